Background: an optimization exercise with open tools, aiming at small area and a short achievable clock period. Do not read the settings as production practice.
At most, simulation tests tie the RTL to the original design; equivalence was not proved.
Order is by start time. A run may have started before the one above it ended, and the first run may already hold edits.
Not every run is shown, and edits may drop behaviour that the tests do not exercise.
The RTL of runs 4 to 8, 10, 11, 13 to 17, 21, 22, 34 and 41 to 46 was laid out without a check of its function.
The clock cells of runs 8 to 11 and 13 to 50 come from the design's own scripts or RTL, not from TritonCTS.
No driver is modelled on the clock port, so clock power and skew are understated where the tree is cut down; a real chip needs a root buffer or a tree.
Power figures rest on the tool's default switching activity, not on a simulated workload.

<file path="design/flow/run.sh">
#!/bin/bash
# synth_recipe.tcl (not shown) runs the flow's synth.tcl, then flattens the netlist and writes it again
# the make line also repeats each setting of config.mk as NAME=value (left out here)
make -C /OpenROAD-flow-scripts/flow DESIGN_CONFIG=/design/flow/config.mk WORK_HOME=/design/flow/orfs CLKGATE_MAP_FILE= SYNTH_SCRIPT=/design/flow/synth_recipe.tcl finish
</file>
<file path="design/flow/config.mk">
export PLATFORM = sky130hd
export DESIGN_NAME = Router_Top_Level_1x3
export DESIGN_NICKNAME = Router_Top_Level_1x3
export VERILOG_FILES = /design/flow/design.v
export SDC_FILE = /design/flow/constraint.sdc
export NUM_CORES = 4
export LEC_CHECK = 0
export CAP_MARGIN = 20
export CORE_MARGIN = 2
export CORE_UTILIZATION = 40
export SLEW_MARGIN = 20
</file>
<file path="design/flow/design.v">
`timescale 1ns / 1ps
module FIFO_Project(clk,resetnfi,soft_reset,read_enb,write_enb,data_infi,lfd_statefi,data_out,empty,full);
input clk,resetnfi,soft_reset,read_enb,write_enb,lfd_statefi;
input [7:0] data_infi;
output reg [7:0]data_out;
output empty, full;
integer i;
reg [4:0]write_ptr; 
reg [4:0]read_ptr; 
reg [5:0] counter;
reg [8:0] fifo [15:0];
always@(posedge clk)
begin
    if (!resetnfi)
    begin
       write_ptr <= 0;
       for(i=0;i<16;i=i+1) 
       begin 
           fifo[i] <= 9'd0;
       end
    end
    else if (soft_reset)
    begin
        write_ptr <= 0;
        for(i=0;i<16;i=i+1) 
        begin 
           fifo[i] <= 9'd0;
       end   
    end
    else if (write_enb == 1'b1 && full == 1'b0)
    begin
        fifo[write_ptr[3:0]] <= {lfd_statefi,data_infi};
        write_ptr <= write_ptr + 1;
    end   
end
always@(posedge clk)
begin
    if (!resetnfi)
    begin
       data_out <= 0;
       read_ptr <= 0;
    end
    else if (soft_reset)
    begin
        data_out <= 0;
        read_ptr <= 0;
    end
    else if(read_enb == 1'b1 && empty == 0)
    begin
        data_out <= fifo[read_ptr[3:0]];
        read_ptr <= read_ptr + 1;
    end
end
always@(posedge clk)
begin
    if (!resetnfi)
    begin
       counter <= 0;
    end
    else if (soft_reset)
    begin
        counter <= 0;
    end
    else if (read_enb && !empty)
    begin
        if (fifo[read_ptr[3:0]][8] == 1'b1)
        begin
            counter <= fifo[read_ptr[3:0]][7:2] + 1'b1;
        end
        else if (counter != 0)
        begin
            counter <= counter -1;
        end
    end
end
assign full = (write_ptr == {~read_ptr[4],read_ptr[3:0]}) ? 1'b1 : 1'b0;
assign empty = (write_ptr == read_ptr ) ? 1'b1 : 1'b0;
endmodule
`timescale 1ns / 1ps
module Synchronizer_Project(detect_adds,data_ins,write_enb_reg,clocks,resetns,valid_out_0s,valid_out_1s,valid_out_2s,read_enb_0s,read_enb_1s,read_enb_2s,write_enb,fifo_full,empty_0,empty_1,empty_2,soft_reset_0,soft_reset_1,soft_reset_2,full_0,full_1,full_2);
input detect_adds,write_enb_reg,clocks,resetns;
input read_enb_0s,read_enb_1s,read_enb_2s;
input [1:0] data_ins;
input empty_0,empty_1,empty_2,full_0,full_1,full_2;
output valid_out_0s,valid_out_1s,valid_out_2s;
output reg soft_reset_0,soft_reset_1,soft_reset_2 , fifo_full;
output reg [2:0] write_enb;
reg [1:0]din;
reg [4:0] cnt0, cnt1,cnt2;
assign valid_out_0s = !empty_0;
assign valid_out_1s = !empty_1;
assign valid_out_2s = !empty_2;
always@(posedge clocks)
begin
    if (~resetns)
        din <= 2'b0;
    else if (detect_adds)
        din <= data_ins;
end
always@(*)
begin
    case(din)
    2'b00: begin
           fifo_full <= full_0;
           if (write_enb_reg)
               write_enb <=3'b001;
           else
               write_enb <= 0;
           end
    2'b01: begin
           fifo_full<=full_1;
           if(write_enb_reg)
               write_enb<=3'b010;
           else
               write_enb<=0;
           end
    2'b10: begin
           fifo_full<=full_2;
           if(write_enb_reg)
               write_enb<=3'b100;
           else
               write_enb<=0;
           end
    default: begin
            fifo_full<=0;
            write_enb<=0;
            end
    endcase 
end
always@(posedge clocks)
begin
	if(~resetns)
	begin
		cnt0<=0;
		soft_reset_0<=0;
	end
	else if(~valid_out_0s || read_enb_0s)
	begin
		cnt0<=0;
		soft_reset_0<=1'b0;
	end
	else
	begin
		if(1'b1)
		begin
			if(cnt0==29)
			begin
				soft_reset_0<=1'b1;
				cnt0<=0;
			end
			else
			begin
				soft_reset_0<=1'b0;
				cnt0<=cnt0+1'b1;
			end
		end
		else
			cnt0<=0;
	end
end
always@(posedge clocks)
begin
	if(~resetns)
	begin
		cnt1<=0;
		soft_reset_1<=0;
	end
	else if(~valid_out_1s || read_enb_1s)
	begin
		cnt1<=0;
		soft_reset_1<=1'b0;
	end
	else
	begin
		if(1'b1)
		begin
			if(cnt1==29)
			begin
				soft_reset_1<=1'b1;
				cnt1<=0;
			end
			else
			begin
				soft_reset_1<=1'b0;
				cnt1<=cnt1+1'b1;
			end
		end
		else
			cnt1<=0;
	end
end
always@(posedge clocks)
begin
	if(~resetns)
	begin
		cnt2<=0;
		soft_reset_2<=0;
	end
	else if(~valid_out_2s || read_enb_2s)
	begin
		cnt2<=0;
		soft_reset_2<=1'b0;
	end
	else
	begin
		if(1'b1)
		begin
			if(cnt2==29)
			begin
				soft_reset_2<=1'b1;
				cnt2<=0;
			end
			else
			begin
				soft_reset_2<=1'b0;
				cnt2<=cnt2+1'b1;
			end
		end
		else
			cnt2<=0;
	end
end
endmodule
`timescale 1ns / 1ps
module FSM_Project(clockf,resetnf,pkt_validf,busyf,parity_done,data_inf,soft_reset_0,soft_reset_1,soft_reset_2,fifo_fullf,low_pkt_valid,fifo_empty_0,fifo_empty_1,fifo_empty_2,detect_add,ld_state,laf_state,full_state,write_enb_regf,rst_int_reg,lfd_state);
input clockf,resetnf,pkt_validf,soft_reset_0,soft_reset_1,soft_reset_2,fifo_fullf,parity_done;
input [1:0] data_inf;
input low_pkt_valid,fifo_empty_0,fifo_empty_1,fifo_empty_2;
output busyf,detect_add,ld_state,laf_state,full_state,write_enb_regf,rst_int_reg,lfd_state;
parameter decode_address = 3'b000,
          load_first_data = 3'b001,
          load_data = 3'b010,
          load_parity = 3'b011,
          check_parity_error = 3'b100,
          fifo_full_state = 3'b101,
          load_after_full = 3'b110,
          wait_till_empty = 3'b111;
reg [2:0] present_state,next_state;
reg [1:0] addr;
always@(posedge clockf)
begin
    if(!resetnf || soft_reset_0 || soft_reset_1 || soft_reset_2)
        present_state <= decode_address;
    else
        present_state <= next_state;
    if (present_state == decode_address)
        addr <= data_inf;
end
always@(*)
begin
    next_state = decode_address;
    case(present_state)
    decode_address : begin
                     if ((pkt_validf & (data_inf[1:0] == 0) & fifo_empty_0) | 
                         (pkt_validf & (data_inf[1:0] == 1) & fifo_empty_1) | 
                         (pkt_validf & (data_inf[1:0] == 2) & fifo_empty_2))
                        next_state = load_first_data;
                     else if ((pkt_validf & (data_inf[1:0] == 0) & !fifo_empty_0) | 
                              (pkt_validf & (data_inf[1:0] == 1) & !fifo_empty_1) | 
                              (pkt_validf & (data_inf[1:0] == 2) & !fifo_empty_2))
                        next_state = wait_till_empty;
                     else 
                        next_state = decode_address;
                     end
    load_first_data : begin next_state = load_data; end
    load_data       : begin
                      if (!fifo_fullf && !pkt_validf)
                          next_state = load_parity;
                      else if (fifo_fullf)
                          next_state = fifo_full_state;
                      else
                          next_state = load_data;
                      end
    load_parity     : begin next_state = check_parity_error; end
    fifo_full_state : begin
                      if (!fifo_fullf)
                          next_state = load_after_full;
                      else
                          next_state = fifo_full_state;
                      end
    check_parity_error : begin
                         if (!fifo_fullf)
                            next_state = decode_address;
                         else next_state = fifo_full_state; end
    load_after_full : begin 
                      if (parity_done)
                          next_state = decode_address;
                      else if (!parity_done && low_pkt_valid)
                          next_state = load_parity;
                      else if (!parity_done && !low_pkt_valid)
                          next_state = load_data;
                      else
                          next_state = load_after_full;
                      end
    wait_till_empty : begin 
                      if ((fifo_empty_0 && (addr == 0)) ||
                          (fifo_empty_1 && (addr == 1)) ||
                          (fifo_empty_2 && (addr == 2)))
                         next_state = load_first_data; 
                      else next_state = wait_till_empty;
                      end
    default: next_state = decode_address;
    endcase
end
assign detect_add = (present_state == decode_address);
assign ld_state = (present_state == load_data);
assign laf_state = (present_state == load_after_full);
assign full_state = (present_state ==  fifo_full_state);
assign write_enb_regf = ((present_state == load_data) || (present_state == load_parity) || (present_state == load_after_full));
assign rst_int_reg = (present_state == check_parity_error);
assign lfd_state = (present_state == load_first_data);
assign busyf = !((present_state == decode_address) || (present_state == load_data));
endmodule
`timescale 1ns / 1ps
module Register_Project(input clockr,resetnr,pkt_validr,
input [7:0] data_inr,
input fifo_fullr,detect_addr,ld_stater,laf_stater,full_stater,lfd_state,rst_int_regr,
output reg err,parity_doner,low_pkt_validr,
output reg [7:0] data_out);
reg [7:0] hold_header_byte,fifo_full_state_byte,internal_parity,packet_parity_byte;
always@(posedge clockr)
begin
	if(!resetnr)
	begin
		parity_doner<=1'b0;
	end
	else
	begin
		if(ld_stater && !fifo_fullr && !pkt_validr)
			parity_doner<=1'b1;
		else if(laf_stater && low_pkt_validr && !parity_doner)
			parity_doner<=1'b1;
		else
		begin
			if(detect_addr)
				parity_doner<=1'b0;
		end
	end
end
always@(posedge clockr)
begin
	if(!resetnr)
		low_pkt_validr<=1'b0;
	else
	begin
		if(rst_int_regr)
			low_pkt_validr<=1'b0;
		if(ld_stater==1'b1 && pkt_validr==1'b0)
			low_pkt_validr<=1'b1;
	end
end
always@(posedge clockr)
begin
	if(!resetnr)
		data_out<=8'b0;
	else
	begin
		if(detect_addr && pkt_validr)
			hold_header_byte<=data_inr;
		else if(lfd_state)
			data_out<=hold_header_byte;
		else if(ld_stater && !fifo_fullr)
			data_out<=data_inr;
		else if(ld_stater && fifo_fullr)
			fifo_full_state_byte<=data_inr;
		else
		begin
		if(laf_stater)
			data_out<=fifo_full_state_byte;
		end
	end
end
always@(posedge clockr)
	begin
		if(!resetnr)
			internal_parity<=8'b0;
		else if(lfd_state)
			internal_parity<=internal_parity ^ hold_header_byte;
		else if(ld_stater && pkt_validr && !full_stater)
			internal_parity<=internal_parity ^ data_inr;
		else
		begin
			if (detect_addr)
				internal_parity<=8'b0;
		end
end
always@(posedge clockr)
begin
	if(!resetnr)
		packet_parity_byte<=8'b0;
	else
	begin
		if(!pkt_validr && ld_stater)
			packet_parity_byte<=data_inr;
	end
end
always@(posedge clockr)
begin
	if(!resetnr)
		err<=1'b0;
	else
	begin
		if(parity_doner)
		begin
			if(internal_parity!=packet_parity_byte)
				err<=1'b1;
			else
				err<=1'b0;
		end
	end
end
endmodule
`timescale 1ns / 1ps
module Router_Top_Level_1x3(clock,resetn,read_enb_0,read_enb_1,read_enb_2,data_in,pkt_valid,data_out_0,data_out_1,data_out_2,valid_out_0,valid_out_1,valid_out_2,error,busy);
input clock,resetn,read_enb_0,read_enb_1,read_enb_2,pkt_valid;
input [7:0] data_in;
output valid_out_0,valid_out_1,valid_out_2,error,busy;
output [7:0] data_out_0,data_out_1,data_out_2;
wire [2:0] soft_reset,write_enable,empty,full_f,valid_out;
wire [7:0] reg_out;
assign valid_out_0 = valid_out[0];
assign valid_out_1 = valid_out[1];
assign valid_out_2 = valid_out[2];
FIFO_Project fifo_0
            (.clk(clock)
            ,.resetnfi(resetn)
            ,.soft_reset(soft_reset[0])
            ,.read_enb(read_enb_0)
            ,.write_enb(write_enable[0])
            ,.data_infi(reg_out)
            ,.lfd_statefi(lfdstate)
            ,.data_out(data_out_0),
            .empty(empty[0])
            ,.full(full_f[0]));
FIFO_Project fifo_1
            (.clk(clock)
            ,.resetnfi(resetn)
            ,.soft_reset(soft_reset[1])
            ,.read_enb(read_enb_1)
            ,.write_enb(write_enable[1])
            ,.data_infi(reg_out)
            ,.lfd_statefi(lfdstate)
            ,.data_out(data_out_1),
            .empty(empty[1])
            ,.full(full_f[1]));
FIFO_Project fifo_2
            (.clk(clock)
            ,.resetnfi(resetn)
            ,.soft_reset(soft_reset[2])
            ,.read_enb(read_enb_2)
            ,.write_enb(write_enable[2])
            ,.data_infi(reg_out)
            ,.lfd_statefi(lfdstate)
            ,.data_out(data_out_2),
            .empty(empty[2])
            ,.full(full_f[2]));
Synchronizer_Project sync(.detect_adds(detect_address)
                    ,.data_ins(data_in[1:0])
                    ,.write_enb_reg(write_en_reg)
                    ,.clocks(clock)
                    ,.resetns(resetn)
                    ,.valid_out_0s(valid_out[0])
                    ,.valid_out_1s(valid_out[1])
                    ,.valid_out_2s(valid_out[2])
                    ,.read_enb_0s(read_enb_0)
                    ,.read_enb_1s(read_enb_1)
                    ,.read_enb_2s(read_enb_2)
                    ,.write_enb(write_enable)
                    ,.fifo_full(fifofull)
                    ,.empty_0(empty[0])
                    ,.empty_1(empty[1])
                    ,.empty_2(empty[2])
                    ,.soft_reset_0(soft_reset[0])
                    ,.soft_reset_1(soft_reset[1])
                    ,.soft_reset_2(soft_reset[2])
                    ,.full_0(full_f[0])
                    ,.full_1(full_f[1])
                    ,.full_2(full_f[2]));
FSM_Project fsm0(.clockf(clock)
                ,.resetnf(resetn)
                ,.pkt_validf(pkt_valid)
                ,.busyf(busy)
                ,.parity_done(paritydone)
                ,.data_inf(data_in[1:0])
                ,.soft_reset_0(soft_reset[0])
                ,.soft_reset_1(soft_reset[1])
                ,.soft_reset_2(soft_reset[2])
                ,.fifo_fullf(fifofull)
                ,.low_pkt_valid(lowpktvalid)
                ,.fifo_empty_0(empty[0])
                ,.fifo_empty_1(empty[1])
                ,.fifo_empty_2(empty[2])
                ,.detect_add(detect_address)
                ,.ld_state(ldstate)
                ,.laf_state(lafstate)
                ,.full_state(fullstate)
                ,.write_enb_regf(write_en_reg)
                ,.rst_int_reg(rstintreg)
                ,.lfd_state(lfdstate));
Register_Project register(.clockr(clock)
                   ,.resetnr(resetn)
                   ,.pkt_validr(pkt_valid)
                   ,.data_inr(data_in)
                   ,.fifo_fullr(fifofull)
                   ,.rst_int_regr(rstintreg)
                   ,.detect_addr(detect_address)
                   ,.ld_stater(ldstate)
                   ,.laf_stater(lafstate)
                   ,.full_stater(fullstate)
                   ,.lfd_state(lfdstate)
                   ,.parity_doner(paritydone)
                   ,.low_pkt_validr(lowpktvalid)
                   ,.err(error)
                   ,.data_out(reg_out));
endmodule
</file>
<file path="design/flow/constraint.sdc">
create_clock -name core_clock -period 5.0 [get_ports {clock}]
set_input_delay 1.0000 -clock core_clock [delete_from_list [all_inputs] [get_ports {clock}]]
set_output_delay 1.0000 -clock core_clock [all_outputs]
set_load 0.01 [all_outputs]
</file>
==> out/results.tsv, run 1 <==
metric	value	unit
Fin. Hold Viols	0	
CP delay by family, top	flip-flops	
# rows	88	
reg2reg setup slack	2.00	ns
synth warn	14	
Die ar.	60300	sq um
cts hold-fix bufs	0	
Commonest cells post-synth	edfxtp_1, and2_1, dfxtp_1	
RD Place Congestion	0.794	
M1 GR Usage	26.3	%
EDFF count, synth	402	
cell taking the most area after synthesis	edfxtp_1	
post-cts resize count	0	
top post-synthesis cells by area	edfxtp_1, and2_1, mux4_2, dfxtp_1, nor2_1	
Worst Path Max Fanout	17	
#FFs+latches synth	506	
simple-gate portion of the synthesized area	17.3	%
CTS max path bufs	3	
GR Util All Layers	18.7	%
Rel. slew slack	37.0	%
global-route wire length before repair	85200	um
Leakage Power	0.00921	uW
slowest CP cell	dfxtp_1	
FMAX	269	MHz
r2r startpoint	fifo_0.write_ptr[2]	
Clock Skew	0.0201	ns
fill count	5139	
Residual DRC	0	
Synth Instances	1747	
Port Buffers	42	
synthesized area per cell	13.4	sq um
Skew-Pair Late Insertion Delay	0.61	ns
min cycle time layout	3.71	ns
Worst R2R Path Depth	6	
post-synthesis mux area share	9.51	%
layout cell share with drive strength beyond 1	17.2	%
Worst Hold Class	reg2reg	
global-route met3 utilization	2.95	%
total grt overflow	0	
Mapped Area	23400	sq um
Multi-input gate area	8680	sq um
Setup CP Type	reg2out	
max-slew violations	0	
number of buffers created by CTS	54	
Post-Route WL	55300	um
Post-synth ARST share	0	%
Tcrit/Tclk final	74.2	%
worst slack, placed	1.15	ns
Worst Max-Slew Pin Slew	0.944	ns
maxcap violations	0	
Layout area overhead	13.2	%
Worst EP required	4.00	ns
via count of the first global-routing pass	14000	
CTS root buf	clkbuf_16	
RR Endpoint	fifo_0.fifo[5][5]	
Ports	43	
busiest layer in global routing	met2	
Post-CTS Setup Bufs	0	
Setup crit end kind	primary output	
via count	13600	
Vias/cell	5.32	
CTS Sinks	506	
total power	11200	uW
Syn Nets	1782	
complex-gate fraction of the synthesized area	6.75	%
Nets	1788	
sequential fraction of the synthesis area	60.6	%
Final setup viols	0	
ANT nets after route	0	
status	no timing/DRC/antenna violations	
fin area	26400	sq um
Seq. cell area	14200	sq um
XOR/XNOR share of the synthesized area	2.35	%
1st-iter DRT viols	1106	
largest net degree at the start of global routing	50	
largest family of logic cells by synthesized area	simple AND/OR/NAND/NOR gates	
VDD IR-drop max	313	uV
initial antenna violation count	0	
Post-DP Area	24500	sq um
hold path start	fifo_1.data_out[4]	
dpl hpwl	36100	um
Worst EP arrival	2.71	ns
width of the die	246	um
Die Y	246	um
setup TNS	0	ns
Initial Util	40.5	%
grt met2 use	30.4	%
Most used DFF post-synth	edfxtp_1	
drt first pass iters	5	
post-synthesis adder-cell area fraction	1.12	%
CP Launch Type	register	
count leader, synth	edfxtp_1	
Slowest Stage Delay on Critical Path	0.72	ns
post-DR wirelength/cell	21.6	um
Synth top area share	51.7	%
CTS tree	built	
Worst-path clk slew	0.06	ns
Pwr Density	424	nW/um^2
RSZ-0062 raised after global routing	no	
Worst Hold Depth	2	
hold worst-path end	fifo_1.data_out[4]	
CORE AREA	57700	sq um
# H-tree levels	2	
crit path cell chain	xnor2_1, nand4_2, buf_4, or2_2, clkdlybuf4s50_1	
min setup slack post-route	1.29	ns
Cell variety after synth	61	
buffers plus inverters on the worst setup path	2	
[cells in the final DEF (no fill, tap or decap), types with 16 or more instances in the layout]
cell type / netlist / final
a21o_1: 33 / 33
a21oi_1: 50 / 50
a22oi_1: 48 / 48
and2_1: 387 / 387
buf_4: 1 / 24
clkbuf_16: 0 / 55
clkdlybuf4s50_1: 0 / 42
dfxtp_1: 104 / 93
edfxtp_1: 402 / 402
ha_1: 21 / 21
inv_1: 17 / 17
mux4_2: 96 / 96
nand2_1: 74 / 74
nor2_1: 98 / 98
o211ai_1: 16 / 16
o21ai_0: 17 / 17
or2_2: 48 / 48
xnor2_1: 29 / 29
xor2_1: 30 / 30
[report_power, final]
part           total, uW  switching, uW  internal, uW
sequential          5080            310          4770
clock               4380           1700          2670
combinational       1740           1090           654
[per-layer routing]
layer	part of all wire (%)	vias up	wire length [um]
met1	45	6795	24800
met2	48	415	26300
met5	0	-	0
met3	5.7	78	3160
met4	1.8	0	1020
li1	-	6361	-
[area by class of cell]
type | instances | share of cell area (%)
sequential | 506 | 53.6
multi-input combinational | 1107 | 32.8
clock buffer | 62 | 5.38
tap | 765 | 3.62
timing repair buffer | 66 | 2.27
clock inverter | 40 | 2.04
inverter | 18 | 0.256
antenna | 1 | 0.00947
[worst max path at each step]
stage,start,to,slack [ns],cells past startpoint
2_1_floorplan,resetn,register.hold_header_byte[0],2.17,4
4_1_cts,fifo_0.write_ptr[2],valid_out_0,1.26,5
6_report,fifo_0.write_ptr[2],valid_out_0,1.29,5
3_3_place_gp,resetn,fifo_2.fifo[7][1],1.25,6
3_5_place_dp,resetn,fifo_2.fifo[7][0],1.15,6
5_1_grt,fifo_0.write_ptr[2],valid_out_0,1.17,5
[per-stage QoR]
stage / std cells / utilization [%] / hold WS (ns)
after floorplan: 1747 / - / 0.433
after global placement: 2462 / 42.4 / 0.446
after detailed placement: 2462 / 42.4 / 0.450
after CTS: 2564 / 45.8 / 0.459
final: 2565 / 45.8 / 0.456
after global routing: 2564 / 45.8 / 0.481
[flip-flops by register name, summed over array words and instances, names as in the netlist, 2 cells and up]
register	count
register.hold_header_byte	8
fifo_2.data_out	8
sync.cnt2	5
register.fifo_full_state_byte	8
fifo_2.read_ptr	5
fifo_0.write_ptr	5
fifo_1.data_out	8
register.internal_parity	8
sync.din	2
fifo_0.read_ptr	5
register.packet_parity_byte	8
fifo_1.fifo	128
sync.cnt1	5
fsm0.present_state	3
fifo_2.write_ptr	5
fifo_1.write_ptr	5
fsm0.addr	2
sync.cnt0	5
fifo_0.fifo	128
fifo_1.read_ptr	5
fifo_2.fifo	128
fifo_0.data_out	8
register.data_out	8
[worst reg2reg max path: stages (launching register included)]
cell	delay (ns)
dfxtp_1	0.72
xnor2_1	0.21
nand4_2	0.11
buf_4	0.21
o211ai_1	0.73
nor2_1	0.30
or2_2	0.45
[cells by family after synthesis]
kind of cell | after synthesis
adders and majority gates | 21
muxes | 102
DFF | 506
xor gates and xnor gates | 61
AOI/OAI and AO/OA | 221
and+or+nand+nor | 702
buffers and inverters | 134
==> run 2, diff against run 1 <==
==> design/flow/design.v (replaced) <==
`timescale 1ns / 1ps
module FIFO_Project(clk, resetn, soft_reset, read_enb, write_enb, data_in,
                    data_out, valid, full);
input clk, resetn, soft_reset, read_enb, write_enb;
input [7:0] data_in;
output reg [7:0] data_out;
output reg valid;    
output reg full;
reg [3:0] write_ptr;
reg [3:0] read_ptr;
reg [7:0] fifo [0:15];
wire clr = !resetn || soft_reset;
wire wr  = write_enb && !full;
wire rd  = read_enb && valid;
always @(posedge clk)
    if (wr)
        fifo[write_ptr] <= data_in;
always @(posedge clk)
    if (clr)
        write_ptr <= 4'd0;
    else if (wr)
        write_ptr <= write_ptr + 4'd1;
always @(posedge clk)
    if (clr) begin
        data_out <= 8'd0;
        read_ptr <= 4'd0;
    end else if (rd) begin
        data_out <= fifo[read_ptr];
        read_ptr <= read_ptr + 4'd1;
    end
always @(posedge clk)
    if (clr) begin
        valid <= 1'b0;
        full  <= 1'b0;
    end else if (wr && !rd) begin
        valid <= 1'b1;
        full  <= (write_ptr + 4'd1) == read_ptr;
    end else if (rd && !wr) begin
        valid <= (read_ptr + 4'd1) != write_ptr;
        full  <= 1'b0;
    end
endmodule
`timescale 1ns / 1ps
module Synchronizer_Project(clk, resetn, valid, read_enb, soft_reset);
input clk, resetn, valid, read_enb;
output reg soft_reset;
reg [4:0] cnt;
always @(posedge clk)
    if (!resetn || !valid || read_enb) begin
        cnt <= 5'd0;
        soft_reset <= 1'b0;
    end else if (cnt == 5'd29) begin
        cnt <= 5'd0;
        soft_reset <= 1'b1;
    end else begin
        cnt <= cnt + 5'd1;
        soft_reset <= 1'b0;
    end
endmodule
`timescale 1ns / 1ps
module FSM_Project(clk, resetn, soft_reset, pkt_valid, addr_in, empty_in,
                   fifo_full, parity_done, low_pkt_valid, addr,
                   detect_add, lfd_state, ld_state, lp_state, cpe_state,
                   full_state, laf_state, busy);
input clk, resetn, soft_reset, pkt_valid;
input [1:0] addr_in;
input [2:0] empty_in;
input fifo_full, parity_done, low_pkt_valid;
output reg [1:0] addr;
output detect_add, lfd_state, ld_state, lp_state, cpe_state, full_state, laf_state;
output reg busy;
localparam decode_address     = 3'b000,
           load_first_data    = 3'b001,
           load_data          = 3'b010,
           load_parity        = 3'b011,
           check_parity_error = 3'b100,
           fifo_full_state    = 3'b101,
           load_after_full    = 3'b110,
           wait_till_empty    = 3'b111;
reg [2:0] state, next_state;
wire [3:0] empty4 = {1'b0, empty_in};
wire hdr_ok     = pkt_valid && (addr_in != 2'd3);
wire hdr_empty  = empty4[addr_in];
wire addr_empty = empty4[addr];
always @(*) begin
    case (state)
    decode_address:     next_state = !hdr_ok ? decode_address :
                                     hdr_empty ? load_first_data : wait_till_empty;
    load_first_data:    next_state = load_data;
    load_data:          next_state = fifo_full ? fifo_full_state :
                                     !pkt_valid ? load_parity : load_data;
    load_parity:        next_state = check_parity_error;
    check_parity_error: next_state = fifo_full ? fifo_full_state : decode_address;
    fifo_full_state:    next_state = fifo_full ? fifo_full_state : load_after_full;
    load_after_full:    next_state = parity_done ? decode_address :
                                     low_pkt_valid ? load_parity : load_data;
    default:            next_state = addr_empty ? load_first_data : wait_till_empty;
    endcase
end
always @(posedge clk)
    if (!resetn || soft_reset) begin
        state <= decode_address;
        busy  <= 1'b0;
    end else begin
        state <= next_state;
        busy  <= !(next_state == decode_address || next_state == load_data);
    end
always @(posedge clk)
    if (state == decode_address)
        addr <= addr_in;
assign detect_add = state == decode_address;
assign lfd_state  = state == load_first_data;
assign ld_state   = state == load_data;
assign lp_state   = state == load_parity;
assign cpe_state  = state == check_parity_error;
assign full_state = state == fifo_full_state;
assign laf_state  = state == load_after_full;
endmodule
`timescale 1ns / 1ps
module Register_Project(input clk, resetn, pkt_valid,
                        input [7:0] data_in,
                        input fifo_full, detect_add, ld_state, laf_state, lfd_state, cpe_state,
                        output reg err, parity_done, low_pkt_valid,
                        output reg [7:0] data_out);
reg [7:0] hold_header_byte, fifo_full_state_byte, internal_parity, packet_parity_byte;
always @(posedge clk)
    if (!resetn)
        parity_done <= 1'b0;
    else if (ld_state && !fifo_full && !pkt_valid)
        parity_done <= 1'b1;
    else if (laf_state && low_pkt_valid && !parity_done)
        parity_done <= 1'b1;
    else if (detect_add)
        parity_done <= 1'b0;
always @(posedge clk)
    if (!resetn)
        low_pkt_valid <= 1'b0;
    else if (ld_state && !pkt_valid)
        low_pkt_valid <= 1'b1;
    else if (cpe_state)
        low_pkt_valid <= 1'b0;
always @(posedge clk)
    if (resetn && detect_add && pkt_valid)
        hold_header_byte <= data_in;
always @(posedge clk)
    if (resetn && ld_state && fifo_full)
        fifo_full_state_byte <= data_in;
always @(posedge clk)
    if (!resetn)
        data_out <= 8'd0;
    else if (lfd_state)
        data_out <= hold_header_byte;
    else if (ld_state && !fifo_full)
        data_out <= data_in;
    else if (laf_state)
        data_out <= fifo_full_state_byte;
always @(posedge clk)
    if (!resetn)
        internal_parity <= 8'd0;
    else if (lfd_state)
        internal_parity <= internal_parity ^ hold_header_byte;
    else if (ld_state && pkt_valid)
        internal_parity <= internal_parity ^ data_in;
    else if (detect_add)
        internal_parity <= 8'd0;
always @(posedge clk)
    if (!resetn)
        packet_parity_byte <= 8'd0;
    else if (ld_state && !pkt_valid)
        packet_parity_byte <= data_in;
always @(posedge clk)
    if (!resetn)
        err <= 1'b0;
    else if (parity_done)
        err <= internal_parity != packet_parity_byte;
endmodule
`timescale 1ns / 1ps
module Router_Top_Level_1x3(clock,resetn,read_enb_0,read_enb_1,read_enb_2,data_in,pkt_valid,data_out_0,data_out_1,data_out_2,valid_out_0,valid_out_1,valid_out_2,error,busy);
input clock,resetn,read_enb_0,read_enb_1,read_enb_2,pkt_valid;
input [7:0] data_in;
output valid_out_0,valid_out_1,valid_out_2,error,busy;
output [7:0] data_out_0,data_out_1,data_out_2;
wire [2:0] soft_reset, valid, full, read_enb;
wire [7:0] reg_out;
wire [1:0] addr;
wire detect_add, lfd_state, ld_state, lp_state, cpe_state, full_state, laf_state;
wire parity_done, low_pkt_valid;
assign read_enb = {read_enb_2, read_enb_1, read_enb_0};
assign valid_out_0 = valid[0];
assign valid_out_1 = valid[1];
assign valid_out_2 = valid[2];
wire [3:0] full4 = {1'b0, full};
wire fifo_full = full4[addr];
wire write_enb_reg = ld_state || lp_state || laf_state;
wire [2:0] write_enb = {3{write_enb_reg}} & {addr == 2'd2, addr == 2'd1, addr == 2'd0};
FIFO_Project fifo_0(.clk(clock), .resetn(resetn), .soft_reset(soft_reset[0]),
                    .read_enb(read_enb_0), .write_enb(write_enb[0]), .data_in(reg_out),
                    .data_out(data_out_0), .valid(valid[0]), .full(full[0]));
FIFO_Project fifo_1(.clk(clock), .resetn(resetn), .soft_reset(soft_reset[1]),
                    .read_enb(read_enb_1), .write_enb(write_enb[1]), .data_in(reg_out),
                    .data_out(data_out_1), .valid(valid[1]), .full(full[1]));
FIFO_Project fifo_2(.clk(clock), .resetn(resetn), .soft_reset(soft_reset[2]),
                    .read_enb(read_enb_2), .write_enb(write_enb[2]), .data_in(reg_out),
                    .data_out(data_out_2), .valid(valid[2]), .full(full[2]));
Synchronizer_Project sync_0(.clk(clock), .resetn(resetn), .valid(valid[0]),
                            .read_enb(read_enb_0), .soft_reset(soft_reset[0]));
Synchronizer_Project sync_1(.clk(clock), .resetn(resetn), .valid(valid[1]),
                            .read_enb(read_enb_1), .soft_reset(soft_reset[1]));
Synchronizer_Project sync_2(.clk(clock), .resetn(resetn), .valid(valid[2]),
                            .read_enb(read_enb_2), .soft_reset(soft_reset[2]));
FSM_Project fsm0(.clk(clock), .resetn(resetn), .soft_reset(|soft_reset),
                 .pkt_valid(pkt_valid), .addr_in(data_in[1:0]), .empty_in(~valid),
                 .fifo_full(fifo_full), .parity_done(parity_done), .low_pkt_valid(low_pkt_valid),
                 .addr(addr), .detect_add(detect_add), .lfd_state(lfd_state), .ld_state(ld_state),
                 .lp_state(lp_state), .cpe_state(cpe_state), .full_state(full_state),
                 .laf_state(laf_state), .busy(busy));
Register_Project register(.clk(clock), .resetn(resetn), .pkt_valid(pkt_valid), .data_in(data_in),
                          .fifo_full(fifo_full), .detect_add(detect_add), .ld_state(ld_state),
                          .laf_state(laf_state), .lfd_state(lfd_state), .cpe_state(cpe_state),
                          .err(error), .parity_done(parity_done), .low_pkt_valid(low_pkt_valid),
                          .data_out(reg_out));
endmodule
==> run 2 against run 1 <==
  * Power is 12% lower
  * Clock skew grew 0.0045 ns
  * Clock-buffer cell count grew 10
  * Largest cell class unchanged
  * Largest power group unchanged
==> out/results.tsv, run 2 <==
metric	value	unit
status	no timing/DRC/antenna violations	
combinational fraction of design power	5.8	%
hold worst-path end	sync_0.cnt[0]	
CTS Sinks	505	
layout cell share with drive strength beyond 1	18.5	%
CTS max path bufs	3	
hold path start	sync_0.cnt[0]	
most common cell after layout, fill and taps aside	edfxtp_1	
Synth Instances	1224	
via count	10600	
Syn Nets	1262	
Worst Hold Class	reg2reg	
post-cts resize count	0	
maxcap violations	0	
count leader, synth	edfxtp_1	
Skew-Pair Late Insertion Delay	0.60	ns
Mapped Area	20300	sq um
VDD IR-drop max	257	uV
Worst EP arrival	3.36	ns
Seq pwr share	54.2	%
Post-DP Area	21500	sq um
CORE AREA	50200	sq um
clock group share of total power	40.0	%
post-DR wirelength/cell	21.1	um
Final setup viols	0	
non-filler instance count after layout	1994	
RR Endpoint	fifo_1.fifo[10][5]	
CTS tree	built	
Setup CP Type	reg2reg	
synth warn	4	
sequential fraction of the synthesis area	69.5	%
Clock Skew	0.0246	ns
fill count	4283	
Largest regs	fifo_0.fifo x128, fifo_1.fifo x128, fifo_2.fifo x128	
1st-iter DRT viols	730	
min cycle time layout	3.15	ns
number of buffers created by CTS	52	
width of the die	230	um
EDFF count, synth	402	
FMAX	317	MHz
Synth top area share	59.3	%
cts hold-fix bufs	0	
cell taking the most area after synthesis	edfxtp_1	
Port Buffers	42	
Sw Share	23.2	%
placed cells	1897	
r2r startpoint	fsm0.state[1]	
CP Launch Type	register	
GR Util All Layers	16.1	%
Tcrit/Tclk final	63.0	%
Die ar.	52700	sq um
Post-synth ARST share	0	%
Nets	1318	
drt first pass iters	5	
largest net degree at the start of global routing	50	
Setup crit end kind	register	
Worst Hold Depth	1	
# H-tree levels	2	
ANT nets after route	0	
Worst-path clk slew	0.06	ns
Int Pwr	7530	uW
top post-synthesis cells by area	edfxtp_1, dfxtp_1, mux4_2, nor2_1, xor2_1	
Most used DFF post-synth	edfxtp_1	
Worst Max-Slew Pin Slew	1.09	ns
Cell variety after synth	61	
# rows	82	
Worst EP required	5.21	ns
Commonest cells post-synth	edfxtp_1, dfxtp_1, nor2_1	
RSZ-0062 raised after global routing	no	
Worst R2R Path Depth	5	
Vias/cell	5.31	
P_sw	2280	uW
Post-Route WL	42000	um
RD Place Congestion	0.791	
fin area	23300	sq um
Initial Util	40.5	%
CTS root buf	clkbuf_16	
Multi-input gate area	5840	sq um
max-slew violations	0	
crit path from	fsm0.state[1]	
Fin. Hold Viols	0	
#FFs+latches synth	505	
Residual DRC	0	
Pwr Density	422	nW/um^2
Seq. cell area	14200	sq um
Leakage Power	0.00751	uW
Rel. slew slack	27.2	%
initial antenna violation count	0	
commonest cells after routing, fill and taps aside	edfxtp_1, nor2_1, dfxtp_1	
Worst Path Max Fanout	18	
Die Y	230	um
synthesized area per cell	16.6	sq um
reg2reg setup slack	1.85	ns
global-route wire length before repair	65100	um
via count of the first global-routing pass	10900	
Post-CTS Setup Bufs	0	
dpl hpwl	26200	um
Ports	43	
Antenna Cells	0	
setup TNS	0	ns
Layout area overhead	14.3	%
total grt overflow	0	
[run 2: layout make-up]
| type | instances | share of cell area [%] |
|---|---|---|
| inverters | 17 | 0.274 |
| clock inverters | 24 | 0.979 |
| flip-flops and latches | 505 | 60.8 |
| clock buffers | 72 | 6.62 |
| repair buffers | 63 | 2.57 |
| well taps | 672 | 3.62 |
| multi-input cells | 641 | 25.1 |
[run 2: worst max-delay path, cell delays in order, from the launching register on]
cell	delay, ns
dfxtp_1	0.67
a21boi_0	0.68
buf_4	0.28
and2_1	0.29
nand2_1	0.20
nor2_1	0.66
[run 2: logic make-up (layout without fill, tap and decap cells)]
logic type	count (synthesis)	count (layout)	synth area share, %
xor gates and xnor gates	60	60	2.58
DFF	505	505	69.5
buffers and inverters	78	176	1.83
AOI/OAI and AO/OA	146	146	5.60
adders and majority gates	24	24	1.48
muxes	139	139	12.4
and+or+nand+nor	272	272	6.67
[run 2: stage by stage]
step | utilization, % | hold WS [ns] | power, uW | worst slack [ns]
2_1_floorplan | - | 0.433 | 5600 | 2.59
5_1_grt | 46.4 | 0.491 | 10200 | 1.57
4_1_cts | 46.3 | 0.475 | 9900 | 1.79
6_report | 46.4 | 0.472 | 9800 | 1.85
3_5_place_dp | 42.8 | 0.457 | 5980 | 1.48
3_3_place_gp | 42.8 | 0.446 | 5950 | 1.60
[run 2: routing by layer]
layer | vias to the layer above | wire length (um) | track usage, % | share of wire (%)
met3 | 69 | 1480 | 2.39 | 3.5
met4 | 0 | 1040 | 5.58 | 2.5
met1 | 5385 | 18800 | 21.7 | 45
li1 | 4924 | - | - | -
met2 | 215 | 20700 | 26.8 | 49
met5 | - | 0 | 0 | 0
[run 2: worst max-delay path by stage]
stage | depth (start not counted) | endpoint
floorplan | 7 | fifo_0.full
global placement | 5 | fifo_2.data_out[0]
detailed placement | 5 | fifo_2.data_out[2]
CTS | 5 | fifo_0.fifo[8][4]
global route | 5 | fifo_0.fifo[8][4]
finish | 5 | fifo_1.fifo[10][5]
[run 2: power by group through the flow]
stage | registers, uW | clock network (uW) | logic, uW
3_3_place_gp | 5420 | 0 | 531
4_1_cts | 5350 | 4010 | 538
3_5_place_dp | 5440 | 0 | 535
5_1_grt | 5360 | 4170 | 627
2_1_floorplan | 5180 | 0 | 419
6_report | 5310 | 3920 | 570
==> run 3, diff against run 2 <==
--- a/design/flow/config.mk
+++ b/design/flow/config.mk
@@ -7,5 +7,7 @@
 export LEC_CHECK = 0
 export CAP_MARGIN = 20
 export CORE_MARGIN = 2
-export CORE_UTILIZATION = 40
+export CORE_UTILIZATION = 55
+export PLACE_DENSITY = 0.65
+export SETUP_SLACK_MARGIN = 3.0
 export SLEW_MARGIN = 20
==> run 3 against run 2 <==
  * Via count rose by 2.0%
  * Register-to-register slack improved by 1.1 ns
  * Worst hold slack got worse by 0.0065 ns
  * Power fell by 0.56%
  * Maximum frequency rose by 53%
  * Critical path depth fell by 4
  * Combinational power rose by 25%
  * Design area rose by 4.4%
  * Utilization rose by 20 points
  * Clock power fell by 5%
  * Non-clock buffer count rose by 44
  * Critical path type is now reg2out
  * Largest cell class unchanged
==> out/results.tsv, run 3 <==
metric	value	unit
status	no timing/DRC/antenna violations	
hold worst-path end	sync_2.cnt[0]	
Synth Instances	1224	
number of buffers created by CTS	50	
sequential fraction of the synthesis area	69.5	%
cts hold-fix bufs	0	
most common cell after layout, fill and taps aside	edfxtp_1	
Worst Hold Depth	1	
RD Place Congestion	0.791	
Final setup viols	0	
Largest regs	fifo_0.fifo x128, fifo_1.fifo x128, fifo_2.fifo x128	
maxcap violations	0	
count leader, synth	edfxtp_1	
RSZ-0062 raised after global routing	yes	
Port Buffers	42	
layout cell share with drive strength beyond 1	32.4	%
M1 GR Usage	32.0	%
CORE AREA	36500	sq um
Worst Path Max Fanout	2	
cell taking the most area after synthesis	edfxtp_1	
slowest CP cell	dfxtp_4	
dpl hpwl	25500	um
setup TNS	0	ns
global-route met3 utilization	3.21	%
CP Launch Type	register	
Vias/cell	5.90	
Cell variety after synth	61	
Worst EP arrival	1.06	ns
clock group share of total power	38.1	%
Clock Skew	0.0144	ns
fill count	2470	
Setup crit end kind	primary output	
#FFs+latches synth	505	
P_sw	2310	uW
Post-Route WL	42500	um
Slowest Stage Delay on Critical Path	0.39	ns
grt met2 use	36.7	%
Seq pwr share	54.6	%
# H-tree levels	2	
Rel. slew slack	26.4	%
total grt overflow	0	
Worst R2R Path Depth	7	
CTS Sinks	505	
Worst Max-Slew Pin Slew	1.10	ns
Mapped Area	20300	sq um
Antenna Cells	0	
Worst Hold Class	reg2reg	
ANT nets after route	0	
Synth top area share	59.3	%
# rows	70	
Tcrit/Tclk final	41.2	%
drt first pass iters	4	
top post-synthesis cells by area	edfxtp_1, dfxtp_1, mux4_2, nor2_1, xor2_1	
Ports	43	
Hold Slack	0.466	ns
r2r startpoint	fsm0.addr[0]	
CTS tree	built	
Residual DRC	0	
Pwr Density	402	nW/um^2
commonest cells after routing, fill and taps aside	edfxtp_1, mux4_2, dfxtp_1	
Post-synth ARST share	0	%
CTS max path bufs	3	
Commonest cells post-synth	edfxtp_1, dfxtp_1, nor2_1	
Multi-input gate area	6550	sq um
crit path cell chain	buf_6	
1st-iter DRT viols	589	
synthesized area per cell	16.6	sq um
width of the die	196	um
Sw Share	23.7	%
Die Y	196	um
global-route wire length before repair	65200	um
Syn Nets	1262	
Leakage Power	0.00794	uW
largest net degree at the start of global routing	50	
via count of the first global-routing pass	10900	
via count	10800	
synth warn	4	
Skew-Pair Late Insertion Delay	0.57	ns
Setup CP Type	reg2out	
min cycle time layout	2.06	ns
hold path start	sync_2.cnt[0]	
FMAX	486	MHz
Layout area overhead	19.4	%
Worst-path clk slew	0.06	ns
Fin. Hold Viols	0	
max-slew violations	0	
VDD IR-drop max	272	uV
EDFF count, synth	402	
reg2reg setup slack	2.94	ns
combinational fraction of design power	7.3	%
Seq. cell area	14200	sq um
CP delay by family, top	flip-flops	
busiest layer in global routing	met2	
initial antenna violation count	0	
Initial Util	55.7	%
crit path from	fifo_0.valid	
post-DR wirelength/cell	23.2	um
Int Pwr	7440	uW
buffers plus inverters on the worst setup path	1	
Most used DFF post-synth	edfxtp_1	
CTS root buf	clkbuf_16	
Die ar.	38500	sq um
Worst EP required	4.00	ns
Nets	1360	
RR Endpoint	fifo_0.full	
GR Util All Layers	22.5	%
run 3: final cells by class:
cell class	instances	share of cell area [%]
Sequential cell	505	58.6
Clock buffer	74	6.03
Timing Repair Buffer	107	4.93
Inverter	17	0.314
Multi-Input combinational cell	641	27.0
Tap cell	468	2.41
Clock inverter	19	0.727
run 3: logic make-up (layout without fill, tap and decap cells):
logic type | count (synthesis) | after routing | synth area share, %
AO/OA/AOI/OAI | 146 | 146 | 5.60
XOR/XNOR | 60 | 60 | 2.58
adder cells (fa/ha/maj) | 24 | 24 | 1.48
buffers and inverters | 78 | 217 | 1.83
flip-flops | 505 | 505 | 69.5
multiplexers | 139 | 139 | 12.4
AND/OR/NAND/NOR | 272 | 272 | 6.67
run 3: metal layers:
| metal | part of all wire (%) | up-vias | wire length [um] |
|---|---|---|---|
| li1 | - | 5018 | - |
| met3 | 4.4 | 70 | 1890 |
| met2 | 49 | 243 | 20700 |
| met5 | 0 | - | 0 |
| met1 | 44 | 5475 | 18900 |
| met4 | 2.4 | 0 | 1010 |
run 3: how the worst max path moves through the flow:
| stage | slack [ns] | cells after the start | endpoint |
|---|---|---|---|
| floorplan | 2.77 | 7 | fifo_0.full |
| global placement | 1.78 | 5 | fifo_0.data_out[3] |
| detailed placement | 1.72 | 5 | fifo_0.data_out[3] |
| CTS | 2.92 | 1 | valid_out_0 |
| global route | 2.88 | 7 | fifo_0.full |
| finish | 2.94 | 1 | valid_out_0 |
run 3: stage by stage:
| stage | instance area (sq um) | worst slack (ns) | cells | util [%] | power, uW |
|---|---|---|---|---|---|
| after floorplan | 20700 | 2.77 | 1224 | - | 5620 |
| after global placement | 21500 | 1.78 | 1679 | 58.8 | 5960 |
| after detailed placement | 21500 | 1.72 | 1679 | 58.8 | 5980 |
| after CTS | 24100 | 2.92 | 1821 | 65.9 | 9790 |
| after global routing | 24300 | 2.88 | 1831 | 66.5 | 10100 |
| final | 24300 | 2.94 | 1831 | 66.5 | 9750 |
run 3: power by group through the flow:
stage               combinational (uW)  clock [uW]  sequential, uW
floorplan                          444           0            5180
global placement                   540           0            5420
detailed placement                 546           0            5430
CTS                                684        3780            5320
global route                       770        3950            5370
finish                             711        3720            5320
run 3: timing repair:
item / CTS / global route
setup buffers: 49 / 10
endpoints found under the setup margin: 505 / 319
cloned: 0 / 0
pin swaps: 20 / 12
gates resized for setup: 270 / 27
==> run 4, diff against run 3 <==
--- a/design/flow/design.v
+++ b/design/flow/design.v
@@ -20,12 +20,20 @@
         write_ptr <= 4'd0;
     else if (wr)
         write_ptr <= write_ptr + 4'd1;
+wire [15:0] rsel = 16'd1 << read_ptr;
+reg [7:0] rdata;
+integer k;
+always @(*) begin
+    rdata = 8'd0;
+    for (k = 0; k < 16; k = k + 1)
+        rdata = rdata | (fifo[k] & {8{rsel[k]}});
+end
 always @(posedge clk)
     if (clr) begin
         data_out <= 8'd0;
         read_ptr <= 4'd0;
     end else if (rd) begin
-        data_out <= fifo[read_ptr];
+        data_out <= rdata;
         read_ptr <= read_ptr + 4'd1;
     end
 always @(posedge clk)
@@ -49,11 +57,11 @@
     if (!resetn || !valid || read_enb) begin
         cnt <= 5'd0;
         soft_reset <= 1'b0;
-    end else if (cnt == 5'd29) begin
+    end else if (cnt == 5'b11000) begin
         cnt <= 5'd0;
         soft_reset <= 1'b1;
     end else begin
-        cnt <= cnt + 5'd1;
+        cnt <= {cnt[3:0], ~(cnt[4] ^ cnt[2])};
         soft_reset <= 1'b0;
     end
 endmodule
@@ -122,7 +130,7 @@
                         input fifo_full, detect_add, ld_state, laf_state, lfd_state, cpe_state,
                         output reg err, parity_done, low_pkt_valid,
                         output reg [7:0] data_out);
-reg [7:0] hold_header_byte, fifo_full_state_byte, internal_parity, packet_parity_byte;
+reg [7:0] fifo_full_state_byte, internal_parity, packet_parity_byte;
 always @(posedge clk)
     if (!resetn)
         parity_done <= 1'b0;
@@ -140,33 +148,22 @@
     else if (cpe_state)
         low_pkt_valid <= 1'b0;
 always @(posedge clk)
-    if (resetn && detect_add && pkt_valid)
-        hold_header_byte <= data_in;
-always @(posedge clk)
     if (resetn && ld_state && fifo_full)
         fifo_full_state_byte <= data_in;
 always @(posedge clk)
-    if (!resetn)
-        data_out <= 8'd0;
-    else if (lfd_state)
-        data_out <= hold_header_byte;
-    else if (ld_state && !fifo_full)
+    if ((detect_add && pkt_valid) || (ld_state && !fifo_full))
         data_out <= data_in;
     else if (laf_state)
         data_out <= fifo_full_state_byte;
 always @(posedge clk)
-    if (!resetn)
-        internal_parity <= 8'd0;
-    else if (lfd_state)
-        internal_parity <= internal_parity ^ hold_header_byte;
+    if (lfd_state)
+        internal_parity <= data_out;
     else if (ld_state && pkt_valid)
         internal_parity <= internal_parity ^ data_in;
     else if (detect_add)
         internal_parity <= 8'd0;
 always @(posedge clk)
-    if (!resetn)
-        packet_parity_byte <= 8'd0;
-    else if (ld_state && !pkt_valid)
+    if (ld_state && !pkt_valid)
         packet_parity_byte <= data_in;
 always @(posedge clk)
     if (!resetn)
--- a/design/flow/config.mk
+++ b/design/flow/config.mk
@@ -8,6 +8,8 @@
 export CAP_MARGIN = 20
 export CORE_MARGIN = 2
 export CORE_UTILIZATION = 55
+export CTS_CLUSTER_DIAMETER = 100
+export CTS_CLUSTER_SIZE = 30
 export PLACE_DENSITY = 0.65
 export SETUP_SLACK_MARGIN = 3.0
 export SLEW_MARGIN = 20
==> run 4 against run 3 <==
  * Critical path depth unchanged
  * Clock power down 46%
  * Die area down 2.1%
  * Power down 23%
  * Cell count up 7.9%
  * Routed wire length up 19%
  * Utilization down 0.065 points
  * Worst setup slack worse by 0.0023 ns
  * Clock skew up 0.0051 ns
  * Critical path type unchanged
  * Sequential share of layout area up 1.7 points
  * Worst hold slack worse by 0.033 ns
==> out/results.tsv, run 4 <==
metric	value	unit
status	no timing/DRC/antenna violations	
most common cell after layout, fill and taps aside	edfxtp_1	
Setup CP Type	reg2out	
GR Util All Layers	26.3	%
Post-DP Area	20900	sq um
Worst EP arrival	1.06	ns
Commonest cells post-synth	edfxtp_1, nand2_1, nor2_1	
max-slew violations	0	
Worst EP required	4.00	ns
Ports	43	
Pwr Density	320	nW/um^2
via count	12500	
Worst Path Max Fanout	2	
number of buffers created by CTS	20	
top post-synthesis cells by area	edfxtp_1, dfxtp_1, ha_1, nand2_1, a22oi_1	
initial antenna violation count	0	
Residual DRC	0	
via count of the first global-routing pass	12000	
Mapped Area	19900	sq um
Most used DFF post-synth	edfxtp_1	
drt first pass iters	5	
Hold Slack	0.433	ns
Vias/cell	6.33	
RD Place Congestion	0.857	
r2r startpoint	fifo_0.read_ptr[0]	
Post-Route WL	50500	um
Critical Path Stages	1	
Setup crit end kind	primary output	
synth warn	4	
Slowest Stage Delay on Critical Path	0.40	ns
RSZ-0062 raised after global routing	yes	
crit path cell chain	buf_6	
largest net degree at the start of global routing	50	
count leader, synth	edfxtp_1	
Leakage Power	0.00769	uW
maxcap violations	0	
non-filler instance count after layout	1976	
Worst Hold Class	reg2reg	
total power	7550	uW
# rows	69	
fin area	23600	sq um
CTS max path bufs	3	
reg2reg setup slack	3.01	ns
CP delay by family, top	flip-flops	
cts hold-fix bufs	0	
EDFF count, synth	418	
Cell variety after synth	66	
FMAX	485	MHz
Die ar.	37700	sq um
VDD IR-drop max	269	uV
crit path from	fifo_1.valid	
setup TNS	0	ns
post-DR wirelength/cell	25.6	um
layout cell share with drive strength beyond 1	24.6	%
Largest regs	fifo_0.fifo x128, fifo_1.fifo x128, fifo_2.fifo x128	
CTS root buf	clkbuf_16	
Synth top area share	63.0	%
Port Buffers	42	
sequential fraction of the synthesis area	71.0	%
ANT nets after route	0	
CP Launch Type	register	
dpl hpwl	29200	um
CTS Sinks	497	
# H-tree levels	1	
Worst Hold Depth	2	
Worst R2R Path Depth	8	
Syn Nets	1453	
1st-iter DRT viols	1243	
CORE AREA	35600	sq um
synthesized area per cell	14.2	sq um
width of the die	194	um
Final setup viols	0	
slowest CP cell	dfxtp_4	
RR Endpoint	fifo_0.data_out[6]	
Die Y	194	um
Worst Max-Slew Pin Slew	1.09	ns
Rel. slew slack	26.4	%
Layout area overhead	18.6	%
Multi-input gate area	6290	sq um
Synth Instances	1406	
min cycle time layout	2.06	ns
Tcrit/Tclk final	41.2	%
Skew-Pair Late Insertion Delay	0.55	ns
CTS tree	built	
#FFs+latches synth	497	
crit path capture	valid_out_1	
Initial Util	56.0	%
Nets	1548	
Worst-path clk slew	0.12	ns
cell taking the most area after synthesis	edfxtp_1	
commonest cells after routing, fill and taps aside	edfxtp_1, nand2_1, buf_4	
global-route wire length before repair	75500	um
buffers plus inverters on the worst setup path	1	
total grt overflow	0	
Seq. cell area	14200	sq um
Antenna Cells	0	
placed cells	1846	
Fin. Hold Viols	0	
fill count	2518	
Clock Skew	0.0195	ns
Post-synth ARST share	0	%
## run 4: cell types whose count changed in the layout (fill, tap and decap cells not counted), moves of 15 or more
cell       delta
mux4_2       -86
a21oi_1      +32
nand2_1      +57
edfxtp_1     +16
buf_4        +25
dfxtp_1      -21
o21ai_0      +46
a221oi_1     +28
a21boi_0     -15
a31oi_1      +23
mux2i_1      -16
a22oi_1      +38
clkbuf_16    -32
## run 4: cell families after synthesis
group,after synthesis,share of synthesized area [%]
DFF,497,71.0
AOI/OAI and AO/OA,343,12.2
and+or+nand+nor,330,8.11
buffers and inverters,111,2.16
xor gates and xnor gates,59,2.60
muxes,33,1.85
adders and majority gates,33,2.07
## run 4: cell type report
| type | count | share of cell area [%] |
|---|---|---|
| multi-input combinational | 798 | 26.6 |
| sequential | 497 | 60.3 |
| clock buffer | 34 | 2.43 |
| tap | 461 | 2.44 |
| inverter | 26 | 0.514 |
| clock inverter | 2 | 0.0741 |
| timing repair buffer | 158 | 7.64 |
## run 4: what timing repair did
action                                  in CTS  in global routing
pin swaps                                   34                 28
cloned                                       2                  0
endpoints found under the setup margin     509                354
setup buffers                               55                 37
resized for setup                          351                 70
## run 4: where the power goes
group | internal (uW) | switching [uW]
Clock | 806 | 1200
Sequential | 4690 | 70.5
Combinational | 277 | 504
Total | 5780 | 1770
## run 4: through the flow
stage	worst slack [ns]	utilization (%)
after floorplan	2.84	-
after global placement	1.86	58.9
after detailed placement	1.76	58.9
after CTS	2.79	64.5
after global routing	2.91	66.4
final	2.94	66.4
## run 4: worst min path at each step
stage / startpoint / slack (ns) / end
2_1_floorplan: sync_0.cnt[3] / 0.41 / sync_0.cnt[4]
3_3_place_gp: sync_2.cnt[3] / 0.41 / sync_2.cnt[4]
3_5_place_dp: sync_2.cnt[3] / 0.42 / sync_2.cnt[4]
4_1_cts: sync_1.cnt[3] / 0.44 / sync_1.cnt[4]
5_1_grt: sync_2.cnt[3] / 0.48 / sync_2.cnt[4]
6_report: sync_1.cnt[3] / 0.43 / sync_1.cnt[4]
## run 4: metal layers
layer  vias up  wire, um  track usage, %
met5         -         0               0
met4         0      1540            7.46
met3        84      3640            2.80
met2       532     24200            42.8
met1      6275     21100            37.9
li1       5619         -               -
==> run 5, diff against run 4 <==
--- a/design/flow/config.mk
+++ b/design/flow/config.mk
@@ -7,9 +7,7 @@
 export LEC_CHECK = 0
 export CAP_MARGIN = 20
 export CORE_MARGIN = 2
-export CORE_UTILIZATION = 55
-export CTS_CLUSTER_DIAMETER = 100
-export CTS_CLUSTER_SIZE = 30
-export PLACE_DENSITY = 0.65
+export CORE_UTILIZATION = 70
+export PLACE_DENSITY = 0.78
 export SETUP_SLACK_MARGIN = 3.0
 export SLEW_MARGIN = 20
==> run 5 against run 4 <==
  * Synthesized cell count unchanged
  * Worst hold slack got worse by 0.0031 ns
  * Sequential power increased by 0.8%
  * Largest power group unchanged
==> out/results.tsv, run 5 <==
metric	value	unit
largest net degree at the start of global routing	50	
Final Core Density	87.6	%
Leakage Power	0.00812	uW
Sw Share	23.6	%
Syn Nets	1453	
top post-synthesis cells by area	edfxtp_1, dfxtp_1, ha_1, nand2_1, a22oi_1	
# H-tree levels	2	
Residual DRC	0	
synthesized area per cell	14.2	sq um
Setup crit end kind	primary output	
#FFs+latches synth	497	
# rows	61	
Synth top area share	63.0	%
Fin. Hold Viols	0	
dpl hpwl	28300	um
CTS tree	built	
sequential fraction of the synthesis area	71.0	%
Die ar.	29800	sq um
CP delay by family, top	flip-flops	
crit path cell chain	buf_6	
Mapped Area	19900	sq um
Clock Skew	0.0178	ns
status	no timing/DRC/antenna violations	
Tcrit/Tclk final	41.9	%
Post-synth ARST share	0	%
post-DR wirelength/cell	29.6	um
setup TNS	0	ns
Layout area overhead	22.6	%
RSZ-0062 raised after global routing	yes	
via count	14100	
RR Endpoint	fifo_0.full	
reg2reg setup slack	2.91	ns
hold worst-path end	sync_2.cnt[4]	
Synth Instances	1406	
FMAX	477	MHz
RD Place Congestion	0.887	
most common cell after layout, fill and taps aside	edfxtp_1	
global-route wire length before repair	80600	um
Pwr Density	367	nW/um^2
top routing layer in use	met4	
Ports	43	
1st-iter DRT viols	2573	
Vias/cell	7.21	
Setup CP Type	reg2out	
Int Pwr	6850	uW
EDFF count, synth	418	
commonest cells after routing, fill and taps aside	edfxtp_1, nand2_1, buf_4	
clock group share of total power	37.3	%
ANT nets after route	0	
Worst EP required	4.00	ns
hold path start	sync_2.cnt[3]	
Seq pwr share	53.6	%
Port Buffers	42	
Worst Max-Slew Pin Slew	1.13	ns
Worst Path Max Fanout	6	
CTS Sinks	497	
Hold Slack	0.430	ns
Rel. slew slack	24.9	%
CORE AREA	27900	sq um
CP Launch Type	register	
Worst Hold Class	reg2reg	
Nets	1584	
Worst-path clk slew	0.06	ns
count leader, synth	edfxtp_1	
GR Util All Layers	35.6	%
WL met3	6970	um
Worst R2R Path Depth	7	
Slowest Stage Delay on Critical Path	0.42	ns
r2r startpoint	fsm0.addr[0]	
Commonest cells post-synth	edfxtp_1, nand2_1, nor2_1	
VDD IR-drop max	450	uV
Antenna Cells	0	
via count of the first global-routing pass	13500	
total grt overflow	0	
min cycle time layout	2.10	ns
cts hold-fix bufs	0	
initial antenna violation count	1	
routed length on met2	27500	um
Skew-Pair Late Insertion Delay	0.55	ns
CTS root buf	clkbuf_16	
Post-Route WL	57700	um
cell taking the most area after synthesis	edfxtp_1	
drt first pass iters	8	
combinational fraction of design power	9.1	%
number of buffers created by CTS	47	
Worst EP arrival	1.10	ns
Worst Hold Depth	2	
synth warn	4	
maxcap violations	0	
Die Y	173	um
max-slew violations	0	
P_sw	2120	uW
M1 WL	19700	um
Cell variety after synth	66	
Largest regs	fifo_0.fifo x128, fifo_1.fifo x128, fifo_2.fifo x128	
layout cell share with drive strength beyond 1	27.1	%
CTS max path bufs	3	
Most used DFF post-synth	edfxtp_1	
buffers plus inverters on the worst setup path	1	
Final setup viols	0	
Initial Util	71.5	%
slowest CP cell	dfxtp_4	
width of the die	173	um
## run 5: worst max-delay path by stage
stage / from / depth (start not counted) / slack, ns / endpoint
detailed placement: resetn / 6 / 1.66 / fifo_2.data_out[4]
CTS: fifo_1.valid / 1 / 2.91 / valid_out_1
global route: fsm0.addr[0] / 7 / 2.84 / fifo_0.full
floorplan: fsm0.state[0] / 5 / 2.84 / fifo_2.fifo[15][0]
finish: fifo_1.valid / 1 / 2.90 / valid_out_1
global placement: read_enb_2 / 7 / 1.85 / fifo_2.full
## run 5: per-layer routing
layer | track usage [%] | vias to the layer above
met5 | 0 | -
li1 | - | 5712
met2 | 57.8 | 1202
met1 | 48.0 | 6837
met4 | 14.6 | 0
met3 | 6.99 | 305
## run 5: power by group through the flow
stage / sequential, uW / combinational [uW] / clock [uW]
3_3_place_gp: 4880 / 586 / 0
6_report: 4800 / 812 / 3350
5_1_grt: 4810 / 845 / 3470
3_5_place_dp: 4890 / 602 / 0
4_1_cts: 4800 / 692 / 3300
2_1_floorplan: 4910 / 301 / 0
## run 5: layout make-up
| class | count | area (sq um) |
|---|---|---|
| clock buffer | 62 | 1270 |
| clock inverter | 22 | 133 |
| fill | 1132 | 3450 |
| inverter | 26 | 136 |
| multi-input combinational | 798 | 6300 |
| sequential | 497 | 14200 |
| tap | 378 | 473 |
| timing repair buffer | 167 | 1860 |
## run 5: kinds of logic (layout without fill, tap and decap cells)
family / count (synthesis) / after routing / synth area share (%)
muxes: 33 / 33 / 1.85
and+or+nand+nor: 330 / 330 / 8.11
AOI/OAI and AO/OA: 343 / 343 / 12.2
buffers and inverters: 111 / 277 / 2.16
adders and majority gates: 33 / 33 / 2.07
DFF: 497 / 497 / 71.0
xor gates and xnor gates: 59 / 59 / 2.60
## run 5: timing repair
action | CTS | global route
pin swaps | 39 | 37
endpoints found under the setup margin | 509 | 389
buffers inserted | 59 | 40
cloned | 3 | 3
resized for setup | 342 | 88
## run 5: per-stage QoR
| step | total power [uW] | cells | setup slack, ns | instance area, sq um |
|---|---|---|---|---|
| 2_1_floorplan | 5210 | 1406 | 2.84 | 20100 |
| 3_5_place_dp | 5490 | 1761 | 1.66 | 20800 |
| 6_report | 8960 | 1950 | 2.90 | 24400 |
| 3_3_place_gp | 5470 | 1761 | 1.85 | 20800 |
| 4_1_cts | 8790 | 1907 | 2.91 | 23600 |
| 5_1_grt | 9130 | 1950 | 2.84 | 24400 |
==> run 6, diff against run 5 <==
--- a/design/flow/design.v
+++ b/design/flow/design.v
@@ -36,17 +36,12 @@
         data_out <= rdata;
         read_ptr <= read_ptr + 4'd1;
     end
-always @(posedge clk)
-    if (clr) begin
-        valid <= 1'b0;
-        full  <= 1'b0;
-    end else if (wr && !rd) begin
-        valid <= 1'b1;
-        full  <= (write_ptr + 4'd1) == read_ptr;
-    end else if (rd && !wr) begin
-        valid <= (read_ptr + 4'd1) != write_ptr;
-        full  <= 1'b0;
-    end
+wire last_one = (read_ptr + 4'd1) == write_ptr;
+wire last_gap = (write_ptr + 4'd1) == read_ptr;
+always @(posedge clk) begin
+    valid <= !clr && (wr || (valid && !(read_enb && last_one)));
+    full  <= !clr && !(read_enb && valid) && (wr ? last_gap : full);
+end
 endmodule
 `timescale 1ns / 1ps
 module Synchronizer_Project(clk, resetn, valid, read_enb, soft_reset);
--- a/design/flow/config.mk
+++ b/design/flow/config.mk
@@ -7,7 +7,9 @@
 export LEC_CHECK = 0
 export CAP_MARGIN = 20
 export CORE_MARGIN = 2
-export CORE_UTILIZATION = 70
-export PLACE_DENSITY = 0.78
-export SETUP_SLACK_MARGIN = 3.0
+export CORE_UTILIZATION = 55
+export CTS_CLUSTER_DIAMETER = 100
+export CTS_CLUSTER_SIZE = 30
+export PLACE_DENSITY = 0.65
+export SETUP_SLACK_MARGIN = 2.9
 export SLEW_MARGIN = 20
==> run 6 against run 5 <==
  * Via count shrank 13%
  * Worst hold slack gained 0.0027 ns
  * Combinational power grew 3.7%
  * Sequential power grew 3%
  * Clock-buffer cell count shrank 27
  * Worst setup slack gained 0.035 ns
  * Global-route usage shrank 10 points
  * Power shrank 13%
==> out/results.tsv, run 6 <==
metric	value	unit
status	no timing/DRC/antenna violations	
post-DR wirelength/cell	25.3	um
Synth Instances	1385	
cts hold-fix bufs	0	
Die ar.	37600	sq um
Largest regs	fifo_0.fifo x128, fifo_1.fifo x128, fifo_2.fifo x128	
min cycle time layout	2.06	ns
Worst Hold Depth	2	
fin area	22500	sq um
Tcrit/Tclk final	41.2	%
#FFs+latches synth	497	
via count of the first global-routing pass	11700	
Vias/cell	6.37	
Post-DP Area	20700	sq um
buffers plus inverters on the worst setup path	1	
Die Y	194	um
crit path cell chain	buf_6	
width of the die	194	um
Most used DFF post-synth	edfxtp_1	
GR Util All Layers	25.4	%
sequential fraction of the synthesis area	71.3	%
CORE AREA	35600	sq um
non-filler instance count after layout	1916	
cell taking the most area after synthesis	edfxtp_1	
CP Launch Type	register	
synth warn	4	
Clock Skew	0.0219	ns
Worst Path Max Fanout	2	
combinational fraction of design power	10.8	%
Final setup viols	0	
Initial Util	55.7	%
VDD IR-drop max	302	uV
P_sw	1920	uW
maxcap violations	0	
number of buffers created by CTS	20	
Critical Path Stages	1	
max-slew violations	0	
EDFF count, synth	418	
synthesized area per cell	14.3	sq um
Nets	1485	
CTS Sinks	497	
Post-synth ARST share	0	%
dpl hpwl	28700	um
CP delay by family, top	flip-flops	
layout cell share with drive strength beyond 1	20.3	%
Leakage Power	0.00724	uW
Mapped Area	19800	sq um
Worst EP arrival	1.06	ns
Ports	43	
clock group share of total power	25.9	%
Worst Hold Class	reg2reg	
CTS tree	built	
Worst R2R Path Depth	7	
RD Place Congestion	0.819	
Layout area overhead	13.4	%
Worst Max-Slew Pin Slew	1.13	ns
global-route wire length before repair	73000	um
Pwr Density	347	nW/um^2
Port Buffers	42	
Slowest Stage Delay on Critical Path	0.39	ns
initial antenna violation count	0	
Antenna Cells	0	
Cell variety after synth	62	
placed cells	1824	
largest net degree at the start of global routing	50	
most common cell after layout, fill and taps aside	edfxtp_1	
Final Core Density	63.2	%
drt first pass iters	5	
top post-synthesis cells by area	edfxtp_1, dfxtp_1, ha_1, xor2_1, nand2_1	
Post-Route WL	48600	um
1st-iter DRT viols	1248	
Synth top area share	63.3	%
CTS root buf	clkbuf_16	
slowest CP cell	dfxtp_4	
Residual DRC	0	
Commonest cells post-synth	edfxtp_1, nand2_1, nor2_1	
via count	12200	
CTS max path bufs	3	
FMAX	485	MHz
Sw Share	24.6	%
Int Pwr	5880	uW
ANT nets after route	0	
count leader, synth	edfxtp_1	
# H-tree levels	1	
setup TNS	0	ns
Skew-Pair Late Insertion Delay	0.55	ns
# rows	69	
Seq pwr share	63.3	%
Worst EP required	4.00	ns
RSZ-0062 raised after global routing	yes	
Worst-path clk slew	0.11	ns
Setup crit end kind	primary output	
Fin. Hold Viols	0	
commonest cells after routing, fill and taps aside	edfxtp_1, nand2_1, a21oi_1	
Syn Nets	1429	
Rel. slew slack	24.8	%
total grt overflow	0	
Setup CP Type	reg2out	
[run 6: stage by stage]
step	setup slack, ns	total power [uW]	hold WS (ns)
CTS	2.79	7780	0.433
global placement	1.85	5790	0.407
finish	2.94	7790	0.433
detailed placement	1.77	5800	0.419
global route	2.84	8030	0.446
floorplan	2.91	5430	0.405
[run 6: what timing repair did]
| item | 4_1_cts | 5_1_grt |
|---|---|---|
| pin swaps | 28 | 13 |
| setup endpoints to repair | 466 | 318 |
| cloned | 0 | 1 |
| gates resized for setup | 290 | 48 |
| setup buffers | 42 | 13 |
[run 6: path summary, 6_finish.rpt]
path | start | endpoint | slack [ns]
worst max-delay path | fifo_1.valid | valid_out_1 | 2.94
worst min-delay path | sync_0.cnt[3] | sync_0.cnt[4] | 0.43
worst max register to register | fifo_2.read_ptr[0] | fifo_2.data_out[1] | 2.94
worst min register to register | sync_0.cnt[3] | sync_0.cnt[4] | 0.43
[run 6: area by class of cell]
class / instances / area, sq um
fillers: 2629 / 13100
flip-flops and latches: 497 / 14200
clock inverters: 1 / 16.3
clock buffers: 35 / 578
repair buffers: 121 / 1150
multi-input cells: 779 / 5860
inverters: 22 / 87.6
well taps: 461 / 577
[run 6: metal layers]
| metal | GRT usage, % | up-vias | part of all wire, % |
|---|---|---|---|
| met4 | 6.99 | 0 | 2.8 |
| met2 | 41.8 | 573 | 48 |
| met5 | 0 | - | 0 |
| met1 | 36.1 | 6087 | 42 |
| met3 | 2.99 | 79 | 7.2 |
| li1 | - | 5474 | - |
[run 6: kinds of logic after synthesis]
group                      count (synthesis)  synth area share (%)
DFF                                      497                  71.3
muxes                                     32                  1.73
and+or+nand+nor                          318                  7.66
adders and majority gates                 30                  1.89
xor gates and xnor gates                  58                  2.56
AOI/OAI and AO/OA                        341                  12.5
buffers and inverters                    109                  2.35
[run 6: power groups by stage]
stage / Clock [uW] / Combinational, uW / Sequential (uW)
2_1_floorplan: 0 / 351 / 5080
5_1_grt: 2170 / 908 / 4950
4_1_cts: 2040 / 810 / 4940
3_3_place_gp: 0 / 756 / 5030
3_5_place_dp: 0 / 768 / 5030
6_report: 2020 / 842 / 4930
==> run 7, diff against run 6 <==
--- a/design/flow/config.mk
+++ b/design/flow/config.mk
@@ -11,5 +11,5 @@
 export CTS_CLUSTER_DIAMETER = 100
 export CTS_CLUSTER_SIZE = 30
 export PLACE_DENSITY = 0.65
-export SETUP_SLACK_MARGIN = 2.9
+export SETUP_SLACK_MARGIN = 2.7
 export SLEW_MARGIN = 20
==> run 7 against run 6 <==
  * Still clean
  * Highest routed layer is now met5
  * Die area stayed put
  * Synthesized area stayed put
  * Worst hold slack better by 0.0063 ns
  * Maximum frequency is 11% lower
  * Sequential share of layout area is 2.2 points higher
  * Largest cell class unchanged
  * Via count is 1.4% lower
  * Flip-flop and latch count stayed put
  * Design area is 3.7% lower
  * Utilization is 2.3 points lower
  * First-iteration DRC count is 9.8% higher
==> out/results.tsv, run 7 <==
metric	value	unit
cell taking the most area after synthesis	edfxtp_1	
commonest cells after routing, fill and taps aside	edfxtp_1, nand2_1, dfxtp_1	
layout cell share with drive strength beyond 1	12.0	%
Port Buffers	42	
Die Y	194	um
Final setup viols	0	
Initial Util	55.7	%
synth warn	4	
Setup CP Type	reg2reg	
Die ar.	37600	sq um
most common cell after layout, fill and taps aside	edfxtp_1	
CTS root buf	clkbuf_16	
status	no timing/DRC/antenna violations	
Worst Path Max Fanout	8	
largest net degree at the start of global routing	50	
setup TNS	0	ns
Clock Skew	0.0181	ns
Antenna Cells	0	
Worst Hold Class	reg2reg	
Mapped Area	19800	sq um
Largest regs	fifo_0.fifo x128, fifo_1.fifo x128, fifo_2.fifo x128	
worst slack, placed	2.10	ns
CTS tree	built	
Post-DP Area	20700	sq um
fin area	21700	sq um
RR Endpoint	fifo_1.fifo[7][0]	
#FFs+latches synth	497	
# H-tree levels	1	
Worst R2R Path Depth	5	
CTS max path bufs	3	
Worst EP required	5.20	ns
Rel. slew slack	44.7	%
CTS Sinks	497	
via count of the first global-routing pass	11800	
max-slew violations	0	
total power	7750	uW
Syn Nets	1429	
Commonest cells post-synth	edfxtp_1, nand2_1, nor2_1	
min cycle time layout	2.31	ns
Synth Instances	1385	
width of the die	194	um
ANT nets after route	0	
total grt overflow	0	
Pwr Density	358	nW/um^2
count leader, synth	edfxtp_1	
Fin. Hold Viols	0	
via count	12000	
initial antenna violation count	2	
Vias/cell	6.41	
Layout area overhead	9.23	%
Synth top area share	63.3	%
post-DR wirelength/cell	25.4	um
Tcrit/Tclk final	46.2	%
VDD IR-drop max	280	uV
Cell variety after synth	62	
Residual DRC	0	
CP Launch Type	register	
Ports	43	
Worst Max-Slew Pin Slew	0.829	ns
Setup crit end kind	register	
CORE AREA	35600	sq um
Nets	1448	
drt first pass iters	5	
top post-synthesis cells by area	edfxtp_1, dfxtp_1, ha_1, xor2_1, nand2_1	
Post-Route WL	47700	um
synthesized area per cell	14.3	sq um
RSZ-0062 raised after global routing	yes	
reg2reg setup slack	2.69	ns
min setup slack post-route	2.69	ns
FMAX	432	MHz
Worst Hold Depth	2	
1st-iter DRT viols	1370	
Post-synth ARST share	0	%
Leakage Power	0.00695	uW
hold worst-path end	sync_0.cnt[4]	
# rows	69	
RD Place Congestion	0.841	
GR Util All Layers	25.2	%
r2r startpoint	fsm0.addr[1]	
Worst EP arrival	2.51	ns
global-route wire length before repair	73000	um
EDFF count, synth	418	
number of buffers created by CTS	20	
maxcap violations	0	
Final Core Density	60.9	%
Worst-path clk slew	0.11	ns
dpl hpwl	29300	um
hold path start	sync_0.cnt[3]	
sequential fraction of the synthesis area	71.3	%
Most used DFF post-synth	edfxtp_1	
Skew-Pair Late Insertion Delay	0.55	ns
## run 7: cell counts after synthesis
Identical to the previous run, type by type.
## run 7: cell type report
class	count	area, sq um
flip-flops and latches	497	14200
fillers	2783	13900
multi-input cells	779	5530
repair buffers	84	707
well taps	461	577
clock buffers	34	574
inverters	22	90.1
clock inverters	1	16.3
## run 7: routing by layer
| layer | global-route usage, % | routed length (um) |
|---|---|---|
| met5 | 0 | 13 |
| met1 | 36.7 | 20400 |
| met4 | 5.84 | 966 |
| met2 | 41.3 | 23100 |
| met3 | 2.84 | 3260 |
## run 7: cells by family (layout without fill, tap and decap cells)
family	count (synthesis)	count (layout)	share of synthesized area, %
mux	32	32	1.73
flops	497	497	71.3
simple gates	318	318	7.66
xor+xnor	58	58	2.56
compound gates	341	341	12.5
buf+inv	109	141	2.35
fa+ha+maj	30	30	1.89
## run 7: critical path, cell delays in order (launching register included)
cell and delay [ns]:
edfxtp_1 0.53, a21o_1 0.26, nor4_4 0.27, buf_4 0.18, nand2_1 0.19, nor2_2 0.52
## run 7: how the worst max path moves through the flow
stage / startpoint / end
CTS: fsm0.addr[1] / fifo_1.fifo[2][4]
global placement: resetn / fsm0.busy
finish: fsm0.addr[1] / fifo_1.fifo[7][0]
global route: fsm0.addr[1] / fifo_1.fifo[7][0]
floorplan: fsm0.addr[1] / fifo_0.fifo[0][0]
detailed placement: read_enb_1 / fifo_1.data_out[7]
## run 7: repair_timing
item	in CTS	in global routing
resized for setup	111	30
hold buffers	0	0
endpoints found under the setup margin	374	229
buffers inserted	5	1
pin swaps	4	2
## run 7: where the power goes
part           internal [uW]  switching, uW
combinational            229            573
clock                    808           1220
sequential              4810            109
## run 7: stage by stage
step	cells	hold WS [ns]
after global placement	1836	0.411
after floorplan	1385	0.405
after detailed placement	1836	0.425
after CTS	1876	0.440
after global routing	1878	0.455
final	1878	0.439
==> run 8, diff against run 7 <==
==> design/flow/flow/run.sh (new file) <==
#!/bin/bash
# Standard ORFS layout, except that the clock tree is a hand-built two-level
# inverter tree (flow/cts_hook.tcl) instead of TritonCTS's buffer H-tree.
set -euo pipefail
work=$(pwd)
bash standard.sh PRE_CTS_TCL="$work/flow/cts_hook.tcl" finish > "$work/standard.log" 2>&1
==> design/flow/flow/cts_hook.tcl (new file) <==
proc cell_out { master } {
  foreach mt [$master getMTerms] {
    if {[$mt getIoType] eq "OUTPUT"} { return [$mt getName] }
  }
}
proc build_clock_tree { rows cols leaf_master root_master } {
  set db [ord::get_db]
  set block [ord::get_db_block]
  set clk [$block findNet clock]
  set sinks {}
  foreach it [$clk getITerms] {
    set bb [[$it getInst] getBBox]
    lappend sinks [list $it [expr {([$bb xMin] + [$bb xMax]) / 2}] [expr {([$bb yMin] + [$bb yMax]) / 2}]]
  }
  set n [llength $sinks]
  set lm [$db findMaster $leaf_master]
  set rm [$db findMaster $root_master]
  set lo [cell_out $lm]
  set ro [cell_out $rm]
  set nroot [expr {($rows > 1 ? 2 : 1) * ($cols > 1 ? 2 : 1)}]
  for {set q 0} {$q < $nroot} {incr q} {
    set rootnet($q) [odb::dbNet_create $block clknet_root_$q]
    $rootnet($q) setSigType CLOCK
    set qx($q) 0; set qy($q) 0; set qn($q) 0
  }
  set sinks [lsort -integer -index 2 $sinks]
  set i 0
  for {set r 0} {$r < $rows} {incr r} {
    set row [lsort -integer -index 1 [lrange $sinks [expr {$r * $n / $rows}] [expr {($r + 1) * $n / $rows - 1}]]]
    set m [llength $row]
    for {set c 0} {$c < $cols} {incr c} {
      set g [lrange $row [expr {$c * $m / $cols}] [expr {($c + 1) * $m / $cols - 1}]]
      set gx 0; set gy 0
      foreach s $g { incr gx [lindex $s 1]; incr gy [lindex $s 2] }
      set gx [expr {$gx / [llength $g]}]
      set gy [expr {$gy / [llength $g]}]
      set q [expr {($rows > 1 && $r >= $rows / 2 ? 2 : 0) + ($cols > 1 && $c >= $cols / 2 ? 1 : 0)}]
      if {$nroot == 2 && $rows == 1} { set q [expr {$c >= $cols / 2}] }
      incr qx($q) $gx; incr qy($q) $gy; incr qn($q)
      set buf [odb::dbInst_create $block $lm clkbuf_leaf_$i]
      set net [odb::dbNet_create $block clknet_leaf_$i]
      $net setSigType CLOCK
      $buf setLocation [expr {$gx - [$lm getWidth] / 2}] [expr {$gy - [$lm getHeight] / 2}]
      $buf setPlacementStatus PLACED
      [$buf findITerm A] connect $rootnet($q)
      [$buf findITerm $lo] connect $net
      foreach s $g {
        set it [lindex $s 0]
        $it disconnect
        $it connect $net
      }
      incr i
    }
  }
  for {set q 0} {$q < $nroot} {incr q} {
    set root [odb::dbInst_create $block $rm clkbuf_root_$q]
    set cx [expr {$qx($q) / $qn($q)}]; set cy [expr {$qy($q) / $qn($q)}]
    $root setLocation [expr {$cx - [$rm getWidth] / 2}] [expr {$cy - [$rm getHeight] / 2}]
    $root setPlacementStatus PLACED
    [$root findITerm A] connect $clk
    [$root findITerm $ro] connect $rootnet($q)
  }
  puts "clock tree: $n sinks, $i leaves, $nroot roots"
}

# Sourced by ORFS cts.tcl as PRE_CTS_TCL: the clock tree is built by
# build_clock_tree above in place of TritonCTS; the rest of cts.tcl (legalizing,
# timing repair) runs unchanged. The tree has no inverter that
# repair_clock_inverters should clone, so that step is skipped.
rename repair_clock_inverters orfs_repair_clock_inverters
proc repair_clock_inverters { args } {}
rename clock_tree_synthesis orfs_clock_tree_synthesis
proc clock_tree_synthesis { args } {
  build_clock_tree 4 6 sky130_fd_sc_hd__clkinv_8 sky130_fd_sc_hd__clkinv_16
  set_propagated_clock [all_clocks]
}
==> design/flow/standard.sh (new file) <==
#!/bin/bash
# synth_recipe.tcl (not shown) runs the flow's synth.tcl, then flattens the netlist and writes it again
# the make line also repeats each setting of config.mk as NAME=value (left out here)
make -C /OpenROAD-flow-scripts/flow DESIGN_CONFIG=/design/flow/config.mk WORK_HOME=/design/flow/orfs CLKGATE_MAP_FILE= SYNTH_SCRIPT=/design/flow/synth_recipe.tcl "${@:-finish}"
--- a/design/flow/config.mk
+++ b/design/flow/config.mk
@@ -8,8 +8,6 @@
 export CAP_MARGIN = 20
 export CORE_MARGIN = 2
 export CORE_UTILIZATION = 55
-export CTS_CLUSTER_DIAMETER = 100
-export CTS_CLUSTER_SIZE = 30
 export PLACE_DENSITY = 0.65
-export SETUP_SLACK_MARGIN = 2.7
+export SETUP_SLACK_MARGIN = 3.2
 export SLEW_MARGIN = 20
removed: design/flow/run.sh
==> run 8 against run 7 <==
  * Still clean
  * Clock skew rose by 0.0014 ns
  * Global-route usage is 2.0 points higher
  * Clock power shrank 18%
  * Utilization grew 8.9 points
  * Register-to-register slack improved by 0.36 ns
  * Combinational power up 36%
  * Cell count grew 7.4%
  * Critical path depth increased by 1
  * Largest power group unchanged
  * Highest routed layer is now met4
==> out/results.tsv, run 8 <==
metric	value	unit
1st-iter DRT viols	1375	
Layout area overhead	25.2	%
EDFF count, synth	418	
Skew-Pair Late Insertion Delay	0.21	ns
Mapped Area	19800	sq um
Clock Skew	0.0195	ns
Initial Util	55.7	%
Pwr Density	308	nW/um^2
RD Place Congestion	0.806	
Residual DRC	0	
Worst-path clk slew	0.09	ns
top post-synthesis cells by area	edfxtp_1, dfxtp_1, ha_1, xor2_1, nand2_1	
post-DR wirelength/cell	26.5	um
VDD IR-drop max	298	uV
busiest layer in global routing	met2	
Tcrit/Tclk final	39.0	%
Commonest cells post-synth	edfxtp_1, nand2_1, nor2_1	
Worst Hold Class	reg2reg	
total power	7650	uW
setup TNS	0	ns
sequential fraction of the synthesis area	71.3	%
GR Util All Layers	27.2	%
Post-Route WL	53400	um
total grt overflow	0	
Slowest Stage Delay on Critical Path	0.47	ns
global-route met3 utilization	3.74	%
layout cell share with drive strength beyond 1	31.4	%
crit path cell chain	buf_6, nor4_4, buf_6, nand2_8, nor3_4, buf_12	
Worst Max-Slew Pin Slew	0.731	ns
simple-gate portion of the synthesized area	7.66	%
# rows	69	
Fin. Hold Viols	0	
width of the die	194	um
Most used DFF post-synth	edfxtp_1	
FMAX	513	MHz
largest family of logic cells by synthesized area	compound AO/OA/AOI/OAI gates	
grt met2 use	44.1	%
Ports	43	
Nets	1602	
Worst Hold Depth	2	
synth warn	4	
maxcap violations	0	
Rel. slew slack	51.1	%
complex-gate fraction of the synthesized area	12.5	%
CORE AREA	35600	sq um
RR Endpoint	fifo_0.fifo[0][3]	
CP Launch Type	register	
global-route wire length before repair	78200	um
via count of the first global-routing pass	12600	
post-synthesis mux area share	1.73	%
cell taking the most area after synthesis	edfxtp_1	
r2r startpoint	fsm0.addr[0]	
Largest regs	fifo_0.fifo x128, fifo_1.fifo x128, fifo_2.fifo x128	
hold worst-path end	sync_0.cnt[4]	
ANT nets after route	0	
fill count	2322	
XOR/XNOR share of the synthesized area	2.56	%
Die ar.	37600	sq um
Worst EP required	4.93	ns
hold path start	sync_0.cnt[3]	
Synth top area share	63.3	%
Die Y	194	um
Synth Instances	1385	
most common cell after layout, fill and taps aside	edfxtp_1	
reg2reg setup slack	3.05	ns
initial antenna violation count	0	
Worst Path Max Fanout	8	
#FFs+latches synth	497	
Worst EP arrival	1.88	ns
slowest CP cell	edfxtp_1	
Syn Nets	1429	
Leakage Power	0.00814	uW
Vias/cell	6.44	
Antenna Cells	0	
via count	13000	
largest net degree at the start of global routing	51	
most frequent CP cell	buf_6	
Worst R2R Path Depth	6	
Seq. cell area	14200	sq um
M1 GR Usage	39.1	%
synthesized area per cell	14.3	sq um
Cell variety after synth	62	
Setup crit end kind	register	
Port Buffers	42	
dpl hpwl	28100	um
post-synthesis adder-cell area fraction	1.89	%
drt first pass iters	5	
Final setup viols	0	
Post-synth ARST share	0	%
count leader, synth	edfxtp_1	
Multi-input gate area	6580	sq um
commonest cells after routing, fill and taps aside	edfxtp_1, buf_4, nand2_1	
min cycle time layout	1.95	ns
status	no timing/DRC/antenna violations	
RSZ-0062 raised after global routing	yes	
max-slew violations	0	
Setup CP Type	reg2reg	
[run 8: cell counts after synthesis]
No cell type changed its count.
[run 8: per-layer routing]
metal	wire [um]	vias to the layer above
met5	0	-
met4	1430	0
met3	4370	88
met2	25700	623
met1	21900	6552
li1	-	5723
[run 8: final cells by class]
class | instances | share of cell area [%]
sequential | 497 | 57.3
multi-input combinational | 781 | 26.5
timing repair buffer | 228 | 11.4
inverter | 50 | 2.49
tap | 461 | 2.32
[run 8: report_power, final]
part	switching [uW]	total, uW	internal (uW)
clock	1400	1670	267
combinational	701	1090	390
sequential	78.2	4890	4810
total	2180	7650	5470
[run 8: kinds of logic (layout without fill, tap and decap cells)]
| group | count (synthesis) | after routing |
|---|---|---|
| DFF | 497 | 497 |
| AOI/OAI and AO/OA | 341 | 342 |
| and+or+nand+nor | 318 | 319 |
| buffers and inverters | 109 | 278 |
| xor gates and xnor gates | 58 | 58 |
| muxes | 32 | 32 |
| adders and majority gates | 30 | 30 |
[run 8: through the flow]
stage	cell area, sq um	hold slack (ns)	cells	utilization (%)	setup slack, ns
floorplan	20200	0.405	1385	-	2.97
global placement	20900	0.410	1822	58.8	1.91
detailed placement	20900	0.416	1822	58.8	1.91
CTS	24000	0.428	1974	67.5	3.02
global route	24800	0.466	2017	69.8	3.00
finish	24800	0.427	2017	69.8	3.05
[run 8: worst max-delay path, delay by kind of cell, from the launching register on]
kind,cells,cell delay (ns)
AND/OR/NAND/NOR,3,0.60
flip-flops,1,0.47
buffers and inverters,3,0.58
[run 8: worst max path at each step]
stage	to	start	cells past startpoint
CTS	fifo_1.fifo[0][1]	fsm0.addr[1]	6
finish	fifo_0.fifo[0][3]	fsm0.addr[0]	6
global placement	fsm0.busy	resetn	6
floorplan	fsm0.busy	pkt_valid	6
detailed placement	fsm0.busy	resetn	6
global route	fifo_0.fifo[2][6]	fsm0.addr[0]	6
[run 8: timing repair]
action | CTS | global route
pin swaps | 108 | 76
setup endpoints to repair | 540 | 429
gates resized for setup | 371 | 117
cloned | 12 | 0
hold buffers | 0 | 0
buffers inserted | 112 | 43
==> run 9, diff against run 8 <==
--- a/design/flow/design.v
+++ b/design/flow/design.v
@@ -6,41 +6,33 @@
 output reg [7:0] data_out;
 output reg valid;    
 output reg full;
-reg [3:0] write_ptr;
-reg [3:0] read_ptr;
 reg [7:0] fifo [0:15];
+reg [3:0] last;      
 wire clr = !resetn || soft_reset;
 wire wr  = write_enb && !full;
 wire rd  = read_enb && valid;
+integer k;
 always @(posedge clk)
-    if (wr)
-        fifo[write_ptr] <= data_in;
+    if (wr) begin
+        fifo[0] <= data_in;
+        for (k = 1; k < 16; k = k + 1)
+            fifo[k] <= fifo[k - 1];
+    end
 always @(posedge clk)
     if (clr)
-        write_ptr <= 4'd0;
-    else if (wr)
-        write_ptr <= write_ptr + 4'd1;
-wire [15:0] rsel = 16'd1 << read_ptr;
-reg [7:0] rdata;
-integer k;
-always @(*) begin
-    rdata = 8'd0;
-    for (k = 0; k < 16; k = k + 1)
-        rdata = rdata | (fifo[k] & {8{rsel[k]}});
-end
+        data_out <= 8'd0;
+    else if (rd)
+        data_out <= fifo[last];
 always @(posedge clk)
-    if (clr) begin
-        data_out <= 8'd0;
-        read_ptr <= 4'd0;
-    end else if (rd) begin
-        data_out <= rdata;
-        read_ptr <= read_ptr + 4'd1;
-    end
-wire last_one = (read_ptr + 4'd1) == write_ptr;
-wire last_gap = (write_ptr + 4'd1) == read_ptr;
+    if (clr)
+        last <= 4'd0;
+    else if (wr && !rd && valid)
+        last <= last + 4'd1;
+    else if (rd && !wr && last != 4'd0)
+        last <= last - 4'd1;
 always @(posedge clk) begin
-    valid <= !clr && (wr || (valid && !(read_enb && last_one)));
-    full  <= !clr && !(read_enb && valid) && (wr ? last_gap : full);
+    valid <= !clr && (wr || (valid && !(read_enb && last == 4'd0)));
+    full  <= !clr && !(read_enb && valid) && (wr ? (valid && last == 4'd14) : full);
 end
 endmodule
 `timescale 1ns / 1ps
@@ -72,52 +64,37 @@
 output reg [1:0] addr;
 output detect_add, lfd_state, ld_state, lp_state, cpe_state, full_state, laf_state;
 output reg busy;
-localparam decode_address     = 3'b000,
-           load_first_data    = 3'b001,
-           load_data          = 3'b010,
-           load_parity        = 3'b011,
-           check_parity_error = 3'b100,
-           fifo_full_state    = 3'b101,
-           load_after_full    = 3'b110,
-           wait_till_empty    = 3'b111;
-reg [2:0] state, next_state;
+reg s_da, s_lfd, s_ld, s_lp, s_cpe, s_ffs, s_laf, s_wte;
 wire [3:0] empty4 = {1'b0, empty_in};
 wire hdr_ok     = pkt_valid && (addr_in != 2'd3);
 wire hdr_empty  = empty4[addr_in];
 wire addr_empty = empty4[addr];
-always @(*) begin
-    case (state)
-    decode_address:     next_state = !hdr_ok ? decode_address :
-                                     hdr_empty ? load_first_data : wait_till_empty;
-    load_first_data:    next_state = load_data;
-    load_data:          next_state = fifo_full ? fifo_full_state :
-                                     !pkt_valid ? load_parity : load_data;
-    load_parity:        next_state = check_parity_error;
-    check_parity_error: next_state = fifo_full ? fifo_full_state : decode_address;
-    fifo_full_state:    next_state = fifo_full ? fifo_full_state : load_after_full;
-    load_after_full:    next_state = parity_done ? decode_address :
-                                     low_pkt_valid ? load_parity : load_data;
-    default:            next_state = addr_empty ? load_first_data : wait_till_empty;
-    endcase
+wire clr = !resetn || soft_reset;
+always @(posedge clk) begin
+    s_da  <= clr || (s_da && !hdr_ok) || (s_cpe && !fifo_full) || (s_laf && parity_done);
+    s_lfd <= !clr && ((s_da && hdr_ok && hdr_empty) || (s_wte && addr_empty));
+    s_wte <= !clr && ((s_da && hdr_ok && !hdr_empty) || (s_wte && !addr_empty));
+    s_ld  <= !clr && (s_lfd || (s_ld && !fifo_full && pkt_valid) ||
+                      (s_laf && !parity_done && !low_pkt_valid));
+    s_lp  <= !clr && ((s_ld && !fifo_full && !pkt_valid) ||
+                      (s_laf && !parity_done && low_pkt_valid));
+    s_cpe <= !clr && s_lp;
+    s_ffs <= !clr && ((s_ld || s_cpe || s_ffs) && fifo_full);
+    s_laf <= !clr && s_ffs && !fifo_full;
+    busy  <= !clr && ((s_da && hdr_ok) || (s_ld && (fifo_full || !pkt_valid)) ||
+                      s_lp || s_ffs || s_wte || (s_cpe && fifo_full) ||
+                      (s_laf && !parity_done && low_pkt_valid));
 end
 always @(posedge clk)
-    if (!resetn || soft_reset) begin
-        state <= decode_address;
-        busy  <= 1'b0;
-    end else begin
-        state <= next_state;
-        busy  <= !(next_state == decode_address || next_state == load_data);
-    end
-always @(posedge clk)
-    if (state == decode_address)
+    if (s_da)
         addr <= addr_in;
-assign detect_add = state == decode_address;
-assign lfd_state  = state == load_first_data;
-assign ld_state   = state == load_data;
-assign lp_state   = state == load_parity;
-assign cpe_state  = state == check_parity_error;
-assign full_state = state == fifo_full_state;
-assign laf_state  = state == load_after_full;
+assign detect_add = s_da;
+assign lfd_state  = s_lfd;
+assign ld_state   = s_ld;
+assign lp_state   = s_lp;
+assign cpe_state  = s_cpe;
+assign full_state = s_ffs;
+assign laf_state  = s_laf;
 endmodule
 `timescale 1ns / 1ps
 module Register_Project(input clk, resetn, pkt_valid,
@@ -143,10 +120,10 @@
     else if (cpe_state)
         low_pkt_valid <= 1'b0;
 always @(posedge clk)
-    if (resetn && ld_state && fifo_full)
+    if (ld_state && fifo_full)
         fifo_full_state_byte <= data_in;
 always @(posedge clk)
-    if ((detect_add && pkt_valid) || (ld_state && !fifo_full))
+    if (detect_add || (ld_state && !fifo_full))
         data_out <= data_in;
     else if (laf_state)
         data_out <= fifo_full_state_byte;
--- a/design/flow/config.mk
+++ b/design/flow/config.mk
@@ -9,5 +9,5 @@
 export CORE_MARGIN = 2
 export CORE_UTILIZATION = 55
 export PLACE_DENSITY = 0.65
-export SETUP_SLACK_MARGIN = 3.2
+export SETUP_SLACK_MARGIN = 3.25
 export SLEW_MARGIN = 20
==> run 9 against run 8 <==
  * Still clean
  * Flip-flop and latch count shrank 7
  * Synthesized area shrank 4.1%
  * Die area shrank 4.0%
  * Global-route usage shrank 2.3 points
  * Design area shrank 3.1%
  * Sequential share of layout area grew 1.3 points
  * Critical path depth is the same
  * Utilization grew 0.36 points
  * Clock skew shrank 0.0019 ns
  * Sequential power shrank 7.4%
  * Clock power shrank 2%
  * Worst setup slack lost 0.015 ns
  * Largest cell class unchanged
  * Largest power group unchanged
  * Highest routed layer unchanged
==> out/results.tsv, run 9 <==
metric	value	unit
CORE AREA	34300	sq um
Post-DP Area	20000	sq um
Layout area overhead	26.6	%
Skew-Pair Late Insertion Delay	0.21	ns
status	no timing/DRC/antenna violations	
Pwr Density	275	nW/um^2
Syn Nets	1291	
CP delay by family, top	simple AND/OR/NAND/NOR gates	
combinational fraction of design power	6.8	%
Worst Hold Class	reg2reg	
Worst Path Max Fanout	8	
global-route wire length before repair	69600	um
most frequent CP cell	buf_12	
VDD IR-drop max	233	uV
Int Pwr	4970	uW
cell taking the most area after synthesis	edfxtp_1	
Post-Route WL	47100	um
Multi-input gate area	5540	sq um
Setup crit end kind	register	
Seq pwr share	68.5	%
total grt overflow	0	
Port Buffers	42	
initial antenna violation count	1	
Residual DRC	0	
FMAX	509	MHz
post-DR wirelength/cell	24.4	um
setup TNS	0	ns
Die ar.	36100	sq um
#FFs+latches synth	490	
GR Util All Layers	24.9	%
total power	6610	uW
Nets	1503	
fill count	2192	
Slowest Stage Delay on Critical Path	0.44	ns
buffers plus inverters on the worst setup path	4	
WL met3	3660	um
clock group share of total power	24.7	%
Tcrit/Tclk final	39.3	%
most common cell after layout, fill and taps aside	edfxtp_1	
CP Launch Type	register	
Initial Util	55.4	%
maxcap violations	0	
sequential fraction of the synthesis area	73.6	%
Worst Max-Slew Pin Slew	0.572	ns
Synth top area share	66.0	%
fin area	24100	sq um
Most used DFF post-synth	edfxtp_1	
Cell variety after synth	70	
RD Place Congestion	0.801	
drt first pass iters	8	
Sw Share	24.9	%
Hold Slack	0.429	ns
Worst EP required	4.92	ns
Clock Skew	0.0177	ns
Antenna Cells	0	
count leader, synth	edfxtp_1	
layout cell share with drive strength beyond 1	33.6	%
top post-synthesis cells by area	edfxtp_1, dfxtp_1, a22oi_1, nand2_1, o21ai_0	
Final setup viols	0	
Post-synth ARST share	0	%
Final Core Density	70.2	%
min cycle time layout	1.96	ns
RSZ-0062 raised after global routing	yes	
Worst-path clk slew	0.09	ns
Rel. slew slack	61.8	%
routed length on met2	22600	um
max-slew violations	0	
Vias/cell	6.32	
Commonest cells post-synth	edfxtp_1, nand2_1, dfxtp_1	
# rows	68	
Mapped Area	19000	sq um
dpl hpwl	23700	um
Ports	43	
via count	12200	
Worst EP arrival	1.88	ns
crit path cell chain	or3b_4, or2b_4, clkinvlp_4, buf_12, buf_12, buf_16	
Leakage Power	0.00805	uW
commonest cells after routing, fill and taps aside	edfxtp_1, buf_4, nand2_1	
Fin. Hold Viols	0	
Setup CP Type	reg2reg	
Synth Instances	1262	
P_sw	1650	uW
EDFF count, synth	418	
M1 WL	19900	um
1st-iter DRT viols	1243	
synthesized area per cell	15.1	sq um
slowest CP cell	edfxtp_1	
ANT nets after route	0	
width of the die	190	um
via count of the first global-routing pass	11800	
Die Y	190	um
top routing layer in use	met4	
synth warn	5	
largest net degree at the start of global routing	61	
Largest regs	fifo_0.fifo x128, fifo_1.fifo x128, fifo_2.fifo x128	
Seq. cell area	14100	sq um
==> run 9: cell count changes after synthesis, moves of 15 or more <==
| cell | before | now |
|---|---|---|
| nor2_1 | 85 | 26 |
| xor2_1 | 39 | 13 |
| a22oi_1 | 38 | 59 |
| o22ai_1 | 1 | 21 |
| buf_2 | 33 | 15 |
| a31oi_1 | 22 | 6 |
| ha_1 | 30 | 15 |
| nand3_1 | 41 | 26 |
==> run 9: routing by layer <==
layer,vias up,track usage [%]
met5,-,0
met4,0,4.89
met3,60,3.63
met2,534,39.2
met1,6161,37.5
li1,5425,-
==> run 9: stage by stage <==
stage	setup slack, ns	instances
floorplan	1.59	1262
global placement	2.07	1706
detailed placement	2.03	1706
CTS	3.08	1875
global route	2.97	1927
finish	3.04	1927
==> run 9: cell type report <==
cell class / instances / area share (%)
repair buffers: 249 / 13.2
repair inverters: 7 / 0.218
inverters: 48 / 2.61
multi-input cells: 678 / 23.0
well taps: 455 / 2.37
flip-flops and latches: 490 / 58.6
==> run 9: power by group through the flow <==
stage          logic [uW]  registers (uW)  clock network (uW)
3_5_place_dp          235            4630                   0
3_3_place_gp          232            4630                   0
6_report              451            4530                1630
5_1_grt               479            4540                1810
2_1_floorplan         171            4600                   0
4_1_cts               389            4530                1680
==> run 9: repair_timing <==
item                                    4_1_cts  5_1_grt
pin swaps                                    92       49
hold endpoints to repair                      0        0
endpoints found under the setup margin      536      410
gates cloned                                 29       18
gates resized for setup                     442       78
hold buffers                                  0        0
setup buffers                               112       34
==> run 9: path summary, 6_finish.rpt <==
path	startpoint	to	slack (ns)	cells after the start
worst max-delay path	fsm0.addr[0]	fifo_2.fifo[13][1]	3.04	6
worst min-delay path	sync_1.cnt[3]	sync_1.cnt[4]	0.43	2
worst max register to register	fsm0.addr[0]	fifo_2.fifo[13][1]	3.04	6
worst min register to register	sync_1.cnt[3]	sync_1.cnt[4]	0.43	2
==> run 9: worst reg2reg max path: stages (launching register included) <==
cell and delay, ns:
edfxtp_1 0.44, or3b_4 0.40, or2b_4 0.28, clkinvlp_4 0.15, buf_12 0.15, buf_12 0.10, buf_16 0.13
==> run 9: kinds of logic (layout without fill, tap and decap cells) <==
logic type / count (synthesis) / in the layout / share of synthesized area [%]
flops: 490 / 490 / 73.6
mux: 46 / 46 / 2.60
buf+inv: 95 / 304 / 2.06
xor+xnor: 25 / 25 / 1.15
fa+ha+maj: 15 / 15 / 0.987
simple gates: 257 / 257 / 6.92
compound gates: 334 / 335 / 12.7
==> run 10, diff against run 9 <==
--- a/design/flow/design.v
+++ b/design/flow/design.v
@@ -23,13 +23,10 @@
         data_out <= 8'd0;
     else if (rd)
         data_out <= fifo[last];
+wire [3:0] last_rd   = wr ? last : (last == 4'd0 ? 4'd0 : last - 4'd1);
+wire [3:0] last_nord = (wr && valid) ? last + 4'd1 : last;
 always @(posedge clk)
-    if (clr)
-        last <= 4'd0;
-    else if (wr && !rd && valid)
-        last <= last + 4'd1;
-    else if (rd && !wr && last != 4'd0)
-        last <= last - 4'd1;
+    last <= clr ? 4'd0 : (read_enb && valid) ? last_rd : last_nord;
 always @(posedge clk) begin
     valid <= !clr && (wr || (valid && !(read_enb && last == 4'd0)));
     full  <= !clr && !(read_enb && valid) && (wr ? (valid && last == 4'd14) : full);
@@ -56,7 +53,7 @@
 module FSM_Project(clk, resetn, soft_reset, pkt_valid, addr_in, empty_in,
                    fifo_full, parity_done, low_pkt_valid, addr,
                    detect_add, lfd_state, ld_state, lp_state, cpe_state,
-                   full_state, laf_state, busy);
+                   full_state, laf_state, busy, write_enb);
 input clk, resetn, soft_reset, pkt_valid;
 input [1:0] addr_in;
 input [2:0] empty_in;
@@ -64,30 +61,42 @@
 output reg [1:0] addr;
 output detect_add, lfd_state, ld_state, lp_state, cpe_state, full_state, laf_state;
 output reg busy;
+output reg [2:0] write_enb;    
 reg s_da, s_lfd, s_ld, s_lp, s_cpe, s_ffs, s_laf, s_wte;
 wire [3:0] empty4 = {1'b0, empty_in};
 wire hdr_ok     = pkt_valid && (addr_in != 2'd3);
 wire hdr_empty  = empty4[addr_in];
 wire addr_empty = empty4[addr];
 wire clr = !resetn || soft_reset;
+wire n_da  = clr || (s_da && !hdr_ok) || (s_cpe && !fifo_full) || (s_laf && parity_done);
+wire n_lfd = !clr && ((s_da && hdr_ok && hdr_empty) || (s_wte && addr_empty));
+wire n_wte = !clr && ((s_da && hdr_ok && !hdr_empty) || (s_wte && !addr_empty));
+wire n_ld  = !clr && (s_lfd || (s_ld && !fifo_full && pkt_valid) ||
+                      (s_laf && !parity_done && !low_pkt_valid));
+wire n_lp  = !clr && ((s_ld && !fifo_full && !pkt_valid) ||
+                      (s_laf && !parity_done && low_pkt_valid));
+wire n_cpe = !clr && s_lp;
+wire n_ffs = !clr && ((s_ld || s_cpe || s_ffs) && fifo_full);
+wire n_laf = !clr && s_ffs && !fifo_full;
+wire n_busy = !clr && ((s_da && hdr_ok) || (s_ld && (fifo_full || !pkt_valid)) ||
+                       s_lp || s_ffs || s_wte || (s_cpe && fifo_full) ||
+                       (s_laf && !parity_done && low_pkt_valid));
+wire [1:0] n_addr = s_da ? addr_in : addr;
+wire n_we = n_ld || n_lp || n_laf;
 always @(posedge clk) begin
-    s_da  <= clr || (s_da && !hdr_ok) || (s_cpe && !fifo_full) || (s_laf && parity_done);
-    s_lfd <= !clr && ((s_da && hdr_ok && hdr_empty) || (s_wte && addr_empty));
-    s_wte <= !clr && ((s_da && hdr_ok && !hdr_empty) || (s_wte && !addr_empty));
-    s_ld  <= !clr && (s_lfd || (s_ld && !fifo_full && pkt_valid) ||
-                      (s_laf && !parity_done && !low_pkt_valid));
-    s_lp  <= !clr && ((s_ld && !fifo_full && !pkt_valid) ||
-                      (s_laf && !parity_done && low_pkt_valid));
-    s_cpe <= !clr && s_lp;
-    s_ffs <= !clr && ((s_ld || s_cpe || s_ffs) && fifo_full);
-    s_laf <= !clr && s_ffs && !fifo_full;
-    busy  <= !clr && ((s_da && hdr_ok) || (s_ld && (fifo_full || !pkt_valid)) ||
-                      s_lp || s_ffs || s_wte || (s_cpe && fifo_full) ||
-                      (s_laf && !parity_done && low_pkt_valid));
+    s_da  <= n_da;
+    s_lfd <= n_lfd;
+    s_wte <= n_wte;
+    s_ld  <= n_ld;
+    s_lp  <= n_lp;
+    s_cpe <= n_cpe;
+    s_ffs <= n_ffs;
+    s_laf <= n_laf;
+    busy  <= n_busy;
+    write_enb <= {3{n_we}} & {n_addr == 2'd2, n_addr == 2'd1, n_addr == 2'd0};
 end
 always @(posedge clk)
-    if (s_da)
-        addr <= addr_in;
+    addr <= n_addr;
 assign detect_add = s_da;
 assign lfd_state  = s_lfd;
 assign ld_state   = s_ld;
@@ -160,8 +169,7 @@
 assign valid_out_2 = valid[2];
 wire [3:0] full4 = {1'b0, full};
 wire fifo_full = full4[addr];
-wire write_enb_reg = ld_state || lp_state || laf_state;
-wire [2:0] write_enb = {3{write_enb_reg}} & {addr == 2'd2, addr == 2'd1, addr == 2'd0};
+wire [2:0] write_enb;
 FIFO_Project fifo_0(.clk(clock), .resetn(resetn), .soft_reset(soft_reset[0]),
                     .read_enb(read_enb_0), .write_enb(write_enb[0]), .data_in(reg_out),
                     .data_out(data_out_0), .valid(valid[0]), .full(full[0]));
@@ -182,7 +190,7 @@
                  .fifo_full(fifo_full), .parity_done(parity_done), .low_pkt_valid(low_pkt_valid),
                  .addr(addr), .detect_add(detect_add), .lfd_state(lfd_state), .ld_state(ld_state),
                  .lp_state(lp_state), .cpe_state(cpe_state), .full_state(full_state),
-                 .laf_state(laf_state), .busy(busy));
+                 .laf_state(laf_state), .busy(busy), .write_enb(write_enb));
 Register_Project register(.clk(clock), .resetn(resetn), .pkt_valid(pkt_valid), .data_in(data_in),
                           .fifo_full(fifo_full), .detect_add(detect_add), .ld_state(ld_state),
                           .laf_state(laf_state), .lfd_state(lfd_state), .cpe_state(cpe_state),
--- a/design/flow/config.mk
+++ b/design/flow/config.mk
@@ -9,5 +9,5 @@
 export CORE_MARGIN = 2
 export CORE_UTILIZATION = 55
 export PLACE_DENSITY = 0.65
-export SETUP_SLACK_MARGIN = 3.25
+export SETUP_SLACK_MARGIN = 3.15
 export SLEW_MARGIN = 20
==> run 10 against run 9 <==
  * Worst hold slack lost 0.0012 ns
  * Synthesized area grew 1.6%
  * Maximum frequency shrank 2.2%
  * Clock skew is essentially flat
  * Sequential power grew 0.9%
  * Design area shrank 5.0%
  * Flip-flop and latch count grew 3
  * Global-route usage shrank 0.98 points
  * Cell count shrank 2.0%
  * Routed wire length shrank 4.1%
  * Critical endpoint is now fifo_1.data_out[1]
  * Largest cell class unchanged
==> out/results.tsv, run 10 <==
metric	value	unit
largest net degree at the start of global routing	131	
width of the die	191	um
Synth top area share	64.7	%
RR Endpoint	fifo_1.data_out[1]	
crit path from	fifo_1.last[0]	
Die Y	191	um
Post-synth ARST share	0	%
Die ar.	36600	sq um
Initial Util	55.9	%
global-route wire length before repair	67600	um
Leakage Power	0.00738	uW
worst slack, placed	1.88	ns
Pwr Density	281	nW/um^2
Vias/cell	6.39	
CP Launch Type	register	
EDFF count, synth	416	
post-DR wirelength/cell	23.9	um
Seq. cell area	14100	sq um
Worst Hold Class	reg2reg	
Antenna Cells	0	
Synth Instances	1309	
most common cell after layout, fill and taps aside	edfxtp_1	
Fin. Hold Viols	0	
cell taking the most area after synthesis	edfxtp_1	
fill count	2438	
sequential fraction of the synthesis area	72.6	%
Rel. slew slack	26.0	%
reg2reg setup slack	2.99	ns
Cell variety after synth	75	
Worst EP arrival	2.09	ns
Slowest Stage Delay on Critical Path	0.38	ns
slowest CP cell	dfxtp_4	
total grt overflow	0	
count leader, synth	edfxtp_1	
min cycle time layout	2.01	ns
cts hold-fix bufs	0	
top post-synthesis cells by area	edfxtp_1, dfxtp_1, a22oi_1, nand2_1, mux2i_1	
r2r startpoint	fifo_1.last[0]	
Syn Nets	1338	
Worst Path Max Fanout	6	
Layout area overhead	18.4	%
# rows	68	
setup TNS	0	ns
top routing layer in use	met4	
via count	12100	
via count of the first global-routing pass	11400	
Worst EP required	5.08	ns
Tcrit/Tclk final	40.2	%
Multi-input gate area	5760	sq um
GR Util All Layers	23.9	%
crit path cell chain	buf_6, ha_4, buf_12, buf_8, nor3_4, nand2_2, buf_6, o21ai_0, o21ai_1	
min setup slack post-route	2.99	ns
crit path capture	fifo_1.data_out[1]	
VDD IR-drop max	203	uV
drt first pass iters	7	
most frequent CP cell	buf_6	
Commonest cells post-synth	edfxtp_1, dfxtp_1, nand2_1	
Skew-Pair Late Insertion Delay	0.21	ns
Worst R2R Path Depth	9	
initial antenna violation count	1	
Residual DRC	0	
Most used DFF post-synth	edfxtp_1	
dpl hpwl	25000	um
WL met3	3680	um
Post-Route WL	45200	um
Clock Skew	0.0179	ns
Mapped Area	19300	sq um
Largest regs	fifo_0.fifo x128, fifo_1.fifo x128, fifo_2.fifo x128	
Worst-path clk slew	0.08	ns
RD Place Congestion	0.800	
Port Buffers	42	
M1 WL	19700	um
synth warn	5	
Final setup viols	0	
CORE AREA	34500	sq um
Setup CP Type	reg2reg	
commonest cells after routing, fill and taps aside	edfxtp_1, buf_4, nand2_1	
Setup crit end kind	register	
layout cell share with drive strength beyond 1	26.3	%
routed length on met2	20600	um
FMAX	498	MHz
Nets	1465	
Ports	43	
max-slew violations	0	
maxcap violations	0	
ANT nets after route	0	
Worst Max-Slew Pin Slew	1.10	ns
status	no timing/DRC/antenna violations	
1st-iter DRT viols	1325	
RSZ-0062 raised after global routing	yes	
synthesized area per cell	14.8	sq um
#FFs+latches synth	493	
-- run 10: where the power goes --
part / internal (uW) / total (uW) / switching, uW
registers: 4490 / 4570 / 71.1
logic: 103 / 238 / 135
clock network: 267 / 1630 / 1360
-- run 10: through the flow --
stage	power, uW	hold slack (ns)	utilization, %	cell area [sq um]	cells
4_1_cts	6450	0.429	64.3	22200	1860
3_3_place_gp	4840	0.409	58.7	20300	1750
2_1_floorplan	4760	0.405	-	19500	1309
3_5_place_dp	4850	0.418	58.7	20300	1750
6_report	6430	0.428	66.2	22900	1889
5_1_grt	6660	0.453	66.2	22900	1889
-- run 10: cell families (layout without fill, tap and decap cells) --
logic type,count (synthesis),count (layout),share of synthesized area [%]
xor gates and xnor gates,26,26,1.18
DFF,493,493,72.6
adders and majority gates,15,15,0.972
buffers and inverters,99,220,2.22
muxes,44,44,2.56
and+or+nand+nor,274,278,7.03
AOI/OAI and AO/OA,358,358,13.4
-- run 10: worst max-delay path: cells and delay by family (launching register included) --
kind | cells | cell delay, ns
simple gates | 2 | 0.45
fa+ha+maj | 1 | 0.18
compound gates | 2 | 0.30
flops | 1 | 0.38
buf+inv | 4 | 0.57
-- run 10: timing repair --
action	4_1_cts	5_1_grt
pin swaps	49	49
hold endpoints to repair	0	0
gates resized for setup	270	135
gates cloned	12	3
buffers inserted	70	26
endpoints found under the setup margin	332	85
-- run 10: area by class of cell --
type	instances	area share (%)
sequential	493	61.7
tap	455	2.49
multi-input combinational	721	25.2
timing repair inverter	1	0.0219
timing repair buffer	173	7.99
inverter	46	2.63
-- run 10: how the worst min path moves through the flow --
stage	from	end	slack (ns)	depth (start not counted)
after detailed placement	sync_0.cnt[3]	sync_0.cnt[4]	0.42	2
after global routing	fifo_0.fifo[1][7]	fifo_0.fifo[2][7]	0.45	0
after global placement	sync_0.cnt[3]	sync_0.cnt[4]	0.41	2
after CTS	sync_0.cnt[3]	sync_0.cnt[4]	0.43	2
after floorplan	sync_0.cnt[3]	sync_0.cnt[4]	0.41	2
final	sync_0.cnt[3]	sync_0.cnt[4]	0.43	2
-- run 10: routing by layer --
| layer | up-vias | global-route usage, % |
|---|---|---|
| li1 | 5402 | - |
| met4 | 0 | 4.97 |
| met2 | 539 | 36.6 |
| met3 | 70 | 2.53 |
| met1 | 6067 | 37.4 |
| met5 | - | 0 |
==> run 11, diff against run 10 <==
--- a/design/flow/config.mk
+++ b/design/flow/config.mk
@@ -9,5 +9,5 @@
 export CORE_MARGIN = 2
 export CORE_UTILIZATION = 55
 export PLACE_DENSITY = 0.65
-export SETUP_SLACK_MARGIN = 3.15
+export SETUP_SLACK_MARGIN = 3.25
 export SLEW_MARGIN = 20
==> run 11 against run 10 <==
  * Still clean on timing, DRC and antenna
  * Flip-flop and latch count did not move
  * First-iteration DRC count grew 8.3%
  * Power grew 0.41%
  * Design area rose by 0.61%
  * Synthesized cell count did not move
  * Critical path depth decreased by 1
  * Via count up 0.44%
  * Sequential share of layout area fell by 0.25 points
  * Clock skew is 0.0024 ns lower
  * Worst setup slack better by 0.054 ns
  * Combinational power rose by 5%
  * Clock power hardly changed
  * Critical path type unchanged
  * Critical endpoint unchanged
==> out/results.tsv, run 11 <==
metric	value	unit
Mapped Area	19300	sq um
Post-synth ARST share	0	%
1st-iter DRT viols	1435	
Final setup viols	0	
Largest regs	fifo_0.fifo x128, fifo_1.fifo x128, fifo_2.fifo x128	
Initial Util	55.9	%
Worst Path Max Fanout	11	
Commonest cells post-synth	edfxtp_1, dfxtp_1, nand2_1	
Setup crit end kind	register	
GR Util All Layers	24.3	%
Syn Nets	1338	
maxcap violations	0	
#FFs+latches synth	493	
via count	12100	
EDFF count, synth	416	
min setup slack post-route	3.05	ns
most common cell after layout, fill and taps aside	edfxtp_1	
Worst EP arrival	2.05	ns
Pwr Density	281	nW/um^2
Worst-path clk slew	0.08	ns
Leakage Power	0.00747	uW
Tcrit/Tclk final	39.1	%
total grt overflow	0	
count leader, synth	edfxtp_1	
Skew-Pair Late Insertion Delay	0.21	ns
RD Place Congestion	0.838	
CP Launch Type	register	
Synth top area share	64.7	%
FMAX	512	MHz
synth warn	5	
initial antenna violation count	0	
RSZ-0062 raised after global routing	yes	
Hold Slack	0.424	ns
Worst Max-Slew Pin Slew	0.781	ns
Vias/cell	6.39	
cts hold-fix bufs	0	
status	no timing/DRC/antenna violations	
Worst EP required	5.10	ns
largest net degree at the start of global routing	112	
Residual DRC	0	
slowest CP cell	dfxtp_4	
cell taking the most area after synthesis	edfxtp_1	
Worst Hold Class	reg2reg	
Final Core Density	66.6	%
dpl hpwl	24800	um
crit path cell chain	buf_4, ha_4, buf_12, nor2b_4, a221oi_2, a21oi_2, a2111oi_4, o21ai_1	
via count of the first global-routing pass	11800	
Nets	1471	
buffers plus inverters on the worst setup path	2	
ANT nets after route	0	
Layout area overhead	19.1	%
synthesized area per cell	14.8	sq um
# rows	68	
global-route wire length before repair	69300	um
post-DR wirelength/cell	24.1	um
Port Buffers	42	
Die ar.	36600	sq um
Ports	43	
Rel. slew slack	47.9	%
width of the die	191	um
CORE AREA	34500	sq um
max-slew violations	0	
Fin. Hold Viols	0	
drt first pass iters	7	
Cell variety after synth	75	
Post-Route WL	45800	um
Synth Instances	1309	
min cycle time layout	1.95	ns
commonest cells after routing, fill and taps aside	edfxtp_1, buf_4, nand2_1	
Most used DFF post-synth	edfxtp_1	
setup TNS	0	ns
Slowest Stage Delay on Critical Path	0.38	ns
Clock Skew	0.0155	ns
worst slack, placed	1.79	ns
Die Y	191	um
top post-synthesis cells by area	edfxtp_1, dfxtp_1, a22oi_1, nand2_1, mux2i_1	
Setup CP Type	reg2reg	
layout cell share with drive strength beyond 1	28.3	%
sequential fraction of the synthesis area	72.6	%
VDD IR-drop max	218	uV
CP delay by family, top	compound AO/OA/AOI/OAI gates	
## run 11: cell types whose count changed in the layout (fill, tap and decap cells not counted), moves of 5 or more
| cell | before | now |
|---|---|---|
| clkbuf_2 | 16 | 0 |
| o21ai_0 | 37 | 43 |
| a22oi_1 | 52 | 57 |
| dfxtp_1 | 41 | 32 |
| clkdlybuf4s15_1 | 12 | 0 |
| o21ai_1 | 15 | 9 |
| dfxtp_4 | 11 | 18 |
| a22oi_2 | 15 | 10 |
| buf_12 | 16 | 25 |
| buf_2 | 1 | 31 |
## run 11: worst paths after layout
check                       end           start  slack (ns)  cells past startpoint
max          fifo_1.data_out[1]  fifo_1.last[0]        3.05                      8
min               sync_0.cnt[4]   sync_0.cnt[3]        0.42                      2
max reg2reg  fifo_1.data_out[1]  fifo_1.last[0]        3.05                      8
min reg2reg       sync_0.cnt[4]   sync_0.cnt[3]        0.42                      2
## run 11: cell type report
cell class                      instances  area [sq um]
Multi-Input combinational cell        721          5750
Antenna cell                            2          5.00
Fill cell                            2456         11500
Timing Repair inverter                  1          5.00
Tap cell                              455           569
Timing Repair Buffer                  179          1940
Inverter                               46           604
Sequential cell                       493         14100
## run 11: report_power, final
part,leakage (uW),internal [uW],switching (uW)
Combinational,0.00283,110,139
Clock,0.000211,266,1380
Sequential,0.00443,4490,71.4
Total,0.00747,4870,1590
## run 11: worst reg2reg max path, cell delays in order, from the launching register on
cell	delay, ns
dfxtp_4	0.38
buf_4	0.15
ha_4	0.17
buf_12	0.15
nor2b_4	0.17
a221oi_2	0.31
a21oi_2	0.09
a2111oi_4	0.35
o21ai_1	0.09
## run 11: through the flow
step                power, uW  instance area [sq um]  instances
floorplan                4760                  19700       1309
global placement         4840                  20300       1747
detailed placement       4850                  20300       1747
CTS                      6470                  22400       1864
global route             6670                  23000       1895
finish                   6460                  23000       1897
## run 11: per-layer routing
metal  routed length [um]  vias up  global-route usage (%)
li1                     -     5433                       -
met1                20400     6170                    36.8
met2                21500      472                    38.7
met3                 2920       56                    2.40
met4                  895        0                    5.03
met5                    0        -                       0
## run 11: timing repair
action,CTS,global route
resized for setup,375,82
setup buffers,79,24
pin swaps,57,61
endpoints found under the setup margin,336,354
gates cloned,10,7
## run 11: cell families after synthesis
kind of cell / after synthesis / synth area share, %
AOI/OAI and AO/OA: 358 / 13.4
xor gates and xnor gates: 26 / 1.18
adders and majority gates: 15 / 0.972
buffers and inverters: 99 / 2.22
DFF: 493 / 72.6
muxes: 44 / 2.56
and+or+nand+nor: 274 / 7.03
==> run 12, diff against run 11 <==
==> design/flow/design.v: back to that of run 9 <==
==> design/flow/run.sh (new file) <==
#!/bin/bash
# synth_recipe.tcl (not shown) runs the flow's synth.tcl, then flattens the netlist and writes it again
# the make line also repeats each setting of config.mk as NAME=value (left out here)
make -C /OpenROAD-flow-scripts/flow DESIGN_CONFIG=/design/flow/config.mk WORK_HOME=/design/flow/orfs CLKGATE_MAP_FILE= SYNTH_SCRIPT=/design/flow/synth_recipe.tcl finish
--- a/design/flow/config.mk
+++ b/design/flow/config.mk
@@ -8,6 +8,8 @@
 export CAP_MARGIN = 20
 export CORE_MARGIN = 2
 export CORE_UTILIZATION = 55
+export CTS_CLUSTER_DIAMETER = 100
+export CTS_CLUSTER_SIZE = 30
 export PLACE_DENSITY = 0.65
-export SETUP_SLACK_MARGIN = 3.25
+export SETUP_SLACK_MARGIN = 2.9
 export SLEW_MARGIN = 20
removed: design/flow/flow/run.sh
removed: design/flow/flow/cts_hook.tcl
removed: design/flow/standard.sh
==> run 12 against run 11 <==
  * Still clean
  * Sequential power is essentially flat
  * Sequential share of layout area up 4.4 points
  * Critical path depth fell by 7
  * Utilization down 4.3 points
  * Clock skew increased by 0.0040 ns
  * Routed wire length shrank 11%
  * Synthesized cell count is 3.6% lower
  * Power rose by 5.6%
  * Maximum frequency down 5.6%
  * Cell count down 5.9%
  * First-iteration DRC count is 26% lower
  * Worst hold slack improved by 0.013 ns
  * Critical endpoint is now data_out_2[1]
  * Largest cell class unchanged
==> out/results.tsv, run 12 <==
metric	value	unit
fill count	2525	
Tcrit/Tclk final	41.4	%
drt first pass iters	5	
CTS root buf	clkbuf_16	
Clock Skew	0.0195	ns
reg2reg setup slack	2.93	ns
Worst Max-Slew Pin Slew	0.675	ns
total power	6820	uW
max-slew violations	0	
Post-DP Area	19900	sq um
Layout area overhead	12.4	%
via count	11200	
EDFF count, synth	418	
simple-gate portion of the synthesized area	6.92	%
placed cells	1709	
hold worst-path end	sync_0.cnt[4]	
Synth top area share	66.0	%
Slowest Stage Delay on Critical Path	0.38	ns
ANT nets after route	0	
Post-Route WL	40600	um
Die Y	190	um
VDD IR-drop max	260	uV
Fin. Hold Viols	0	
Worst EP required	4.00	ns
CORE AREA	34300	sq um
Post-synth ARST share	0	%
width of the die	190	um
RD Place Congestion	0.806	
CP delay by family, top	flip-flops	
layout cell share with drive strength beyond 1	18.1	%
non-filler instance count after layout	1785	
commonest cells after routing, fill and taps aside	edfxtp_1, nand2_1, a22oi_1	
post-DR wirelength/cell	22.7	um
synth warn	5	
Setup crit end kind	primary output	
Most used DFF post-synth	edfxtp_1	
via count of the first global-routing pass	10700	
XOR/XNOR share of the synthesized area	1.15	%
count leader, synth	edfxtp_1	
Synth Instances	1262	
Residual DRC	0	
Skew-Pair Late Insertion Delay	0.56	ns
dpl hpwl	23800	um
Final Core Density	62.3	%
post-synthesis mux area share	2.60	%
total grt overflow	0	
Seq. cell area	14100	sq um
maxcap violations	0	
complex-gate fraction of the synthesized area	12.7	%
Vias/cell	6.26	
GR Util All Layers	22.3	%
largest net degree at the start of global routing	56	
Syn Nets	1291	
Final setup viols	0	
Initial Util	55.4	%
Worst R2R Path Depth	6	
sequential fraction of the synthesis area	73.6	%
cts hold-fix bufs	0	
RR Endpoint	fifo_2.fifo[15][4]	
FMAX	483	MHz
Leakage Power	0.00688	uW
Worst Hold Depth	2	
r2r startpoint	fsm0.addr[1]	
#FFs+latches synth	490	
status	no timing/DRC/antenna violations	
buffers plus inverters on the worst setup path	1	
fin area	21400	sq um
min cycle time layout	2.07	ns
Commonest cells post-synth	edfxtp_1, nand2_1, dfxtp_1	
synthesized area per cell	15.1	sq um
cell taking the most area after synthesis	edfxtp_1	
Setup CP Type	reg2out	
number of buffers created by CTS	20	
top post-synthesis cells by area	edfxtp_1, dfxtp_1, a22oi_1, nand2_1, o21ai_0	
Mapped Area	19000	sq um
Multi-input gate area	4910	sq um
most common cell after layout, fill and taps aside	edfxtp_1	
CTS max path bufs	3	
Worst-path clk slew	0.11	ns
Worst Path Max Fanout	2	
largest family of logic cells by synthesized area	compound AO/OA/AOI/OAI gates	
Cell variety after synth	70	
global-route wire length before repair	62600	um
CP Launch Type	register	
RSZ-0062 raised after global routing	yes	
# H-tree levels	1	
Nets	1346	
Pwr Density	319	nW/um^2
crit path cell chain	buf_2	
CTS Sinks	490	
hold path start	sync_0.cnt[3]	
Ports	43	
Die ar.	36100	sq um
Largest regs	fifo_0.fifo x128, fifo_1.fifo x128, fifo_2.fifo x128	
initial antenna violation count	1	
post-synthesis adder-cell area fraction	0.987	%
Antenna Cells	0	
CTS tree	built	
Worst Hold Class	reg2reg	
slowest CP cell	dfxtp_4	
Port Buffers	42	
Worst EP arrival	1.07	ns
setup TNS	0	ns
Rel. slew slack	54.8	%
1st-iter DRT viols	1056	
# rows	68	
==> run 12: worst reg2reg max path, cell delays in order (launching register included) <==
cell        delay, ns
edfxtp_1         0.52
or3b_4           0.43
or2b_4           0.29
clkinvlp_4       0.12
buf_12           0.15
buf_12           0.12
buf_16           0.15
==> run 12: per-layer routing <==
metal	vias to the layer above	GRT usage [%]	wire length [um]
met1	5672	36.2	19100
met3	53	2.64	2520
met2	363	32.4	18100
li1	5093	-	-
met5	-	0	10
met4	2	4.59	774
==> run 12: worst max-delay path by stage <==
stage | start | endpoint | slack, ns | depth (start not counted)
after detailed placement | resetn | fifo_1.data_out[6] | 1.68 | 6
after floorplan | fsm0.s_ld | fifo_2.fifo[0][0] | 1.59 | 5
after global placement | resetn | fifo_1.data_out[6] | 1.73 | 6
final | fifo_2.data_out[1] | data_out_2[1] | 2.93 | 1
after CTS | fsm0.addr[1] | fifo_0.fifo[7][0] | 2.89 | 4
after global routing | fifo_1.last[0] | fifo_1.data_out[6] | 2.86 | 7
==> run 12: cell type report <==
cell class / instances / area share (%)
clock buffer: 33 / 2.67
clock inverter: 2 / 0.117
inverter: 20 / 0.422
multi-input combinational: 677 / 23.0
sequential: 490 / 65.8
tap: 455 / 2.66
timing repair buffer: 106 / 5.24
timing repair inverter: 2 / 0.0703
==> run 12: stage by stage <==
| step | hold slack, ns | setup slack, ns |
|---|---|---|
| after global placement | 0.407 | 1.73 |
| after CTS | 0.436 | 2.89 |
| after detailed placement | 0.419 | 1.68 |
| after global routing | 0.451 | 2.86 |
| final | 0.437 | 2.93 |
| after floorplan | 0.405 | 1.59 |
==> run 12: kinds of logic (layout without fill, tap and decap cells) <==
group | count (synthesis) | count (layout)
flip-flops | 490 | 490
buffers and inverters | 95 | 163
multiplexers | 46 | 46
adder cells (fa/ha/maj) | 15 | 15
AND/OR/NAND/NOR | 257 | 257
XOR/XNOR | 25 | 25
AO/OA/AOI/OAI | 334 | 334
==> run 12: report_power, final <==
group | switching (uW) | internal [uW] | total (uW)
Clock | 1210 | 808 | 2010
Sequential | 62.8 | 4470 | 4530
Combinational | 161 | 118 | 279
==> run 12: what timing repair did <==
item | CTS | global route
setup buffers | 25 | 8
endpoints found under the hold margin | 0 | 0
setup endpoints to repair | 464 | 301
cloned | 7 | 1
pin swaps | 5 | 9
gates resized for setup | 236 | 42
==> run 13, diff against run 12 <==
--- a/design/flow/design.v
+++ b/design/flow/design.v
@@ -18,22 +18,26 @@
         for (k = 1; k < 16; k = k + 1)
             fifo[k] <= fifo[k - 1];
     end
+wire [7:0] rdata;
+FIFO_Read_Mux read_mux(.d({fifo[15], fifo[14], fifo[13], fifo[12], fifo[11], fifo[10], fifo[9], fifo[8],
+                          fifo[7], fifo[6], fifo[5], fifo[4], fifo[3], fifo[2], fifo[1], fifo[0]}),
+                       .sel(last), .q(rdata));
 always @(posedge clk)
     if (clr)
         data_out <= 8'd0;
     else if (rd)
-        data_out <= fifo[last];
-always @(posedge clk)
-    if (clr)
-        last <= 4'd0;
-    else if (wr && !rd && valid)
-        last <= last + 4'd1;
-    else if (rd && !wr && last != 4'd0)
-        last <= last - 4'd1;
+        data_out <= rdata;
+wire [3:0] last_rd   = wr ? last : (last == 4'd0 ? 4'd0 : last - 4'd1);
+wire [3:0] last_nord = (wr && valid) ? last + 4'd1 : last;
+always @(posedge clk)
+    last <= clr ? 4'd0 : (read_enb && valid) ? last_rd : last_nord;
 always @(posedge clk) begin
     valid <= !clr && (wr || (valid && !(read_enb && last == 4'd0)));
     full  <= !clr && !(read_enb && valid) && (wr ? (valid && last == 4'd14) : full);
 end
+endmodule
+module FIFO_Read_Mux(input [127:0] d, input [3:0] sel, output [7:0] q);
+assign q = d[8*sel +: 8];
 endmodule
 `timescale 1ns / 1ps
 module Synchronizer_Project(clk, resetn, valid, read_enb, soft_reset);
@@ -56,7 +60,7 @@
 module FSM_Project(clk, resetn, soft_reset, pkt_valid, addr_in, empty_in,
                    fifo_full, parity_done, low_pkt_valid, addr,
                    detect_add, lfd_state, ld_state, lp_state, cpe_state,
-                   full_state, laf_state, busy);
+                   full_state, laf_state, busy, write_enb);
 input clk, resetn, soft_reset, pkt_valid;
 input [1:0] addr_in;
 input [2:0] empty_in;
@@ -64,30 +68,42 @@
 output reg [1:0] addr;
 output detect_add, lfd_state, ld_state, lp_state, cpe_state, full_state, laf_state;
 output reg busy;
+output reg [2:0] write_enb;    
 reg s_da, s_lfd, s_ld, s_lp, s_cpe, s_ffs, s_laf, s_wte;
 wire [3:0] empty4 = {1'b0, empty_in};
 wire hdr_ok     = pkt_valid && (addr_in != 2'd3);
 wire hdr_empty  = empty4[addr_in];
 wire addr_empty = empty4[addr];
 wire clr = !resetn || soft_reset;
+wire n_da  = clr || (s_da && !hdr_ok) || (s_cpe && !fifo_full) || (s_laf && parity_done);
+wire n_lfd = !clr && ((s_da && hdr_ok && hdr_empty) || (s_wte && addr_empty));
+wire n_wte = !clr && ((s_da && hdr_ok && !hdr_empty) || (s_wte && !addr_empty));
+wire n_ld  = !clr && (s_lfd || (s_ld && !fifo_full && pkt_valid) ||
+                      (s_laf && !parity_done && !low_pkt_valid));
+wire n_lp  = !clr && ((s_ld && !fifo_full && !pkt_valid) ||
+                      (s_laf && !parity_done && low_pkt_valid));
+wire n_cpe = !clr && s_lp;
+wire n_ffs = !clr && ((s_ld || s_cpe || s_ffs) && fifo_full);
+wire n_laf = !clr && s_ffs && !fifo_full;
+wire n_busy = !clr && ((s_da && hdr_ok) || (s_ld && (fifo_full || !pkt_valid)) ||
+                       s_lp || s_ffs || s_wte || (s_cpe && fifo_full) ||
+                       (s_laf && !parity_done && low_pkt_valid));
+wire [1:0] n_addr = s_da ? addr_in : addr;
+wire n_we = n_ld || n_lp || n_laf;
 always @(posedge clk) begin
-    s_da  <= clr || (s_da && !hdr_ok) || (s_cpe && !fifo_full) || (s_laf && parity_done);
-    s_lfd <= !clr && ((s_da && hdr_ok && hdr_empty) || (s_wte && addr_empty));
-    s_wte <= !clr && ((s_da && hdr_ok && !hdr_empty) || (s_wte && !addr_empty));
-    s_ld  <= !clr && (s_lfd || (s_ld && !fifo_full && pkt_valid) ||
-                      (s_laf && !parity_done && !low_pkt_valid));
-    s_lp  <= !clr && ((s_ld && !fifo_full && !pkt_valid) ||
-                      (s_laf && !parity_done && low_pkt_valid));
-    s_cpe <= !clr && s_lp;
-    s_ffs <= !clr && ((s_ld || s_cpe || s_ffs) && fifo_full);
-    s_laf <= !clr && s_ffs && !fifo_full;
-    busy  <= !clr && ((s_da && hdr_ok) || (s_ld && (fifo_full || !pkt_valid)) ||
-                      s_lp || s_ffs || s_wte || (s_cpe && fifo_full) ||
-                      (s_laf && !parity_done && low_pkt_valid));
+    s_da  <= n_da;
+    s_lfd <= n_lfd;
+    s_wte <= n_wte;
+    s_ld  <= n_ld;
+    s_lp  <= n_lp;
+    s_cpe <= n_cpe;
+    s_ffs <= n_ffs;
+    s_laf <= n_laf;
+    busy  <= n_busy;
+    write_enb <= {3{n_we}} & {n_addr == 2'd2, n_addr == 2'd1, n_addr == 2'd0};
 end
 always @(posedge clk)
-    if (s_da)
-        addr <= addr_in;
+    addr <= n_addr;
 assign detect_add = s_da;
 assign lfd_state  = s_lfd;
 assign ld_state   = s_ld;
@@ -160,8 +176,7 @@
 assign valid_out_2 = valid[2];
 wire [3:0] full4 = {1'b0, full};
 wire fifo_full = full4[addr];
-wire write_enb_reg = ld_state || lp_state || laf_state;
-wire [2:0] write_enb = {3{write_enb_reg}} & {addr == 2'd2, addr == 2'd1, addr == 2'd0};
+wire [2:0] write_enb;
 FIFO_Project fifo_0(.clk(clock), .resetn(resetn), .soft_reset(soft_reset[0]),
                     .read_enb(read_enb_0), .write_enb(write_enb[0]), .data_in(reg_out),
                     .data_out(data_out_0), .valid(valid[0]), .full(full[0]));
@@ -182,7 +197,7 @@
                  .fifo_full(fifo_full), .parity_done(parity_done), .low_pkt_valid(low_pkt_valid),
                  .addr(addr), .detect_add(detect_add), .lfd_state(lfd_state), .ld_state(ld_state),
                  .lp_state(lp_state), .cpe_state(cpe_state), .full_state(full_state),
-                 .laf_state(laf_state), .busy(busy));
+                 .laf_state(laf_state), .busy(busy), .write_enb(write_enb));
 Register_Project register(.clk(clock), .resetn(resetn), .pkt_valid(pkt_valid), .data_in(data_in),
                           .fifo_full(fifo_full), .detect_add(detect_add), .ld_state(ld_state),
                           .laf_state(laf_state), .lfd_state(lfd_state), .cpe_state(cpe_state),
==> design/flow/flow/run.sh (new file) <==
#!/bin/bash
# Standard ORFS layout, except that the clock tree is a hand-built two-level
# inverter tree (flow/cts_hook.tcl) instead of TritonCTS's buffer H-tree.
set -euo pipefail
work=$(pwd)
bash standard.sh PRE_CTS_TCL="$work/flow/cts_hook.tcl" finish > "$work/standard.log" 2>&1
==> design/flow/flow/cts_hook.tcl: back to that of run 8 <==
==> design/flow/standard.sh (new file) <==
#!/bin/bash
# synth_recipe.tcl (not shown) runs the flow's synth.tcl, then flattens the netlist and writes it again
# the make line also repeats each setting of config.mk as NAME=value (left out here)
make -C /OpenROAD-flow-scripts/flow DESIGN_CONFIG=/design/flow/config.mk WORK_HOME=/design/flow/orfs CLKGATE_MAP_FILE= SYNTH_SCRIPT=/design/flow/synth_recipe.tcl "${@:-finish}"
--- a/design/flow/config.mk
+++ b/design/flow/config.mk
@@ -8,8 +8,8 @@
 export CAP_MARGIN = 20
 export CORE_MARGIN = 2
 export CORE_UTILIZATION = 55
-export CTS_CLUSTER_DIAMETER = 100
-export CTS_CLUSTER_SIZE = 30
 export PLACE_DENSITY = 0.65
-export SETUP_SLACK_MARGIN = 2.9
+export SETUP_SLACK_MARGIN = 3.2
 export SLEW_MARGIN = 20
+export SYNTH_HIERARCHICAL = 1
+export SYNTH_MINIMUM_KEEP_SIZE = 0
removed: design/flow/run.sh
==> run 13 against run 12 <==
  * Still clean on timing, DRC and antenna
  * Maximum frequency increased by 14%
  * Power decreased by 6.7%
  * Utilization decreased by 1.3 points
  * Critical path depth increased by 4
  * Worst setup slack improved by 0.25 ns
  * Critical endpoint is now fifo_0.last[3]
  * Largest cell class unchanged
  * Largest power group unchanged
==> out/results.tsv, run 13 <==
metric	value	unit
synthesized area per cell	18.2	sq um
Cell variety after synth	58	
Skew-Pair Late Insertion Delay	0.21	ns
Worst Path Max Fanout	13	
Residual DRC	0	
cts hold-fix bufs	0	
dpl hpwl	20600	um
CP delay by family, top	simple AND/OR/NAND/NOR gates	
Die ar.	37100	sq um
Commonest cells post-synth	edfxtp_1, nand2_1, dfxtp_1	
Worst EP required	5.10	ns
Pwr Density	295	nW/um^2
drt first pass iters	5	
Post-Route WL	35500	um
1st-iter DRT viols	726	
total power	6370	uW
Worst-path clk slew	0.08	ns
Initial Util	55.3	%
fill count	2534	
status	no timing/DRC/antenna violations	
Port Buffers	42	
Fin. Hold Viols	0	
slowest CP cell	or4_4	
Syn Nets	1102	
Final Core Density	61.0	%
Final setup viols	0	
Most used DFF post-synth	edfxtp_1	
VDD IR-drop max	212	uV
buffers plus inverters on the worst setup path	1	
Mapped Area	19500	sq um
Ports	43	
Post-synth ARST share	0	%
most common cell after layout, fill and taps aside	edfxtp_1	
layout cell share with drive strength beyond 1	25.3	%
Largest regs	fifo_0.fifo x128, fifo_1.fifo x128, fifo_2.fifo x128	
Post-DP Area	20300	sq um
# rows	69	
Rel. slew slack	55.8	%
Tcrit/Tclk final	36.3	%
width of the die	192	um
total grt overflow	0	
Leakage Power	0.00682	uW
Worst Hold Class	reg2reg	
Seq. cell area	14100	sq um
Die Y	192	um
max-slew violations	0	
Nets	1177	
fin area	21600	sq um
Vias/cell	5.99	
Setup crit end kind	register	
Setup CP Type	in2reg	
global-route wire length before repair	54600	um
Worst Max-Slew Pin Slew	0.661	ns
CP Launch Type	input port	
CORE AREA	35300	sq um
initial antenna violation count	1	
via count	9647	
Layout area overhead	10.3	%
setup TNS	0	ns
largest net degree at the start of global routing	96	
FMAX	551	MHz
RSZ-0062 raised after global routing	yes	
via count of the first global-routing pass	9438	
Clock Skew	0.0128	ns
EDFF count, synth	416	
Slowest Stage Delay on Critical Path	0.44	ns
min cycle time layout	1.82	ns
RD Place Congestion	0.768	
cell taking the most area after synthesis	edfxtp_1	
commonest cells after routing, fill and taps aside	edfxtp_1, nand2_1, mux4_2	
sequential fraction of the synthesis area	71.8	%
maxcap violations	0	
Synth Instances	1076	
top post-synthesis cells by area	edfxtp_1, dfxtp_1, mux4_2, mux4_1, a22oi_1	
Worst EP arrival	1.91	ns
count leader, synth	edfxtp_1	
ANT nets after route	0	
#FFs+latches synth	493	
post-DR wirelength/cell	22.0	um
crit path cell chain	buf_8, nand2_8, or4_4, a211oi_2, o2bb2ai_1	
synth warn	11	
Synth top area share	63.9	%
Multi-input gate area	5260	sq um
GR Util All Layers	18.8	%
run 13: cell families after synthesis:
logic type	synth area share (%)
AO/OA/AOI/OAI	5.09
adder cells (fa/ha/maj)	0.768
AND/OR/NAND/NOR	5.99
XOR/XNOR	1.12
flip-flops	71.8
multiplexers	12.8
buffers and inverters	2.43
run 13: final cells by class:
cell class                 instances  share of cell area, %
antenna                            1                 0.0116
inverter                          50                   2.75
multi-input combinational        512                   24.4
sequential                       493                   65.4
tap                              461                   2.68
timing repair buffer              94                   4.75
run 13: per-module statistics from Yosys (local to each module, per instance):
module / flip-flops and latches / cells inside / cell area (sq um)
Router_Top_Level_1x3: 0 / 7 / 37.5
FSM_Project: 14 / 59 / 579
Synchronizer_Project: 6 / 15 / 195
FIFO_Read_Mux: 0 / 70 / 1030
Register_Project: 35 / 95 / 1450
FIFO_Project: 142 / 220 / 4600
run 13: repair_timing:
action,4_1_cts,5_1_grt
pin swaps,3,6
setup buffers,21,11
gates cloned,2,7
resized for setup,200,79
setup endpoints to repair,240,70
run 13: path summary, 6_finish.rpt:
kind | endpoint | cells past startpoint | slack [ns] | start
worst max-delay path | fifo_0.last[3] | 5 | 3.18 | read_enb_0
worst min-delay path | fifo_1.fifo[10][4] | 0 | 0.44 | fifo_1.fifo[9][4]
worst max register to register | fifo_1.data_out[4] | 6 | 3.21 | fifo_1.last[0]
worst min register to register | fifo_1.fifo[10][4] | 0 | 0.44 | fifo_1.fifo[9][4]
run 13: metrics by stage:
step | hold WS (ns) | cells | setup slack [ns]
global route | 0.449 | 1610 | 3.14
floorplan | 0.417 | 1076 | 3.08
detailed placement | 0.426 | 1541 | 2.05
CTS | 0.446 | 1592 | 3.12
finish | 0.440 | 1611 | 3.18
global placement | 0.421 | 1541 | 2.04
run 13: worst reg2reg max path, cell delays in order (launching register included):
cell       delay [ns]
dfxtp_4          0.47
clkbuf_16        0.20
mux4_1           0.54
a22oi_1          0.25
nand2_1          0.09
nand2_1          0.07
a21oi_1          0.06
run 13: power by group:
| part | switching (uW) | internal, uW | leakage [uW] |
|---|---|---|---|
| Sequential | 63.4 | 4490 | 0.00442 |
| Combinational | 111 | 92.6 | 0.00219 |
| Clock | 1340 | 266 | 0.000211 |
run 13: layer usage:
metal | GRT usage (%) | up-vias | routed length (um)
li1 | - | 4418 | -
met1 | 29.7 | 4957 | 16500
met2 | 28.5 | 223 | 16400
met3 | 2.42 | 49 | 1810
met4 | 3.76 | 0 | 756
met5 | 0 | - | 0
==> run 14, diff against run 13 <==
--- a/design/flow/config.mk
+++ b/design/flow/config.mk
@@ -11,5 +11,3 @@
 export PLACE_DENSITY = 0.65
 export SETUP_SLACK_MARGIN = 3.2
 export SLEW_MARGIN = 20
-export SYNTH_HIERARCHICAL = 1
-export SYNTH_MINIMUM_KEEP_SIZE = 0
==> run 14 against run 13 <==
  * Die area fell by 1.3%
  * Clock skew down 0.0013 ns
  * Global-route usage rose by 2.1 points
  * Synthesized area is 1.3% lower
  * Sequential share of layout area down 1.0 points
  * Highest routed layer unchanged
  * Largest cell class unchanged
  * Maximum frequency fell by 5.2%
  * Combinational power up 14%
  * Critical endpoint is now fifo_0.data_out[5]
==> out/results.tsv, run 14 <==
metric	value	unit
status	no timing/DRC/antenna violations	
RSZ-0062 raised after global routing	yes	
Final Core Density	63.4	%
Post-synth ARST share	0	%
Final setup viols	0	
Pwr Density	292	nW/um^2
max-slew violations	0	
Setup CP Type	in2reg	
Syn Nets	1199	
Leakage Power	0.00702	uW
global-route met3 utilization	2.40	%
CORE AREA	34500	sq um
Most used DFF post-synth	edfxtp_1	
maxcap violations	0	
most common cell after layout, fill and taps aside	edfxtp_1	
Die ar.	36600	sq um
most frequent CP cell	buf_12	
Setup crit end kind	register	
drt first pass iters	5	
Port Buffers	42	
slowest CP cell	a221oi_2	
#FFs+latches synth	493	
Antenna Cells	0	
total grt overflow	0	
grt met2 use	31.8	%
Worst-path clk slew	0.08	ns
M1 GR Usage	33.1	%
ANT nets after route	0	
top post-synthesis cells by area	edfxtp_1, dfxtp_1, mux2i_1, mux4_2, o21ai_0	
Worst Hold Depth	2	
count leader, synth	edfxtp_1	
min cycle time layout	1.92	ns
Rel. slew slack	61.2	%
global-route wire length before repair	59700	um
FMAX	522	MHz
post-DR wirelength/cell	22.2	um
post-synthesis mux area share	11.2	%
RD Place Congestion	0.773	
dpl hpwl	22300	um
VDD IR-drop max	277	uV
Vias/cell	5.99	
Layout area overhead	13.6	%
Nets	1299	
via count	10300	
min setup slack post-route	3.08	ns
Worst Hold Class	reg2reg	
worst slack, placed	1.67	ns
Ports	43	
Hold Slack	0.419	ns
reg2reg setup slack	3.18	ns
width of the die	191	um
Skew-Pair Late Insertion Delay	0.20	ns
EDFF count, synth	416	
largest family of logic cells by synthesized area	multiplexers	
Largest regs	fifo_0.fifo x128, fifo_1.fifo x128, fifo_2.fifo x128	
Slowest Stage Delay on Critical Path	0.22	ns
Worst R2R Path Depth	8	
largest net degree at the start of global routing	75	
synthesized area per cell	16.4	sq um
via count of the first global-routing pass	10200	
Worst Max-Slew Pin Slew	0.581	ns
Synth Instances	1173	
commonest cells after routing, fill and taps aside	edfxtp_1, mux2i_1, o21ai_0	
Initial Util	55.8	%
crit path cell chain	buf_12, nor2b_4, buf_12, a31oi_1, o21ai_1, a221oi_2, nor3_1	
post-synthesis adder-cell area fraction	0.779	%
Die Y	191	um
Worst EP required	5.09	ns
Fin. Hold Viols	0	
Commonest cells post-synth	edfxtp_1, mux2i_1, dfxtp_1	
busiest layer in global routing	met1	
fill count	2548	
Residual DRC	0	
Synth top area share	64.8	%
synth warn	5	
1st-iter DRT viols	1108	
complex-gate fraction of the synthesized area	6.83	%
setup TNS	0	ns
Post-Route WL	38400	um
Mapped Area	19300	sq um
sequential fraction of the synthesis area	72.8	%
total power	6400	uW
GR Util All Layers	20.9	%
CP Launch Type	input port	
layout cell share with drive strength beyond 1	26.0	%
simple-gate portion of the synthesized area	5.62	%
XOR/XNOR share of the synthesized area	0.999	%
initial antenna violation count	0	
Tcrit/Tclk final	38.3	%
Clock Skew	0.0115	ns
Worst EP arrival	2.00	ns
Cell variety after synth	58	
# rows	68	
Worst Path Max Fanout	6	
cell taking the most area after synthesis	edfxtp_1	
==> run 14: changes by cell type after synthesis, moves of 13 or more <==
cell	previous run	this run
o21ai_0	19	76
a221oi_1	1	15
mux4_1	42	0
mux2i_1	6	104
o211ai_1	0	18
a22oi_1	48	17
clkbuf_1	6	28
nor2_1	14	27
buf_6	15	1
nand2_1	96	60
nand3_1	3	24
a21oi_1	41	17
==> run 14: path summary, 6_finish.rpt <==
| kind | start | end |
|---|---|---|
| worst max register to register | fifo_0.last[1] | fifo_0.data_out[3] |
| worst min register to register | sync_1.cnt[3] | sync_1.cnt[4] |
| worst max-delay path | resetn | fifo_0.data_out[5] |
| worst min-delay path | sync_1.cnt[3] | sync_1.cnt[4] |
==> run 14: cells by family after synthesis <==
family                     after synthesis
AOI/OAI and AO/OA                      201
buffers and inverters                   75
adders and majority gates               12
DFF                                    493
muxes                                  157
and+or+nand+nor                        213
xor gates and xnor gates                22
==> run 14: layout make-up <==
type | instances | area, sq um | area share [%]
Inverter | 43 | 587 | 2.68
Multi-Input combinational cell | 605 | 5350 | 24.4
Sequential cell | 493 | 14100 | 64.4
Tap cell | 455 | 569 | 2.60
Timing Repair Buffer | 127 | 1280 | 5.83
Timing Repair inverter | 3 | 17.5 | 0.0799
==> run 14: worst max-delay path: cells and delay by family <==
| family | cells | cell delay, ns |
|---|---|---|
| AOI/OAI and AO/OA | 3 | 0.52 |
| buffers and inverters | 2 | 0.26 |
| and+or+nand+nor | 2 | 0.22 |
==> run 14: metal layers <==
layer	vias up	routed length (um)
li1	4797	-
met1	5215	18100
met2	284	17500
met3	48	2080
met4	0	713
met5	-	0
==> run 14: power breakdown <==
part	internal, uW	switching, uW
sequential	4490	65.6
combinational	104	128
clock	267	1350
total	4860	1540
==> run 14: timing repair <==
| item | in CTS | in global routing |
|---|---|---|
| hold buffers | 0 | 0 |
| resized for setup | 242 | 77 |
| buffers inserted | 34 | 34 |
| setup endpoints to repair | 240 | 276 |
| cloned | 6 | 2 |
| endpoints found under the hold margin | 0 | 0 |
| pin swaps | 14 | 21 |
==> run 14: through the flow <==
step	cell area, sq um	instances
finish	21900	1726
global route	21900	1726
CTS	21500	1690
detailed placement	20300	1622
global placement	20200	1621
floorplan	19500	1173
==> run 15, diff against run 14 <==
--- a/design/flow/config.mk
+++ b/design/flow/config.mk
@@ -9,5 +9,7 @@
 export CORE_MARGIN = 2
 export CORE_UTILIZATION = 55
 export PLACE_DENSITY = 0.65
-export SETUP_SLACK_MARGIN = 3.2
+export SETUP_SLACK_MARGIN = 3.3
 export SLEW_MARGIN = 20
+export SYNTH_HIERARCHICAL = 1
+export SYNTH_MINIMUM_KEEP_SIZE = 0
==> run 15 against run 14 <==
  * Critical path depth down 2
  * Design area up 2.7%
  * Utilization up 0.27 points
  * Cell count down 4.4%
  * Global-route usage down 1.3 points
  * Worst setup slack better by 0.12 ns
  * Still clean on timing, DRC and antenna
  * Die area up 1.3%
==> out/results.tsv, run 15 <==
metric	value	unit
status	no timing/DRC/antenna violations	
Rel. slew slack	39.4	%
sequential fraction of the synthesis area	71.8	%
Commonest cells post-synth	edfxtp_1, nand2_1, dfxtp_1	
crit path cell chain	buf_12, nand2_8, or4_4, a211oi_2, o2bb2ai_1	
max-slew violations	0	
Worst EP required	5.09	ns
buffers plus inverters on the worst setup path	1	
#FFs+latches synth	493	
total grt overflow	0	
Post-Route WL	37200	um
Antenna Cells	0	
Residual DRC	0	
Die ar.	37100	sq um
cts hold-fix bufs	0	
top post-synthesis cells by area	edfxtp_1, dfxtp_1, mux4_2, mux4_1, a22oi_1	
CP Launch Type	input port	
via count of the first global-routing pass	9605	
most common cell after layout, fill and taps aside	edfxtp_1	
Layout area overhead	15.1	%
Nets	1217	
Fin. Hold Viols	0	
Port Buffers	42	
Skew-Pair Late Insertion Delay	0.21	ns
FMAX	557	MHz
ANT nets after route	0	
Most used DFF post-synth	edfxtp_1	
Cell variety after synth	58	
Ports	43	
1st-iter DRT viols	826	
synthesized area per cell	18.2	sq um
Clock Skew	0.0134	ns
via count	9938	
Leakage Power	0.00712	uW
Worst Max-Slew Pin Slew	0.905	ns
Largest regs	fifo_0.fifo x128, fifo_1.fifo x128, fifo_2.fifo x128	
Worst Hold Class	reg2reg	
Synth Instances	1076	
dpl hpwl	20800	um
slowest CP cell	or4_4	
fill count	2442	
initial antenna violation count	1	
CP delay by family, top	simple AND/OR/NAND/NOR gates	
Setup CP Type	in2reg	
count leader, synth	edfxtp_1	
Worst-path clk slew	0.08	ns
total power	6400	uW
GR Util All Layers	19.6	%
RD Place Congestion	0.840	
Final setup viols	0	
min cycle time layout	1.80	ns
width of the die	192	um
Worst Path Max Fanout	7	
commonest cells after routing, fill and taps aside	edfxtp_1, nand2_1, mux4_2	
VDD IR-drop max	221	uV
Mapped Area	19500	sq um
# rows	69	
cell taking the most area after synthesis	edfxtp_1	
synth warn	11	
Initial Util	55.3	%
Tcrit/Tclk final	35.9	%
Worst EP arrival	1.89	ns
layout cell share with drive strength beyond 1	34.7	%
maxcap violations	0	
setup TNS	0	ns
global-route wire length before repair	56200	um
Setup crit end kind	register	
RSZ-0062 raised after global routing	yes	
EDFF count, synth	416	
Syn Nets	1102	
Synth top area share	63.9	%
Pwr Density	285	nW/um^2
Vias/cell	6.02	
post-DR wirelength/cell	22.6	um
drt first pass iters	5	
Die Y	192	um
Post-synth ARST share	0	%
Slowest Stage Delay on Critical Path	0.42	ns
CORE AREA	35300	sq um
largest net degree at the start of global routing	79	
-- run 15: final cells by class --
type	instances	area [sq um]	area share, %
tap	461	577	2.56
inverter	50	596	2.65
timing repair buffer	132	1610	7.15
multi-input combinational	514	5580	24.8
sequential	493	14100	62.8
-- run 15: cell families after synthesis --
group,after synthesis,share of synthesized area [%]
AO/OA/AOI/OAI,145,5.09
XOR/XNOR,25,1.12
adder cells (fa/ha/maj),12,0.768
buffers and inverters,71,2.43
flip-flops,493,71.8
multiplexers,112,12.8
AND/OR/NAND/NOR,218,5.99
-- run 15: path summary, 6_finish.rpt --
check	to	startpoint	cells after the start	slack, ns
max	fifo_1.last[3]	read_enb_1	5	3.20
min	fifo_1.fifo[15][5]	fifo_1.fifo[14][5]	0	0.44
max reg2reg	fifo_2.last[1]	fifo_2.last[0]	8	3.24
min reg2reg	fifo_1.fifo[15][5]	fifo_1.fifo[14][5]	0	0.44
-- run 15: timing repair --
item | 4_1_cts | 5_1_grt
cloned | 8 | 3
endpoints found under the hold margin | 0 | 0
setup buffers | 49 | 20
pin swaps | 21 | 50
setup endpoints to repair | 354 | 90
gates resized for setup | 327 | 127
-- run 15: modules after synthesis (local to each module, per instance) --
module                times used  flip-flops and latches
FIFO_Project                   3                     142
FIFO_Read_Mux                  3                       0
FSM_Project                    1                      14
Synchronizer_Project           3                       6
Register_Project               1                      35
Router_Top_Level_1x3           1                       0
-- run 15: where the power goes --
part | internal [uW] | switching, uW
sequential | 4490 | 62.5
clock | 267 | 1350
combinational | 112 | 124
-- run 15: per-stage QoR --
stage | area (sq um) | utilization [%] | setup slack (ns) | cells | hold slack (ns)
finish | 22500 | 63.7 | 3.20 | 1650 | 0.439
global route | 22500 | 63.7 | 3.16 | 1650 | 0.450
CTS | 21800 | 61.8 | 3.17 | 1627 | 0.444
detailed placement | 20300 | 57.5 | 2.12 | 1542 | 0.424
global placement | 20300 | 57.5 | 2.15 | 1542 | 0.420
floorplan | 19600 | - | 3.08 | 1076 | 0.417
-- run 15: layer usage --
layer	vias up	GRT usage, %	routed length [um]
li1	4486	-	-
met1	5173	31.3	17400
met5	-	0	11
met3	26	2.67	2040
met2	251	30.0	17400
met4	2	1.97	373
==> run 16, diff against run 15 <==
--- a/design/flow/design.v
+++ b/design/flow/design.v
@@ -29,8 +29,10 @@
         data_out <= rdata;
 wire [3:0] last_rd   = wr ? last : (last == 4'd0 ? 4'd0 : last - 4'd1);
 wire [3:0] last_nord = (wr && valid) ? last + 4'd1 : last;
-always @(posedge clk)
-    last <= clr ? 4'd0 : (read_enb && valid) ? last_rd : last_nord;
+wire [3:0] last_next;
+FIFO_Pick4 pick_last(.clr(clr), .sel(read_enb && valid), .a(last_rd), .b(last_nord), .q(last_next));
+always @(posedge clk)
+    last <= last_next;
 always @(posedge clk) begin
     valid <= !clr && (wr || (valid && !(read_enb && last == 4'd0)));
     full  <= !clr && !(read_enb && valid) && (wr ? (valid && last == 4'd14) : full);
@@ -38,6 +40,9 @@
 endmodule
 module FIFO_Read_Mux(input [127:0] d, input [3:0] sel, output [7:0] q);
 assign q = d[8*sel +: 8];
+endmodule
+module FIFO_Pick4(input clr, input sel, input [3:0] a, input [3:0] b, output [3:0] q);
+assign q = clr ? 4'd0 : sel ? a : b;
 endmodule
 `timescale 1ns / 1ps
 module Synchronizer_Project(clk, resetn, valid, read_enb, soft_reset);
@@ -100,7 +105,7 @@
     s_ffs <= n_ffs;
     s_laf <= n_laf;
     busy  <= n_busy;
-    write_enb <= {3{n_we}} & {n_addr == 2'd2, n_addr == 2'd1, n_addr == 2'd0};
+    write_enb <= {3{n_we}} & {addr == 2'd2, addr == 2'd1, addr == 2'd0};
 end
 always @(posedge clk)
     addr <= n_addr;
--- a/design/flow/config.mk
+++ b/design/flow/config.mk
@@ -9,7 +9,7 @@
 export CORE_MARGIN = 2
 export CORE_UTILIZATION = 55
 export PLACE_DENSITY = 0.65
-export SETUP_SLACK_MARGIN = 3.3
+export SETUP_SLACK_MARGIN = 3.2
 export SLEW_MARGIN = 20
 export SYNTH_HIERARCHICAL = 1
 export SYNTH_MINIMUM_KEEP_SIZE = 0
==> run 16 against run 15 <==
  * Flip-flop and latch count unchanged
  * Sequential share of layout area up 2.9 points
  * Worst hold slack worse by 0.00051 ns
  * Via count is 4.9% lower
  * Clock skew hardly changed
  * Sequential power about the same
  * First-iteration DRC count decreased by 13%
  * Synthesized area decreased by 0.49%
  * Maximum frequency is 0.54% lower
  * Design area fell by 4.5%
  * Highest routed layer is now met4
==> out/results.tsv, run 16 <==
metric	value	unit
Int Pwr	4810	uW
status	no timing/DRC/antenna violations	
GR Util All Layers	18.6	%
Syn Nets	1074	
count leader, synth	edfxtp_1	
via count	9448	
Die Y	192	um
global-route wire length before repair	53700	um
Seq pwr share	72.1	%
max-slew violations	0	
drt first pass iters	5	
layout cell share with drive strength beyond 1	26.0	%
RSZ-0062 raised after global routing	yes	
Fin. Hold Viols	0	
Post-synth ARST share	0	%
maxcap violations	0	
via count of the first global-routing pass	9273	
slowest CP cell	edfxtp_1	
Skew-Pair Late Insertion Delay	0.21	ns
Antenna Cells	0	
crit path cell chain	mux2i_1, o22ai_2, inv_2, a21oi_4, buf_12, mux2_4	
Synth top area share	64.6	%
Layout area overhead	10.5	%
Post-Route WL	34700	um
CP delay by family, top	multiplexers	
Setup crit end kind	register	
Clock Skew	0.0129	ns
synth warn	11	
Final Core Density	61.9	%
sequential fraction of the synthesis area	72.3	%
Vias/cell	5.93	
1st-iter DRT viols	717	
# rows	68	
Leakage Power	0.00693	uW
cts hold-fix bufs	0	
Pwr Density	293	nW/um^2
Worst Path Max Fanout	7	
min cycle time layout	1.81	ns
ANT nets after route	0	
RD Place Congestion	0.764	
Port Buffers	42	
Worst EP required	4.95	ns
Worst Hold Class	reg2reg	
non-filler instance count after layout	1594	
Worst-path clk slew	0.08	ns
top post-synthesis cells by area	edfxtp_1, dfxtp_1, mux4_2, mux4_1, a22oi_1	
Hold Slack	0.438	ns
clock group share of total power	25.6	%
Synth Instances	1048	
setup TNS	0	ns
Commonest cells post-synth	edfxtp_1, nand2_1, dfxtp_1	
Tcrit/Tclk final	36.1	%
CP Launch Type	register	
cell taking the most area after synthesis	edfxtp_1	
#FFs+latches synth	493	
combinational fraction of design power	2.3	%
dpl hpwl	20000	um
Cell variety after synth	59	
Rel. slew slack	57.3	%
VDD IR-drop max	189	uV
Ports	43	
Nets	1167	
Final setup viols	0	
placed cells	1514	
CORE AREA	34700	sq um
buffers plus inverters on the worst setup path	2	
Initial Util	56.0	%
reg2reg setup slack	3.19	ns
total grt overflow	0	
fill count	2513	
EDFF count, synth	418	
Mapped Area	19400	sq um
synthesized area per cell	18.6	sq um
FMAX	554	MHz
Residual DRC	0	
P_sw	1490	uW
post-DR wirelength/cell	21.8	um
commonest cells after routing, fill and taps aside	edfxtp_1, nand2_1, mux4_2	
Worst Max-Slew Pin Slew	0.639	ns
Largest regs	fifo_0.fifo x128, fifo_1.fifo x128, fifo_2.fifo x128	
most common cell after layout, fill and taps aside	edfxtp_1	
Sw Share	23.6	%
Slowest Stage Delay on Critical Path	0.43	ns
Most used DFF post-synth	edfxtp_1	
width of the die	192	um
largest net degree at the start of global routing	137	
Worst EP arrival	1.76	ns
Die ar.	36900	sq um
initial antenna violation count	0	
Setup CP Type	reg2reg	
[run 16: metal layers]
| metal | up-vias | share of wire [%] | track usage, % |
|---|---|---|---|
| met1 | 4900 | 48 | 29.3 |
| met5 | - | 0 | 0 |
| met3 | 35 | 3.2 | 1.53 |
| met2 | 167 | 47 | 29.5 |
| li1 | 4346 | - | - |
| met4 | 0 | 1.7 | 2.67 |
[run 16: logic make-up after synthesis]
| kind of cell | Yosys count | synth area share, % |
|---|---|---|
| adder cells (fa/ha/maj) | 12 | 0.772 |
| multiplexers | 125 | 13.5 |
| AO/OA/AOI/OAI | 121 | 4.27 |
| AND/OR/NAND/NOR | 211 | 5.97 |
| buffers and inverters | 58 | 1.94 |
| flip-flops | 493 | 72.3 |
| XOR/XNOR | 28 | 1.26 |
[run 16: power groups by stage]
stage / Combinational [uW] / Clock, uW / Sequential, uW
5_1_grt: 160 / 1810 / 4550
3_5_place_dp: 131 / 0 / 4640
2_1_floorplan: 88.2 / 0 / 4610
3_3_place_gp: 129 / 0 / 4640
6_report: 147 / 1610 / 4540
4_1_cts: 144 / 1680 / 4540
[run 16: cell type report]
type	count	area (sq um)	area share, %
sequential	493	14100	65.7
multi-input combinational	497	5180	24.1
timing repair buffer	97	918	4.27
inverter	49	679	3.16
tap	455	569	2.65
timing repair inverter	3	31.3	0.146
[run 16: timing repair]
action | in CTS | in global routing
setup buffers | 18 | 28
endpoints found under the setup margin | 144 | 71
cloned | 3 | 3
pin swaps | 2 | 3
resized for setup | 190 | 70
[run 16: final timing paths]
check / startpoint / to / cells past startpoint
setup / recovery: fsm0.addr[1] / register.data_out[5] / 6
hold / removal: fifo_1.fifo[9][2] / fifo_1.fifo[10][2] / 0
setup reg to reg: fsm0.addr[1] / register.data_out[5] / 6
hold reg to reg: fifo_1.fifo[9][2] / fifo_1.fifo[10][2] / 0
[run 16: modules after synthesis (local to each module, per instance)]
module                cells  times used
Register_Project         95           1
FIFO_Project            203           3
Router_Top_Level_1x3      7           1
Synchronizer_Project     15           3
FIFO_Pick4                9           3
FIFO_Read_Mux            70           3
FSM_Project              55           1
[run 16: metrics by stage]
step	cell area [sq um]	setup slack, ns	total power (uW)
global placement	20200	2.27	4770
detailed placement	20200	2.22	4770
CTS	21200	3.18	6370
finish	21500	3.19	6300
floorplan	19500	3.21	4700
global route	21500	3.15	6520
==> run 17, diff against run 16 <==
--- a/design/flow/config.mk
+++ b/design/flow/config.mk
@@ -9,7 +9,7 @@
 export CORE_MARGIN = 2
 export CORE_UTILIZATION = 55
 export PLACE_DENSITY = 0.65
-export SETUP_SLACK_MARGIN = 3.2
+export SETUP_SLACK_MARGIN = 3.1
 export SLEW_MARGIN = 20
 export SYNTH_HIERARCHICAL = 1
 export SYNTH_MINIMUM_KEEP_SIZE = 0
==> run 17 against run 16 <==
  * Largest power group unchanged
  * Clock skew is 0.00089 ns lower
  * Global-route usage is 0.72 points lower
  * Cell count is 2.0% lower
==> out/results.tsv, run 17 <==
metric	value	unit
1st-iter DRT viols	767	
drt first pass iters	5	
Worst EP required	4.00	ns
crit path cell chain	dlygate4sd2_1	
FMAX	534	MHz
sequential fraction of the synthesis area	72.3	%
Skew-Pair Late Insertion Delay	0.20	ns
reg2reg setup slack	3.14	ns
Rel. slew slack	51.5	%
ANT nets after route	0	
r2r startpoint	fsm0.addr[1]	
Syn Nets	1074	
Tcrit/Tclk final	37.4	%
Commonest cells post-synth	edfxtp_1, nand2_1, dfxtp_1	
slowest CP cell	dfxtp_1	
Cell variety after synth	59	
Setup crit end kind	primary output	
global-route wire length before repair	52100	um
total power	6280	uW
most common cell after layout, fill and taps aside	edfxtp_1	
Layout area overhead	8.16	%
total grt overflow	0	
RD Place Congestion	0.748	
commonest cells after routing, fill and taps aside	edfxtp_1, nand2_1, dfxtp_1	
# rows	68	
Pwr Density	299	nW/um^2
Worst Max-Slew Pin Slew	0.725	ns
Worst EP arrival	0.87	ns
Vias/cell	5.97	
top post-synthesis cells by area	edfxtp_1, dfxtp_1, mux4_2, mux4_1, a22oi_1	
crit path from	fifo_1.data_out[7]	
Leakage Power	0.00674	uW
Initial Util	56.0	%
status	no timing/DRC/antenna violations	
Fin. Hold Viols	0	
RSZ-0062 raised after global routing	yes	
Worst Hold Class	reg2reg	
Most used DFF post-synth	edfxtp_1	
buffers plus inverters on the worst setup path	1	
Mapped Area	19400	sq um
layout cell share with drive strength beyond 1	17.5	%
Hold Slack	0.439	ns
Worst-path clk slew	0.08	ns
Nets	1134	
min cycle time layout	1.87	ns
max-slew violations	0	
Die ar.	36900	sq um
width of the die	192	um
Final setup viols	0	
setup TNS	0	ns
via count of the first global-routing pass	9156	
CP Launch Type	register	
Port Buffers	42	
CORE AREA	34700	sq um
dpl hpwl	20000	um
Worst Path Max Fanout	2	
Largest regs	fifo_0.fifo x128, fifo_1.fifo x128, fifo_2.fifo x128	
Synth Instances	1048	
GR Util All Layers	17.9	%
#FFs+latches synth	493	
cell taking the most area after synthesis	edfxtp_1	
cts hold-fix bufs	0	
initial antenna violation count	2	
Die Y	192	um
Critical Path Stages	1	
Worst R2R Path Depth	6	
VDD IR-drop max	229	uV
synthesized area per cell	18.6	sq um
CP delay by family, top	flip-flops	
hold path start	fifo_1.fifo[14][3]	
count leader, synth	edfxtp_1	
crit path capture	data_out_1[7]	
post-DR wirelength/cell	21.1	um
largest net degree at the start of global routing	137	
Residual DRC	0	
Clock Skew	0.0120	ns
Synth top area share	64.6	%
Ports	43	
via count	9322	
Setup CP Type	reg2out	
Slowest Stage Delay on Critical Path	0.39	ns
synth warn	11	
Post-Route WL	33000	um
RR Endpoint	register.data_out[2]	
Post-synth ARST share	0	%
EDFF count, synth	418	
maxcap violations	0	
==> run 17: kinds of logic (layout without fill, tap and decap cells) <==
logic type | after synthesis | after routing | share of synthesized area [%]
AOI/OAI and AO/OA | 121 | 121 | 4.27
and+or+nand+nor | 211 | 211 | 5.97
buffers and inverters | 58 | 116 | 1.94
muxes | 125 | 125 | 13.5
DFF | 493 | 493 | 72.3
other | 0 | 1 | 0
adders and majority gates | 12 | 12 | 0.772
xor gates and xnor gates | 28 | 28 | 1.26
==> run 17: timing repair <==
action                                  in CTS  in global routing
resized for setup                           97                 27
buffers inserted                            13                  4
endpoints found under the setup margin     211                130
cloned                                       0                  1
pin swaps                                    2                  1
==> run 17: modules after synthesis (local to each module, per instance) <==
module	times used	flops+latches	cell area, sq um	cells inside
Synchronizer_Project	3	6	195	15
FIFO_Pick4	3	0	60.1	9
FIFO_Project	3	142	4500	203
Register_Project	1	35	1450	95
Router_Top_Level_1x3	1	0	37.5	7
FSM_Project	1	14	584	55
FIFO_Read_Mux	3	0	1030	70
==> run 17: worst min-delay path by stage <==
stage | cells after the start | to
global placement | 0 | fifo_0.fifo[3][7]
CTS | 0 | fifo_0.fifo[2][2]
global route | 0 | fifo_0.fifo[6][0]
detailed placement | 0 | fifo_2.fifo[2][2]
floorplan | 0 | fifo_0.fifo[10][2]
finish | 0 | fifo_1.fifo[15][3]
==> run 17: metrics by stage <==
stage | worst slack [ns] | std cells | area [sq um] | utilization, %
floorplan | 3.12 | 1048 | 19500 | -
global placement | 2.27 | 1515 | 20200 | 58.2
detailed placement | 2.22 | 1515 | 20200 | 58.2
CTS | 3.00 | 1556 | 21000 | 60.4
global route | 3.08 | 1562 | 21000 | 60.6
finish | 3.13 | 1562 | 21000 | 60.6
==> run 17: area by class of cell <==
type / instances / area [sq um]
antenna: 1 / 2.50
fill: 2534 / 13700
inverter: 49 / 637
multi-input combinational: 497 / 5060
sequential: 493 / 14100
tap: 455 / 569
timing repair buffer: 67 / 668
==> run 17: where the power goes <==
| part | internal (uW) | switching, uW |
|---|---|---|
| logic | 57.2 | 78.3 |
| registers | 4480 | 55.6 |
| clock network | 267 | 1340 |
==> run 17: routing by layer <==
metal  vias to the layer above  global-route usage, %  wire length [um]
met5                         -                      0                 0
met4                         0                   2.79               512
met3                        26                   2.05              1360
met2                       174                   27.5             15400
met1                      4832                   28.5             15800
li1                       4290                      -                 -
==> run 18, diff against run 17 <==
--- a/design/flow/design.v
+++ b/design/flow/design.v
@@ -1,11 +1,12 @@
 `timescale 1ns / 1ps
 module FIFO_Project(clk, resetn, soft_reset, read_enb, write_enb, data_in,
-                    data_out, valid, full);
+                    data_out, valid, full, full_next);
 input clk, resetn, soft_reset, read_enb, write_enb;
 input [7:0] data_in;
 output reg [7:0] data_out;
 output reg valid;    
 output reg full;
+output full_next;
 reg [7:0] fifo [0:15];
 reg [3:0] last;      
 wire clr = !resetn || soft_reset;
@@ -33,9 +34,10 @@
 FIFO_Pick4 pick_last(.clr(clr), .sel(read_enb && valid), .a(last_rd), .b(last_nord), .q(last_next));
 always @(posedge clk)
     last <= last_next;
+assign full_next = !clr && !(read_enb && valid) && (wr ? (valid && last == 4'd14) : full);
 always @(posedge clk) begin
     valid <= !clr && (wr || (valid && !(read_enb && last == 4'd0)));
-    full  <= !clr && !(read_enb && valid) && (wr ? (valid && last == 4'd14) : full);
+    full  <= full_next;
 end
 endmodule
 module FIFO_Read_Mux(input [127:0] d, input [3:0] sel, output [7:0] q);
@@ -179,18 +181,24 @@
 assign valid_out_0 = valid[0];
 assign valid_out_1 = valid[1];
 assign valid_out_2 = valid[2];
-wire [3:0] full4 = {1'b0, full};
-wire fifo_full = full4[addr];
+wire [2:0] full_next;
+wire [3:0] full_next4 = {1'b0, full_next};
+reg fifo_full;
+always @(posedge clock)
+    fifo_full <= full_next4[addr];
 wire [2:0] write_enb;
 FIFO_Project fifo_0(.clk(clock), .resetn(resetn), .soft_reset(soft_reset[0]),
                     .read_enb(read_enb_0), .write_enb(write_enb[0]), .data_in(reg_out),
-                    .data_out(data_out_0), .valid(valid[0]), .full(full[0]));
+                    .data_out(data_out_0), .valid(valid[0]), .full(full[0]),
+                    .full_next(full_next[0]));
 FIFO_Project fifo_1(.clk(clock), .resetn(resetn), .soft_reset(soft_reset[1]),
                     .read_enb(read_enb_1), .write_enb(write_enb[1]), .data_in(reg_out),
-                    .data_out(data_out_1), .valid(valid[1]), .full(full[1]));
+                    .data_out(data_out_1), .valid(valid[1]), .full(full[1]),
+                    .full_next(full_next[1]));
 FIFO_Project fifo_2(.clk(clock), .resetn(resetn), .soft_reset(soft_reset[2]),
                     .read_enb(read_enb_2), .write_enb(write_enb[2]), .data_in(reg_out),
-                    .data_out(data_out_2), .valid(valid[2]), .full(full[2]));
+                    .data_out(data_out_2), .valid(valid[2]), .full(full[2]),
+                    .full_next(full_next[2]));
 Synchronizer_Project sync_0(.clk(clock), .resetn(resetn), .valid(valid[0]),
                             .read_enb(read_enb_0), .soft_reset(soft_reset[0]));
 Synchronizer_Project sync_1(.clk(clock), .resetn(resetn), .valid(valid[1]),
==> design/flow/flow/run.sh (replaced) <==
#!/bin/bash
# Standard ORFS layout, except that the clock tree is a hand-built two-level
# inverter tree (flow/cts_hook.tcl) instead of TritonCTS's buffer H-tree, and
# the port buffers start as buf_4 instead of the smallest buffer.
set -euo pipefail
work=$(pwd)
bash standard.sh PRE_CTS_TCL="$work/flow/cts_hook.tcl" \
  BUFFER_PORTS_ARGS="-buffer_cell sky130_fd_sc_hd__buf_4" finish > "$work/standard.log" 2>&1
--- a/design/flow/config.mk
+++ b/design/flow/config.mk
@@ -9,7 +9,7 @@
 export CORE_MARGIN = 2
 export CORE_UTILIZATION = 55
 export PLACE_DENSITY = 0.65
-export SETUP_SLACK_MARGIN = 3.1
+export SETUP_SLACK_MARGIN = 3.2
 export SLEW_MARGIN = 20
 export SYNTH_HIERARCHICAL = 1
 export SYNTH_MINIMUM_KEEP_SIZE = 0
==> run 18 against run 17 <==
  * Cell count up 1.6%
  * First-iteration DRC count grew 8.7%
  * Clock power about the same
  * Worst setup slack better by 0.094 ns
  * Global-route usage rose by 0.72 points
  * Die area rose by 0.11%
  * Sequential share of layout area is 1.4 points lower
  * Power increased by 0.24%
  * Worst hold slack improved by 0.0017 ns
  * Largest cell class unchanged
==> out/results.tsv, run 18 <==
metric	value	unit
status	no timing/DRC/antenna violations	
#FFs+latches synth	494	
max-slew violations	0	
Worst-path clk slew	0.08	ns
Antenna Cells	0	
Nets	1160	
Hold Slack	0.441	ns
via count of the first global-routing pass	9291	
Clock Skew	0.0188	ns
Pwr Density	293	nW/um^2
slowest CP cell	inv_4	
Most used DFF post-synth	edfxtp_1	
drt first pass iters	5	
cell taking the most area after synthesis	edfxtp_1	
Cell variety after synth	59	
initial antenna violation count	3	
CP delay by family, top	buffers and inverters	
dpl hpwl	20100	um
largest net degree at the start of global routing	137	
CORE AREA	34700	sq um
complex-gate fraction of the synthesized area	4.26	%
Fin. Hold Viols	0	
width of the die	192	um
Ports	43	
Setup CP Type	in2reg	
VDD IR-drop max	208	uV
RD Place Congestion	0.745	
XOR/XNOR share of the synthesized area	1.26	%
1st-iter DRT viols	834	
global-route wire length before repair	53800	um
buffers plus inverters on the worst setup path	2	
Initial Util	56.1	%
sequential fraction of the synthesis area	72.3	%
Worst EP arrival	1.86	ns
Largest regs	fifo_0.fifo x128, fifo_1.fifo x128, fifo_2.fifo x128	
simple-gate portion of the synthesized area	5.98	%
Port Buffers	42	
Worst Path Max Fanout	13	
top post-synthesis cells by area	edfxtp_1, dfxtp_1, mux4_2, mux4_1, a22oi_1	
Synth Instances	1049	
maxcap violations	0	
Slowest Stage Delay on Critical Path	0.22	ns
CP Launch Type	input port	
post-synthesis mux area share	13.5	%
Worst EP required	5.08	ns
Layout area overhead	10.5	%
Die Y	192	um
synth warn	12	
Syn Nets	1075	
min cycle time layout	1.78	ns
count leader, synth	edfxtp_1	
FMAX	562	MHz
Residual DRC	0	
setup TNS	0	ns
Final setup viols	0	
commonest cells after routing, fill and taps aside	edfxtp_1, nand2_1, dfxtp_1	
Post-Route WL	35400	um
Die ar.	36900	sq um
total grt overflow	0	
most common cell after layout, fill and taps aside	edfxtp_1	
Synth top area share	64.5	%
RSZ-0062 raised after global routing	yes	
synthesized area per cell	18.6	sq um
largest family of logic cells by synthesized area	multiplexers	
Rel. slew slack	59.5	%
# rows	68	
Commonest cells post-synth	edfxtp_1, nand2_1, dfxtp_1	
Post-synth ARST share	0	%
Mapped Area	19500	sq um
ANT nets after route	0	
layout cell share with drive strength beyond 1	23.0	%
Vias/cell	6.00	
Worst Max-Slew Pin Slew	0.607	ns
post-synthesis adder-cell area fraction	0.771	%
Setup crit end kind	register	
via count	9529	
worst slack, placed	2.43	ns
reg2reg setup slack	3.26	ns
crit path cell chain	buf_4, nand2_8, inv_4, nor3_4, mux2i_1, o21ai_0	
EDFF count, synth	418	
min setup slack post-route	3.22	ns
non-filler instance count after layout	1587	
cts hold-fix bufs	0	
post-DR wirelength/cell	22.3	um
Worst Hold Class	reg2reg	
Tcrit/Tclk final	35.6	%
placed cells	1516	
Leakage Power	0.00690	uW
Skew-Pair Late Insertion Delay	0.21	ns
GR Util All Layers	18.6	%
==> run 18: cell types whose count changed in the layout (fill, tap and decap cells not counted), moves of 6 or more <==
cell | previous run | this run
dlygate4sd2_1 | 25 | 0
dfxtp_2 | 8 | 1
a22oi_2 | 0 | 9
a22oi_1 | 48 | 39
dfxtp_1 | 59 | 67
buf_4 | 13 | 66
clkdlybuf4s50_1 | 6 | 0
==> run 18: cell families (layout without fill, tap and decap cells) <==
logic type	after synthesis	after routing
adders and majority gates	12	12
buffers and inverters	58	141
AOI/OAI and AO/OA	121	121
xor gates and xnor gates	28	28
DFF	494	494
and+or+nand+nor	211	211
muxes	125	125
==> run 18: path summary, 6_finish.rpt <==
kind	start	end	depth (start not counted)
worst max-delay path	read_enb_0	fifo_full	6
worst min-delay path	fifo_2.fifo[7][2]	fifo_2.fifo[8][2]	0
worst max register to register	fifo_2.last[0]	fifo_2.data_out[5]	8
worst min register to register	fifo_2.fifo[7][2]	fifo_2.fifo[8][2]	0
==> run 18: per-layer routing <==
layer  GRT usage (%)  up-vias  routed length [um]
met3            2.06       34                1780
met1            29.5     4907               16500
met2            28.5      249               16500
met4            3.41        2                 674
li1                -     4337                   -
met5               0        -                  14
==> run 18: timing repair <==
action,in CTS,in global routing
resized for setup,45,40
endpoints found under the setup margin,46,33
buffers inserted,15,17
endpoints found under the hold margin,0,0
gates cloned,3,8
pin swaps,0,3
==> run 18: per-stage QoR <==
| stage | total power, uW | util [%] | instance area [sq um] |
|---|---|---|---|
| floorplan | 4700 | - | 19500 |
| global placement | 4780 | 58.0 | 20100 |
| detailed placement | 4780 | 58.0 | 20100 |
| CTS | 6370 | 60.6 | 21000 |
| global route | 6550 | 62.0 | 21500 |
| finish | 6300 | 62.0 | 21500 |
==> run 18: Yosys stat by module, one instance, submodules excluded <==
module | copies in the design | cell area, sq um
FIFO_Pick4 | 3 | 60.1
FIFO_Project | 3 | 4500
FIFO_Read_Mux | 3 | 1030
FSM_Project | 1 | 584
Register_Project | 1 | 1450
Router_Top_Level_1x3 | 1 | 60.1
Synchronizer_Project | 3 | 195
==> run 18: layout make-up <==
cell class	instances	area, sq um
flip-flops and latches	494	14100
fillers	2476	13200
multi-input cells	497	5140
repair buffers	89	993
inverters	49	666
well taps	455	569
repair inverters	3	33.8
==> run 18: power breakdown <==
group          total (uW)  switching [uW]  internal, uW  leakage [uW]
combinational         135            80.3          54.8       0.00227
sequential           4550            59.3          4490       0.00442
clock                1610            1340           266      0.000211
==> run 19, diff against run 18 <==
--- a/design/flow/flow/cts_hook.tcl
+++ b/design/flow/flow/cts_hook.tcl
@@ -71,6 +71,6 @@
 proc repair_clock_inverters { args } {}
 rename clock_tree_synthesis orfs_clock_tree_synthesis
 proc clock_tree_synthesis { args } {
-  build_clock_tree 4 6 sky130_fd_sc_hd__clkinv_8 sky130_fd_sc_hd__clkinv_16
+  build_clock_tree 4 4 sky130_fd_sc_hd__clkinv_8 sky130_fd_sc_hd__clkinv_16
   set_propagated_clock [all_clocks]
 }
--- a/design/flow/config.mk
+++ b/design/flow/config.mk
@@ -9,7 +9,7 @@
 export CORE_MARGIN = 2
 export CORE_UTILIZATION = 55
 export PLACE_DENSITY = 0.65
-export SETUP_SLACK_MARGIN = 3.2
+export SETUP_SLACK_MARGIN = 3.25
 export SLEW_MARGIN = 20
 export SYNTH_HIERARCHICAL = 1
 export SYNTH_MINIMUM_KEEP_SIZE = 0
==> run 19 against run 18 <==
  * Synthesized cell count did not move
  * Flip-flop and latch count did not move
  * Critical path depth fell by 5
  * Largest power group unchanged
  * Highest routed layer is now met4
  * Critical path type is now reg2out
  * Die area did not move
  * Worst hold slack improved by 0.0042 ns
  * Clock power fell by 12%
  * Maximum frequency rose by 3.1%
  * Cell count fell by 0.50%
  * Sequential share of layout area rose by 0.28 points
==> out/results.tsv, run 19 <==
metric	value	unit
status	no timing/DRC/antenna violations	
Worst Max-Slew Pin Slew	0.593	ns
Initial Util	56.1	%
Nets	1152	
# rows	68	
crit path cell chain	buf_4	
most common cell after layout, fill and taps aside	edfxtp_1	
Syn Nets	1075	
layout cell share with drive strength beyond 1	25.3	%
CP Launch Type	register	
CORE AREA	34700	sq um
1st-iter DRT viols	789	
RD Place Congestion	0.738	
setup TNS	0	ns
Slowest Stage Delay on Critical Path	0.38	ns
Setup crit end kind	primary output	
Multi-input gate area	5270	sq um
Worst EP required	4.00	ns
Ports	43	
via count of the first global-routing pass	9146	
Die ar.	36900	sq um
cts hold-fix bufs	0	
Post-Route WL	34600	um
Worst-path clk slew	0.11	ns
maxcap violations	0	
count leader, synth	edfxtp_1	
Seq. cell area	14100	sq um
Layout area overhead	10.1	%
Post-synth ARST share	0	%
dpl hpwl	20100	um
buffers plus inverters on the worst setup path	1	
Mapped Area	19500	sq um
Pwr Density	285	nW/um^2
total grt overflow	0	
Tcrit/Tclk final	34.5	%
Synth top area share	64.5	%
Worst EP arrival	0.72	ns
FMAX	580	MHz
largest net degree at the start of global routing	137	
EDFF count, synth	418	
Vias/cell	6.02	
post-DR wirelength/cell	21.9	um
Most used DFF post-synth	edfxtp_1	
ANT nets after route	0	
cell taking the most area after synthesis	edfxtp_1	
Worst Path Max Fanout	2	
Commonest cells post-synth	edfxtp_1, nand2_1, dfxtp_1	
CP delay by family, top	flip-flops	
RSZ-0062 raised after global routing	yes	
#FFs+latches synth	494	
drt first pass iters	7	
Clock Skew	0.0176	ns
Die Y	192	um
Skew-Pair Late Insertion Delay	0.20	ns
Hold Slack	0.445	ns
top post-synthesis cells by area	edfxtp_1, dfxtp_1, mux4_2, mux4_1, a22oi_1	
Port Buffers	42	
fill count	2470	
Final setup viols	0	
global-route wire length before repair	52500	um
Residual DRC	0	
commonest cells after routing, fill and taps aside	edfxtp_1, nand2_1, buf_4	
Antenna Cells	0	
VDD IR-drop max	222	uV
Synth Instances	1049	
GR Util All Layers	18.0	%
Setup CP Type	reg2out	
max-slew violations	0	
Worst Hold Class	reg2reg	
Leakage Power	0.00680	uW
Fin. Hold Viols	0	
Largest regs	fifo_0.fifo x128, fifo_1.fifo x128, fifo_2.fifo x128	
synthesized area per cell	18.6	sq um
slowest CP cell	dfxtp_4	
initial antenna violation count	0	
Rel. slew slack	60.4	%
via count	9509	
Cell variety after synth	59	
synth warn	12	
sequential fraction of the synthesis area	72.3	%
min cycle time layout	1.72	ns
width of the die	192	um
run 19: cell count changes in the layout (fill, tap and decap cells not counted), moves of 3 or more:
cell	previous run	this run
dfxtp_1	67	63
a22oi_1	39	26
nor3b_2	5	2
nor3b_4	0	3
mux4_2	58	66
mux4_1	38	30
clkinv_8	24	16
dfxtp_2	1	5
a22oi_2	9	22
run 19: worst paths after layout:
path | end | slack, ns | startpoint | cells past startpoint
min | fifo_0.fifo[13][3] | 0.44 | fifo_0.fifo[12][3] | 0
max reg2reg | fifo_1.data_out[3] | 3.29 | fifo_1.last[0] | 6
max | valid_out_2 | 3.28 | fifo_2.valid | 1
min reg2reg | fifo_0.fifo[13][3] | 0.44 | fifo_0.fifo[12][3] | 0
run 19: power breakdown:
part / switching, uW / internal [uW]
registers: 55.5 / 4490
clock network: 1210 / 215
logic: 85.5 / 60.5
total: 1350 / 4770
run 19: repair_timing:
action                     in CTS  in global routing
resized for setup              54                 76
pin swaps                       1                 10
setup buffers                  15                 21
setup endpoints to repair      56                 49
gates cloned                    0                  8
run 19: cell families after synthesis:
kind of cell	share of synthesized area, %
AO/OA/AOI/OAI	4.26
XOR/XNOR	1.26
adder cells (fa/ha/maj)	0.771
buffers and inverters	1.93
flip-flops	72.3
multiplexers	13.5
AND/OR/NAND/NOR	5.98
run 19: per-layer routing:
metal / global-route usage (%) / vias up / routed length (um)
met5: 0 / - / 0
met4: 2.44 / 0 / 524
met3: 1.39 / 28 / 1310
met2: 27.8 / 178 / 16100
met1: 29.2 / 5000 / 16700
li1: - / 4303 / -
run 19: modules after synthesis (local to each module, per instance):
| module | flops+latches | copies in the design |
|---|---|---|
| FIFO_Project | 142 | 3 |
| Synchronizer_Project | 6 | 3 |
| FIFO_Read_Mux | 0 | 3 |
| FIFO_Pick4 | 0 | 3 |
| Router_Top_Level_1x3 | 1 | 1 |
| Register_Project | 35 | 1 |
| FSM_Project | 14 | 1 |
run 19: metrics by stage:
step / setup WS (ns) / cells / util, % / instance area (sq um) / power (uW)
global route: 3.17 / 1579 / 61.7 / 21400 / 6330
floorplan: 3.25 / 1049 / - / 19500 / 4700
global placement: 2.52 / 1515 / 58.0 / 20100 / 4770
CTS: 3.19 / 1550 / 60.1 / 20800 / 6180
detailed placement: 2.48 / 1515 / 58.0 / 20100 / 4780
finish: 3.28 / 1579 / 61.7 / 21400 / 6120
run 19: cell type report:
type | instances | share of cell area, %
sequential | 494 | 65.9
timing repair inverter | 4 | 0.210
multi-input combinational | 497 | 24.6
timing repair buffer | 88 | 4.20
tap | 455 | 2.66
inverter | 41 | 2.50
==> run 20, diff against run 19 <==
--- a/design/flow/config.mk
+++ b/design/flow/config.mk
@@ -7,8 +7,8 @@
 export LEC_CHECK = 0
 export CAP_MARGIN = 20
 export CORE_MARGIN = 2
-export CORE_UTILIZATION = 55
-export PLACE_DENSITY = 0.65
+export CORE_UTILIZATION = 65
+export PLACE_DENSITY = 0.75
 export SETUP_SLACK_MARGIN = 3.25
 export SLEW_MARGIN = 20
 export SYNTH_HIERARCHICAL = 1
==> run 20 against run 19 <==
  * Sequential share of layout area fell by 0.058 points
  * Sequential power barely moved
  * Combinational power barely moved
  * Worst setup slack improved by 0.00076 ns
  * Critical path type unchanged
  * Clock skew fell by 0.0050 ns
  * Die area fell by 15%
  * Utilization rose by 11 points
  * Critical path depth did not move
==> out/results.tsv, run 20 <==
metric	value	unit
Largest regs	fifo_0.fifo x128, fifo_1.fifo x128, fifo_2.fifo x128	
CP delay by family, top	flip-flops	
Die Y	177	um
count leader, synth	edfxtp_1	
Most used DFF post-synth	edfxtp_1	
Mapped Area	19500	sq um
drt first pass iters	5	
ANT nets after route	0	
Ports	43	
Skew-Pair Late Insertion Delay	0.19	ns
Setup CP Type	reg2out	
Slowest Stage Delay on Critical Path	0.39	ns
Worst-path clk slew	0.11	ns
min cycle time layout	1.72	ns
reg2reg setup slack	3.29	ns
WL met3	1920	um
Synth Instances	1049	
most common cell after layout, fill and taps aside	edfxtp_1	
initial antenna violation count	0	
1st-iter DRT viols	964	
Pwr Density	285	nW/um^2
Antenna Cells	0	
cell taking the most area after synthesis	edfxtp_1	
Port Buffers	42	
Nets	1160	
Die ar.	31300	sq um
sequential fraction of the synthesis area	72.3	%
Initial Util	65.9	%
fill count	1776	
VDD IR-drop max	249	uV
Worst Path Max Fanout	2	
synth warn	12	
top post-synthesis cells by area	edfxtp_1, dfxtp_1, mux4_2, mux4_1, a22oi_1	
worst slack, placed	2.52	ns
buffers plus inverters on the worst setup path	1	
slowest CP cell	dfxtp_1	
Post-Route WL	35200	um
via count of the first global-routing pass	9027	
total grt overflow	0	
Post-synth ARST share	0	%
dpl hpwl	20000	um
RSZ-0062 raised after global routing	yes	
synthesized area per cell	18.6	sq um
Worst Hold Class	reg2reg	
Rel. slew slack	58.1	%
#FFs+latches synth	494	
Hold Slack	0.446	ns
commonest cells after routing, fill and taps aside	edfxtp_1, nand2_1, buf_4	
post-DR wirelength/cell	23.1	um
FMAX	580	MHz
Tcrit/Tclk final	34.5	%
CP Launch Type	register	
EDFF count, synth	418	
Clock Skew	0.0126	ns
maxcap violations	0	
Worst EP required	4.00	ns
setup TNS	0	ns
Cell variety after synth	59	
M1 WL	16100	um
RD Place Congestion	0.799	
Vias/cell	6.38	
max-slew violations	0	
Fin. Hold Viols	0	
CORE AREA	29600	sq um
layout cell share with drive strength beyond 1	25.3	%
routed length on met2	16800	um
Commonest cells post-synth	edfxtp_1, nand2_1, dfxtp_1	
global-route wire length before repair	52000	um
Residual DRC	0	
top routing layer in use	met4	
Syn Nets	1075	
Final setup viols	0	
Worst Max-Slew Pin Slew	0.628	ns
total power	6120	uW
Worst EP arrival	0.72	ns
# rows	63	
largest net degree at the start of global routing	137	
Layout area overhead	10.2	%
Leakage Power	0.00685	uW
Synth top area share	64.5	%
Post-DP Area	20000	sq um
via count	9712	
status	no timing/DRC/antenna violations	
crit path cell chain	buf_4	
min setup slack post-route	3.28	ns
width of the die	177	um
Setup crit end kind	primary output	
fin area	21400	sq um
GR Util All Layers	21.1	%
## run 20: what timing repair did
action | CTS | global route
cloned | 1 | 13
resized for setup | 56 | 68
pin swaps | 0 | 7
buffers inserted | 15 | 23
hold buffers | 0 | 0
endpoints found under the setup margin | 47 | 48
## run 20: routing by layer
layer	up-vias	GRT usage (%)
met1	5040	34.3
met2	314	32.4
met3	33	2.30
met5	-	0
met4	0	2.89
li1	4325	-
## run 20: area by class of cell
type / count / area, sq um / area share (%)
sequential: 494 / 14100 / 65.8
multi-input combinational: 497 / 5230 / 24.4
timing repair buffer: 94 / 993 / 4.63
inverter: 41 / 552 / 2.57
tap: 390 / 488 / 2.28
timing repair inverter: 6 / 67.6 / 0.315
## run 20: worst reg2reg max path, cell delays in order, from the launching register on
cell     delay [ns]
dfxtp_4        0.44
buf_6          0.16
mux4_1         0.60
a22oi_2        0.22
nand2_1        0.08
nand2_1        0.06
a21oi_1        0.06
## run 20: cell families after synthesis
family | synth area share (%)
AOI/OAI and AO/OA | 4.26
and+or+nand+nor | 5.98
buffers and inverters | 1.93
xor gates and xnor gates | 1.26
adders and majority gates | 0.771
DFF | 72.3
muxes | 13.5
## run 20: worst paths after layout
kind / startpoint / to / depth (start not counted)
worst max-delay path: fifo_1.data_out[0] / data_out_1[0] / 1
worst min-delay path: fifo_0.fifo[3][5] / fifo_0.fifo[4][5] / 0
worst max register to register: fifo_1.last[0] / fifo_1.data_out[1] / 6
worst min register to register: fifo_0.fifo[3][5] / fifo_0.fifo[4][5] / 0
## run 20: power by group
group          internal (uW)  switching [uW]  leakage, uW
logic                   63.4            86.0      0.00228
registers               4490            59.5      0.00442
clock network            216            1200     0.000156
## run 20: metrics by stage
step | instances | util, %
5_1_grt | 1522 | 72.5
2_1_floorplan | 1049 | -
3_3_place_gp | 1450 | 67.8
6_report | 1522 | 72.5
3_5_place_dp | 1450 | 67.8
4_1_cts | 1486 | 70.3
## run 20: modules after synthesis (local to each module, per instance)
module | flops+latches | area (sq um)
Router_Top_Level_1x3 | 1 | 60.1
FIFO_Read_Mux | 0 | 1030
FIFO_Pick4 | 0 | 60.1
Synchronizer_Project | 6 | 195
FSM_Project | 14 | 584
FIFO_Project | 142 | 4500
Register_Project | 35 | 1450
==> run 21, diff against run 20 <==
--- a/design/flow/design.v
+++ b/design/flow/design.v
@@ -41,7 +41,38 @@
 end
 endmodule
 module FIFO_Read_Mux(input [127:0] d, input [3:0] sel, output [7:0] q);
-assign q = d[8*sel +: 8];
+wire [15:0] s;
+FIFO_Dec16 dec(.a(sel), .y(s));
+genvar b;
+generate
+    for (b = 0; b < 8; b = b + 1) begin : bit_
+        wire [5:0] n;
+        FIFO_AOI222 g0(.a1(s[0]),  .a2(d[8*0+b]),  .b1(s[1]),  .b2(d[8*1+b]),  .c1(s[2]),  .c2(d[8*2+b]),  .y(n[0]));
+        FIFO_AOI222 g1(.a1(s[3]),  .a2(d[8*3+b]),  .b1(s[4]),  .b2(d[8*4+b]),  .c1(s[5]),  .c2(d[8*5+b]),  .y(n[1]));
+        FIFO_AOI222 g2(.a1(s[6]),  .a2(d[8*6+b]),  .b1(s[7]),  .b2(d[8*7+b]),  .c1(s[8]),  .c2(d[8*8+b]),  .y(n[2]));
+        FIFO_AOI222 g3(.a1(s[9]),  .a2(d[8*9+b]),  .b1(s[10]), .b2(d[8*10+b]), .c1(s[11]), .c2(d[8*11+b]), .y(n[3]));
+        FIFO_AOI222 g4(.a1(s[12]), .a2(d[8*12+b]), .b1(s[13]), .b2(d[8*13+b]), .c1(s[14]), .c2(d[8*14+b]), .y(n[4]));
+        assign n[5] = !(s[15] && d[8*15+b]);
+        assign q[b] = !(&n);
+    end
+endgenerate
+endmodule
+module FIFO_Dec16(input [3:0] a, output [15:0] y);
+wire [3:0] lo_n, hi_n;
+FIFO_Dec4n dec_lo(.a(a[1:0]), .y_n(lo_n));
+FIFO_Dec4n dec_hi(.a(a[3:2]), .y_n(hi_n));
+genvar k;
+generate
+    for (k = 0; k < 16; k = k + 1) begin : out_
+        assign y[k] = !(lo_n[k % 4] || hi_n[k / 4]);
+    end
+endgenerate
+endmodule
+module FIFO_Dec4n(input [1:0] a, output [3:0] y_n);
+assign y_n = ~(4'd1 << a);
+endmodule
+module FIFO_AOI222(input a1, a2, b1, b2, c1, c2, output y);
+assign y = !((a1 && a2) || (b1 && b2) || (c1 && c2));
 endmodule
 module FIFO_Pick4(input clr, input sel, input [3:0] a, input [3:0] b, output [3:0] q);
 assign q = clr ? 4'd0 : sel ? a : b;
--- a/design/flow/config.mk
+++ b/design/flow/config.mk
@@ -7,8 +7,8 @@
 export LEC_CHECK = 0
 export CAP_MARGIN = 20
 export CORE_MARGIN = 2
-export CORE_UTILIZATION = 65
-export PLACE_DENSITY = 0.75
+export CORE_UTILIZATION = 55
+export PLACE_DENSITY = 0.65
 export SETUP_SLACK_MARGIN = 3.25
 export SLEW_MARGIN = 20
 export SYNTH_HIERARCHICAL = 1
==> run 21 against run 20 <==
  * Register-to-register slack worse by 0.18 ns
  * Power about the same
  * Clock power is essentially flat
  * Sequential share of layout area increased by 2.8 points
  * Maximum frequency down 8.8%
  * Critical path type is now reg2reg
  * Highest routed layer unchanged
==> out/results.tsv, run 21 <==
metric	value	unit
status	no timing/DRC/antenna violations	
Worst Max-Slew Pin Slew	0.691	ns
min cycle time layout	1.89	ns
max-slew violations	0	
Post-synth ARST share	0	%
Die ar.	34700	sq um
commonest cells after routing, fill and taps aside	edfxtp_1, a222oi_1, nand2_1	
Most used DFF post-synth	edfxtp_1	
Post-CTS Setup Bufs	24	
sequential fraction of the synthesis area	77.0	%
Mapped Area	18300	sq um
worst slack, placed	2.58	ns
initial antenna violation count	0	
buffers plus inverters on the worst setup path	0	
VDD IR-drop max	208	uV
crit path cell chain	or2_4, nor2_4, a222oi_1, and3_1, nand4_1, nand2_1, a21oi_1	
Pwr Density	297	nW/um^2
Final setup viols	0	
Synth Instances	1106	
global-route wire length before repair	58300	um
via count of the first global-routing pass	9899	
Commonest cells post-synth	edfxtp_1, a222oi_1, nand2_1	
Nets	1240	
Skew-Pair Late Insertion Delay	0.20	ns
Die Y	186	um
layout cell share with drive strength beyond 1	22.4	%
Cell variety after synth	55	
Worst EP arrival	1.98	ns
Synth top area share	68.6	%
Worst-path clk slew	0.11	ns
post-DR wirelength/cell	23.3	um
min setup slack post-route	3.11	ns
FMAX	529	MHz
RSZ-0062 raised after global routing	yes	
Setup CP Type	reg2reg	
Ports	43	
CP delay by family, top	compound AO/OA/AOI/OAI gates	
setup TNS	0	ns
Final Core Density	63.2	%
#FFs+latches synth	494	
largest net degree at the start of global routing	137	
EDFF count, synth	418	
Slowest Stage Delay on Critical Path	0.64	ns
Rel. slew slack	54.0	%
total grt overflow	0	
RD Place Congestion	0.828	
synth warn	12	
post-cts resize count	136	
Setup crit end kind	register	
Worst EP required	5.09	ns
Vias/cell	6.27	
Fin. Hold Viols	0	
dpl hpwl	23400	um
Syn Nets	1132	
1st-iter DRT viols	1592	
Initial Util	56.1	%
synthesized area per cell	16.5	sq um
Post-Route WL	38500	um
GR Util All Layers	21.0	%
CORE AREA	32600	sq um
Residual DRC	0	
total power	6120	uW
Largest regs	fifo_0.fifo x128, fifo_1.fifo x128, fifo_2.fifo x128	
top post-synthesis cells by area	edfxtp_1, dfxtp_1, a222oi_1, nand2_1, nor2_1	
# rows	66	
cell taking the most area after synthesis	edfxtp_1	
Antenna Cells	0	
maxcap violations	0	
Tcrit/Tclk final	37.8	%
count leader, synth	edfxtp_1	
most common cell after layout, fill and taps aside	edfxtp_1	
CP Launch Type	register	
Clock Skew	0.0228	ns
width of the die	186	um
slowest CP cell	a222oi_1	
Port Buffers	42	
Leakage Power	0.00647	uW
Worst Hold Class	reg2reg	
cts hold-fix bufs	0	
Layout area overhead	12.7	%
drt first pass iters	7	
via count	10400	
Worst Path Max Fanout	8	
ANT nets after route	0	
-- run 21: changes by cell type after synthesis, sizes merged, moves of 24 or more --
cell / before / now
and3: 10 / 34
mux4: 96 / 0
nand4: 0 / 24
a222oi: 0 / 120
nor2: 25 / 70
a22oi: 48 / 0
-- run 21: stage by stage --
stage                     cells  hold slack (ns)  instance area, sq um
after global placement     1580            0.428                 19100
final                      1654            0.445                 20600
after global routing       1654            0.459                 20600
after CTS                  1625            0.450                 20100
after detailed placement   1580            0.432                 19100
after floorplan            1106            0.425                 18300
-- run 21: where the power goes --
part	total [uW]	internal, uW	switching (uW)	leakage (uW)
Sequential	4550	4490	56.1	0.00443
Combinational	128	48.6	79.9	0.00189
Clock	1450	215	1230	0.000156
-- run 21: per-module statistics from Yosys, one instance, submodules excluded, excerpt --
module | copies in the design | flops+latches
FIFO_Read_Mux | 3 | 0
FSM_Project | 1 | 14
FIFO_Pick4 | 3 | 0
FIFO_AOI222 | 120 | 0
Synchronizer_Project | 3 | 6
FIFO_Dec16 | 3 | 0
FIFO_Project | 3 | 142
Register_Project | 1 | 35
-- run 21: cell type report --
cell class	count	area, sq um
Sequential cell	494	14100
Fill cell	2354	12000
Multi-Input combinational cell	581	4580
Timing Repair Buffer	91	754
Tap cell	442	553
Inverter	41	536
Timing Repair inverter	5	53.8
-- run 21: worst paths after layout --
| path | start | to | slack, ns | cells past startpoint |
|---|---|---|---|---|
| worst min-delay path | fifo_0.fifo[4][2] | fifo_0.fifo[5][2] | 0.45 | 0 |
| worst min register to register | fifo_0.fifo[4][2] | fifo_0.fifo[5][2] | 0.45 | 0 |
| worst max-delay path | fifo_1.last[3] | fifo_1.data_out[6] | 3.11 | 7 |
| worst max register to register | fifo_1.last[3] | fifo_1.data_out[6] | 3.11 | 7 |
-- run 21: metal layers --
layer  part of all wire, %  global-route usage (%)  routed length, um
met5                     0                       0                  0
met4                   2.4                    4.00                930
met3                   6.9                    2.88               2670
met2                    47                    34.0              18200
met1                    43                    31.0              16700
-- run 21: cells by family after synthesis --
| family | count (synthesis) | synth area share (%) |
|---|---|---|
| AND/OR/NAND/NOR | 319 | 9.34 |
| AO/OA/AOI/OAI | 193 | 9.13 |
| XOR/XNOR | 28 | 1.34 |
| flip-flops | 494 | 77.0 |
| adder cells (fa/ha/maj) | 12 | 0.821 |
| multiplexers | 29 | 1.68 |
| buffers and inverters | 31 | 0.725 |
==> run 22, diff against run 21 <==
--- a/design/flow/config.mk
+++ b/design/flow/config.mk
@@ -9,7 +9,7 @@
 export CORE_MARGIN = 2
 export CORE_UTILIZATION = 55
 export PLACE_DENSITY = 0.65
-export SETUP_SLACK_MARGIN = 3.25
+export SETUP_SLACK_MARGIN = 3.2
 export SLEW_MARGIN = 20
 export SYNTH_HIERARCHICAL = 1
 export SYNTH_MINIMUM_KEEP_SIZE = 0
==> run 22 against run 21 <==
  * Flip-flop and latch count unchanged
  * Design area down 1.6%
  * Via count down 1.9%
  * Clock skew down 0.0053 ns
  * Combinational power about the same
  * Synthesized area unchanged
  * Routed wire length down 5.2%
  * Sequential share of layout area up 1.1 points
  * Clock power about the same
  * Sequential power about the same
  * Global-route usage down 1.1 points
==> out/results.tsv, run 22 <==
metric	value	unit
P_sw	1360	uW
sequential fraction of the synthesis area	77.0	%
Setup CP Type	reg2reg	
Skew-Pair Late Insertion Delay	0.20	ns
combinational fraction of design power	2.1	%
Clock Skew	0.0175	ns
setup TNS	0	ns
VDD IR-drop max	202	uV
Worst-path clk slew	0.11	ns
RD Place Congestion	0.797	
Seq pwr share	74.4	%
# rows	66	
Worst Hold Class	reg2reg	
cell taking the most area after synthesis	edfxtp_1	
max-slew violations	0	
Most used DFF post-synth	edfxtp_1	
cts hold-fix bufs	0	
Antenna Cells	0	
Layout area overhead	11.0	%
commonest cells after routing, fill and taps aside	edfxtp_1, a222oi_1, nand2_1	
count leader, synth	edfxtp_1	
r2r startpoint	fifo_2.last[2]	
via count	10200	
Synth top area share	68.6	%
Final setup viols	0	
Worst EP required	5.09	ns
drt first pass iters	8	
Worst Max-Slew Pin Slew	0.683	ns
hold path start	fifo_1.fifo[9][1]	
initial antenna violation count	1	
post-DR wirelength/cell	22.3	um
global-route met3 utilization	1.75	%
Die ar.	34700	sq um
total power	6110	uW
fill count	2395	
Tcrit/Tclk final	36.8	%
Ports	43	
Initial Util	56.1	%
dpl hpwl	23000	um
slowest CP cell	a222oi_1	
Post-Route WL	36400	um
Setup crit end kind	register	
Worst EP arrival	1.93	ns
Syn Nets	1132	
RSZ-0062 raised after global routing	yes	
Synth Instances	1106	
Rel. slew slack	54.3	%
Die Y	186	um
global-route wire length before repair	55600	um
width of the die	186	um
reg2reg setup slack	3.16	ns
ANT nets after route	0	
Residual DRC	0	
CORE AREA	32600	sq um
Post-synth ARST share	0	%
GR Util All Layers	19.9	%
via count of the first global-routing pass	9721	
RR Endpoint	fifo_2.data_out[0]	
most common cell after layout, fill and taps aside	edfxtp_1	
synth warn	12	
Slowest Stage Delay on Critical Path	0.52	ns
Worst Path Max Fanout	8	
Int Pwr	4750	uW
Fin. Hold Viols	0	
clock group share of total power	23.5	%
busiest layer in global routing	met2	
Sw Share	22.2	%
1st-iter DRT viols	1374	
grt met2 use	32.1	%
Cell variety after synth	55	
Pwr Density	301	nW/um^2
top post-synthesis cells by area	edfxtp_1, dfxtp_1, a222oi_1, nand2_1, nor2_1	
buffers plus inverters on the worst setup path	0	
Worst Hold Depth	0	
Nets	1220	
CP Launch Type	register	
Commonest cells post-synth	edfxtp_1, a222oi_1, nand2_1	
crit path cell chain	or2_4, nor2_4, a222oi_1, and3_1, nand4_1, nand2_1, a21oi_1	
FMAX	544	MHz
Mapped Area	18300	sq um
total grt overflow	0	
Leakage Power	0.00637	uW
Vias/cell	6.22	
#FFs+latches synth	494	
largest net degree at the start of global routing	137	
M1 GR Usage	30.0	%
Port Buffers	42	
hold worst-path end	fifo_1.fifo[10][1]	
status	no timing/DRC/antenna violations	
EDFF count, synth	418	
min cycle time layout	1.84	ns
synthesized area per cell	16.5	sq um
maxcap violations	0	
Largest regs	fifo_0.fifo x128, fifo_1.fifo x128, fifo_2.fifo x128	
CP delay by family, top	simple AND/OR/NAND/NOR gates	
Worst R2R Path Depth	7	
layout cell share with drive strength beyond 1	19.5	%
-- run 22: routing by layer --
| metal | wire length, um | vias up |
|---|---|---|
| li1 | - | 4657 |
| met1 | 16300 | 5150 |
| met2 | 17400 | 310 |
| met3 | 1970 | 51 |
| met4 | 734 | 2 |
| met5 | 16 | - |
-- run 22: cell type report --
class                      instances  area (sq um)  area share (%)
timing repair buffer              71           541            2.66
timing repair inverter             5          56.3           0.277
inverter                          41           546            2.69
multi-input combinational        581          4470            22.0
tap                              442           553            2.73
sequential                       494         14100            69.6
-- run 22: cells by family after synthesis --
| kind of cell | count (synthesis) | share of synthesized area [%] |
|---|---|---|
| muxes | 29 | 1.68 |
| AOI/OAI and AO/OA | 193 | 9.13 |
| and+or+nand+nor | 319 | 9.34 |
| xor gates and xnor gates | 28 | 1.34 |
| DFF | 494 | 77.0 |
| buffers and inverters | 31 | 0.725 |
| adders and majority gates | 12 | 0.821 |
-- run 22: power groups by stage --
stage | sequential (uW) | clock, uW | combinational [uW]
global placement | 4650 | 0 | 116
global route | 4550 | 1630 | 137
finish | 4550 | 1430 | 126
CTS | 4550 | 1490 | 120
floorplan | 4620 | 0 | 78.0
detailed placement | 4650 | 0 | 117
-- run 22: through the flow --
stage          util, %  cells  hold slack (ns)  worst slack, ns  cell area [sq um]
2_1_floorplan        -   1106            0.425             3.21              18300
3_3_place_gp      58.6   1580            0.427             2.75              19100
3_5_place_dp      58.6   1580            0.432             2.69              19100
4_1_cts           60.9   1610            0.458             3.18              19900
5_1_grt           62.2   1634            0.467             3.11              20300
6_report          62.2   1634            0.457             3.16              20300
-- run 22: how the worst max path moves through the flow --
stage / startpoint / to / cells past startpoint
final: fifo_2.last[2] / fifo_2.data_out[0] / 7
after global routing: fifo_1.last[0] / fifo_1.data_out[3] / 7
after global placement: resetn / fifo_full / 5
after CTS: read_enb_1 / fifo_full / 6
after detailed placement: resetn / fifo_full / 5
after floorplan: resetn / fifo_full / 5
-- run 22: Yosys stat by module (local to each module, per instance) --
module	copies in the design	cells	flip-flops and latches
FIFO_AOI222	120	1	0
FIFO_Read_Mux	3	25	0
FIFO_Pick4	3	9	0
FIFO_Dec16	3	16	0
FIFO_Dec4n	6	4	0
Synchronizer_Project	3	15	6
FSM_Project	1	55	14
Router_Top_Level_1x3	1	8	1
FIFO_Project	3	203	142
Register_Project	1	95	35
-- run 22: repair_timing --
action | in CTS | in global routing
setup endpoints to repair | 44 | 43
gates resized for setup | 102 | 53
pin swaps | 14 | 51
gates cloned | 0 | 5
buffers inserted | 10 | 19
==> run 23, diff against run 22 <==
--- a/design/flow/design.v
+++ b/design/flow/design.v
@@ -46,16 +46,19 @@
 genvar b;
 generate
     for (b = 0; b < 8; b = b + 1) begin : bit_
-        wire [5:0] n;
-        FIFO_AOI222 g0(.a1(s[0]),  .a2(d[8*0+b]),  .b1(s[1]),  .b2(d[8*1+b]),  .c1(s[2]),  .c2(d[8*2+b]),  .y(n[0]));
-        FIFO_AOI222 g1(.a1(s[3]),  .a2(d[8*3+b]),  .b1(s[4]),  .b2(d[8*4+b]),  .c1(s[5]),  .c2(d[8*5+b]),  .y(n[1]));
-        FIFO_AOI222 g2(.a1(s[6]),  .a2(d[8*6+b]),  .b1(s[7]),  .b2(d[8*7+b]),  .c1(s[8]),  .c2(d[8*8+b]),  .y(n[2]));
-        FIFO_AOI222 g3(.a1(s[9]),  .a2(d[8*9+b]),  .b1(s[10]), .b2(d[8*10+b]), .c1(s[11]), .c2(d[8*11+b]), .y(n[3]));
-        FIFO_AOI222 g4(.a1(s[12]), .a2(d[8*12+b]), .b1(s[13]), .b2(d[8*13+b]), .c1(s[14]), .c2(d[8*14+b]), .y(n[4]));
-        assign n[5] = !(s[15] && d[8*15+b]);
-        assign q[b] = !(&n);
+        wire lo, hi;
+        FIFO_AO8 g_lo(.s(s[7:0]),
+                      .d({d[8*7+b], d[8*6+b], d[8*5+b], d[8*4+b], d[8*3+b], d[8*2+b], d[8*1+b], d[8*0+b]}),
+                      .y(lo));
+        FIFO_AO8 g_hi(.s(s[15:8]),
+                      .d({d[8*15+b], d[8*14+b], d[8*13+b], d[8*12+b], d[8*11+b], d[8*10+b], d[8*9+b], d[8*8+b]}),
+                      .y(hi));
+        assign q[b] = lo || hi;
     end
 endgenerate
+endmodule
+module FIFO_AO8(input [7:0] s, input [7:0] d, output y);
+assign y = |(s & d);
 endmodule
 module FIFO_Dec16(input [3:0] a, output [15:0] y);
 wire [3:0] lo_n, hi_n;
@@ -70,9 +73,6 @@
 endmodule
 module FIFO_Dec4n(input [1:0] a, output [3:0] y_n);
 assign y_n = ~(4'd1 << a);
-endmodule
-module FIFO_AOI222(input a1, a2, b1, b2, c1, c2, output y);
-assign y = !((a1 && a2) || (b1 && b2) || (c1 && c2));
 endmodule
 module FIFO_Pick4(input clr, input sel, input [3:0] a, input [3:0] b, output [3:0] q);
 assign q = clr ? 4'd0 : sel ? a : b;
--- a/design/flow/config.mk
+++ b/design/flow/config.mk
@@ -9,7 +9,7 @@
 export CORE_MARGIN = 2
 export CORE_UTILIZATION = 55
 export PLACE_DENSITY = 0.65
-export SETUP_SLACK_MARGIN = 3.2
+export SETUP_SLACK_MARGIN = 3.25
 export SLEW_MARGIN = 20
 export SYNTH_HIERARCHICAL = 1
 export SYNTH_MINIMUM_KEEP_SIZE = 0
==> run 23 against run 22 <==
  * Critical path depth is 6 lower
  * Cell count is 5.3% higher
  * Clock skew is 0.0020 ns lower
  * Sequential power hardly changed
  * First-iteration DRC count is 38% lower
  * Worst hold slack worse by 0.0050 ns
  * Routed wire length is 4.5% higher
  * Synthesized cell count is 6.2% higher
  * Critical endpoint is now valid_out_1
==> out/results.tsv, run 23 <==
metric	value	unit
top post-synthesis cells by area	edfxtp_1, dfxtp_1, a22oi_1, nand4_1, nor2_1	
Fin. Hold Viols	0	
Mapped Area	18600	sq um
drt first pass iters	5	
min cycle time layout	1.73	ns
Initial Util	55.7	%
Leakage Power	0.00651	uW
max-slew violations	0	
routed length on met2	18000	um
non-filler instance count after layout	1720	
buffers plus inverters on the worst setup path	1	
cts hold-fix bufs	0	
Vias/cell	6.05	
WL met3	2200	um
Post-synth ARST share	0	%
CP Launch Type	register	
synth warn	12	
Worst EP arrival	0.73	ns
initial antenna violation count	1	
Commonest cells post-synth	edfxtp_1, a22oi_1, dfxtp_1	
Syn Nets	1201	
CORE AREA	33400	sq um
Final setup viols	0	
Slowest Stage Delay on Critical Path	0.41	ns
EDFF count, synth	418	
simple-gate portion of the synthesized area	9.52	%
Port Buffers	42	
Setup crit end kind	primary output	
width of the die	188	um
FMAX	579	MHz
ANT nets after route	0	
Residual DRC	0	
total power	6130	uW
via count of the first global-routing pass	9908	
Worst Path Max Fanout	6	
placed cells	1658	
Worst Hold Class	reg2reg	
Pwr Density	293	nW/um^2
post-synthesis mux area share	1.66	%
Tcrit/Tclk final	34.6	%
Ports	43	
Most used DFF post-synth	edfxtp_1	
crit path cell chain	buf_6	
status	no timing/DRC/antenna violations	
XOR/XNOR share of the synthesized area	1.32	%
setup TNS	0	ns
total grt overflow	0	
commonest cells after routing, fill and taps aside	edfxtp_1, a22oi_1, buf_4	
Worst Max-Slew Pin Slew	0.595	ns
dpl hpwl	23500	um
Largest regs	fifo_0.fifo x128, fifo_1.fifo x128, fifo_2.fifo x128	
Antenna Cells	0	
Nets	1300	
sequential fraction of the synthesis area	75.8	%
GR Util All Layers	20.7	%
most common cell after layout, fill and taps aside	edfxtp_1	
Synth Instances	1175	
Synth top area share	67.6	%
top routing layer in use	met5	
post-synthesis adder-cell area fraction	0.808	%
largest net degree at the start of global routing	137	
count leader, synth	edfxtp_1	
Setup CP Type	reg2out	
Rel. slew slack	60.3	%
Skew-Pair Late Insertion Delay	0.20	ns
Layout area overhead	12.4	%
RD Place Congestion	0.775	
global-route wire length before repair	57400	um
cell taking the most area after synthesis	edfxtp_1	
Worst-path clk slew	0.12	ns
Die Y	188	um
VDD IR-drop max	190	uV
maxcap violations	0	
#FFs+latches synth	494	
slowest CP cell	dfxtp_4	
complex-gate fraction of the synthesized area	10.3	%
synthesized area per cell	15.8	sq um
RSZ-0062 raised after global routing	yes	
Die ar.	35300	sq um
Cell variety after synth	55	
largest family of logic cells by synthesized area	compound AO/OA/AOI/OAI gates	
layout cell share with drive strength beyond 1	21.1	%
# rows	67	
CP delay by family, top	flip-flops	
M1 WL	17000	um
Post-Route WL	38100	um
via count	10400	
Worst EP required	4.00	ns
Clock Skew	0.0155	ns
1st-iter DRT viols	851	
post-DR wirelength/cell	22.1	um
==> run 23: cell count changes after synthesis <==
| cell | before | now |
|---|---|---|
| a22oi_1 | 0 | 192 |
| or2_1 | 6 | 30 |
| and3_1 | 31 | 7 |
| nand2_1 | 92 | 68 |
| nand4_1 | 24 | 48 |
| a222oi_1 | 120 | 0 |
| buf_2 | 4 | 1 |
==> run 23: repair_timing <==
action,in CTS,in global routing
setup endpoints to repair,58,56
pin swaps,6,14
resized for setup,176,37
cloned,1,2
buffers inserted,5,34
==> run 23: logic make-up (layout without fill, tap and decap cells) <==
family,Yosys count,after routing
AOI/OAI and AO/OA,265,265
xor gates and xnor gates,28,28
adders and majority gates,12,12
buffers and inverters,28,125
DFF,494,494
muxes,29,29
and+or+nand+nor,319,319
==> run 23: metal layers <==
layer	global-route usage, %	vias to the layer above
li1	-	4830
met1	31.9	5220
met2	32.6	299
met3	1.93	47
met4	4.15	2
met5	0	-
==> run 23: Yosys stat by module (local to each module, per instance) <==
module	cell area [sq um]	cells inside	copies in the design
FIFO_Project	4500	203	3
Register_Project	1450	95	1
FSM_Project	584	55	1
Synchronizer_Project	195	15	3
FIFO_Dec16	60.1	16	3
FIFO_Pick4	60.1	9	3
Router_Top_Level_1x3	60.1	8	1
FIFO_Read_Mux	50.0	8	3
FIFO_AO8	36.3	5	48
FIFO_Dec4n	22.5	4	6
==> run 23: cell type report <==
cell class	instances	area (sq um)
fillers	2494	12500
inverters	41	536
multi-input cells	653	4960
flip-flops and latches	494	14100
well taps	448	561
repair buffers	81	639
repair inverters	3	31.3
==> run 23: stage by stage <==
stage | hold slack (ns) | utilization (%) | setup slack [ns] | area, sq um
3_5_place_dp | 0.433 | 58.3 | 2.57 | 19400
5_1_grt | 0.466 | 62.6 | 3.20 | 20900
6_report | 0.452 | 62.6 | 3.27 | 20900
4_1_cts | 0.459 | 61.3 | 3.18 | 20400
2_1_floorplan | 0.427 | - | 3.25 | 18600
3_3_place_gp | 0.428 | 58.3 | 2.66 | 19400
==> run 23: path summary, 6_finish.rpt <==
kind,start,endpoint,slack [ns],cells past startpoint
setup / recovery,fifo_1.valid,valid_out_1,3.27,1
hold / removal,fifo_2.fifo[1][2],fifo_2.fifo[2][2],0.45,0
setup reg to reg,fifo_0.last[3],fifo_0.data_out[4],3.31,8
hold reg to reg,fifo_2.fifo[1][2],fifo_2.fifo[2][2],0.45,0
==> run 23: power breakdown <==
group	internal, uW	switching [uW]
Clock	216	1240
Combinational	46.9	76.4
Sequential	4490	58.5
==> run 24, diff against run 23 <==
--- a/design/flow/config.mk
+++ b/design/flow/config.mk
@@ -9,7 +9,7 @@
 export CORE_MARGIN = 2
 export CORE_UTILIZATION = 55
 export PLACE_DENSITY = 0.65
-export SETUP_SLACK_MARGIN = 3.25
+export SETUP_SLACK_MARGIN = 3.35
 export SLEW_MARGIN = 20
 export SYNTH_HIERARCHICAL = 1
 export SYNTH_MINIMUM_KEEP_SIZE = 0
==> run 24 against run 23 <==
  * Maximum frequency is 2.1% higher
  * Sequential share of layout area down 2.8 points
  * Critical endpoint is now data_out_2[2]
  * Power barely moved
  * Routed wire length up 4.2%
  * Global-route usage increased by 0.79 points
  * Critical path type unchanged
  * Flip-flop and latch count unchanged
  * Clock power is essentially flat
  * Largest cell class unchanged
==> out/results.tsv, run 24 <==
metric	value	unit
M1 GR Usage	32.4	%
RSZ-0062 raised after global routing	yes	
1st-iter DRT viols	963	
EDFF count, synth	418	
hold path start	fifo_0.fifo[2][1]	
top post-synthesis cells by area	edfxtp_1, dfxtp_1, a22oi_1, nand4_1, nor2_1	
VDD IR-drop max	203	uV
Syn Nets	1201	
min cycle time layout	1.69	ns
drt first pass iters	5	
r2r startpoint	fifo_0.last[2]	
Die ar.	35300	sq um
setup TNS	0	ns
Antenna Cells	0	
Post-synth ARST share	0	%
global-route met3 utilization	2.26	%
Tcrit/Tclk final	33.9	%
status	no timing/DRC/antenna violations	
Ports	43	
CORE AREA	33400	sq um
crit path cell chain	buf_6	
Pwr Density	281	nW/um^2
fin area	21800	sq um
largest net degree at the start of global routing	69	
count leader, synth	edfxtp_1	
Worst-path clk slew	0.12	ns
cts hold-fix bufs	0	
grt met2 use	34.4	%
Post-Route WL	39700	um
reg2reg setup slack	3.33	ns
dpl hpwl	23700	um
Slowest Stage Delay on Critical Path	0.38	ns
hold worst-path end	fifo_0.fifo[3][1]	
Cell variety after synth	55	
sequential fraction of the synthesis area	75.8	%
commonest cells after routing, fill and taps aside	edfxtp_1, a22oi_1, a22oi_2	
CP delay by family, top	flip-flops	
fill count	2398	
Most used DFF post-synth	edfxtp_1	
ANT nets after route	0	
post-DR wirelength/cell	22.7	um
max-slew violations	0	
# rows	67	
CP Launch Type	register	
#FFs+latches synth	494	
total power	6130	uW
Rel. slew slack	59.5	%
maxcap violations	0	
busiest layer in global routing	met2	
most common cell after layout, fill and taps aside	edfxtp_1	
GR Util All Layers	21.5	%
Clock Skew	0.0184	ns
RR Endpoint	fifo_0.data_out[2]	
Largest regs	fifo_0.fifo x128, fifo_1.fifo x128, fifo_2.fifo x128	
Commonest cells post-synth	edfxtp_1, a22oi_1, dfxtp_1	
Final setup viols	0	
Worst Hold Depth	0	
Residual DRC	0	
slowest CP cell	dfxtp_4	
FMAX	591	MHz
synthesized area per cell	15.8	sq um
width of the die	188	um
Worst Hold Class	reg2reg	
Post-DP Area	19500	sq um
layout cell share with drive strength beyond 1	29.5	%
cell taking the most area after synthesis	edfxtp_1	
synth warn	12	
Worst EP required	4.00	ns
via count of the first global-routing pass	10200	
global-route wire length before repair	59300	um
Mapped Area	18600	sq um
Layout area overhead	17.6	%
initial antenna violation count	1	
Synth Instances	1175	
buffers plus inverters on the worst setup path	1	
Worst EP arrival	0.69	ns
total grt overflow	0	
Setup CP Type	reg2out	
Initial Util	55.7	%
Worst Path Max Fanout	2	
Synth top area share	67.6	%
Critical Path Stages	1	
Multi-input gate area	5380	sq um
Worst R2R Path Depth	8	
Vias/cell	6.03	
via count	10600	
Port Buffers	42	
Worst Max-Slew Pin Slew	0.608	ns
Seq. cell area	14200	sq um
Setup crit end kind	primary output	
Die Y	188	um
Leakage Power	0.00682	uW
Nets	1331	
RD Place Congestion	0.786	
Skew-Pair Late Insertion Delay	0.20	ns
Fin. Hold Viols	0	
## run 24: cell types whose count changed in the layout (fill, tap and decap cells not counted), moves of 11 or more
cell     delta
buf_6      +34
a22oi_1    -60
buf_4      -16
buf_12     +12
dfxtp_1    -11
a22oi_2    +60
## run 24: kinds of logic (layout without fill, tap and decap cells)
logic type,Yosys count,after routing,share of synthesized area (%)
DFF,494,494,75.8
buffers and inverters,28,156,0.633
AOI/OAI and AO/OA,265,265,10.3
adders and majority gates,12,12,0.808
and+or+nand+nor,319,319,9.52
muxes,29,29,1.66
xor gates and xnor gates,28,28,1.32
## run 24: modules after synthesis, one instance, submodules excluded, a selection
module            copies in the design  cell area (sq um)
FSM_Project                          1                584
FIFO_AO8                            48               36.3
FIFO_Read_Mux                        3               50.0
Register_Project                     1               1450
FIFO_Dec4n                           6               22.5
FIFO_Pick4                           3               60.1
## run 24: repair_timing
action / 4_1_cts / 5_1_grt
setup endpoints to repair: 81 / 102
endpoints found under the hold margin: 0 / 0
cloned: 3 / 2
buffers inserted: 22 / 46
resized for setup: 242 / 98
pin swaps: 19 / 80
## run 24: power by group
part / switching [uW] / internal (uW)
logic: 81.8 / 56.4
registers: 62.1 / 4480
clock network: 1230 / 215
total: 1370 / 4760
## run 24: worst max-delay path by stage
stage | start | end | slack [ns]
global route | fifo_1.last[0] | fifo_1.data_out[1] | 3.25
floorplan | read_enb_0 | fifo_0.last[0] | 3.35
CTS | read_enb_1 | fifo_full | 3.27
finish | fifo_2.data_out[2] | data_out_2[2] | 3.31
global placement | resetn | fifo_full | 2.71
detailed placement | resetn | fifo_full | 2.69
## run 24: layout make-up
type,instances,share of cell area [%]
Sequential cell,494,65.0
Multi-Input combinational cell,653,24.6
Timing Repair Buffer,110,5.21
Tap cell,448,2.57
Timing Repair inverter,5,0.223
Inverter,41,2.43
## run 24: metal layers
layer  up-vias  wire [um]
li1       4877          -
met1      5332      17900
met2       287      18700
met3        56       2150
met4         2        929
met5         -         13
## run 24: stage by stage
stage,utilization [%],worst slack (ns),hold WS (ns),std cells
floorplan,-,3.35,0.427,1175
global placement,58.4,2.71,0.428,1658
detailed placement,58.4,2.69,0.433,1658
CTS,62.6,3.27,0.448,1703
global route,65.5,3.25,0.468,1751
finish,65.5,3.31,0.456,1751
==> run 25, diff against run 24 <==
--- a/design/flow/config.mk
+++ b/design/flow/config.mk
@@ -9,7 +9,7 @@
 export CORE_MARGIN = 2
 export CORE_UTILIZATION = 55
 export PLACE_DENSITY = 0.65
-export SETUP_SLACK_MARGIN = 3.35
+export SETUP_SLACK_MARGIN = 3.4
 export SLEW_MARGIN = 20
 export SYNTH_HIERARCHICAL = 1
 export SYNTH_MINIMUM_KEEP_SIZE = 0
==> run 25 against run 24 <==
  * Still clean
  * Via count increased by 2.3%
  * First-iteration DRC count decreased by 2.4%
  * Critical path depth increased by 8
  * Critical path type is now reg2reg
==> out/results.tsv, run 25 <==
metric	value	unit
Post-synth ARST share	0	%
GR Util All Layers	22.2	%
Worst Max-Slew Pin Slew	0.620	ns
layout cell share with drive strength beyond 1	33.5	%
Slowest Stage Delay on Critical Path	0.40	ns
max-slew violations	0	
1st-iter DRT viols	940	
Ports	43	
Largest regs	fifo_0.fifo x128, fifo_1.fifo x128, fifo_2.fifo x128	
Mapped Area	18600	sq um
comb_multi_in	653	
Synth Instances	1175	
Port Buffers	42	
Setup CP Type	reg2reg	
EDFF count, synth	418	
dpl hpwl	23800	um
slowest CP cell	dfxtp_4	
synthesized area per cell	15.8	sq um
Commonest cells post-synth	edfxtp_1, a22oi_1, dfxtp_1	
status	no timing/DRC/antenna violations	
Tap Cells	448	
P_sw	1390	uW
drt first pass iters	5	
# rows	67	
cts hold-fix bufs	0	
RSZ-0062 raised after global routing	yes	
Cell variety after synth	55	
Multi-input gate area	5570	sq um
post-DR wirelength/cell	22.9	um
Worst Hold Class	reg2reg	
Leading cell kind	sequential cells	
#FFs+latches synth	494	
clock group share of total power	23.7	%
width of the die	188	um
total power	6150	uW
RD Place Congestion	0.781	
Clock Skew	0.0117	ns
commonest cells after routing, fill and taps aside	edfxtp_1, a22oi_1, a22oi_2	
Worst EP arrival	1.79	ns
Worst Path Max Fanout	8	
CP delay by family, top	simple AND/OR/NAND/NOR gates	
combinational fraction of design power	2.3	%
Final setup viols	0	
Worst EP required	5.09	ns
Fin. Hold Viols	0	
Initial Util	55.7	%
synth warn	12	
initial antenna violation count	0	
fill count	2325	
maxcap violations	0	
via count	10800	
Worst-path clk slew	0.11	ns
Synth top area share	67.6	%
sequential fraction of the synthesis area	75.8	%
Leakage Power	0.00696	uW
Seq/total area	63.7	%
Layout area overhead	19.8	%
Rel. slew slack	58.6	%
Die ar.	35300	sq um
Antenna Cells	0	
global-route wire length before repair	62000	um
Nets	1354	
cell taking the most area after synthesis	edfxtp_1	
setup TNS	0	ns
Vias/cell	6.09	
CORE AREA	33400	sq um
Setup crit end kind	register	
Skew-Pair Late Insertion Delay	0.20	ns
Syn Nets	1201	
Post-Route WL	40700	um
Residual DRC	0	
via count of the first global-routing pass	10700	
Pwr Density	277	nW/um^2
Inverters excl. clock	47	
Most used DFF post-synth	edfxtp_1	
FMAX	589	MHz
ANT nets after route	0	
VDD IR-drop max	220	uV
Int Pwr	4760	uW
most common cell after layout, fill and taps aside	edfxtp_1	
CP Launch Type	register	
min cycle time layout	1.70	ns
Seq. cell area	14200	sq um
Sw Share	22.6	%
count leader, synth	edfxtp_1	
Seq cells	494	
Seq pwr share	74.0	%
crit path cell chain	buf_6, nand2b_4, nor2_4, buf_12, a22oi_2, nand4_1, or2_1, nand2_1, a21oi_1	
Tcrit/Tclk final	34.0	%
Die Y	188	um
buffers plus inverters on the worst setup path	2	
top post-synthesis cells by area	edfxtp_1, dfxtp_1, a22oi_1, nand4_1, nor2_1	
multi-input combinational area share	25.0	%
largest net degree at the start of global routing	69	
total grt overflow	0	
[run 25: cell count changes in the layout (fill, tap and decap cells not counted), sizes merged]
cell    change
buf        +25
clkbuf      -3
inv         +1
[run 25: repair_timing]
item,CTS,global route
endpoints found under the setup margin,90,86
buffers inserted,55,35
pin swaps,57,94
gates resized for setup,278,103
cloned,4,2
hold endpoints to repair,0,0
[run 25: metal layers]
layer / part of all wire, % / global-route usage, % / up-vias
li1: - / - / 4944
met1: 45 / 33.1 / 5504
met2: 48 / 36.2 / 297
met3: 4.5 / 2.13 / 52
met4: 2.5 / 4.88 / 0
met5: 0 / 0 / -
[run 25: modules after synthesis, one instance, submodules excluded, excerpt]
module                copies in the design  flip-flops and latches  area (sq um)
Register_Project                         1                      35          1450
FSM_Project                              1                      14           584
Synchronizer_Project                     3                       6           195
FIFO_Dec16                               3                       0          60.1
FIFO_Read_Mux                            3                       0          50.0
FIFO_AO8                                48                       0          36.3
FIFO_Dec4n                               6                       0          22.5
[run 25: power by group through the flow]
| stage | Combinational (uW) | Sequential, uW | Clock (uW) |
|---|---|---|---|
| 2_1_floorplan | 81.6 | 4620 | 0 |
| 3_3_place_gp | 119 | 4650 | 0 |
| 3_5_place_dp | 121 | 4650 | 0 |
| 4_1_cts | 133 | 4550 | 1490 |
| 5_1_grt | 156 | 4560 | 1640 |
| 6_report | 143 | 4550 | 1460 |
[run 25: stage by stage]
stage / util, % / area [sq um] / worst slack [ns] / hold WS, ns / instances
after CTS: 64.1 / 21400 / 3.30 / 0.457 / 1737
after global routing: 66.7 / 22200 / 3.25 / 0.461 / 1774
after detailed placement: 58.6 / 19500 / 2.70 / 0.434 / 1658
final: 66.7 / 22200 / 3.30 / 0.455 / 1774
after global placement: 58.6 / 19500 / 2.81 / 0.429 / 1658
after floorplan: - / 18700 / 3.39 / 0.427 / 1175
[run 25: cells by family after synthesis]
logic type	after synthesis	synth area share [%]
XOR/XNOR	28	1.32
multiplexers	29	1.66
buffers and inverters	28	0.633
AO/OA/AOI/OAI	265	10.3
adder cells (fa/ha/maj)	12	0.808
flip-flops	494	75.8
AND/OR/NAND/NOR	319	9.52
[run 25: worst paths after layout]
check | depth (start not counted) | slack, ns | end | start
hold reg to reg | 0 | 0.45 | fifo_2.fifo[2][1] | fifo_2.fifo[1][1]
setup / recovery | 9 | 3.30 | fifo_2.data_out[5] | fifo_2.last[1]
setup reg to reg | 9 | 3.30 | fifo_2.data_out[5] | fifo_2.last[1]
hold / removal | 0 | 0.45 | fifo_2.fifo[2][1] | fifo_2.fifo[1][1]
==> run 26, diff against run 25 <==
--- a/design/flow/config.mk
+++ b/design/flow/config.mk
@@ -9,7 +9,7 @@
 export CORE_MARGIN = 2
 export CORE_UTILIZATION = 55
 export PLACE_DENSITY = 0.65
-export SETUP_SLACK_MARGIN = 3.4
+export SETUP_SLACK_MARGIN = 3.3
 export SLEW_MARGIN = 20
 export SYNTH_HIERARCHICAL = 1
 export SYNTH_MINIMUM_KEEP_SIZE = 0
==> run 26 against run 25 <==
  * Routed wire length fell by 5.7%
  * Die area did not move
  * Synthesized area did not move
  * Critical path type is now reg2out
  * Sequential share of layout area rose by 3.7 points
  * Clock power barely moved
  * Combinational power fell by 11%
  * Still clean
  * Global-route usage fell by 1.1 points
  * Maximum frequency rose by 0.73%
  * Register-to-register slack improved by 0.05 ns
  * Sequential power barely moved
  * Design area fell by 5.6%
==> out/results.tsv, run 26 <==
metric	value	unit
status	no timing/DRC/antenna violations	
Post-synth ARST share	0	%
Slowest Stage Delay on Critical Path	0.38	ns
Worst Hold Class	reg2reg	
via count	10300	
post-synthesis mux area share	1.66	%
Die ar.	35300	sq um
RD Place Congestion	0.785	
Worst EP arrival	0.69	ns
Setup CP Type	reg2out	
drt first pass iters	5	
Synth top area share	67.6	%
total grt overflow	0	
RSZ-0062 raised after global routing	yes	
setup TNS	0	ns
Post-DP Area	19400	sq um
cell taking the most area after synthesis	edfxtp_1	
fill count	2508	
VDD IR-drop max	223	uV
Worst-path clk slew	0.11	ns
Initial Util	55.7	%
total power	6130	uW
ANT nets after route	0	
non-filler instance count after layout	1717	
width of the die	188	um
complex-gate fraction of the synthesized area	10.3	%
Critical Path Stages	1	
# rows	67	
Syn Nets	1201	
Worst EP required	4.00	ns
Seq. cell area	14200	sq um
Pwr Density	292	nW/um^2
Cell variety after synth	55	
crit path cell chain	buf_6	
Die Y	188	um
Fin. Hold Viols	0	
commonest cells after routing, fill and taps aside	edfxtp_1, a22oi_1, nand2_1	
XOR/XNOR share of the synthesized area	1.32	%
top post-synthesis cells by area	edfxtp_1, dfxtp_1, a22oi_1, nand4_1, nor2_1	
crit path capture	data_out_1[5]	
Ports	43	
Rel. slew slack	57.0	%
Mapped Area	18600	sq um
placed cells	1658	
grt met2 use	34.0	%
Worst R2R Path Depth	8	
GR Util All Layers	21.1	%
largest net degree at the start of global routing	69	
CP delay by family, top	flip-flops	
Most used DFF post-synth	edfxtp_1	
Worst Max-Slew Pin Slew	0.645	ns
Vias/cell	6.00	
initial antenna violation count	1	
RR Endpoint	fifo_1.data_out[1]	
layout cell share with drive strength beyond 1	22.6	%
post-synthesis adder-cell area fraction	0.808	%
Layout area overhead	13.1	%
slowest CP cell	dfxtp_2	
min setup slack post-route	3.31	ns
Final Core Density	62.9	%
Hold Slack	0.457	ns
cts hold-fix bufs	0	
fin area	21000	sq um
worst slack, placed	2.59	ns
max-slew violations	0	
Nets	1296	
Leakage Power	0.00652	uW
Largest regs	fifo_0.fifo x128, fifo_1.fifo x128, fifo_2.fifo x128	
1st-iter DRT viols	1073	
via count of the first global-routing pass	10000	
Tcrit/Tclk final	33.7	%
Residual DRC	0	
global-route met3 utilization	2.30	%
Multi-input gate area	5060	sq um
sequential fraction of the synthesis area	75.8	%
post-DR wirelength/cell	22.3	um
min cycle time layout	1.69	ns
EDFF count, synth	418	
Skew-Pair Late Insertion Delay	0.19	ns
dpl hpwl	23800	um
#FFs+latches synth	494	
Port Buffers	42	
Setup crit end kind	primary output	
Post-Route WL	38400	um
maxcap violations	0	
Commonest cells post-synth	edfxtp_1, a22oi_1, dfxtp_1	
r2r startpoint	fifo_1.last[1]	
Clock Skew	0.0145	ns
CP Launch Type	register	
M1 GR Usage	32.0	%
buffers plus inverters on the worst setup path	1	
synth warn	12	
simple-gate portion of the synthesized area	9.52	%
Synth Instances	1175	
global-route wire length before repair	58800	um
largest family of logic cells by synthesized area	compound AO/OA/AOI/OAI gates	
reg2reg setup slack	3.35	ns
Worst Path Max Fanout	2	
count leader, synth	edfxtp_1	
CORE AREA	33400	sq um
busiest layer in global routing	met2	
synthesized area per cell	15.8	sq um
crit path from	fifo_1.data_out[5]	
most common cell after layout, fill and taps aside	edfxtp_1	
Final setup viols	0	
FMAX	593	MHz
run 26: changes by cell type in the layout (fill, tap and decap cells not counted), moves of 4 or more:
cell,change
a21oi_1,+7
a21oi_2,-7
a22oi_1,+70
a22oi_2,-70
buf_12,-11
buf_4,-21
buf_6,-26
dfxtp_1,+4
inv_1,+6
inv_2,-5
inv_8,-5
run 26: cells by family (layout without fill, tap and decap cells):
family / Yosys count / count (layout)
flip-flops: 494 / 494
AND/OR/NAND/NOR: 319 / 319
adder cells (fa/ha/maj): 12 / 12
multiplexers: 29 / 29
buffers and inverters: 28 / 121
other: 0 / 1
XOR/XNOR: 28 / 28
AO/OA/AOI/OAI: 265 / 265
run 26: layout make-up:
| class | count | share of cell area, % |
|---|---|---|
| flip-flops and latches | 494 | 67.4 |
| repair inverters | 3 | 0.125 |
| multi-input cells | 653 | 24.1 |
| repair buffers | 77 | 3.20 |
| well taps | 448 | 2.67 |
| diodes | 1 | 0.0119 |
| inverters | 41 | 2.48 |
run 26: worst reg2reg max path: cells and delay by family (launching register included):
kind	cells	cell delay [ns]
AOI/OAI and AO/OA	2	0.25
buffers and inverters	1	0.14
DFF	1	0.41
and+or+nand+nor	5	0.74
run 26: Yosys stat by module (local to each module, per instance), a selection:
module / times used / cell area (sq um)
FIFO_Dec16: 3 / 60.1
FSM_Project: 1 / 584
Register_Project: 1 / 1450
FIFO_Dec4n: 6 / 22.5
Synchronizer_Project: 3 / 195
FIFO_AO8: 48 / 36.3
FIFO_Pick4: 3 / 60.1
FIFO_Read_Mux: 3 / 50.0
Router_Top_Level_1x3: 1 / 60.1
run 26: how the worst min path moves through the flow:
stage / cells after the start / endpoint / from
after global placement: 0 / fifo_0.fifo[11][4] / fifo_0.fifo[10][4]
after detailed placement: 0 / fifo_0.fifo[11][0] / fifo_0.fifo[10][0]
after global routing: 0 / fifo_1.fifo[8][5] / fifo_1.fifo[7][5]
after CTS: 0 / fifo_1.fifo[7][2] / fifo_1.fifo[6][2]
final: 0 / fifo_0.fifo[11][0] / fifo_0.fifo[10][0]
after floorplan: 0 / fifo_0.fifo[11][0] / fifo_0.fifo[10][0]
run 26: layer usage:
layer	vias to the layer above	share of wire, %
li1	4834	-
met1	5126	46
met2	302	47
met3	40	5.4
met4	0	1.8
met5	-	0
run 26: timing repair:
item	4_1_cts	5_1_grt
setup endpoints to repair	81	63
gates resized for setup	194	63
gates cloned	3	0
setup buffers	4	31
pin swaps	1	25
run 26: power by group:
part	leakage [uW]	internal (uW)	switching, uW
clock network	0.000156	217	1230
registers	0.00444	4490	60.9
logic	0.00193	48.8	78.2
==> run 27, diff against run 26 <==
--- a/design/flow/flow/cts_hook.tcl
+++ b/design/flow/flow/cts_hook.tcl
@@ -71,6 +71,6 @@
 proc repair_clock_inverters { args } {}
 rename clock_tree_synthesis orfs_clock_tree_synthesis
 proc clock_tree_synthesis { args } {
-  build_clock_tree 4 4 sky130_fd_sc_hd__clkinv_8 sky130_fd_sc_hd__clkinv_16
+  build_clock_tree 4 4 sky130_fd_sc_hd__inv_12 sky130_fd_sc_hd__inv_16
   set_propagated_clock [all_clocks]
 }
--- a/design/flow/config.mk
+++ b/design/flow/config.mk
@@ -5,11 +5,11 @@
 export SDC_FILE = /design/flow/constraint.sdc
 export NUM_CORES = 4
 export LEC_CHECK = 0
-export CAP_MARGIN = 20
+export CAP_MARGIN = 0
 export CORE_MARGIN = 2
 export CORE_UTILIZATION = 55
 export PLACE_DENSITY = 0.65
 export SETUP_SLACK_MARGIN = 3.3
-export SLEW_MARGIN = 20
+export SLEW_MARGIN = 0
 export SYNTH_HIERARCHICAL = 1
 export SYNTH_MINIMUM_KEEP_SIZE = 0
==> run 27 against run 26 <==
  * Power increased by 1.3%
  * Register-to-register slack got worse by 0.02 ns
  * Flip-flop and latch count unchanged
  * Global-route usage about the same
  * Routed wire length increased by 0.24%
  * Combinational power about the same
  * Synthesized area unchanged
  * Design area decreased by 0.41%
  * Maximum frequency increased by 0.28%
  * Sequential power about the same
  * Die area unchanged
  * Cell count decreased by 0.12%
==> out/results.tsv, run 27 <==
metric	value	unit
combinational fraction of design power	2.1	%
cell taking the most area after synthesis	edfxtp_1	
crit path capture	data_out_2[7]	
CP Launch Type	register	
RD Place Congestion	0.785	
Syn Nets	1201	
Final Core Density	62.7	%
synthesized area per cell	15.8	sq um
Worst-path clk slew	0.11	ns
count leader, synth	edfxtp_1	
initial antenna violation count	1	
width of the die	188	um
Skew-Pair Late Insertion Delay	0.17	ns
Initial Util	55.7	%
Commonest cells post-synth	edfxtp_1, a22oi_1, dfxtp_1	
status	no timing/DRC/antenna violations	
Worst R2R Path Depth	8	
total grt overflow	0	
Critical Path Stages	1	
Clock Skew	0.0130	ns
cts hold-fix bufs	0	
via count of the first global-routing pass	10000	
largest net degree at the start of global routing	69	
EDFF count, synth	418	
Leakage Power	0.00649	uW
Setup CP Type	reg2out	
Setup crit end kind	primary output	
slowest CP cell	dfxtp_2	
Worst EP arrival	0.68	ns
Hold Slack	0.455	ns
top post-synthesis cells by area	edfxtp_1, dfxtp_1, a22oi_1, nand4_1, nor2_1	
CORE AREA	33400	sq um
P_sw	1430	uW
maxcap violations	0	
fill count	2502	
VDD IR-drop max	228	uV
synth warn	12	
Ports	43	
Largest regs	fifo_0.fifo x128, fifo_1.fifo x128, fifo_2.fifo x128	
Seq pwr share	73.3	%
Most used DFF post-synth	edfxtp_1	
min cycle time layout	1.68	ns
1st-iter DRT viols	997	
Residual DRC	0	
Vias/cell	6.03	
drt first pass iters	5	
setup TNS	0	ns
most common cell after layout, fill and taps aside	edfxtp_1	
Rel. slew slack	56.9	%
max-slew violations	0	
global-route wire length before repair	58900	um
Pwr Density	297	nW/um^2
Port Buffers	42	
reg2reg setup slack	3.33	ns
layout cell share with drive strength beyond 1	22.0	%
crit path from	fifo_2.data_out[7]	
Layout area overhead	12.6	%
Nets	1294	
clock group share of total power	24.6	%
RSZ-0062 raised after global routing	yes	
sequential fraction of the synthesis area	75.8	%
Seq. cell area	14200	sq um
via count	10300	
Synth top area share	67.6	%
commonest cells after routing, fill and taps aside	edfxtp_1, a22oi_1, nand2_1	
post-DR wirelength/cell	22.4	um
Int Pwr	4780	uW
# rows	67	
Fin. Hold Viols	0	
Post-synth ARST share	0	%
Cell variety after synth	55	
Sw Share	23.0	%
Final setup viols	0	
Post-Route WL	38500	um
Die Y	188	um
total power	6200	uW
dpl hpwl	23800	um
Worst Path Max Fanout	2	
GR Util All Layers	21.2	%
crit path cell chain	buf_4	
RR Endpoint	fifo_1.data_out[1]	
ANT nets after route	0	
FMAX	595	MHz
Multi-input gate area	5070	sq um
Synth Instances	1175	
r2r startpoint	fifo_1.last[1]	
Tcrit/Tclk final	33.6	%
CP delay by family, top	flip-flops	
Mapped Area	18600	sq um
Slowest Stage Delay on Critical Path	0.39	ns
Worst EP required	4.00	ns
Die ar.	35300	sq um
buffers plus inverters on the worst setup path	1	
Worst Max-Slew Pin Slew	0.646	ns
#FFs+latches synth	494	
Worst Hold Class	reg2reg	
==> run 27: area by class of cell <==
class	instances	area share (%)
sequential	494	67.7
multi-input combinational	653	24.3
timing repair buffer	75	2.95
tap	448	2.68
inverter	41	2.31
timing repair inverter	3	0.126
antenna	1	0.0120
==> run 27: cells by family (layout without fill, tap and decap cells) <==
group	count (synthesis)	in the layout	share of synthesized area [%]
fa+ha+maj	12	12	0.808
xor+xnor	28	28	1.32
flops	494	494	75.8
simple gates	319	319	9.52
other cells	0	1	0
mux	29	29	1.66
compound gates	265	265	10.3
buf+inv	28	119	0.633
==> run 27: Yosys stat by module, one instance, submodules excluded <==
module	cells inside	area, sq um
Synchronizer_Project	15	195
FIFO_Project	203	4500
Router_Top_Level_1x3	8	60.1
FIFO_Dec4n	4	22.5
Register_Project	95	1450
FSM_Project	55	584
FIFO_Dec16	16	60.1
FIFO_Read_Mux	8	50.0
FIFO_Pick4	9	60.1
FIFO_AO8	5	36.3
==> run 27: per-layer routing <==
layer | global-route usage, % | vias to the layer above | routed length (um)
li1 | - | 4836 | -
met1 | 31.8 | 5158 | 17600
met2 | 34.0 | 299 | 18000
met3 | 2.66 | 41 | 2190
met4 | 3.63 | 0 | 718
met5 | 0 | - | 0
==> run 27: through the flow <==
stage               instances  cell area, sq um  setup WS (ns)
finish                   1715             20900           3.32
global route             1714             20900           3.26
CTS                      1686             20500           3.24
detailed placement       1658             19400           2.59
global placement         1658             19400           2.66
floorplan                1175             18600           3.31
==> run 27: worst min-delay path by stage <==
stage / cells after the start / slack (ns) / endpoint / startpoint
2_1_floorplan: 0 / 0.43 / fifo_0.fifo[11][0] / fifo_0.fifo[10][0]
3_3_place_gp: 0 / 0.43 / fifo_0.fifo[11][4] / fifo_0.fifo[10][4]
3_5_place_dp: 0 / 0.43 / fifo_0.fifo[11][0] / fifo_0.fifo[10][0]
4_1_cts: 0 / 0.46 / fifo_1.fifo[7][2] / fifo_1.fifo[6][2]
5_1_grt: 0 / 0.46 / fifo_1.fifo[8][5] / fifo_1.fifo[7][5]
6_report: 0 / 0.45 / fifo_1.fifo[7][2] / fifo_1.fifo[6][2]
==> run 27: power groups by stage <==
stage | logic (uW) | clock network [uW] | registers, uW
global route | 140 | 1700 | 4560
CTS | 125 | 1580 | 4550
floorplan | 77.7 | 0 | 4620
detailed placement | 117 | 0 | 4650
finish | 128 | 1530 | 4550
global placement | 115 | 0 | 4650
==> run 27: what timing repair did <==
action	in CTS	in global routing
cloned	3	0
endpoints found under the setup margin	75	44
pin swaps	2	24
hold endpoints to repair	0	0
setup buffers	5	28
gates resized for setup	187	52
==> run 28, diff against run 27 <==
==> design/flow/config.mk (replaced) <==
export PLATFORM = sky130hd
export DESIGN_NAME = Router_Top_Level_1x3
export DESIGN_NICKNAME = Router_Top_Level_1x3
export VERILOG_FILES = /design/flow/design.v
export SDC_FILE = /design/flow/constraint.sdc
export NUM_CORES = 4
export LEC_CHECK = 0
export CAP_MARGIN = 20
export CORE_MARGIN = 2
export CORE_UTILIZATION = 55
export PLACE_DENSITY = 0.65
export SETUP_SLACK_MARGIN = 3.35
export SLEW_MARGIN = 20
export SYNTH_HIERARCHICAL = 1
export SYNTH_MINIMUM_KEEP_SIZE = 0
==> run 28 against run 27 <==
  * Still clean on timing, DRC and antenna
  * Critical path depth grew 7
  * Clock skew is 0.013 ns higher
  * Worst setup slack worse by 0.012 ns
  * Largest cell class unchanged
  * Largest power group unchanged
==> out/results.tsv, run 28 <==
metric	value	unit
global-route wire length before repair	59100	um
Clock Skew	0.0257	ns
most common cell after layout, fill and taps aside	edfxtp_1	
initial antenna violation count	2	
commonest cells after routing, fill and taps aside	edfxtp_1, a22oi_1, buf_4	
Slowest Stage Delay on Critical Path	0.43	ns
Rel. slew slack	58.1	%
Largest regs	fifo_0.fifo x128, fifo_1.fifo x128, fifo_2.fifo x128	
Nets	1329	
layout cell share with drive strength beyond 1	29.0	%
Pwr Density	286	nW/um^2
ANT nets after route	0	
Skew-Pair Late Insertion Delay	0.18	ns
Fin. Hold Viols	0	
Worst EP required	5.07	ns
min cycle time layout	1.69	ns
Cell variety after synth	55	
sequential fraction of the synthesis area	75.8	%
cell taking the most area after synthesis	edfxtp_1	
combinational fraction of design power	2.3	%
Seq pwr share	73.2	%
Initial Util	55.7	%
synthesized area per cell	15.8	sq um
top post-synthesis cells by area	edfxtp_1, dfxtp_1, a22oi_1, nand4_1, nor2_1	
Most used DFF post-synth	edfxtp_1	
Residual DRC	0	
1st-iter DRT viols	911	
Synth Instances	1175	
via count	10500	
Synth top area share	67.6	%
dpl hpwl	23700	um
Commonest cells post-synth	edfxtp_1, a22oi_1, dfxtp_1	
crit path cell chain	or2_4, nor2_4, buf_12, a22oi_1, nand4_1, or2_1, nand2_1, a21oi_1	
drt first pass iters	5	
VDD IR-drop max	204	uV
Final setup viols	0	
RD Place Congestion	0.786	
Setup CP Type	reg2reg	
# rows	67	
total grt overflow	0	
Worst-path clk slew	0.12	ns
FMAX	591	MHz
status	no timing/DRC/antenna violations	
Die Y	188	um
setup TNS	0	ns
width of the die	188	um
Syn Nets	1201	
Vias/cell	6.01	
count leader, synth	edfxtp_1	
maxcap violations	0	
Worst Path Max Fanout	8	
P_sw	1430	uW
Post-Route WL	39500	um
Port Buffers	42	
CORE AREA	33400	sq um
CP Launch Type	register	
clock group share of total power	24.5	%
CP delay by family, top	simple AND/OR/NAND/NOR gates	
EDFF count, synth	418	
#FFs+latches synth	494	
Post-synth ARST share	0	%
max-slew violations	0	
total power	6210	uW
Worst EP arrival	1.77	ns
via count of the first global-routing pass	10200	
Int Pwr	4780	uW
Mapped Area	18600	sq um
post-DR wirelength/cell	22.6	um
Ports	43	
cts hold-fix bufs	0	
Setup crit end kind	register	
GR Util All Layers	21.4	%
Die ar.	35300	sq um
Tcrit/Tclk final	33.9	%
Worst Hold Class	reg2reg	
Leakage Power	0.00675	uW
largest net degree at the start of global routing	69	
Sw Share	23.0	%
Worst Max-Slew Pin Slew	0.628	ns
Layout area overhead	17.1	%
buffers plus inverters on the worst setup path	1	
RSZ-0062 raised after global routing	yes	
synth warn	12	
slowest CP cell	dfxtp_4	
[run 28: worst paths after layout]
check / start / endpoint / slack, ns / cells after the start
setup / recovery: fifo_2.last[0] / fifo_2.data_out[7] / 3.31 / 8
setup reg to reg: fifo_2.last[0] / fifo_2.data_out[7] / 3.31 / 8
hold / removal: fifo_0.fifo[2][1] / fifo_0.fifo[3][1] / 0.44 / 0
hold reg to reg: fifo_0.fifo[2][1] / fifo_0.fifo[3][1] / 0.44 / 0
[run 28: Yosys stat by module (local to each module, per instance)]
module	cells	copies in the design
FIFO_AO8	5	48
FIFO_Dec16	16	3
FIFO_Dec4n	4	6
FIFO_Pick4	9	3
FIFO_Project	203	3
FIFO_Read_Mux	8	3
FSM_Project	55	1
Register_Project	95	1
Router_Top_Level_1x3	8	1
Synchronizer_Project	15	3
[run 28: logic make-up (layout without fill, tap and decap cells)]
group	Yosys count	after routing	synth area share, %
fa+ha+maj	12	12	0.808
buf+inv	28	154	0.633
compound gates	265	265	10.3
mux	29	29	1.66
simple gates	319	319	9.52
flops	494	494	75.8
xor+xnor	28	28	1.32
other cells	0	2	0
[run 28: cell type report]
class                   instances  area (sq um)
multi-input cells             653          5360
well taps                     448           561
fillers                      2405         11600
inverters                      41           500
diodes                          2          5.00
repair buffers                108          1080
repair inverters                5          48.8
flip-flops and latches        494         14200
[run 28: what timing repair did]
action,CTS,global route
gates cloned,3,2
endpoints found under the setup margin,101,86
resized for setup,234,105
pin swaps,5,78
buffers inserted,12,54
[run 28: power groups by stage]
| stage | Sequential [uW] | Combinational [uW] | Clock [uW] |
|---|---|---|---|
| global route | 4550 | 156 | 1720 |
| CTS | 4550 | 127 | 1580 |
| finish | 4540 | 142 | 1520 |
| floorplan | 4620 | 78.6 | 0 |
| global placement | 4650 | 116 | 0 |
| detailed placement | 4650 | 117 | 0 |
[run 28: metrics by stage]
step	instances	hold WS (ns)	setup WS (ns)	utilization (%)	area, sq um
after detailed placement	1658	0.433	2.69	58.4	19500
after global placement	1658	0.428	2.71	58.4	19500
after floorplan	1175	0.427	3.35	-	18700
after global routing	1749	0.468	3.22	65.2	21700
final	1751	0.444	3.31	65.2	21700
after CTS	1693	0.448	3.27	62.0	20700
[run 28: layer usage]
metal | vias to the layer above | wire (um) | GRT usage (%)
met1 | 5271 | 17900 | 32.2
met5 | - | 16 | 0
met2 | 281 | 18600 | 33.5
met3 | 57 | 1970 | 2.25
met4 | 2 | 1040 | 5.94
li1 | 4906 | - | -
==> run 29, diff against run 28 <==
--- a/design/flow/config.mk
+++ b/design/flow/config.mk
@@ -9,7 +9,7 @@
 export CORE_MARGIN = 2
 export CORE_UTILIZATION = 55
 export PLACE_DENSITY = 0.65
-export SETUP_SLACK_MARGIN = 3.35
+export SETUP_SLACK_MARGIN = 3.4
 export SLEW_MARGIN = 20
 export SYNTH_HIERARCHICAL = 1
 export SYNTH_MINIMUM_KEEP_SIZE = 0
==> run 29 against run 28 <==
  * Worst setup slack improved by 0.016 ns
  * Clock skew fell by 0.014 ns
  * Via count rose by 3.3%
  * Routed wire length rose by 2.0%
  * First-iteration DRC count rose by 4.8%
  * Power rose by 0.29%
  * Clock power barely moved
  * Register-to-register slack improved by 0.02 ns
  * Worst hold slack improved by 0.0075 ns
  * Cell count rose by 1.3%
  * Critical path type unchanged
  * Critical endpoint is now fifo_1.data_out[3]
==> out/results.tsv, run 29 <==
metric	value	unit
Worst R2R Path Depth	9	
top post-synthesis cells by area	edfxtp_1, dfxtp_1, a22oi_1, nand4_1, nor2_1	
ANT nets after route	0	
CP Launch Type	register	
fill count	2353	
worst slack, placed	2.70	ns
Initial Util	55.7	%
r2r startpoint	fifo_1.last[2]	
maxcap violations	0	
Die ar.	35300	sq um
layout cell share with drive strength beyond 1	31.9	%
RR Endpoint	fifo_1.data_out[3]	
Fin. Hold Viols	0	
min setup slack post-route	3.32	ns
Worst EP required	5.06	ns
Post-Route WL	40300	um
Mapped Area	18600	sq um
Final Core Density	66.3	%
Final setup viols	0	
Nets	1354	
Antenna Cells	0	
Cell variety after synth	55	
RSZ-0062 raised after global routing	yes	
hold path start	fifo_2.fifo[1][1]	
Hold Slack	0.451	ns
largest net degree at the start of global routing	69	
Vias/cell	6.12	
Synth top area share	67.6	%
Seq. cell area	14200	sq um
Slowest Stage Delay on Critical Path	0.38	ns
crit path cell chain	buf_8, nand2b_4, nor2_4, buf_12, a22oi_2, nand4_1, or2_1, nand2_1, a21oi_1	
Rel. slew slack	58.4	%
CORE AREA	33400	sq um
Clock Skew	0.0117	ns
FMAX	596	MHz
GR Util All Layers	22.0	%
Tcrit/Tclk final	33.6	%
setup TNS	0	ns
dpl hpwl	23800	um
Skew-Pair Late Insertion Delay	0.17	ns
synthesized area per cell	15.8	sq um
Worst Path Max Fanout	8	
Most used DFF post-synth	edfxtp_1	
Ports	43	
Synth Instances	1175	
Worst Max-Slew Pin Slew	0.624	ns
min cycle time layout	1.68	ns
non-filler instance count after layout	1774	
max-slew violations	0	
cell taking the most area after synthesis	edfxtp_1	
initial antenna violation count	0	
slowest CP cell	dfxtp_4	
Layout area overhead	19.2	%
Worst Hold Class	reg2reg	
1st-iter DRT viols	955	
Syn Nets	1201	
buffers plus inverters on the worst setup path	2	
post-DR wirelength/cell	22.7	um
hold worst-path end	fifo_2.fifo[2][1]	
Residual DRC	0	
via count	10900	
Worst EP arrival	1.74	ns
width of the die	188	um
Worst-path clk slew	0.11	ns
Leakage Power	0.00695	uW
# rows	67	
most common cell after layout, fill and taps aside	edfxtp_1	
EDFF count, synth	418	
VDD IR-drop max	225	uV
Port Buffers	42	
#FFs+latches synth	494	
count leader, synth	edfxtp_1	
cts hold-fix bufs	0	
sequential fraction of the synthesis area	75.8	%
Worst Hold Depth	0	
Setup CP Type	reg2reg	
reg2reg setup slack	3.32	ns
commonest cells after routing, fill and taps aside	edfxtp_1, a22oi_1, a22oi_2, buf_4, nand2_1	
synth warn	12	
RD Place Congestion	0.781	
Setup crit end kind	register	
via count of the first global-routing pass	10600	
status	no timing/DRC/antenna violations	
Pwr Density	281	nW/um^2
total grt overflow	0	
Largest regs	fifo_0.fifo x128, fifo_1.fifo x128, fifo_2.fifo x128	
placed cells	1658	
Die Y	188	um
Multi-input gate area	5490	sq um
CP delay by family, top	simple AND/OR/NAND/NOR gates	
global-route wire length before repair	61600	um
Commonest cells post-synth	edfxtp_1, a22oi_1, dfxtp_1	
drt first pass iters	5	
Post-synth ARST share	0	%
-- run 29: worst max-delay path by stage --
stage,from,to,slack (ns),cells after the start
after floorplan,read_enb_2,fifo_2.last[0],3.39,5
after global placement,resetn,fifo_full,2.81,5
after detailed placement,resetn,fifo_full,2.70,5
after CTS,fifo_2.last[1],fifo_2.data_out[3],3.29,8
after global routing,fifo_2.last[2],fifo_2.data_out[5],3.24,8
final,fifo_1.last[2],fifo_1.data_out[3],3.32,9
-- run 29: layer usage --
| layer | track usage (%) | routed length [um] |
|---|---|---|
| met5 | 0 | 0 |
| met4 | 4.85 | 946 |
| met3 | 2.04 | 1940 |
| met2 | 35.6 | 19500 |
| met1 | 33.1 | 17900 |
-- run 29: stage by stage --
step | cell area (sq um) | total power, uW
CTS | 21300 | 6260
detailed placement | 19500 | 4770
floorplan | 18700 | 4700
global placement | 19500 | 4770
finish | 22100 | 6230
global route | 22100 | 6440
-- run 29: area by class of cell --
cell class / instances / share of cell area, %
timing repair inverter: 6 / 0.260
sequential: 494 / 64.0
inverter: 41 / 2.28
timing repair buffer: 132 / 6.11
multi-input combinational: 653 / 24.8
tap: 448 / 2.53
-- run 29: power breakdown --
| group | switching [uW] | total (uW) | internal [uW] |
|---|---|---|---|
| Sequential | 62.9 | 4550 | 4490 |
| Clock | 1290 | 1540 | 242 |
| Combinational | 83.7 | 143 | 59.7 |
-- run 29: kinds of logic after synthesis --
group / Yosys count / synth area share, %
muxes: 29 / 1.66
DFF: 494 / 75.8
buffers and inverters: 28 / 0.633
adders and majority gates: 12 / 0.808
xor gates and xnor gates: 28 / 1.32
AOI/OAI and AO/OA: 265 / 10.3
and+or+nand+nor: 319 / 9.52
-- run 29: modules after synthesis (local to each module, per instance) --
module                area (sq um)  copies in the design  cells inside  flip-flops and latches
FIFO_Project                  4500                     3           203                     142
Register_Project              1450                     1            95                      35
FSM_Project                    584                     1            55                      14
Synchronizer_Project           195                     3            15                       6
FIFO_Dec16                    60.1                     3            16                       0
FIFO_Pick4                    60.1                     3             9                       0
Router_Top_Level_1x3          60.1                     1             8                       1
FIFO_Read_Mux                 50.0                     3             8                       0
FIFO_AO8                      36.3                    48             5                       0
FIFO_Dec4n                    22.5                     6             4                       0
-- run 29: timing repair --
item                                    4_1_cts  5_1_grt
buffers inserted                             52       38
pin swaps                                    50      101
endpoints found under the setup margin      109       88
gates resized for setup                     271       92
cloned                                        4        2
==> run 30, diff against run 29 <==
--- a/design/flow/config.mk
+++ b/design/flow/config.mk
@@ -8,8 +8,8 @@
 export CAP_MARGIN = 20
 export CORE_MARGIN = 2
 export CORE_UTILIZATION = 55
-export PLACE_DENSITY = 0.65
-export SETUP_SLACK_MARGIN = 3.4
+export PLACE_DENSITY = 0.5
+export SETUP_SLACK_MARGIN = 3.3
 export SLEW_MARGIN = 20
 export SYNTH_HIERARCHICAL = 1
 export SYNTH_MINIMUM_KEEP_SIZE = 0
==> run 30 against run 29 <==
  * Still clean on timing, DRC and antenna
  * Maximum frequency shrank 0.12%
  * Via count decreased by 4.8%
  * Design area fell by 4.9%
==> out/results.tsv, run 30 <==
metric	value	unit
Worst Max-Slew Pin Slew	0.625	ns
P_sw	1430	uW
cts hold-fix bufs	0	
most common cell after layout, fill and taps aside	edfxtp_1	
Worst-path clk slew	0.11	ns
Rel. slew slack	58.3	%
Leakage Power	0.00656	uW
Residual DRC	0	
Tcrit/Tclk final	33.6	%
#FFs+latches synth	494	
Synth top area share	67.6	%
Nets	1311	
fill count	2577	
FMAX	595	MHz
total grt overflow	0	
Commonest cells post-synth	edfxtp_1, a22oi_1, dfxtp_1	
initial antenna violation count	1	
commonest cells after routing, fill and taps aside	edfxtp_1, a22oi_1, buf_4	
Die Y	188	um
Worst Hold Class	reg2reg	
CORE AREA	33400	sq um
Post-Route WL	38800	um
global-route wire length before repair	59700	um
largest net degree at the start of global routing	69	
CP Launch Type	input port	
Sw Share	23.1	%
clock group share of total power	24.7	%
Post-synth ARST share	0	%
Skew-Pair Late Insertion Delay	0.17	ns
Worst EP arrival	1.79	ns
Clock Skew	0.0105	ns
count leader, synth	edfxtp_1	
total power	6210	uW
Vias/cell	5.97	
layout cell share with drive strength beyond 1	23.2	%
via count of the first global-routing pass	10100	
Die ar.	35300	sq um
VDD IR-drop max	210	uV
setup TNS	0	ns
Synth Instances	1175	
Layout area overhead	13.3	%
ANT nets after route	0	
reg2reg setup slack	3.33	ns
Inverters excl. clock	44	
top post-synthesis cells by area	edfxtp_1, dfxtp_1, a22oi_1, nand4_1, nor2_1	
Final setup viols	0	
multi-input combinational area share	24.1	%
min cycle time layout	1.68	ns
Ports	43	
Multi-input gate area	5080	sq um
Cell variety after synth	55	
Worst Path Max Fanout	13	
comb_multi_in	653	
Pwr Density	295	nW/um^2
Seq cells	494	
Leading cell kind	sequential cells	
Fin. Hold Viols	0	
Largest regs	fifo_0.fifo x128, fifo_1.fifo x128, fifo_2.fifo x128	
RSZ-0062 raised after global routing	yes	
max-slew violations	0	
cell taking the most area after synthesis	edfxtp_1	
Port Buffers	42	
Seq. cell area	14200	sq um
sequential fraction of the synthesis area	75.8	%
Antenna Cells	0	
status	no timing/DRC/antenna violations	
Most used DFF post-synth	edfxtp_1	
Setup crit end kind	register	
Syn Nets	1201	
via count	10300	
drt first pass iters	5	
Setup CP Type	in2reg	
synthesized area per cell	15.8	sq um
Mapped Area	18600	sq um
Initial Util	55.7	%
Tap Cells	448	
Seq pwr share	73.2	%
Seq/total area	67.2	%
dpl hpwl	23800	um
width of the die	188	um
Int Pwr	4780	uW
maxcap violations	0	
GR Util All Layers	21.5	%
combinational fraction of design power	2.1	%
synth warn	12	
Worst EP required	5.11	ns
# rows	67	
EDFF count, synth	418	
post-DR wirelength/cell	22.4	um
1st-iter DRT viols	911	
RD Place Congestion	0.777	
-- run 30: cell counts after synthesis --
Identical to the previous run, type by type.
-- run 30: what timing repair did --
action	CTS	global route
pin swaps	3	49
endpoints found under the setup margin	75	57
gates cloned	3	0
resized for setup	193	47
buffers inserted	5	45
-- run 30: through the flow --
stage | instance area (sq um) | utilization, % | hold WS, ns | worst slack (ns) | std cells
6_report | 21000 | 63.1 | 0.448 | 3.32 | 1731
5_1_grt | 21000 | 63.1 | 0.467 | 3.25 | 1731
4_1_cts | 20500 | 61.4 | 0.449 | 3.26 | 1686
3_5_place_dp | 19400 | 58.3 | 0.433 | 2.66 | 1658
3_3_place_gp | 19400 | 58.3 | 0.429 | 2.64 | 1658
2_1_floorplan | 18600 | - | 0.427 | 3.31 | 1175
-- run 30: worst max-delay path, cell delays in order --
cell and delay, ns:
buf_4 0.13, nand2_4 0.12, inv_4 0.10, nor3_2 0.21, mux2i_1 0.11, o21ai_1 0.12
-- run 30: metal layers --
layer,routed length [um],track usage [%],part of all wire [%],vias to the layer above
li1,-,-,-,4853
met5,13,0,0.034,-
met3,1630,1.89,4.2,46
met1,18100,33.6,47,5211
met2,18300,33.8,47,227
met4,749,3.48,1.9,2
-- run 30: power groups by stage --
| stage | logic [uW] | registers, uW | clock network (uW) |
|---|---|---|---|
| floorplan | 77.7 | 4620 | 0 |
| global placement | 116 | 4650 | 0 |
| detailed placement | 117 | 4650 | 0 |
| CTS | 124 | 4550 | 1600 |
| global route | 143 | 4560 | 1740 |
| finish | 130 | 4550 | 1530 |
-- run 30: final timing paths --
check,start,to,cells after the start
worst max-delay path,read_enb_0,fifo_full,6
worst min-delay path,fifo_0.fifo[5][1],fifo_0.fifo[6][1],0
worst max register to register,fifo_1.last[2],fifo_1.data_out[5],9
worst min register to register,fifo_0.fifo[5][1],fifo_0.fifo[6][1],0
-- run 30: cells by family after synthesis --
group           synth area share (%)
flops                           75.8
buf+inv                        0.633
simple gates                    9.52
xor+xnor                        1.32
mux                             1.66
compound gates                  10.3
fa+ha+maj                      0.808
-- run 30: per-module statistics from Yosys (local to each module, per instance) --
module                flip-flops and latches  copies in the design  area (sq um)  cells
FIFO_AO8                                   0                    48          36.3      5
FIFO_Read_Mux                              0                     3          50.0      8
Router_Top_Level_1x3                       1                     1          60.1      8
FIFO_Dec4n                                 0                     6          22.5      4
FIFO_Pick4                                 0                     3          60.1      9
Register_Project                          35                     1          1450     95
Synchronizer_Project                       6                     3           195     15
FIFO_Project                             142                     3          4500    203
FIFO_Dec16                                 0                     3          60.1     16
FSM_Project                               14                     1           584     55
==> run 31, diff against run 30 <==
--- a/design/flow/config.mk
+++ b/design/flow/config.mk
@@ -8,7 +8,7 @@
 export CAP_MARGIN = 20
 export CORE_MARGIN = 2
 export CORE_UTILIZATION = 55
-export PLACE_DENSITY = 0.5
+export PLACE_DENSITY = 0.8
 export SETUP_SLACK_MARGIN = 3.3
 export SLEW_MARGIN = 20
 export SYNTH_HIERARCHICAL = 1
==> run 31 against run 30 <==
  * Still clean on timing, DRC and antenna
  * Clock power barely moved
  * Register-to-register slack got worse by 0.03 ns
  * Cell count barely moved
  * Global-route usage fell by 0.78 points
  * Power fell by 0.38%
  * Via count rose by 4.3%
  * Flip-flop and latch count did not move
  * Combinational power barely moved
  * Worst hold slack improved by 0.0097 ns
  * Critical endpoint is now fifo_0.data_out[2]
==> out/results.tsv, run 31 <==
metric	value	unit
status	no timing/DRC/antenna violations	
CORE AREA	33400	sq um
initial antenna violation count	0	
most common cell after layout, fill and taps aside	edfxtp_1	
top post-synthesis cells by area	edfxtp_1, dfxtp_1, a22oi_1, nand4_1, nor2_1	
Port Buffers	42	
Setup CP Type	reg2reg	
Nets	1312	
crit path cell chain	or2_4, nor2_4, buf_12, a22oi_1, nand4_1, or2_1, nand2_1, a21oi_1	
hold worst-path end	fifo_2.fifo[4][2]	
RSZ-0062 raised after global routing	yes	
Final setup viols	0	
via count	10800	
Tcrit/Tclk final	34.0	%
total grt overflow	0	
Skew-Pair Late Insertion Delay	0.18	ns
synth warn	12	
EDFF count, synth	418	
Synth top area share	67.6	%
Rel. slew slack	58.5	%
Clock Skew	0.0169	ns
Synth Instances	1175	
GR Util All Layers	20.7	%
min cycle time layout	1.70	ns
dpl hpwl	23700	um
Worst-path clk slew	0.11	ns
Worst R2R Path Depth	8	
RR Endpoint	fifo_0.data_out[2]	
Leakage Power	0.00658	uW
Worst Path Max Fanout	8	
Worst EP arrival	1.78	ns
global-route wire length before repair	58100	um
Cell variety after synth	55	
setup TNS	0	ns
Die ar.	35300	sq um
slowest CP cell	dfxtp_4	
#FFs+latches synth	494	
Worst Max-Slew Pin Slew	0.622	ns
1st-iter DRT viols	1162	
commonest cells after routing, fill and taps aside	edfxtp_1, a22oi_1, buf_4	
ANT nets after route	0	
Vias/cell	6.23	
Post-synth ARST share	0	%
Post-Route WL	38800	um
synthesized area per cell	15.8	sq um
Die Y	188	um
Worst Hold Depth	0	
count leader, synth	edfxtp_1	
Syn Nets	1201	
FMAX	588	MHz
via count of the first global-routing pass	10300	
Fin. Hold Viols	0	
max-slew violations	0	
Worst EP required	5.08	ns
Ports	43	
post-DR wirelength/cell	22.4	um
largest net degree at the start of global routing	69	
width of the die	188	um
Mapped Area	18600	sq um
Largest regs	fifo_0.fifo x128, fifo_1.fifo x128, fifo_2.fifo x128	
Commonest cells post-synth	edfxtp_1, a22oi_1, dfxtp_1	
maxcap violations	0	
cell taking the most area after synthesis	edfxtp_1	
Seq. cell area	14100	sq um
placed cells	1658	
# rows	67	
fill count	2319	
hold path start	fifo_2.fifo[3][2]	
Multi-input gate area	5060	sq um
reg2reg setup slack	3.30	ns
sequential fraction of the synthesis area	75.8	%
Most used DFF post-synth	edfxtp_1	
Pwr Density	294	nW/um^2
layout cell share with drive strength beyond 1	22.3	%
Initial Util	55.7	%
RD Place Congestion	0.784	
Setup crit end kind	register	
Layout area overhead	13.3	%
Residual DRC	0	
r2r startpoint	fifo_0.last[1]	
Worst Hold Class	reg2reg	
Antenna Cells	0	
VDD IR-drop max	196	uV
Slowest Stage Delay on Critical Path	0.42	ns
cts hold-fix bufs	0	
drt first pass iters	5	
non-filler instance count after layout	1732	
CP Launch Type	register	
## run 31: cell counts after synthesis
No cell type changed its count.
## run 31: how the worst max path moves through the flow
stage,startpoint,cells after the start,end
after floorplan,fifo_0.full,6,fifo_0.last[1]
after global placement,resetn,5,fifo_full
after detailed placement,resetn,5,fifo_full
after CTS,read_enb_2,6,fifo_full
after global routing,read_enb_0,6,fifo_full
final,fifo_0.last[1],8,fifo_0.data_out[2]
## run 31: report_power, final
part	switching, uW	internal [uW]
combinational	80.7	51.9
sequential	57.9	4490
clock	1270	239
total	1410	4780
## run 31: worst max-delay path: cells and delay by family, from the launching register on
kind,cells,cell delay [ns]
simple gates,5,0.75
buf+inv,1,0.14
flops,1,0.42
compound gates,2,0.29
## run 31: per-module statistics from Yosys (local to each module, per instance), excerpt
module / cells / cell area (sq um) / flip-flops and latches
Synchronizer_Project: 15 / 195 / 6
FIFO_Read_Mux: 8 / 50.0 / 0
FIFO_Dec4n: 4 / 22.5 / 0
Register_Project: 95 / 1450 / 35
Router_Top_Level_1x3: 8 / 60.1 / 1
FIFO_Project: 203 / 4500 / 142
## run 31: area by class of cell
type,instances,area share (%)
Inverter,41,2.32
Multi-Input combinational cell,653,24.1
Sequential cell,494,67.2
Tap cell,448,2.66
Timing Repair Buffer,93,3.60
Timing Repair inverter,3,0.125
## run 31: kinds of logic (layout without fill, tap and decap cells)
| logic type | Yosys count | after routing | share of synthesized area [%] |
|---|---|---|---|
| compound gates | 265 | 265 | 10.3 |
| xor+xnor | 28 | 28 | 1.32 |
| simple gates | 319 | 319 | 9.52 |
| flops | 494 | 494 | 75.8 |
| buf+inv | 28 | 137 | 0.633 |
| mux | 29 | 29 | 1.66 |
| fa+ha+maj | 12 | 12 | 0.808 |
## run 31: layer usage
layer / vias to the layer above / global-route usage (%) / wire, um
met5: - / 0 / 0
met4: 0 / 2.97 / 556
met3: 40 / 2.00 / 2660
met2: 432 / 34.6 / 19400
met1: 5446 / 30.5 / 16100
li1: 4868 / - / -
## run 31: timing repair
action	4_1_cts	5_1_grt
setup endpoints to repair	62	47
gates resized for setup	172	55
buffers inserted	10	41
pin swaps	4	35
gates cloned	3	0
## run 31: metrics by stage
step                power, uW  setup WS [ns]  util (%)  area (sq um)  hold WS (ns)
floorplan                4700           3.31         -         18600         0.427
global placement         4760           2.63      58.3         19400         0.428
detailed placement       4760           2.58      58.3         19400         0.434
CTS                      6230           3.23      61.3         20500         0.454
global route             6370           3.24      63.0         21000         0.467
finish                   6190           3.30      63.0         21000         0.458
==> run 32, diff against run 31 <==
--- a/design/flow/config.mk
+++ b/design/flow/config.mk
@@ -8,7 +8,8 @@
 export CAP_MARGIN = 20
 export CORE_MARGIN = 2
 export CORE_UTILIZATION = 55
-export PLACE_DENSITY = 0.8
+export GPL_ROUTABILITY_DRIVEN = 0
+export PLACE_DENSITY = 0.65
 export SETUP_SLACK_MARGIN = 3.3
 export SLEW_MARGIN = 20
 export SYNTH_HIERARCHICAL = 1
==> run 32 against run 31 <==
  * Combinational power about the same
  * Routed wire length fell by 0.87%
  * Clock skew shrank 0.0045 ns
  * Worst hold slack worse by 0.0013 ns
  * Critical path depth fell by 7
  * Via count decreased by 3.6%
  * Global-route usage up 0.51 points
  * Worst setup slack improved by 0.031 ns
  * Still clean
  * Die area stayed put
  * Maximum frequency increased by 1.9%
  * Design area fell by 0.48%
==> out/results.tsv, run 32 <==
metric	value	unit
Worst Path Max Fanout	2	
slowest CP cell	dfxtp_1	
Nets	1296	
Commonest cells post-synth	edfxtp_1, a22oi_1, dfxtp_1	
setup TNS	0	ns
placed cells	1658	
top routing layer in use	met4	
Sw Share	23.0	%
Fin. Hold Viols	0	
via count	10400	
Post-DP Area	19400	sq um
via count of the first global-routing pass	10000	
combinational fraction of design power	2.1	%
Worst Hold Class	reg2reg	
buffers plus inverters on the worst setup path	1	
routed length on met2	17900	um
Seq pwr share	73.3	%
1st-iter DRT viols	992	
crit path cell chain	buf_4	
Residual DRC	0	
clock group share of total power	24.6	%
Most used DFF post-synth	edfxtp_1	
sequential fraction of the synthesis area	75.8	%
Post-synth ARST share	0	%
Cell variety after synth	55	
Final Core Density	62.7	%
FMAX	599	MHz
M1 WL	17600	um
Syn Nets	1201	
Post-Route WL	38400	um
fin area	20900	sq um
status	no timing/DRC/antenna violations	
Int Pwr	4780	uW
max-slew violations	0	
Tcrit/Tclk final	33.4	%
global-route wire length before repair	59000	um
width of the die	188	um
Vias/cell	6.05	
Hold Slack	0.456	ns
Setup crit end kind	primary output	
dpl hpwl	23800	um
ANT nets after route	0	
synth warn	12	
CORE AREA	33400	sq um
total grt overflow	0	
Clock Skew	0.0124	ns
RSZ-0062 raised after global routing	yes	
Skew-Pair Late Insertion Delay	0.17	ns
layout cell share with drive strength beyond 1	22.3	%
Initial Util	55.7	%
Pwr Density	297	nW/um^2
Slowest Stage Delay on Critical Path	0.38	ns
min cycle time layout	1.67	ns
Mapped Area	18600	sq um
fill count	2507	
GR Util All Layers	21.2	%
top post-synthesis cells by area	edfxtp_1, dfxtp_1, a22oi_1, nand4_1, nor2_1	
most common cell after layout, fill and taps aside	edfxtp_1	
Port Buffers	42	
Ports	43	
Worst Max-Slew Pin Slew	0.642	ns
count leader, synth	edfxtp_1	
Synth top area share	67.6	%
cell taking the most area after synthesis	edfxtp_1	
CP delay by family, top	flip-flops	
Worst-path clk slew	0.11	ns
Largest regs	fifo_0.fifo x128, fifo_1.fifo x128, fifo_2.fifo x128	
P_sw	1430	uW
Worst EP arrival	0.67	ns
cts hold-fix bufs	0	
CP Launch Type	register	
Final setup viols	0	
drt first pass iters	5	
largest net degree at the start of global routing	69	
WL met3	2140	um
EDFF count, synth	418	
# rows	67	
Setup CP Type	reg2out	
total power	6210	uW
Die ar.	35300	sq um
Layout area overhead	12.7	%
VDD IR-drop max	228	uV
worst slack, placed	2.59	ns
Worst EP required	4.00	ns
synthesized area per cell	15.8	sq um
min setup slack post-route	3.33	ns
maxcap violations	0	
post-DR wirelength/cell	22.4	um
Synth Instances	1175	
initial antenna violation count	1	
non-filler instance count after layout	1717	
Leakage Power	0.00650	uW
#FFs+latches synth	494	
commonest cells after routing, fill and taps aside	edfxtp_1, a22oi_1, buf_4	
Rel. slew slack	57.2	%
Die Y	188	um
run 32: changes by cell type in the layout (fill, tap and decap cells not counted), moves of 4 or more:
cell,previous run,this run
dfxtp_1,55,41
buf_4,82,63
buf_6,2,6
dfxtp_2,6,19
run 32: layout make-up:
type	count	area [sq um]	share of cell area (%)
antenna	1	2.50	0.0120
multi-input combinational	653	5080	24.3
tap	448	561	2.68
inverter	41	483	2.31
sequential	494	14200	67.6
timing repair buffer	77	626	2.99
timing repair inverter	3	26.3	0.126
run 32: layer usage:
metal / up-vias / track usage, %
met4: 0 / 3.73
met1: 5217 / 32.1
met2: 284 / 33.8
li1: 4850 / -
met5: - / 0
met3: 44 / 2.62
run 32: cells by family (layout without fill, tap and decap cells):
family | count (synthesis) | after routing | synth area share (%)
AOI/OAI and AO/OA | 265 | 265 | 10.3
other | 0 | 1 | 0
DFF | 494 | 494 | 75.8
muxes | 29 | 29 | 1.66
and+or+nand+nor | 319 | 319 | 9.52
buffers and inverters | 28 | 121 | 0.633
adders and majority gates | 12 | 12 | 0.808
xor gates and xnor gates | 28 | 28 | 1.32
run 32: power by group through the flow:
stage	Clock (uW)	Sequential, uW	Combinational [uW]
detailed placement	0	4650	117
finish	1530	4550	131
floorplan	0	4620	77.7
CTS	1570	4550	124
global route	1700	4560	144
global placement	0	4650	115
run 32: repair_timing:
action / CTS / global route
endpoints found under the hold margin: 0 / 0
pin swaps: 1 / 31
gates cloned: 3 / 0
gates resized for setup: 192 / 51
setup endpoints to repair: 81 / 41
setup buffers: 4 / 31
run 32: worst paths after layout:
check                      from                 end  slack (ns)  cells after the start
max          fifo_2.data_out[1]       data_out_2[1]        3.33                      1
max reg2reg      fifo_1.last[1]  fifo_1.data_out[1]        3.35                      8
min          fifo_1.fifo[13][5]  fifo_1.fifo[14][5]        0.46                      0
min reg2reg  fifo_1.fifo[13][5]  fifo_1.fifo[14][5]        0.46                      0
run 32: per-module statistics from Yosys, one instance, submodules excluded:
module	cell area, sq um	cells	flip-flops and latches
FIFO_Project	4500	203	142
Register_Project	1450	95	35
FSM_Project	584	55	14
Synchronizer_Project	195	15	6
FIFO_Dec16	60.1	16	0
FIFO_Pick4	60.1	9	0
Router_Top_Level_1x3	60.1	8	1
FIFO_Read_Mux	50.0	8	0
FIFO_AO8	36.3	5	0
FIFO_Dec4n	22.5	4	0
==> run 33, diff against run 32 <==
--- a/design/flow/config.mk
+++ b/design/flow/config.mk
@@ -8,7 +8,6 @@
 export CAP_MARGIN = 20
 export CORE_MARGIN = 2
 export CORE_UTILIZATION = 55
-export GPL_ROUTABILITY_DRIVEN = 0
 export PLACE_DENSITY = 0.65
 export SETUP_SLACK_MARGIN = 3.3
 export SLEW_MARGIN = 20
==> run 33 against run 32 <==
  * Critical path depth is the same
  * Clock skew up 0.00058 ns
  * Register-to-register slack worse by 0.02 ns
  * Critical endpoint is now data_out_2[7]
  * Maximum frequency decreased by 0.67%
==> out/results.tsv, run 33 <==
metric	value	unit
via count of the first global-routing pass	10000	
Most used DFF post-synth	edfxtp_1	
RD Place Congestion	0.785	
fin area	20900	sq um
total power	6200	uW
non-filler instance count after layout	1715	
Mapped Area	18600	sq um
Worst Path Max Fanout	2	
GR Util All Layers	21.2	%
Post-DP Area	19400	sq um
P_sw	1430	uW
buffers plus inverters on the worst setup path	1	
Post-synth ARST share	0	%
Residual DRC	0	
status	no timing/DRC/antenna violations	
width of the die	188	um
placed cells	1658	
Setup CP Type	reg2out	
Slowest Stage Delay on Critical Path	0.39	ns
Worst-path clk slew	0.11	ns
slowest CP cell	dfxtp_2	
layout cell share with drive strength beyond 1	22.0	%
total grt overflow	0	
Synth top area share	67.6	%
Final Core Density	62.7	%
Worst R2R Path Depth	8	
post-DR wirelength/cell	22.4	um
Leakage Power	0.00649	uW
Pwr Density	297	nW/um^2
dpl hpwl	23800	um
maxcap violations	0	
commonest cells after routing, fill and taps aside	edfxtp_1, a22oi_1, nand2_1	
crit path capture	data_out_2[7]	
Nets	1294	
Worst Hold Class	reg2reg	
r2r startpoint	fifo_1.last[1]	
Worst Max-Slew Pin Slew	0.646	ns
min setup slack post-route	3.32	ns
Synth Instances	1175	
Largest regs	fifo_0.fifo x128, fifo_1.fifo x128, fifo_2.fifo x128	
CP Launch Type	register	
Initial Util	55.7	%
worst slack, placed	2.59	ns
Vias/cell	6.03	
drt first pass iters	5	
initial antenna violation count	1	
Die Y	188	um
RR Endpoint	fifo_1.data_out[1]	
Cell variety after synth	55	
Commonest cells post-synth	edfxtp_1, a22oi_1, dfxtp_1	
Final setup viols	0	
global-route wire length before repair	58900	um
Fin. Hold Viols	0	
Worst EP arrival	0.68	ns
most common cell after layout, fill and taps aside	edfxtp_1	
Hold Slack	0.455	ns
top post-synthesis cells by area	edfxtp_1, dfxtp_1, a22oi_1, nand4_1, nor2_1	
FMAX	595	MHz
Rel. slew slack	56.9	%
sequential fraction of the synthesis area	75.8	%
Tcrit/Tclk final	33.6	%
count leader, synth	edfxtp_1	
Sw Share	23.0	%
combinational fraction of design power	2.1	%
via count	10300	
1st-iter DRT viols	997	
Ports	43	
Int Pwr	4780	uW
Skew-Pair Late Insertion Delay	0.17	ns
CORE AREA	33400	sq um
# rows	67	
min cycle time layout	1.68	ns
synth warn	12	
Clock Skew	0.0130	ns
crit path from	fifo_2.data_out[7]	
RSZ-0062 raised after global routing	yes	
Port Buffers	42	
Worst EP required	4.00	ns
clock group share of total power	24.6	%
Setup crit end kind	primary output	
setup TNS	0	ns
max-slew violations	0	
synthesized area per cell	15.8	sq um
cell taking the most area after synthesis	edfxtp_1	
reg2reg setup slack	3.33	ns
Die ar.	35300	sq um
Syn Nets	1201	
Layout area overhead	12.6	%
Seq pwr share	73.3	%
crit path cell chain	buf_4	
Post-Route WL	38500	um
largest net degree at the start of global routing	69	
Critical Path Stages	1	
CP delay by family, top	flip-flops	
ANT nets after route	0	
EDFF count, synth	418	
VDD IR-drop max	228	uV
#FFs+latches synth	494	
==> run 33: cell families after synthesis <==
kind of cell	after synthesis	share of synthesized area, %
XOR/XNOR	28	1.32
multiplexers	29	1.66
buffers and inverters	28	0.633
adder cells (fa/ha/maj)	12	0.808
flip-flops	494	75.8
AO/OA/AOI/OAI	265	10.3
AND/OR/NAND/NOR	319	9.52
==> run 33: area by class of cell <==
class / count / area (sq um)
Fill cell: 2502 / 12400
Sequential cell: 494 / 14200
Timing Repair Buffer: 75 / 617
Antenna cell: 1 / 2.50
Tap cell: 448 / 561
Inverter: 41 / 483
Multi-Input combinational cell: 653 / 5070
Timing Repair inverter: 3 / 26.3
==> run 33: routing by layer <==
metal	GRT usage (%)	wire, um
met3	2.66	2190
met1	31.8	17600
met4	3.63	718
met2	34.0	18000
met5	0	0
==> run 33: per-module statistics from Yosys (local to each module, per instance), excerpt <==
| module | times used | flip-flops and latches | cells inside |
|---|---|---|---|
| Register_Project | 1 | 35 | 95 |
| FIFO_Dec16 | 3 | 0 | 16 |
| FIFO_Read_Mux | 3 | 0 | 8 |
| Synchronizer_Project | 3 | 6 | 15 |
| FIFO_Project | 3 | 142 | 203 |
| FIFO_Pick4 | 3 | 0 | 9 |
==> run 33: how the worst min path moves through the flow <==
stage                             from                  to  slack [ns]  cells after the start
finish               fifo_1.fifo[6][2]   fifo_1.fifo[7][2]        0.45                      0
global placement    fifo_0.fifo[10][4]  fifo_0.fifo[11][4]        0.43                      0
global route         fifo_1.fifo[7][5]   fifo_1.fifo[8][5]        0.46                      0
detailed placement  fifo_0.fifo[10][0]  fifo_0.fifo[11][0]        0.43                      0
floorplan           fifo_0.fifo[10][0]  fifo_0.fifo[11][0]        0.43                      0
CTS                  fifo_1.fifo[6][2]   fifo_1.fifo[7][2]        0.46                      0
==> run 33: repair_timing <==
item	CTS	global route
resized for setup	187	52
setup buffers	5	28
hold endpoints to repair	0	0
setup endpoints to repair	75	44
gates cloned	3	0
pin swaps	2	24
hold buffers	0	0
==> run 33: power groups by stage <==
stage	sequential (uW)	combinational [uW]	clock [uW]
finish	4550	128	1530
global route	4560	140	1700
CTS	4550	125	1580
detailed placement	4650	117	0
global placement	4650	115	0
floorplan	4620	77.7	0
==> run 34, diff against run 33 <==
--- a/design/flow/design.v
+++ b/design/flow/design.v
@@ -1,12 +1,11 @@
 `timescale 1ns / 1ps
 module FIFO_Project(clk, resetn, soft_reset, read_enb, write_enb, data_in,
-                    data_out, valid, full, full_next);
+                    data_out, valid, full);
 input clk, resetn, soft_reset, read_enb, write_enb;
 input [7:0] data_in;
 output reg [7:0] data_out;
 output reg valid;    
 output reg full;
-output full_next;
 reg [7:0] fifo [0:15];
 reg [3:0] last;      
 wire clr = !resetn || soft_reset;
@@ -34,7 +33,7 @@
 FIFO_Pick4 pick_last(.clr(clr), .sel(read_enb && valid), .a(last_rd), .b(last_nord), .q(last_next));
 always @(posedge clk)
     last <= last_next;
-assign full_next = !clr && !(read_enb && valid) && (wr ? (valid && last == 4'd14) : full);
+wire full_next = !clr && !(read_enb && valid) && (wr ? (valid && last == 4'd14) : full);
 always @(posedge clk) begin
     valid <= !clr && (wr || (valid && !(read_enb && last == 4'd0)));
     full  <= full_next;
@@ -103,7 +102,7 @@
 input [1:0] addr_in;
 input [2:0] empty_in;
 input fifo_full, parity_done, low_pkt_valid;
-output reg [1:0] addr;
+output reg [2:0] addr;        
 output detect_add, lfd_state, ld_state, lp_state, cpe_state, full_state, laf_state;
 output reg busy;
 output reg [2:0] write_enb;    
@@ -111,7 +110,7 @@
 wire [3:0] empty4 = {1'b0, empty_in};
 wire hdr_ok     = pkt_valid && (addr_in != 2'd3);
 wire hdr_empty  = empty4[addr_in];
-wire addr_empty = empty4[addr];
+wire addr_empty = |(addr & empty_in);
 wire clr = !resetn || soft_reset;
 wire n_da  = clr || (s_da && !hdr_ok) || (s_cpe && !fifo_full) || (s_laf && parity_done);
 wire n_lfd = !clr && ((s_da && hdr_ok && hdr_empty) || (s_wte && addr_empty));
@@ -126,7 +125,7 @@
 wire n_busy = !clr && ((s_da && hdr_ok) || (s_ld && (fifo_full || !pkt_valid)) ||
                        s_lp || s_ffs || s_wte || (s_cpe && fifo_full) ||
                        (s_laf && !parity_done && low_pkt_valid));
-wire [1:0] n_addr = s_da ? addr_in : addr;
+wire [2:0] n_addr = s_da ? {addr_in == 2'd2, addr_in == 2'd1, addr_in == 2'd0} : addr;
 wire n_we = n_ld || n_lp || n_laf;
 always @(posedge clk) begin
     s_da  <= n_da;
@@ -138,7 +137,7 @@
     s_ffs <= n_ffs;
     s_laf <= n_laf;
     busy  <= n_busy;
-    write_enb <= {3{n_we}} & {addr == 2'd2, addr == 2'd1, addr == 2'd0};
+    write_enb <= {3{n_we}} & addr;
 end
 always @(posedge clk)
     addr <= n_addr;
@@ -205,31 +204,24 @@
 output [7:0] data_out_0,data_out_1,data_out_2;
 wire [2:0] soft_reset, valid, full, read_enb;
 wire [7:0] reg_out;
-wire [1:0] addr;
+wire [2:0] addr;
 wire detect_add, lfd_state, ld_state, lp_state, cpe_state, full_state, laf_state;
 wire parity_done, low_pkt_valid;
 assign read_enb = {read_enb_2, read_enb_1, read_enb_0};
 assign valid_out_0 = valid[0];
 assign valid_out_1 = valid[1];
 assign valid_out_2 = valid[2];
-wire [2:0] full_next;
-wire [3:0] full_next4 = {1'b0, full_next};
-reg fifo_full;
-always @(posedge clock)
-    fifo_full <= full_next4[addr];
+wire fifo_full = |(addr & full);
 wire [2:0] write_enb;
 FIFO_Project fifo_0(.clk(clock), .resetn(resetn), .soft_reset(soft_reset[0]),
                     .read_enb(read_enb_0), .write_enb(write_enb[0]), .data_in(reg_out),
-                    .data_out(data_out_0), .valid(valid[0]), .full(full[0]),
-                    .full_next(full_next[0]));
+                    .data_out(data_out_0), .valid(valid[0]), .full(full[0]));
 FIFO_Project fifo_1(.clk(clock), .resetn(resetn), .soft_reset(soft_reset[1]),
                     .read_enb(read_enb_1), .write_enb(write_enb[1]), .data_in(reg_out),
-                    .data_out(data_out_1), .valid(valid[1]), .full(full[1]),
-                    .full_next(full_next[1]));
+                    .data_out(data_out_1), .valid(valid[1]), .full(full[1]));
 FIFO_Project fifo_2(.clk(clock), .resetn(resetn), .soft_reset(soft_reset[2]),
                     .read_enb(read_enb_2), .write_enb(write_enb[2]), .data_in(reg_out),
-                    .data_out(data_out_2), .valid(valid[2]), .full(full[2]),
-                    .full_next(full_next[2]));
+                    .data_out(data_out_2), .valid(valid[2]), .full(full[2]));
 Synchronizer_Project sync_0(.clk(clock), .resetn(resetn), .valid(valid[0]),
                             .read_enb(read_enb_0), .soft_reset(soft_reset[0]));
 Synchronizer_Project sync_1(.clk(clock), .resetn(resetn), .valid(valid[1]),
==> run 34 against run 33 <==
  * Worst hold slack got worse by 0.0043 ns
  * Sequential power about the same
  * Clock skew decreased by 0.00087 ns
  * Combinational power increased by 16%
  * Utilization increased by 0.24 points
  * Critical path type is now in2reg
  * Highest routed layer unchanged
==> out/results.tsv, run 34 <==
metric	value	unit
Worst Hold Depth	0	
Worst Hold Class	reg2reg	
Worst Path Max Fanout	7	
top routing layer in use	met4	
top post-synthesis cells by area	edfxtp_1, dfxtp_1, a22oi_1, nand4_1, nor2_1	
Clock Skew	0.0121	ns
cell taking the most area after synthesis	edfxtp_1	
1st-iter DRT viols	1059	
GR Util All Layers	21.0	%
largest net degree at the start of global routing	69	
Residual DRC	0	
hold path start	fifo_2.fifo[13][1]	
drt first pass iters	7	
Commonest cells post-synth	edfxtp_1, a22oi_1, dfxtp_1	
sequential fraction of the synthesis area	75.8	%
RSZ-0062 raised after global routing	yes	
Worst-path clk slew	0.11	ns
post-DR wirelength/cell	22.0	um
Layout area overhead	13.1	%
status	no timing/DRC/antenna violations	
synth warn	11	
Syn Nets	1198	
VDD IR-drop max	189	uV
Die Y	188	um
Largest regs	fifo_0.fifo x128, fifo_1.fifo x128, fifo_2.fifo x128	
Vias/cell	6.01	
Final Core Density	62.9	%
Leakage Power	0.00659	uW
ANT nets after route	0	
commonest cells after routing, fill and taps aside	edfxtp_1, a22oi_1, buf_4	
FMAX	591	MHz
RD Place Congestion	0.812	
EDFF count, synth	419	
maxcap violations	0	
Mapped Area	18600	sq um
Die ar.	35200	sq um
most common cell after layout, fill and taps aside	edfxtp_1	
reg2reg setup slack	3.36	ns
Rel. slew slack	57.2	%
global-route wire length before repair	58800	um
Setup crit end kind	register	
buffers plus inverters on the worst setup path	2	
Final setup viols	0	
via count	10300	
M1 WL	17600	um
Pwr Density	298	nW/um^2
busiest layer in global routing	met1	
dpl hpwl	23400	um
worst slack, placed	2.82	ns
Ports	43	
CP Launch Type	input port	
Most used DFF post-synth	edfxtp_1	
CORE AREA	33400	sq um
M1 GR Usage	33.2	%
#FFs+latches synth	494	
grt met2 use	32.5	%
Post-DP Area	19500	sq um
Initial Util	55.7	%
Multi-input gate area	5090	sq um
slowest CP cell	a2111oi_4	
Worst EP required	5.03	ns
layout cell share with drive strength beyond 1	22.9	%
Synth Instances	1172	
Setup CP Type	in2reg	
via count of the first global-routing pass	10100	
Cell variety after synth	60	
count leader, synth	edfxtp_1	
Post-synth ARST share	0	%
fin area	21000	sq um
width of the die	188	um
fill count	2501	
Port Buffers	42	
global-route met3 utilization	1.93	%
min setup slack post-route	3.31	ns
Nets	1300	
hold worst-path end	fifo_2.fifo[14][1]	
Synth top area share	67.8	%
# rows	67	
initial antenna violation count	1	
total grt overflow	0	
Skew-Pair Late Insertion Delay	0.17	ns
crit path cell chain	buf_4, inv_1, a2111oi_4, a41oi_2	
synthesized area per cell	15.8	sq um
r2r startpoint	fifo_0.last[0]	
Fin. Hold Viols	0	
RR Endpoint	fifo_0.data_out[6]	
Post-Route WL	37900	um
min cycle time layout	1.69	ns
Slowest Stage Delay on Critical Path	0.35	ns
Worst R2R Path Depth	8	
Worst Max-Slew Pin Slew	0.641	ns
setup TNS	0	ns
max-slew violations	0	
CP delay by family, top	compound AO/OA/AOI/OAI gates	
routed length on met2	17700	um
Seq. cell area	14200	sq um
WL met3	1850	um
Worst EP arrival	1.73	ns
Tcrit/Tclk final	33.9	%
run 34: cell types whose count changed in the layout (fill, tap and decap cells not counted), sizes merged, moves of 2 or more:
cell	delta
a222oi	+2
buf	+6
o21ai	-2
nor3	-3
mux2i	-2
o22ai	-2
and2	+3
run 34: final cells by class:
cell class,instances,share of cell area [%]
timing repair buffer,83,3.16
timing repair inverter,3,0.125
antenna,1,0.0119
inverter,41,2.31
tap,448,2.67
multi-input combinational,651,24.2
sequential,494,67.5
run 34: how the worst max path moves through the flow:
stage / end / from / slack (ns) / cells after the start
2_1_floorplan: register.packet_parity_byte[0] / pkt_valid / 3.33 / 2
3_3_place_gp: fifo_0.valid / resetn / 2.81 / 3
3_5_place_dp: fifo_0.valid / resetn / 2.82 / 3
4_1_cts: fifo_1.data_out[7] / fifo_1.last[2] / 3.22 / 7
5_1_grt: register.data_out[1] / fsm0.addr[1] / 3.24 / 5
6_report: fsm0.busy / pkt_valid / 3.31 / 4
run 34: power by group:
group / switching (uW) / leakage (uW) / internal, uW
registers: 64.3 / 0.00444 / 4510
clock network: 1290 / 0.000156 / 242
logic: 93.2 / 0.00199 / 54.7
total: 1450 / 0.00659 / 4800
run 34: repair_timing:
item,in CTS,in global routing
hold buffers,0,0
resized for setup,159,85
gates cloned,4,0
pin swaps,3,26
buffers inserted,11,30
endpoints found under the setup margin,84,75
run 34: worst register-to-register path: cells and delay by family (launching register included):
kind	cells	cell delay [ns]
AOI/OAI and AO/OA	2	0.21
and+or+nand+nor	5	0.81
buffers and inverters	1	0.12
DFF	1	0.39
run 34: logic make-up after synthesis:
family | count (synthesis) | share of synthesized area [%]
AND/OR/NAND/NOR | 319 | 9.49
AO/OA/AOI/OAI | 264 | 10.4
multiplexers | 27 | 1.55
buffers and inverters | 28 | 0.633
XOR/XNOR | 28 | 1.32
flip-flops | 494 | 75.8
adder cells (fa/ha/maj) | 12 | 0.809
run 34: metrics by stage:
| stage | total power (uW) | hold slack (ns) | instances |
|---|---|---|---|
| 6_report | 6250 | 0.450 | 1721 |
| 5_1_grt | 6450 | 0.466 | 1720 |
| 4_1_cts | 6300 | 0.457 | 1690 |
| 3_5_place_dp | 4810 | 0.433 | 1655 |
| 3_3_place_gp | 4800 | 0.427 | 1655 |
| 2_1_floorplan | 4730 | 0.427 | 1172 |
==> run 35, diff against run 34 <==
==> design/flow/design.v: back to that of run 23 <==
--- a/design/flow/flow/cts_hook.tcl
+++ b/design/flow/flow/cts_hook.tcl
@@ -71,6 +71,6 @@
 proc repair_clock_inverters { args } {}
 rename clock_tree_synthesis orfs_clock_tree_synthesis
 proc clock_tree_synthesis { args } {
-  build_clock_tree 4 4 sky130_fd_sc_hd__inv_12 sky130_fd_sc_hd__inv_16
+  build_clock_tree 4 6 sky130_fd_sc_hd__inv_12 sky130_fd_sc_hd__inv_16
   set_propagated_clock [all_clocks]
 }
==> run 35 against run 34 <==
  * Still clean
  * Routed wire length rose by 1.4%
  * Maximum frequency rose by 1.1%
  * Synthesized area barely moved
  * First-iteration DRC count fell by 4.9%
  * Largest power group unchanged
  * Sequential power barely moved
  * Synthesized cell count rose by 0.26%
  * Combinational power fell by 14%
  * Die area barely moved
  * Sequential share of layout area barely moved
  * Highest routed layer unchanged
==> out/results.tsv, run 35 <==
metric	value	unit
Initial Util	55.7	%
reg2reg setup slack	3.33	ns
Sw Share	24.5	%
Worst Hold Class	reg2reg	
post-DR wirelength/cell	22.3	um
Tcrit/Tclk final	33.5	%
1st-iter DRT viols	1007	
min cycle time layout	1.67	ns
largest net degree at the start of global routing	69	
Worst Path Max Fanout	13	
Clock Skew	0.0122	ns
synth warn	12	
Post-DP Area	19400	sq um
Worst-path clk slew	0.08	ns
# rows	67	
total grt overflow	0	
top post-synthesis cells by area	edfxtp_1, dfxtp_1, a22oi_1, nand4_1, nor2_1	
fin area	21000	sq um
Layout area overhead	13.0	%
largest family of logic cells by synthesized area	compound AO/OA/AOI/OAI gates	
Leakage Power	0.00653	uW
XOR/XNOR share of the synthesized area	1.32	%
crit path capture	fifo_full	
min setup slack post-route	3.33	ns
cell taking the most area after synthesis	edfxtp_1	
Commonest cells post-synth	edfxtp_1, a22oi_1, dfxtp_1	
Die Y	188	um
RSZ-0062 raised after global routing	yes	
max-slew violations	0	
dpl hpwl	23800	um
Vias/cell	6.03	
RD Place Congestion	0.785	
layout cell share with drive strength beyond 1	22.1	%
Residual DRC	0	
Setup CP Type	in2reg	
Worst EP arrival	1.77	ns
Top Consumer	sequential cells	
width of the die	188	um
Cell variety after synth	55	
RR Endpoint	fifo_0.data_out[5]	
Post-Route WL	38400	um
synthesized area per cell	15.8	sq um
Largest regs	fifo_0.fifo x128, fifo_1.fifo x128, fifo_2.fifo x128	
status	no timing/DRC/antenna violations	
#FFs+latches synth	494	
cts hold-fix bufs	0	
Final Core Density	62.9	%
maxcap violations	0	
Post-synth ARST share	0	%
Port Buffers	42	
worst slack, placed	2.59	ns
Hold Slack	0.442	ns
drt first pass iters	5	
P_clk	1740	uW
Nets	1303	
total power	6420	uW
non-filler instance count after layout	1724	
Int Pwr	4850	uW
GR Util All Layers	21.3	%
post-synthesis mux area share	1.66	%
via count	10400	
sequential fraction of the synthesis area	75.8	%
commonest cells after routing, fill and taps aside	edfxtp_1, a22oi_1, buf_4	
initial antenna violation count	2	
via count of the first global-routing pass	10100	
CORE AREA	33400	sq um
Most used DFF post-synth	edfxtp_1	
clock group share of total power	27.1	%
Worst Max-Slew Pin Slew	0.614	ns
placed cells	1658	
count leader, synth	edfxtp_1	
simple-gate portion of the synthesized area	9.52	%
combinational gate power	128	uW
Final setup viols	0	
Mapped Area	18600	sq um
Fin. Hold Viols	0	
P_sw	1570	uW
Worst Hold Depth	0	
FMAX	597	MHz
setup TNS	0	ns
VDD IR-drop max	241	uV
crit path from	read_enb_1	
P_seq	4550	uW
Die ar.	35300	sq um
post-synthesis adder-cell area fraction	0.808	%
Skew-Pair Late Insertion Delay	0.17	ns
Rel. slew slack	59.1	%
most common cell after layout, fill and taps aside	edfxtp_1	
Syn Nets	1201	
CP Launch Type	input port	
Worst R2R Path Depth	8	
Worst EP required	5.09	ns
complex-gate fraction of the synthesized area	10.3	%
global-route wire length before repair	59200	um
EDFF count, synth	418	
r2r startpoint	fifo_0.last[0]	
Seq pwr share	70.9	%
Setup crit end kind	register	
Synth Instances	1175	
Synth top area share	67.6	%
ANT nets after route	0	
Ports	43	
combinational fraction of design power	2.0	%
Pwr Density	306	nW/um^2
==> run 35: cell count changes in the layout (fill, tap and decap cells not counted), moves of 3 or more <==
| cell | before | now |
|---|---|---|
| a22oi_1 | 170 | 181 |
| a22oi_2 | 22 | 11 |
| and2_1 | 14 | 11 |
| buf_6 | 6 | 3 |
| dfxtp_2 | 11 | 18 |
| dfxtp_4 | 19 | 15 |
| inv_12 | 16 | 24 |
| mux2i_1 | 12 | 15 |
| nand2_4 | 6 | 2 |
| nand2_8 | 0 | 3 |
| nor3_4 | 0 | 3 |
==> run 35: modules after synthesis (local to each module, per instance), excerpt <==
module	times used	area, sq um
FIFO_Pick4	3	60.1
FSM_Project	1	584
FIFO_Read_Mux	3	50.0
FIFO_AO8	48	36.3
Register_Project	1	1450
Router_Top_Level_1x3	1	60.1
FIFO_Project	3	4500
Synchronizer_Project	3	195
FIFO_Dec16	3	60.1
==> run 35: worst max-delay path, cell delays in order <==
cell,delay [ns]
buf_6,0.12
nand2_8,0.09
inv_8,0.06
nor3_4,0.23
mux2i_1,0.11
o21ai_1,0.14
==> run 35: area by class of cell <==
type / count / area (sq um)
Timing Repair inverter: 3 / 26.3
Sequential cell: 494 / 14200
Multi-Input combinational cell: 653 / 5040
Tap cell: 448 / 561
Antenna cell: 1 / 2.50
Inverter: 49 / 613
Timing Repair Buffer: 76 / 582
Fill cell: 2506 / 12400
==> run 35: layer usage <==
metal,GRT usage (%),wire length [um]
met5,0,0
met4,4.42,846
met3,2.75,2340
met2,33.9,18100
met1,32.0,17200
==> run 35: worst min-delay path by stage <==
stage | end | from
2_1_floorplan | fifo_0.fifo[11][0] | fifo_0.fifo[10][0]
3_3_place_gp | fifo_0.fifo[11][4] | fifo_0.fifo[10][4]
6_report | fifo_2.fifo[15][1] | fifo_2.fifo[14][1]
5_1_grt | fifo_2.fifo[6][4] | fifo_2.fifo[5][4]
4_1_cts | fifo_2.fifo[15][1] | fifo_2.fifo[14][1]
3_5_place_dp | fifo_0.fifo[11][0] | fifo_0.fifo[10][0]
==> run 35: kinds of logic after synthesis <==
| kind of cell | Yosys count |
|---|---|
| AND/OR/NAND/NOR | 319 |
| flip-flops | 494 |
| XOR/XNOR | 28 |
| AO/OA/AOI/OAI | 265 |
| buffers and inverters | 28 |
| multiplexers | 29 |
| adder cells (fa/ha/maj) | 12 |
==> run 35: timing repair <==
item	4_1_cts	5_1_grt
pin swaps	1	28
endpoints found under the hold margin	0	0
cloned	3	0
setup endpoints to repair	72	47
setup buffers	4	30
gates resized for setup	177	54
==> run 36, diff against run 35 <==
--- a/design/flow/flow/cts_hook.tcl
+++ b/design/flow/flow/cts_hook.tcl
@@ -71,6 +71,6 @@
 proc repair_clock_inverters { args } {}
 rename clock_tree_synthesis orfs_clock_tree_synthesis
 proc clock_tree_synthesis { args } {
-  build_clock_tree 4 6 sky130_fd_sc_hd__inv_12 sky130_fd_sc_hd__inv_16
+  build_clock_tree 4 4 sky130_fd_sc_hd__inv_12 sky130_fd_sc_hd__inv_16
   set_propagated_clock [all_clocks]
 }
--- a/design/flow/config.mk
+++ b/design/flow/config.mk
@@ -9,7 +9,7 @@
 export CORE_MARGIN = 2
 export CORE_UTILIZATION = 55
 export PLACE_DENSITY = 0.65
-export SETUP_SLACK_MARGIN = 3.3
+export SETUP_SLACK_MARGIN = 3.32
 export SLEW_MARGIN = 20
 export SYNTH_HIERARCHICAL = 1
 export SYNTH_MINIMUM_KEEP_SIZE = 0
==> run 36 against run 35 <==
  * Still clean on timing, DRC and antenna
  * Clock skew increased by 0.0015 ns
  * Worst hold slack gained 0.016 ns
  * Via count up 1.2%
  * Maximum frequency decreased by 1.2%
  * Critical path depth is the same
  * Clock power fell by 11%
  * Largest cell class unchanged
==> out/results.tsv, run 36 <==
metric	value	unit
count leader, synth	edfxtp_1	
most common cell after layout, fill and taps aside	edfxtp_1	
Final setup viols	0	
status	no timing/DRC/antenna violations	
Layout area overhead	15.7	%
Initial Util	55.7	%
Hold Slack	0.458	ns
Vias/cell	6.04	
largest net degree at the start of global routing	69	
Worst R2R Path Depth	9	
via count	10500	
Clock Skew	0.0136	ns
CORE AREA	33400	sq um
#FFs+latches synth	494	
Mapped Area	18600	sq um
top post-synthesis cells by area	edfxtp_1, dfxtp_1, a22oi_1, nand4_1, nor2_1	
RSZ-0062 raised after global routing	yes	
GR Util All Layers	21.2	%
synthesized area per cell	15.8	sq um
initial antenna violation count	0	
maxcap violations	0	
setup TNS	0	ns
hold worst-path end	fifo_2.fifo[3][4]	
Synth Instances	1175	
sequential fraction of the synthesis area	75.8	%
r2r startpoint	fifo_0.last[0]	
min cycle time layout	1.69	ns
Post-synth ARST share	0	%
Nets	1323	
Skew-Pair Late Insertion Delay	0.17	ns
Worst Hold Depth	0	
Residual DRC	0	
Fin. Hold Viols	0	
RD Place Congestion	0.768	
cts hold-fix bufs	0	
Syn Nets	1201	
commonest cells after routing, fill and taps aside	edfxtp_1, a22oi_1, buf_4	
Worst EP required	5.11	ns
width of the die	188	um
reg2reg setup slack	3.31	ns
# rows	67	
Die Y	188	um
Pwr Density	289	nW/um^2
Rel. slew slack	59.8	%
Leakage Power	0.00676	uW
via count of the first global-routing pass	10200	
non-filler instance count after layout	1743	
Worst Max-Slew Pin Slew	0.602	ns
ANT nets after route	0	
placed cells	1658	
hold path start	fifo_2.fifo[2][4]	
RR Endpoint	fifo_0.data_out[1]	
FMAX	590	MHz
Cell variety after synth	55	
Worst-path clk slew	0.11	ns
1st-iter DRT viols	1035	
Port Buffers	42	
Worst Hold Class	reg2reg	
EDFF count, synth	418	
Post-Route WL	39000	um
Synth top area share	67.6	%
drt first pass iters	5	
Most used DFF post-synth	edfxtp_1	
Largest regs	fifo_0.fifo x128, fifo_1.fifo x128, fifo_2.fifo x128	
dpl hpwl	23400	um
total power	6220	uW
Setup crit end kind	register	
Ports	43	
CP Launch Type	input port	
cell taking the most area after synthesis	edfxtp_1	
total grt overflow	0	
Setup CP Type	in2reg	
global-route wire length before repair	59000	um
max-slew violations	0	
layout cell share with drive strength beyond 1	26.4	%
post-DR wirelength/cell	22.4	um
Commonest cells post-synth	edfxtp_1, a22oi_1, dfxtp_1	
Tcrit/Tclk final	33.9	%
Worst EP arrival	1.80	ns
Worst Path Max Fanout	13	
Antenna Cells	0	
synth warn	12	
VDD IR-drop max	204	uV
Die ar.	35300	sq um
[run 36: cell counts after synthesis]
No cell type changed its count.
[run 36: routing by layer]
metal  track usage, %  part of all wire [%]  wire (um)  up-vias
li1                 -                     -          -     4891
met1             32.7                    46      18000     5319
met2             33.6                    47      18300      272
met3             2.36                   4.9       1920       44
met4             3.45                   2.0        775        0
met5                0                     0          0        -
[run 36: how the worst max path moves through the flow]
| stage | slack, ns | to | start |
|---|---|---|---|
| global placement | 2.57 | fifo_full | resetn |
| CTS | 3.23 | fifo_full | read_enb_0 |
| global route | 3.24 | fifo_full | read_enb_1 |
| floorplan | 3.32 | fifo_full | resetn |
| finish | 3.31 | fifo_full | read_enb_1 |
| detailed placement | 2.51 | fifo_full | resetn |
[run 36: logic make-up after synthesis]
family / share of synthesized area, %
flip-flops: 75.8
adder cells (fa/ha/maj): 0.808
multiplexers: 1.66
AO/OA/AOI/OAI: 10.3
XOR/XNOR: 1.32
AND/OR/NAND/NOR: 9.52
buffers and inverters: 0.633
[run 36: cell type report]
class / instances / area [sq um]
Sequential cell: 494 / 14200
Fill cell: 2454 / 11900
Multi-Input combinational cell: 653 / 5250
Timing Repair Buffer: 103 / 987
Tap cell: 448 / 561
Inverter: 41 / 490
Timing Repair inverter: 4 / 37.5
[run 36: repair_timing]
action                     CTS  global route
pin swaps                    7            52
resized for setup          193            88
setup endpoints to repair   70            74
setup buffers               14            47
gates cloned                 3             1
[run 36: Yosys stat by module (local to each module, per instance)]
module / times used / area (sq um) / cells
FIFO_Read_Mux: 3 / 50.0 / 8
FIFO_AO8: 48 / 36.3 / 5
FIFO_Dec16: 3 / 60.1 / 16
FIFO_Project: 3 / 4500 / 203
Router_Top_Level_1x3: 1 / 60.1 / 8
Register_Project: 1 / 1450 / 95
FSM_Project: 1 / 584 / 55
FIFO_Pick4: 3 / 60.1 / 9
FIFO_Dec4n: 6 / 22.5 / 4
Synchronizer_Project: 3 / 195 / 15
[run 36: metrics by stage]
stage / cell area [sq um] / setup slack, ns / utilization (%)
after floorplan: 18700 / 3.32 / -
after global placement: 19500 / 2.57 / 58.4
after detailed placement: 19500 / 2.51 / 58.4
after CTS: 20600 / 3.23 / 61.8
after global routing: 21500 / 3.24 / 64.4
final: 21500 / 3.31 / 64.4
[run 36: power by group]
part           switching (uW)  total [uW]  internal [uW]
clock                    1300        1540            241
sequential               60.5        4550           4490
combinational            80.3         133           52.9
[run 36: worst max-delay path, stage by stage]
cell and delay, ns:
buf_4 0.16, nand2_8 0.10, inv_6 0.08, nor3_4 0.24
mux2i_1 0.10, o21ai_1 0.12
==> run 37, diff against run 36 <==
--- a/design/flow/config.mk
+++ b/design/flow/config.mk
@@ -9,7 +9,8 @@
 export CORE_MARGIN = 2
 export CORE_UTILIZATION = 55
 export PLACE_DENSITY = 0.65
-export SETUP_SLACK_MARGIN = 3.32
+export SETUP_SLACK_MARGIN = 3.3
 export SLEW_MARGIN = 20
 export SYNTH_HIERARCHICAL = 1
 export SYNTH_MINIMUM_KEEP_SIZE = 0
+export TNS_END_PERCENT = 0
==> run 37 against run 36 <==
  * Design area decreased by 3.9%
  * Synthesized area did not move
  * First-iteration DRC count decreased by 14%
  * Routed wire length is 3.7% lower
  * Clock power barely moved
  * Global-route usage shrank 0.68 points
  * Utilization is 2.5 points lower
  * Worst hold slack got worse by 0.0060 ns
  * Die area is the same
  * Cell count shrank 2.5%
  * Critical path depth is the same
  * Flip-flop and latch count unchanged
  * Critical path type is now reg2reg
  * Critical endpoint is now fifo_1.last[3]
  * Largest cell class unchanged
  * Largest power group unchanged
==> out/results.tsv, run 37 <==
metric	value	unit
top post-synthesis cells by area	edfxtp_1, dfxtp_1, a22oi_1, nand4_1, nor2_1	
drt first pass iters	7	
Layout area overhead	11.2	%
most common cell after layout, fill and taps aside	edfxtp_1	
Post-Route WL	37500	um
# rows	67	
RSZ-0062 raised after global routing	yes	
GR Util All Layers	20.5	%
cell taking the most area after synthesis	edfxtp_1	
Worst Hold Class	reg2reg	
global-route wire length before repair	57100	um
sequential fraction of the synthesis area	75.8	%
EDFF count, synth	418	
setup TNS	0	ns
Die Y	188	um
Fin. Hold Viols	0	
Clock Skew	0.0107	ns
initial antenna violation count	0	
Antenna Cells	0	
via count	10300	
reg2reg setup slack	3.22	ns
layout cell share with drive strength beyond 1	18.2	%
status	no timing/DRC/antenna violations	
count leader, synth	edfxtp_1	
Worst EP required	5.06	ns
Skew-Pair Late Insertion Delay	0.17	ns
Hold Slack	0.452	ns
Vias/cell	6.05	
Setup crit end kind	register	
Nets	1280	
Die ar.	35300	sq um
Ports	43	
Synth Instances	1175	
min cycle time layout	1.78	ns
CORE AREA	33400	sq um
placed cells	1658	
Worst EP arrival	1.84	ns
CP Launch Type	register	
Commonest cells post-synth	edfxtp_1, a22oi_1, dfxtp_1	
Mapped Area	18600	sq um
1st-iter DRT viols	889	
cts hold-fix bufs	0	
largest net degree at the start of global routing	137	
commonest cells after routing, fill and taps aside	edfxtp_1, a22oi_1, nand2_1	
Most used DFF post-synth	edfxtp_1	
Leakage Power	0.00639	uW
max-slew violations	0	
post-DR wirelength/cell	22.1	um
Setup CP Type	reg2reg	
Residual DRC	0	
Cell variety after synth	55	
Rel. slew slack	63.6	%
Worst Max-Slew Pin Slew	0.545	ns
total grt overflow	0	
#FFs+latches synth	494	
via count of the first global-routing pass	9839	
FMAX	562	MHz
dpl hpwl	23500	um
Initial Util	55.7	%
Tcrit/Tclk final	35.6	%
Synth top area share	67.6	%
ANT nets after route	0	
fill count	2517	
non-filler instance count after layout	1700	
Pwr Density	300	nW/um^2
Final setup viols	0	
Port Buffers	42	
synth warn	12	
Largest regs	fifo_0.fifo x128, fifo_1.fifo x128, fifo_2.fifo x128	
maxcap violations	0	
Worst-path clk slew	0.11	ns
Syn Nets	1201	
synthesized area per cell	15.8	sq um
RD Place Congestion	0.775	
Worst Path Max Fanout	68	
Post-synth ARST share	0	%
VDD IR-drop max	189	uV
width of the die	188	um
## run 37: layout make-up
cell class	count	area (sq um)	area share, %
multi-input combinational	653	4940	23.9
timing repair inverter	3	33.8	0.164
sequential	494	14100	68.4
tap	448	561	2.71
timing repair buffer	61	487	2.36
inverter	41	505	2.45
## run 37: final timing paths
check,start,to,cells after the start
min reg2reg,fifo_2.fifo[1][2],fifo_2.fifo[2][2],0
max reg2reg,fifo_1.full,fifo_1.last[3],6
min,fifo_2.fifo[1][2],fifo_2.fifo[2][2],0
max,fifo_1.full,fifo_1.last[3],6
## run 37: kinds of logic (layout without fill, tap and decap cells)
kind of cell | count (synthesis) | after routing | synth area share [%]
flops | 494 | 494 | 75.8
simple gates | 319 | 319 | 9.52
compound gates | 265 | 265 | 10.3
mux | 29 | 29 | 1.66
xor+xnor | 28 | 28 | 1.32
buf+inv | 28 | 105 | 0.633
fa+ha+maj | 12 | 12 | 0.808
## run 37: timing repair
item,4_1_cts,5_1_grt
pin swaps,3,7
gates resized for setup,155,36
setup endpoints to repair,75,79
buffers inserted,2,17
cloned,0,3
## run 37: report_power, final
part	leakage [uW]	internal (uW)	switching, uW
clock	0.000156	241	1290
sequential	0.00442	4490	58.7
combinational	0.00181	46.3	75.9
## run 37: per-module statistics from Yosys (local to each module, per instance)
module,cell area (sq um),flops+latches,cells,copies in the design
Router_Top_Level_1x3,60.1,1,8,1
Register_Project,1450,35,95,1
FIFO_Dec4n,22.5,0,4,6
FIFO_Project,4500,142,203,3
FSM_Project,584,14,55,1
Synchronizer_Project,195,6,15,3
FIFO_Read_Mux,50.0,0,8,3
FIFO_Dec16,60.1,0,16,3
FIFO_AO8,36.3,0,5,48
FIFO_Pick4,60.1,0,9,3
## run 37: per-stage QoR
step | cell area [sq um] | worst slack, ns | total power (uW) | util, %
after floorplan | 18600 | 3.25 | 4700 | -
after global placement | 19400 | 2.66 | 4760 | 58.3
after detailed placement | 19400 | 2.57 | 4770 | 58.3
after CTS | 20300 | 3.22 | 6260 | 60.9
after global routing | 20700 | 3.08 | 6390 | 61.9
final | 20700 | 3.22 | 6200 | 61.9
## run 37: worst max-delay path, cell delays in order (launching register included)
cell	delay [ns]
dfxtp_1	0.34
nand2b_4	0.27
clkinv_16	0.20
nor4_2	0.24
mux2_1	0.37
mux2i_1	0.17
nor2_1	0.06
## run 37: metal layers
metal	vias up	global-route usage, %	routed length, um
met5	-	0	0
met4	0	3.79	818
met3	47	2.13	2100
met2	290	32.3	17600
met1	5159	31.8	17000
li1	4795	-	-
==> run 38, diff against run 37 <==
--- a/design/flow/config.mk
+++ b/design/flow/config.mk
@@ -13,4 +13,4 @@
 export SLEW_MARGIN = 20
 export SYNTH_HIERARCHICAL = 1
 export SYNTH_MINIMUM_KEEP_SIZE = 0
-export TNS_END_PERCENT = 0
+export TNS_END_PERCENT = 30
==> run 38 against run 37 <==
  * Still clean
  * Critical path depth decreased by 5
  * Synthesized area unchanged
  * Maximum frequency increased by 0.52%
  * First-iteration DRC count increased by 9.8%
  * Largest cell class unchanged
==> out/results.tsv, run 38 <==
metric	value	unit
status	no timing/DRC/antenna violations	
sequential fraction of the synthesis area	75.8	%
Residual DRC	0	
GR Util All Layers	20.9	%
Worst EP arrival	0.77	ns
Tcrit/Tclk final	35.4	%
largest family of logic cells by synthesized area	compound AO/OA/AOI/OAI gates	
max-slew violations	0	
Fin. Hold Viols	0	
setup TNS	0	ns
XOR/XNOR share of the synthesized area	1.32	%
simple-gate portion of the synthesized area	9.52	%
Final Core Density	62.0	%
Largest regs	fifo_0.fifo x128, fifo_1.fifo x128, fifo_2.fifo x128	
Ports	43	
min cycle time layout	1.77	ns
Cell variety after synth	55	
via count of the first global-routing pass	9981	
synthesized area per cell	15.8	sq um
1st-iter DRT viols	976	
slowest CP cell	dfxtp_4	
top routing layer in use	met4	
CORE AREA	33400	sq um
layout cell share with drive strength beyond 1	19.0	%
synth warn	12	
total grt overflow	0	
width of the die	188	um
most common cell after layout, fill and taps aside	edfxtp_1	
worst slack, placed	2.59	ns
CP delay by family, top	flip-flops	
Commonest cells post-synth	edfxtp_1, a22oi_1, dfxtp_1	
Worst Hold Class	reg2reg	
Post-synth ARST share	0	%
# rows	67	
ANT nets after route	0	
count leader, synth	edfxtp_1	
Rel. slew slack	64.4	%
Slowest Stage Delay on Critical Path	0.45	ns
placed cells	1658	
RSZ-0062 raised after global routing	yes	
Synth Instances	1175	
Skew-Pair Late Insertion Delay	0.17	ns
Initial Util	55.7	%
post-synthesis adder-cell area fraction	0.808	%
Die ar.	35300	sq um
reg2reg setup slack	3.31	ns
Most used DFF post-synth	edfxtp_1	
hold path start	fifo_0.fifo[6][6]	
Port Buffers	42	
crit path cell chain	buf_4	
post-DR wirelength/cell	22.6	um
via count	10300	
maxcap violations	0	
non-filler instance count after layout	1704	
Worst Path Max Fanout	9	
Final setup viols	0	
Setup crit end kind	primary output	
Worst EP required	4.00	ns
buffers plus inverters on the worst setup path	1	
VDD IR-drop max	228	uV
Post-Route WL	38500	um
global-route wire length before repair	58300	um
complex-gate fraction of the synthesized area	10.3	%
Die Y	188	um
routed length on met2	17900	um
Vias/cell	6.03	
Clock Skew	0.0110	ns
CP Launch Type	register	
min setup slack post-route	3.23	ns
Mapped Area	18600	sq um
initial antenna violation count	1	
FMAX	565	MHz
Layout area overhead	11.4	%
M1 WL	17600	um
post-synthesis mux area share	1.66	%
top post-synthesis cells by area	edfxtp_1, dfxtp_1, a22oi_1, nand4_1, nor2_1	
Hold Slack	0.455	ns
#FFs+latches synth	494	
Worst-path clk slew	0.11	ns
cts hold-fix bufs	0	
largest net degree at the start of global routing	137	
WL met3	2190	um
Synth top area share	67.6	%
Setup CP Type	reg2out	
dpl hpwl	23800	um
Leakage Power	0.00641	uW
crit path from	fifo_1.valid	
RD Place Congestion	0.785	
Nets	1283	
drt first pass iters	5	
commonest cells after routing, fill and taps aside	edfxtp_1, a22oi_1, nand2_1	
Syn Nets	1201	
cell taking the most area after synthesis	edfxtp_1	
Worst Max-Slew Pin Slew	0.533	ns
Pwr Density	300	nW/um^2
r2r startpoint	fifo_2.last[2]	
EDFF count, synth	418	
[run 38: cell types whose count changed in the layout (fill, tap and decap cells not counted), moves of 2 or more]
cell,delta
nor3_2,+2
nor2_2,+3
nor2_4,-3
buf_4,-2
buf_2,+2
a22oi_1,-4
a22oi_2,+4
inv_8,+2
[run 38: kinds of logic (layout without fill, tap and decap cells)]
| kind of cell | after synthesis | after routing |
|---|---|---|
| DFF | 494 | 494 |
| and+or+nand+nor | 319 | 319 |
| AOI/OAI and AO/OA | 265 | 265 |
| muxes | 29 | 29 |
| xor gates and xnor gates | 28 | 28 |
| buffers and inverters | 28 | 108 |
| adders and majority gates | 12 | 12 |
| other | 0 | 1 |
[run 38: power breakdown]
group	internal [uW]	switching, uW	total [uW]	leakage [uW]
registers	4490	60.7	4550	0.00442
clock network	242	1290	1530	0.000156
logic	47.1	77.9	125	0.00183
total	4780	1430	6210	0.00641
[run 38: worst paths after layout]
path | to | cells after the start
min | fifo_0.fifo[7][6] | 0
min reg2reg | fifo_0.fifo[7][6] | 0
max | valid_out_1 | 1
max reg2reg | fifo_2.data_out[1] | 7
[run 38: per-module statistics from Yosys, one instance, submodules excluded, a selection]
module / cell area (sq um) / cells
FIFO_Dec16: 60.1 / 16
FSM_Project: 584 / 55
Register_Project: 1450 / 95
Synchronizer_Project: 195 / 15
FIFO_Dec4n: 22.5 / 4
FIFO_Read_Mux: 50.0 / 8
FIFO_AO8: 36.3 / 5
Router_Top_Level_1x3: 60.1 / 8
[run 38: final cells by class]
class	instances	area (sq um)
multi-input cells	653	4940
diodes	1	2.50
repair buffers	62	495
inverters	41	508
flip-flops and latches	494	14100
well taps	448	561
fillers	2536	12700
repair inverters	5	56.3
[run 38: per-layer routing]
layer	global-route usage (%)	up-vias
li1	-	4810
met4	4.09	0
met1	31.6	5138
met5	0	-
met3	2.68	43
met2	33.1	282
[run 38: through the flow]
step / power (uW) / cell area, sq um
4_1_cts: 6250 / 20400
6_report: 6210 / 20700
3_3_place_gp: 4760 / 19400
3_5_place_dp: 4770 / 19400
2_1_floorplan: 4700 / 18600
5_1_grt: 6400 / 20700
[run 38: timing repair]
action,4_1_cts,5_1_grt
pin swaps,2,7
hold endpoints to repair,0,0
resized for setup,170,20
gates cloned,0,5
setup endpoints to repair,75,76
buffers inserted,2,18
==> run 39, diff against run 38 <==
--- a/design/flow/config.mk
+++ b/design/flow/config.mk
@@ -7,10 +7,9 @@
 export LEC_CHECK = 0
 export CAP_MARGIN = 20
 export CORE_MARGIN = 2
-export CORE_UTILIZATION = 55
+export CORE_UTILIZATION = 50
 export PLACE_DENSITY = 0.65
 export SETUP_SLACK_MARGIN = 3.3
 export SLEW_MARGIN = 20
 export SYNTH_HIERARCHICAL = 1
 export SYNTH_MINIMUM_KEEP_SIZE = 0
-export TNS_END_PERCENT = 30
==> run 39 against run 38 <==
  * Still clean
  * Global-route usage decreased by 2.0 points
  * First-iteration DRC count decreased by 11%
  * Synthesized area unchanged
  * Flip-flop and latch count unchanged
  * Cell count increased by 2.7%
  * Die area increased by 9.8%
==> out/results.tsv, run 39 <==
metric	value	unit
Worst Hold Class	reg2reg	
Setup CP Type	reg2reg	
sequential fraction of the synthesis area	75.8	%
CP Launch Type	register	
Syn Nets	1201	
min cycle time layout	1.71	ns
CORE AREA	36600	sq um
synth warn	12	
post-DR wirelength/cell	21.5	um
Leakage Power	0.00656	uW
FMAX	585	MHz
drt first pass iters	5	
cell taking the most area after synthesis	edfxtp_1	
# rows	70	
status	no timing/DRC/antenna violations	
Worst R2R Path Depth	8	
Synth Instances	1175	
Worst Hold Depth	0	
synthesized area per cell	15.8	sq um
Multi-input gate area	5070	sq um
Rel. slew slack	59.3	%
Tcrit/Tclk final	34.2	%
reg2reg setup slack	3.29	ns
Largest regs	fifo_0.fifo x128, fifo_1.fifo x128, fifo_2.fifo x128	
Worst EP required	5.07	ns
Hold Slack	0.455	ns
Post-Route WL	37700	um
count leader, synth	edfxtp_1	
Vias/cell	5.93	
worst slack, placed	2.52	ns
Worst Path Max Fanout	8	
top post-synthesis cells by area	edfxtp_1, dfxtp_1, a22oi_1, nand4_1, nor2_1	
Port Buffers	42	
Mapped Area	18600	sq um
largest net degree at the start of global routing	69	
Most used DFF post-synth	edfxtp_1	
Die ar.	38700	sq um
Nets	1310	
Ports	43	
setup TNS	0	ns
VDD IR-drop max	162	uV
initial antenna violation count	1	
total grt overflow	0	
Post-DP Area	19500	sq um
RD Place Congestion	0.781	
layout cell share with drive strength beyond 1	22.1	%
Die Y	197	um
Pwr Density	295	nW/um^2
Commonest cells post-synth	edfxtp_1, a22oi_1, dfxtp_1	
1st-iter DRT viols	867	
most common cell after layout, fill and taps aside	edfxtp_1	
Synth top area share	67.6	%
max-slew violations	0	
fill count	2818	
Post-synth ARST share	0	%
Residual DRC	0	
Worst-path clk slew	0.11	ns
via count of the first global-routing pass	9944	
Fin. Hold Viols	0	
EDFF count, synth	418	
#FFs+latches synth	494	
Setup crit end kind	register	
Cell variety after synth	55	
dpl hpwl	23400	um
Antenna Cells	0	
global-route wire length before repair	57300	um
ANT nets after route	0	
commonest cells after routing, fill and taps aside	edfxtp_1, a22oi_1, buf_4	
Clock Skew	0.0126	ns
maxcap violations	0	
width of the die	197	um
Layout area overhead	13.3	%
fin area	21000	sq um
Worst Max-Slew Pin Slew	0.609	ns
GR Util All Layers	18.9	%
Seq. cell area	14100	sq um
via count	10400	
Final setup viols	0	
RSZ-0062 raised after global routing	yes	
Worst EP arrival	1.78	ns
Skew-Pair Late Insertion Delay	0.17	ns
Initial Util	50.7	%
min setup slack post-route	3.29	ns
-- run 39: cell counts after synthesis --
Identical to the previous run, type by type.
-- run 39: repair_timing --
action                     in CTS  in global routing
cloned                          3                  0
pin swaps                       6                 42
setup endpoints to repair      56                 42
buffers inserted               11                 38
gates resized for setup       180                 45
hold buffers                    0                  0
-- run 39: cell type report --
cell class                 count  area share, %
sequential                   494           67.2
multi-input combinational    653           24.1
timing repair buffer          91           3.49
inverter                      41           2.31
timing repair inverter         3          0.125
tap                          468           2.78
-- run 39: worst max-delay path, stage by stage (launching register included) --
cell	delay [ns]
dfxtp_4	0.40
or2_4	0.20
nor2_4	0.06
buf_12	0.14
a22oi_1	0.20
nand4_1	0.20
or2_1	0.27
nand2_1	0.06
a21oi_1	0.06
-- run 39: power breakdown --
part	leakage, uW	switching (uW)	internal (uW)
combinational	0.00197	78.6	50.0
sequential	0.00443	57.5	4490
clock	0.000156	1290	242
total	0.00656	1430	4780
-- run 39: metrics by stage --
| step | cells | utilization [%] | power [uW] |
|---|---|---|---|
| floorplan | 1175 | - | 4700 |
| global placement | 1678 | 53.2 | 4760 |
| detailed placement | 1678 | 53.2 | 4770 |
| CTS | 1712 | 56.1 | 6260 |
| global route | 1750 | 57.5 | 6400 |
| finish | 1750 | 57.5 | 6210 |
-- run 39: modules after synthesis, one instance, submodules excluded, a selection --
module                cell area [sq um]  flip-flops and latches  copies in the design  cells inside
FIFO_AO8                           36.3                       0                    48             5
FIFO_Dec4n                         22.5                       0                     6             4
FIFO_Pick4                         60.1                       0                     3             9
FIFO_Project                       4500                     142                     3           203
FIFO_Read_Mux                      50.0                       0                     3             8
Register_Project                   1450                      35                     1            95
Router_Top_Level_1x3               60.1                       1                     1             8
Synchronizer_Project                195                       6                     3            15
-- run 39: logic make-up (layout without fill, tap and decap cells) --
kind of cell               after synthesis  in the layout  synth area share (%)
buffers and inverters                   28            135                 0.633
muxes                                   29             29                  1.66
xor gates and xnor gates                28             28                  1.32
DFF                                    494            494                  75.8
and+or+nand+nor                        319            319                  9.52
AOI/OAI and AO/OA                      265            265                  10.3
adders and majority gates               12             12                 0.808
-- run 39: worst paths after layout --
kind	startpoint	endpoint
hold reg to reg	fifo_2.fifo[13][7]	fifo_2.fifo[14][7]
setup / recovery	fifo_1.last[1]	fifo_1.data_out[7]
hold / removal	fifo_2.fifo[13][7]	fifo_2.fifo[14][7]
setup reg to reg	fifo_1.last[1]	fifo_1.data_out[7]
-- run 39: routing by layer --
metal	share of wire, %	track usage [%]
met5	0.021	0
met4	0.99	1.75
met3	4.8	1.66
met2	49	31.2
met1	45	28.7
==> run 40, diff against run 39 <==
--- a/design/flow/config.mk
+++ b/design/flow/config.mk
@@ -7,7 +7,7 @@
 export LEC_CHECK = 0
 export CAP_MARGIN = 20
 export CORE_MARGIN = 2
-export CORE_UTILIZATION = 50
+export CORE_UTILIZATION = 60
 export PLACE_DENSITY = 0.65
 export SETUP_SLACK_MARGIN = 3.3
 export SLEW_MARGIN = 20
==> run 40 against run 39 <==
  * Largest cell class unchanged
  * Worst hold slack worse by 0.0040 ns
  * Synthesized area unchanged
  * Clock skew grew 0.00065 ns
  * Still clean on timing, DRC and antenna
==> out/results.tsv, run 40 <==
metric	value	unit
status	no timing/DRC/antenna violations	
Leakage Power	0.00662	uW
Commonest cells post-synth	edfxtp_1, a22oi_1, dfxtp_1	
fill count	2105	
Skew-Pair Late Insertion Delay	0.17	ns
complex-gate fraction of the synthesized area	10.3	%
cts hold-fix bufs	0	
1st-iter DRT viols	1078	
Post-DP Area	19400	sq um
total power	6190	uW
Tcrit/Tclk final	34.0	%
Synth top area share	67.6	%
GR Util All Layers	22.3	%
Post-Route WL	37700	um
Worst-path clk slew	0.11	ns
ANT nets after route	0	
FMAX	588	MHz
Worst Max-Slew Pin Slew	0.617	ns
commonest cells after routing, fill and taps aside	edfxtp_1, a22oi_1, buf_4	
count leader, synth	edfxtp_1	
Nets	1310	
Residual DRC	0	
layout cell share with drive strength beyond 1	22.9	%
RD Place Congestion	0.756	
Mapped Area	18600	sq um
Die ar.	32400	sq um
synth warn	12	
setup TNS	0	ns
# rows	64	
max-slew violations	0	
Worst Path Max Fanout	8	
dpl hpwl	23100	um
Clock Skew	0.0133	ns
Synth Instances	1175	
initial antenna violation count	2	
most common cell after layout, fill and taps aside	edfxtp_1	
min cycle time layout	1.70	ns
Initial Util	60.9	%
Die Y	180	um
Syn Nets	1201	
Post-synth ARST share	0	%
via count	10400	
Port Buffers	42	
post-synthesis mux area share	1.66	%
Pwr Density	295	nW/um^2
Hold Slack	0.451	ns
non-filler instance count after layout	1679	
post-synthesis adder-cell area fraction	0.808	%
reg2reg setup slack	3.30	ns
cell taking the most area after synthesis	edfxtp_1	
largest net degree at the start of global routing	69	
synthesized area per cell	15.8	sq um
r2r startpoint	fifo_0.last[1]	
Slowest Stage Delay on Critical Path	0.40	ns
Largest regs	fifo_0.fifo x128, fifo_1.fifo x128, fifo_2.fifo x128	
total grt overflow	0	
crit path capture	fifo_0.data_out[4]	
RSZ-0062 raised after global routing	yes	
drt first pass iters	7	
Final setup viols	0	
Setup crit end kind	register	
Fin. Hold Viols	0	
placed cells	1606	
simple-gate portion of the synthesized area	9.52	%
crit path cell chain	or2_4, nor2_4, a22oi_1, nand4_1, or2_1, nand2_1, a21oi_2	
Most used DFF post-synth	edfxtp_1	
fin area	21000	sq um
RR Endpoint	fifo_0.data_out[4]	
Worst EP arrival	1.81	ns
Rel. slew slack	58.9	%
XOR/XNOR share of the synthesized area	1.32	%
EDFF count, synth	418	
Cell variety after synth	55	
crit path from	fifo_0.last[1]	
maxcap violations	0	
Ports	43	
Worst R2R Path Depth	7	
Vias/cell	6.17	
global-route wire length before repair	57400	um
CP Launch Type	register	
slowest CP cell	dfxtp_4	
Worst Hold Class	reg2reg	
VDD IR-drop max	251	uV
#FFs+latches synth	494	
post-DR wirelength/cell	22.4	um
largest family of logic cells by synthesized area	compound AO/OA/AOI/OAI gates	
top post-synthesis cells by area	edfxtp_1, dfxtp_1, a22oi_1, nand4_1, nor2_1	
Setup CP Type	reg2reg	
CORE AREA	30500	sq um
sequential fraction of the synthesis area	75.8	%
Layout area overhead	13.0	%
Worst EP required	5.10	ns
via count of the first global-routing pass	9852	
width of the die	180	um
[run 40: cell counts after synthesis]
Identical to the previous run, type by type.
[run 40: final cells by class]
| type | count | area, sq um | area share (%) |
|---|---|---|---|
| inverters | 41 | 475 | 2.27 |
| repair inverters | 3 | 26.3 | 0.125 |
| flip-flops and latches | 494 | 14200 | 67.5 |
| diodes | 1 | 2.50 | 0.0119 |
| multi-input cells | 653 | 5100 | 24.3 |
| repair buffers | 91 | 729 | 3.48 |
| well taps | 396 | 495 | 2.36 |
[run 40: repair_timing]
item                                    4_1_cts  5_1_grt
endpoints found under the setup margin       64       53
cloned                                        3        0
gates resized for setup                     186       51
pin swaps                                     3       51
hold endpoints to repair                      0        0
setup buffers                                 8       41
[run 40: modules after synthesis (local to each module, per instance)]
module                cell area (sq um)  cells inside
Router_Top_Level_1x3               60.1             8
FIFO_Dec16                         60.1            16
FIFO_Dec4n                         22.5             4
FIFO_Pick4                         60.1             9
FIFO_Read_Mux                      50.0             8
FIFO_AO8                           36.3             5
Synchronizer_Project                195            15
FIFO_Project                       4500           203
Register_Project                   1450            95
FSM_Project                         584            55
[run 40: worst max-delay path, delay by kind of cell, from the launching register on]
kind	cells	cell delay, ns
and+or+nand+nor	5	0.96
DFF	1	0.40
AOI/OAI and AO/OA	2	0.27
[run 40: worst min path at each step]
stage	end	cells after the start	slack (ns)	start
floorplan	fifo_0.fifo[11][0]	0	0.43	fifo_0.fifo[10][0]
global placement	fifo_2.fifo[14][1]	0	0.43	fifo_2.fifo[13][1]
finish	fifo_2.fifo[14][2]	0	0.45	fifo_2.fifo[13][2]
CTS	fifo_2.fifo[14][1]	0	0.45	fifo_2.fifo[13][1]
detailed placement	fifo_0.fifo[2][7]	0	0.43	fifo_0.fifo[1][7]
global route	fifo_2.fifo[14][2]	0	0.46	fifo_2.fifo[13][2]
[run 40: per-layer routing]
metal / vias to the layer above / part of all wire [%] / GRT usage [%]
li1: 4862 / - / -
met3: 50 / 4.9 / 1.74
met1: 5155 / 47 / 35.1
met5: - / 0.035 / 0
met4: 2 / 2.1 / 4.20
met2: 293 / 46 / 35.1
[run 40: through the flow]
stage | worst slack (ns) | util (%)
finish | 3.30 | 68.8
global route | 3.23 | 68.8
CTS | 3.22 | 66.9
detailed placement | 2.63 | 63.5
global placement | 2.70 | 63.5
floorplan | 3.31 | -
[run 40: where the power goes]
group          leakage, uW  switching (uW)  internal [uW]  total [uW]
Sequential         0.00443            59.3           4490        4550
Clock             0.000156            1280            242        1520
Combinational      0.00203            76.6           47.1         124
Total              0.00662            1410           4780        6190
==> run 41, diff against run 40 <==
--- a/design/flow/design.v
+++ b/design/flow/design.v
@@ -1,14 +1,15 @@
 `timescale 1ns / 1ps
 module FIFO_Project(clk, resetn, soft_reset, read_enb, write_enb, data_in,
-                    data_out, valid, full, full_next);
+                    data_out, valid, full);
 input clk, resetn, soft_reset, read_enb, write_enb;
 input [7:0] data_in;
 output reg [7:0] data_out;
 output reg valid;    
 output reg full;
-output full_next;
 reg [7:0] fifo [0:15];
-reg [3:0] last;      
+reg [3:0] lo_n, hi_n;    
+wire last_is_0  = !lo_n[0] && !hi_n[0];
+wire last_is_14 = !lo_n[2] && !hi_n[3];
 wire clr = !resetn || soft_reset;
 wire wr  = write_enb && !full;
 wire rd  = read_enb && valid;
@@ -22,27 +23,30 @@
 wire [7:0] rdata;
 FIFO_Read_Mux read_mux(.d({fifo[15], fifo[14], fifo[13], fifo[12], fifo[11], fifo[10], fifo[9], fifo[8],
                           fifo[7], fifo[6], fifo[5], fifo[4], fifo[3], fifo[2], fifo[1], fifo[0]}),
-                       .sel(last), .q(rdata));
+                       .lo_n(lo_n), .hi_n(hi_n), .q(rdata));
 always @(posedge clk)
     if (clr)
         data_out <= 8'd0;
     else if (rd)
         data_out <= rdata;
-wire [3:0] last_rd   = wr ? last : (last == 4'd0 ? 4'd0 : last - 4'd1);
-wire [3:0] last_nord = (wr && valid) ? last + 4'd1 : last;
-wire [3:0] last_next;
-FIFO_Pick4 pick_last(.clr(clr), .sel(read_enb && valid), .a(last_rd), .b(last_nord), .q(last_next));
-always @(posedge clk)
-    last <= last_next;
-assign full_next = !clr && !(read_enb && valid) && (wr ? (valid && last == 4'd14) : full);
+wire [7:0] pos     = {hi_n, lo_n};
+wire [7:0] pos_up  = {lo_n[3] ? hi_n : {hi_n[2:0], hi_n[3]}, lo_n[2:0], lo_n[3]};
+wire [7:0] pos_dn  = {lo_n[0] ? hi_n : {hi_n[0], hi_n[3:1]}, lo_n[0], lo_n[3:1]};
+wire [7:0] pos_rd   = (wr || last_is_0) ? pos : pos_dn;
+wire [7:0] pos_nord = (wr && valid) ? pos_up : pos;
+wire [7:0] pos_next;
+FIFO_Pick8 pick_pos(.clr(clr), .sel(read_enb && valid), .a(pos_rd), .b(pos_nord), .q(pos_next));
+always @(posedge clk)
+    {hi_n, lo_n} <= pos_next;
+wire full_next = !clr && !(read_enb && valid) && (wr ? (valid && last_is_14) : full);
 always @(posedge clk) begin
-    valid <= !clr && (wr || (valid && !(read_enb && last == 4'd0)));
+    valid <= !clr && (wr || (valid && !(read_enb && last_is_0)));
     full  <= full_next;
 end
 endmodule
-module FIFO_Read_Mux(input [127:0] d, input [3:0] sel, output [7:0] q);
+module FIFO_Read_Mux(input [127:0] d, input [3:0] lo_n, input [3:0] hi_n, output [7:0] q);
 wire [15:0] s;
-FIFO_Dec16 dec(.a(sel), .y(s));
+FIFO_Sel16 dec(.lo_n(lo_n), .hi_n(hi_n), .y(s));
 genvar b;
 generate
     for (b = 0; b < 8; b = b + 1) begin : bit_
@@ -60,10 +64,7 @@
 module FIFO_AO8(input [7:0] s, input [7:0] d, output y);
 assign y = |(s & d);
 endmodule
-module FIFO_Dec16(input [3:0] a, output [15:0] y);
-wire [3:0] lo_n, hi_n;
-FIFO_Dec4n dec_lo(.a(a[1:0]), .y_n(lo_n));
-FIFO_Dec4n dec_hi(.a(a[3:2]), .y_n(hi_n));
+module FIFO_Sel16(input [3:0] lo_n, input [3:0] hi_n, output [15:0] y);
 genvar k;
 generate
     for (k = 0; k < 16; k = k + 1) begin : out_
@@ -71,11 +72,8 @@
     end
 endgenerate
 endmodule
-module FIFO_Dec4n(input [1:0] a, output [3:0] y_n);
-assign y_n = ~(4'd1 << a);
-endmodule
-module FIFO_Pick4(input clr, input sel, input [3:0] a, input [3:0] b, output [3:0] q);
-assign q = clr ? 4'd0 : sel ? a : b;
+module FIFO_Pick8(input clr, input sel, input [7:0] a, input [7:0] b, output [7:0] q);
+assign q = clr ? 8'b1110_1110 : sel ? a : b;
 endmodule
 `timescale 1ns / 1ps
 module Synchronizer_Project(clk, resetn, valid, read_enb, soft_reset);
@@ -103,7 +101,7 @@
 input [1:0] addr_in;
 input [2:0] empty_in;
 input fifo_full, parity_done, low_pkt_valid;
-output reg [1:0] addr;
+output reg [2:0] addr;        
 output detect_add, lfd_state, ld_state, lp_state, cpe_state, full_state, laf_state;
 output reg busy;
 output reg [2:0] write_enb;    
@@ -111,7 +109,7 @@
 wire [3:0] empty4 = {1'b0, empty_in};
 wire hdr_ok     = pkt_valid && (addr_in != 2'd3);
 wire hdr_empty  = empty4[addr_in];
-wire addr_empty = empty4[addr];
+wire addr_empty = |(addr & empty_in);
 wire clr = !resetn || soft_reset;
 wire n_da  = clr || (s_da && !hdr_ok) || (s_cpe && !fifo_full) || (s_laf && parity_done);
 wire n_lfd = !clr && ((s_da && hdr_ok && hdr_empty) || (s_wte && addr_empty));
@@ -126,7 +124,7 @@
 wire n_busy = !clr && ((s_da && hdr_ok) || (s_ld && (fifo_full || !pkt_valid)) ||
                        s_lp || s_ffs || s_wte || (s_cpe && fifo_full) ||
                        (s_laf && !parity_done && low_pkt_valid));
-wire [1:0] n_addr = s_da ? addr_in : addr;
+wire [2:0] n_addr = s_da ? {addr_in == 2'd2, addr_in == 2'd1, addr_in == 2'd0} : addr;
 wire n_we = n_ld || n_lp || n_laf;
 always @(posedge clk) begin
     s_da  <= n_da;
@@ -138,7 +136,7 @@
     s_ffs <= n_ffs;
     s_laf <= n_laf;
     busy  <= n_busy;
-    write_enb <= {3{n_we}} & {addr == 2'd2, addr == 2'd1, addr == 2'd0};
+    write_enb <= {3{n_we}} & addr;
 end
 always @(posedge clk)
     addr <= n_addr;
@@ -205,31 +203,24 @@
 output [7:0] data_out_0,data_out_1,data_out_2;
 wire [2:0] soft_reset, valid, full, read_enb;
 wire [7:0] reg_out;
-wire [1:0] addr;
+wire [2:0] addr;
 wire detect_add, lfd_state, ld_state, lp_state, cpe_state, full_state, laf_state;
 wire parity_done, low_pkt_valid;
 assign read_enb = {read_enb_2, read_enb_1, read_enb_0};
 assign valid_out_0 = valid[0];
 assign valid_out_1 = valid[1];
 assign valid_out_2 = valid[2];
-wire [2:0] full_next;
-wire [3:0] full_next4 = {1'b0, full_next};
-reg fifo_full;
-always @(posedge clock)
-    fifo_full <= full_next4[addr];
+wire fifo_full = |(addr & full);
 wire [2:0] write_enb;
 FIFO_Project fifo_0(.clk(clock), .resetn(resetn), .soft_reset(soft_reset[0]),
                     .read_enb(read_enb_0), .write_enb(write_enb[0]), .data_in(reg_out),
-                    .data_out(data_out_0), .valid(valid[0]), .full(full[0]),
-                    .full_next(full_next[0]));
+                    .data_out(data_out_0), .valid(valid[0]), .full(full[0]));
 FIFO_Project fifo_1(.clk(clock), .resetn(resetn), .soft_reset(soft_reset[1]),
                     .read_enb(read_enb_1), .write_enb(write_enb[1]), .data_in(reg_out),
-                    .data_out(data_out_1), .valid(valid[1]), .full(full[1]),
-                    .full_next(full_next[1]));
+                    .data_out(data_out_1), .valid(valid[1]), .full(full[1]));
 FIFO_Project fifo_2(.clk(clock), .resetn(resetn), .soft_reset(soft_reset[2]),
                     .read_enb(read_enb_2), .write_enb(write_enb[2]), .data_in(reg_out),
-                    .data_out(data_out_2), .valid(valid[2]), .full(full[2]),
-                    .full_next(full_next[2]));
+                    .data_out(data_out_2), .valid(valid[2]), .full(full[2]));
 Synchronizer_Project sync_0(.clk(clock), .resetn(resetn), .valid(valid[0]),
                             .read_enb(read_enb_0), .soft_reset(soft_reset[0]));
 Synchronizer_Project sync_1(.clk(clock), .resetn(resetn), .valid(valid[1]),
--- a/design/flow/config.mk
+++ b/design/flow/config.mk
@@ -7,7 +7,7 @@
 export LEC_CHECK = 0
 export CAP_MARGIN = 20
 export CORE_MARGIN = 2
-export CORE_UTILIZATION = 60
+export CORE_UTILIZATION = 55
 export PLACE_DENSITY = 0.65
 export SETUP_SLACK_MARGIN = 3.3
 export SLEW_MARGIN = 20
==> run 41 against run 40 <==
  * Highest routed layer is now met4
  * Largest power group unchanged
  * Cell count is 2.8% higher
  * Global-route usage fell by 1.3 points
  * Critical path depth down 6
  * Still clean on timing, DRC and antenna
  * Die area rose by 12%
  * Critical endpoint is now valid_out_1
==> out/results.tsv, run 41 <==
metric	value	unit
Final setup viols	0	
sequential fraction of the synthesis area	75.2	%
width of the die	190	um
Worst EP required	4.00	ns
synthesized area per cell	16.1	sq um
EDFF count, synth	419	
routed length on met2	18500	um
#FFs+latches synth	506	
Die Y	190	um
top post-synthesis cells by area	edfxtp_1, dfxtp_1, a22oi_1, nand4_1, nor2_1	
Nets	1287	
Worst EP arrival	0.70	ns
synth warn	11	
M1 GR Usage	32.2	%
M1 WL	17900	um
Worst R2R Path Depth	5	
Fin. Hold Viols	0	
dpl hpwl	24000	um
total power	6410	uW
via count of the first global-routing pass	10400	
WL met3	1950	um
fill count	2590	
max-slew violations	0	
Die ar.	36100	sq um
busiest layer in global routing	met2	
buffers plus inverters on the worst setup path	1	
Most used DFF post-synth	edfxtp_1	
CP Launch Type	register	
min setup slack post-route	3.30	ns
r2r startpoint	fsm0.addr[0]	
maxcap violations	0	
Synth top area share	66.1	%
Seq. cell area	14400	sq um
Layout area overhead	9.94	%
CORE AREA	34300	sq um
CP delay by family, top	flip-flops	
ANT nets after route	0	
crit path from	fifo_1.valid	
Post-Route WL	38900	um
via count	10500	
Synth Instances	1184	
top routing layer in use	met4	
setup TNS	0	ns
GR Util All Layers	21.1	%
RD Place Congestion	0.820	
cell taking the most area after synthesis	edfxtp_1	
Cell variety after synth	63	
Tcrit/Tclk final	34.0	%
RR Endpoint	register.data_out[0]	
largest net degree at the start of global routing	68	
global-route wire length before repair	59500	um
drt first pass iters	6	
status	no timing/DRC/antenna violations	
Mapped Area	19000	sq um
min cycle time layout	1.70	ns
Worst Max-Slew Pin Slew	0.507	ns
post-DR wirelength/cell	22.6	um
Syn Nets	1198	
most common cell after layout, fill and taps aside	edfxtp_1	
Commonest cells post-synth	edfxtp_1, a22oi_1, dfxtp_1	
Largest regs	fifo_0.fifo x128, fifo_1.fifo x128, fifo_2.fifo x128	
crit path capture	valid_out_1	
FMAX	588	MHz
worst slack, placed	3.01	ns
Skew-Pair Late Insertion Delay	0.17	ns
layout cell share with drive strength beyond 1	22.7	%
Slowest Stage Delay on Critical Path	0.42	ns
Post-synth ARST share	0	%
Final Core Density	61.0	%
Residual DRC	0	
grt met2 use	34.2	%
Worst Path Max Fanout	4	
Setup CP Type	reg2out	
Port Buffers	42	
Leakage Power	0.00662	uW
# rows	68	
VDD IR-drop max	234	uV
global-route met3 utilization	1.86	%
total grt overflow	0	
initial antenna violation count	0	
Vias/cell	6.06	
Pwr Density	306	nW/um^2
count leader, synth	edfxtp_1	
slowest CP cell	dfxtp_4	
Worst-path clk slew	0.12	ns
1st-iter DRT viols	863	
Rel. slew slack	66.2	%
Initial Util	55.5	%
crit path cell chain	buf_6	
Worst Hold Class	reg2reg	
Setup crit end kind	primary output	
Clock Skew	0.0129	ns
Hold Slack	0.450	ns
RSZ-0062 raised after global routing	yes	
Multi-input gate area	4810	sq um
commonest cells after routing, fill and taps aside	edfxtp_1, a22oi_1, buf_4	
reg2reg setup slack	3.34	ns
Ports	43	
Antenna Cells	0	
Critical Path Stages	1	
run 41: changes by cell type in the layout (fill, tap and decap cells not counted), moves of 10 or more:
cell	before	now
nor2_2	0	46
nor2_4	48	5
dfxtp_2	14	38
a22oi_1	175	192
a22oi_2	17	0
mux2_2	8	23
a211o_2	0	12
ha_1	12	0
nor2b_1	0	12
nand2b_4	18	7
buf_4	76	66
run 41: power by group:
group	internal (uW)	switching, uW
clock network	243	1320
registers	4610	69.1
logic	62.5	105
run 41: what timing repair did:
item | CTS | global route
hold buffers | 0 | 0
gates resized for setup | 77 | 47
setup endpoints to repair | 78 | 73
setup buffers | 16 | 14
pin swaps | 3 | 8
gates cloned | 3 | 2
run 41: worst register-to-register path: stages (launching register included):
cell,delay [ns]
edfxtp_1,0.41
a222oi_1,0.40
inv_2,0.08
inv_1,0.10
a21oi_4,0.12
mux2_2,0.32
run 41: how the worst min path moves through the flow:
stage / from / to / slack (ns) / cells after the start
3_5_place_dp: fifo_2.fifo[0][2] / fifo_2.fifo[1][2] / 0.43 / 0
6_report: fifo_0.fifo[13][2] / fifo_0.fifo[14][2] / 0.45 / 0
5_1_grt: fifo_0.fifo[14][5] / fifo_0.fifo[15][5] / 0.47 / 0
3_3_place_gp: fifo_2.fifo[10][6] / fifo_2.fifo[11][6] / 0.43 / 0
4_1_cts: fifo_2.fifo[1][4] / fifo_2.fifo[2][4] / 0.45 / 0
2_1_floorplan: fifo_0.fifo[10][0] / fifo_0.fifo[11][0] / 0.43 / 0
run 41: modules after synthesis, one instance, submodules excluded:
module	cells	copies in the design	area, sq um	flops+latches
FIFO_Sel16	16	3	60.1	0
FIFO_Project	206	3	4620	146
Router_Top_Level_1x3	6	1	31.3	0
FIFO_Pick8	18	3	143	0
FSM_Project	54	1	609	15
Synchronizer_Project	15	3	195	6
FIFO_Read_Mux	8	3	50.0	0
FIFO_AO8	5	48	36.3	0
Register_Project	95	1	1450	35
run 41: cell type report:
type,count,share of cell area (%)
sequential,506,68.8
multi-input combinational,653,23.0
tap,455,2.72
timing repair buffer,72,2.71
inverter,35,2.45
timing repair inverter,5,0.341
run 41: logic make-up (layout without fill, tap and decap cells):
group	count (synthesis)	count (layout)	synth area share, %
simple gates	301	301	9.17
mux	48	48	2.91
flops	506	506	75.2
compound gates	285	285	11.1
buf+inv	25	112	0.697
xor+xnor	19	19	0.874
run 41: through the flow:
step                instance area (sq um)  cells
global route                        20900   1726
detailed placement                  20000   1671
global placement                    20000   1671
finish                              20900   1726
CTS                                 20700   1710
floorplan                           19200   1184
==> run 42, diff against run 41 <==
--- a/design/flow/config.mk
+++ b/design/flow/config.mk
@@ -9,7 +9,7 @@
 export CORE_MARGIN = 2
 export CORE_UTILIZATION = 55
 export PLACE_DENSITY = 0.65
-export SETUP_SLACK_MARGIN = 3.3
+export SETUP_SLACK_MARGIN = 3.36
 export SLEW_MARGIN = 20
 export SYNTH_HIERARCHICAL = 1
 export SYNTH_MINIMUM_KEEP_SIZE = 0
==> run 42 against run 41 <==
  * Worst setup slack worse by 0.0055 ns
  * Synthesized area stayed put
  * Clock skew is 0.0020 ns lower
  * Still clean
  * Largest power group unchanged
==> out/results.tsv, run 42 <==
metric	value	unit
VDD IR-drop max	200	uV
Hold Slack	0.458	ns
top post-synthesis cells by area	edfxtp_1, dfxtp_1, a22oi_1, nand4_1, nor2_1	
Die ar.	36100	sq um
Most used DFF post-synth	edfxtp_1	
Initial Util	55.5	%
ANT nets after route	0	
post-DR wirelength/cell	22.3	um
Synth Instances	1184	
Final setup viols	0	
Worst Max-Slew Pin Slew	0.572	ns
Critical Path Stages	1	
FMAX	586	MHz
Worst EP arrival	0.71	ns
Die Y	190	um
GR Util All Layers	21.3	%
Syn Nets	1198	
Setup crit end kind	primary output	
Commonest cells post-synth	edfxtp_1, a22oi_1, dfxtp_1	
Fin. Hold Viols	0	
cts hold-fix bufs	0	
Worst Hold Class	reg2reg	
Rel. slew slack	61.8	%
Worst-path clk slew	0.11	ns
fin area	21300	sq um
M1 GR Usage	32.3	%
grt met2 use	34.1	%
commonest cells after routing, fill and taps aside	edfxtp_1, a22oi_1, nand2_1	
synth warn	11	
synthesized area per cell	16.1	sq um
Synth top area share	66.1	%
crit path cell chain	buf_6	
Worst Hold Depth	0	
Post-synth ARST share	0	%
Slowest Stage Delay on Critical Path	0.42	ns
Tcrit/Tclk final	34.1	%
Leakage Power	0.00677	uW
Multi-input gate area	4870	sq um
Skew-Pair Late Insertion Delay	0.17	ns
global-route wire length before repair	59700	um
setup TNS	0	ns
Ports	43	
dpl hpwl	23700	um
Port Buffers	42	
CORE AREA	34300	sq um
RD Place Congestion	0.810	
Cell variety after synth	63	
Clock Skew	0.0109	ns
via count of the first global-routing pass	10300	
Nets	1305	
CP delay by family, top	flip-flops	
Worst Path Max Fanout	4	
RSZ-0062 raised after global routing	yes	
Worst EP required	4.00	ns
total grt overflow	0	
busiest layer in global routing	met2	
fill count	2495	
min cycle time layout	1.71	ns
via count	10600	
maxcap violations	0	
Vias/cell	6.07	
Layout area overhead	11.9	%
status	no timing/DRC/antenna violations	
largest net degree at the start of global routing	67	
EDFF count, synth	419	
Post-DP Area	20000	sq um
slowest CP cell	dfxtp_4	
# rows	68	
sequential fraction of the synthesis area	75.2	%
cell taking the most area after synthesis	edfxtp_1	
initial antenna violation count	0	
#FFs+latches synth	506	
worst slack, placed	2.99	ns
Pwr Density	301	nW/um^2
drt first pass iters	5	
CP Launch Type	register	
Mapped Area	19000	sq um
width of the die	190	um
most common cell after layout, fill and taps aside	edfxtp_1	
Worst R2R Path Depth	5	
layout cell share with drive strength beyond 1	25.3	%
1st-iter DRT viols	954	
Largest regs	fifo_0.fifo x128, fifo_1.fifo x128, fifo_2.fifo x128	
Seq. cell area	14400	sq um
max-slew violations	0	
Post-Route WL	39000	um
Setup CP Type	reg2out	
count leader, synth	edfxtp_1	
min setup slack post-route	3.29	ns
buffers plus inverters on the worst setup path	1	
Residual DRC	0	
global-route met3 utilization	2.05	%
[run 42: cell counts after synthesis]
No cell type changed its count.
[run 42: metal layers]
metal,part of all wire [%],routed length (um)
met1,46,17900
met2,47,18200
met3,5.6,2180
met4,1.9,739
met5,0,0
[run 42: cell type report]
cell class	count	share of cell area, %
repair buffers	85	3.68
well taps	455	2.67
inverters	35	2.47
flip-flops and latches	506	67.7
multi-input cells	654	22.9
repair inverters	9	0.599
diodes	1	0.0117
[run 42: through the flow]
step | total power (uW) | utilization [%] | cells
after detailed placement | 4930 | 58.4 | 1671
final | 6410 | 62.1 | 1745
after global routing | 6610 | 62.1 | 1744
after global placement | 4920 | 58.4 | 1671
after floorplan | 4850 | - | 1184
after CTS | 6470 | 61.6 | 1736
[run 42: power breakdown]
| part | switching (uW) | leakage, uW | total [uW] | internal, uW |
|---|---|---|---|---|
| sequential | 68.0 | 0.00453 | 4680 | 4610 |
| combinational | 106 | 0.00208 | 172 | 66.0 |
| clock | 1320 | 0.000156 | 1560 | 242 |
[run 42: kinds of logic after synthesis]
| group | synth area share, % |
|---|---|
| and+or+nand+nor | 9.17 |
| DFF | 75.2 |
| xor gates and xnor gates | 0.874 |
| muxes | 2.91 |
| buffers and inverters | 0.697 |
| AOI/OAI and AO/OA | 11.1 |
[run 42: timing repair]
item                                    in CTS  in global routing
gates cloned                                10                  0
resized for setup                          140                 44
hold endpoints to repair                     0                  0
endpoints found under the setup margin     116                107
pin swaps                                    9                  8
buffers inserted                            35                  8
[run 42: Yosys stat by module (local to each module, per instance), excerpt]
| module | cell area, sq um | copies in the design | flip-flops and latches | cells |
|---|---|---|---|---|
| FIFO_Project | 4620 | 3 | 146 | 206 |
| FSM_Project | 609 | 1 | 15 | 54 |
| Synchronizer_Project | 195 | 3 | 6 | 15 |
| FIFO_Pick8 | 143 | 3 | 0 | 18 |
| FIFO_Sel16 | 60.1 | 3 | 0 | 16 |
| FIFO_Read_Mux | 50.0 | 3 | 0 | 8 |
| FIFO_AO8 | 36.3 | 48 | 0 | 5 |
| Router_Top_Level_1x3 | 31.3 | 1 | 0 | 6 |
[run 42: path summary, 6_finish.rpt]
path	slack, ns	from	end
min	0.46	fifo_2.fifo[2][5]	fifo_2.fifo[3][5]
max reg2reg	3.34	fsm0.addr[1]	register.data_out[4]
min reg2reg	0.46	fifo_2.fifo[2][5]	fifo_2.fifo[3][5]
max	3.29	fifo_1.valid	valid_out_1
==> run 43, diff against run 42 <==
--- a/design/flow/design.v
+++ b/design/flow/design.v
@@ -1,10 +1,11 @@
 `timescale 1ns / 1ps
 module FIFO_Project(clk, resetn, soft_reset, read_enb, write_enb, data_in,
-                    data_out, valid, full);
+                    data_out, valid, empty, full);
 input clk, resetn, soft_reset, read_enb, write_enb;
 input [7:0] data_in;
 output reg [7:0] data_out;
 output reg valid;    
+output reg empty;    
 output reg full;
 reg [7:0] fifo [0:15];
 reg [3:0] lo_n, hi_n;    
@@ -12,7 +13,7 @@
 wire last_is_14 = !lo_n[2] && !hi_n[3];
 wire clr = !resetn || soft_reset;
 wire wr  = write_enb && !full;
-wire rd  = read_enb && valid;
+wire rd  = read_enb && !empty;
 integer k;
 always @(posedge clk)
     if (wr) begin
@@ -33,14 +34,16 @@
 wire [7:0] pos_up  = {lo_n[3] ? hi_n : {hi_n[2:0], hi_n[3]}, lo_n[2:0], lo_n[3]};
 wire [7:0] pos_dn  = {lo_n[0] ? hi_n : {hi_n[0], hi_n[3:1]}, lo_n[0], lo_n[3:1]};
 wire [7:0] pos_rd   = (wr || last_is_0) ? pos : pos_dn;
-wire [7:0] pos_nord = (wr && valid) ? pos_up : pos;
+wire [7:0] pos_nord = (wr && !empty) ? pos_up : pos;
 wire [7:0] pos_next;
-FIFO_Pick8 pick_pos(.clr(clr), .sel(read_enb && valid), .a(pos_rd), .b(pos_nord), .q(pos_next));
+FIFO_Pick8 pick_pos(.clr(clr), .sel(read_enb && !empty), .a(pos_rd), .b(pos_nord), .q(pos_next));
 always @(posedge clk)
     {hi_n, lo_n} <= pos_next;
-wire full_next = !clr && !(read_enb && valid) && (wr ? (valid && last_is_14) : full);
+wire full_next = !clr && !(read_enb && !empty) && (wr ? (!empty && last_is_14) : full);
+wire valid_next = !clr && (wr || (!empty && !(read_enb && last_is_0)));
 always @(posedge clk) begin
-    valid <= !clr && (wr || (valid && !(read_enb && last_is_0)));
+    valid <= valid_next;
+    empty <= !valid_next;
     full  <= full_next;
 end
 endmodule
@@ -201,7 +204,7 @@
 input [7:0] data_in;
 output valid_out_0,valid_out_1,valid_out_2,error,busy;
 output [7:0] data_out_0,data_out_1,data_out_2;
-wire [2:0] soft_reset, valid, full, read_enb;
+wire [2:0] soft_reset, valid, empty, full, read_enb;
 wire [7:0] reg_out;
 wire [2:0] addr;
 wire detect_add, lfd_state, ld_state, lp_state, cpe_state, full_state, laf_state;
@@ -214,21 +217,21 @@
 wire [2:0] write_enb;
 FIFO_Project fifo_0(.clk(clock), .resetn(resetn), .soft_reset(soft_reset[0]),
                     .read_enb(read_enb_0), .write_enb(write_enb[0]), .data_in(reg_out),
-                    .data_out(data_out_0), .valid(valid[0]), .full(full[0]));
+                    .data_out(data_out_0), .valid(valid[0]), .empty(empty[0]), .full(full[0]));
 FIFO_Project fifo_1(.clk(clock), .resetn(resetn), .soft_reset(soft_reset[1]),
                     .read_enb(read_enb_1), .write_enb(write_enb[1]), .data_in(reg_out),
-                    .data_out(data_out_1), .valid(valid[1]), .full(full[1]));
+                    .data_out(data_out_1), .valid(valid[1]), .empty(empty[1]), .full(full[1]));
 FIFO_Project fifo_2(.clk(clock), .resetn(resetn), .soft_reset(soft_reset[2]),
                     .read_enb(read_enb_2), .write_enb(write_enb[2]), .data_in(reg_out),
-                    .data_out(data_out_2), .valid(valid[2]), .full(full[2]));
-Synchronizer_Project sync_0(.clk(clock), .resetn(resetn), .valid(valid[0]),
+                    .data_out(data_out_2), .valid(valid[2]), .empty(empty[2]), .full(full[2]));
+Synchronizer_Project sync_0(.clk(clock), .resetn(resetn), .valid(!empty[0]),
                             .read_enb(read_enb_0), .soft_reset(soft_reset[0]));
-Synchronizer_Project sync_1(.clk(clock), .resetn(resetn), .valid(valid[1]),
+Synchronizer_Project sync_1(.clk(clock), .resetn(resetn), .valid(!empty[1]),
                             .read_enb(read_enb_1), .soft_reset(soft_reset[1]));
-Synchronizer_Project sync_2(.clk(clock), .resetn(resetn), .valid(valid[2]),
+Synchronizer_Project sync_2(.clk(clock), .resetn(resetn), .valid(!empty[2]),
                             .read_enb(read_enb_2), .soft_reset(soft_reset[2]));
 FSM_Project fsm0(.clk(clock), .resetn(resetn), .soft_reset(|soft_reset),
-                 .pkt_valid(pkt_valid), .addr_in(data_in[1:0]), .empty_in(~valid),
+                 .pkt_valid(pkt_valid), .addr_in(data_in[1:0]), .empty_in(empty),
                  .fifo_full(fifo_full), .parity_done(parity_done), .low_pkt_valid(low_pkt_valid),
                  .addr(addr), .detect_add(detect_add), .lfd_state(lfd_state), .ld_state(ld_state),
                  .lp_state(lp_state), .cpe_state(cpe_state), .full_state(full_state),
--- a/design/flow/config.mk
+++ b/design/flow/config.mk
@@ -9,7 +9,7 @@
 export CORE_MARGIN = 2
 export CORE_UTILIZATION = 55
 export PLACE_DENSITY = 0.65
-export SETUP_SLACK_MARGIN = 3.36
+export SETUP_SLACK_MARGIN = 3.33
 export SLEW_MARGIN = 20
 export SYNTH_HIERARCHICAL = 1
 export SYNTH_MINIMUM_KEEP_SIZE = 0
==> run 43 against run 42 <==
  * Still clean on timing, DRC and antenna
  * Routed wire length grew 0.59%
  * First-iteration DRC count shrank 6.0%
  * Sequential power is essentially flat
  * Cell count shrank 0.52%
  * Worst setup slack gained 0.011 ns
  * Worst hold slack lost 0.0075 ns
  * Global-route usage is essentially flat
  * Via count shrank 1.0%
  * Design area shrank 0.46%
  * Critical endpoint is now register.data_out[3]
==> out/results.tsv, run 43 <==
metric	value	unit
Synth Instances	1193	
Final setup viols	0	
Residual DRC	0	
RSZ-0062 raised after global routing	yes	
global-route wire length before repair	59900	um
ANT nets after route	0	
post-DR wirelength/cell	22.6	um
GR Util All Layers	21.2	%
Cell variety after synth	63	
#FFs+latches synth	509	
Rel. slew slack	59.6	%
RD Place Congestion	0.776	
synth warn	11	
Vias/cell	6.04	
total grt overflow	0	
Fin. Hold Viols	0	
largest net degree at the start of global routing	68	
largest family of logic cells by synthesized area	compound AO/OA/AOI/OAI gates	
Final Core Density	61.7	%
initial antenna violation count	0	
width of the die	190	um
cell taking the most area after synthesis	edfxtp_1	
Skew-Pair Late Insertion Delay	0.17	ns
Tcrit/Tclk final	33.9	%
Pwr Density	305	nW/um^2
complex-gate fraction of the synthesized area	11.1	%
Die ar.	36200	sq um
Largest regs	fifo_0.fifo x128, fifo_1.fifo x128, fifo_2.fifo x128	
layout cell share with drive strength beyond 1	25.8	%
post-synthesis mux area share	2.79	%
FMAX	590	MHz
Die Y	190	um
Worst Hold Class	reg2reg	
VDD IR-drop max	220	uV
min setup slack post-route	3.30	ns
Nets	1297	
commonest cells after routing, fill and taps aside	edfxtp_1, a22oi_1, nand2_1	
top post-synthesis cells by area	edfxtp_1, dfxtp_1, a22oi_1, mux2_2, nand4_1	
Worst-path clk slew	0.12	ns
via count of the first global-routing pass	10400	
simple-gate portion of the synthesized area	9.11	%
Syn Nets	1207	
fill count	2630	
setup TNS	0	ns
Setup crit end kind	register	
post-synthesis adder-cell area fraction	0	%
max-slew violations	0	
maxcap violations	0	
Initial Util	55.5	%
Post-Route WL	39200	um
Worst Path Max Fanout	5	
Antenna Cells	0	
Post-synth ARST share	0	%
count leader, synth	edfxtp_1	
sequential fraction of the synthesis area	75.3	%
status	no timing/DRC/antenna violations	
Worst EP arrival	1.62	ns
EDFF count, synth	419	
Commonest cells post-synth	edfxtp_1, a22oi_1, dfxtp_1	
dpl hpwl	23900	um
Leakage Power	0.00673	uW
most common cell after layout, fill and taps aside	edfxtp_1	
# rows	68	
Worst Max-Slew Pin Slew	0.605	ns
drt first pass iters	5	
Ports	43	
Layout area overhead	11.1	%
Synth top area share	65.9	%
Clock Skew	0.0140	ns
XOR/XNOR share of the synthesized area	0.872	%
Most used DFF post-synth	edfxtp_1	
worst slack, placed	2.77	ns
CORE AREA	34400	sq um
via count	10500	
CP Launch Type	register	
Mapped Area	19100	sq um
1st-iter DRT viols	897	
min cycle time layout	1.70	ns
Setup CP Type	reg2reg	
cts hold-fix bufs	0	
synthesized area per cell	16.0	sq um
Worst EP required	4.92	ns
Port Buffers	42	
## run 43: cell type report
class / instances / area, sq um / area share (%)
repair inverters: 9 / 83.8 / 0.395
inverters: 35 / 498 / 2.35
multi-input cells: 657 / 4930 / 23.3
repair buffers: 71 / 654 / 3.09
well taps: 455 / 569 / 2.68
flip-flops and latches: 509 / 14500 / 68.2
## run 43: repair_timing
item	4_1_cts	5_1_grt
pin swaps	9	16
cloned	8	2
buffers inserted	19	10
gates resized for setup	133	72
setup endpoints to repair	108	139
## run 43: per-module statistics from Yosys (local to each module, per instance), excerpt
module,cells inside,flops+latches,cell area [sq um]
Register_Project,95,35,1450
Synchronizer_Project,15,6,195
FIFO_AO8,5,0,36.3
FIFO_Sel16,16,0,60.1
Router_Top_Level_1x3,6,0,31.3
FSM_Project,54,15,609
FIFO_Pick8,18,0,143
FIFO_Read_Mux,8,0,50.0
## run 43: final timing paths
check,startpoint,endpoint,slack [ns],depth (start not counted)
setup reg to reg,fsm0.addr[1],register.data_out[3],3.30,5
hold / removal,fifo_2.fifo[0][2],fifo_2.fifo[1][2],0.45,0
setup / recovery,fsm0.addr[1],register.data_out[3],3.30,5
hold reg to reg,fifo_2.fifo[0][2],fifo_2.fifo[1][2],0.45,0
## run 43: layer usage
layer | vias up | routed length, um | track usage [%] | part of all wire, %
met5 | - | 0 | 0 | 0
met4 | 0 | 771 | 3.79 | 2.0
met3 | 45 | 1680 | 1.91 | 4.3
met2 | 235 | 18800 | 34.3 | 48
met1 | 5293 | 18000 | 32.0 | 46
li1 | 4918 | - | - | -
## run 43: metrics by stage
stage / hold WS [ns] / total power, uW / instance area, sq um / std cells
after CTS: 0.454 / 6530 / 20900 / 1724
after detailed placement: 0.433 / 4980 / 20000 / 1677
after global routing: 0.466 / 6680 / 21200 / 1736
after floorplan: 0.427 / 4890 / 19200 / 1193
after global placement: 0.428 / 4970 / 20000 / 1677
final: 0.451 / 6470 / 21200 / 1736
## run 43: cell families after synthesis
group / count (synthesis)
mux: 48
xor+xnor: 19
simple gates: 304
compound gates: 285
flops: 509
buf+inv: 28
## run 43: worst max-delay path, cell delays in order, from the launching register on
cell	delay, ns
edfxtp_1	0.44
a222oi_1	0.39
inv_2	0.13
inv_4	0.10
a21oi_4	0.08
mux2_2	0.30
## run 43: report_power, final
| part | switching (uW) | total, uW | internal (uW) |
|---|---|---|---|
| logic | 115 | 192 | 76.9 |
| registers | 74.8 | 4710 | 4640 |
| clock network | 1320 | 1560 | 242 |
==> run 44, diff against run 43 <==
--- a/design/flow/config.mk
+++ b/design/flow/config.mk
@@ -9,7 +9,7 @@
 export CORE_MARGIN = 2
 export CORE_UTILIZATION = 55
 export PLACE_DENSITY = 0.65
-export SETUP_SLACK_MARGIN = 3.33
+export SETUP_SLACK_MARGIN = 3.38
 export SLEW_MARGIN = 20
 export SYNTH_HIERARCHICAL = 1
 export SYNTH_MINIMUM_KEEP_SIZE = 0
==> run 44 against run 43 <==
  * Maximum frequency decreased by 1.7%
  * Die area unchanged
  * Still clean
  * Sequential power about the same
  * Largest power group unchanged
==> out/results.tsv, run 44 <==
metric	value	unit
status	no timing/DRC/antenna violations	
Top Consumer	sequential cells	
setup TNS	0	ns
Leakage Power	0.00700	uW
Vias/cell	6.03	
initial antenna violation count	1	
Tcrit/Tclk final	34.5	%
clock group share of total power	24.3	%
P_seq	4710	uW
layout cell share with drive strength beyond 1	27.9	%
most common cell after layout, fill and taps aside	edfxtp_1	
ANT nets after route	0	
EDFF count, synth	419	
synth warn	11	
via count	10600	
global-route met3 utilization	2.04	%
Most used DFF post-synth	edfxtp_1	
Hold Slack	0.449	ns
Initial Util	55.5	%
combinational gate power	209	uW
Final setup viols	0	
largest net degree at the start of global routing	67	
RSZ-0062 raised after global routing	yes	
GR Util All Layers	21.6	%
# rows	68	
dpl hpwl	23600	um
fill count	2563	
post-DR wirelength/cell	22.8	um
P_sw	1530	uW
fin area	21700	sq um
drt first pass iters	5	
Port Buffers	42	
Post-Route WL	40200	um
Worst Path Max Fanout	5	
Largest regs	fifo_0.fifo x128, fifo_1.fifo x128, fifo_2.fifo x128	
1st-iter DRT viols	1147	
Residual DRC	0	
width of the die	190	um
Commonest cells post-synth	edfxtp_1, a22oi_1, dfxtp_1	
Setup CP Type	reg2reg	
busiest layer in global routing	met2	
M1 GR Usage	33.5	%
Setup crit end kind	register	
combinational fraction of design power	3.2	%
Worst EP required	4.93	ns
Skew-Pair Late Insertion Delay	0.18	ns
top post-synthesis cells by area	edfxtp_1, dfxtp_1, a22oi_1, mux2_2, nand4_1	
Clock Skew	0.0177	ns
P_clk	1580	uW
Seq pwr share	72.5	%
CP Launch Type	register	
total grt overflow	0	
global-route wire length before repair	60800	um
Pwr Density	299	nW/um^2
Worst Hold Class	reg2reg	
commonest cells after routing, fill and taps aside	edfxtp_1, a22oi_1, nand2_1	
Post-synth ARST share	0	%
Worst Max-Slew Pin Slew	0.677	ns
#FFs+latches synth	509	
count leader, synth	edfxtp_1	
min cycle time layout	1.73	ns
Final Core Density	63.1	%
Die ar.	36200	sq um
Post-DP Area	20000	sq um
Mapped Area	19100	sq um
Sw Share	23.6	%
Synth top area share	65.9	%
Antenna Cells	0	
via count of the first global-routing pass	10300	
RD Place Congestion	0.766	
Worst EP arrival	1.65	ns
Die Y	190	um
FMAX	579	MHz
CORE AREA	34400	sq um
Layout area overhead	13.6	%
Synth Instances	1193	
Int Pwr	4970	uW
max-slew violations	0	
cts hold-fix bufs	0	
Fin. Hold Viols	0	
synthesized area per cell	16.0	sq um
Syn Nets	1207	
Ports	43	
cell taking the most area after synthesis	edfxtp_1	
Cell variety after synth	63	
sequential fraction of the synthesis area	75.3	%
VDD IR-drop max	219	uV
grt met2 use	34.0	%
maxcap violations	0	
Rel. slew slack	54.8	%
Nets	1322	
Worst-path clk slew	0.11	ns
## run 44: cell types whose count changed in the layout (fill, tap and decap cells not counted), moves of 4 or more
cell,delta
buf_4,+7
buf_6,+8
dfxtp_1,-4
dfxtp_4,+7
mux2_2,-7
mux2_4,+7
nor2_2,-10
nor2_4,+10
nor2b_2,-6
nor2b_4,+6
## run 44: per-layer routing
metal	share of wire [%]	vias to the layer above
met4	1.9	0
met1	45	5329
li1	-	4969
met2	47	270
met3	5.3	48
met5	0	-
## run 44: critical path, cell delays in order, from the launching register on
cell and delay (ns):
dfxtp_4 0.38, buf_12 0.12, a222oi_1 0.26, buf_4 0.19, inv_6 0.05, inv_6 0.06, a21oi_4 0.09, mux2_4 0.33
## run 44: per-module statistics from Yosys, one instance, submodules excluded
module / flip-flops and latches / cells inside
Router_Top_Level_1x3: 0 / 6
Register_Project: 35 / 95
FIFO_Read_Mux: 0 / 8
Synchronizer_Project: 6 / 15
FSM_Project: 15 / 54
FIFO_Project: 147 / 209
FIFO_Sel16: 0 / 16
FIFO_AO8: 0 / 5
FIFO_Pick8: 0 / 18
## run 44: cell families after synthesis
family	count (synthesis)	synth area share (%)
flip-flops	509	75.3
AND/OR/NAND/NOR	304	9.11
AO/OA/AOI/OAI	285	11.1
multiplexers	48	2.79
buffers and inverters	28	0.773
XOR/XNOR	19	0.872
## run 44: path summary, 6_finish.rpt
path                startpoint                   end  slack [ns]  cells past startpoint
min          fifo_2.fifo[9][5]    fifo_2.fifo[10][5]        0.45                      0
max reg2reg        fifo_1.full  register.data_out[0]        3.27                      7
min reg2reg  fifo_2.fifo[9][5]    fifo_2.fifo[10][5]        0.45                      0
max                fifo_1.full  register.data_out[0]        3.27                      7
## run 44: stage by stage
step	setup slack [ns]	power, uW	instances
2_1_floorplan	3.25	4890	1193
3_3_place_gp	2.77	4970	1677
3_5_place_dp	2.77	4980	1677
4_1_cts	3.28	6530	1740
5_1_grt	3.21	6700	1761
6_report	3.27	6500	1761
## run 44: area by class of cell
| cell class | instances | area (sq um) | area share [%] |
|---|---|---|---|
| inverter | 35 | 518 | 2.39 |
| tap | 455 | 569 | 2.62 |
| timing repair inverter | 14 | 134 | 0.617 |
| sequential | 509 | 14500 | 66.8 |
| timing repair buffer | 91 | 887 | 4.09 |
| multi-input combinational | 657 | 5090 | 23.5 |
## run 44: repair_timing
action	4_1_cts	5_1_grt
cloned	11	4
buffers inserted	32	17
hold endpoints to repair	0	0
endpoints found under the setup margin	136	227
pin swaps	20	15
gates resized for setup	194	74
==> run 45, diff against run 44 <==
--- a/design/flow/design.v
+++ b/design/flow/design.v
@@ -1,16 +1,15 @@
 `timescale 1ns / 1ps
 module FIFO_Project(clk, resetn, soft_reset, read_enb, write_enb, data_in,
-                    data_out, valid, empty, full);
+                    data_out, valid, empty, full, full_next);
 input clk, resetn, soft_reset, read_enb, write_enb;
 input [7:0] data_in;
 output reg [7:0] data_out;
 output reg valid;    
 output reg empty;    
 output reg full;
+output full_next;
 reg [7:0] fifo [0:15];
-reg [3:0] lo_n, hi_n;    
-wire last_is_0  = !lo_n[0] && !hi_n[0];
-wire last_is_14 = !lo_n[2] && !hi_n[3];
+reg [3:0] last;      
 wire clr = !resetn || soft_reset;
 wire wr  = write_enb && !full;
 wire rd  = read_enb && !empty;
@@ -24,32 +23,29 @@
 wire [7:0] rdata;
 FIFO_Read_Mux read_mux(.d({fifo[15], fifo[14], fifo[13], fifo[12], fifo[11], fifo[10], fifo[9], fifo[8],
                           fifo[7], fifo[6], fifo[5], fifo[4], fifo[3], fifo[2], fifo[1], fifo[0]}),
-                       .lo_n(lo_n), .hi_n(hi_n), .q(rdata));
+                       .sel(last), .q(rdata));
 always @(posedge clk)
     if (clr)
         data_out <= 8'd0;
     else if (rd)
         data_out <= rdata;
-wire [7:0] pos     = {hi_n, lo_n};
-wire [7:0] pos_up  = {lo_n[3] ? hi_n : {hi_n[2:0], hi_n[3]}, lo_n[2:0], lo_n[3]};
-wire [7:0] pos_dn  = {lo_n[0] ? hi_n : {hi_n[0], hi_n[3:1]}, lo_n[0], lo_n[3:1]};
-wire [7:0] pos_rd   = (wr || last_is_0) ? pos : pos_dn;
-wire [7:0] pos_nord = (wr && !empty) ? pos_up : pos;
-wire [7:0] pos_next;
-FIFO_Pick8 pick_pos(.clr(clr), .sel(read_enb && !empty), .a(pos_rd), .b(pos_nord), .q(pos_next));
-always @(posedge clk)
-    {hi_n, lo_n} <= pos_next;
-wire full_next = !clr && !(read_enb && !empty) && (wr ? (!empty && last_is_14) : full);
-wire valid_next = !clr && (wr || (!empty && !(read_enb && last_is_0)));
+wire [3:0] last_rd   = wr ? last : (last == 4'd0 ? 4'd0 : last - 4'd1);
+wire [3:0] last_nord = (wr && !empty) ? last + 4'd1 : last;
+wire [3:0] last_next;
+FIFO_Pick4 pick_last(.clr(clr), .sel(read_enb && !empty), .a(last_rd), .b(last_nord), .q(last_next));
+always @(posedge clk)
+    last <= last_next;
+assign full_next = !clr && !(read_enb && !empty) && (wr ? (!empty && last == 4'd14) : full);
+wire valid_next = !clr && (wr || (!empty && !(read_enb && last == 4'd0)));
 always @(posedge clk) begin
     valid <= valid_next;
     empty <= !valid_next;
     full  <= full_next;
 end
 endmodule
-module FIFO_Read_Mux(input [127:0] d, input [3:0] lo_n, input [3:0] hi_n, output [7:0] q);
+module FIFO_Read_Mux(input [127:0] d, input [3:0] sel, output [7:0] q);
 wire [15:0] s;
-FIFO_Sel16 dec(.lo_n(lo_n), .hi_n(hi_n), .y(s));
+FIFO_Dec16 dec(.a(sel), .y(s));
 genvar b;
 generate
     for (b = 0; b < 8; b = b + 1) begin : bit_
@@ -67,7 +63,10 @@
 module FIFO_AO8(input [7:0] s, input [7:0] d, output y);
 assign y = |(s & d);
 endmodule
-module FIFO_Sel16(input [3:0] lo_n, input [3:0] hi_n, output [15:0] y);
+module FIFO_Dec16(input [3:0] a, output [15:0] y);
+wire [3:0] lo_n, hi_n;
+FIFO_Dec4n dec_lo(.a(a[1:0]), .y_n(lo_n));
+FIFO_Dec4n dec_hi(.a(a[3:2]), .y_n(hi_n));
 genvar k;
 generate
     for (k = 0; k < 16; k = k + 1) begin : out_
@@ -75,8 +74,11 @@
     end
 endgenerate
 endmodule
-module FIFO_Pick8(input clr, input sel, input [7:0] a, input [7:0] b, output [7:0] q);
-assign q = clr ? 8'b1110_1110 : sel ? a : b;
+module FIFO_Dec4n(input [1:0] a, output [3:0] y_n);
+assign y_n = ~(4'd1 << a);
+endmodule
+module FIFO_Pick4(input clr, input sel, input [3:0] a, input [3:0] b, output [3:0] q);
+assign q = clr ? 4'd0 : sel ? a : b;
 endmodule
 `timescale 1ns / 1ps
 module Synchronizer_Project(clk, resetn, valid, read_enb, soft_reset);
@@ -104,7 +106,7 @@
 input [1:0] addr_in;
 input [2:0] empty_in;
 input fifo_full, parity_done, low_pkt_valid;
-output reg [2:0] addr;        
+output reg [1:0] addr;
 output detect_add, lfd_state, ld_state, lp_state, cpe_state, full_state, laf_state;
 output reg busy;
 output reg [2:0] write_enb;    
@@ -112,7 +114,7 @@
 wire [3:0] empty4 = {1'b0, empty_in};
 wire hdr_ok     = pkt_valid && (addr_in != 2'd3);
 wire hdr_empty  = empty4[addr_in];
-wire addr_empty = |(addr & empty_in);
+wire addr_empty = empty4[addr];
 wire clr = !resetn || soft_reset;
 wire n_da  = clr || (s_da && !hdr_ok) || (s_cpe && !fifo_full) || (s_laf && parity_done);
 wire n_lfd = !clr && ((s_da && hdr_ok && hdr_empty) || (s_wte && addr_empty));
@@ -127,7 +129,7 @@
 wire n_busy = !clr && ((s_da && hdr_ok) || (s_ld && (fifo_full || !pkt_valid)) ||
                        s_lp || s_ffs || s_wte || (s_cpe && fifo_full) ||
                        (s_laf && !parity_done && low_pkt_valid));
-wire [2:0] n_addr = s_da ? {addr_in == 2'd2, addr_in == 2'd1, addr_in == 2'd0} : addr;
+wire [1:0] n_addr = s_da ? addr_in : addr;
 wire n_we = n_ld || n_lp || n_laf;
 always @(posedge clk) begin
     s_da  <= n_da;
@@ -139,7 +141,7 @@
     s_ffs <= n_ffs;
     s_laf <= n_laf;
     busy  <= n_busy;
-    write_enb <= {3{n_we}} & addr;
+    write_enb <= {3{n_we}} & {addr == 2'd2, addr == 2'd1, addr == 2'd0};
 end
 always @(posedge clk)
     addr <= n_addr;
@@ -206,24 +208,31 @@
 output [7:0] data_out_0,data_out_1,data_out_2;
 wire [2:0] soft_reset, valid, empty, full, read_enb;
 wire [7:0] reg_out;
-wire [2:0] addr;
+wire [1:0] addr;
 wire detect_add, lfd_state, ld_state, lp_state, cpe_state, full_state, laf_state;
 wire parity_done, low_pkt_valid;
 assign read_enb = {read_enb_2, read_enb_1, read_enb_0};
 assign valid_out_0 = valid[0];
 assign valid_out_1 = valid[1];
 assign valid_out_2 = valid[2];
-wire fifo_full = |(addr & full);
+wire [2:0] full_next;
+wire [3:0] full_next4 = {1'b0, full_next};
+reg fifo_full;
+always @(posedge clock)
+    fifo_full <= full_next4[addr];
 wire [2:0] write_enb;
 FIFO_Project fifo_0(.clk(clock), .resetn(resetn), .soft_reset(soft_reset[0]),
                     .read_enb(read_enb_0), .write_enb(write_enb[0]), .data_in(reg_out),
-                    .data_out(data_out_0), .valid(valid[0]), .empty(empty[0]), .full(full[0]));
+                    .data_out(data_out_0), .valid(valid[0]), .empty(empty[0]), .full(full[0]),
+                    .full_next(full_next[0]));
 FIFO_Project fifo_1(.clk(clock), .resetn(resetn), .soft_reset(soft_reset[1]),
                     .read_enb(read_enb_1), .write_enb(write_enb[1]), .data_in(reg_out),
-                    .data_out(data_out_1), .valid(valid[1]), .empty(empty[1]), .full(full[1]));
+                    .data_out(data_out_1), .valid(valid[1]), .empty(empty[1]), .full(full[1]),
+                    .full_next(full_next[1]));
 FIFO_Project fifo_2(.clk(clock), .resetn(resetn), .soft_reset(soft_reset[2]),
                     .read_enb(read_enb_2), .write_enb(write_enb[2]), .data_in(reg_out),
-                    .data_out(data_out_2), .valid(valid[2]), .empty(empty[2]), .full(full[2]));
+                    .data_out(data_out_2), .valid(valid[2]), .empty(empty[2]), .full(full[2]),
+                    .full_next(full_next[2]));
 Synchronizer_Project sync_0(.clk(clock), .resetn(resetn), .valid(!empty[0]),
                             .read_enb(read_enb_0), .soft_reset(soft_reset[0]));
 Synchronizer_Project sync_1(.clk(clock), .resetn(resetn), .valid(!empty[1]),
--- a/design/flow/config.mk
+++ b/design/flow/config.mk
@@ -9,7 +9,7 @@
 export CORE_MARGIN = 2
 export CORE_UTILIZATION = 55
 export PLACE_DENSITY = 0.65
-export SETUP_SLACK_MARGIN = 3.38
+export SETUP_SLACK_MARGIN = 3.3
 export SLEW_MARGIN = 20
 export SYNTH_HIERARCHICAL = 1
 export SYNTH_MINIMUM_KEEP_SIZE = 0
==> run 45 against run 44 <==
  * Still clean on timing, DRC and antenna
  * Utilization rose by 1.2 points
  * Flip-flop and latch count fell by 12
  * Design area fell by 0.55%
  * Global-route usage fell by 0.30 points
  * Routed wire length fell by 1.1%
  * Via count fell by 0.33%
  * Sequential share of layout area fell by 0.99 points
  * Critical path depth rose by 1
  * Critical path type unchanged
  * Largest power group unchanged
==> out/results.tsv, run 45 <==
metric	value	unit
Final Core Density	64.3	%
Clock Skew	0.0104	ns
Worst Path Max Fanout	8	
post-DR wirelength/cell	22.7	um
largest net degree at the start of global routing	70	
Post-DP Area	19700	sq um
Initial Util	55.9	%
min cycle time layout	1.73	ns
count leader, synth	edfxtp_1	
synthesized area per cell	15.8	sq um
CP delay by family, top	simple AND/OR/NAND/NOR gates	
Residual DRC	0	
Setup CP Type	reg2reg	
global-route wire length before repair	59300	um
Hold Slack	0.453	ns
Pwr Density	291	nW/um^2
RD Place Congestion	0.768	
dpl hpwl	24200	um
max-slew violations	0	
Synth top area share	67.0	%
Post-Route WL	39800	um
commonest cells after routing, fill and taps aside	edfxtp_1, a22oi_1, buf_4	
Critical Path Stages	8	
Worst EP required	5.06	ns
Worst Max-Slew Pin Slew	0.606	ns
maxcap violations	0	
Setup crit end kind	register	
Antenna Cells	0	
total grt overflow	0	
Nets	1336	
Post-synth ARST share	0	%
ANT nets after route	0	
initial antenna violation count	0	
FMAX	577	MHz
# rows	67	
Mapped Area	18700	sq um
Fin. Hold Viols	0	
placed cells	1667	
top post-synthesis cells by area	edfxtp_1, dfxtp_1, a22oi_1, nand4_1, nand2_1	
Die ar.	35600	sq um
status	no timing/DRC/antenna violations	
Worst R2R Path Depth	8	
Ports	43	
EDFF count, synth	418	
Leakage Power	0.00690	uW
slowest CP cell	dfxtp_4	
worst slack, placed	2.38	ns
most common cell after layout, fill and taps aside	edfxtp_1	
cts hold-fix bufs	0	
Vias/cell	6.03	
1st-iter DRT viols	835	
Tcrit/Tclk final	34.7	%
Skew-Pair Late Insertion Delay	0.17	ns
Final setup viols	0	
Worst EP arrival	1.79	ns
GR Util All Layers	21.3	%
layout cell share with drive strength beyond 1	24.8	%
#FFs+latches synth	497	
via count of the first global-routing pass	10200	
Largest regs	fifo_0.fifo x128, fifo_1.fifo x128, fifo_2.fifo x128	
Slowest Stage Delay on Critical Path	0.46	ns
Layout area overhead	15.1	%
total power	6280	uW
non-filler instance count after layout	1756	
VDD IR-drop max	236	uV
Die Y	189	um
Port Buffers	42	
Commonest cells post-synth	edfxtp_1, a22oi_1, dfxtp_1	
fin area	21600	sq um
Synth Instances	1187	
min setup slack post-route	3.27	ns
Cell variety after synth	57	
crit path cell chain	or2_4, nor2_4, buf_12, a22oi_2, nand4_1, or2_1, nand2_1, a21oi_1	
via count	10600	
Rel. slew slack	59.5	%
Syn Nets	1213	
buffers plus inverters on the worst setup path	1	
CORE AREA	33500	sq um
Worst Hold Class	reg2reg	
width of the die	189	um
Most used DFF post-synth	edfxtp_1	
cell taking the most area after synthesis	edfxtp_1	
RSZ-0062 raised after global routing	yes	
drt first pass iters	5	
Worst-path clk slew	0.11	ns
setup TNS	0	ns
Worst Hold Depth	0	
sequential fraction of the synthesis area	75.4	%
CP Launch Type	register	
synth warn	12	
run 45: changes by cell type in the layout (fill, tap and decap cells not counted), moves of 34 or more:
cell,delta
dfxtp_2,-34
buf_4,+39
a22oi_1,-34
nor2_4,+34
nor2_2,-37
a22oi_2,+34
run 45: repair_timing:
item                       CTS  global route
pin swaps                    3            57
setup endpoints to repair  161            76
gates resized for setup    171            74
setup buffers                7            56
cloned                       5             1
run 45: Yosys stat by module (local to each module, per instance), a selection:
module / copies in the design / flops+latches / cell area, sq um / cells inside
FIFO_Pick4: 3 / 0 / 60.1 / 9
FSM_Project: 1 / 14 / 584 / 55
Router_Top_Level_1x3: 1 / 1 / 60.1 / 8
FIFO_Project: 3 / 143 / 4560 / 207
Synchronizer_Project: 3 / 6 / 195 / 15
FIFO_AO8: 48 / 0 / 36.3 / 5
run 45: layout make-up:
| class | instances | area, sq um |
|---|---|---|
| Fill cell | 2432 | 12000 |
| Inverter | 41 | 449 |
| Multi-Input combinational cell | 658 | 5250 |
| Sequential cell | 497 | 14200 |
| Tap cell | 448 | 561 |
| Timing Repair Buffer | 112 | 1110 |
run 45: worst reg2reg max path, cell delays in order, from the launching register on:
cell and delay, ns:
dfxtp_4 0.46, or2_4 0.21, nor2_4 0.05, buf_12 0.14
a22oi_2 0.17, nand4_1 0.19, or2_1 0.29, nand2_1 0.06
a21oi_1 0.05
run 45: worst paths after layout:
| check | to | start | slack (ns) |
|---|---|---|---|
| hold / removal | fifo_2.fifo[15][4] | fifo_2.fifo[14][4] | 0.45 |
| setup reg to reg | fifo_0.data_out[4] | fifo_0.last[0] | 3.27 |
| hold reg to reg | fifo_2.fifo[15][4] | fifo_2.fifo[14][4] | 0.45 |
| setup / recovery | fifo_0.data_out[4] | fifo_0.last[0] | 3.27 |
run 45: kinds of logic (layout without fill, tap and decap cells):
family          count (synthesis)  in the layout  synth area share [%]
simple gates                  316            318                  9.63
mux                            26             26                  1.52
fa+ha+maj                      12             12                 0.801
compound gates                274            274                  10.5
xor+xnor                       28             28                  1.31
flops                         497            497                  75.4
buf+inv                        34            153                 0.888
run 45: report_power, final:
part,switching [uW],internal [uW]
clock network,1310,242
registers,62.6,4510
logic,82.2,60.8
total,1460,4820
run 45: per-layer routing:
layer	global-route usage, %	share of wire, %	vias to the layer above
met4	3.28	1.7	0
met2	34.3	48	265
met5	0	0	-
met1	32.8	45	5343
met3	1.86	5.1	47
li1	-	-	4926
==> run 46, diff against run 45 <==
--- a/design/flow/config.mk
+++ b/design/flow/config.mk
@@ -9,7 +9,7 @@
 export CORE_MARGIN = 2
 export CORE_UTILIZATION = 55
 export PLACE_DENSITY = 0.65
-export SETUP_SLACK_MARGIN = 3.3
+export SETUP_SLACK_MARGIN = 3.33
 export SLEW_MARGIN = 20
 export SYNTH_HIERARCHICAL = 1
 export SYNTH_MINIMUM_KEEP_SIZE = 0
==> run 46 against run 45 <==
  * Sequential power barely moved
  * Clock power barely moved
  * Routed wire length fell by 3.6%
  * Clock skew barely moved
  * Combinational power fell by 6%
  * Still clean on timing, DRC and antenna
  * Critical path type is now in2reg
  * Synthesized area did not move
  * Sequential share of layout area rose by 0.98 points
  * Design area fell by 1.4%
==> out/results.tsv, run 46 <==
metric	value	unit
status	no timing/DRC/antenna violations	
Slowest Stage Delay on Critical Path	0.20	ns
Tcrit/Tclk final	34.5	%
Residual DRC	0	
global-route wire length before repair	59400	um
Synth Instances	1187	
sequential fraction of the synthesis area	75.4	%
# rows	67	
Setup crit end kind	register	
reg2reg setup slack	3.31	ns
post-DR wirelength/cell	22.0	um
synthesized area per cell	15.8	sq um
max-slew violations	0	
Worst-path clk slew	0.11	ns
Seq. cell area	14200	sq um
RSZ-0062 raised after global routing	yes	
Leading cell kind	sequential cells	
Ports	43	
comb_multi_in	657	
initial antenna violation count	0	
Port Buffers	42	
Fin. Hold Viols	0	
Multi-input gate area	5140	sq um
#FFs+latches synth	497	
Tap Cells	448	
Worst Hold Class	reg2reg	
Pwr Density	294	nW/um^2
width of the die	189	um
top post-synthesis cells by area	edfxtp_1, dfxtp_1, a22oi_1, nand4_1, nand2_1	
cts hold-fix bufs	0	
most common cell after layout, fill and taps aside	edfxtp_1	
synth warn	12	
CP Launch Type	input port	
total grt overflow	0	
Initial Util	55.9	%
Rel. slew slack	43.8	%
Commonest cells post-synth	edfxtp_1, a22oi_1, dfxtp_1	
slowest CP cell	nor3_2	
maxcap violations	0	
cell taking the most area after synthesis	edfxtp_1	
count leader, synth	edfxtp_1	
Die Y	189	um
fin area	21300	sq um
Clock Skew	0.0108	ns
Post-synth ARST share	0	%
Skew-Pair Late Insertion Delay	0.17	ns
setup TNS	0	ns
Inverters excl. clock	41	
crit path cell chain	buf_4, nand2b_4, inv_8, nor3_2, mux2i_1, o21ai_0	
Synth top area share	67.0	%
Post-Route WL	38400	um
ANT nets after route	0	
FMAX	580	MHz
Largest regs	fifo_0.fifo x128, fifo_1.fifo x128, fifo_2.fifo x128	
commonest cells after routing, fill and taps aside	edfxtp_1, a22oi_1, nand2_1, buf_4, nand4_1	
Leakage Power	0.00678	uW
Final setup viols	0	
drt first pass iters	5	
largest net degree at the start of global routing	105	
VDD IR-drop max	207	uV
RD Place Congestion	0.772	
Setup CP Type	in2reg	
Worst Path Max Fanout	13	
non-filler instance count after layout	1741	
GR Util All Layers	21.2	%
Post-DP Area	19700	sq um
Worst EP required	5.10	ns
Antenna Cells	0	
via count of the first global-routing pass	10300	
placed cells	1669	
Syn Nets	1213	
multi-input combinational area share	24.2	%
fill count	2492	
Most used DFF post-synth	edfxtp_1	
1st-iter DRT viols	887	
EDFF count, synth	418	
min cycle time layout	1.73	ns
layout cell share with drive strength beyond 1	23.4	%
Seq/total area	66.8	%
Seq cells	497	
dpl hpwl	23800	um
Nets	1321	
Die ar.	35600	sq um
Vias/cell	6.04	
Mapped Area	18700	sq um
CORE AREA	33500	sq um
Worst Max-Slew Pin Slew	0.840	ns
Layout area overhead	13.4	%
Cell variety after synth	57	
Worst EP arrival	1.82	ns
via count	10500	
## run 46: cell counts after synthesis
Identical to the previous run, type by type.
## run 46: path summary, 6_finish.rpt
path                                         start            endpoint  depth (start not counted)
worst max register to register      fifo_2.last[1]  fifo_2.data_out[2]                          7
worst max-delay path                    read_enb_1           fifo_full                          6
worst min register to register  fifo_0.data_out[1]  fifo_0.data_out[1]                          2
worst min-delay path            fifo_0.data_out[1]  fifo_0.data_out[1]                          2
## run 46: through the flow
stage / setup WS, ns / utilization (%) / power (uW) / hold WS, ns
3_5_place_dp: 2.51 / 58.6 / 4800 / 0.435
2_1_floorplan: 3.30 / - / 4730 / 0.427
3_3_place_gp: 2.48 / 58.6 / 4800 / 0.428
6_report: 3.27 / 63.4 / 6250 / 0.459
5_1_grt: 3.24 / 63.4 / 6450 / 0.465
4_1_cts: 3.19 / 62.1 / 6290 / 0.459
## run 46: cell families after synthesis
kind of cell	Yosys count	share of synthesized area (%)
buf+inv	34	0.888
flops	497	75.4
compound gates	274	10.5
simple gates	316	9.63
mux	26	1.52
fa+ha+maj	12	0.801
xor+xnor	28	1.31
## run 46: per-layer routing
metal,global-route usage (%),share of wire [%]
met1,32.6,46
met2,33.2,47
met3,2.44,5.2
met4,4.15,2.0
met5,0,0
## run 46: repair_timing
item                                   CTS  global route
gates cloned                             1             0
setup buffers                           28            23
gates resized for setup                182            62
endpoints found under the hold margin    0             0
pin swaps                                9            44
setup endpoints to repair              376            88
## run 46: critical path, delay by kind of cell
kind	cells	cell delay [ns]
compound gates	1	0.14
buf+inv	2	0.22
simple gates	2	0.37
mux	1	0.09
## run 46: where the power goes
part / leakage (uW) / internal, uW / switching, uW
clock: 0.000156 / 242 / 1300
combinational: 0.00217 / 55.2 / 78.7
sequential: 0.00446 / 4510 / 60.4
total: 0.00678 / 4810 / 1440
## run 46: modules after synthesis (local to each module, per instance)
| module | area (sq um) | cells inside | flops+latches | times used |
|---|---|---|---|---|
| FIFO_AO8 | 36.3 | 5 | 0 | 48 |
| FIFO_Dec16 | 60.1 | 16 | 0 | 3 |
| FIFO_Dec4n | 22.5 | 4 | 0 | 6 |
| FIFO_Pick4 | 60.1 | 9 | 0 | 3 |
| FIFO_Project | 4560 | 207 | 143 | 3 |
| FIFO_Read_Mux | 50.0 | 8 | 0 | 3 |
| FSM_Project | 584 | 55 | 14 | 1 |
| Register_Project | 1450 | 95 | 35 | 1 |
| Router_Top_Level_1x3 | 60.1 | 8 | 1 | 1 |
| Synchronizer_Project | 195 | 15 | 6 | 3 |
==> run 47, diff against run 46 <==
==> design/flow/design.v: back to that of run 23 <==
==> design/flow/flow/run.sh (replaced) <==
#!/bin/bash
# Standard ORFS layout, except that the clock tree is a hand-built two-level
# inverter tree (flow/cts_hook.tcl) instead of TritonCTS's buffer H-tree, and
# the port buffers start as buf_6 instead of the smallest buffer.
set -euo pipefail
work=$(pwd)
bash standard.sh PRE_CTS_TCL="$work/flow/cts_hook.tcl" \
  BUFFER_PORTS_ARGS="-buffer_cell sky130_fd_sc_hd__buf_6" finish > "$work/standard.log" 2>&1
--- a/design/flow/config.mk
+++ b/design/flow/config.mk
@@ -9,7 +9,7 @@
 export CORE_MARGIN = 2
 export CORE_UTILIZATION = 55
 export PLACE_DENSITY = 0.65
-export SETUP_SLACK_MARGIN = 3.33
+export SETUP_SLACK_MARGIN = 3.3
 export SLEW_MARGIN = 20
 export SYNTH_HIERARCHICAL = 1
 export SYNTH_MINIMUM_KEEP_SIZE = 0
==> run 47 against run 46 <==
  * First-iteration DRC count grew 16%
  * Via count shrank 0.44%
  * Synthesized area shrank 0.92%
  * Critical path depth is the same
  * Critical path type unchanged
  * Largest cell class unchanged
  * Largest power group unchanged
==> out/results.tsv, run 47 <==
metric	value	unit
post-DR wirelength/cell	22.5	um
top post-synthesis cells by area	edfxtp_1, dfxtp_1, a22oi_1, nand4_1, nor2_1	
Synth top area share	67.6	%
Sw Share	22.9	%
commonest cells after routing, fill and taps aside	edfxtp_1, a22oi_1, nand2_1	
Clock Skew	0.0166	ns
width of the die	188	um
Nets	1304	
layout cell share with drive strength beyond 1	23.0	%
sequential fraction of the synthesis area	75.8	%
XOR/XNOR share of the synthesized area	1.32	%
Post-synth ARST share	0	%
cell taking the most area after synthesis	edfxtp_1	
combinational fraction of design power	2.1	%
Worst Max-Slew Pin Slew	0.621	ns
Worst Hold Class	reg2reg	
worst slack, placed	2.47	ns
Worst-path clk slew	0.11	ns
min cycle time layout	1.74	ns
cts hold-fix bufs	0	
#FFs+latches synth	494	
Pwr Density	293	nW/um^2
Skew-Pair Late Insertion Delay	0.17	ns
Final setup viols	0	
Residual DRC	0	
status	no timing/DRC/antenna violations	
Setup CP Type	in2reg	
Fin. Hold Viols	0	
Mapped Area	18600	sq um
setup TNS	0	ns
Commonest cells post-synth	edfxtp_1, a22oi_1, dfxtp_1	
Largest regs	fifo_0.fifo x128, fifo_1.fifo x128, fifo_2.fifo x128	
Rel. slew slack	58.6	%
Die ar.	35300	sq um
initial antenna violation count	0	
fill count	2478	
Seq. cell area	14100	sq um
Leakage Power	0.00661	uW
simple-gate portion of the synthesized area	9.52	%
Most used DFF post-synth	edfxtp_1	
Multi-input gate area	5100	sq um
Worst Path Max Fanout	13	
largest net degree at the start of global routing	69	
Vias/cell	6.07	
Antenna Cells	0	
synth warn	12	
count leader, synth	edfxtp_1	
Ports	43	
Worst EP required	5.10	ns
Post-Route WL	38800	um
Initial Util	55.7	%
placed cells	1658	
maxcap violations	0	
Setup crit end kind	register	
complex-gate fraction of the synthesized area	10.3	%
most common cell after layout, fill and taps aside	edfxtp_1	
drt first pass iters	5	
Port Buffers	42	
largest family of logic cells by synthesized area	compound AO/OA/AOI/OAI gates	
EDFF count, synth	418	
total grt overflow	0	
Layout area overhead	14.0	%
Seq pwr share	73.3	%
CORE AREA	33400	sq um
Int Pwr	4780	uW
via count of the first global-routing pass	10300	
max-slew violations	0	
FMAX	575	MHz
Worst EP arrival	1.84	ns
synthesized area per cell	15.8	sq um
global-route wire length before repair	59300	um
non-filler instance count after layout	1724	
GR Util All Layers	21.3	%
dpl hpwl	23800	um
P_sw	1420	uW
Cell variety after synth	55	
Tcrit/Tclk final	34.8	%
CP Launch Type	input port	
clock group share of total power	24.6	%
RSZ-0062 raised after global routing	yes	
VDD IR-drop max	251	uV
post-synthesis adder-cell area fraction	0.808	%
1st-iter DRT viols	1030	
RD Place Congestion	0.777	
post-synthesis mux area share	1.66	%
Die Y	188	um
Syn Nets	1201	
ANT nets after route	0	
Synth Instances	1175	
min setup slack post-route	3.26	ns
via count	10500	
# rows	67	
[run 47: power by group through the flow]
stage	Clock, uW	Sequential, uW	Combinational [uW]
after global routing	1710	4560	144
after floorplan	0	4620	77.7
after detailed placement	0	4650	123
after global placement	0	4650	121
after CTS	1580	4550	128
final	1530	4550	130
[run 47: cells by family after synthesis]
group	count (synthesis)
and+or+nand+nor	319
adders and majority gates	12
buffers and inverters	28
DFF	494
AOI/OAI and AO/OA	265
xor gates and xnor gates	28
muxes	29
[run 47: path summary, 6_finish.rpt]
check | startpoint | end | slack, ns | cells past startpoint
max | read_enb_1 | fifo_full | 3.26 | 6
min | fifo_2.fifo[2][0] | fifo_2.fifo[3][0] | 0.45 | 0
max reg2reg | fifo_0.last[1] | fifo_0.data_out[5] | 3.31 | 8
min reg2reg | fifo_2.fifo[2][0] | fifo_2.fifo[3][0] | 0.45 | 0
[run 47: worst max-delay path: stages]
cell and delay, ns:
buf_6 0.12, nand2_8 0.11, inv_6 0.09, nor3_4 0.26, mux2i_1 0.11, o21ai_1 0.12
[run 47: area by class of cell]
class | instances | area share, %
sequential | 494 | 66.8
tap | 448 | 2.65
multi-input combinational | 653 | 24.1
inverter | 41 | 2.27
timing repair buffer | 85 | 4.06
timing repair inverter | 3 | 0.124
[run 47: timing repair]
item / 4_1_cts / 5_1_grt
endpoints found under the setup margin: 64 / 55
resized for setup: 173 / 60
gates cloned: 3 / 0
pin swaps: 2 / 43
setup buffers: 2 / 41
[run 47: metal layers]
layer | up-vias | global-route usage [%] | share of wire [%]
met5 | - | 0 | 0
met4 | 0 | 4.48 | 2.4
met3 | 60 | 2.26 | 5.4
met2 | 300 | 34.2 | 47
met1 | 5256 | 32.0 | 46
li1 | 4846 | - | -
[run 47: metrics by stage]
| step | hold slack, ns | utilization (%) | total power (uW) | instance area (sq um) |
|---|---|---|---|---|
| after floorplan | 0.427 | - | 4700 | 18600 |
| after global placement | 0.428 | 58.7 | 4770 | 19600 |
| after detailed placement | 0.434 | 58.7 | 4770 | 19600 |
| after CTS | 0.458 | 61.5 | 6250 | 20500 |
| after global routing | 0.469 | 63.5 | 6410 | 21200 |
| final | 0.450 | 63.5 | 6200 | 21200 |
[run 47: modules after synthesis, one instance, submodules excluded]
module / area, sq um / times used
FIFO_Pick4: 60.1 / 3
Router_Top_Level_1x3: 60.1 / 1
FIFO_Project: 4500 / 3
FIFO_Read_Mux: 50.0 / 3
FIFO_Dec4n: 22.5 / 6
FSM_Project: 584 / 1
Register_Project: 1450 / 1
FIFO_AO8: 36.3 / 48
FIFO_Dec16: 60.1 / 3
Synchronizer_Project: 195 / 3
==> run 48, diff against run 47 <==
--- a/design/flow/config.mk
+++ b/design/flow/config.mk
@@ -9,7 +9,7 @@
 export CORE_MARGIN = 2
 export CORE_UTILIZATION = 55
 export PLACE_DENSITY = 0.65
-export SETUP_SLACK_MARGIN = 3.3
+export SETUP_SLACK_MARGIN = 3.33
 export SLEW_MARGIN = 20
 export SYNTH_HIERARCHICAL = 1
 export SYNTH_MINIMUM_KEEP_SIZE = 0
==> run 48 against run 47 <==
  * Still clean on timing, DRC and antenna
  * First-iteration DRC count fell by 15%
  * Worst hold slack worse by 0.0097 ns
  * Sequential power hardly changed
  * Power up 0.11%
  * Critical endpoint is now fifo_0.data_out[7]
==> out/results.tsv, run 48 <==
metric	value	unit
maxcap violations	0	
Vias/cell	6.03	
Syn Nets	1201	
Initial Util	55.7	%
cell taking the most area after synthesis	edfxtp_1	
commonest cells after routing, fill and taps aside	edfxtp_1, a22oi_1, nand2_1	
reg2reg setup slack	3.32	ns
Post-synth ARST share	0	%
Most used DFF post-synth	edfxtp_1	
Setup CP Type	reg2reg	
total grt overflow	0	
status	no timing/DRC/antenna violations	
Die Y	188	um
Synth top area share	67.6	%
Largest regs	fifo_0.fifo x128, fifo_1.fifo x128, fifo_2.fifo x128	
Worst Path Max Fanout	8	
simple-gate portion of the synthesized area	9.52	%
Die ar.	35300	sq um
post-synthesis mux area share	1.66	%
ANT nets after route	0	
Final setup viols	0	
RSZ-0062 raised after global routing	yes	
count leader, synth	edfxtp_1	
Cell variety after synth	55	
GR Util All Layers	21.4	%
EDFF count, synth	418	
total power	6210	uW
Pwr Density	292	nW/um^2
XOR/XNOR share of the synthesized area	1.32	%
Residual DRC	0	
Worst EP required	5.11	ns
Antenna Cells	0	
Mapped Area	18600	sq um
Synth Instances	1175	
# rows	67	
CP Launch Type	register	
synthesized area per cell	15.8	sq um
Nets	1319	
min cycle time layout	1.68	ns
width of the die	188	um
Worst EP arrival	1.79	ns
Skew-Pair Late Insertion Delay	0.17	ns
placed cells	1658	
largest net degree at the start of global routing	69	
Setup crit end kind	register	
post-synthesis adder-cell area fraction	0.808	%
synth warn	12	
initial antenna violation count	2	
Post-Route WL	38600	um
worst slack, placed	2.62	ns
min setup slack post-route	3.32	ns
Rel. slew slack	59.0	%
post-DR wirelength/cell	22.2	um
global-route wire length before repair	59400	um
max-slew violations	0	
sequential fraction of the synthesis area	75.8	%
drt first pass iters	5	
dpl hpwl	23600	um
Ports	43	
Worst Hold Class	reg2reg	
layout cell share with drive strength beyond 1	24.7	%
#FFs+latches synth	494	
non-filler instance count after layout	1739	
largest family of logic cells by synthesized area	compound AO/OA/AOI/OAI gates	
RD Place Congestion	0.769	
Worst-path clk slew	0.11	ns
via count	10500	
Port Buffers	42	
complex-gate fraction of the synthesized area	10.3	%
most common cell after layout, fill and taps aside	edfxtp_1	
Layout area overhead	14.7	%
Fin. Hold Viols	0	
Commonest cells post-synth	edfxtp_1, a22oi_1, dfxtp_1	
Leakage Power	0.00664	uW
Post-DP Area	19600	sq um
Worst Max-Slew Pin Slew	0.616	ns
FMAX	594	MHz
fin area	21300	sq um
Clock Skew	0.0182	ns
1st-iter DRT viols	875	
top post-synthesis cells by area	edfxtp_1, dfxtp_1, a22oi_1, nand4_1, nor2_1	
Tcrit/Tclk final	33.7	%
via count of the first global-routing pass	10400	
setup TNS	0	ns
CORE AREA	33400	sq um
VDD IR-drop max	206	uV
-- run 48: cell count changes in the layout (fill, tap and decap cells not counted), sizes merged --
cell    change
buf        +14
clkinv      +1
-- run 48: area by class of cell --
class / count / area, sq um
fill: 2491 / 12100
inverter: 41 / 495
multi-input combinational: 653 / 5110
sequential: 494 / 14200
tap: 448 / 561
timing repair buffer: 99 / 927
timing repair inverter: 4 / 37.5
-- run 48: final timing paths --
check,to,startpoint,depth (start not counted)
min,fifo_0.fifo[3][2],fifo_0.fifo[2][2],0
min reg2reg,fifo_0.fifo[3][2],fifo_0.fifo[2][2],0
max,fifo_0.data_out[7],fifo_0.last[3],7
max reg2reg,fifo_0.data_out[7],fifo_0.last[3],7
-- run 48: critical path, stage by stage (launching register included) --
cell     delay, ns
dfxtp_4       0.39
or2_4         0.31
nor2_4        0.30
a22oi_1       0.15
nand4_1       0.16
or2_1         0.12
nand2_1       0.06
a21oi_2       0.13
-- run 48: cells by family after synthesis --
logic type / after synthesis
AO/OA/AOI/OAI: 265
XOR/XNOR: 28
adder cells (fa/ha/maj): 12
buffers and inverters: 28
flip-flops: 494
multiplexers: 29
AND/OR/NAND/NOR: 319
-- run 48: where the power goes --
group          total, uW  internal [uW]  switching, uW
registers           4550           4490           61.0
clock network       1520            241           1280
logic                139           58.0           81.2
total               6210           4790           1430
-- run 48: timing repair --
action,CTS,global route
gates resized for setup,192,53
gates cloned,3,1
hold buffers,0,0
pin swaps,8,38
setup endpoints to repair,72,70
setup buffers,14,43
-- run 48: per-stage QoR --
| step | util (%) | hold WS, ns |
|---|---|---|
| 6_report | 63.8 | 0.440 |
| 5_1_grt | 63.8 | 0.468 |
| 4_1_cts | 62.1 | 0.453 |
| 3_5_place_dp | 58.9 | 0.434 |
| 3_3_place_gp | 58.9 | 0.428 |
| 2_1_floorplan | - | 0.427 |
-- run 48: routing by layer --
metal / share of wire (%) / global-route usage (%) / vias to the layer above
met5: 0.067 / 0 / -
li1: - / - / 4885
met4: 2.1 / 4.03 / 4
met1: 45 / 32.3 / 5297
met3: 4.6 / 1.46 / 48
met2: 48 / 34.8 / 249
-- run 48: modules after synthesis, one instance, submodules excluded, excerpt --
module / times used / flip-flops and latches / cells
FIFO_Project: 3 / 142 / 203
Synchronizer_Project: 3 / 6 / 15
FIFO_Pick4: 3 / 0 / 9
FIFO_Dec16: 3 / 0 / 16
FIFO_AO8: 48 / 0 / 5
FIFO_Read_Mux: 3 / 0 / 8
FIFO_Dec4n: 6 / 0 / 4
Register_Project: 1 / 35 / 95
Router_Top_Level_1x3: 1 / 1 / 8
==> run 49, diff against run 48 <==
==> design/flow/flow/run.sh (replaced) <==
#!/bin/bash
# Standard ORFS layout, except that the clock tree is a hand-built two-level
# inverter tree (flow/cts_hook.tcl) instead of TritonCTS's buffer H-tree, and
# the port buffers start as buf_4 instead of the smallest buffer.
set -euo pipefail
work=$(pwd)
bash standard.sh PRE_CTS_TCL="$work/flow/cts_hook.tcl" \
  BUFFER_PORTS_ARGS="-buffer_cell sky130_fd_sc_hd__buf_4" finish > "$work/standard.log" 2>&1
--- a/design/flow/config.mk
+++ b/design/flow/config.mk
@@ -9,7 +9,7 @@
 export CORE_MARGIN = 2
 export CORE_UTILIZATION = 55
 export PLACE_DENSITY = 0.65
-export SETUP_SLACK_MARGIN = 3.33
+export SETUP_SLACK_MARGIN = 3.29
 export SLEW_MARGIN = 20
 export SYNTH_HIERARCHICAL = 1
 export SYNTH_MINIMUM_KEEP_SIZE = 0
==> run 49 against run 48 <==
  * Cell count down 1.6%
  * Power about the same
  * Flip-flop and latch count stayed put
  * Combinational power decreased by 9%
  * Critical path depth fell by 6
  * Worst setup slack improved by 0.0027 ns
  * Synthesized cell count stayed put
  * Largest cell class unchanged
  * Highest routed layer is now met4
==> out/results.tsv, run 49 <==
metric	value	unit
Slowest Stage Delay on Critical Path	0.37	ns
Leakage Power	0.00647	uW
Die Y	188	um
global-route wire length before repair	58900	um
Residual DRC	0	
slowest CP cell	dfxtp_4	
# rows	67	
Port Buffers	42	
Layout area overhead	12.1	%
fill count	2520	
CP Launch Type	register	
Cell variety after synth	55	
reg2reg setup slack	3.33	ns
maxcap violations	0	
status	no timing/DRC/antenna violations	
most common cell after layout, fill and taps aside	edfxtp_1	
Largest regs	fifo_0.fifo x128, fifo_1.fifo x128, fifo_2.fifo x128	
commonest cells after routing, fill and taps aside	edfxtp_1, a22oi_1, buf_4	
RR Endpoint	fifo_1.data_out[1]	
non-filler instance count after layout	1712	
Ports	43	
CP delay by family, top	flip-flops	
Worst EP required	4.00	ns
RD Place Congestion	0.785	
Final setup viols	0	
dpl hpwl	23800	um
GR Util All Layers	21.1	%
Setup crit end kind	primary output	
placed cells	1658	
Most used DFF post-synth	edfxtp_1	
Synth Instances	1175	
Critical Path Stages	1	
drt first pass iters	5	
Post-Route WL	38400	um
min setup slack post-route	3.32	ns
Seq. cell area	14100	sq um
total grt overflow	0	
Fin. Hold Viols	0	
sequential fraction of the synthesis area	75.8	%
Synth top area share	67.6	%
total power	6210	uW
Rel. slew slack	57.3	%
Worst Hold Depth	0	
FMAX	595	MHz
VDD IR-drop max	228	uV
hold worst-path end	fifo_0.fifo[7][6]	
Tcrit/Tclk final	33.6	%
layout cell share with drive strength beyond 1	21.0	%
RSZ-0062 raised after global routing	yes	
via count of the first global-routing pass	10000	
min cycle time layout	1.68	ns
ANT nets after route	0	
width of the die	188	um
synth warn	12	
worst slack, placed	2.59	ns
cell taking the most area after synthesis	edfxtp_1	
Worst-path clk slew	0.11	ns
CORE AREA	33400	sq um
max-slew violations	0	
hold path start	fifo_0.fifo[6][6]	
1st-iter DRT viols	1017	
#FFs+latches synth	494	
Vias/cell	6.07	
via count	10400	
Initial Util	55.7	%
Mapped Area	18600	sq um
post-DR wirelength/cell	22.4	um
largest net degree at the start of global routing	69	
initial antenna violation count	1	
Worst Max-Slew Pin Slew	0.640	ns
Setup CP Type	reg2out	
EDFF count, synth	418	
Skew-Pair Late Insertion Delay	0.17	ns
Worst Path Max Fanout	2	
Syn Nets	1201	
top post-synthesis cells by area	edfxtp_1, dfxtp_1, a22oi_1, nand4_1, nor2_1	
synthesized area per cell	15.8	sq um
count leader, synth	edfxtp_1	
Worst EP arrival	0.68	ns
Hold Slack	0.453	ns
Worst R2R Path Depth	8	
crit path cell chain	buf_4	
Post-synth ARST share	0	%
r2r startpoint	fifo_1.last[0]	
setup TNS	0	ns
Die ar.	35300	sq um
buffers plus inverters on the worst setup path	1	
Nets	1291	
Clock Skew	0.0132	ns
Worst Hold Class	reg2reg	
Pwr Density	298	nW/um^2
Multi-input gate area	5030	sq um
Commonest cells post-synth	edfxtp_1, a22oi_1, dfxtp_1	
==> run 49: Yosys stat by module, one instance, submodules excluded <==
module,times used,flops+latches
FIFO_AO8,48,0
FIFO_Dec16,3,0
FIFO_Dec4n,6,0
FIFO_Pick4,3,0
FIFO_Project,3,142
FIFO_Read_Mux,3,0
FSM_Project,1,14
Register_Project,1,35
Router_Top_Level_1x3,1,1
Synchronizer_Project,3,6
==> run 49: worst max-delay path by stage <==
| stage | slack, ns | to | from |
|---|---|---|---|
| finish | 3.32 | valid_out_1 | fifo_1.valid |
| global placement | 2.66 | fifo_full | resetn |
| global route | 3.26 | fifo_1.data_out[1] | fifo_1.last[0] |
| detailed placement | 2.59 | fifo_full | resetn |
| CTS | 3.24 | fifo_full | read_enb_1 |
| floorplan | 3.31 | fifo_0.last[1] | fifo_0.full |
==> run 49: repair_timing <==
item                       in CTS  in global routing
cloned                          3                  0
setup endpoints to repair      68                 47
hold endpoints to repair        0                  0
pin swaps                       1                 21
hold buffers                    0                  0
setup buffers                   4                 26
gates resized for setup       172                 52
==> run 49: routing by layer <==
metal,wire (um),global-route usage [%]
met1,17500,31.9
met2,17900,33.9
met3,2160,2.51
met4,787,3.66
met5,0,0
==> run 49: report_power, final <==
| group | total [uW] | switching [uW] | internal (uW) |
|---|---|---|---|
| Sequential | 4550 | 60.7 | 4490 |
| Clock | 1530 | 1290 | 242 |
| Combinational | 127 | 78.5 | 48.8 |
==> run 49: metrics by stage <==
stage / util (%) / cell area (sq um)
6_report: 62.4 / 20800
5_1_grt: 62.4 / 20800
4_1_cts: 61.1 / 20400
3_5_place_dp: 58.3 / 19400
3_3_place_gp: 58.3 / 19400
2_1_floorplan: - / 18600
==> run 49: cell families (layout without fill, tap and decap cells) <==
family          count (synthesis)  after routing  share of synthesized area, %
fa+ha+maj                      12             12                         0.808
buf+inv                        28            116                         0.633
xor+xnor                       28             28                          1.32
compound gates                265            265                          10.3
mux                            29             29                          1.66
simple gates                  319            319                          9.52
other cells                     0              1                             0
flops                         494            494                          75.8
==> run 49: cell type report <==
class	instances	area share, %
multi-input combinational	653	24.2
timing repair buffer	72	2.69
sequential	494	68.0
timing repair inverter	3	0.126
tap	448	2.69
inverter	41	2.32
antenna	1	0.0120
==> run 50, diff against run 49 <==
--- a/design/flow/config.mk
+++ b/design/flow/config.mk
@@ -9,7 +9,7 @@
 export CORE_MARGIN = 2
 export CORE_UTILIZATION = 55
 export PLACE_DENSITY = 0.65
-export SETUP_SLACK_MARGIN = 3.29
+export SETUP_SLACK_MARGIN = 3.31
 export SLEW_MARGIN = 20
 export SYNTH_HIERARCHICAL = 1
 export SYNTH_MINIMUM_KEEP_SIZE = 0
==> run 50 against run 49 <==
  * Register-to-register slack gained 0.02 ns
  * Via count grew 0.55%
  * Maximum frequency grew 0.39%
  * Cell count grew 1.1%
  * Clock skew is essentially flat
  * Die area is the same
  * Routed wire length shrank 0.27%
  * Utilization grew 0.65 points
  * Design area grew 1.0%
==> out/results.tsv, run 50 <==
metric	value	unit
dpl hpwl	23200	um
Worst Hold Class	reg2reg	
Final setup viols	0	
Fin. Hold Viols	0	
Ports	43	
min cycle time layout	1.68	ns
placed cells	1658	
Worst Path Max Fanout	8	
Clock Skew	0.0128	ns
Synth Instances	1175	
via count	10500	
initial antenna violation count	0	
simple-gate portion of the synthesized area	9.52	%
buffers plus inverters on the worst setup path	1	
Initial Util	55.7	%
Die Y	188	um
post-synthesis adder-cell area fraction	0.808	%
Worst-path clk slew	0.11	ns
GR Util All Layers	21.1	%
Synth top area share	67.6	%
max-slew violations	0	
ANT nets after route	0	
Syn Nets	1201	
VDD IR-drop max	234	uV
Most used DFF post-synth	edfxtp_1	
Mapped Area	18600	sq um
top post-synthesis cells by area	edfxtp_1, dfxtp_1, a22oi_1, nand4_1, nor2_1	
Commonest cells post-synth	edfxtp_1, a22oi_1, dfxtp_1	
Layout area overhead	13.3	%
RD Place Congestion	0.781	
Pwr Density	295	nW/um^2
via count of the first global-routing pass	10100	
fill count	2510	
synth warn	12	
total grt overflow	0	
Die ar.	35300	sq um
Slowest Stage Delay on Critical Path	0.41	ns
CP delay by family, top	compound AO/OA/AOI/OAI gates	
global-route wire length before repair	58600	um
Skew-Pair Late Insertion Delay	0.17	ns
crit path cell chain	buf_4, a211o_1	
XOR/XNOR share of the synthesized area	1.32	%
complex-gate fraction of the synthesized area	10.3	%
Rel. slew slack	59.2	%
Setup CP Type	in2reg	
cell taking the most area after synthesis	edfxtp_1	
Residual DRC	0	
Tcrit/Tclk final	33.5	%
FMAX	597	MHz
Antenna Cells	0	
Port Buffers	42	
Cell variety after synth	55	
largest family of logic cells by synthesized area	compound AO/OA/AOI/OAI gates	
Worst EP required	4.88	ns
Nets	1310	
CORE AREA	33400	sq um
commonest cells after routing, fill and taps aside	edfxtp_1, a22oi_1, buf_4	
synthesized area per cell	15.8	sq um
Post-synth ARST share	0	%
#FFs+latches synth	494	
non-filler instance count after layout	1730	
EDFF count, synth	418	
maxcap violations	0	
width of the die	188	um
Worst Max-Slew Pin Slew	0.611	ns
slowest CP cell	a211o_1	
post-synthesis mux area share	1.66	%
status	no timing/DRC/antenna violations	
count leader, synth	edfxtp_1	
Leakage Power	0.00660	uW
Worst EP arrival	1.55	ns
Largest regs	fifo_0.fifo x128, fifo_1.fifo x128, fifo_2.fifo x128	
1st-iter DRT viols	955	
CP Launch Type	input port	
layout cell share with drive strength beyond 1	23.0	%
most common cell after layout, fill and taps aside	edfxtp_1	
sequential fraction of the synthesis area	75.8	%
Vias/cell	6.04	
Setup crit end kind	register	
# rows	67	
drt first pass iters	5	
post-DR wirelength/cell	22.1	um
setup TNS	0	ns
largest net degree at the start of global routing	69	
RSZ-0062 raised after global routing	yes	
Post-Route WL	38300	um
-- run 50: cells by family after synthesis --
group                      Yosys count
AOI/OAI and AO/OA                  265
and+or+nand+nor                    319
muxes                               29
xor gates and xnor gates            28
DFF                                494
buffers and inverters               28
adders and majority gates           12
-- run 50: routing by layer --
metal | track usage, % | part of all wire, % | vias to the layer above
li1 | - | - | 4869
met1 | 32.1 | 46 | 5301
met2 | 34.2 | 47 | 245
met3 | 1.87 | 4.7 | 36
met4 | 3.27 | 1.7 | 0
met5 | 0 | 0 | -
-- run 50: final timing paths --
check | startpoint | to | slack, ns | cells after the start
hold / removal | fifo_0.fifo[1][7] | fifo_0.fifo[2][7] | 0.46 | 0
setup / recovery | pkt_valid | register.internal_parity[4] | 3.32 | 2
setup reg to reg | fifo_0.last[1] | fifo_0.data_out[1] | 3.35 | 7
hold reg to reg | fifo_0.fifo[1][7] | fifo_0.fifo[2][7] | 0.46 | 0
-- run 50: where the power goes --
part	total, uW	leakage [uW]	internal [uW]	switching, uW
Sequential	4550	0.00443	4490	58.8
Clock	1540	0.000156	242	1290
Combinational	129	0.00201	50.3	78.9
Total	6210	0.00660	4780	1430
-- run 50: Yosys stat by module, one instance, submodules excluded, excerpt --
module | area, sq um | flip-flops and latches | times used
FIFO_Dec16 | 60.1 | 0 | 3
Router_Top_Level_1x3 | 60.1 | 1 | 1
Register_Project | 1450 | 35 | 1
FIFO_AO8 | 36.3 | 0 | 48
FIFO_Project | 4500 | 142 | 3
FSM_Project | 584 | 14 | 1
FIFO_Read_Mux | 50.0 | 0 | 3
Synchronizer_Project | 195 | 6 | 3
-- run 50: area by class of cell --
class                      instances  area, sq um  area share, %
multi-input combinational        653         5060           24.1
sequential                       494        14200           67.3
inverter                          41          483           2.30
timing repair inverter             3         26.3          0.125
timing repair buffer              91          743           3.53
tap                              448          561           2.66
-- run 50: repair_timing --
item	in CTS	in global routing
buffers inserted	6	43
gates cloned	3	0
hold buffers	0	0
resized for setup	192	51
pin swaps	7	28
setup endpoints to repair	76	64
hold endpoints to repair	0	0
-- run 50: per-stage QoR --
| stage | worst slack [ns] | utilization [%] | instance area, sq um | hold slack [ns] | power (uW) |
|---|---|---|---|---|---|
| final | 3.32 | 63.0 | 21000 | 0.458 | 6210 |
| after floorplan | 3.31 | - | 18600 | 0.427 | 4700 |
| after global routing | 3.27 | 63.0 | 21000 | 0.467 | 6420 |
| after global placement | 2.59 | 58.3 | 19400 | 0.428 | 4760 |
| after CTS | 3.24 | 61.5 | 20500 | 0.455 | 6250 |
| after detailed placement | 2.51 | 58.3 | 19400 | 0.434 | 4770 |

## re-timing with driven ports
How much do the figures lean on ideal ports? The routed layouts below were timed once more, with nothing changed but the port constraints.
Step 1 assumes that a clkbuf_16 drives the clock port and a buf_2 every other input.
Step 2 times the ports against the registers' clock, not the clock port: input delays grow and output delays shrink by t, the midpoint of the rising clock arrivals with the driver on.
a / b / c = no drivers / after step 1 / after step 2; a / b = the first two.
run	shift t [ns]	setup slack, ns	worst setup path at the end	slew at the worst register clock pin (ns)
run 1	0.659	1.288 / 1.232 / 1.108	input to register	0.07 / 0.07
run 2	0.637	1.848 / 1.848 / 1.447	input to register	0.06 / 0.06
run 3	0.613	2.942 / 2.890 / 2.415	input to register	0.06 / 0.06
run 4	0.596	2.939 / 2.884 / 2.477	input to register	0.12 / 0.12
run 5	0.597	2.904 / 2.852 / 2.506	input to register	0.07 / 0.07
run 6	0.599	2.939 / 2.884 / 2.332	input to register	0.12 / 0.12
run 7	0.595	2.688 / 2.688 / 2.195	input to register	0.12 / 0.12
run 8	0.456	3.052 / 2.961 / 2.825	input to register	0.09 / 0.09
run 9	0.447	3.037 / 3.019 / 2.821	input to register	0.09 / 0.09
run 10	0.451	2.992 / 2.884 / 2.856	input to register	0.09 / 0.09
run 11	0.448	3.046 / 2.967 / 2.869	input to register	0.09 / 0.09
run 12	0.603	2.931 / 2.881 / 2.383	input to register	0.12 / 0.12
run 13	0.444	3.184 / 2.993 / 2.892	input to register	0.08 / 0.08
run 14	0.444	3.084 / 2.927 / 2.838	input to register	0.08 / 0.08
run 15	0.439	3.204 / 3.068 / 2.893	input to register	0.08 / 0.08
run 16	0.437	3.194 / 2.983 / 3.051	input to register	0.08 / 0.08
run 17	0.436	3.128 / 2.890 / 2.942	input to register	0.08 / 0.08
run 18	0.441	3.222 / 2.987 / 2.994	input to register	0.08 / 0.09
run 19	0.419	3.276 / 3.045 / 3.094	input to register	0.11 / 0.11
run 20	0.422	3.276 / 3.039 / 3.065	input to register	0.11 / 0.11
run 21	0.425	3.111 / 3.046 / 2.994	input to register	0.11 / 0.11
run 22	0.426	3.162 / 3.034 / 3.018	input to register	0.11 / 0.11
run 23	0.431	3.271 / 3.036 / 3.061	input to register	0.12 / 0.12
run 24	0.427	3.307 / 3.071 / 3.097	input to register	0.12 / 0.12
run 25	0.432	3.301 / 3.066 / 3.138	input to register	0.11 / 0.11
run 26	0.424	3.313 / 3.076 / 3.107	input to register	0.11 / 0.11
run 27	0.376	3.318 / 3.105 / 3.143	input to register	0.11 / 0.11
run 28	0.379	3.307 / 3.108 / 3.137	input to register	0.12 / 0.12
run 29	0.382	3.322 / 3.114 / 3.198	input to register	0.11 / 0.11
run 30	0.381	3.320 / 3.107 / 3.129	input to register	0.11 / 0.11
run 31	0.370	3.298 / 3.118 / 3.101	input to register	0.11 / 0.11
run 32	0.374	3.329 / 3.118 / 3.134	input to register	0.11 / 0.11
run 33	0.376	3.318 / 3.105 / 3.143	input to register	0.11 / 0.11
run 34	0.372	3.307 / 3.109 / 3.110	input to register	0.11 / 0.11
run 35	0.378	3.326 / 3.113 / 3.131	input to register	0.08 / 0.08
run 36	0.379	3.306 / 3.112 / 3.119	input to register	0.11 / 0.11
run 37	0.375	3.222 / 3.027 / 3.107	input to register	0.11 / 0.11
run 38	0.373	3.231 / 3.020 / 3.055	input to register	0.11 / 0.11
run 39	0.378	3.292 / 3.098 / 3.126	input to register	0.11 / 0.11
run 40	0.369	3.298 / 3.111 / 3.145	input to register	0.11 / 0.11
run 41	0.376	3.298 / 3.087 / 3.115	input to register	0.12 / 0.12
run 42	0.382	3.293 / 3.077 / 3.157	input to register	0.11 / 0.11
run 43	0.379	3.304 / 3.123 / 3.148	input to register	0.12 / 0.12
run 44	0.386	3.274 / 3.110 / 3.158	input to register	0.12 / 0.12
run 45	0.375	3.266 / 3.119 / 3.083	input to register	0.11 / 0.11
run 46	0.382	3.275 / 3.116 / 3.085	input to register	0.11 / 0.11
run 47	0.376	3.260 / 3.104 / 3.067	input to register	0.11 / 0.11
run 48	0.377	3.315 / 3.112 / 3.149	input to register	0.11 / 0.11
run 49	0.376	3.318 / 3.106 / 3.123	input to register	0.11 / 0.11
run 50	0.379	3.324 / 3.110 / 3.127	input to register	0.11 / 0.11
After both steps every run listed still meets setup and hold. The setup slack of run 6, which loses most, moves by -0.055 ns with the drivers and by -0.607 ns with both steps.
